This design comes from an exercise in tuning for small area and a short achievable clock period on the open sky130 flow, not from production work. Where RTL was checked, it was by simulation tests only, not by an equivalence proof against the original. Order is by start time. A run may have started before the one above it ended, and the first run may already hold edits. Not every run is shown, and edits may drop behaviour that the tests do not exercise. The RTL of runs 2 to 7, 11 to 16 and 18 was laid out without a check of its function. No driver is modelled on the clock port, so clock power and skew are understated where the tree is cut down; a real chip needs a root buffer or a tree. Power and IR drop assume default switching activity.

**run.sh**
```bash
#!/bin/bash
# synth_recipe.tcl (not shown) runs the flow's synth.tcl, then flattens the netlist and writes it again
# the make line also repeats each setting of config.mk as NAME=value (left out here)
make -C /OpenROAD-flow-scripts/flow DESIGN_CONFIG=/design/flow/config.mk WORK_HOME=/design/flow/orfs CLKGATE_MAP_FILE= SYNTH_SCRIPT=/design/flow/synth_recipe.tcl finish
```
**config.mk**
```make
export PLATFORM = sky130hd
export DESIGN_NAME = top
export DESIGN_NICKNAME = top
export VERILOG_FILES = /design/flow/design.v
export SDC_FILE = /design/flow/constraint.sdc
export NUM_CORES = 4
export LEC_CHECK = 0
export CAP_MARGIN = 20
export CORE_MARGIN = 2
export CORE_UTILIZATION = 40
export SLEW_MARGIN = 20
```
**constraint.sdc**
```tcl
create_clock -name core_clock -period 10.0 [get_ports {clk}]
set_input_delay 2.0000 -clock core_clock [delete_from_list [all_inputs] [get_ports {clk}]]
set_output_delay 2.0000 -clock core_clock [all_outputs]
set_load 0.01 [all_outputs]
```
**design.v**
```verilog
module top (
    input clk,
    input rst_n,
    input vld_in,
    input [31:0] x,
    output reg vld_out,
    output reg [16:0] y
);
    parameter d_width = 32;
    parameter q_width = 16;
    reg     [d_width-1:0] D     [q_width:1]; 
    reg     [q_width-1:0] Q_z   [q_width:1]; 
    reg     [q_width-1:0] Q_q   [q_width:1]; 
    reg     valid_flag          [q_width:1]; 
    always@(posedge clk or negedge  rst_n)begin
        if(!rst_n)begin
            D[q_width] <= 0;
            Q_z[q_width] <= 0;
            Q_q[q_width] <= 0;
            valid_flag[q_width] <= 0;
        end else if(vld_in) begin
            D[q_width] <= x; 
            Q_z[q_width] <= {1'b1,{(q_width-1){1'b0}}}; 
            Q_q[q_width] <= 0; 
            valid_flag[q_width] <= 1;
        end else begin
            D[q_width] <= 0;
            Q_z[q_width] <= 0;
            Q_q[q_width] <= 0;
            valid_flag[q_width] <= 0;
        end 
    end
generate
genvar i; 
    for(i=q_width-1;i>=1;i=i-1)begin:U
        always@(posedge clk or negedge  rst_n)begin
            if(!rst_n)begin
                D[i] <= 0;
                Q_z[i] <= 0;
                Q_q[i] <= 0;
                valid_flag[i] <= 0;
            end else if(valid_flag[i+1])begin
                if(Q_z[i+1]*Q_z[i+1] > D[i+1]) begin
                    Q_z[i] <= {Q_q[i+1][q_width-1:i],1'b1,{{i-1}{1'b0}}};
                    Q_q[i] <= Q_q[i+1];
                end else begin
                    Q_z[i] <= {Q_z[i+1][q_width-1:i],1'b1,{{i-1}{1'b0}}};
                    Q_q[i] <= Q_z[i+1];
                end
                D[i] <= D[i+1];
                valid_flag[i] <= 1;
            end else begin
                valid_flag[i] <= 0;
                D[i] <= 0;
                Q_q[i] <= 0;
                Q_z[i] <= 0;
            end
        end
    end
endgenerate
    always@(posedge clk or negedge  rst_n) begin
        if(!rst_n) begin
            y <= 0;
            vld_out <= 0;
        end else if(valid_flag[1]) begin
            if(Q_z[1]*Q_z[1] > D[1]) begin
                y <= Q_q[1];
                vld_out <= 1;
            end else begin
                y <= {Q_q[1][q_width-1:1],Q_z[1][0]};
                vld_out <= 1;
             end
        end
        else begin
            y <= 0;
            vld_out <= 0;
         end
    end
endmodule
```
==> results.py, run 1 <==
metrics = {
    "clock_tree": {
        "post-cts-setup-buffer-count": 0,
        "htreeDepth": 3,
        "clk_pin_slew_worst_paths_ns": 0.06,
        "cts_tree": "built",
        "clock_path_buffers": 3,
        "cts_sinks": 665,
        "root_buffer": "clkbuf_16",
        "cts_buffers": 78,
        "cts-resized-gates": 0,
        "cts_hold_buf": 0,
        "insertion_delay_ns": 0.71,
    },
    "worst_setup_path": {
        "cp.buffers_inverters": 4,
        "crit_cells": 25,
        "max_stage_delay_ns": 0.83,
        "cp_top_family": "adder cells",
        "crit_top_cell": "fa_1",
        "worstPathArrival_ns": 8.56,
        "r2r_start": "Q_z[2][1]",
        "critPathCaptureType": "register",
        "rrSetupSlack_ns": 2.01,
        "reg2reg_depth": 25,
        "critical_path.max_fanout": 22,
        "reg2reg_to": "Q_z[1][1]",
        "start_kind": "register",
        "critical_path.slowest_cell": "dfrtp_1",
        "required_ns": 10.57,
        "crit_start": "Q_z[2][1]",
        "path_class": "register to register",
    },
    "die": {
        "coreArea_um2": 173400,
        "ios": 53,
        "die_w_um": 421.3,
        "start_util": 0.4016,
        "dieArea_um2": 177500,
        "num_rows": 153,
        "die_h_um": 421.3,
    },
    "synth": {
        "ys.flop_type": "dfrtp_1",
        "synthArstFlopShare": 1.000,
        "synth.avg_cell_area_um2": 9.925,
        "syn_area_um2": 69660,
        "yosysWarningCount": 5,
        "synth_cell_types": 74,
        "synth-seq-area-share": 0.2389,
        "synth-edff-count": 0,
        "synth-seq-cells": 665,
        "syn_inst": 7019,
    },
    "placed_design": {
        "place.gp.congestion": 0.8682,
        "dp_hpwl_mm": 123.0,
        "dp_slack_ns": 1.948,
        "portBuffers": 51,
    },
    "power": {
        "combPwrFrac": 0.145,
        "power.share.sequential": 0.419,
        "switching_power_uw": 2006,
        "leakagePower_uw": 0.04301,
        "powerDensity_nw_per_um2": 93.22,
        "vdd_drop_max_mv": 0.1301,
        "clockPowerShare": 0.436,
        "cellInternalPower_uw": 5018,
        "power.total_uw": 7024,
        "switching_share": 0.2856,
    },
    "final_layout": {
        "area_growth_pct": 8.169,
        "finalNetCount": 8915,
        "seq_area_um2": 16640,
        "multi_input_area_um2": 46830,
        "antennaDiodeCount": 0,
        "drive_gt1_frac": 0.02699,
        "fillers": 16714,
    },
    "drt": {
        "dr.pass1.iters": 7,
        "drt_iter0_markers": 1989,
        "drc": 0,
        "vias": 45215,
        "wl_mm": 150.6,
        "viasPerCell": 4.828,
        "antenna_left": 0,
        "routedWlPerCell_um": 16.08,
    },
    "grt": {
        "grt_max_degree": 183,
        "grt_pass1_vias": 49722,
        "grt_pass1_wl_mm": 257.5,
        "grt.total_usage": 0.1771,
        "overflow": 0,
        "antenna_found_initial": 2,
    },
    "timing": {
        "holdWs_ns": 0.4660,
        "fmax_ghz": 0.1252,
        "skew_ns": 0.05966,
        "fin_crit_sh": 0.7988,
        "period_needed_ns": 7.988,
        "worstMarginPinSlew_ns": 1.067,
        "rsz0062_at_grt": "false",
        "report.final.slew_viol_count": 0,
        "finalSetupViolations": 0,
        "hold_viol": 0,
        "tns_ns": 0,
        "slew_headroom": 0.2884,
        "setup_ws_ns": 2.012,
    },
    "min_path": {
        "holdPathStages": 1,
        "holdPathEnd": "D[5][7]",
        "min_path_type": "register to register",
        "hp-start": "D[6][7]",
    },
    "run_status": {
        "status": "finished clean",
    },
    "flow_run": {
        "drv_cap": 0,
    },
}
how the worst max path moves through the flow:
stage	end	slack [ns]
after floorplan	Q_z[1][1]	2.96
after global placement	Q_z[1][1]	2.07
after detailed placement	Q_z[1][1]	1.95
after CTS	Q_z[1][1]	1.96
after global routing	Q_z[1][1]	1.55
final	Q_z[1][1]	2.01
layout make-up:
class	count	area share
clock inverters	40	0.008884
clock buffers	102	0.02843
multi-input cells	4707	0.6215
inverters	1457	0.07258
well taps	2325	0.03861
flip-flops and latches	665	0.2208
repair buffers	69	0.009133
synth_stat cells, drive strengths merged, types with 55 or more instances:
cell,number,area share
inv,1457,0.079
ha,1106,0.20
and2,899,0.081
fa,796,0.23
dfrtp,665,0.24
nand2,377,0.020
a21oi,221,0.016
xnor2,190,0.024
clkbuf,187,0.010
a21o,157,0.017
nor2,156,0.0084
o21ai,126,0.0091
nor2b,80,0.0072
nand4,65,0.0058
xor2,57,0.0072
nor4,55,0.0049
kinds of logic after synthesis:
kind of cell | count (synthesis) | synth area share
xor+xnor | 247 | 0.03106
fa+ha+maj | 1903 | 0.4276
buf+inv | 1648 | 0.08887
compound gates | 696 | 0.06407
flops | 665 | 0.2389
simple gates | 1843 | 0.1470
other cells | 1 | 0.00005383
mux | 16 | 0.002533
registers in the layout (all words and copies together), names as in the netlist:
| name | cells |
|---|---|
| vld_out | 1 |
| D | 512 |
| Q_q | 1 |
| y | 16 |
| Q_z | 134 |
| valid_flag | 1 |
through the flow:
stage | cells | area, µm² | util
6_report | 9365 | 75350 | 0.4345
3_3_place_gp | 9223 | 72540 | 0.4182
5_1_grt | 9365 | 75350 | 0.4345
4_1_cts | 9365 | 75350 | 0.4345
2_1_floorplan | 7020 | 69660 | -
3_5_place_dp | 9223 | 72540 | 0.4182
routing by layer:
metal / GRT usage / up-vias / part of all wire
li1: - / 21996 / -
met1: 0.2380 / 22447 / 0.46
met2: 0.3040 / 567 / 0.49
met3: 0.01782 / 205 / 0.025
met4: 0.04803 / 0 / 0.026
met5: 0 / - / 0
power by group through the flow:
| stage | registers, µW | clock network, µW | logic (µW) |
|---|---|---|---|
| global route | 2960 | 3250 | 1180 |
| finish | 2950 | 3060 | 1020 |
| global placement | 2990 | 0 | 996 |
| CTS | 2950 | 3140 | 1030 |
| floorplan | 2860 | 0 | 756 |
| detailed placement | 3000 | 0 | 1020 |
cell usage in the layout, fill, tap and decap left out, types with 8 or more instances in the layout:
| cell | Yosys | routed |
|---|---|---|
| inv_1 | 1457 | 1457 |
| ha_1 | 1106 | 1106 |
| and2_1 | 899 | 899 |
| fa_1 | 796 | 796 |
| dfrtp_1 | 665 | 665 |
| nand2_1 | 377 | 377 |
| a21oi_1 | 221 | 221 |
| xnor2_1 | 190 | 190 |
| a21o_1 | 157 | 157 |
| nor2_1 | 156 | 156 |
| o21ai_0 | 124 | 124 |
| nor2b_1 | 80 | 80 |
| clkbuf_16 | 0 | 78 |
| nand4_1 | 65 | 65 |
| xor2_1 | 57 | 57 |
| nor4_1 | 55 | 55 |
| clkdlybuf4s50_1 | 0 | 50 |
| nand3_1 | 43 | 43 |
| nor3_1 | 33 | 33 |
| nand2b_1 | 29 | 29 |
| o21a_1 | 29 | 29 |
| a211oi_1 | 24 | 24 |
| and3_1 | 21 | 21 |
| a31oi_1 | 21 | 21 |
| or2_2 | 15 | 15 |
| o21bai_1 | 15 | 15 |
| buf_4 | 1 | 15 |
| clkbuf_1 | 187 | 14 |
| mux2_2 | 13 | 13 |
| nor4b_1 | 12 | 12 |
| and4_1 | 12 | 12 |
| o211ai_1 | 12 | 12 |
| o31ai_1 | 10 | 10 |
| bufinv_16 | 0 | 10 |
| clkinvlp_4 | 0 | 10 |
| clkbuf_8 | 0 | 10 |
| or4_1 | 9 | 9 |
| a31o_2 | 8 | 8 |
==> run 2, diff against run 1 <==
==> design.v (replaced) <==
module top (
    input clk,
    input rst_n,
    input vld_in,
    input [31:0] x,
    output reg vld_out,
    output reg [16:0] y
);
    wire [2:0] s1_0_sum = {1'b0, x[31:30]} - 3'd1;
    wire [1:0] s1_0_r = s1_0_sum[1:0];
    wire s1_0_q = ~s1_0_sum[2];
    reg v1;
    always @(posedge clk or negedge rst_n)
        if (!rst_n) v1 <= 1'b0;
        else v1 <= vld_in;
    reg [0:0] q1;
    reg [1:0] r1;
    reg [29:0] x1;
    always @(posedge clk) begin
        q1 <= s1_0_q;
        r1 <= s1_0_r;
        x1 <= x[29:0];
    end
    wire s2_1_s = ~q1[0];
    wire [3:0] s2_1_sum = {r1, x1[29:28]} + {~s2_1_s, q1 ^ {1{~s2_1_s}}, 2'b11};
    wire [2:0] s2_1_r = s2_1_sum[2:0];
    wire [1:0] s2_1_q = {q1, ~s2_1_sum[3]};
    reg v2;
    always @(posedge clk or negedge rst_n)
        if (!rst_n) v2 <= 1'b0;
        else v2 <= v1;
    reg [1:0] q2;
    reg [2:0] r2;
    reg [27:0] x2;
    always @(posedge clk) begin
        q2 <= s2_1_q;
        r2 <= s2_1_r;
        x2 <= x1[27:0];
    end
    wire s3_2_s = ~q2[0];
    wire [4:0] s3_2_sum = {r2, x2[27:26]} + {~s3_2_s, q2 ^ {2{~s3_2_s}}, 2'b11};
    wire [3:0] s3_2_r = s3_2_sum[3:0];
    wire [2:0] s3_2_q = {q2, ~s3_2_sum[4]};
    reg v3;
    always @(posedge clk or negedge rst_n)
        if (!rst_n) v3 <= 1'b0;
        else v3 <= v2;
    reg [2:0] q3;
    reg [3:0] r3;
    reg [25:0] x3;
    always @(posedge clk) begin
        q3 <= s3_2_q;
        r3 <= s3_2_r;
        x3 <= x2[25:0];
    end
    wire s4_3_s = ~q3[0];
    wire [5:0] s4_3_sum = {r3, x3[25:24]} + {~s4_3_s, q3 ^ {3{~s4_3_s}}, 2'b11};
    wire [4:0] s4_3_r = s4_3_sum[4:0];
    wire [3:0] s4_3_q = {q3, ~s4_3_sum[5]};
    reg v4;
    always @(posedge clk or negedge rst_n)
        if (!rst_n) v4 <= 1'b0;
        else v4 <= v3;
    reg [3:0] q4;
    reg [4:0] r4;
    reg [23:0] x4;
    always @(posedge clk) begin
        q4 <= s4_3_q;
        r4 <= s4_3_r;
        x4 <= x3[23:0];
    end
    wire s5_4_s = ~q4[0];
    wire [6:0] s5_4_sum = {r4, x4[23:22]} + {~s5_4_s, q4 ^ {4{~s5_4_s}}, 2'b11};
    wire [5:0] s5_4_r = s5_4_sum[5:0];
    wire [4:0] s5_4_q = {q4, ~s5_4_sum[6]};
    reg v5;
    always @(posedge clk or negedge rst_n)
        if (!rst_n) v5 <= 1'b0;
        else v5 <= v4;
    reg [4:0] q5;
    reg [5:0] r5;
    reg [21:0] x5;
    always @(posedge clk) begin
        q5 <= s5_4_q;
        r5 <= s5_4_r;
        x5 <= x4[21:0];
    end
    wire s6_5_s = ~q5[0];
    wire [7:0] s6_5_sum = {r5, x5[21:20]} + {~s6_5_s, q5 ^ {5{~s6_5_s}}, 2'b11};
    wire [6:0] s6_5_r = s6_5_sum[6:0];
    wire [5:0] s6_5_q = {q5, ~s6_5_sum[7]};
    reg v6;
    always @(posedge clk or negedge rst_n)
        if (!rst_n) v6 <= 1'b0;
        else v6 <= v5;
    reg [5:0] q6;
    reg [6:0] r6;
    reg [19:0] x6;
    always @(posedge clk) begin
        q6 <= s6_5_q;
        r6 <= s6_5_r;
        x6 <= x5[19:0];
    end
    wire s7_6_s = ~q6[0];
    wire [8:0] s7_6_sum = {r6, x6[19:18]} + {~s7_6_s, q6 ^ {6{~s7_6_s}}, 2'b11};
    wire [7:0] s7_6_r = s7_6_sum[7:0];
    wire [6:0] s7_6_q = {q6, ~s7_6_sum[8]};
    reg v7;
    always @(posedge clk or negedge rst_n)
        if (!rst_n) v7 <= 1'b0;
        else v7 <= v6;
    reg [6:0] q7;
    reg [7:0] r7;
    reg [17:0] x7;
    always @(posedge clk) begin
        q7 <= s7_6_q;
        r7 <= s7_6_r;
        x7 <= x6[17:0];
    end
    wire s8_7_s = ~q7[0];
    wire [9:0] s8_7_sum = {r7, x7[17:16]} + {~s8_7_s, q7 ^ {7{~s8_7_s}}, 2'b11};
    wire [8:0] s8_7_r = s8_7_sum[8:0];
    wire [7:0] s8_7_q = {q7, ~s8_7_sum[9]};
    reg v8;
    always @(posedge clk or negedge rst_n)
        if (!rst_n) v8 <= 1'b0;
        else v8 <= v7;
    reg [7:0] q8;
    reg [8:0] r8;
    reg [15:0] x8;
    always @(posedge clk) begin
        q8 <= s8_7_q;
        r8 <= s8_7_r;
        x8 <= x7[15:0];
    end
    wire s9_8_s = ~q8[0];
    wire [10:0] s9_8_sum = {r8, x8[15:14]} + {~s9_8_s, q8 ^ {8{~s9_8_s}}, 2'b11};
    wire [9:0] s9_8_r = s9_8_sum[9:0];
    wire [8:0] s9_8_q = {q8, ~s9_8_sum[10]};
    reg v9;
    always @(posedge clk or negedge rst_n)
        if (!rst_n) v9 <= 1'b0;
        else v9 <= v8;
    reg [8:0] q9;
    reg [9:0] r9;
    reg [13:0] x9;
    always @(posedge clk) begin
        q9 <= s9_8_q;
        r9 <= s9_8_r;
        x9 <= x8[13:0];
    end
    wire s10_9_s = ~q9[0];
    wire [11:0] s10_9_sum = {r9, x9[13:12]} + {~s10_9_s, q9 ^ {9{~s10_9_s}}, 2'b11};
    wire [10:0] s10_9_r = s10_9_sum[10:0];
    wire [9:0] s10_9_q = {q9, ~s10_9_sum[11]};
    reg v10;
    always @(posedge clk or negedge rst_n)
        if (!rst_n) v10 <= 1'b0;
        else v10 <= v9;
    reg [9:0] q10;
    reg [10:0] r10;
    reg [11:0] x10;
    always @(posedge clk) begin
        q10 <= s10_9_q;
        r10 <= s10_9_r;
        x10 <= x9[11:0];
    end
    wire s11_10_s = ~q10[0];
    wire [12:0] s11_10_sum = {r10, x10[11:10]} + {~s11_10_s, q10 ^ {10{~s11_10_s}}, 2'b11};
    wire [11:0] s11_10_r = s11_10_sum[11:0];
    wire [10:0] s11_10_q = {q10, ~s11_10_sum[12]};
    reg v11;
    always @(posedge clk or negedge rst_n)
        if (!rst_n) v11 <= 1'b0;
        else v11 <= v10;
    reg [10:0] q11;
    reg [11:0] r11;
    reg [9:0] x11;
    always @(posedge clk) begin
        q11 <= s11_10_q;
        r11 <= s11_10_r;
        x11 <= x10[9:0];
    end
    wire s12_11_s = ~q11[0];
    wire [13:0] s12_11_sum = {r11, x11[9:8]} + {~s12_11_s, q11 ^ {11{~s12_11_s}}, 2'b11};
    wire [12:0] s12_11_r = s12_11_sum[12:0];
    wire [11:0] s12_11_q = {q11, ~s12_11_sum[13]};
    reg v12;
    always @(posedge clk or negedge rst_n)
        if (!rst_n) v12 <= 1'b0;
        else v12 <= v11;
    reg [11:0] q12;
    reg [12:0] r12;
    reg [7:0] x12;
    always @(posedge clk) begin
        q12 <= s12_11_q;
        r12 <= s12_11_r;
        x12 <= x11[7:0];
    end
    wire s13_12_s = ~q12[0];
    wire [14:0] s13_12_sum = {r12, x12[7:6]} + {~s13_12_s, q12 ^ {12{~s13_12_s}}, 2'b11};
    wire [13:0] s13_12_r = s13_12_sum[13:0];
    wire [12:0] s13_12_q = {q12, ~s13_12_sum[14]};
    reg v13;
    always @(posedge clk or negedge rst_n)
        if (!rst_n) v13 <= 1'b0;
        else v13 <= v12;
    reg [12:0] q13;
    reg [13:0] r13;
    reg [5:0] x13;
    always @(posedge clk) begin
        q13 <= s13_12_q;
        r13 <= s13_12_r;
        x13 <= x12[5:0];
    end
    wire s14_13_s = ~q13[0];
    wire [15:0] s14_13_sum = {r13, x13[5:4]} + {~s14_13_s, q13 ^ {13{~s14_13_s}}, 2'b11};
    wire [14:0] s14_13_r = s14_13_sum[14:0];
    wire [13:0] s14_13_q = {q13, ~s14_13_sum[15]};
    reg v14;
    always @(posedge clk or negedge rst_n)
        if (!rst_n) v14 <= 1'b0;
        else v14 <= v13;
    reg [13:0] q14;
    reg [14:0] r14;
    reg [3:0] x14;
    always @(posedge clk) begin
        q14 <= s14_13_q;
        r14 <= s14_13_r;
        x14 <= x13[3:0];
    end
    wire s15_14_s = ~q14[0];
    wire [16:0] s15_14_sum = {r14, x14[3:2]} + {~s15_14_s, q14 ^ {14{~s15_14_s}}, 2'b11};
    wire [15:0] s15_14_r = s15_14_sum[15:0];
    wire [14:0] s15_14_q = {q14, ~s15_14_sum[16]};
    reg v15;
    always @(posedge clk or negedge rst_n)
        if (!rst_n) v15 <= 1'b0;
        else v15 <= v14;
    reg [14:0] q15;
    reg [15:0] r15;
    reg [1:0] x15;
    always @(posedge clk) begin
        q15 <= s15_14_q;
        r15 <= s15_14_r;
        x15 <= x14[1:0];
    end
    wire s16_15_s = ~q15[0];
    wire [17:0] s16_15_sum = {r15, x15[1:0]} + {~s16_15_s, q15 ^ {15{~s16_15_s}}, 2'b11};
    wire [15:0] s16_15_q = {q15, ~s16_15_sum[17]};
    reg v16;
    always @(posedge clk or negedge rst_n)
        if (!rst_n) v16 <= 1'b0;
        else v16 <= v15;
    reg [15:0] q16;
    always @(posedge clk) begin
        q16 <= s16_15_q;
    end
    always @(posedge clk or negedge rst_n)
        if (!rst_n) begin
            vld_out <= 1'b0;
            y <= 17'd0;
        end else begin
            vld_out <= v16;
            y <= {1'b0, q16 & {16{v16}}};
        end
endmodule
==> run 2 against run 1 <==
  * Highest routed layer unchanged
  * Still clean
  * Clock skew is 0.038 ns lower
  * Utilization is 4.3 points higher
  * Critical path type is now register to output port
  * Critical path depth is 24 lower
==> results.py, run 2 <==
metrics = {
    "final_layout": {
        "fillers": 3802,
        "antennaDiodeCount": 0,
        "final_common_cell": "dfxtp_1",
        "largest_reg_flops": 30,
        "area_growth_pct": 17.95,
        "top_register": "x1",
        "finalNetCount": 1649,
        "drive_gt1_frac": 0.06957,
        "stdcell_count": 2123,
        "layout_common_cells": "511 x dfxtp_1, 132 x xor2_1, 120 x ha_1",
        "top_regs": "x1 x30, x2 x28, x3 x26",
        "design_area_um2": 20570,
    },
    "worst_setup_path": {
        "crit_cells": 1,
        "required_ns": 8.00,
        "reg2reg_depth": 7,
        "critical_path.slowest_cell": "clkdlybuf4s50_1",
        "max_stage_delay_ns": 0.52,
        "start_kind": "register",
        "cp_top_family": "buffers and inverters",
        "worstPathArrival_ns": 1.42,
        "critical_path.max_fanout": 1,
        "cp.buffers_inverters": 1,
        "path_class": "register to output port",
        "critPathCaptureType": "output port",
        "path_cells": "clkdlybuf4s50_1",
    },
    "drt": {
        "drc": 0,
        "antenna_left": 0,
        "vias": 9436,
        "wl_mm": 24.51,
        "routedWlPerCell_um": 11.54,
        "dr.pass1.iters": 4,
        "viasPerCell": 4.445,
        "drt_iter0_markers": 363,
    },
    "synth": {
        "yosys.cell_count.top_type": "dfxtp_1",
        "synth_top_area_cell": "dfxtp_1",
        "synth.avg_cell_area_um2": 12.39,
        "ys.flop_type": "dfxtp_1",
        "synth_cell_types": 63,
        "synth-seq-cells": 544,
        "syn_inst": 1407,
        "synthTopCellsByArea": "dfxtp_1 59%, ha_1 8.6%, xor2_1 6.6%",
        "synth_top_area_frac": 0.5866,
        "syn_area_um2": 17440,
        "synth-seq-area-share": 0.6340,
        "synth-edff-count": 0,
        "yosys-top-cells-count": "511 x dfxtp_1, 132 x xor2_1, 120 x ha_1, 91 x xnor2_1, 74 x inv_1",
        "synthArstFlopShare": 0.06066,
        "yosysWarningCount": 1,
    },
    "grt": {
        "grt_pass1_wl_mm": 42.22,
        "overflow": 0,
        "grt.total_usage": 0.1137,
        "grt_use_met1": 0.1284,
        "grt.busiest_layer": "met2",
        "use_met3": 0.02853,
        "grt_pass1_vias": 9459,
        "use_met2": 0.1978,
        "grt_max_degree": 34,
        "antenna_found_initial": 0,
    },
    "timing": {
        "rsz0062_at_grt": "false",
        "period_needed_ns": 3.424,
        "hold_viol": 0,
        "worstMarginPinSlew_ns": 0.8530,
        "skew_ns": 0.02191,
        "report.final.slew_viol_count": 0,
        "fmax_ghz": 0.2921,
        "tns_ns": 0,
        "finalSetupViolations": 0,
        "slew_headroom": 0.4305,
        "fin_crit_sh": 0.3424,
        "setup_ws_ns": 6.576,
    },
    "clock_tree": {
        "insertion_delay_ns": 0.60,
        "post-cts-setup-buffer-count": 0,
        "cts_hold_buf": 0,
        "clk_pin_slew_worst_paths_ns": 0.06,
        "htreeDepth": 2,
        "cts_buffers": 53,
        "clock_path_buffers": 3,
        "root_buffer": "clkbuf_16",
        "cts_tree": "built",
        "cts-resized-gates": 0,
        "cts_sinks": 544,
    },
    "die": {
        "die_h_um": 212.8,
        "start_util": 0.4048,
        "die_w_um": 212.8,
        "ios": 53,
        "dieArea_um2": 45280,
        "num_rows": 76,
        "coreArea_um2": 43080,
    },
    "run_status": {
        "status": "finished clean",
    },
    "placed_design": {
        "dp_hpwl_mm": 17.29,
        "dp_slack_ns": 7.040,
        "place_inst": 2024,
        "placed_area_um2": 18610,
        "place.gp.congestion": 0.8295,
        "portBuffers": 51,
    },
    "flow_run": {
        "drv_cap": 0,
    },
    "min_path": {
        "holdPathStages": 0,
        "min_path_type": "register to register",
    },
}
==> run 2: cell type report <==
class                      count  area, µm²  area share
tap                          585      732.0     0.03558
multi-input combinational    769       6023      0.2928
sequential                   544      11060      0.5375
timing repair buffer          52      518.0     0.02518
clock inverter                24      414.1     0.02013
clock buffer                  75       1549     0.07530
inverter                      74      277.8     0.01350
==> run 2: kinds of logic (layout without fill, tap and decap cells) <==
kind of cell | count (synthesis) | in the layout | synth area share
flip-flops | 544 | 544 | 0.6340
AO/OA/AOI/OAI | 224 | 224 | 0.08775
XOR/XNOR | 223 | 223 | 0.1120
AND/OR/NAND/NOR | 201 | 201 | 0.05933
adder cells (fa/ha/maj) | 120 | 120 | 0.08610
buffers and inverters | 94 | 225 | 0.02066
other | 1 | 1 | 0.0002150
==> run 2: layer usage <==
| metal | routed length [µm] | vias to the layer above | share of wire |
|---|---|---|---|
| met5 | 0 | - | 0 |
| met2 | 11930 | 141 | 0.49 |
| met1 | 10670 | 4293 | 0.44 |
| met4 | 887 | 0 | 0.036 |
| met3 | 1016 | 73 | 0.041 |
| li1 | - | 4929 | - |
==> run 2: path summary, 6_finish.rpt <==
check | startpoint | to | slack [ns]
worst max register to register | q13[0] | r14[14] | 7.18
max in group asynchronous | rst_n | v6 | 7.89
worst min register to register | x4[7] | x5[7] | 0.32
min in group asynchronous | rst_n | y[5] | 1.81
worst min-delay path | x4[7] | x5[7] | 0.32
worst max-delay path | y[15] | y[15] | 6.58
==> run 2: stage by stage <==
| stage | util | hold WS, ns |
|---|---|---|
| 2_1_floorplan | - | 0.3096 |
| 3_3_place_gp | 0.4319 | 0.3101 |
| 3_5_place_dp | 0.4319 | 0.3121 |
| 4_1_cts | 0.4775 | 0.3197 |
| 5_1_grt | 0.4775 | 0.3257 |
| 6_report | 0.4775 | 0.3217 |
Power of run 2 is not shown: default switching activity piles up to over one toggle a cycle in this logic, so the estimate is an artifact.
==> run 3, diff against run 2 <==
--- a/config.mk
+++ b/config.mk
@@ -8,4 +8,7 @@
 export CAP_MARGIN = 20
 export CORE_MARGIN = 2
 export CORE_UTILIZATION = 40
+export CTS_BUF_LIST = sky130_fd_sc_hd__clkbuf_8
+export CTS_CLUSTER_DIAMETER = 50
+export CTS_CLUSTER_SIZE = 16
 export SLEW_MARGIN = 20
==> run 3 against run 2 <==
  * Still clean
  * Non-clock buffer count is the same
  * Synthesized cell count is the same
  * Flip-flop and latch count is the same
  * Critical path type unchanged
==> results.py, run 3 <==
metrics = {
    "timing": {
        "skew_ns": 0.03047,
        "finalSetupViolations": 0,
        "report.final.slew_viol_count": 0,
        "fin_crit_sh": 0.3468,
        "period_needed_ns": 3.468,
        "slew_headroom": 0.4322,
        "rsz0062_at_grt": "false",
        "setup_ws_ns": 6.532,
        "hold_viol": 0,
        "tns_ns": 0,
        "fmax_ghz": 0.2884,
        "worstMarginPinSlew_ns": 0.8505,
    },
    "clock_tree": {
        "cts-resized-gates": 0,
        "clock_path_buffers": 3,
        "insertion_delay_ns": 0.62,
        "clk_pin_slew_worst_paths_ns": 0.09,
        "post-cts-setup-buffer-count": 0,
        "htreeDepth": 2,
        "cts_sinks": 544,
        "cts_hold_buf": 0,
        "cts_tree": "built",
        "root_buffer": "clkbuf_8",
        "cts_buffers": 48,
    },
    "final_layout": {
        "final_common_cell": "dfxtp_1",
        "antennaDiodeCount": 0,
        "drive_gt1_frac": 0.06069,
        "largest_reg_flops": 30,
        "design_area_um2": 19580,
        "area_growth_pct": 12.25,
        "layout_common_cells": "511 x dfxtp_1, 132 x xor2_1, 120 x ha_1",
        "finalNetCount": 1644,
        "top_register": "x1",
        "top_regs": "x1 x30, x2 x28, x3 x26",
        "fin_util": 0.4544,
    },
    "grt": {
        "antenna_found_initial": 0,
        "overflow": 0,
        "grt_max_degree": 34,
        "grt_pass1_wl_mm": 41.41,
        "grt_pass1_vias": 9342,
        "grt.total_usage": 0.1109,
    },
    "drt": {
        "routedWlPerCell_um": 11.45,
        "wl_mm": 24.05,
        "viasPerCell": 4.458,
        "drt_iter0_markers": 373,
        "vias": 9367,
        "dr.pass1.iters": 4,
        "antenna_left": 0,
        "drc": 0,
    },
    "worst_setup_path": {
        "max_stage_delay_ns": 0.52,
        "start_kind": "register",
        "cp.buffers_inverters": 1,
        "required_ns": 8.00,
        "critical_path.slowest_cell": "clkdlybuf4s50_1",
        "r2r_start": "q13[0]",
        "worstPathArrival_ns": 1.47,
        "crit_start": "y[5]",
        "path_class": "register to output port",
        "critical_path.max_fanout": 1,
        "critPathCaptureType": "output port",
        "reg2reg_depth": 7,
        "cp_top_family": "buffers and inverters",
        "rrSetupSlack_ns": 7.21,
        "reg2reg_to": "r14[12]",
        "path_cells": "clkdlybuf4s50_1",
    },
    "synth": {
        "synth_top_area_frac": 0.5866,
        "synthTopCellsByArea": "dfxtp_1 59%, ha_1 8.6%, xor2_1 6.6%",
        "synth-edff-count": 0,
        "yosys.cell_count.top_type": "dfxtp_1",
        "synth_cell_types": 63,
        "synth-seq-cells": 544,
        "syn_inst": 1407,
        "ys.flop_type": "dfxtp_1",
        "yosysWarningCount": 1,
        "synth.avg_cell_area_um2": 12.39,
        "synth-seq-area-share": 0.6340,
        "synthArstFlopShare": 0.06066,
        "syn_area_um2": 17440,
        "synth_top_area_cell": "dfxtp_1",
        "yosys-top-cells-count": "511 x dfxtp_1, 132 x xor2_1, 120 x ha_1, 91 x xnor2_1, 74 x inv_1",
    },
    "die": {
        "coreArea_um2": 43080,
        "dieArea_um2": 45280,
        "num_rows": 76,
        "die_h_um": 212.8,
        "start_util": 0.4048,
        "ios": 53,
        "die_w_um": 212.8,
    },
    "min_path": {
        "holdPathStages": 0,
        "holdPathEnd": "x2[3]",
        "min_path_type": "register to register",
        "hp-start": "x1[3]",
    },
    "placed_design": {
        "place.gp.congestion": 0.8295,
        "portBuffers": 51,
        "dp_hpwl_mm": 17.29,
        "placed_area_um2": 18610,
        "dp_slack_ns": 7.040,
    },
    "flow_run": {
        "drv_cap": 0,
    },
    "run_status": {
        "status": "finished clean",
    },
}
[run 3: routing by layer]
metal,track usage,wire length (µm),up-vias
met5,0,0,-
met4,0.05787,850,0
met3,0.02530,935,71
met2,0.1955,11680,140
met1,0.1252,10590,4260
li1,-,-,4896
[run 3: area by class of cell]
| class | instances | area, µm² |
|---|---|---|
| Timing Repair Buffer | 52 | 518.0 |
| Clock buffer | 52 | 715.7 |
| Tap cell | 585 | 732.0 |
| Fill cell | 3922 | 23500 |
| Multi-Input combinational cell | 769 | 6023 |
| Sequential cell | 544 | 11060 |
| Clock inverter | 25 | 252.7 |
| Inverter | 74 | 277.8 |
[run 3: how the worst max path moves through the flow]
stage | slack, ns | to | cells after the start
4_1_cts | 6.45 | y[2] | 1
3_3_place_gp | 7.08 | r1[1] | 4
3_5_place_dp | 7.04 | r1[1] | 4
2_1_floorplan | 7.58 | r1[1] | 3
6_report | 6.53 | y[5] | 1
5_1_grt | 6.42 | y[6] | 1
[run 3: cells by family after synthesis]
group / synth area share
xor gates and xnor gates: 0.1120
other: 0.0002150
adders and majority gates: 0.08610
and+or+nand+nor: 0.05933
buffers and inverters: 0.02066
AOI/OAI and AO/OA: 0.08775
DFF: 0.6340
[run 3: metrics by stage]
| step | cells | hold WS (ns) |
|---|---|---|
| 2_1_floorplan | 1407 | 0.3096 |
| 3_3_place_gp | 2024 | 0.3101 |
| 3_5_place_dp | 2024 | 0.3121 |
| 4_1_cts | 2101 | 0.3055 |
| 5_1_grt | 2101 | 0.2939 |
| 6_report | 2101 | 0.3027 |
Power of run 3 is left out for the same reason.
==> run 4, diff against run 3 <==
--- a/config.mk
+++ b/config.mk
@@ -8,7 +8,7 @@
 export CAP_MARGIN = 20
 export CORE_MARGIN = 2
 export CORE_UTILIZATION = 40
-export CTS_BUF_LIST = sky130_fd_sc_hd__clkbuf_8
-export CTS_CLUSTER_DIAMETER = 50
-export CTS_CLUSTER_SIZE = 16
+export CTS_BUF_LIST = sky130_fd_sc_hd__clkbuf_4
+export CTS_CLUSTER_DIAMETER = 40
+export CTS_CLUSTER_SIZE = 10
 export SLEW_MARGIN = 20
==> run 4 against run 3 <==
  * Routed wire length increased by 2.7%
  * Synthesized area unchanged
  * Synthesized cell count did not move
  * Largest cell class unchanged
==> results.py, run 4 <==
metrics = {
    "synth": {
        "synth-seq-area-share": 0.6340,
        "synth-seq-cells": 544,
        "synth-edff-count": 0,
        "yosys.cell_count.top_type": "dfxtp_1",
        "ys.flop_type": "dfxtp_1",
        "yosysWarningCount": 1,
        "synth_top_area_frac": 0.5866,
        "synth_cell_types": 63,
        "synth.avg_cell_area_um2": 12.39,
        "synthArstFlopShare": 0.06066,
        "yosys-top-cells-count": "511 x dfxtp_1, 132 x xor2_1, 120 x ha_1, 91 x xnor2_1, 74 x inv_1",
        "syn_area_um2": 17440,
        "synth_top_area_cell": "dfxtp_1",
        "syn_inst": 1407,
        "synthTopCellsByArea": "dfxtp_1 59%, ha_1 8.6%, xor2_1 6.6%",
    },
    "worst_setup_path": {
        "max_stage_delay_ns": 0.52,
        "cp_top_family": "buffers and inverters",
        "r2r_start": "q13[0]",
        "rrSetupSlack_ns": 7.21,
        "critical_path.slowest_cell": "clkdlybuf4s50_1",
        "start_kind": "register",
        "path_class": "register to output port",
        "critPathCaptureType": "output port",
        "required_ns": 8.00,
        "worstPathArrival_ns": 1.62,
        "reg2reg_to": "r14[12]",
        "critical_path.max_fanout": 1,
        "cp.buffers_inverters": 1,
        "path_cells": "clkdlybuf4s50_1",
        "reg2reg_depth": 7,
    },
    "clock_tree": {
        "cts_sinks": 544,
        "post-cts-setup-buffer-count": 0,
        "insertion_delay_ns": 0.80,
        "htreeDepth": 3,
        "cts_tree": "built",
        "cts-resized-gates": 0,
        "cts_hold_buf": 0,
        "clk_pin_slew_worst_paths_ns": 0.10,
        "root_buffer": "clkbuf_4",
        "clock_path_buffers": 3,
        "cts_buffers": 80,
    },
    "timing": {
        "worstMarginPinSlew_ns": 0.8479,
        "hold_viol": 0,
        "period_needed_ns": 3.615,
        "setup_ws_ns": 6.385,
        "fmax_ghz": 0.2766,
        "skew_ns": 0.06460,
        "finalSetupViolations": 0,
        "rsz0062_at_grt": "false",
        "fin_crit_sh": 0.3615,
        "slew_headroom": 0.4339,
        "report.final.slew_viol_count": 0,
        "tns_ns": 0,
    },
    "placed_design": {
        "dp_hpwl_mm": 17.29,
        "place_inst": 2024,
        "place.gp.congestion": 0.8295,
        "dp_slack_ns": 7.040,
        "portBuffers": 51,
    },
    "drt": {
        "routedWlPerCell_um": 11.47,
        "antenna_left": 0,
        "drc": 0,
        "drt_iter0_markers": 329,
        "wl_mm": 24.69,
        "dr.pass1.iters": 4,
        "vias": 9614,
        "viasPerCell": 4.465,
    },
    "die": {
        "num_rows": 76,
        "ios": 53,
        "start_util": 0.4048,
        "dieArea_um2": 45280,
        "coreArea_um2": 43080,
        "die_w_um": 212.8,
        "die_h_um": 212.8,
    },
    "final_layout": {
        "largest_reg_flops": 30,
        "top_regs": "x1 x30, x2 x28, x3 x26",
        "area_growth_pct": 12.16,
        "stdcell_count": 2153,
        "final_common_cell": "dfxtp_1",
        "drive_gt1_frac": 0.08424,
        "finalNetCount": 1676,
        "top_register": "x1",
        "layout_common_cells": "511 x dfxtp_1, 132 x xor2_1, 120 x ha_1",
    },
    "grt": {
        "grt_max_degree": 34,
        "overflow": 0,
        "grt.total_usage": 0.1152,
        "antenna_found_initial": 1,
        "grt_pass1_wl_mm": 42.52,
        "grt_pass1_vias": 9658,
    },
    "flow_run": {
        "drv_cap": 0,
    },
    "min_path": {
        "holdPathStages": 0,
        "min_path_type": "register to register",
        "holdPathEnd": "x2[22]",
        "hp-start": "x1[22]",
    },
    "run_status": {
        "status": "finished clean",
    },
}
[run 4: cell counts after synthesis]
Identical to the previous run, type by type.
[run 4: layout make-up]
class                      instances  area (µm²)
fill                            3975       23520
sequential                       544       11060
inverter                          74       277.8
clock buffer                      86       645.6
timing repair buffer              52       518.0
antenna                            1       2.502
clock inverter                    42       305.3
multi-input combinational        769        6023
tap                              585       732.0
[run 4: per-stage QoR]
step / hold WS (ns) / utilization / instance area (µm²)
finish: 0.2948 / 0.4541 / 19560
global route: 0.2936 / 0.4541 / 19560
CTS: 0.2855 / 0.4540 / 19560
detailed placement: 0.3121 / 0.4319 / 18610
global placement: 0.3101 / 0.4319 / 18610
floorplan: 0.3096 / - / 17440
[run 4: worst register-to-register path, stage by stage, from the launching register on]
cell       delay (ns)
dfxtp_1          0.79
xor2_1           0.15
ha_1             0.38
and3_1           0.22
and2_1           0.17
a2111oi_1        0.65
nor2_1           0.17
xor2_1           0.17
[run 4: logic make-up after synthesis]
kind of cell,count (synthesis),share of synthesized area
other,1,0.0002150
buffers and inverters,94,0.02066
AOI/OAI and AO/OA,224,0.08775
xor gates and xnor gates,223,0.1120
and+or+nand+nor,201,0.05933
DFF,544,0.6340
adders and majority gates,120,0.08610
[run 4: worst max path at each step]
stage | from | end | cells past startpoint
floorplan | x[30] | r1[1] | 3
global placement | x[30] | r1[1] | 4
detailed placement | x[30] | r1[1] | 4
CTS | y[9] | y[9] | 1
global route | y[1] | y[1] | 1
finish | y[5] | y[5] | 1
[run 4: per-layer routing]
layer	part of all wire	routed length [µm]	up-vias	GRT usage
li1	-	-	5003	-
met1	0.43	10650	4341	0.1248
met2	0.48	11890	166	0.1981
met3	0.040	979	104	0.03074
met4	0.047	1167	0	0.07668
met5	0	0	-	0
Power of run 4 is left out for the same reason.
==> run 5, diff against run 4 <==
==> flow/run.sh (new file) <==
#!/bin/bash
# Standard ORFS layout, with the port buffers made from buf_2 cells instead of
# the flow's default choice (a slow clkdlybuf4s50_1 delay cell).
set -euo pipefail
export BUFFER_PORTS_ARGS="-buffer_cell sky130_fd_sc_hd__buf_2"
bash standard.sh > standard_flow.log 2>&1
==> standard.sh (new file) <==
#!/bin/bash
# synth_recipe.tcl (not shown) runs the flow's synth.tcl, then flattens the netlist and writes it again
# the make line also repeats each setting of config.mk as NAME=value (left out here)
make -C /OpenROAD-flow-scripts/flow DESIGN_CONFIG=/design/flow/config.mk WORK_HOME=/design/flow/orfs CLKGATE_MAP_FILE= SYNTH_SCRIPT=/design/flow/synth_recipe.tcl "${@:-finish}"
--- a/config.mk
+++ b/config.mk
@@ -8,7 +8,7 @@
 export CAP_MARGIN = 20
 export CORE_MARGIN = 2
 export CORE_UTILIZATION = 40
-export CTS_BUF_LIST = sky130_fd_sc_hd__clkbuf_4
-export CTS_CLUSTER_DIAMETER = 40
-export CTS_CLUSTER_SIZE = 10
+export CTS_BUF_LIST = sky130_fd_sc_hd__clkbuf_8
+export CTS_CLUSTER_DIAMETER = 50
+export CTS_CLUSTER_SIZE = 16
 export SLEW_MARGIN = 20
removed: run.sh
==> run 5 against run 4 <==
  * Still clean on timing, DRC and antenna
  * Synthesized area did not move
  * Fmax rose by 15%
  * Utilization fell by 0.71 points
  * Critical path depth did not move
  * Count of clock-buffer cells in the layout fell by 31
  * Sequential share of layout area rose by 0.89 points
  * Cell area fell by 1.6%
  * Critical path type unchanged
  * Critical endpoint is now y[2]
==> results.py, run 5 <==
metrics = {
    "clock_tree": {
        "insertion_delay_ns": 0.65,
        "root_buffer": "clkbuf_8",
        "cts_hold_buf": 0,
        "cts_buffers": 47,
        "cts_sinks": 544,
        "cts_tree": "built",
        "cts-resized-gates": 0,
        "post-cts-setup-buffer-count": 0,
        "clock_path_buffers": 3,
        "clk_pin_slew_worst_paths_ns": 0.09,
        "htreeDepth": 2,
    },
    "synth": {
        "synth_cell_types": 63,
        "synthTopCellsByArea": "dfxtp_1 59%, ha_1 8.6%, xor2_1 6.6%",
        "yosysWarningCount": 1,
        "syn_inst": 1407,
        "synth_top_area_cell": "dfxtp_1",
        "synth-edff-count": 0,
        "ys.flop_type": "dfxtp_1",
        "syn_area_um2": 17440,
        "synth.avg_cell_area_um2": 12.39,
        "synth-seq-cells": 544,
        "synth-seq-area-share": 0.6340,
        "synthArstFlopShare": 0.06066,
        "yosys.cell_count.top_type": "dfxtp_1",
        "yosys-top-cells-count": "511 x dfxtp_1, 132 x xor2_1, 120 x ha_1, 91 x xnor2_1, 74 x inv_1",
        "synth_top_area_frac": 0.5866,
    },
    "worst_setup_path": {
        "cp_top_family": "flip-flops",
        "start_kind": "register",
        "path_cells": "buf_2",
        "cp.buffers_inverters": 1,
        "required_ns": 8.00,
        "critical_path.slowest_cell": "dfrtp_1",
        "path_class": "register to output port",
        "critPathCaptureType": "output port",
        "max_stage_delay_ns": 0.38,
        "critical_path.max_fanout": 1,
        "worstPathArrival_ns": 1.15,
    },
    "final_layout": {
        "antennaDiodeCount": 0,
        "finalNetCount": 1642,
        "top_register": "x1",
        "drive_gt1_frac": 0.08923,
        "fin_util": 0.4470,
        "largest_reg_flops": 30,
        "top_regs": "x1 x30, x2 x28, x3 x26",
        "layout_common_cells": "511 x dfxtp_1, 132 x xor2_1, 120 x ha_1",
        "final_common_cell": "dfxtp_1",
        "area_growth_pct": 10.42,
        "stdcell_count": 2098,
    },
    "drt": {
        "viasPerCell": 4.440,
        "dr.pass1.iters": 4,
        "routedWlPerCell_um": 11.61,
        "wl_met3_mm": 1.110,
        "dr.max_layer_used": "met4",
        "vias": 9316,
        "drc": 0,
        "antenna_left": 0,
        "wl_met1_mm": 11.07,
        "met2_length_mm": 11.32,
        "wl_mm": 24.36,
        "drt_iter0_markers": 263,
    },
    "timing": {
        "fin_crit_sh": 0.3148,
        "skew_ns": 0.04500,
        "report.final.slew_viol_count": 0,
        "tns_ns": 0,
        "worstMarginPinSlew_ns": 0.8581,
        "period_needed_ns": 3.148,
        "finalSetupViolations": 0,
        "slew_headroom": 0.4272,
        "fmax_ghz": 0.3177,
        "hold_viol": 0,
        "rsz0062_at_grt": "false",
    },
    "die": {
        "start_util": 0.4048,
        "num_rows": 76,
        "die_h_um": 212.8,
        "ios": 53,
        "dieArea_um2": 45280,
        "coreArea_um2": 43080,
        "die_w_um": 212.8,
    },
    "flow_run": {
        "drv_cap": 0,
    },
    "grt": {
        "grt_max_degree": 34,
        "grt_pass1_vias": 9406,
        "grt_pass1_wl_mm": 41.85,
        "grt.total_usage": 0.1125,
        "overflow": 0,
        "antenna_found_initial": 0,
    },
    "placed_design": {
        "portBuffers": 51,
        "place.gp.congestion": 0.8156,
        "place_inst": 2023,
        "dp_hpwl_mm": 17.30,
    },
    "run_status": {
        "status": "finished clean",
    },
    "min_path": {
        "min_path_type": "register to register",
    },
}
## run 5: cell counts after synthesis
No cell type changed its count.
## run 5: layer usage
metal,vias to the layer above,track usage
met5,-,0
met1,4229,0.1296
met3,64,0.02839
li1,4885,-
met4,0,0.05667
met2,138,0.1941
## run 5: kinds of logic after synthesis
group / count (synthesis) / share of synthesized area
compound gates: 224 / 0.08775
flops: 544 / 0.6340
other cells: 1 / 0.0002150
buf+inv: 94 / 0.02066
simple gates: 201 / 0.05933
xor+xnor: 223 / 0.1120
fa+ha+maj: 120 / 0.08610
## run 5: final timing paths
path	to	depth (start not counted)	start	slack, ns
setup / recovery	y[2]	1	y[2]	6.85
hold / removal	x14[0]	0	x13[0]	0.31
setup reg to reg	q14[0]	7	q13[0]	7.26
hold reg to reg	x14[0]	0	x13[0]	0.31
max in group asynchronous	v3	1	rst_n	8.15
min in group asynchronous	v12	1	rst_n	1.39
## run 5: through the flow
stage / hold slack (ns) / setup WS, ns / area, µm²
4_1_cts: 0.3079 / 6.768 / 19260
2_1_floorplan: 0.3096 / 7.579 / 17440
3_5_place_dp: 0.3121 / 7.329 / 18340
3_3_place_gp: 0.3097 / 7.377 / 18340
6_report: 0.3096 / 6.852 / 19260
5_1_grt: 0.3157 / 6.759 / 19260
## run 5: layout make-up
type                            count  area [µm²]
Clock buffer                       55       757.0
Clock inverter                     20       155.1
Fill cell                        3963       23820
Inverter                           74       277.8
Multi-Input combinational cell    769        6023
Sequential cell                   544       11060
Tap cell                          585       732.0
Timing Repair Buffer               51       255.2
Power of run 5 is left out for the same reason.
==> run 6, diff against run 5 <==
==> design.v (replaced) <==
module top (
    input clk,
    input rst_n,
    input vld_in,
    input [31:0] x,
    output reg vld_out,
    output reg [16:0] y
);
    wire [2:0] s1_0_sum = {1'b0, x[31:30]} - 3'd1;
    wire [1:0] s1_0_r = s1_0_sum[1:0];
    wire [0:0] s1_0_q = ~s1_0_sum[2];
    wire s1_1_s = ~s1_0_q[0];
    wire [3:0] s1_1_sum = {s1_0_r, x[29:28]} + {~s1_1_s, s1_0_q ^ {1{~s1_1_s}}, 2'b11};
    wire [2:0] s1_1_r = s1_1_sum[2:0];
    wire [1:0] s1_1_q = {s1_0_q, ~s1_1_sum[3]};
    reg v1;
    always @(posedge clk or negedge rst_n)
        if (!rst_n) v1 <= 1'b0;
        else v1 <= vld_in;
    reg [1:0] q1;
    reg [2:0] r1;
    reg [27:0] x1;
    always @(posedge clk) begin
        q1 <= s1_1_q;
        r1 <= s1_1_r;
        x1 <= x[27:0];
    end
    wire s2_2_s = ~q1[0];
    wire [4:0] s2_2_sum = {r1, x1[27:26]} + {~s2_2_s, q1 ^ {2{~s2_2_s}}, 2'b11};
    wire [3:0] s2_2_r = s2_2_sum[3:0];
    wire [2:0] s2_2_q = {q1, ~s2_2_sum[4]};
    wire s2_3_s = ~s2_2_q[0];
    wire [5:0] s2_3_sum = {s2_2_r, x1[25:24]} + {~s2_3_s, s2_2_q ^ {3{~s2_3_s}}, 2'b11};
    wire [4:0] s2_3_r = s2_3_sum[4:0];
    wire [3:0] s2_3_q = {s2_2_q, ~s2_3_sum[5]};
    reg v2;
    always @(posedge clk or negedge rst_n)
        if (!rst_n) v2 <= 1'b0;
        else v2 <= v1;
    reg [3:0] q2;
    reg [4:0] r2;
    reg [23:0] x2;
    always @(posedge clk) begin
        q2 <= s2_3_q;
        r2 <= s2_3_r;
        x2 <= x1[23:0];
    end
    wire s3_4_s = ~q2[0];
    wire [6:0] s3_4_sum = {r2, x2[23:22]} + {~s3_4_s, q2 ^ {4{~s3_4_s}}, 2'b11};
    wire [5:0] s3_4_r = s3_4_sum[5:0];
    wire [4:0] s3_4_q = {q2, ~s3_4_sum[6]};
    wire s3_5_s = ~s3_4_q[0];
    wire [7:0] s3_5_sum = {s3_4_r, x2[21:20]} + {~s3_5_s, s3_4_q ^ {5{~s3_5_s}}, 2'b11};
    wire [6:0] s3_5_r = s3_5_sum[6:0];
    wire [5:0] s3_5_q = {s3_4_q, ~s3_5_sum[7]};
    reg v3;
    always @(posedge clk or negedge rst_n)
        if (!rst_n) v3 <= 1'b0;
        else v3 <= v2;
    reg [5:0] q3;
    reg [6:0] r3;
    reg [19:0] x3;
    always @(posedge clk) begin
        q3 <= s3_5_q;
        r3 <= s3_5_r;
        x3 <= x2[19:0];
    end
    wire s4_6_s = ~q3[0];
    wire [8:0] s4_6_sum = {r3, x3[19:18]} + {~s4_6_s, q3 ^ {6{~s4_6_s}}, 2'b11};
    wire [7:0] s4_6_r = s4_6_sum[7:0];
    wire [6:0] s4_6_q = {q3, ~s4_6_sum[8]};
    reg v4;
    always @(posedge clk or negedge rst_n)
        if (!rst_n) v4 <= 1'b0;
        else v4 <= v3;
    reg [6:0] q4;
    reg [7:0] r4;
    reg [17:0] x4;
    always @(posedge clk) begin
        q4 <= s4_6_q;
        r4 <= s4_6_r;
        x4 <= x3[17:0];
    end
    wire s5_7_s = ~q4[0];
    wire [9:0] s5_7_sum = {r4, x4[17:16]} + {~s5_7_s, q4 ^ {7{~s5_7_s}}, 2'b11};
    wire [8:0] s5_7_r = s5_7_sum[8:0];
    wire [7:0] s5_7_q = {q4, ~s5_7_sum[9]};
    reg v5;
    always @(posedge clk or negedge rst_n)
        if (!rst_n) v5 <= 1'b0;
        else v5 <= v4;
    reg [7:0] q5;
    reg [8:0] r5;
    reg [15:0] x5;
    always @(posedge clk) begin
        q5 <= s5_7_q;
        r5 <= s5_7_r;
        x5 <= x4[15:0];
    end
    wire s6_8_s = ~q5[0];
    wire [10:0] s6_8_sum = {r5, x5[15:14]} + {~s6_8_s, q5 ^ {8{~s6_8_s}}, 2'b11};
    wire [9:0] s6_8_r = s6_8_sum[9:0];
    wire [8:0] s6_8_q = {q5, ~s6_8_sum[10]};
    reg v6;
    always @(posedge clk or negedge rst_n)
        if (!rst_n) v6 <= 1'b0;
        else v6 <= v5;
    reg [8:0] q6;
    reg [9:0] r6;
    reg [13:0] x6;
    always @(posedge clk) begin
        q6 <= s6_8_q;
        r6 <= s6_8_r;
        x6 <= x5[13:0];
    end
    wire s7_9_s = ~q6[0];
    wire [11:0] s7_9_sum = {r6, x6[13:12]} + {~s7_9_s, q6 ^ {9{~s7_9_s}}, 2'b11};
    wire [10:0] s7_9_r = s7_9_sum[10:0];
    wire [9:0] s7_9_q = {q6, ~s7_9_sum[11]};
    reg v7;
    always @(posedge clk or negedge rst_n)
        if (!rst_n) v7 <= 1'b0;
        else v7 <= v6;
    reg [9:0] q7;
    reg [10:0] r7;
    reg [11:0] x7;
    always @(posedge clk) begin
        q7 <= s7_9_q;
        r7 <= s7_9_r;
        x7 <= x6[11:0];
    end
    wire s8_10_s = ~q7[0];
    wire [12:0] s8_10_sum = {r7, x7[11:10]} + {~s8_10_s, q7 ^ {10{~s8_10_s}}, 2'b11};
    wire [11:0] s8_10_r = s8_10_sum[11:0];
    wire [10:0] s8_10_q = {q7, ~s8_10_sum[12]};
    reg v8;
    always @(posedge clk or negedge rst_n)
        if (!rst_n) v8 <= 1'b0;
        else v8 <= v7;
    reg [10:0] q8;
    reg [11:0] r8;
    reg [9:0] x8;
    always @(posedge clk) begin
        q8 <= s8_10_q;
        r8 <= s8_10_r;
        x8 <= x7[9:0];
    end
    wire s9_11_s = ~q8[0];
    wire [13:0] s9_11_sum = {r8, x8[9:8]} + {~s9_11_s, q8 ^ {11{~s9_11_s}}, 2'b11};
    wire [12:0] s9_11_r = s9_11_sum[12:0];
    wire [11:0] s9_11_q = {q8, ~s9_11_sum[13]};
    reg v9;
    always @(posedge clk or negedge rst_n)
        if (!rst_n) v9 <= 1'b0;
        else v9 <= v8;
    reg [11:0] q9;
    reg [12:0] r9;
    reg [7:0] x9;
    always @(posedge clk) begin
        q9 <= s9_11_q;
        r9 <= s9_11_r;
        x9 <= x8[7:0];
    end
    wire s10_12_s = ~q9[0];
    wire [14:0] s10_12_sum = {r9, x9[7:6]} + {~s10_12_s, q9 ^ {12{~s10_12_s}}, 2'b11};
    wire [13:0] s10_12_r = s10_12_sum[13:0];
    wire [12:0] s10_12_q = {q9, ~s10_12_sum[14]};
    reg v10;
    always @(posedge clk or negedge rst_n)
        if (!rst_n) v10 <= 1'b0;
        else v10 <= v9;
    reg [12:0] q10;
    reg [13:0] r10;
    reg [5:0] x10;
    always @(posedge clk) begin
        q10 <= s10_12_q;
        r10 <= s10_12_r;
        x10 <= x9[5:0];
    end
    wire s11_13_s = ~q10[0];
    wire [15:0] s11_13_sum = {r10, x10[5:4]} + {~s11_13_s, q10 ^ {13{~s11_13_s}}, 2'b11};
    wire [14:0] s11_13_r = s11_13_sum[14:0];
    wire [13:0] s11_13_q = {q10, ~s11_13_sum[15]};
    reg v11;
    always @(posedge clk or negedge rst_n)
        if (!rst_n) v11 <= 1'b0;
        else v11 <= v10;
    reg [13:0] q11;
    reg [14:0] r11;
    reg [3:0] x11;
    always @(posedge clk) begin
        q11 <= s11_13_q;
        r11 <= s11_13_r;
        x11 <= x10[3:0];
    end
    wire s12_14_s = ~q11[0];
    wire [16:0] s12_14_sum = {r11, x11[3:2]} + {~s12_14_s, q11 ^ {14{~s12_14_s}}, 2'b11};
    wire [15:0] s12_14_r = s12_14_sum[15:0];
    wire [14:0] s12_14_q = {q11, ~s12_14_sum[16]};
    reg v12;
    always @(posedge clk or negedge rst_n)
        if (!rst_n) v12 <= 1'b0;
        else v12 <= v11;
    reg [14:0] q12;
    reg [15:0] r12;
    reg [1:0] x12;
    always @(posedge clk) begin
        q12 <= s12_14_q;
        r12 <= s12_14_r;
        x12 <= x11[1:0];
    end
    wire s13_15_s = ~q12[0];
    wire [17:0] s13_15_sum = {r12, x12[1:0]} + {~s13_15_s, q12 ^ {15{~s13_15_s}}, 2'b11};
    wire [15:0] s13_15_q = {q12, ~s13_15_sum[17]};
    reg v13;
    always @(posedge clk or negedge rst_n)
        if (!rst_n) v13 <= 1'b0;
        else v13 <= v12;
    reg [15:0] q13;
    always @(posedge clk) begin
        q13 <= s13_15_q;
    end
    reg v14;
    always @(posedge clk or negedge rst_n)
        if (!rst_n) v14 <= 1'b0;
        else v14 <= v13;
    reg [15:0] q14;
    always @(posedge clk) begin
        q14 <= q13;
    end
    reg v15;
    always @(posedge clk or negedge rst_n)
        if (!rst_n) v15 <= 1'b0;
        else v15 <= v14;
    reg [15:0] q15;
    always @(posedge clk) begin
        q15 <= q14;
    end
    reg v16;
    always @(posedge clk or negedge rst_n)
        if (!rst_n) v16 <= 1'b0;
        else v16 <= v15;
    reg [15:0] q16;
    always @(posedge clk) begin
        q16 <= q15;
    end
    always @(posedge clk or negedge rst_n)
        if (!rst_n) begin
            vld_out <= 1'b0;
            y <= 17'd0;
        end else begin
            vld_out <= v16;
            y <= {1'b0, q16 & {16{v16}}};
        end
endmodule
==> run.sh (new file) <==
#!/bin/bash
# synth_recipe.tcl (not shown) runs the flow's synth.tcl, then flattens the netlist and writes it again
# the make line also repeats each setting of config.mk as NAME=value (left out here)
make -C /OpenROAD-flow-scripts/flow DESIGN_CONFIG=/design/flow/config.mk WORK_HOME=/design/flow/orfs CLKGATE_MAP_FILE= SYNTH_SCRIPT=/design/flow/synth_recipe.tcl finish
removed: flow/run.sh
removed: standard.sh
==> run 6 against run 5 <==
  * Sequential share of layout area decreased by 2.8 points
  * Final cell count down 5.1%
  * Die area decreased by 6.2%
  * Via count is 3.0% lower
  * First-iteration DRC count grew 29%
  * Still clean on timing, DRC and antenna
  * Cell area is 4.5% lower
  * Non-clock buffer count grew 1
  * Critical path type unchanged
==> results.py, run 6 <==
metrics = {
    "run_status": {
        "status": "finished clean",
    },
    "clock_tree": {
        "root_buffer": "clkbuf_8",
        "cts_tree": "built",
        "insertion_delay_ns": 0.61,
        "cts_hold_buf": 0,
        "cts-resized-gates": 0,
        "clock_path_buffers": 3,
        "htreeDepth": 2,
        "cts_buffers": 45,
        "post-cts-setup-buffer-count": 0,
        "clk_pin_slew_worst_paths_ns": 0.09,
        "cts_sinks": 493,
    },
    "synth": {
        "synth-seq-cells": 493,
        "synthTopCellsByArea": "dfxtp_1 56%, ha_1 9.1%, xor2_1 7.0%",
        "yosysWarningCount": 1,
        "synth_cell_types": 66,
        "yosys.cell_count.top_type": "dfxtp_1",
        "synth_top_area_cell": "dfxtp_1",
        "synthArstFlopShare": 0.06694,
        "ys.flop_type": "dfxtp_1",
        "synth-edff-count": 0,
        "synth_top_area_frac": 0.5634,
        "syn_area_um2": 16350,
        "yosys-top-cells-count": "460 x dfxtp_1, 130 x xor2_1, 119 x ha_1, 75 x xnor2_1, 69 x inv_1",
        "synth-seq-area-share": 0.6139,
        "syn_inst": 1349,
        "synth.avg_cell_area_um2": 12.12,
    },
    "timing": {
        "worstMarginPinSlew_ns": 0.8885,
        "slew_headroom": 0.4069,
        "report.final.slew_viol_count": 0,
        "rsz0062_at_grt": "false",
        "skew_ns": 0.03120,
        "finalSetupViolations": 0,
        "period_needed_ns": 3.477,
        "hold_viol": 0,
        "fmax_ghz": 0.2876,
        "tns_ns": 0,
        "fin_crit_sh": 0.3477,
    },
    "final_layout": {
        "layout_common_cells": "460 x dfxtp_1, 130 x xor2_1, 119 x ha_1",
        "final_common_cell": "dfxtp_1",
        "drive_gt1_frac": 0.05822,
        "fillers": 3734,
        "finalNetCount": 1584,
        "area_growth_pct": 12.48,
        "largest_reg_flops": 28,
        "fin_util": 0.4534,
        "antennaDiodeCount": 0,
        "top_regs": "x1 x28, x2 x24, x3 x20",
        "top_register": "x1",
        "stdcell_count": 1992,
    },
    "worst_setup_path": {
        "crit_cells": 1,
        "r2r_start": "q2[0]",
        "rrSetupSlack_ns": 6.88,
        "required_ns": 8.00,
        "cp_top_family": "buffers and inverters",
        "critical_path.slowest_cell": "clkdlybuf4s50_1",
        "reg2reg_to": "q3[0]",
        "start_kind": "register",
        "critical_path.max_fanout": 1,
        "crit_end": "y[8]",
        "path_class": "register to output port",
        "max_stage_delay_ns": 0.53,
        "cp.buffers_inverters": 1,
        "reg2reg_depth": 14,
        "path_cells": "clkdlybuf4s50_1",
        "critPathCaptureType": "output port",
        "worstPathArrival_ns": 1.48,
        "crit_start": "y[8]",
    },
    "grt": {
        "grt_max_degree": 34,
        "grt_pass1_vias": 8879,
        "overflow": 0,
        "grt_pass1_wl_mm": 40.04,
        "antenna_found_initial": 0,
        "grt.total_usage": 0.1151,
    },
    "min_path": {
        "min_path_type": "register to register",
    },
    "die": {
        "coreArea_um2": 40550,
        "ios": 53,
        "die_h_um": 206.2,
        "die_w_um": 206.2,
        "dieArea_um2": 42500,
        "num_rows": 74,
        "start_util": 0.4031,
    },
    "placed_design": {
        "place.gp.congestion": 0.8514,
        "dp_hpwl_mm": 16.91,
        "portBuffers": 51,
        "place_inst": 1915,
    },
    "drt": {
        "vias": 9035,
        "drt_iter0_markers": 338,
        "drc": 0,
        "dr.pass1.iters": 6,
        "wl_mm": 23.65,
        "viasPerCell": 4.536,
        "routedWlPerCell_um": 11.87,
        "antenna_left": 0,
    },
    "flow_run": {
        "drv_cap": 0,
    },
}
[run 6: cell count changes after synthesis, moves of 9 or more]
cell	before	now
nand3_1	20	5
xnor2_1	91	75
o21ai_0	41	52
o21a_1	9	26
o211ai_1	18	9
nor2_1	50	62
dfxtp_1	511	460
[run 6: per-layer routing]
| metal | vias up | global-route usage | share of wire |
|---|---|---|---|
| met2 | 144 | 0.1988 | 0.48 |
| met5 | - | 0 | 0 |
| met1 | 4104 | 0.1294 | 0.44 |
| met4 | 0 | 0.07015 | 0.046 |
| met3 | 78 | 0.02523 | 0.039 |
| li1 | 4709 | - | - |
[run 6: through the flow]
step,hold WS (ns),worst slack [ns],area [µm²]
2_1_floorplan,0.3096,7.110,16350
3_3_place_gp,0.3099,6.945,17450
3_5_place_dp,0.3121,6.878,17450
4_1_cts,0.3143,6.449,18390
5_1_grt,0.3170,6.433,18390
6_report,0.3143,6.523,18390
[run 6: cells by family after synthesis]
| kind of cell | after synthesis | share of synthesized area |
|---|---|---|
| other cells | 1 | 0.0002294 |
| simple gates | 199 | 0.06223 |
| compound gates | 240 | 0.09683 |
| flops | 493 | 0.6139 |
| mux | 2 | 0.001225 |
| buf+inv | 87 | 0.02059 |
| fa+ha+maj | 119 | 0.09109 |
| xor+xnor | 208 | 0.1139 |
[run 6: how the worst min path moves through the flow]
stage | to | slack, ns | startpoint | cells past startpoint
2_1_floorplan | q14[0] | 0.31 | q13[0] | 0
3_3_place_gp | q14[12] | 0.31 | q13[12] | 0
3_5_place_dp | q14[11] | 0.31 | q13[11] | 0
4_1_cts | x8[0] | 0.31 | x7[0] | 0
5_1_grt | x8[0] | 0.32 | x7[0] | 0
6_report | x8[0] | 0.31 | x7[0] | 0
[run 6: area by class of cell]
type                            instances  area, µm²  share of cell area
Inverter                               69      259.0             0.01409
Clock inverter                         28      260.3             0.01415
Sequential cell                       493      10030              0.5458
Multi-Input combinational cell        769       5974              0.3249
Tap cell                              532      665.6             0.03620
Clock buffer                           49      674.4             0.03668
Timing Repair Buffer                   52      518.0             0.02817
[run 6: worst reg2reg max path, stage by stage (launching register included)]
cell	delay, ns
dfxtp_1	0.48
xor2_1	0.19
ha_1	0.29
nand2_1	0.09
o21bai_2	0.07
a21o_1	0.21
a21oi_4	0.23
xor2_1	0.18
ha_1	0.27
nand2b_1	0.10
o21bai_1	0.08
a21oi_1	0.23
o21bai_1	0.09
a21oi_1	0.18
xnor3_1	0.31
Power of run 6 is left out for the same reason.
==> run 7, diff against run 6 <==
==> design.v (replaced) <==
module top (
    input clk,
    input rst_n,
    input vld_in,
    input [31:0] x,
    output reg vld_out,
    output reg [16:0] y
);
    wire [2:0] s1_0_sum = {1'b0, x[31:30]} - 3'd1;
    wire [1:0] s1_0_r = s1_0_sum[1:0];
    wire [0:0] s1_0_q = ~s1_0_sum[2];
    wire s1_1_s = ~s1_0_q[0];
    wire [3:0] s1_1_sum = {s1_0_r, x[29:28]} + {~s1_1_s, s1_0_q ^ {1{~s1_1_s}}, 2'b11};
    wire [2:0] s1_1_r = s1_1_sum[2:0];
    wire [1:0] s1_1_q = {s1_0_q, ~s1_1_sum[3]};
    wire s1_2_s = ~s1_1_q[0];
    wire [4:0] s1_2_sum = {s1_1_r, x[27:26]} + {~s1_2_s, s1_1_q ^ {2{~s1_2_s}}, 2'b11};
    wire [3:0] s1_2_r = s1_2_sum[3:0];
    wire [2:0] s1_2_q = {s1_1_q, ~s1_2_sum[4]};
    wire s1_3_s = ~s1_2_q[0];
    wire [5:0] s1_3_sum = {s1_2_r, x[25:24]} + {~s1_3_s, s1_2_q ^ {3{~s1_3_s}}, 2'b11};
    wire [4:0] s1_3_r = s1_3_sum[4:0];
    wire [3:0] s1_3_q = {s1_2_q, ~s1_3_sum[5]};
    reg v1;
    always @(posedge clk or negedge rst_n)
        if (!rst_n) v1 <= 1'b0;
        else v1 <= vld_in;
    reg [3:0] q1;
    reg [4:0] r1;
    reg [23:0] x1;
    always @(posedge clk) begin
        q1 <= s1_3_q;
        r1 <= s1_3_r;
        x1 <= x[23:0];
    end
    wire s2_4_s = ~q1[0];
    wire [6:0] s2_4_sum = {r1, x1[23:22]} + {~s2_4_s, q1 ^ {4{~s2_4_s}}, 2'b11};
    wire [5:0] s2_4_r = s2_4_sum[5:0];
    wire [4:0] s2_4_q = {q1, ~s2_4_sum[6]};
    wire s2_5_s = ~s2_4_q[0];
    wire [7:0] s2_5_sum = {s2_4_r, x1[21:20]} + {~s2_5_s, s2_4_q ^ {5{~s2_5_s}}, 2'b11};
    wire [6:0] s2_5_r = s2_5_sum[6:0];
    wire [5:0] s2_5_q = {s2_4_q, ~s2_5_sum[7]};
    reg v2;
    always @(posedge clk or negedge rst_n)
        if (!rst_n) v2 <= 1'b0;
        else v2 <= v1;
    reg [5:0] q2;
    reg [6:0] r2;
    reg [19:0] x2;
    always @(posedge clk) begin
        q2 <= s2_5_q;
        r2 <= s2_5_r;
        x2 <= x1[19:0];
    end
    wire s3_6_s = ~q2[0];
    wire [8:0] s3_6_sum = {r2, x2[19:18]} + {~s3_6_s, q2 ^ {6{~s3_6_s}}, 2'b11};
    wire [7:0] s3_6_r = s3_6_sum[7:0];
    wire [6:0] s3_6_q = {q2, ~s3_6_sum[8]};
    reg v3;
    always @(posedge clk or negedge rst_n)
        if (!rst_n) v3 <= 1'b0;
        else v3 <= v2;
    reg [6:0] q3;
    reg [7:0] r3;
    reg [17:0] x3;
    always @(posedge clk) begin
        q3 <= s3_6_q;
        r3 <= s3_6_r;
        x3 <= x2[17:0];
    end
    wire s4_7_s = ~q3[0];
    wire [9:0] s4_7_sum = {r3, x3[17:16]} + {~s4_7_s, q3 ^ {7{~s4_7_s}}, 2'b11};
    wire [8:0] s4_7_r = s4_7_sum[8:0];
    wire [7:0] s4_7_q = {q3, ~s4_7_sum[9]};
    reg v4;
    always @(posedge clk or negedge rst_n)
        if (!rst_n) v4 <= 1'b0;
        else v4 <= v3;
    reg [7:0] q4;
    reg [8:0] r4;
    reg [15:0] x4;
    always @(posedge clk) begin
        q4 <= s4_7_q;
        r4 <= s4_7_r;
        x4 <= x3[15:0];
    end
    wire s5_8_s = ~q4[0];
    wire [10:0] s5_8_sum = {r4, x4[15:14]} + {~s5_8_s, q4 ^ {8{~s5_8_s}}, 2'b11};
    wire [9:0] s5_8_r = s5_8_sum[9:0];
    wire [8:0] s5_8_q = {q4, ~s5_8_sum[10]};
    reg v5;
    always @(posedge clk or negedge rst_n)
        if (!rst_n) v5 <= 1'b0;
        else v5 <= v4;
    reg [8:0] q5;
    reg [9:0] r5;
    reg [13:0] x5;
    always @(posedge clk) begin
        q5 <= s5_8_q;
        r5 <= s5_8_r;
        x5 <= x4[13:0];
    end
    wire s6_9_s = ~q5[0];
    wire [11:0] s6_9_sum = {r5, x5[13:12]} + {~s6_9_s, q5 ^ {9{~s6_9_s}}, 2'b11};
    wire [10:0] s6_9_r = s6_9_sum[10:0];
    wire [9:0] s6_9_q = {q5, ~s6_9_sum[11]};
    reg v6;
    always @(posedge clk or negedge rst_n)
        if (!rst_n) v6 <= 1'b0;
        else v6 <= v5;
    reg [9:0] q6;
    reg [10:0] r6;
    reg [11:0] x6;
    always @(posedge clk) begin
        q6 <= s6_9_q;
        r6 <= s6_9_r;
        x6 <= x5[11:0];
    end
    wire s7_10_s = ~q6[0];
    wire [12:0] s7_10_sum = {r6, x6[11:10]} + {~s7_10_s, q6 ^ {10{~s7_10_s}}, 2'b11};
    wire [11:0] s7_10_r = s7_10_sum[11:0];
    wire [10:0] s7_10_q = {q6, ~s7_10_sum[12]};
    reg v7;
    always @(posedge clk or negedge rst_n)
        if (!rst_n) v7 <= 1'b0;
        else v7 <= v6;
    reg [10:0] q7;
    reg [11:0] r7;
    reg [9:0] x7;
    always @(posedge clk) begin
        q7 <= s7_10_q;
        r7 <= s7_10_r;
        x7 <= x6[9:0];
    end
    wire s8_11_s = ~q7[0];
    wire [13:0] s8_11_sum = {r7, x7[9:8]} + {~s8_11_s, q7 ^ {11{~s8_11_s}}, 2'b11};
    wire [12:0] s8_11_r = s8_11_sum[12:0];
    wire [11:0] s8_11_q = {q7, ~s8_11_sum[13]};
    reg v8;
    always @(posedge clk or negedge rst_n)
        if (!rst_n) v8 <= 1'b0;
        else v8 <= v7;
    reg [11:0] q8;
    reg [12:0] r8;
    reg [7:0] x8;
    always @(posedge clk) begin
        q8 <= s8_11_q;
        r8 <= s8_11_r;
        x8 <= x7[7:0];
    end
    wire s9_12_s = ~q8[0];
    wire [14:0] s9_12_sum = {r8, x8[7:6]} + {~s9_12_s, q8 ^ {12{~s9_12_s}}, 2'b11};
    wire [13:0] s9_12_r = s9_12_sum[13:0];
    wire [12:0] s9_12_q = {q8, ~s9_12_sum[14]};
    reg v9;
    always @(posedge clk or negedge rst_n)
        if (!rst_n) v9 <= 1'b0;
        else v9 <= v8;
    reg [12:0] q9;
    reg [13:0] r9;
    reg [5:0] x9;
    always @(posedge clk) begin
        q9 <= s9_12_q;
        r9 <= s9_12_r;
        x9 <= x8[5:0];
    end
    wire s10_13_s = ~q9[0];
    wire [15:0] s10_13_sum = {r9, x9[5:4]} + {~s10_13_s, q9 ^ {13{~s10_13_s}}, 2'b11};
    wire [14:0] s10_13_r = s10_13_sum[14:0];
    wire [13:0] s10_13_q = {q9, ~s10_13_sum[15]};
    reg v10;
    always @(posedge clk or negedge rst_n)
        if (!rst_n) v10 <= 1'b0;
        else v10 <= v9;
    reg [13:0] q10;
    reg [14:0] r10;
    reg [3:0] x10;
    always @(posedge clk) begin
        q10 <= s10_13_q;
        r10 <= s10_13_r;
        x10 <= x9[3:0];
    end
    wire s11_14_s = ~q10[0];
    wire [16:0] s11_14_sum = {r10, x10[3:2]} + {~s11_14_s, q10 ^ {14{~s11_14_s}}, 2'b11};
    wire [15:0] s11_14_r = s11_14_sum[15:0];
    wire [14:0] s11_14_q = {q10, ~s11_14_sum[16]};
    reg v11;
    always @(posedge clk or negedge rst_n)
        if (!rst_n) v11 <= 1'b0;
        else v11 <= v10;
    reg [14:0] q11;
    reg [15:0] r11;
    reg [1:0] x11;
    always @(posedge clk) begin
        q11 <= s11_14_q;
        r11 <= s11_14_r;
        x11 <= x10[1:0];
    end
    wire s12_15_s = ~q11[0];
    wire [17:0] s12_15_sum = {r11, x11[1:0]} + {~s12_15_s, q11 ^ {15{~s12_15_s}}, 2'b11};
    wire [15:0] s12_15_q = {q11, ~s12_15_sum[17]};
    reg v12;
    always @(posedge clk or negedge rst_n)
        if (!rst_n) v12 <= 1'b0;
        else v12 <= v11;
    reg [15:0] q12;
    always @(posedge clk) begin
        q12 <= s12_15_q;
    end
    reg v13;
    always @(posedge clk or negedge rst_n)
        if (!rst_n) v13 <= 1'b0;
        else v13 <= v12;
    reg [15:0] q13;
    always @(posedge clk) begin
        q13 <= q12;
    end
    reg v14;
    always @(posedge clk or negedge rst_n)
        if (!rst_n) v14 <= 1'b0;
        else v14 <= v13;
    reg [15:0] q14;
    always @(posedge clk) begin
        q14 <= q13;
    end
    reg v15;
    always @(posedge clk or negedge rst_n)
        if (!rst_n) v15 <= 1'b0;
        else v15 <= v14;
    reg [15:0] q15;
    always @(posedge clk) begin
        q15 <= q14;
    end
    reg v16;
    always @(posedge clk or negedge rst_n)
        if (!rst_n) v16 <= 1'b0;
        else v16 <= v15;
    reg [15:0] q16;
    always @(posedge clk) begin
        q16 <= q15;
    end
    always @(posedge clk or negedge rst_n)
        if (!rst_n) begin
            vld_out <= 1'b0;
            y <= 17'd0;
        end else begin
            vld_out <= v16;
            y <= {1'b0, q16 & {16{v16}}};
        end
endmodule
==> flow/run.sh (new file) <==
#!/bin/bash
# Standard ORFS layout, with the port buffers made from buf_2 cells instead of
# the flow's default choice (a slow clkdlybuf4s50_1 delay cell).
set -euo pipefail
export BUFFER_PORTS_ARGS="-buffer_cell sky130_fd_sc_hd__buf_2"
bash standard.sh > standard_flow.log 2>&1
==> standard.sh (new file) <==
#!/bin/bash
# synth_recipe.tcl (not shown) runs the flow's synth.tcl, then flattens the netlist and writes it again
# the make line also repeats each setting of config.mk as NAME=value (left out here)
make -C /OpenROAD-flow-scripts/flow DESIGN_CONFIG=/design/flow/config.mk WORK_HOME=/design/flow/orfs CLKGATE_MAP_FILE= SYNTH_SCRIPT=/design/flow/synth_recipe.tcl "${@:-finish}"
removed: run.sh
==> run 7 against run 6 <==
  * Still clean
  * Routed wire length decreased by 2.8%
  * Non-clock buffer count unchanged
  * Utilization fell by 0.099 points
  * Die area decreased by 3.0%
  * Fmax shrank 18%
  * Final cell count down 3.0%
  * Count of clock-buffer cells in the layout fell by 5
  * Cell area decreased by 4.2%
  * Clock skew grew 0.0089 ns
  * First-iteration DRC count decreased by 13%
  * Worst hold slack got worse by 0.011 ns
  * Flip-flop and latch count fell by 17
  * Largest cell class unchanged
==> results.py, run 7 <==
metrics = {
    "die": {
        "die_w_um": 203.1,
        "start_util": 0.4073,
        "dieArea_um2": 41240,
        "ios": 53,
        "coreArea_um2": 38920,
        "die_h_um": 203.1,
        "num_rows": 72,
    },
    "timing": {
        "worstMarginPinSlew_ns": 0.7704,
        "fin_crit_sh": 0.4242,
        "skew_ns": 0.04012,
        "finalSetupViolations": 0,
        "report.final.slew_viol_count": 0,
        "tns_ns": 0,
        "hold_viol": 0,
        "rsz0062_at_grt": "false",
        "fmax_ghz": 0.2357,
        "period_needed_ns": 4.242,
        "slew_headroom": 0.4857,
    },
    "final_layout": {
        "largest_reg_flops": 24,
        "area_growth_pct": 11.07,
        "final_common_cell": "dfxtp_1",
        "drive_gt1_frac": 0.09329,
        "design_area_um2": 17610,
        "layout_common_cells": "443 x dfxtp_1, 127 x xor2_1, 119 x ha_1",
        "multi_input_area_um2": 5838,
        "top_regs": "x1 x24, x2 x20, x3 x18",
        "seq_area_um2": 9694,
        "antennaDiodeCount": 0,
        "top_register": "x1",
        "fillers": 3629,
        "finalNetCount": 1538,
    },
    "clock_tree": {
        "insertion_delay_ns": 0.63,
        "cts_tree": "built",
        "cts_hold_buf": 0,
        "clock_path_buffers": 3,
        "post-cts-setup-buffer-count": 0,
        "cts-resized-gates": 0,
        "cts_buffers": 43,
        "clk_pin_slew_worst_paths_ns": 0.09,
        "root_buffer": "clkbuf_8",
        "cts_sinks": 476,
        "htreeDepth": 2,
    },
    "placed_design": {
        "dp_hpwl_mm": 16.44,
        "portBuffers": 51,
        "placed_area_um2": 16700,
        "place.gp.congestion": 0.7656,
    },
    "synth": {
        "syn_area_um2": 15850,
        "synth-seq-area-share": 0.6116,
        "synth.avg_cell_area_um2": 12.17,
        "ys.flop_type": "dfxtp_1",
        "synth-seq-cells": 476,
        "synthTopCellsByArea": "dfxtp_1 56%, ha_1 9.4%, xor2_1 7.0%",
        "synth-edff-count": 0,
        "syn_inst": 1302,
        "synth_top_area_cell": "dfxtp_1",
        "synthArstFlopShare": 0.06933,
        "yosysWarningCount": 1,
        "synth_cell_types": 71,
        "yosys.cell_count.top_type": "dfxtp_1",
        "synth_top_area_frac": 0.5595,
        "yosys-top-cells-count": "443 x dfxtp_1, 127 x xor2_1, 119 x ha_1, 95 x xnor2_1, 68 x inv_1",
    },
    "drt": {
        "viasPerCell": 4.480,
        "vias": 8659,
        "drt_iter0_markers": 294,
        "drc": 0,
        "wl_mm": 22.98,
        "antenna_left": 0,
        "routedWlPerCell_um": 11.89,
        "dr.pass1.iters": 4,
    },
    "grt": {
        "grt.busiest_layer": "met2",
        "overflow": 0,
        "use_met3": 0.02681,
        "grt_pass1_vias": 8855,
        "grt_max_degree": 34,
        "grt_pass1_wl_mm": 40.09,
        "grt_use_met1": 0.1316,
        "grt.total_usage": 0.1172,
        "antenna_found_initial": 0,
        "use_met2": 0.2094,
    },
    "worst_setup_path": {
        "start_kind": "primary input",
        "crit_start": "x[28]",
        "critical_path.max_fanout": 4,
        "critPathCaptureType": "register",
        "reg2reg_to": "r11[15]",
        "reg2reg_depth": 8,
        "path_class": "primary input to register",
        "required_ns": 10.48,
        "crit_end": "q1[0]",
        "worstPathArrival_ns": 4.72,
        "r2r_start": "q10[0]",
        "rrSetupSlack_ns": 7.19,
    },
    "run_status": {
        "status": "finished clean",
    },
    "flow_run": {
        "drv_cap": 0,
    },
    "min_path": {
        "min_path_type": "register to register",
    },
}
run 7: layout make-up:
| type | instances | share of cell area |
|---|---|---|
| flip-flops and latches | 476 | 0.5506 |
| multi-input cells | 742 | 0.3316 |
| well taps | 518 | 0.03681 |
| clock inverters | 32 | 0.01691 |
| inverters | 69 | 0.01471 |
| repair buffers | 52 | 0.01492 |
| clock buffers | 44 | 0.03440 |
run 7: kinds of logic (layout without fill, tap and decap cells):
group                    Yosys count  in the layout  share of synthesized area
flip-flops                       476            476                     0.6116
XOR/XNOR                         223            223                     0.1237
AO/OA/AOI/OAI                    208            208                    0.08856
AND/OR/NAND/NOR                  190            190                    0.06125
adder cells (fa/ha/maj)          119            119                    0.09393
buffers and inverters             84            197                    0.02013
other                              1              1                  0.0002366
multiplexers                       1              1                  0.0006315
run 7: worst min-delay path by stage:
stage               slack [ns]     end    from  depth (start not counted)
floorplan                 0.31  q13[0]  q12[0]                          0
global placement          0.31  x4[15]  x3[15]                          0
detailed placement        0.31  q15[1]  q14[1]                          0
CTS                       0.30   x7[1]   x6[1]                          0
global route              0.31  x6[10]  x5[10]                          0
finish                    0.30   x7[5]   x6[5]                          0
run 7: critical path, stage by stage:
cell      delay (ns)
buf_2           0.13
nor3_1          0.35
xnor2_1         0.12
ha_1            0.33
a31oi_1         0.22
xor2_1          0.10
xnor2_1         0.39
xnor2_1         0.17
ha_1            0.33
nand2_1         0.07
o21bai_1        0.16
a21oi_1         0.10
xnor2_1         0.13
xnor2_1         0.12
run 7: stage by stage:
| step | setup WS, ns | hold WS, ns | std cells | util |
|---|---|---|---|---|
| after global routing | 5.516 | 0.3139 | 1933 | 0.4524 |
| after global placement | 5.264 | 0.3099 | 1857 | 0.4292 |
| final | 5.758 | 0.3031 | 1933 | 0.4524 |
| after floorplan | 5.548 | 0.3096 | 1302 | - |
| after detailed placement | 5.138 | 0.3121 | 1857 | 0.4292 |
| after CTS | 5.826 | 0.3035 | 1933 | 0.4524 |
run 7: layer usage:
layer	vias to the layer above	wire [µm]
li1	4529	-
met1	3972	10060
met2	110	11400
met3	48	841
met4	0	685
met5	-	0
Power of run 7 is left out for the same reason.
==> run 8, diff against run 7 <==
==> design.v (replaced) <==
module top (
    input clk,
    input rst_n,
    input vld_in,
    input [31:0] x,
    output reg vld_out,
    output reg [16:0] y
);
    wire [2:0] s1_0_sum = {1'b0, x[31:30]} - 3'd1;
    wire [1:0] s1_0_r = s1_0_sum[1:0];
    wire [0:0] s1_0_q = ~s1_0_sum[2];
    wire s1_1_s = ~s1_0_q[0];
    wire [3:0] s1_1_sum = {s1_0_r, x[29:28]} + {~s1_1_s, s1_0_q ^ {1{~s1_1_s}}, 2'b11};
    wire [2:0] s1_1_r = s1_1_sum[2:0];
    wire [1:0] s1_1_q = {s1_0_q, ~s1_1_sum[3]};
    wire s1_2_s = ~s1_1_q[0];
    wire [4:0] s1_2_sum = {s1_1_r, x[27:26]} + {~s1_2_s, s1_1_q ^ {2{~s1_2_s}}, 2'b11};
    wire [3:0] s1_2_r = s1_2_sum[3:0];
    wire [2:0] s1_2_q = {s1_1_q, ~s1_2_sum[4]};
    reg v1;
    always @(posedge clk or negedge rst_n)
        if (!rst_n) v1 <= 1'b0;
        else v1 <= vld_in;
    reg [2:0] q1;
    reg [3:0] r1;
    reg [25:0] x1;
    always @(posedge clk) begin
        q1 <= s1_2_q;
        r1 <= s1_2_r;
        x1 <= x[25:0];
    end
    wire s2_3_s = ~q1[0];
    wire [5:0] s2_3_sum = {r1, x1[25:24]} + {~s2_3_s, q1 ^ {3{~s2_3_s}}, 2'b11};
    wire [4:0] s2_3_r = s2_3_sum[4:0];
    wire [3:0] s2_3_q = {q1, ~s2_3_sum[5]};
    wire s2_4_s = ~s2_3_q[0];
    wire [6:0] s2_4_sum = {s2_3_r, x1[23:22]} + {~s2_4_s, s2_3_q ^ {4{~s2_4_s}}, 2'b11};
    wire [5:0] s2_4_r = s2_4_sum[5:0];
    wire [4:0] s2_4_q = {s2_3_q, ~s2_4_sum[6]};
    reg v2;
    always @(posedge clk or negedge rst_n)
        if (!rst_n) v2 <= 1'b0;
        else v2 <= v1;
    reg [4:0] q2;
    reg [5:0] r2;
    reg [21:0] x2;
    always @(posedge clk) begin
        q2 <= s2_4_q;
        r2 <= s2_4_r;
        x2 <= x1[21:0];
    end
    wire s3_5_s = ~q2[0];
    wire [7:0] s3_5_sum = {r2, x2[21:20]} + {~s3_5_s, q2 ^ {5{~s3_5_s}}, 2'b11};
    wire [6:0] s3_5_r = s3_5_sum[6:0];
    wire [5:0] s3_5_q = {q2, ~s3_5_sum[7]};
    reg v3;
    always @(posedge clk or negedge rst_n)
        if (!rst_n) v3 <= 1'b0;
        else v3 <= v2;
    reg [5:0] q3;
    reg [6:0] r3;
    reg [19:0] x3;
    always @(posedge clk) begin
        q3 <= s3_5_q;
        r3 <= s3_5_r;
        x3 <= x2[19:0];
    end
    wire s4_6_s = ~q3[0];
    wire [8:0] s4_6_sum = {r3, x3[19:18]} + {~s4_6_s, q3 ^ {6{~s4_6_s}}, 2'b11};
    wire [7:0] s4_6_r = s4_6_sum[7:0];
    wire [6:0] s4_6_q = {q3, ~s4_6_sum[8]};
    reg v4;
    always @(posedge clk or negedge rst_n)
        if (!rst_n) v4 <= 1'b0;
        else v4 <= v3;
    reg [6:0] q4;
    reg [7:0] r4;
    reg [17:0] x4;
    always @(posedge clk) begin
        q4 <= s4_6_q;
        r4 <= s4_6_r;
        x4 <= x3[17:0];
    end
    wire s5_7_s = ~q4[0];
    wire [9:0] s5_7_sum = {r4, x4[17:16]} + {~s5_7_s, q4 ^ {7{~s5_7_s}}, 2'b11};
    wire [8:0] s5_7_r = s5_7_sum[8:0];
    wire [7:0] s5_7_q = {q4, ~s5_7_sum[9]};
    reg v5;
    always @(posedge clk or negedge rst_n)
        if (!rst_n) v5 <= 1'b0;
        else v5 <= v4;
    reg [7:0] q5;
    reg [8:0] r5;
    reg [15:0] x5;
    always @(posedge clk) begin
        q5 <= s5_7_q;
        r5 <= s5_7_r;
        x5 <= x4[15:0];
    end
    wire s6_8_s = ~q5[0];
    wire [10:0] s6_8_sum = {r5, x5[15:14]} + {~s6_8_s, q5 ^ {8{~s6_8_s}}, 2'b11};
    wire [9:0] s6_8_r = s6_8_sum[9:0];
    wire [8:0] s6_8_q = {q5, ~s6_8_sum[10]};
    reg v6;
    always @(posedge clk or negedge rst_n)
        if (!rst_n) v6 <= 1'b0;
        else v6 <= v5;
    reg [8:0] q6;
    reg [9:0] r6;
    reg [13:0] x6;
    always @(posedge clk) begin
        q6 <= s6_8_q;
        r6 <= s6_8_r;
        x6 <= x5[13:0];
    end
    wire s7_9_s = ~q6[0];
    wire [11:0] s7_9_sum = {r6, x6[13:12]} + {~s7_9_s, q6 ^ {9{~s7_9_s}}, 2'b11};
    wire [10:0] s7_9_r = s7_9_sum[10:0];
    wire [9:0] s7_9_q = {q6, ~s7_9_sum[11]};
    reg v7;
    always @(posedge clk or negedge rst_n)
        if (!rst_n) v7 <= 1'b0;
        else v7 <= v6;
    reg [9:0] q7;
    reg [10:0] r7;
    reg [11:0] x7;
    always @(posedge clk) begin
        q7 <= s7_9_q;
        r7 <= s7_9_r;
        x7 <= x6[11:0];
    end
    wire s8_10_s = ~q7[0];
    wire [12:0] s8_10_sum = {r7, x7[11:10]} + {~s8_10_s, q7 ^ {10{~s8_10_s}}, 2'b11};
    wire [11:0] s8_10_r = s8_10_sum[11:0];
    wire [10:0] s8_10_q = {q7, ~s8_10_sum[12]};
    reg v8;
    always @(posedge clk or negedge rst_n)
        if (!rst_n) v8 <= 1'b0;
        else v8 <= v7;
    reg [10:0] q8;
    reg [11:0] r8;
    reg [9:0] x8;
    always @(posedge clk) begin
        q8 <= s8_10_q;
        r8 <= s8_10_r;
        x8 <= x7[9:0];
    end
    wire s9_11_s = ~q8[0];
    wire [13:0] s9_11_sum = {r8, x8[9:8]} + {~s9_11_s, q8 ^ {11{~s9_11_s}}, 2'b11};
    wire [12:0] s9_11_r = s9_11_sum[12:0];
    wire [11:0] s9_11_q = {q8, ~s9_11_sum[13]};
    reg v9;
    always @(posedge clk or negedge rst_n)
        if (!rst_n) v9 <= 1'b0;
        else v9 <= v8;
    reg [11:0] q9;
    reg [12:0] r9;
    reg [7:0] x9;
    always @(posedge clk) begin
        q9 <= s9_11_q;
        r9 <= s9_11_r;
        x9 <= x8[7:0];
    end
    wire s10_12_s = ~q9[0];
    wire [14:0] s10_12_sum = {r9, x9[7:6]} + {~s10_12_s, q9 ^ {12{~s10_12_s}}, 2'b11};
    wire [13:0] s10_12_r = s10_12_sum[13:0];
    wire [12:0] s10_12_q = {q9, ~s10_12_sum[14]};
    reg v10;
    always @(posedge clk or negedge rst_n)
        if (!rst_n) v10 <= 1'b0;
        else v10 <= v9;
    reg [12:0] q10;
    reg [13:0] r10;
    reg [5:0] x10;
    always @(posedge clk) begin
        q10 <= s10_12_q;
        r10 <= s10_12_r;
        x10 <= x9[5:0];
    end
    wire s11_13_s = ~q10[0];
    wire [15:0] s11_13_sum = {r10, x10[5:4]} + {~s11_13_s, q10 ^ {13{~s11_13_s}}, 2'b11};
    wire [14:0] s11_13_r = s11_13_sum[14:0];
    wire [13:0] s11_13_q = {q10, ~s11_13_sum[15]};
    reg v11;
    always @(posedge clk or negedge rst_n)
        if (!rst_n) v11 <= 1'b0;
        else v11 <= v10;
    reg [13:0] q11;
    reg [14:0] r11;
    reg [3:0] x11;
    always @(posedge clk) begin
        q11 <= s11_13_q;
        r11 <= s11_13_r;
        x11 <= x10[3:0];
    end
    wire s12_14_s = ~q11[0];
    wire [16:0] s12_14_sum = {r11, x11[3:2]} + {~s12_14_s, q11 ^ {14{~s12_14_s}}, 2'b11};
    wire [15:0] s12_14_r = s12_14_sum[15:0];
    wire [14:0] s12_14_q = {q11, ~s12_14_sum[16]};
    reg v12;
    always @(posedge clk or negedge rst_n)
        if (!rst_n) v12 <= 1'b0;
        else v12 <= v11;
    reg [14:0] q12;
    reg [15:0] r12;
    reg [1:0] x12;
    always @(posedge clk) begin
        q12 <= s12_14_q;
        r12 <= s12_14_r;
        x12 <= x11[1:0];
    end
    wire s13_15_s = ~q12[0];
    wire [17:0] s13_15_sum = {r12, x12[1:0]} + {~s13_15_s, q12 ^ {15{~s13_15_s}}, 2'b11};
    wire [15:0] s13_15_q = {q12, ~s13_15_sum[17]};
    reg v13;
    always @(posedge clk or negedge rst_n)
        if (!rst_n) v13 <= 1'b0;
        else v13 <= v12;
    reg [15:0] q13;
    always @(posedge clk) begin
        q13 <= s13_15_q;
    end
    reg v14;
    always @(posedge clk or negedge rst_n)
        if (!rst_n) v14 <= 1'b0;
        else v14 <= v13;
    reg [15:0] q14;
    always @(posedge clk) begin
        q14 <= q13;
    end
    reg v15;
    always @(posedge clk or negedge rst_n)
        if (!rst_n) v15 <= 1'b0;
        else v15 <= v14;
    reg [15:0] q15;
    always @(posedge clk) begin
        q15 <= q14;
    end
    reg v16;
    always @(posedge clk or negedge rst_n)
        if (!rst_n) v16 <= 1'b0;
        else v16 <= v15;
    reg [15:0] q16;
    always @(posedge clk) begin
        q16 <= q15;
    end
    always @(posedge clk or negedge rst_n)
        if (!rst_n) begin
            vld_out <= 1'b0;
            y <= 17'd0;
        end else begin
            vld_out <= v16;
            y <= {1'b0, q16 & {16{v16}}};
        end
endmodule
==> run 8 against run 7 <==
  * Die area up 3.2%
  * Synthesized cell count up 3.5%
  * Utilization is 0.70 points lower
  * Synthesized area rose by 3.2%
  * Largest cell class unchanged
  * Highest routed layer unchanged
  * Final cell count grew 2.6%
  * Critical path type is now register to output port
==> results.py, run 8 <==
metrics = {
    "synth": {
        "synth_cell_types": 69,
        "synthArstFlopShare": 0.06694,
        "syn_inst": 1347,
        "synth_top_area_frac": 0.5627,
        "synth-seq-area-share": 0.6131,
        "yosys-top-cells-count": "460 x dfxtp_1, 132 x xor2_1, 119 x ha_1, 86 x xnor2_1, 67 x nor2_1",
        "yosysWarningCount": 1,
        "yosys.cell_count.top_type": "dfxtp_1",
        "synthTopCellsByArea": "dfxtp_1 56%, ha_1 9.1%, xor2_1 7.1%",
        "synth-edff-count": 0,
        "synth_top_area_cell": "dfxtp_1",
        "ys.flop_type": "dfxtp_1",
        "synth-seq-cells": 493,
        "syn_area_um2": 16370,
        "synth.avg_cell_area_um2": 12.15,
    },
    "final_layout": {
        "area_growth_pct": 10.61,
        "finalNetCount": 1577,
        "antennaDiodeCount": 0,
        "layout_common_cells": "460 x dfxtp_1, 132 x xor2_1, 119 x ha_1",
        "final_common_cell": "dfxtp_1",
        "drive_gt1_frac": 0.09304,
        "design_area_um2": 18100,
        "largest_reg_flops": 26,
        "top_register": "x1",
        "top_regs": "x1 x26, x2 x22, x3 x20",
        "fin_util": 0.4454,
    },
    "clock_tree": {
        "insertion_delay_ns": 0.61,
        "clk_pin_slew_worst_paths_ns": 0.09,
        "post-cts-setup-buffer-count": 0,
        "cts_sinks": 493,
        "root_buffer": "clkbuf_8",
        "cts-resized-gates": 0,
        "clock_path_buffers": 3,
        "cts_hold_buf": 0,
        "htreeDepth": 2,
        "cts_buffers": 44,
        "cts_tree": "built",
    },
    "min_path": {
        "hp-start": "x4[5]",
        "holdPathEnd": "x5[5]",
        "holdPathStages": 0,
        "min_path_type": "register to register",
    },
    "grt": {
        "grt_max_degree": 34,
        "grt_pass1_wl_mm": 39.95,
        "overflow": 0,
        "grt.total_usage": 0.1147,
        "grt_pass1_vias": 9090,
        "antenna_found_initial": 0,
    },
    "timing": {
        "worstMarginPinSlew_ns": 0.8425,
        "finalSetupViolations": 0,
        "skew_ns": 0.01603,
        "fmax_ghz": 0.3215,
        "hold_viol": 0,
        "rsz0062_at_grt": "false",
        "report.final.slew_viol_count": 0,
        "tns_ns": 0,
        "slew_headroom": 0.4376,
        "period_needed_ns": 3.110,
        "fin_crit_sh": 0.3110,
    },
    "drt": {
        "routedWlPerCell_um": 11.80,
        "vias": 8982,
        "viasPerCell": 4.530,
        "drt_iter0_markers": 264,
        "wl_mm": 23.40,
        "dr.pass1.iters": 6,
        "antenna_left": 0,
        "drc": 0,
    },
    "worst_setup_path": {
        "start_kind": "register",
        "critPathCaptureType": "output port",
        "r2r_start": "q11[0]",
        "cp.buffers_inverters": 1,
        "rrSetupSlack_ns": 7.31,
        "required_ns": 8.00,
        "worstPathArrival_ns": 1.11,
        "max_stage_delay_ns": 0.37,
        "reg2reg_to": "r12[15]",
        "cp_top_family": "flip-flops",
        "path_cells": "buf_2",
        "critical_path.max_fanout": 1,
        "critical_path.slowest_cell": "dfrtp_1",
        "reg2reg_depth": 8,
        "path_class": "register to output port",
    },
    "placed_design": {
        "place.gp.congestion": 0.8411,
        "portBuffers": 51,
        "dp_hpwl_mm": 16.97,
        "placed_area_um2": 17200,
    },
    "run_status": {
        "status": "finished clean",
    },
    "die": {
        "start_util": 0.4026,
        "die_h_um": 206.3,
        "die_w_um": 206.3,
        "dieArea_um2": 42550,
        "num_rows": 74,
        "ios": 53,
        "coreArea_um2": 40650,
    },
    "flow_run": {
        "drv_cap": 0,
    },
}
==> run 8: cell types whose count changed after synthesis, sizes merged, moves of 5 or more <==
cell    before  now
nor2        61   67
dfxtp      443  460
nand2       30   42
inv         69   54
a21oi       60   70
xor2       127  132
a31oi       12    7
xnor2       96   86
nand2b      13   18
==> run 8: area by class of cell <==
class                           count  area (µm²)
Clock inverter                     26       244.0
Tap cell                          532       665.6
Fill cell                        3779       22540
Sequential cell                   493       10030
Timing Repair Buffer               51       255.2
Multi-Input combinational cell    779        6040
Clock buffer                       48       660.6
Inverter                           54       202.7
==> run 8: layer usage <==
metal / share of wire / global-route usage
met3: 0.042 / 0.02870
met5: 0 / 0
met4: 0.040 / 0.06378
met1: 0.40 / 0.1148
met2: 0.52 / 0.2155
==> run 8: cell families after synthesis <==
logic type               after synthesis  share of synthesized area
XOR/XNOR                             218                     0.1167
AO/OA/AOI/OAI                        223                    0.09274
multiplexers                           4                   0.002447
flip-flops                           493                     0.6131
buffers and inverters                 75                    0.01781
AND/OR/NAND/NOR                      214                    0.06598
adder cells (fa/ha/maj)              119                    0.09098
other                                  1                  0.0002291
==> run 8: how the worst max path moves through the flow <==
stage / from / end / slack [ns] / cells past startpoint
6_report: y[8] / y[8] / 6.89 / 1
3_5_place_dp: x[28] / q1[0] / 6.47 / 7
4_1_cts: y[8] / y[8] / 6.80 / 1
3_3_place_gp: x[28] / q1[0] / 6.56 / 7
2_1_floorplan: x[28] / q1[0] / 6.74 / 6
5_1_grt: y[8] / y[8] / 6.78 / 1
==> run 8: per-stage QoR <==
stage / hold slack (ns) / setup slack [ns] / std cells
floorplan: 0.3096 / 6.744 / 1347
global placement: 0.3097 / 6.560 / 1909
detailed placement: 0.3121 / 6.472 / 1909
CTS: 0.3214 / 6.804 / 1983
global route: 0.3237 / 6.778 / 1983
finish: 0.3196 / 6.890 / 1983
Power of run 8 is left out for the same reason.
==> run 9, diff against run 8 <==
--- a/config.mk
+++ b/config.mk
@@ -7,8 +7,8 @@
 export LEC_CHECK = 0
 export CAP_MARGIN = 20
 export CORE_MARGIN = 2
-export CORE_UTILIZATION = 40
-export CTS_BUF_LIST = sky130_fd_sc_hd__clkbuf_8
+export CORE_UTILIZATION = 60
+export CTS_BUF_LIST = sky130_fd_sc_hd__clkbuf_8 sky130_fd_sc_hd__clkbuf_16
 export CTS_CLUSTER_DIAMETER = 50
 export CTS_CLUSTER_SIZE = 16
 export SLEW_MARGIN = 20
==> run 9 against run 8 <==
  * Cell area rose by 0.46%
  * Die area fell by 33%
  * First-iteration DRC count rose by 38%
  * Utilization rose by 23 points
  * Sequential share of layout area fell by 0.25 points
  * Flip-flop and latch count did not move
  * Final cell count fell by 10%
  * Largest cell class unchanged
==> results.py, run 9 <==
metrics = {
    "run_status": {
        "status": "finished clean",
    },
    "min_path": {
        "min_path_type": "register to register",
    },
    "drt": {
        "wl_mm": 23.55,
        "dr.pass1.iters": 4,
        "drt_iter0_markers": 364,
        "vias": 8999,
        "routedWlPerCell_um": 13.19,
        "drc": 0,
        "antenna_left": 0,
        "viasPerCell": 5.041,
    },
    "final_layout": {
        "stdcell_count": 1785,
        "top_regs": "x1 x26, x2 x22, x3 x20",
        "top_register": "x1",
        "design_area_um2": 18180,
        "area_growth_pct": 11.12,
        "layout_common_cells": "460 x dfxtp_1, 132 x xor2_1, 119 x ha_1",
        "largest_reg_flops": 26,
        "final_common_cell": "dfxtp_1",
        "antennaDiodeCount": 0,
        "drive_gt1_frac": 0.08726,
        "finalNetCount": 1573,
    },
    "clock_tree": {
        "htreeDepth": 2,
        "insertion_delay_ns": 0.52,
        "cts-resized-gates": 0,
        "clk_pin_slew_worst_paths_ns": 0.06,
        "post-cts-setup-buffer-count": 0,
        "clock_path_buffers": 3,
        "cts_sinks": 493,
        "cts_hold_buf": 0,
        "root_buffer": "clkbuf_16",
        "cts_buffers": 40,
        "cts_tree": "built",
    },
    "placed_design": {
        "placed_area_um2": 16960,
        "dp_hpwl_mm": 16.80,
        "portBuffers": 51,
        "place.gp.congestion": 0.8300,
        "place_inst": 1718,
    },
    "die": {
        "num_rows": 60,
        "ios": 53,
        "dieArea_um2": 28610,
        "die_h_um": 169.2,
        "die_w_um": 169.2,
        "coreArea_um2": 26880,
        "start_util": 0.6089,
    },
    "timing": {
        "rsz0062_at_grt": "false",
        "hold_viol": 0,
        "worstMarginPinSlew_ns": 0.8651,
        "finalSetupViolations": 0,
        "holdWs_ns": 0.3219,
        "fin_crit_sh": 0.3016,
        "report.final.slew_viol_count": 0,
        "fmax_ghz": 0.3316,
        "skew_ns": 0.01431,
        "period_needed_ns": 3.016,
        "slew_headroom": 0.4225,
        "tns_ns": 0,
    },
    "synth": {
        "synth.avg_cell_area_um2": 12.15,
        "synth_top_area_frac": 0.5627,
        "syn_inst": 1347,
        "yosys.cell_count.top_type": "dfxtp_1",
        "synth_cell_types": 69,
        "synthArstFlopShare": 0.06694,
        "synth-seq-cells": 493,
        "ys.flop_type": "dfxtp_1",
        "synthTopCellsByArea": "dfxtp_1 56%, ha_1 9.1%, xor2_1 7.1%",
        "synth_top_area_cell": "dfxtp_1",
        "synth-edff-count": 0,
        "yosys-top-cells-count": "460 x dfxtp_1, 132 x xor2_1, 119 x ha_1, 86 x xnor2_1, 67 x nor2_1",
        "syn_area_um2": 16370,
        "synth-seq-area-share": 0.6131,
        "yosysWarningCount": 1,
    },
    "grt": {
        "use_met3": 0.03078,
        "grt_use_met1": 0.2019,
        "antenna_found_initial": 0,
        "grt_pass1_wl_mm": 39.65,
        "grt_max_degree": 34,
        "grt.total_usage": 0.1682,
        "grt_pass1_vias": 8747,
        "grt.busiest_layer": "met2",
        "use_met2": 0.3020,
        "overflow": 0,
    },
    "worst_setup_path": {
        "max_stage_delay_ns": 0.37,
        "critical_path.slowest_cell": "dfrtp_1",
        "critPathCaptureType": "output port",
        "rrSetupSlack_ns": 7.29,
        "path_cells": "buf_2",
        "path_class": "register to output port",
        "cp.buffers_inverters": 1,
        "worstPathArrival_ns": 1.02,
        "required_ns": 8.00,
        "start_kind": "register",
        "critical_path.max_fanout": 1,
        "cp_top_family": "flip-flops",
    },
    "flow_run": {
        "drv_cap": 0,
    },
}
run 9: cell counts after synthesis:
No cell type changed its count.
run 9: stage by stage:
| step | utilization | setup slack (ns) |
|---|---|---|
| floorplan | - | 6.744 |
| detailed placement | 0.6310 | 6.496 |
| global placement | 0.6310 | 6.564 |
| finish | 0.6766 | 6.984 |
| CTS | 0.6766 | 6.951 |
| global route | 0.6766 | 6.919 |
run 9: cells by family (layout without fill, tap and decap cells):
group / after synthesis / count (layout) / share of synthesized area
xor+xnor: 218 / 218 / 0.1167
fa+ha+maj: 119 / 119 / 0.09098
other cells: 1 / 1 / 0.0002291
simple gates: 214 / 214 / 0.06598
buf+inv: 75 / 172 / 0.01781
mux: 4 / 4 / 0.002447
flops: 493 / 493 / 0.6131
compound gates: 223 / 223 / 0.09274
run 9: worst register-to-register path: stages, from the launching register on:
cell	delay, ns
dfxtp_1	0.88
xor2_1	0.15
ha_1	0.39
a21oi_2	0.20
nand2_2	0.10
o2111ai_2	0.24
o22ai_2	0.16
o41ai_2	0.37
xnor2_1	0.16
run 9: path summary, 6_finish.rpt:
path / start / endpoint / cells after the start
max in group asynchronous: rst_n / y[2] / 1
min: x4[8] / x5[8] / 0
max: y[14] / y[14] / 1
max reg2reg: q11[0] / r12[15] / 8
min in group asynchronous: rst_n / y[7] / 1
min reg2reg: x4[8] / x5[8] / 0
run 9: area by class of cell:
type | count | area [µm²]
sequential | 493 | 10030
fill | 2040 | 8691
multi-input combinational | 779 | 6040
clock buffer | 44 | 1067
tap | 341 | 426.7
timing repair buffer | 51 | 255.2
inverter | 54 | 202.7
clock inverter | 23 | 158.9
run 9: per-layer routing:
layer	vias up	wire length, µm
met5	-	0
met4	0	622
met3	50	759
met2	125	11500
met1	4140	10660
li1	4684	-
Power of run 9 is left out for the same reason.
==> run 10, diff against run 9 <==
--- a/config.mk
+++ b/config.mk
@@ -8,7 +8,7 @@
 export CAP_MARGIN = 20
 export CORE_MARGIN = 2
 export CORE_UTILIZATION = 60
-export CTS_BUF_LIST = sky130_fd_sc_hd__clkbuf_8 sky130_fd_sc_hd__clkbuf_16
+export CTS_BUF_LIST = sky130_fd_sc_hd__clkbuf_8
 export CTS_CLUSTER_DIAMETER = 50
 export CTS_CLUSTER_SIZE = 16
 export SLEW_MARGIN = 20
==> run 10 against run 9 <==
  * Final cell count did not move
  * Global-route usage fell by 0.28 points
  * Clock skew rose by 0.00077 ns
  * Critical path type unchanged
  * Flip-flop and latch count did not move
  * Highest routed layer unchanged
==> results.py, run 10 <==
metrics = {
    "worst_setup_path": {
        "reg2reg_to": "r12[15]",
        "rrSetupSlack_ns": 7.29,
        "max_stage_delay_ns": 0.37,
        "start_kind": "register",
        "required_ns": 8.00,
        "worstPathArrival_ns": 1.06,
        "crit_end": "y[14]",
        "cp.buffers_inverters": 1,
        "critPathCaptureType": "output port",
        "reg2reg_depth": 8,
        "path_cells": "buf_2",
        "critical_path.slowest_cell": "dfrtp_1",
        "path_class": "register to output port",
        "crit_cells": 1,
        "r2r_start": "q11[0]",
        "critical_path.max_fanout": 1,
        "crit_start": "y[14]",
        "cp_top_family": "flip-flops",
    },
    "clock_tree": {
        "clk_pin_slew_worst_paths_ns": 0.09,
        "cts_buffers": 40,
        "root_buffer": "clkbuf_8",
        "cts_tree": "built",
        "cts_sinks": 493,
        "cts_hold_buf": 0,
        "cts-resized-gates": 0,
        "insertion_delay_ns": 0.55,
        "clock_path_buffers": 3,
        "post-cts-setup-buffer-count": 0,
        "htreeDepth": 2,
    },
    "synth": {
        "synthAdderAreaFrac": 0.09098,
        "syn_area_um2": 16370,
        "synth_top_area_frac": 0.5627,
        "synth_top_area_cell": "dfxtp_1",
        "synthSimpleGateAreaFrac": 0.06598,
        "synth-seq-area-share": 0.6131,
        "syn_inst": 1347,
        "synth_cell_types": 69,
        "synth-compound-area-share": 0.09274,
        "synth_xor_xnor_area_share": 0.1167,
        "synthTopCellsByArea": "dfxtp_1 56%, ha_1 9.1%, xor2_1 7.1%",
        "ys.flop_type": "dfxtp_1",
        "yosys-top-cells-count": "460 x dfxtp_1, 132 x xor2_1, 119 x ha_1, 86 x xnor2_1, 67 x nor2_1",
        "yosysWarningCount": 1,
        "synth_top_family_by_area": "XOR/XNOR gates",
        "synthArstFlopShare": 0.06694,
        "synth-seq-cells": 493,
        "synthMuxAreaShare": 0.002446,
        "synth-edff-count": 0,
        "yosys.cell_count.top_type": "dfxtp_1",
        "synth.avg_cell_area_um2": 12.15,
    },
    "timing": {
        "tns_ns": 0,
        "slew_headroom": 0.4172,
        "worstMarginPinSlew_ns": 0.8730,
        "hold_viol": 0,
        "fin_crit_sh": 0.3056,
        "period_needed_ns": 3.056,
        "skew_ns": 0.01508,
        "rsz0062_at_grt": "false",
        "report.final.slew_viol_count": 0,
        "fmax_ghz": 0.3273,
        "finalSetupViolations": 0,
    },
    "final_layout": {
        "design_area_um2": 17720,
        "fin_util": 0.6594,
        "antennaDiodeCount": 0,
        "area_growth_pct": 8.280,
        "layout_common_cells": "460 x dfxtp_1, 132 x xor2_1, 119 x ha_1",
        "top_register": "x1",
        "largest_reg_flops": 26,
        "final_common_cell": "dfxtp_1",
        "fillers": 2098,
        "finalNetCount": 1573,
        "top_regs": "x1 x26, x2 x22, x3 x20",
        "drive_gt1_frac": 0.08726,
    },
    "placed_design": {
        "placed_area_um2": 16960,
        "dp_hpwl_mm": 16.80,
        "portBuffers": 51,
        "place.gp.congestion": 0.8300,
    },
    "drt": {
        "dr.pass1.iters": 4,
        "drc": 0,
        "antenna_left": 0,
        "routedWlPerCell_um": 13.05,
        "wl_mm": 23.30,
        "viasPerCell": 5.018,
        "vias": 8958,
        "drt_iter0_markers": 313,
    },
    "die": {
        "ios": 53,
        "num_rows": 60,
        "die_h_um": 169.2,
        "die_w_um": 169.2,
        "start_util": 0.6089,
        "dieArea_um2": 28610,
        "coreArea_um2": 26880,
    },
    "grt": {
        "grt_pass1_vias": 8698,
        "overflow": 0,
        "grt.total_usage": 0.1654,
        "antenna_found_initial": 0,
        "grt_max_degree": 34,
        "grt_pass1_wl_mm": 39.11,
    },
    "run_status": {
        "status": "finished clean",
    },
    "flow_run": {
        "drv_cap": 0,
    },
    "min_path": {
        "hp-start": "x1[14]",
        "min_path_type": "register to register",
    },
}
[run 10: cell counts after synthesis]
Identical to the previous run, type by type.
[run 10: kinds of logic after synthesis]
group                    count (synthesis)
multiplexers                             4
AO/OA/AOI/OAI                          223
buffers and inverters                   75
AND/OR/NAND/NOR                        214
XOR/XNOR                               218
other                                    1
adder cells (fa/ha/maj)                119
flip-flops                             493
[run 10: layout make-up]
cell class / instances / area [µm²] / area share
multi-input combinational: 779 / 6040 / 0.3408
timing repair buffer: 51 / 255.2 / 0.01440
clock buffer: 44 / 605.6 / 0.03417
inverter: 54 / 202.7 / 0.01144
tap: 341 / 426.7 / 0.02408
clock inverter: 23 / 156.4 / 0.008826
sequential: 493 / 10030 / 0.5663
[run 10: layer usage]
metal,routed length [µm],vias up,GRT usage
li1,-,4676,-
met1,10670,4113,0.1997
met2,11230,113,0.2953
met3,739,56,0.02962
met4,657,0,0.06132
met5,0,-,0
[run 10: how the worst min path moves through the flow]
stage                   end  slack [ns]  depth (start not counted)
finish               x2[14]        0.32                          0
detailed placement  q14[15]        0.31                          0
floorplan            q14[0]        0.31                          0
CTS                  x7[10]        0.33                          0
global route         x6[13]        0.33                          0
global placement      x2[8]        0.31                          0
[run 10: metrics by stage]
stage / cells / setup slack, ns / hold WS (ns)
after floorplan: 1347 / 6.744 / 0.3096
after global placement: 1718 / 6.564 / 0.3096
after detailed placement: 1718 / 6.496 / 0.3121
after CTS: 1785 / 6.898 / 0.3256
after global routing: 1785 / 6.881 / 0.3302
final: 1785 / 6.944 / 0.3242
Power of run 10 is left out for the same reason.
==> run 11, diff against run 10 <==
--- a/design.v
+++ b/design.v
@@ -10,11 +10,44 @@
     wire [1:0] s1_0_r = s1_0_sum[1:0];
     wire [0:0] s1_0_q = ~s1_0_sum[2];
     wire s1_1_s = ~s1_0_q[0];
-    wire [3:0] s1_1_sum = {s1_0_r, x[29:28]} + {~s1_1_s, s1_0_q ^ {1{~s1_1_s}}, 2'b11};
+    wire [3:0] s1_1_a = {s1_0_r, x[29:28]};
+    wire [3:0] s1_1_b = {~s1_1_s, s1_0_q ^ {1{~s1_1_s}}, 2'b11};
+    wire [3:0] s1_1_p = s1_1_a ^ s1_1_b;
+    wire s1_1_n1 = (s1_1_a[0] & s1_1_b[0]);
+    wire s1_1_n2 = (s1_1_a[1] & s1_1_b[1]);
+    wire s1_1_n3 = (s1_1_a[2] & s1_1_b[2]);
+    wire s1_1_n4 = (s1_1_a[3] & s1_1_b[3]);
+    wire s1_1_n5 = s1_1_n2 | (s1_1_p[1] & s1_1_n1);
+    wire s1_1_n6 = s1_1_p[1] & s1_1_p[0];
+    wire s1_1_n7 = s1_1_n4 | (s1_1_p[3] & s1_1_n3);
+    wire s1_1_n8 = s1_1_p[3] & s1_1_p[2];
+    wire s1_1_n9 = s1_1_n3 | (s1_1_p[2] & s1_1_n5);
+    wire s1_1_n10 = s1_1_p[2] & s1_1_n6;
+    wire s1_1_n11 = s1_1_n7 | (s1_1_n8 & s1_1_n5);
+    wire s1_1_n12 = s1_1_n8 & s1_1_n6;
+    wire [3:0] s1_1_sum = {s1_1_p[3] ^ s1_1_n9, s1_1_p[2] ^ s1_1_n5, s1_1_p[1] ^ s1_1_n1, s1_1_p[0]};
     wire [2:0] s1_1_r = s1_1_sum[2:0];
     wire [1:0] s1_1_q = {s1_0_q, ~s1_1_sum[3]};
     wire s1_2_s = ~s1_1_q[0];
-    wire [4:0] s1_2_sum = {s1_1_r, x[27:26]} + {~s1_2_s, s1_1_q ^ {2{~s1_2_s}}, 2'b11};
+    wire [4:0] s1_2_a = {s1_1_r, x[27:26]};
+    wire [4:0] s1_2_b = {~s1_2_s, s1_1_q ^ {2{~s1_2_s}}, 2'b11};
+    wire [4:0] s1_2_p = s1_2_a ^ s1_2_b;
+    wire s1_2_n1 = (s1_2_a[0] & s1_2_b[0]);
+    wire s1_2_n2 = (s1_2_a[1] & s1_2_b[1]);
+    wire s1_2_n3 = (s1_2_a[2] & s1_2_b[2]);
+    wire s1_2_n4 = (s1_2_a[3] & s1_2_b[3]);
+    wire s1_2_n5 = (s1_2_a[4] & s1_2_b[4]);
+    wire s1_2_n6 = s1_2_n2 | (s1_2_p[1] & s1_2_n1);
+    wire s1_2_n7 = s1_2_p[1] & s1_2_p[0];
+    wire s1_2_n8 = s1_2_n4 | (s1_2_p[3] & s1_2_n3);
+    wire s1_2_n9 = s1_2_p[3] & s1_2_p[2];
+    wire s1_2_n10 = s1_2_n3 | (s1_2_p[2] & s1_2_n6);
+    wire s1_2_n11 = s1_2_p[2] & s1_2_n7;
+    wire s1_2_n12 = s1_2_n8 | (s1_2_n9 & s1_2_n6);
+    wire s1_2_n13 = s1_2_n9 & s1_2_n7;
+    wire s1_2_n14 = s1_2_n5 | (s1_2_p[4] & s1_2_n12);
+    wire s1_2_n15 = s1_2_p[4] & s1_2_n13;
+    wire [4:0] s1_2_sum = {s1_2_p[4] ^ s1_2_n12, s1_2_p[3] ^ s1_2_n10, s1_2_p[2] ^ s1_2_n6, s1_2_p[1] ^ s1_2_n1, s1_2_p[0]};
     wire [3:0] s1_2_r = s1_2_sum[3:0];
     wire [2:0] s1_2_q = {s1_1_q, ~s1_2_sum[4]};
     reg v1;
@@ -50,7 +83,42 @@
         x2 <= x1[21:0];
     end
     wire s3_5_s = ~q2[0];
-    wire [7:0] s3_5_sum = {r2, x2[21:20]} + {~s3_5_s, q2 ^ {5{~s3_5_s}}, 2'b11};
+    wire [7:0] s3_5_a = {r2, x2[21:20]};
+    wire [7:0] s3_5_b = {~s3_5_s, q2 ^ {5{~s3_5_s}}, 2'b11};
+    wire [7:0] s3_5_p = s3_5_a ^ s3_5_b;
+    wire s3_5_n1 = (s3_5_a[0] & s3_5_b[0]);
+    wire s3_5_n2 = (s3_5_a[1] & s3_5_b[1]);
+    wire s3_5_n3 = (s3_5_a[2] & s3_5_b[2]);
+    wire s3_5_n4 = (s3_5_a[3] & s3_5_b[3]);
+    wire s3_5_n5 = (s3_5_a[4] & s3_5_b[4]);
+    wire s3_5_n6 = (s3_5_a[5] & s3_5_b[5]);
+    wire s3_5_n7 = (s3_5_a[6] & s3_5_b[6]);
+    wire s3_5_n8 = (s3_5_a[7] & s3_5_b[7]);
+    wire s3_5_n9 = s3_5_n2 | (s3_5_p[1] & s3_5_n1);
+    wire s3_5_n10 = s3_5_p[1] & s3_5_p[0];
+    wire s3_5_n11 = s3_5_n4 | (s3_5_p[3] & s3_5_n3);
+    wire s3_5_n12 = s3_5_p[3] & s3_5_p[2];
+    wire s3_5_n13 = s3_5_n6 | (s3_5_p[5] & s3_5_n5);
+    wire s3_5_n14 = s3_5_p[5] & s3_5_p[4];
+    wire s3_5_n15 = s3_5_n8 | (s3_5_p[7] & s3_5_n7);
+    wire s3_5_n16 = s3_5_p[7] & s3_5_p[6];
+    wire s3_5_n17 = s3_5_n3 | (s3_5_p[2] & s3_5_n9);
+    wire s3_5_n18 = s3_5_p[2] & s3_5_n10;
+    wire s3_5_n19 = s3_5_n11 | (s3_5_n12 & s3_5_n9);
+    wire s3_5_n20 = s3_5_n12 & s3_5_n10;
+    wire s3_5_n21 = s3_5_n7 | (s3_5_p[6] & s3_5_n13);
+    wire s3_5_n22 = s3_5_p[6] & s3_5_n14;
+    wire s3_5_n23 = s3_5_n15 | (s3_5_n16 & s3_5_n13);
+    wire s3_5_n24 = s3_5_n16 & s3_5_n14;
+    wire s3_5_n25 = s3_5_n5 | (s3_5_p[4] & s3_5_n19);
+    wire s3_5_n26 = s3_5_p[4] & s3_5_n20;
+    wire s3_5_n27 = s3_5_n13 | (s3_5_n14 & s3_5_n19);
+    wire s3_5_n28 = s3_5_n14 & s3_5_n20;
+    wire s3_5_n29 = s3_5_n21 | (s3_5_n22 & s3_5_n19);
+    wire s3_5_n30 = s3_5_n22 & s3_5_n20;
+    wire s3_5_n31 = s3_5_n23 | (s3_5_n24 & s3_5_n19);
+    wire s3_5_n32 = s3_5_n24 & s3_5_n20;
+    wire [7:0] s3_5_sum = {s3_5_p[7] ^ s3_5_n29, s3_5_p[6] ^ s3_5_n27, s3_5_p[5] ^ s3_5_n25, s3_5_p[4] ^ s3_5_n19, s3_5_p[3] ^ s3_5_n17, s3_5_p[2] ^ s3_5_n9, s3_5_p[1] ^ s3_5_n1, s3_5_p[0]};
     wire [6:0] s3_5_r = s3_5_sum[6:0];
     wire [5:0] s3_5_q = {q2, ~s3_5_sum[7]};
     reg v3;
@@ -66,7 +134,45 @@
         x3 <= x2[19:0];
     end
     wire s4_6_s = ~q3[0];
-    wire [8:0] s4_6_sum = {r3, x3[19:18]} + {~s4_6_s, q3 ^ {6{~s4_6_s}}, 2'b11};
+    wire [8:0] s4_6_a = {r3, x3[19:18]};
+    wire [8:0] s4_6_b = {~s4_6_s, q3 ^ {6{~s4_6_s}}, 2'b11};
+    wire [8:0] s4_6_p = s4_6_a ^ s4_6_b;
+    wire s4_6_n1 = (s4_6_a[0] & s4_6_b[0]);
+    wire s4_6_n2 = (s4_6_a[1] & s4_6_b[1]);
+    wire s4_6_n3 = (s4_6_a[2] & s4_6_b[2]);
+    wire s4_6_n4 = (s4_6_a[3] & s4_6_b[3]);
+    wire s4_6_n5 = (s4_6_a[4] & s4_6_b[4]);
+    wire s4_6_n6 = (s4_6_a[5] & s4_6_b[5]);
+    wire s4_6_n7 = (s4_6_a[6] & s4_6_b[6]);
+    wire s4_6_n8 = (s4_6_a[7] & s4_6_b[7]);
+    wire s4_6_n9 = (s4_6_a[8] & s4_6_b[8]);
+    wire s4_6_n10 = s4_6_n2 | (s4_6_p[1] & s4_6_n1);
+    wire s4_6_n11 = s4_6_p[1] & s4_6_p[0];
+    wire s4_6_n12 = s4_6_n4 | (s4_6_p[3] & s4_6_n3);
+    wire s4_6_n13 = s4_6_p[3] & s4_6_p[2];
+    wire s4_6_n14 = s4_6_n6 | (s4_6_p[5] & s4_6_n5);
+    wire s4_6_n15 = s4_6_p[5] & s4_6_p[4];
+    wire s4_6_n16 = s4_6_n8 | (s4_6_p[7] & s4_6_n7);
+    wire s4_6_n17 = s4_6_p[7] & s4_6_p[6];
+    wire s4_6_n18 = s4_6_n3 | (s4_6_p[2] & s4_6_n10);
+    wire s4_6_n19 = s4_6_p[2] & s4_6_n11;
+    wire s4_6_n20 = s4_6_n12 | (s4_6_n13 & s4_6_n10);
+    wire s4_6_n21 = s4_6_n13 & s4_6_n11;
+    wire s4_6_n22 = s4_6_n7 | (s4_6_p[6] & s4_6_n14);
+    wire s4_6_n23 = s4_6_p[6] & s4_6_n15;
+    wire s4_6_n24 = s4_6_n16 | (s4_6_n17 & s4_6_n14);
+    wire s4_6_n25 = s4_6_n17 & s4_6_n15;
+    wire s4_6_n26 = s4_6_n5 | (s4_6_p[4] & s4_6_n20);
+    wire s4_6_n27 = s4_6_p[4] & s4_6_n21;
+    wire s4_6_n28 = s4_6_n14 | (s4_6_n15 & s4_6_n20);
+    wire s4_6_n29 = s4_6_n15 & s4_6_n21;
+    wire s4_6_n30 = s4_6_n22 | (s4_6_n23 & s4_6_n20);
+    wire s4_6_n31 = s4_6_n23 & s4_6_n21;
+    wire s4_6_n32 = s4_6_n24 | (s4_6_n25 & s4_6_n20);
+    wire s4_6_n33 = s4_6_n25 & s4_6_n21;
+    wire s4_6_n34 = s4_6_n9 | (s4_6_p[8] & s4_6_n32);
+    wire s4_6_n35 = s4_6_p[8] & s4_6_n33;
+    wire [8:0] s4_6_sum = {s4_6_p[8] ^ s4_6_n32, s4_6_p[7] ^ s4_6_n30, s4_6_p[6] ^ s4_6_n28, s4_6_p[5] ^ s4_6_n26, s4_6_p[4] ^ s4_6_n20, s4_6_p[3] ^ s4_6_n18, s4_6_p[2] ^ s4_6_n10, s4_6_p[1] ^ s4_6_n1, s4_6_p[0]};
     wire [7:0] s4_6_r = s4_6_sum[7:0];
     wire [6:0] s4_6_q = {q3, ~s4_6_sum[8]};
     reg v4;
@@ -82,7 +188,50 @@
         x4 <= x3[17:0];
     end
     wire s5_7_s = ~q4[0];
-    wire [9:0] s5_7_sum = {r4, x4[17:16]} + {~s5_7_s, q4 ^ {7{~s5_7_s}}, 2'b11};
+    wire [9:0] s5_7_a = {r4, x4[17:16]};
+    wire [9:0] s5_7_b = {~s5_7_s, q4 ^ {7{~s5_7_s}}, 2'b11};
+    wire [9:0] s5_7_p = s5_7_a ^ s5_7_b;
+    wire s5_7_n1 = (s5_7_a[0] & s5_7_b[0]);
+    wire s5_7_n2 = (s5_7_a[1] & s5_7_b[1]);
+    wire s5_7_n3 = (s5_7_a[2] & s5_7_b[2]);
+    wire s5_7_n4 = (s5_7_a[3] & s5_7_b[3]);
+    wire s5_7_n5 = (s5_7_a[4] & s5_7_b[4]);
+    wire s5_7_n6 = (s5_7_a[5] & s5_7_b[5]);
+    wire s5_7_n7 = (s5_7_a[6] & s5_7_b[6]);
+    wire s5_7_n8 = (s5_7_a[7] & s5_7_b[7]);
+    wire s5_7_n9 = (s5_7_a[8] & s5_7_b[8]);
+    wire s5_7_n10 = (s5_7_a[9] & s5_7_b[9]);
+    wire s5_7_n11 = s5_7_n2 | (s5_7_p[1] & s5_7_n1);
+    wire s5_7_n12 = s5_7_p[1] & s5_7_p[0];
+    wire s5_7_n13 = s5_7_n4 | (s5_7_p[3] & s5_7_n3);
+    wire s5_7_n14 = s5_7_p[3] & s5_7_p[2];
+    wire s5_7_n15 = s5_7_n6 | (s5_7_p[5] & s5_7_n5);
+    wire s5_7_n16 = s5_7_p[5] & s5_7_p[4];
+    wire s5_7_n17 = s5_7_n8 | (s5_7_p[7] & s5_7_n7);
+    wire s5_7_n18 = s5_7_p[7] & s5_7_p[6];
+    wire s5_7_n19 = s5_7_n10 | (s5_7_p[9] & s5_7_n9);
+    wire s5_7_n20 = s5_7_p[9] & s5_7_p[8];
+    wire s5_7_n21 = s5_7_n3 | (s5_7_p[2] & s5_7_n11);
+    wire s5_7_n22 = s5_7_p[2] & s5_7_n12;
+    wire s5_7_n23 = s5_7_n13 | (s5_7_n14 & s5_7_n11);
+    wire s5_7_n24 = s5_7_n14 & s5_7_n12;
+    wire s5_7_n25 = s5_7_n7 | (s5_7_p[6] & s5_7_n15);
+    wire s5_7_n26 = s5_7_p[6] & s5_7_n16;
+    wire s5_7_n27 = s5_7_n17 | (s5_7_n18 & s5_7_n15);
+    wire s5_7_n28 = s5_7_n18 & s5_7_n16;
+    wire s5_7_n29 = s5_7_n5 | (s5_7_p[4] & s5_7_n23);
+    wire s5_7_n30 = s5_7_p[4] & s5_7_n24;
+    wire s5_7_n31 = s5_7_n15 | (s5_7_n16 & s5_7_n23);
+    wire s5_7_n32 = s5_7_n16 & s5_7_n24;
+    wire s5_7_n33 = s5_7_n25 | (s5_7_n26 & s5_7_n23);
+    wire s5_7_n34 = s5_7_n26 & s5_7_n24;
+    wire s5_7_n35 = s5_7_n27 | (s5_7_n28 & s5_7_n23);
+    wire s5_7_n36 = s5_7_n28 & s5_7_n24;
+    wire s5_7_n37 = s5_7_n9 | (s5_7_p[8] & s5_7_n35);
+    wire s5_7_n38 = s5_7_p[8] & s5_7_n36;
+    wire s5_7_n39 = s5_7_n19 | (s5_7_n20 & s5_7_n35);
+    wire s5_7_n40 = s5_7_n20 & s5_7_n36;
+    wire [9:0] s5_7_sum = {s5_7_p[9] ^ s5_7_n37, s5_7_p[8] ^ s5_7_n35, s5_7_p[7] ^ s5_7_n33, s5_7_p[6] ^ s5_7_n31, s5_7_p[5] ^ s5_7_n29, s5_7_p[4] ^ s5_7_n23, s5_7_p[3] ^ s5_7_n21, s5_7_p[2] ^ s5_7_n11, s5_7_p[1] ^ s5_7_n1, s5_7_p[0]};
     wire [8:0] s5_7_r = s5_7_sum[8:0];
     wire [7:0] s5_7_q = {q4, ~s5_7_sum[9]};
     reg v5;
@@ -98,7 +247,55 @@
         x5 <= x4[15:0];
     end
     wire s6_8_s = ~q5[0];
-    wire [10:0] s6_8_sum = {r5, x5[15:14]} + {~s6_8_s, q5 ^ {8{~s6_8_s}}, 2'b11};
+    wire [10:0] s6_8_a = {r5, x5[15:14]};
+    wire [10:0] s6_8_b = {~s6_8_s, q5 ^ {8{~s6_8_s}}, 2'b11};
+    wire [10:0] s6_8_p = s6_8_a ^ s6_8_b;
+    wire s6_8_n1 = (s6_8_a[0] & s6_8_b[0]);
+    wire s6_8_n2 = (s6_8_a[1] & s6_8_b[1]);
+    wire s6_8_n3 = (s6_8_a[2] & s6_8_b[2]);
+    wire s6_8_n4 = (s6_8_a[3] & s6_8_b[3]);
+    wire s6_8_n5 = (s6_8_a[4] & s6_8_b[4]);
+    wire s6_8_n6 = (s6_8_a[5] & s6_8_b[5]);
+    wire s6_8_n7 = (s6_8_a[6] & s6_8_b[6]);
+    wire s6_8_n8 = (s6_8_a[7] & s6_8_b[7]);
+    wire s6_8_n9 = (s6_8_a[8] & s6_8_b[8]);
+    wire s6_8_n10 = (s6_8_a[9] & s6_8_b[9]);
+    wire s6_8_n11 = (s6_8_a[10] & s6_8_b[10]);
+    wire s6_8_n12 = s6_8_n2 | (s6_8_p[1] & s6_8_n1);
+    wire s6_8_n13 = s6_8_p[1] & s6_8_p[0];
+    wire s6_8_n14 = s6_8_n4 | (s6_8_p[3] & s6_8_n3);
+    wire s6_8_n15 = s6_8_p[3] & s6_8_p[2];
+    wire s6_8_n16 = s6_8_n6 | (s6_8_p[5] & s6_8_n5);
+    wire s6_8_n17 = s6_8_p[5] & s6_8_p[4];
+    wire s6_8_n18 = s6_8_n8 | (s6_8_p[7] & s6_8_n7);
+    wire s6_8_n19 = s6_8_p[7] & s6_8_p[6];
+    wire s6_8_n20 = s6_8_n10 | (s6_8_p[9] & s6_8_n9);
+    wire s6_8_n21 = s6_8_p[9] & s6_8_p[8];
+    wire s6_8_n22 = s6_8_n3 | (s6_8_p[2] & s6_8_n12);
+    wire s6_8_n23 = s6_8_p[2] & s6_8_n13;
+    wire s6_8_n24 = s6_8_n14 | (s6_8_n15 & s6_8_n12);
+    wire s6_8_n25 = s6_8_n15 & s6_8_n13;
+    wire s6_8_n26 = s6_8_n7 | (s6_8_p[6] & s6_8_n16);
+    wire s6_8_n27 = s6_8_p[6] & s6_8_n17;
+    wire s6_8_n28 = s6_8_n18 | (s6_8_n19 & s6_8_n16);
+    wire s6_8_n29 = s6_8_n19 & s6_8_n17;
+    wire s6_8_n30 = s6_8_n11 | (s6_8_p[10] & s6_8_n20);
+    wire s6_8_n31 = s6_8_p[10] & s6_8_n21;
+    wire s6_8_n32 = s6_8_n5 | (s6_8_p[4] & s6_8_n24);
+    wire s6_8_n33 = s6_8_p[4] & s6_8_n25;
+    wire s6_8_n34 = s6_8_n16 | (s6_8_n17 & s6_8_n24);
+    wire s6_8_n35 = s6_8_n17 & s6_8_n25;
+    wire s6_8_n36 = s6_8_n26 | (s6_8_n27 & s6_8_n24);
+    wire s6_8_n37 = s6_8_n27 & s6_8_n25;
+    wire s6_8_n38 = s6_8_n28 | (s6_8_n29 & s6_8_n24);
+    wire s6_8_n39 = s6_8_n29 & s6_8_n25;
+    wire s6_8_n40 = s6_8_n9 | (s6_8_p[8] & s6_8_n38);
+    wire s6_8_n41 = s6_8_p[8] & s6_8_n39;
+    wire s6_8_n42 = s6_8_n20 | (s6_8_n21 & s6_8_n38);
+    wire s6_8_n43 = s6_8_n21 & s6_8_n39;
+    wire s6_8_n44 = s6_8_n30 | (s6_8_n31 & s6_8_n38);
+    wire s6_8_n45 = s6_8_n31 & s6_8_n39;
+    wire [10:0] s6_8_sum = {s6_8_p[10] ^ s6_8_n42, s6_8_p[9] ^ s6_8_n40, s6_8_p[8] ^ s6_8_n38, s6_8_p[7] ^ s6_8_n36, s6_8_p[6] ^ s6_8_n34, s6_8_p[5] ^ s6_8_n32, s6_8_p[4] ^ s6_8_n24, s6_8_p[3] ^ s6_8_n22, s6_8_p[2] ^ s6_8_n12, s6_8_p[1] ^ s6_8_n1, s6_8_p[0]};
     wire [9:0] s6_8_r = s6_8_sum[9:0];
     wire [8:0] s6_8_q = {q5, ~s6_8_sum[10]};
     reg v6;
@@ -114,7 +311,62 @@
         x6 <= x5[13:0];
     end
     wire s7_9_s = ~q6[0];
-    wire [11:0] s7_9_sum = {r6, x6[13:12]} + {~s7_9_s, q6 ^ {9{~s7_9_s}}, 2'b11};
+    wire [11:0] s7_9_a = {r6, x6[13:12]};
+    wire [11:0] s7_9_b = {~s7_9_s, q6 ^ {9{~s7_9_s}}, 2'b11};
+    wire [11:0] s7_9_p = s7_9_a ^ s7_9_b;
+    wire s7_9_n1 = (s7_9_a[0] & s7_9_b[0]);
+    wire s7_9_n2 = (s7_9_a[1] & s7_9_b[1]);
+    wire s7_9_n3 = (s7_9_a[2] & s7_9_b[2]);
+    wire s7_9_n4 = (s7_9_a[3] & s7_9_b[3]);
+    wire s7_9_n5 = (s7_9_a[4] & s7_9_b[4]);
+    wire s7_9_n6 = (s7_9_a[5] & s7_9_b[5]);
+    wire s7_9_n7 = (s7_9_a[6] & s7_9_b[6]);
+    wire s7_9_n8 = (s7_9_a[7] & s7_9_b[7]);
+    wire s7_9_n9 = (s7_9_a[8] & s7_9_b[8]);
+    wire s7_9_n10 = (s7_9_a[9] & s7_9_b[9]);
+    wire s7_9_n11 = (s7_9_a[10] & s7_9_b[10]);
+    wire s7_9_n12 = (s7_9_a[11] & s7_9_b[11]);
+    wire s7_9_n13 = s7_9_n2 | (s7_9_p[1] & s7_9_n1);
+    wire s7_9_n14 = s7_9_p[1] & s7_9_p[0];
+    wire s7_9_n15 = s7_9_n4 | (s7_9_p[3] & s7_9_n3);
+    wire s7_9_n16 = s7_9_p[3] & s7_9_p[2];
+    wire s7_9_n17 = s7_9_n6 | (s7_9_p[5] & s7_9_n5);
+    wire s7_9_n18 = s7_9_p[5] & s7_9_p[4];
+    wire s7_9_n19 = s7_9_n8 | (s7_9_p[7] & s7_9_n7);
+    wire s7_9_n20 = s7_9_p[7] & s7_9_p[6];
+    wire s7_9_n21 = s7_9_n10 | (s7_9_p[9] & s7_9_n9);
+    wire s7_9_n22 = s7_9_p[9] & s7_9_p[8];
+    wire s7_9_n23 = s7_9_n12 | (s7_9_p[11] & s7_9_n11);
+    wire s7_9_n24 = s7_9_p[11] & s7_9_p[10];
+    wire s7_9_n25 = s7_9_n3 | (s7_9_p[2] & s7_9_n13);
+    wire s7_9_n26 = s7_9_p[2] & s7_9_n14;
+    wire s7_9_n27 = s7_9_n15 | (s7_9_n16 & s7_9_n13);
+    wire s7_9_n28 = s7_9_n16 & s7_9_n14;
+    wire s7_9_n29 = s7_9_n7 | (s7_9_p[6] & s7_9_n17);
+    wire s7_9_n30 = s7_9_p[6] & s7_9_n18;
+    wire s7_9_n31 = s7_9_n19 | (s7_9_n20 & s7_9_n17);
+    wire s7_9_n32 = s7_9_n20 & s7_9_n18;
+    wire s7_9_n33 = s7_9_n11 | (s7_9_p[10] & s7_9_n21);
+    wire s7_9_n34 = s7_9_p[10] & s7_9_n22;
+    wire s7_9_n35 = s7_9_n23 | (s7_9_n24 & s7_9_n21);
+    wire s7_9_n36 = s7_9_n24 & s7_9_n22;
+    wire s7_9_n37 = s7_9_n5 | (s7_9_p[4] & s7_9_n27);
+    wire s7_9_n38 = s7_9_p[4] & s7_9_n28;
+    wire s7_9_n39 = s7_9_n17 | (s7_9_n18 & s7_9_n27);
+    wire s7_9_n40 = s7_9_n18 & s7_9_n28;
+    wire s7_9_n41 = s7_9_n29 | (s7_9_n30 & s7_9_n27);
+    wire s7_9_n42 = s7_9_n30 & s7_9_n28;
+    wire s7_9_n43 = s7_9_n31 | (s7_9_n32 & s7_9_n27);
+    wire s7_9_n44 = s7_9_n32 & s7_9_n28;
+    wire s7_9_n45 = s7_9_n9 | (s7_9_p[8] & s7_9_n43);
+    wire s7_9_n46 = s7_9_p[8] & s7_9_n44;
+    wire s7_9_n47 = s7_9_n21 | (s7_9_n22 & s7_9_n43);
+    wire s7_9_n48 = s7_9_n22 & s7_9_n44;
+    wire s7_9_n49 = s7_9_n33 | (s7_9_n34 & s7_9_n43);
+    wire s7_9_n50 = s7_9_n34 & s7_9_n44;
+    wire s7_9_n51 = s7_9_n35 | (s7_9_n36 & s7_9_n43);
+    wire s7_9_n52 = s7_9_n36 & s7_9_n44;
+    wire [11:0] s7_9_sum = {s7_9_p[11] ^ s7_9_n49, s7_9_p[10] ^ s7_9_n47, s7_9_p[9] ^ s7_9_n45, s7_9_p[8] ^ s7_9_n43, s7_9_p[7] ^ s7_9_n41, s7_9_p[6] ^ s7_9_n39, s7_9_p[5] ^ s7_9_n37, s7_9_p[4] ^ s7_9_n27, s7_9_p[3] ^ s7_9_n25, s7_9_p[2] ^ s7_9_n13, s7_9_p[1] ^ s7_9_n1, s7_9_p[0]};
     wire [10:0] s7_9_r = s7_9_sum[10:0];
     wire [9:0] s7_9_q = {q6, ~s7_9_sum[11]};
     reg v7;
@@ -130,7 +382,67 @@
         x7 <= x6[11:0];
     end
     wire s8_10_s = ~q7[0];
-    wire [12:0] s8_10_sum = {r7, x7[11:10]} + {~s8_10_s, q7 ^ {10{~s8_10_s}}, 2'b11};
+    wire [12:0] s8_10_a = {r7, x7[11:10]};
+    wire [12:0] s8_10_b = {~s8_10_s, q7 ^ {10{~s8_10_s}}, 2'b11};
+    wire [12:0] s8_10_p = s8_10_a ^ s8_10_b;
+    wire s8_10_n1 = (s8_10_a[0] & s8_10_b[0]);
+    wire s8_10_n2 = (s8_10_a[1] & s8_10_b[1]);
+    wire s8_10_n3 = (s8_10_a[2] & s8_10_b[2]);
+    wire s8_10_n4 = (s8_10_a[3] & s8_10_b[3]);
+    wire s8_10_n5 = (s8_10_a[4] & s8_10_b[4]);
+    wire s8_10_n6 = (s8_10_a[5] & s8_10_b[5]);
+    wire s8_10_n7 = (s8_10_a[6] & s8_10_b[6]);
+    wire s8_10_n8 = (s8_10_a[7] & s8_10_b[7]);
+    wire s8_10_n9 = (s8_10_a[8] & s8_10_b[8]);
+    wire s8_10_n10 = (s8_10_a[9] & s8_10_b[9]);
+    wire s8_10_n11 = (s8_10_a[10] & s8_10_b[10]);
+    wire s8_10_n12 = (s8_10_a[11] & s8_10_b[11]);
+    wire s8_10_n13 = (s8_10_a[12] & s8_10_b[12]);
+    wire s8_10_n14 = s8_10_n2 | (s8_10_p[1] & s8_10_n1);
+    wire s8_10_n15 = s8_10_p[1] & s8_10_p[0];
+    wire s8_10_n16 = s8_10_n4 | (s8_10_p[3] & s8_10_n3);
+    wire s8_10_n17 = s8_10_p[3] & s8_10_p[2];
+    wire s8_10_n18 = s8_10_n6 | (s8_10_p[5] & s8_10_n5);
+    wire s8_10_n19 = s8_10_p[5] & s8_10_p[4];
+    wire s8_10_n20 = s8_10_n8 | (s8_10_p[7] & s8_10_n7);
+    wire s8_10_n21 = s8_10_p[7] & s8_10_p[6];
+    wire s8_10_n22 = s8_10_n10 | (s8_10_p[9] & s8_10_n9);
+    wire s8_10_n23 = s8_10_p[9] & s8_10_p[8];
+    wire s8_10_n24 = s8_10_n12 | (s8_10_p[11] & s8_10_n11);
+    wire s8_10_n25 = s8_10_p[11] & s8_10_p[10];
+    wire s8_10_n26 = s8_10_n3 | (s8_10_p[2] & s8_10_n14);
+    wire s8_10_n27 = s8_10_p[2] & s8_10_n15;
+    wire s8_10_n28 = s8_10_n16 | (s8_10_n17 & s8_10_n14);
+    wire s8_10_n29 = s8_10_n17 & s8_10_n15;
+    wire s8_10_n30 = s8_10_n7 | (s8_10_p[6] & s8_10_n18);
+    wire s8_10_n31 = s8_10_p[6] & s8_10_n19;
+    wire s8_10_n32 = s8_10_n20 | (s8_10_n21 & s8_10_n18);
+    wire s8_10_n33 = s8_10_n21 & s8_10_n19;
+    wire s8_10_n34 = s8_10_n11 | (s8_10_p[10] & s8_10_n22);
+    wire s8_10_n35 = s8_10_p[10] & s8_10_n23;
+    wire s8_10_n36 = s8_10_n24 | (s8_10_n25 & s8_10_n22);
+    wire s8_10_n37 = s8_10_n25 & s8_10_n23;
+    wire s8_10_n38 = s8_10_n5 | (s8_10_p[4] & s8_10_n28);
+    wire s8_10_n39 = s8_10_p[4] & s8_10_n29;
+    wire s8_10_n40 = s8_10_n18 | (s8_10_n19 & s8_10_n28);
+    wire s8_10_n41 = s8_10_n19 & s8_10_n29;
+    wire s8_10_n42 = s8_10_n30 | (s8_10_n31 & s8_10_n28);
+    wire s8_10_n43 = s8_10_n31 & s8_10_n29;
+    wire s8_10_n44 = s8_10_n32 | (s8_10_n33 & s8_10_n28);
+    wire s8_10_n45 = s8_10_n33 & s8_10_n29;
+    wire s8_10_n46 = s8_10_n13 | (s8_10_p[12] & s8_10_n36);
+    wire s8_10_n47 = s8_10_p[12] & s8_10_n37;
+    wire s8_10_n48 = s8_10_n9 | (s8_10_p[8] & s8_10_n44);
+    wire s8_10_n49 = s8_10_p[8] & s8_10_n45;
+    wire s8_10_n50 = s8_10_n22 | (s8_10_n23 & s8_10_n44);
+    wire s8_10_n51 = s8_10_n23 & s8_10_n45;
+    wire s8_10_n52 = s8_10_n34 | (s8_10_n35 & s8_10_n44);
+    wire s8_10_n53 = s8_10_n35 & s8_10_n45;
+    wire s8_10_n54 = s8_10_n36 | (s8_10_n37 & s8_10_n44);
+    wire s8_10_n55 = s8_10_n37 & s8_10_n45;
+    wire s8_10_n56 = s8_10_n46 | (s8_10_n47 & s8_10_n44);
+    wire s8_10_n57 = s8_10_n47 & s8_10_n45;
+    wire [12:0] s8_10_sum = {s8_10_p[12] ^ s8_10_n54, s8_10_p[11] ^ s8_10_n52, s8_10_p[10] ^ s8_10_n50, s8_10_p[9] ^ s8_10_n48, s8_10_p[8] ^ s8_10_n44, s8_10_p[7] ^ s8_10_n42, s8_10_p[6] ^ s8_10_n40, s8_10_p[5] ^ s8_10_n38, s8_10_p[4] ^ s8_10_n28, s8_10_p[3] ^ s8_10_n26, s8_10_p[2] ^ s8_10_n14, s8_10_p[1] ^ s8_10_n1, s8_10_p[0]};
     wire [11:0] s8_10_r = s8_10_sum[11:0];
     wire [10:0] s8_10_q = {q7, ~s8_10_sum[12]};
     reg v8;
@@ -146,7 +458,74 @@
         x8 <= x7[9:0];
     end
     wire s9_11_s = ~q8[0];
-    wire [13:0] s9_11_sum = {r8, x8[9:8]} + {~s9_11_s, q8 ^ {11{~s9_11_s}}, 2'b11};
+    wire [13:0] s9_11_a = {r8, x8[9:8]};
+    wire [13:0] s9_11_b = {~s9_11_s, q8 ^ {11{~s9_11_s}}, 2'b11};
+    wire [13:0] s9_11_p = s9_11_a ^ s9_11_b;
+    wire s9_11_n1 = (s9_11_a[0] & s9_11_b[0]);
+    wire s9_11_n2 = (s9_11_a[1] & s9_11_b[1]);
+    wire s9_11_n3 = (s9_11_a[2] & s9_11_b[2]);
+    wire s9_11_n4 = (s9_11_a[3] & s9_11_b[3]);
+    wire s9_11_n5 = (s9_11_a[4] & s9_11_b[4]);
+    wire s9_11_n6 = (s9_11_a[5] & s9_11_b[5]);
+    wire s9_11_n7 = (s9_11_a[6] & s9_11_b[6]);
+    wire s9_11_n8 = (s9_11_a[7] & s9_11_b[7]);
+    wire s9_11_n9 = (s9_11_a[8] & s9_11_b[8]);
+    wire s9_11_n10 = (s9_11_a[9] & s9_11_b[9]);
+    wire s9_11_n11 = (s9_11_a[10] & s9_11_b[10]);
+    wire s9_11_n12 = (s9_11_a[11] & s9_11_b[11]);
+    wire s9_11_n13 = (s9_11_a[12] & s9_11_b[12]);
+    wire s9_11_n14 = (s9_11_a[13] & s9_11_b[13]);
+    wire s9_11_n15 = s9_11_n2 | (s9_11_p[1] & s9_11_n1);
+    wire s9_11_n16 = s9_11_p[1] & s9_11_p[0];
+    wire s9_11_n17 = s9_11_n4 | (s9_11_p[3] & s9_11_n3);
+    wire s9_11_n18 = s9_11_p[3] & s9_11_p[2];
+    wire s9_11_n19 = s9_11_n6 | (s9_11_p[5] & s9_11_n5);
+    wire s9_11_n20 = s9_11_p[5] & s9_11_p[4];
+    wire s9_11_n21 = s9_11_n8 | (s9_11_p[7] & s9_11_n7);
+    wire s9_11_n22 = s9_11_p[7] & s9_11_p[6];
+    wire s9_11_n23 = s9_11_n10 | (s9_11_p[9] & s9_11_n9);
+    wire s9_11_n24 = s9_11_p[9] & s9_11_p[8];
+    wire s9_11_n25 = s9_11_n12 | (s9_11_p[11] & s9_11_n11);
+    wire s9_11_n26 = s9_11_p[11] & s9_11_p[10];
+    wire s9_11_n27 = s9_11_n14 | (s9_11_p[13] & s9_11_n13);
+    wire s9_11_n28 = s9_11_p[13] & s9_11_p[12];
+    wire s9_11_n29 = s9_11_n3 | (s9_11_p[2] & s9_11_n15);
+    wire s9_11_n30 = s9_11_p[2] & s9_11_n16;
+    wire s9_11_n31 = s9_11_n17 | (s9_11_n18 & s9_11_n15);
+    wire s9_11_n32 = s9_11_n18 & s9_11_n16;
+    wire s9_11_n33 = s9_11_n7 | (s9_11_p[6] & s9_11_n19);
+    wire s9_11_n34 = s9_11_p[6] & s9_11_n20;
+    wire s9_11_n35 = s9_11_n21 | (s9_11_n22 & s9_11_n19);
+    wire s9_11_n36 = s9_11_n22 & s9_11_n20;
+    wire s9_11_n37 = s9_11_n11 | (s9_11_p[10] & s9_11_n23);
+    wire s9_11_n38 = s9_11_p[10] & s9_11_n24;
+    wire s9_11_n39 = s9_11_n25 | (s9_11_n26 & s9_11_n23);
+    wire s9_11_n40 = s9_11_n26 & s9_11_n24;
+    wire s9_11_n41 = s9_11_n5 | (s9_11_p[4] & s9_11_n31);
+    wire s9_11_n42 = s9_11_p[4] & s9_11_n32;
+    wire s9_11_n43 = s9_11_n19 | (s9_11_n20 & s9_11_n31);
+    wire s9_11_n44 = s9_11_n20 & s9_11_n32;
+    wire s9_11_n45 = s9_11_n33 | (s9_11_n34 & s9_11_n31);
+    wire s9_11_n46 = s9_11_n34 & s9_11_n32;
+    wire s9_11_n47 = s9_11_n35 | (s9_11_n36 & s9_11_n31);
+    wire s9_11_n48 = s9_11_n36 & s9_11_n32;
+    wire s9_11_n49 = s9_11_n13 | (s9_11_p[12] & s9_11_n39);
+    wire s9_11_n50 = s9_11_p[12] & s9_11_n40;
+    wire s9_11_n51 = s9_11_n27 | (s9_11_n28 & s9_11_n39);
+    wire s9_11_n52 = s9_11_n28 & s9_11_n40;
+    wire s9_11_n53 = s9_11_n9 | (s9_11_p[8] & s9_11_n47);
+    wire s9_11_n54 = s9_11_p[8] & s9_11_n48;
+    wire s9_11_n55 = s9_11_n23 | (s9_11_n24 & s9_11_n47);
+    wire s9_11_n56 = s9_11_n24 & s9_11_n48;
+    wire s9_11_n57 = s9_11_n37 | (s9_11_n38 & s9_11_n47);
+    wire s9_11_n58 = s9_11_n38 & s9_11_n48;
+    wire s9_11_n59 = s9_11_n39 | (s9_11_n40 & s9_11_n47);
+    wire s9_11_n60 = s9_11_n40 & s9_11_n48;
+    wire s9_11_n61 = s9_11_n49 | (s9_11_n50 & s9_11_n47);
+    wire s9_11_n62 = s9_11_n50 & s9_11_n48;
+    wire s9_11_n63 = s9_11_n51 | (s9_11_n52 & s9_11_n47);
+    wire s9_11_n64 = s9_11_n52 & s9_11_n48;
+    wire [13:0] s9_11_sum = {s9_11_p[13] ^ s9_11_n61, s9_11_p[12] ^ s9_11_n59, s9_11_p[11] ^ s9_11_n57, s9_11_p[10] ^ s9_11_n55, s9_11_p[9] ^ s9_11_n53, s9_11_p[8] ^ s9_11_n47, s9_11_p[7] ^ s9_11_n45, s9_11_p[6] ^ s9_11_n43, s9_11_p[5] ^ s9_11_n41, s9_11_p[4] ^ s9_11_n31, s9_11_p[3] ^ s9_11_n29, s9_11_p[2] ^ s9_11_n15, s9_11_p[1] ^ s9_11_n1, s9_11_p[0]};
     wire [12:0] s9_11_r = s9_11_sum[12:0];
     wire [11:0] s9_11_q = {q8, ~s9_11_sum[13]};
     reg v9;
@@ -162,7 +541,81 @@
         x9 <= x8[7:0];
     end
     wire s10_12_s = ~q9[0];
-    wire [14:0] s10_12_sum = {r9, x9[7:6]} + {~s10_12_s, q9 ^ {12{~s10_12_s}}, 2'b11};
+    wire [14:0] s10_12_a = {r9, x9[7:6]};
+    wire [14:0] s10_12_b = {~s10_12_s, q9 ^ {12{~s10_12_s}}, 2'b11};
+    wire [14:0] s10_12_p = s10_12_a ^ s10_12_b;
+    wire s10_12_n1 = (s10_12_a[0] & s10_12_b[0]);
+    wire s10_12_n2 = (s10_12_a[1] & s10_12_b[1]);
+    wire s10_12_n3 = (s10_12_a[2] & s10_12_b[2]);
+    wire s10_12_n4 = (s10_12_a[3] & s10_12_b[3]);
+    wire s10_12_n5 = (s10_12_a[4] & s10_12_b[4]);
+    wire s10_12_n6 = (s10_12_a[5] & s10_12_b[5]);
+    wire s10_12_n7 = (s10_12_a[6] & s10_12_b[6]);
+    wire s10_12_n8 = (s10_12_a[7] & s10_12_b[7]);
+    wire s10_12_n9 = (s10_12_a[8] & s10_12_b[8]);
+    wire s10_12_n10 = (s10_12_a[9] & s10_12_b[9]);
+    wire s10_12_n11 = (s10_12_a[10] & s10_12_b[10]);
+    wire s10_12_n12 = (s10_12_a[11] & s10_12_b[11]);
+    wire s10_12_n13 = (s10_12_a[12] & s10_12_b[12]);
+    wire s10_12_n14 = (s10_12_a[13] & s10_12_b[13]);
+    wire s10_12_n15 = (s10_12_a[14] & s10_12_b[14]);
+    wire s10_12_n16 = s10_12_n2 | (s10_12_p[1] & s10_12_n1);
+    wire s10_12_n17 = s10_12_p[1] & s10_12_p[0];
+    wire s10_12_n18 = s10_12_n4 | (s10_12_p[3] & s10_12_n3);
+    wire s10_12_n19 = s10_12_p[3] & s10_12_p[2];
+    wire s10_12_n20 = s10_12_n6 | (s10_12_p[5] & s10_12_n5);
+    wire s10_12_n21 = s10_12_p[5] & s10_12_p[4];
+    wire s10_12_n22 = s10_12_n8 | (s10_12_p[7] & s10_12_n7);
+    wire s10_12_n23 = s10_12_p[7] & s10_12_p[6];
+    wire s10_12_n24 = s10_12_n10 | (s10_12_p[9] & s10_12_n9);
+    wire s10_12_n25 = s10_12_p[9] & s10_12_p[8];
+    wire s10_12_n26 = s10_12_n12 | (s10_12_p[11] & s10_12_n11);
+    wire s10_12_n27 = s10_12_p[11] & s10_12_p[10];
+    wire s10_12_n28 = s10_12_n14 | (s10_12_p[13] & s10_12_n13);
+    wire s10_12_n29 = s10_12_p[13] & s10_12_p[12];
+    wire s10_12_n30 = s10_12_n3 | (s10_12_p[2] & s10_12_n16);
+    wire s10_12_n31 = s10_12_p[2] & s10_12_n17;
+    wire s10_12_n32 = s10_12_n18 | (s10_12_n19 & s10_12_n16);
+    wire s10_12_n33 = s10_12_n19 & s10_12_n17;
+    wire s10_12_n34 = s10_12_n7 | (s10_12_p[6] & s10_12_n20);
+    wire s10_12_n35 = s10_12_p[6] & s10_12_n21;
+    wire s10_12_n36 = s10_12_n22 | (s10_12_n23 & s10_12_n20);
+    wire s10_12_n37 = s10_12_n23 & s10_12_n21;
+    wire s10_12_n38 = s10_12_n11 | (s10_12_p[10] & s10_12_n24);
+    wire s10_12_n39 = s10_12_p[10] & s10_12_n25;
+    wire s10_12_n40 = s10_12_n26 | (s10_12_n27 & s10_12_n24);
+    wire s10_12_n41 = s10_12_n27 & s10_12_n25;
+    wire s10_12_n42 = s10_12_n15 | (s10_12_p[14] & s10_12_n28);
+    wire s10_12_n43 = s10_12_p[14] & s10_12_n29;
+    wire s10_12_n44 = s10_12_n5 | (s10_12_p[4] & s10_12_n32);
+    wire s10_12_n45 = s10_12_p[4] & s10_12_n33;
+    wire s10_12_n46 = s10_12_n20 | (s10_12_n21 & s10_12_n32);
+    wire s10_12_n47 = s10_12_n21 & s10_12_n33;
+    wire s10_12_n48 = s10_12_n34 | (s10_12_n35 & s10_12_n32);
+    wire s10_12_n49 = s10_12_n35 & s10_12_n33;
+    wire s10_12_n50 = s10_12_n36 | (s10_12_n37 & s10_12_n32);
+    wire s10_12_n51 = s10_12_n37 & s10_12_n33;
+    wire s10_12_n52 = s10_12_n13 | (s10_12_p[12] & s10_12_n40);
+    wire s10_12_n53 = s10_12_p[12] & s10_12_n41;
+    wire s10_12_n54 = s10_12_n28 | (s10_12_n29 & s10_12_n40);
+    wire s10_12_n55 = s10_12_n29 & s10_12_n41;
+    wire s10_12_n56 = s10_12_n42 | (s10_12_n43 & s10_12_n40);
+    wire s10_12_n57 = s10_12_n43 & s10_12_n41;
+    wire s10_12_n58 = s10_12_n9 | (s10_12_p[8] & s10_12_n50);
+    wire s10_12_n59 = s10_12_p[8] & s10_12_n51;
+    wire s10_12_n60 = s10_12_n24 | (s10_12_n25 & s10_12_n50);
+    wire s10_12_n61 = s10_12_n25 & s10_12_n51;
+    wire s10_12_n62 = s10_12_n38 | (s10_12_n39 & s10_12_n50);
+    wire s10_12_n63 = s10_12_n39 & s10_12_n51;
+    wire s10_12_n64 = s10_12_n40 | (s10_12_n41 & s10_12_n50);
+    wire s10_12_n65 = s10_12_n41 & s10_12_n51;
+    wire s10_12_n66 = s10_12_n52 | (s10_12_n53 & s10_12_n50);
+    wire s10_12_n67 = s10_12_n53 & s10_12_n51;
+    wire s10_12_n68 = s10_12_n54 | (s10_12_n55 & s10_12_n50);
+    wire s10_12_n69 = s10_12_n55 & s10_12_n51;
+    wire s10_12_n70 = s10_12_n56 | (s10_12_n57 & s10_12_n50);
+    wire s10_12_n71 = s10_12_n57 & s10_12_n51;
+    wire [14:0] s10_12_sum = {s10_12_p[14] ^ s10_12_n68, s10_12_p[13] ^ s10_12_n66, s10_12_p[12] ^ s10_12_n64, s10_12_p[11] ^ s10_12_n62, s10_12_p[10] ^ s10_12_n60, s10_12_p[9] ^ s10_12_n58, s10_12_p[8] ^ s10_12_n50, s10_12_p[7] ^ s10_12_n48, s10_12_p[6] ^ s10_12_n46, s10_12_p[5] ^ s10_12_n44, s10_12_p[4] ^ s10_12_n32, s10_12_p[3] ^ s10_12_n30, s10_12_p[2] ^ s10_12_n16, s10_12_p[1] ^ s10_12_n1, s10_12_p[0]};
     wire [13:0] s10_12_r = s10_12_sum[13:0];
     wire [12:0] s10_12_q = {q9, ~s10_12_sum[14]};
     reg v10;
@@ -178,7 +631,90 @@
         x10 <= x9[5:0];
     end
     wire s11_13_s = ~q10[0];
-    wire [15:0] s11_13_sum = {r10, x10[5:4]} + {~s11_13_s, q10 ^ {13{~s11_13_s}}, 2'b11};
+    wire [15:0] s11_13_a = {r10, x10[5:4]};
+    wire [15:0] s11_13_b = {~s11_13_s, q10 ^ {13{~s11_13_s}}, 2'b11};
+    wire [15:0] s11_13_p = s11_13_a ^ s11_13_b;
+    wire s11_13_n1 = (s11_13_a[0] & s11_13_b[0]);
+    wire s11_13_n2 = (s11_13_a[1] & s11_13_b[1]);
+    wire s11_13_n3 = (s11_13_a[2] & s11_13_b[2]);
+    wire s11_13_n4 = (s11_13_a[3] & s11_13_b[3]);
+    wire s11_13_n5 = (s11_13_a[4] & s11_13_b[4]);
+    wire s11_13_n6 = (s11_13_a[5] & s11_13_b[5]);
+    wire s11_13_n7 = (s11_13_a[6] & s11_13_b[6]);
+    wire s11_13_n8 = (s11_13_a[7] & s11_13_b[7]);
+    wire s11_13_n9 = (s11_13_a[8] & s11_13_b[8]);
+    wire s11_13_n10 = (s11_13_a[9] & s11_13_b[9]);
+    wire s11_13_n11 = (s11_13_a[10] & s11_13_b[10]);
+    wire s11_13_n12 = (s11_13_a[11] & s11_13_b[11]);
+    wire s11_13_n13 = (s11_13_a[12] & s11_13_b[12]);
+    wire s11_13_n14 = (s11_13_a[13] & s11_13_b[13]);
+    wire s11_13_n15 = (s11_13_a[14] & s11_13_b[14]);
+    wire s11_13_n16 = (s11_13_a[15] & s11_13_b[15]);
+    wire s11_13_n17 = s11_13_n2 | (s11_13_p[1] & s11_13_n1);
+    wire s11_13_n18 = s11_13_p[1] & s11_13_p[0];
+    wire s11_13_n19 = s11_13_n4 | (s11_13_p[3] & s11_13_n3);
+    wire s11_13_n20 = s11_13_p[3] & s11_13_p[2];
+    wire s11_13_n21 = s11_13_n6 | (s11_13_p[5] & s11_13_n5);
+    wire s11_13_n22 = s11_13_p[5] & s11_13_p[4];
+    wire s11_13_n23 = s11_13_n8 | (s11_13_p[7] & s11_13_n7);
+    wire s11_13_n24 = s11_13_p[7] & s11_13_p[6];
+    wire s11_13_n25 = s11_13_n10 | (s11_13_p[9] & s11_13_n9);
+    wire s11_13_n26 = s11_13_p[9] & s11_13_p[8];
+    wire s11_13_n27 = s11_13_n12 | (s11_13_p[11] & s11_13_n11);
+    wire s11_13_n28 = s11_13_p[11] & s11_13_p[10];
+    wire s11_13_n29 = s11_13_n14 | (s11_13_p[13] & s11_13_n13);
+    wire s11_13_n30 = s11_13_p[13] & s11_13_p[12];
+    wire s11_13_n31 = s11_13_n16 | (s11_13_p[15] & s11_13_n15);
+    wire s11_13_n32 = s11_13_p[15] & s11_13_p[14];
+    wire s11_13_n33 = s11_13_n3 | (s11_13_p[2] & s11_13_n17);
+    wire s11_13_n34 = s11_13_p[2] & s11_13_n18;
+    wire s11_13_n35 = s11_13_n19 | (s11_13_n20 & s11_13_n17);
+    wire s11_13_n36 = s11_13_n20 & s11_13_n18;
+    wire s11_13_n37 = s11_13_n7 | (s11_13_p[6] & s11_13_n21);
+    wire s11_13_n38 = s11_13_p[6] & s11_13_n22;
+    wire s11_13_n39 = s11_13_n23 | (s11_13_n24 & s11_13_n21);
+    wire s11_13_n40 = s11_13_n24 & s11_13_n22;
+    wire s11_13_n41 = s11_13_n11 | (s11_13_p[10] & s11_13_n25);
+    wire s11_13_n42 = s11_13_p[10] & s11_13_n26;
+    wire s11_13_n43 = s11_13_n27 | (s11_13_n28 & s11_13_n25);
+    wire s11_13_n44 = s11_13_n28 & s11_13_n26;
+    wire s11_13_n45 = s11_13_n15 | (s11_13_p[14] & s11_13_n29);
+    wire s11_13_n46 = s11_13_p[14] & s11_13_n30;
+    wire s11_13_n47 = s11_13_n31 | (s11_13_n32 & s11_13_n29);
+    wire s11_13_n48 = s11_13_n32 & s11_13_n30;
+    wire s11_13_n49 = s11_13_n5 | (s11_13_p[4] & s11_13_n35);
+    wire s11_13_n50 = s11_13_p[4] & s11_13_n36;
+    wire s11_13_n51 = s11_13_n21 | (s11_13_n22 & s11_13_n35);
+    wire s11_13_n52 = s11_13_n22 & s11_13_n36;
+    wire s11_13_n53 = s11_13_n37 | (s11_13_n38 & s11_13_n35);
+    wire s11_13_n54 = s11_13_n38 & s11_13_n36;
+    wire s11_13_n55 = s11_13_n39 | (s11_13_n40 & s11_13_n35);
+    wire s11_13_n56 = s11_13_n40 & s11_13_n36;
+    wire s11_13_n57 = s11_13_n13 | (s11_13_p[12] & s11_13_n43);
+    wire s11_13_n58 = s11_13_p[12] & s11_13_n44;
+    wire s11_13_n59 = s11_13_n29 | (s11_13_n30 & s11_13_n43);
+    wire s11_13_n60 = s11_13_n30 & s11_13_n44;
+    wire s11_13_n61 = s11_13_n45 | (s11_13_n46 & s11_13_n43);
+    wire s11_13_n62 = s11_13_n46 & s11_13_n44;
+    wire s11_13_n63 = s11_13_n47 | (s11_13_n48 & s11_13_n43);
+    wire s11_13_n64 = s11_13_n48 & s11_13_n44;
+    wire s11_13_n65 = s11_13_n9 | (s11_13_p[8] & s11_13_n55);
+    wire s11_13_n66 = s11_13_p[8] & s11_13_n56;
+    wire s11_13_n67 = s11_13_n25 | (s11_13_n26 & s11_13_n55);
+    wire s11_13_n68 = s11_13_n26 & s11_13_n56;
+    wire s11_13_n69 = s11_13_n41 | (s11_13_n42 & s11_13_n55);
+    wire s11_13_n70 = s11_13_n42 & s11_13_n56;
+    wire s11_13_n71 = s11_13_n43 | (s11_13_n44 & s11_13_n55);
+    wire s11_13_n72 = s11_13_n44 & s11_13_n56;
+    wire s11_13_n73 = s11_13_n57 | (s11_13_n58 & s11_13_n55);
+    wire s11_13_n74 = s11_13_n58 & s11_13_n56;
+    wire s11_13_n75 = s11_13_n59 | (s11_13_n60 & s11_13_n55);
+    wire s11_13_n76 = s11_13_n60 & s11_13_n56;
+    wire s11_13_n77 = s11_13_n61 | (s11_13_n62 & s11_13_n55);
+    wire s11_13_n78 = s11_13_n62 & s11_13_n56;
+    wire s11_13_n79 = s11_13_n63 | (s11_13_n64 & s11_13_n55);
+    wire s11_13_n80 = s11_13_n64 & s11_13_n56;
+    wire [15:0] s11_13_sum = {s11_13_p[15] ^ s11_13_n77, s11_13_p[14] ^ s11_13_n75, s11_13_p[13] ^ s11_13_n73, s11_13_p[12] ^ s11_13_n71, s11_13_p[11] ^ s11_13_n69, s11_13_p[10] ^ s11_13_n67, s11_13_p[9] ^ s11_13_n65, s11_13_p[8] ^ s11_13_n55, s11_13_p[7] ^ s11_13_n53, s11_13_p[6] ^ s11_13_n51, s11_13_p[5] ^ s11_13_n49, s11_13_p[4] ^ s11_13_n35, s11_13_p[3] ^ s11_13_n33, s11_13_p[2] ^ s11_13_n17, s11_13_p[1] ^ s11_13_n1, s11_13_p[0]};
     wire [14:0] s11_13_r = s11_13_sum[14:0];
     wire [13:0] s11_13_q = {q10, ~s11_13_sum[15]};
     reg v11;
@@ -194,7 +730,93 @@
         x11 <= x10[3:0];
     end
     wire s12_14_s = ~q11[0];
-    wire [16:0] s12_14_sum = {r11, x11[3:2]} + {~s12_14_s, q11 ^ {14{~s12_14_s}}, 2'b11};
+    wire [16:0] s12_14_a = {r11, x11[3:2]};
+    wire [16:0] s12_14_b = {~s12_14_s, q11 ^ {14{~s12_14_s}}, 2'b11};
+    wire [16:0] s12_14_p = s12_14_a ^ s12_14_b;
+    wire s12_14_n1 = (s12_14_a[0] & s12_14_b[0]);
+    wire s12_14_n2 = (s12_14_a[1] & s12_14_b[1]);
+    wire s12_14_n3 = (s12_14_a[2] & s12_14_b[2]);
+    wire s12_14_n4 = (s12_14_a[3] & s12_14_b[3]);
+    wire s12_14_n5 = (s12_14_a[4] & s12_14_b[4]);
+    wire s12_14_n6 = (s12_14_a[5] & s12_14_b[5]);
+    wire s12_14_n7 = (s12_14_a[6] & s12_14_b[6]);
+    wire s12_14_n8 = (s12_14_a[7] & s12_14_b[7]);
+    wire s12_14_n9 = (s12_14_a[8] & s12_14_b[8]);
+    wire s12_14_n10 = (s12_14_a[9] & s12_14_b[9]);
+    wire s12_14_n11 = (s12_14_a[10] & s12_14_b[10]);
+    wire s12_14_n12 = (s12_14_a[11] & s12_14_b[11]);
+    wire s12_14_n13 = (s12_14_a[12] & s12_14_b[12]);
+    wire s12_14_n14 = (s12_14_a[13] & s12_14_b[13]);
+    wire s12_14_n15 = (s12_14_a[14] & s12_14_b[14]);
+    wire s12_14_n16 = (s12_14_a[15] & s12_14_b[15]);
+    wire s12_14_n17 = (s12_14_a[16] & s12_14_b[16]);
+    wire s12_14_n18 = s12_14_n2 | (s12_14_p[1] & s12_14_n1);
+    wire s12_14_n19 = s12_14_p[1] & s12_14_p[0];
+    wire s12_14_n20 = s12_14_n4 | (s12_14_p[3] & s12_14_n3);
+    wire s12_14_n21 = s12_14_p[3] & s12_14_p[2];
+    wire s12_14_n22 = s12_14_n6 | (s12_14_p[5] & s12_14_n5);
+    wire s12_14_n23 = s12_14_p[5] & s12_14_p[4];
+    wire s12_14_n24 = s12_14_n8 | (s12_14_p[7] & s12_14_n7);
+    wire s12_14_n25 = s12_14_p[7] & s12_14_p[6];
+    wire s12_14_n26 = s12_14_n10 | (s12_14_p[9] & s12_14_n9);
+    wire s12_14_n27 = s12_14_p[9] & s12_14_p[8];
+    wire s12_14_n28 = s12_14_n12 | (s12_14_p[11] & s12_14_n11);
+    wire s12_14_n29 = s12_14_p[11] & s12_14_p[10];
+    wire s12_14_n30 = s12_14_n14 | (s12_14_p[13] & s12_14_n13);
+    wire s12_14_n31 = s12_14_p[13] & s12_14_p[12];
+    wire s12_14_n32 = s12_14_n16 | (s12_14_p[15] & s12_14_n15);
+    wire s12_14_n33 = s12_14_p[15] & s12_14_p[14];
+    wire s12_14_n34 = s12_14_n3 | (s12_14_p[2] & s12_14_n18);
+    wire s12_14_n35 = s12_14_p[2] & s12_14_n19;
+    wire s12_14_n36 = s12_14_n20 | (s12_14_n21 & s12_14_n18);
+    wire s12_14_n37 = s12_14_n21 & s12_14_n19;
+    wire s12_14_n38 = s12_14_n7 | (s12_14_p[6] & s12_14_n22);
+    wire s12_14_n39 = s12_14_p[6] & s12_14_n23;
+    wire s12_14_n40 = s12_14_n24 | (s12_14_n25 & s12_14_n22);
+    wire s12_14_n41 = s12_14_n25 & s12_14_n23;
+    wire s12_14_n42 = s12_14_n11 | (s12_14_p[10] & s12_14_n26);
+    wire s12_14_n43 = s12_14_p[10] & s12_14_n27;
+    wire s12_14_n44 = s12_14_n28 | (s12_14_n29 & s12_14_n26);
+    wire s12_14_n45 = s12_14_n29 & s12_14_n27;
+    wire s12_14_n46 = s12_14_n15 | (s12_14_p[14] & s12_14_n30);
+    wire s12_14_n47 = s12_14_p[14] & s12_14_n31;
+    wire s12_14_n48 = s12_14_n32 | (s12_14_n33 & s12_14_n30);
+    wire s12_14_n49 = s12_14_n33 & s12_14_n31;
+    wire s12_14_n50 = s12_14_n5 | (s12_14_p[4] & s12_14_n36);
+    wire s12_14_n51 = s12_14_p[4] & s12_14_n37;
+    wire s12_14_n52 = s12_14_n22 | (s12_14_n23 & s12_14_n36);
+    wire s12_14_n53 = s12_14_n23 & s12_14_n37;
+    wire s12_14_n54 = s12_14_n38 | (s12_14_n39 & s12_14_n36);
+    wire s12_14_n55 = s12_14_n39 & s12_14_n37;
+    wire s12_14_n56 = s12_14_n40 | (s12_14_n41 & s12_14_n36);
+    wire s12_14_n57 = s12_14_n41 & s12_14_n37;
+    wire s12_14_n58 = s12_14_n13 | (s12_14_p[12] & s12_14_n44);
+    wire s12_14_n59 = s12_14_p[12] & s12_14_n45;
+    wire s12_14_n60 = s12_14_n30 | (s12_14_n31 & s12_14_n44);
+    wire s12_14_n61 = s12_14_n31 & s12_14_n45;
+    wire s12_14_n62 = s12_14_n46 | (s12_14_n47 & s12_14_n44);
+    wire s12_14_n63 = s12_14_n47 & s12_14_n45;
+    wire s12_14_n64 = s12_14_n48 | (s12_14_n49 & s12_14_n44);
+    wire s12_14_n65 = s12_14_n49 & s12_14_n45;
+    wire s12_14_n66 = s12_14_n9 | (s12_14_p[8] & s12_14_n56);
+    wire s12_14_n67 = s12_14_p[8] & s12_14_n57;
+    wire s12_14_n68 = s12_14_n26 | (s12_14_n27 & s12_14_n56);
+    wire s12_14_n69 = s12_14_n27 & s12_14_n57;
+    wire s12_14_n70 = s12_14_n42 | (s12_14_n43 & s12_14_n56);
+    wire s12_14_n71 = s12_14_n43 & s12_14_n57;
+    wire s12_14_n72 = s12_14_n44 | (s12_14_n45 & s12_14_n56);
+    wire s12_14_n73 = s12_14_n45 & s12_14_n57;
+    wire s12_14_n74 = s12_14_n58 | (s12_14_n59 & s12_14_n56);
+    wire s12_14_n75 = s12_14_n59 & s12_14_n57;
+    wire s12_14_n76 = s12_14_n60 | (s12_14_n61 & s12_14_n56);
+    wire s12_14_n77 = s12_14_n61 & s12_14_n57;
+    wire s12_14_n78 = s12_14_n62 | (s12_14_n63 & s12_14_n56);
+    wire s12_14_n79 = s12_14_n63 & s12_14_n57;
+    wire s12_14_n80 = s12_14_n64 | (s12_14_n65 & s12_14_n56);
+    wire s12_14_n81 = s12_14_n65 & s12_14_n57;
+    wire s12_14_n82 = s12_14_n17 | (s12_14_p[16] & s12_14_n80);
+    wire s12_14_n83 = s12_14_p[16] & s12_14_n81;
+    wire [16:0] s12_14_sum = {s12_14_p[16] ^ s12_14_n80, s12_14_p[15] ^ s12_14_n78, s12_14_p[14] ^ s12_14_n76, s12_14_p[13] ^ s12_14_n74, s12_14_p[12] ^ s12_14_n72, s12_14_p[11] ^ s12_14_n70, s12_14_p[10] ^ s12_14_n68, s12_14_p[9] ^ s12_14_n66, s12_14_p[8] ^ s12_14_n56, s12_14_p[7] ^ s12_14_n54, s12_14_p[6] ^ s12_14_n52, s12_14_p[5] ^ s12_14_n50, s12_14_p[4] ^ s12_14_n36, s12_14_p[3] ^ s12_14_n34, s12_14_p[2] ^ s12_14_n18, s12_14_p[1] ^ s12_14_n1, s12_14_p[0]};
     wire [15:0] s12_14_r = s12_14_sum[15:0];
     wire [14:0] s12_14_q = {q11, ~s12_14_sum[16]};
     reg v12;
@@ -210,7 +832,98 @@
         x12 <= x11[1:0];
     end
     wire s13_15_s = ~q12[0];
-    wire [17:0] s13_15_sum = {r12, x12[1:0]} + {~s13_15_s, q12 ^ {15{~s13_15_s}}, 2'b11};
+    wire [17:0] s13_15_a = {r12, x12[1:0]};
+    wire [17:0] s13_15_b = {~s13_15_s, q12 ^ {15{~s13_15_s}}, 2'b11};
+    wire [17:0] s13_15_p = s13_15_a ^ s13_15_b;
+    wire s13_15_n1 = (s13_15_a[0] & s13_15_b[0]);
+    wire s13_15_n2 = (s13_15_a[1] & s13_15_b[1]);
+    wire s13_15_n3 = (s13_15_a[2] & s13_15_b[2]);
+    wire s13_15_n4 = (s13_15_a[3] & s13_15_b[3]);
+    wire s13_15_n5 = (s13_15_a[4] & s13_15_b[4]);
+    wire s13_15_n6 = (s13_15_a[5] & s13_15_b[5]);
+    wire s13_15_n7 = (s13_15_a[6] & s13_15_b[6]);
+    wire s13_15_n8 = (s13_15_a[7] & s13_15_b[7]);
+    wire s13_15_n9 = (s13_15_a[8] & s13_15_b[8]);
+    wire s13_15_n10 = (s13_15_a[9] & s13_15_b[9]);
+    wire s13_15_n11 = (s13_15_a[10] & s13_15_b[10]);
+    wire s13_15_n12 = (s13_15_a[11] & s13_15_b[11]);
+    wire s13_15_n13 = (s13_15_a[12] & s13_15_b[12]);
+    wire s13_15_n14 = (s13_15_a[13] & s13_15_b[13]);
+    wire s13_15_n15 = (s13_15_a[14] & s13_15_b[14]);
+    wire s13_15_n16 = (s13_15_a[15] & s13_15_b[15]);
+    wire s13_15_n17 = (s13_15_a[16] & s13_15_b[16]);
+    wire s13_15_n18 = (s13_15_a[17] & s13_15_b[17]);
+    wire s13_15_n19 = s13_15_n2 | (s13_15_p[1] & s13_15_n1);
+    wire s13_15_n20 = s13_15_p[1] & s13_15_p[0];
+    wire s13_15_n21 = s13_15_n4 | (s13_15_p[3] & s13_15_n3);
+    wire s13_15_n22 = s13_15_p[3] & s13_15_p[2];
+    wire s13_15_n23 = s13_15_n6 | (s13_15_p[5] & s13_15_n5);
+    wire s13_15_n24 = s13_15_p[5] & s13_15_p[4];
+    wire s13_15_n25 = s13_15_n8 | (s13_15_p[7] & s13_15_n7);
+    wire s13_15_n26 = s13_15_p[7] & s13_15_p[6];
+    wire s13_15_n27 = s13_15_n10 | (s13_15_p[9] & s13_15_n9);
+    wire s13_15_n28 = s13_15_p[9] & s13_15_p[8];
+    wire s13_15_n29 = s13_15_n12 | (s13_15_p[11] & s13_15_n11);
+    wire s13_15_n30 = s13_15_p[11] & s13_15_p[10];
+    wire s13_15_n31 = s13_15_n14 | (s13_15_p[13] & s13_15_n13);
+    wire s13_15_n32 = s13_15_p[13] & s13_15_p[12];
+    wire s13_15_n33 = s13_15_n16 | (s13_15_p[15] & s13_15_n15);
+    wire s13_15_n34 = s13_15_p[15] & s13_15_p[14];
+    wire s13_15_n35 = s13_15_n18 | (s13_15_p[17] & s13_15_n17);
+    wire s13_15_n36 = s13_15_p[17] & s13_15_p[16];
+    wire s13_15_n37 = s13_15_n3 | (s13_15_p[2] & s13_15_n19);
+    wire s13_15_n38 = s13_15_p[2] & s13_15_n20;
+    wire s13_15_n39 = s13_15_n21 | (s13_15_n22 & s13_15_n19);
+    wire s13_15_n40 = s13_15_n22 & s13_15_n20;
+    wire s13_15_n41 = s13_15_n7 | (s13_15_p[6] & s13_15_n23);
+    wire s13_15_n42 = s13_15_p[6] & s13_15_n24;
+    wire s13_15_n43 = s13_15_n25 | (s13_15_n26 & s13_15_n23);
+    wire s13_15_n44 = s13_15_n26 & s13_15_n24;
+    wire s13_15_n45 = s13_15_n11 | (s13_15_p[10] & s13_15_n27);
+    wire s13_15_n46 = s13_15_p[10] & s13_15_n28;
+    wire s13_15_n47 = s13_15_n29 | (s13_15_n30 & s13_15_n27);
+    wire s13_15_n48 = s13_15_n30 & s13_15_n28;
+    wire s13_15_n49 = s13_15_n15 | (s13_15_p[14] & s13_15_n31);
+    wire s13_15_n50 = s13_15_p[14] & s13_15_n32;
+    wire s13_15_n51 = s13_15_n33 | (s13_15_n34 & s13_15_n31);
+    wire s13_15_n52 = s13_15_n34 & s13_15_n32;
+    wire s13_15_n53 = s13_15_n5 | (s13_15_p[4] & s13_15_n39);
+    wire s13_15_n54 = s13_15_p[4] & s13_15_n40;
+    wire s13_15_n55 = s13_15_n23 | (s13_15_n24 & s13_15_n39);
+    wire s13_15_n56 = s13_15_n24 & s13_15_n40;
+    wire s13_15_n57 = s13_15_n41 | (s13_15_n42 & s13_15_n39);
+    wire s13_15_n58 = s13_15_n42 & s13_15_n40;
+    wire s13_15_n59 = s13_15_n43 | (s13_15_n44 & s13_15_n39);
+    wire s13_15_n60 = s13_15_n44 & s13_15_n40;
+    wire s13_15_n61 = s13_15_n13 | (s13_15_p[12] & s13_15_n47);
+    wire s13_15_n62 = s13_15_p[12] & s13_15_n48;
+    wire s13_15_n63 = s13_15_n31 | (s13_15_n32 & s13_15_n47);
+    wire s13_15_n64 = s13_15_n32 & s13_15_n48;
+    wire s13_15_n65 = s13_15_n49 | (s13_15_n50 & s13_15_n47);
+    wire s13_15_n66 = s13_15_n50 & s13_15_n48;
+    wire s13_15_n67 = s13_15_n51 | (s13_15_n52 & s13_15_n47);
+    wire s13_15_n68 = s13_15_n52 & s13_15_n48;
+    wire s13_15_n69 = s13_15_n9 | (s13_15_p[8] & s13_15_n59);
+    wire s13_15_n70 = s13_15_p[8] & s13_15_n60;
+    wire s13_15_n71 = s13_15_n27 | (s13_15_n28 & s13_15_n59);
+    wire s13_15_n72 = s13_15_n28 & s13_15_n60;
+    wire s13_15_n73 = s13_15_n45 | (s13_15_n46 & s13_15_n59);
+    wire s13_15_n74 = s13_15_n46 & s13_15_n60;
+    wire s13_15_n75 = s13_15_n47 | (s13_15_n48 & s13_15_n59);
+    wire s13_15_n76 = s13_15_n48 & s13_15_n60;
+    wire s13_15_n77 = s13_15_n61 | (s13_15_n62 & s13_15_n59);
+    wire s13_15_n78 = s13_15_n62 & s13_15_n60;
+    wire s13_15_n79 = s13_15_n63 | (s13_15_n64 & s13_15_n59);
+    wire s13_15_n80 = s13_15_n64 & s13_15_n60;
+    wire s13_15_n81 = s13_15_n65 | (s13_15_n66 & s13_15_n59);
+    wire s13_15_n82 = s13_15_n66 & s13_15_n60;
+    wire s13_15_n83 = s13_15_n67 | (s13_15_n68 & s13_15_n59);
+    wire s13_15_n84 = s13_15_n68 & s13_15_n60;
+    wire s13_15_n85 = s13_15_n17 | (s13_15_p[16] & s13_15_n83);
+    wire s13_15_n86 = s13_15_p[16] & s13_15_n84;
+    wire s13_15_n87 = s13_15_n35 | (s13_15_n36 & s13_15_n83);
+    wire s13_15_n88 = s13_15_n36 & s13_15_n84;
+    wire [17:0] s13_15_sum = {s13_15_p[17] ^ s13_15_n85, s13_15_p[16] ^ s13_15_n83, s13_15_p[15] ^ s13_15_n81, s13_15_p[14] ^ s13_15_n79, s13_15_p[13] ^ s13_15_n77, s13_15_p[12] ^ s13_15_n75, s13_15_p[11] ^ s13_15_n73, s13_15_p[10] ^ s13_15_n71, s13_15_p[9] ^ s13_15_n69, s13_15_p[8] ^ s13_15_n59, s13_15_p[7] ^ s13_15_n57, s13_15_p[6] ^ s13_15_n55, s13_15_p[5] ^ s13_15_n53, s13_15_p[4] ^ s13_15_n39, s13_15_p[3] ^ s13_15_n37, s13_15_p[2] ^ s13_15_n19, s13_15_p[1] ^ s13_15_n1, s13_15_p[0]};
     wire [15:0] s13_15_q = {q12, ~s13_15_sum[17]};
     reg v13;
     always @(posedge clk or negedge rst_n)
==> run 11 against run 10 <==
  * Synthesized area fell by 4.1%
  * Die area fell by 4.0%
  * Sequential share of layout area rose by 1.7 points
  * Global-route usage fell by 0.73 points
  * Critical path type unchanged
==> results.py, run 11 <==
metrics = {
    "worst_setup_path": {
        "cp.buffers_inverters": 1,
        "reg2reg_depth": 8,
        "r2r_start": "q11[0]",
        "max_stage_delay_ns": 0.38,
        "rrSetupSlack_ns": 7.17,
        "reg2reg_to": "r12[15]",
        "worstPathArrival_ns": 1.07,
        "required_ns": 8.00,
        "critical_path.max_fanout": 1,
        "path_cells": "buf_2",
        "critPathCaptureType": "output port",
        "start_kind": "register",
        "cp_top_family": "flip-flops",
        "critical_path.slowest_cell": "dfrtp_1",
        "path_class": "register to output port",
    },
    "synth": {
        "synth_top_area_frac": 0.5869,
        "synth-edff-count": 0,
        "synth-seq-area-share": 0.6395,
        "syn_area_um2": 15690,
        "syn_inst": 1196,
        "yosys.cell_count.top_type": "dfxtp_1",
        "synth_top_area_cell": "dfxtp_1",
        "synthArstFlopShare": 0.06694,
        "synthTopCellsByArea": "dfxtp_1 59%, ha_1 10%, xor2_1 8.2%",
        "yosys-top-cells-count": "460 x dfxtp_1, 147 x xor2_1, 129 x ha_1, 86 x inv_1, 53 x xnor2_1",
        "synth.avg_cell_area_um2": 13.12,
        "ys.flop_type": "dfxtp_1",
        "synth-seq-cells": 493,
        "yosysWarningCount": 1,
        "synth_cell_types": 58,
    },
    "drt": {
        "viasPerCell": 4.798,
        "wl_mm": 20.80,
        "vias": 7855,
        "drt_iter0_markers": 314,
        "routedWlPerCell_um": 12.70,
        "dr.pass1.iters": 4,
        "drc": 0,
        "antenna_left": 0,
    },
    "clock_tree": {
        "insertion_delay_ns": 0.56,
        "root_buffer": "clkbuf_8",
        "cts_tree": "built",
        "cts_sinks": 493,
        "cts_buffers": 42,
        "cts-resized-gates": 0,
        "cts_hold_buf": 0,
        "htreeDepth": 2,
        "post-cts-setup-buffer-count": 0,
        "clk_pin_slew_worst_paths_ns": 0.09,
        "clock_path_buffers": 3,
    },
    "die": {
        "num_rows": 59,
        "start_util": 0.6073,
        "die_h_um": 165.7,
        "die_w_um": 165.7,
        "dieArea_um2": 27460,
        "coreArea_um2": 25840,
        "ios": 53,
    },
    "grt": {
        "grt_pass1_wl_mm": 36.18,
        "overflow": 0,
        "antenna_found_initial": 0,
        "grt_pass1_vias": 8131,
        "grt_max_degree": 34,
        "grt.total_usage": 0.1581,
    },
    "min_path": {
        "min_path_type": "register to register",
        "holdPathStages": 0,
        "hp-start": "x3[10]",
        "holdPathEnd": "x4[10]",
    },
    "final_layout": {
        "top_register": "x1",
        "layout_common_cells": "460 x dfxtp_1, 147 x xor2_1, 129 x ha_1",
        "antennaDiodeCount": 0,
        "drive_gt1_frac": 0.1014,
        "final_common_cell": "dfxtp_1",
        "finalNetCount": 1458,
        "area_growth_pct": 9.577,
        "top_regs": "x1 x26, x2 x22, x3 x20",
        "largest_reg_flops": 26,
    },
    "placed_design": {
        "dp_hpwl_mm": 15.01,
        "place.gp.congestion": 0.7489,
        "portBuffers": 51,
    },
    "timing": {
        "hold_viol": 0,
        "fin_crit_sh": 0.3072,
        "skew_ns": 0.01480,
        "report.final.slew_viol_count": 0,
        "slew_headroom": 0.4241,
        "tns_ns": 0,
        "period_needed_ns": 3.072,
        "worstMarginPinSlew_ns": 0.8626,
        "fmax_ghz": 0.3255,
        "finalSetupViolations": 0,
        "rsz0062_at_grt": "false",
    },
    "run_status": {
        "status": "finished clean",
    },
    "flow_run": {
        "drv_cap": 0,
    },
}
run 11: cell count changes in the layout (fill, tap and decap cells not counted), sizes merged, moves of 23 or more:
cell / delta
nor2: -36
a21oi: -31
xnor2: -33
o21ai: -33
inv: +33
nand2: -23
run 11: area by class of cell:
cell class	instances	area [µm²]
clock buffers	46	633.1
flip-flops and latches	493	10030
inverters	86	322.8
multi-input cells	601	5266
clock inverters	24	255.2
well taps	335	419.2
repair buffers	52	262.8
fillers	1984	8643
run 11: kinds of logic (layout without fill, tap and decap cells):
logic type | Yosys count | in the layout | synth area share
AO/OA/AOI/OAI | 120 | 120 | 0.05327
XOR/XNOR | 200 | 200 | 0.1116
adder cells (fa/ha/maj) | 147 | 147 | 0.1258
buffers and inverters | 102 | 208 | 0.02488
flip-flops | 493 | 493 | 0.6395
other | 1 | 1 | 0.0002390
AND/OR/NAND/NOR | 133 | 133 | 0.04465
run 11: worst max-delay path by stage:
stage / startpoint / to / slack (ns) / cells past startpoint
finish: y[13] / y[13] / 6.93 / 1
global placement: x[28] / q1[0] / 6.63 / 8
CTS: y[13] / y[13] / 6.87 / 1
detailed placement: x[28] / q1[0] / 6.55 / 8
floorplan: x[28] / q1[0] / 6.79 / 7
global route: y[1] / y[1] / 6.86 / 1
run 11: routing by layer:
layer	global-route usage	vias up	share of wire
met3	0.02867	66	0.030
li1	-	4068	-
met2	0.2878	104	0.50
met4	0.06805	0	0.036
met5	0	-	0
met1	0.1821	3617	0.44
run 11: through the flow:
step           utilization  setup slack [ns]  cell area, µm²  cells  hold WS (ns)
4_1_cts             0.6655             6.873           17190   1637        0.3233
6_report            0.6655             6.928           17190   1637        0.3207
2_1_floorplan            -             6.787           15690   1196        0.3096
5_1_grt             0.6655             6.863           17190   1637        0.3338
3_3_place_gp        0.6311             6.632           16310   1567        0.3100
3_5_place_dp        0.6311             6.553           16310   1567        0.3121
Power of run 11 is not shown: the default activity estimate is doubtful for this run.
==> run 12, diff against run 11 <==
==> flow/run.sh (replaced) <==
#!/bin/bash
# Standard ORFS layout with two changes: the port buffers are buf_2 cells
# instead of the flow's default choice (a slow clkdlybuf4s50_1 delay cell), and
# clock tree synthesis inserts no dummy balancing loads; timing repair aims
# for 7 ns of setup slack.
set -euo pipefail
export BUFFER_PORTS_ARGS="-buffer_cell sky130_fd_sc_hd__buf_2"
export CTS_ARGS="-sink_clustering_enable -repair_clock_nets -sink_clustering_size 16 -sink_clustering_max_diameter 50 -buf_list sky130_fd_sc_hd__clkbuf_8 -dont_use_dummy_load"
export SETUP_SLACK_MARGIN=7.0
bash standard.sh > standard_flow.log 2>&1
--- a/config.mk
+++ b/config.mk
@@ -8,7 +8,4 @@
 export CAP_MARGIN = 20
 export CORE_MARGIN = 2
 export CORE_UTILIZATION = 60
-export CTS_BUF_LIST = sky130_fd_sc_hd__clkbuf_8
-export CTS_CLUSTER_DIAMETER = 50
-export CTS_CLUSTER_SIZE = 16
 export SLEW_MARGIN = 20
==> run 12 against run 11 <==
  * Via count down 0.95%
  * Critical path depth did not move
  * Synthesized area did not move
  * Global-route usage fell by 0.42 points
  * Final cell count is 1.8% lower
  * First-iteration DRC count is 18% lower
  * Count of clock-buffer cells in the layout decreased by 5
  * Critical endpoint is now y[0]
  * Cell area shrank 1.6%
  * Clock skew up 0.033 ns
  * Flip-flop and latch count unchanged
  * Setup slack gained 0.013 ns
==> results.py, run 12 <==
metrics = {
    "drt": {
        "vias": 7780,
        "drc": 0,
        "wl_mm": 20.42,
        "drt_iter0_markers": 258,
        "dr.pass1.iters": 4,
        "antenna_left": 0,
        "routedWlPerCell_um": 12.70,
        "viasPerCell": 4.838,
    },
    "synth": {
        "synthMuxAreaShare": 0,
        "synth-compound-area-share": 0.05327,
        "synthSimpleGateAreaFrac": 0.04465,
        "synthAdderAreaFrac": 0.1258,
        "syn_area_um2": 15690,
        "synthArstFlopShare": 0.06694,
        "yosys.cell_count.top_type": "dfxtp_1",
        "yosys-top-cells-count": "460 x dfxtp_1, 147 x xor2_1, 129 x ha_1, 86 x inv_1, 53 x xnor2_1",
        "synth.avg_cell_area_um2": 13.12,
        "synth_top_area_cell": "dfxtp_1",
        "synth_top_family_by_area": "adder cells",
        "synth_top_area_frac": 0.5869,
        "yosysWarningCount": 1,
        "syn_inst": 1196,
        "synth-edff-count": 0,
        "synth_cell_types": 58,
        "synth-seq-area-share": 0.6395,
        "ys.flop_type": "dfxtp_1",
        "synth_xor_xnor_area_share": 0.1116,
        "synth-seq-cells": 493,
        "synthTopCellsByArea": "dfxtp_1 59%, ha_1 10%, xor2_1 8.2%",
    },
    "worst_setup_path": {
        "path_cells": "buf_2",
        "start_kind": "register",
        "cp.buffers_inverters": 1,
        "required_ns": 8.00,
        "critPathCaptureType": "output port",
        "worstPathArrival_ns": 1.06,
        "max_stage_delay_ns": 0.37,
        "critical_path.slowest_cell": "dfrtp_1",
        "critical_path.max_fanout": 1,
        "path_class": "register to output port",
        "cp_top_family": "flip-flops",
    },
    "timing": {
        "slew_headroom": 0.4279,
        "rsz0062_at_grt": "true",
        "period_needed_ns": 3.059,
        "holdWs_ns": 0.3084,
        "setup_ws_ns": 6.941,
        "skew_ns": 0.04800,
        "report.final.slew_viol_count": 0,
        "hold_viol": 0,
        "tns_ns": 0,
        "fmax_ghz": 0.3269,
        "worstMarginPinSlew_ns": 0.8569,
        "fin_crit_sh": 0.3059,
        "finalSetupViolations": 0,
    },
    "grt": {
        "grt_max_degree": 34,
        "antenna_found_initial": 0,
        "grt_pass1_vias": 7895,
        "grt_pass1_wl_mm": 35.31,
        "overflow": 0,
        "grt.total_usage": 0.1539,
    },
    "clock_tree": {
        "htreeDepth": 2,
        "cts_hold_buf": 0,
        "insertion_delay_ns": 0.56,
        "cts_sinks": 493,
        "clk_pin_slew_worst_paths_ns": 0.08,
        "root_buffer": "clkbuf_8",
        "cts_tree": "built",
        "cts_buffers": 41,
        "clock_path_buffers": 3,
        "cts-resized-gates": 0,
        "post-cts-setup-buffer-count": 0,
    },
    "final_layout": {
        "fillers": 1991,
        "final_common_cell": "dfxtp_1",
        "largest_reg_flops": 26,
        "area_growth_pct": 7.783,
        "antennaDiodeCount": 0,
        "drive_gt1_frac": 0.09191,
        "stdcell_count": 1608,
        "top_regs": "x1 x26, x2 x22, x3 x20",
        "finalNetCount": 1457,
        "layout_common_cells": "458 x dfxtp_1, 147 x xor2_1, 128 x ha_1",
        "top_register": "x1",
    },
    "placed_design": {
        "place_inst": 1567,
        "dp_hpwl_mm": 15.06,
        "place.gp.congestion": 0.7442,
        "dp_slack_ns": 6.664,
        "portBuffers": 51,
    },
    "flow_run": {
        "drv_cap": 0,
    },
    "min_path": {
        "min_path_type": "register to register",
    },
    "die": {
        "coreArea_um2": 25840,
        "die_w_um": 165.7,
        "ios": 53,
        "die_h_um": 165.7,
        "start_util": 0.6073,
        "num_rows": 59,
        "dieArea_um2": 27460,
    },
    "run_status": {
        "status": "finished clean",
    },
}
## run 12: cell types whose count changed in the layout (fill, tap and decap cells not counted), moves of 2 or more
cell	previous run	this run
clkinvlp_4	4	0
clkbuf_8	46	41
bufinv_16	4	0
dfxtp_1	460	458
inv_1	94	84
dfxtp_2	0	2
clkinv_4	2	0
inv_6	4	0
## run 12: kinds of logic after synthesis
| kind of cell | after synthesis |
|---|---|
| adders and majority gates | 147 |
| buffers and inverters | 102 |
| AOI/OAI and AO/OA | 120 |
| other | 1 |
| DFF | 493 |
| xor gates and xnor gates | 200 |
| and+or+nand+nor | 133 |
## run 12: through the flow
step / cell area [µm²] / utilization
2_1_floorplan: 15730 / -
5_1_grt: 16910 / 0.6546
4_1_cts: 16910 / 0.6545
6_report: 16910 / 0.6546
3_5_place_dp: 16350 / 0.6326
3_3_place_gp: 16350 / 0.6326
## run 12: per-layer routing
layer,vias to the layer above,share of wire,track usage
met5,-,0,0
met4,0,0.022,0.04839
met3,40,0.039,0.03369
met2,76,0.51,0.2814
met1,3629,0.43,0.1798
li1,4035,-,-
## run 12: path summary, 6_finish.rpt
check / slack, ns / startpoint / depth (start not counted) / to
setup / recovery: 6.94 / y[0] / 1 / y[0]
hold / removal: 0.31 / x4[11] / 0 / x5[11]
setup reg to reg: 7.24 / q7[0] / 8 / q8[0]
hold reg to reg: 0.31 / x4[11] / 0 / x5[11]
max in group asynchronous: 8.03 / rst_n / 1 / v1
min in group asynchronous: 1.50 / rst_n / 1 / y[11]
## run 12: layout make-up
class                      count  area [µm²]  area share
clock buffer                  41       564.3     0.03337
inverter                      86       342.8     0.02027
multi-input combinational    601        5286      0.3126
sequential                   493       10040      0.5935
tap                          335       419.2     0.02478
timing repair buffer          52       262.8     0.01554
Power of run 12 is not shown: the default activity estimate is doubtful for this run.
==> run 13, diff against run 12 <==
==> flow/run.sh (replaced) <==
#!/bin/bash
# Standard ORFS layout with two changes: the port buffers are buf_2 cells
# instead of the flow's default choice (a slow clkdlybuf4s50_1 delay cell), and
# clock tree synthesis inserts no dummy balancing loads.
set -euo pipefail
export BUFFER_PORTS_ARGS="-buffer_cell sky130_fd_sc_hd__buf_2"
export CTS_ARGS="-sink_clustering_enable -repair_clock_nets -sink_clustering_size 16 -sink_clustering_max_diameter 50 -buf_list sky130_fd_sc_hd__clkbuf_8 -dont_use_dummy_load"
bash standard.sh > standard_flow.log 2>&1
==> run 13 against run 12 <==
  * Sequential share of layout area grew 0.086 points
  * Critical endpoint is now y[13]
  * Synthesized area is the same
  * Final cell count is essentially flat
  * Highest routed layer unchanged
  * Still clean on timing, DRC and antenna
  * Non-clock buffer count is the same
  * Cell area shrank 0.17%
  * Utilization shrank 0.11 points
  * Clock skew shrank 0.013 ns
  * Worst hold slack lost 0.014 ns
  * Global-route usage grew 0.33 points
  * Register-to-register slack lost 0.05 ns
  * Via count is essentially flat
  * Count of clock-buffer cells in the layout grew 1
==> results.py, run 13 <==
metrics = {
    "synth": {
        "synth.avg_cell_area_um2": 13.12,
        "ys.flop_type": "dfxtp_1",
        "synth_top_area_cell": "dfxtp_1",
        "synth-edff-count": 0,
        "synth-seq-area-share": 0.6395,
        "syn_inst": 1196,
        "yosys.cell_count.top_type": "dfxtp_1",
        "syn_area_um2": 15690,
        "yosysWarningCount": 1,
        "synthArstFlopShare": 0.06694,
        "synth_top_area_frac": 0.5869,
        "synth_cell_types": 58,
        "synth-seq-cells": 493,
        "synthTopCellsByArea": "dfxtp_1 59%, ha_1 10%, xor2_1 8.2%",
        "yosys-top-cells-count": "460 x dfxtp_1, 147 x xor2_1, 129 x ha_1, 86 x inv_1, 53 x xnor2_1",
    },
    "worst_setup_path": {
        "cp_top_family": "flip-flops",
        "path_class": "register to output port",
        "crit_cells": 1,
        "path_cells": "buf_2",
        "critical_path.slowest_cell": "dfrtp_1",
        "required_ns": 8.00,
        "critical_path.max_fanout": 1,
        "start_kind": "register",
        "reg2reg_depth": 8,
        "cp.buffers_inverters": 1,
        "max_stage_delay_ns": 0.38,
        "critPathCaptureType": "output port",
        "worstPathArrival_ns": 1.07,
    },
    "timing": {
        "skew_ns": 0.03452,
        "period_needed_ns": 3.070,
        "slew_headroom": 0.4165,
        "rsz0062_at_grt": "false",
        "worstMarginPinSlew_ns": 0.8741,
        "fmax_ghz": 0.3258,
        "fin_crit_sh": 0.3070,
        "finalSetupViolations": 0,
        "holdWs_ns": 0.2943,
        "hold_viol": 0,
        "tns_ns": 0,
        "report.final.slew_viol_count": 0,
    },
    "final_layout": {
        "final_common_cell": "dfxtp_1",
        "seq_area_um2": 10030,
        "area_growth_pct": 7.599,
        "largest_reg_flops": 26,
        "antennaDiodeCount": 0,
        "top_register": "x1",
        "top_regs": "x1 x26, x2 x22, x3 x20",
        "layout_common_cells": "460 x dfxtp_1, 147 x xor2_1, 129 x ha_1",
        "fillers": 2013,
        "finalNetCount": 1458,
        "drive_gt1_frac": 0.08791,
        "multi_input_area_um2": 5266,
        "fin_util": 0.6535,
    },
    "min_path": {
        "min_path_type": "register to register",
        "holdPathStages": 0,
    },
    "grt": {
        "grt_pass1_wl_mm": 35.85,
        "grt_pass1_vias": 8015,
        "use_met3": 0.03465,
        "antenna_found_initial": 0,
        "grt.total_usage": 0.1572,
        "overflow": 0,
        "grt_use_met1": 0.1794,
        "grt.busiest_layer": "met2",
        "use_met2": 0.2865,
        "grt_max_degree": 34,
    },
    "clock_tree": {
        "clk_pin_slew_worst_paths_ns": 0.09,
        "cts-resized-gates": 0,
        "cts_tree": "built",
        "cts_sinks": 493,
        "cts_buffers": 42,
        "insertion_delay_ns": 0.56,
        "root_buffer": "clkbuf_8",
        "htreeDepth": 2,
        "post-cts-setup-buffer-count": 0,
        "clock_path_buffers": 3,
        "cts_hold_buf": 0,
    },
    "die": {
        "num_rows": 59,
        "coreArea_um2": 25840,
        "dieArea_um2": 27460,
        "start_util": 0.6073,
        "die_w_um": 165.7,
        "ios": 53,
        "die_h_um": 165.7,
    },
    "drt": {
        "viasPerCell": 4.831,
        "drt_iter0_markers": 337,
        "vias": 7773,
        "dr.pass1.iters": 4,
        "antenna_left": 0,
        "wl_mm": 20.59,
        "routedWlPerCell_um": 12.80,
        "drc": 0,
    },
    "flow_run": {
        "drv_cap": 0,
    },
    "placed_design": {
        "portBuffers": 51,
        "dp_hpwl_mm": 15.01,
        "place.gp.congestion": 0.7489,
    },
    "run_status": {
        "status": "finished clean",
    },
}
run 13: cell types whose count changed in the layout (fill, tap and decap cells not counted), sizes merged:
| cell | delta |
|---|---|
| clkbuf | +1 |
run 13: final timing paths:
| check | start | end | slack, ns |
|---|---|---|---|
| min in group asynchronous | rst_n | y[3] | 1.48 |
| max in group asynchronous | rst_n | v1 | 8.05 |
| worst min-delay path | x3[10] | x4[10] | 0.29 |
| worst max register to register | q11[0] | r12[15] | 7.19 |
| worst max-delay path | y[13] | y[13] | 6.93 |
| worst min register to register | x3[10] | x4[10] | 0.29 |
run 13: kinds of logic (layout without fill, tap and decap cells):
group           Yosys count  after routing  synth area share
buf+inv                 102            180           0.02488
fa+ha+maj               147            147            0.1258
flops                   493            493            0.6395
other cells               1              1         0.0002390
simple gates            133            133           0.04465
compound gates          120            120           0.05327
xor+xnor                200            200            0.1116
run 13: final cells by class:
| type | count | share of cell area |
|---|---|---|
| clock buffer | 42 | 0.03424 |
| sequential | 493 | 0.5943 |
| tap | 335 | 0.02483 |
| timing repair buffer | 52 | 0.01556 |
| multi-input combinational | 601 | 0.3119 |
| inverter | 86 | 0.01912 |
run 13: stage by stage:
stage | cells | area [µm²] | setup slack (ns)
2_1_floorplan | 1196 | 15690 | 6.787
3_3_place_gp | 1567 | 16310 | 6.632
3_5_place_dp | 1567 | 16310 | 6.553
4_1_cts | 1609 | 16880 | 6.886
5_1_grt | 1609 | 16880 | 6.865
6_report | 1609 | 16880 | 6.930
run 13: metal layers:
metal  share of wire  routed length (µm)
met5               0                   0
met4           0.032                 656
met3           0.037                 753
met2            0.49               10190
met1            0.44                8993
Power of run 13 is not shown: the default activity estimate is doubtful for this run.
==> run 14, diff against run 13 <==
==> flow/run.sh (replaced) <==
#!/bin/bash
# Standard ORFS layout with two changes: the port buffers are buf_2 cells
# instead of the flow's default choice (a slow clkdlybuf4s50_1 delay cell), and
# clock tree synthesis inserts no dummy balancing loads.
set -euo pipefail
export BUFFER_PORTS_ARGS="-buffer_cell sky130_fd_sc_hd__buf_2"
export CTS_ARGS="-sink_clustering_enable -repair_clock_nets -sink_clustering_size 30 -sink_clustering_max_diameter 80 -buf_list {sky130_fd_sc_hd__clkbuf_8 sky130_fd_sc_hd__clkbuf_16} -root_buf sky130_fd_sc_hd__clkbuf_16 -dont_use_dummy_load"
bash standard.sh > standard_flow.log 2>&1
==> run 14 against run 13 <==
  * Worst hold slack lost 0.0035 ns
  * Still clean
  * Setup slack gained 0.020 ns
  * Count of clock-buffer cells in the layout shrank 22
  * Sequential share of layout area grew 0.27 points
  * Routed wire length shrank 1.5%
  * Critical path depth is the same
  * Final cell count shrank 1.4%
==> results.py, run 14 <==
metrics = {
    "run_status": {
        "status": "finished clean",
    },
    "final_layout": {
        "top_register": "x1",
        "fin_util": 0.6505,
        "top_regs": "x1 x26, x2 x22, x3 x20",
        "final_common_cell": "dfxtp_1",
        "layout_common_cells": "460 x dfxtp_1, 147 x xor2_1, 129 x ha_1",
        "finalNetCount": 1436,
        "fillers": 2028,
        "antennaDiodeCount": 0,
        "largest_reg_flops": 26,
        "drive_gt1_frac": 0.07188,
        "area_growth_pct": 7.105,
    },
    "grt": {
        "grt.total_usage": 0.1529,
        "grt_pass1_wl_mm": 35.24,
        "overflow": 0,
        "grt_pass1_vias": 7766,
        "antenna_found_initial": 0,
        "grt_max_degree": 34,
    },
    "synth": {
        "synth-seq-area-share": 0.6395,
        "synth-edff-count": 0,
        "synth_top_area_cell": "dfxtp_1",
        "synth_cell_types": 58,
        "synthArstFlopShare": 0.06694,
        "ys.flop_type": "dfxtp_1",
        "yosys-top-cells-count": "460 x dfxtp_1, 147 x xor2_1, 129 x ha_1, 86 x inv_1, 53 x xnor2_1",
        "synth_top_area_frac": 0.5869,
        "syn_inst": 1196,
        "synth.avg_cell_area_um2": 13.12,
        "synthTopCellsByArea": "dfxtp_1 59%, ha_1 10%, xor2_1 8.2%",
        "yosysWarningCount": 1,
        "yosys.cell_count.top_type": "dfxtp_1",
        "syn_area_um2": 15690,
        "synth-seq-cells": 493,
    },
    "min_path": {
        "min_path_type": "register to register",
    },
    "worst_setup_path": {
        "critical_path.max_fanout": 1,
        "reg2reg_depth": 8,
        "path_cells": "buf_2",
        "cp_top_family": "flip-flops",
        "critical_path.slowest_cell": "dfrtp_1",
        "critPathCaptureType": "output port",
        "crit_cells": 1,
        "r2r_start": "q11[0]",
        "required_ns": 8.00,
        "start_kind": "register",
        "crit_start": "y[0]",
        "path_class": "register to output port",
        "reg2reg_to": "r12[15]",
        "worstPathArrival_ns": 1.05,
        "crit_end": "y[0]",
        "cp.buffers_inverters": 1,
        "max_stage_delay_ns": 0.39,
        "rrSetupSlack_ns": 7.15,
    },
    "timing": {
        "tns_ns": 0,
        "finalSetupViolations": 0,
        "slew_headroom": 0.4185,
        "period_needed_ns": 3.050,
        "worstMarginPinSlew_ns": 0.8711,
        "fin_crit_sh": 0.3050,
        "setup_ws_ns": 6.950,
        "skew_ns": 0.04223,
        "report.final.slew_viol_count": 0,
        "rsz0062_at_grt": "false",
        "hold_viol": 0,
        "fmax_ghz": 0.3279,
        "holdWs_ns": 0.2907,
    },
    "placed_design": {
        "dp_slack_ns": 6.553,
        "portBuffers": 51,
        "dp_hpwl_mm": 15.01,
        "place.gp.congestion": 0.7489,
    },
    "clock_tree": {
        "cts-resized-gates": 0,
        "htreeDepth": 1,
        "cts_buffers": 20,
        "clk_pin_slew_worst_paths_ns": 0.10,
        "cts_sinks": 493,
        "cts_hold_buf": 0,
        "root_buffer": "clkbuf_16",
        "post-cts-setup-buffer-count": 0,
        "insertion_delay_ns": 0.53,
        "cts_tree": "built",
        "clock_path_buffers": 3,
    },
    "flow_run": {
        "drv_cap": 0,
    },
    "die": {
        "start_util": 0.6073,
        "num_rows": 59,
        "dieArea_um2": 27460,
        "ios": 53,
        "die_w_um": 165.7,
        "die_h_um": 165.7,
        "coreArea_um2": 25840,
    },
    "drt": {
        "antenna_left": 0,
        "drt_iter0_markers": 301,
        "routedWlPerCell_um": 12.78,
        "drc": 0,
        "dr.pass1.iters": 4,
        "vias": 7613,
        "viasPerCell": 4.797,
        "wl_mm": 20.29,
    },
}
run 14: layout make-up:
| cell class | count | area [µm²] | share of cell area |
|---|---|---|---|
| repair buffers | 52 | 262.8 | 0.01563 |
| inverters | 86 | 322.8 | 0.01921 |
| clock buffers | 20 | 500.5 | 0.02978 |
| multi-input cells | 601 | 5266 | 0.3134 |
| well taps | 335 | 419.2 | 0.02494 |
| flip-flops and latches | 493 | 10030 | 0.5971 |
run 14: worst min-delay path by stage:
stage                     cells past startpoint     end  slack (ns)    from
after floorplan                               0  q14[0]        0.31  q13[0]
after global placement                        0   x7[8]        0.31   x6[8]
after detailed placement                      0  q14[5]        0.31  q13[5]
after CTS                                     0  x5[12]        0.29  x4[12]
after global routing                          0  x2[10]        0.30  x1[10]
final                                         0  x5[12]        0.29  x4[12]
run 14: worst reg2reg max path, delay by kind of cell (launching register included):
kind            cells  cell delay [ns]
fa+ha+maj           1             0.30
xor+xnor            2             0.46
flops               1             0.88
simple gates        2             0.30
compound gates      3             0.81
run 14: cell families (layout without fill, tap and decap cells):
| family | Yosys count | after routing | share of synthesized area |
|---|---|---|---|
| adder cells (fa/ha/maj) | 147 | 147 | 0.1258 |
| XOR/XNOR | 200 | 200 | 0.1116 |
| AO/OA/AOI/OAI | 120 | 120 | 0.05327 |
| other | 1 | 1 | 0.0002390 |
| buffers and inverters | 102 | 158 | 0.02488 |
| AND/OR/NAND/NOR | 133 | 133 | 0.04465 |
| flip-flops | 493 | 493 | 0.6395 |
run 14: per-stage QoR:
step                instances  cell area [µm²]
floorplan                1196            15690
global placement         1567            16310
detailed placement       1567            16310
CTS                      1587            16810
global route             1587            16810
finish                   1587            16810
run 14: metal layers:
metal	up-vias	track usage	share of wire	wire [µm]
met4	0	0.04197	0.027	538
met3	32	0.02389	0.027	545
met2	69	0.2854	0.50	10150
li1	3988	-	-	-
met1	3524	0.1826	0.45	9055
met5	-	0	0	0
Power of run 14 is left out: the tool's default activity adds up to more than one toggle a clock period on the data nets, which glitch-free logic cannot reach.
==> run 15, diff against run 14 <==
==> design.v (replaced) <==
module top (
    input clk,
    input rst_n,
    input vld_in,
    input [31:0] x,
    output reg vld_out,
    output reg [16:0] y
);
    wire [2:0] s1_0_sum = {1'b0, x[31:30]} - 3'd1;
    wire [1:0] s1_0_r = s1_0_sum[1:0];
    wire [0:0] s1_0_q = ~s1_0_sum[2];
    wire s1_1_s = ~s1_0_q[0];
    wire [3:0] s1_1_a = {s1_0_r, x[29:28]};
    wire [3:0] s1_1_b = {~s1_1_s, s1_0_q ^ {1{~s1_1_s}}, 2'b11};
    wire [3:0] s1_1_p = s1_1_a ^ s1_1_b;
    wire s1_1_n1 = (s1_1_a[0] & s1_1_b[0]);
    wire s1_1_n2 = (s1_1_a[1] & s1_1_b[1]);
    wire s1_1_n3 = (s1_1_a[2] & s1_1_b[2]);
    wire s1_1_n4 = (s1_1_a[3] & s1_1_b[3]);
    wire s1_1_n5 = s1_1_n2 | (s1_1_p[1] & s1_1_n1);
    wire s1_1_n6 = s1_1_p[1] & s1_1_p[0];
    wire s1_1_n7 = s1_1_n4 | (s1_1_p[3] & s1_1_n3);
    wire s1_1_n8 = s1_1_p[3] & s1_1_p[2];
    wire s1_1_n9 = s1_1_n3 | (s1_1_p[2] & s1_1_n5);
    wire s1_1_n10 = s1_1_p[2] & s1_1_n6;
    wire s1_1_n11 = s1_1_n7 | (s1_1_n8 & s1_1_n5);
    wire s1_1_n12 = s1_1_n8 & s1_1_n6;
    wire [3:0] s1_1_sum = {s1_1_p[3] ^ s1_1_n9, s1_1_p[2] ^ s1_1_n5, s1_1_p[1] ^ s1_1_n1, s1_1_p[0]};
    wire [2:0] s1_1_r = s1_1_sum[2:0];
    wire [1:0] s1_1_q = {s1_0_q, ~s1_1_sum[3]};
    wire s1_2_s = ~s1_1_q[0];
    wire [4:0] s1_2_a = {s1_1_r, x[27:26]};
    wire [4:0] s1_2_b = {~s1_2_s, s1_1_q ^ {2{~s1_2_s}}, 2'b11};
    wire [4:0] s1_2_p = s1_2_a ^ s1_2_b;
    wire s1_2_n1 = (s1_2_a[0] & s1_2_b[0]);
    wire s1_2_n2 = (s1_2_a[1] & s1_2_b[1]);
    wire s1_2_n3 = (s1_2_a[2] & s1_2_b[2]);
    wire s1_2_n4 = (s1_2_a[3] & s1_2_b[3]);
    wire s1_2_n5 = (s1_2_a[4] & s1_2_b[4]);
    wire s1_2_n6 = s1_2_n2 | (s1_2_p[1] & s1_2_n1);
    wire s1_2_n7 = s1_2_p[1] & s1_2_p[0];
    wire s1_2_n8 = s1_2_n4 | (s1_2_p[3] & s1_2_n3);
    wire s1_2_n9 = s1_2_p[3] & s1_2_p[2];
    wire s1_2_n10 = s1_2_n3 | (s1_2_p[2] & s1_2_n6);
    wire s1_2_n11 = s1_2_p[2] & s1_2_n7;
    wire s1_2_n12 = s1_2_n8 | (s1_2_n9 & s1_2_n6);
    wire s1_2_n13 = s1_2_n9 & s1_2_n7;
    wire s1_2_n14 = s1_2_n5 | (s1_2_p[4] & s1_2_n12);
    wire s1_2_n15 = s1_2_p[4] & s1_2_n13;
    wire [4:0] s1_2_sum = {s1_2_p[4] ^ s1_2_n12, s1_2_p[3] ^ s1_2_n10, s1_2_p[2] ^ s1_2_n6, s1_2_p[1] ^ s1_2_n1, s1_2_p[0]};
    wire [3:0] s1_2_r = s1_2_sum[3:0];
    wire [2:0] s1_2_q = {s1_1_q, ~s1_2_sum[4]};
    reg v1;
    always @(posedge clk or negedge rst_n)
        if (!rst_n) v1 <= 1'b0;
        else v1 <= vld_in;
    reg [2:0] q1;
    reg [3:0] r1;
    reg [25:0] x1;
    always @(posedge clk) begin
        q1 <= s1_2_q;
        r1 <= s1_2_r;
        x1 <= x[25:0];
    end
    wire s2_3_s = ~q1[0];
    wire [5:0] s2_3_sum = {r1, x1[25:24]} + {~s2_3_s, q1 ^ {3{~s2_3_s}}, 2'b11};
    wire [4:0] s2_3_r = s2_3_sum[4:0];
    wire [3:0] s2_3_q = {q1, ~s2_3_sum[5]};
    wire s2_4_s = ~s2_3_q[0];
    wire [6:0] s2_4_sum = {s2_3_r, x1[23:22]} + {~s2_4_s, s2_3_q ^ {4{~s2_4_s}}, 2'b11};
    wire [5:0] s2_4_r = s2_4_sum[5:0];
    wire [4:0] s2_4_q = {s2_3_q, ~s2_4_sum[6]};
    reg v2;
    always @(posedge clk or negedge rst_n)
        if (!rst_n) v2 <= 1'b0;
        else v2 <= v1;
    reg [4:0] q2;
    reg [5:0] r2;
    reg [21:0] x2;
    always @(posedge clk) begin
        q2 <= s2_4_q;
        r2 <= s2_4_r;
        x2 <= x1[21:0];
    end
    wire s3_5_s = ~q2[0];
    wire [7:0] s3_5_a = {r2, x2[21:20]};
    wire [7:0] s3_5_b = {~s3_5_s, q2 ^ {5{~s3_5_s}}, 2'b11};
    wire [7:0] s3_5_p = s3_5_a ^ s3_5_b;
    wire s3_5_n1 = (s3_5_a[0] & s3_5_b[0]);
    wire s3_5_n2 = (s3_5_a[1] & s3_5_b[1]);
    wire s3_5_n3 = (s3_5_a[2] & s3_5_b[2]);
    wire s3_5_n4 = (s3_5_a[3] & s3_5_b[3]);
    wire s3_5_n5 = (s3_5_a[4] & s3_5_b[4]);
    wire s3_5_n6 = (s3_5_a[5] & s3_5_b[5]);
    wire s3_5_n7 = (s3_5_a[6] & s3_5_b[6]);
    wire s3_5_n8 = (s3_5_a[7] & s3_5_b[7]);
    wire s3_5_n9 = s3_5_n2 | (s3_5_p[1] & s3_5_n1);
    wire s3_5_n10 = s3_5_p[1] & s3_5_p[0];
    wire s3_5_n11 = s3_5_n4 | (s3_5_p[3] & s3_5_n3);
    wire s3_5_n12 = s3_5_p[3] & s3_5_p[2];
    wire s3_5_n13 = s3_5_n6 | (s3_5_p[5] & s3_5_n5);
    wire s3_5_n14 = s3_5_p[5] & s3_5_p[4];
    wire s3_5_n15 = s3_5_n8 | (s3_5_p[7] & s3_5_n7);
    wire s3_5_n16 = s3_5_p[7] & s3_5_p[6];
    wire s3_5_n17 = s3_5_n3 | (s3_5_p[2] & s3_5_n9);
    wire s3_5_n18 = s3_5_p[2] & s3_5_n10;
    wire s3_5_n19 = s3_5_n11 | (s3_5_n12 & s3_5_n9);
    wire s3_5_n20 = s3_5_n12 & s3_5_n10;
    wire s3_5_n21 = s3_5_n7 | (s3_5_p[6] & s3_5_n13);
    wire s3_5_n22 = s3_5_p[6] & s3_5_n14;
    wire s3_5_n23 = s3_5_n15 | (s3_5_n16 & s3_5_n13);
    wire s3_5_n24 = s3_5_n16 & s3_5_n14;
    wire s3_5_n25 = s3_5_n5 | (s3_5_p[4] & s3_5_n19);
    wire s3_5_n26 = s3_5_p[4] & s3_5_n20;
    wire s3_5_n27 = s3_5_n13 | (s3_5_n14 & s3_5_n19);
    wire s3_5_n28 = s3_5_n14 & s3_5_n20;
    wire s3_5_n29 = s3_5_n21 | (s3_5_n22 & s3_5_n19);
    wire s3_5_n30 = s3_5_n22 & s3_5_n20;
    wire s3_5_n31 = s3_5_n23 | (s3_5_n24 & s3_5_n19);
    wire s3_5_n32 = s3_5_n24 & s3_5_n20;
    wire [7:0] s3_5_sum = {s3_5_p[7] ^ s3_5_n29, s3_5_p[6] ^ s3_5_n27, s3_5_p[5] ^ s3_5_n25, s3_5_p[4] ^ s3_5_n19, s3_5_p[3] ^ s3_5_n17, s3_5_p[2] ^ s3_5_n9, s3_5_p[1] ^ s3_5_n1, s3_5_p[0]};
    wire [6:0] s3_5_r = s3_5_sum[6:0];
    wire [5:0] s3_5_q = {q2, ~s3_5_sum[7]};
    wire s3_6_s = ~s3_5_q[0];
    wire [8:0] s3_6_a = {s3_5_r, x2[19:18]};
    wire [8:0] s3_6_b = {~s3_6_s, s3_5_q ^ {6{~s3_6_s}}, 2'b11};
    wire [8:0] s3_6_p = s3_6_a ^ s3_6_b;
    wire s3_6_n1 = (s3_6_a[0] & s3_6_b[0]);
    wire s3_6_n2 = (s3_6_a[1] & s3_6_b[1]);
    wire s3_6_n3 = (s3_6_a[2] & s3_6_b[2]);
    wire s3_6_n4 = (s3_6_a[3] & s3_6_b[3]);
    wire s3_6_n5 = (s3_6_a[4] & s3_6_b[4]);
    wire s3_6_n6 = (s3_6_a[5] & s3_6_b[5]);
    wire s3_6_n7 = (s3_6_a[6] & s3_6_b[6]);
    wire s3_6_n8 = (s3_6_a[7] & s3_6_b[7]);
    wire s3_6_n9 = (s3_6_a[8] & s3_6_b[8]);
    wire s3_6_n10 = s3_6_n2 | (s3_6_p[1] & s3_6_n1);
    wire s3_6_n11 = s3_6_p[1] & s3_6_p[0];
    wire s3_6_n12 = s3_6_n4 | (s3_6_p[3] & s3_6_n3);
    wire s3_6_n13 = s3_6_p[3] & s3_6_p[2];
    wire s3_6_n14 = s3_6_n6 | (s3_6_p[5] & s3_6_n5);
    wire s3_6_n15 = s3_6_p[5] & s3_6_p[4];
    wire s3_6_n16 = s3_6_n8 | (s3_6_p[7] & s3_6_n7);
    wire s3_6_n17 = s3_6_p[7] & s3_6_p[6];
    wire s3_6_n18 = s3_6_n3 | (s3_6_p[2] & s3_6_n10);
    wire s3_6_n19 = s3_6_p[2] & s3_6_n11;
    wire s3_6_n20 = s3_6_n12 | (s3_6_n13 & s3_6_n10);
    wire s3_6_n21 = s3_6_n13 & s3_6_n11;
    wire s3_6_n22 = s3_6_n7 | (s3_6_p[6] & s3_6_n14);
    wire s3_6_n23 = s3_6_p[6] & s3_6_n15;
    wire s3_6_n24 = s3_6_n16 | (s3_6_n17 & s3_6_n14);
    wire s3_6_n25 = s3_6_n17 & s3_6_n15;
    wire s3_6_n26 = s3_6_n5 | (s3_6_p[4] & s3_6_n20);
    wire s3_6_n27 = s3_6_p[4] & s3_6_n21;
    wire s3_6_n28 = s3_6_n14 | (s3_6_n15 & s3_6_n20);
    wire s3_6_n29 = s3_6_n15 & s3_6_n21;
    wire s3_6_n30 = s3_6_n22 | (s3_6_n23 & s3_6_n20);
    wire s3_6_n31 = s3_6_n23 & s3_6_n21;
    wire s3_6_n32 = s3_6_n24 | (s3_6_n25 & s3_6_n20);
    wire s3_6_n33 = s3_6_n25 & s3_6_n21;
    wire s3_6_n34 = s3_6_n9 | (s3_6_p[8] & s3_6_n32);
    wire s3_6_n35 = s3_6_p[8] & s3_6_n33;
    wire [8:0] s3_6_sum = {s3_6_p[8] ^ s3_6_n32, s3_6_p[7] ^ s3_6_n30, s3_6_p[6] ^ s3_6_n28, s3_6_p[5] ^ s3_6_n26, s3_6_p[4] ^ s3_6_n20, s3_6_p[3] ^ s3_6_n18, s3_6_p[2] ^ s3_6_n10, s3_6_p[1] ^ s3_6_n1, s3_6_p[0]};
    wire [7:0] s3_6_r = s3_6_sum[7:0];
    wire [6:0] s3_6_q = {s3_5_q, ~s3_6_sum[8]};
    reg v3;
    always @(posedge clk or negedge rst_n)
        if (!rst_n) v3 <= 1'b0;
        else v3 <= v2;
    reg [6:0] q3;
    reg [7:0] r3;
    reg [17:0] x3;
    always @(posedge clk) begin
        q3 <= s3_6_q;
        r3 <= s3_6_r;
        x3 <= x2[17:0];
    end
    wire s4_7_s = ~q3[0];
    wire [9:0] s4_7_a = {r3, x3[17:16]};
    wire [9:0] s4_7_b = {~s4_7_s, q3 ^ {7{~s4_7_s}}, 2'b11};
    wire [9:0] s4_7_p = s4_7_a ^ s4_7_b;
    wire s4_7_n1 = (s4_7_a[0] & s4_7_b[0]);
    wire s4_7_n2 = (s4_7_a[1] & s4_7_b[1]);
    wire s4_7_n3 = (s4_7_a[2] & s4_7_b[2]);
    wire s4_7_n4 = (s4_7_a[3] & s4_7_b[3]);
    wire s4_7_n5 = (s4_7_a[4] & s4_7_b[4]);
    wire s4_7_n6 = (s4_7_a[5] & s4_7_b[5]);
    wire s4_7_n7 = (s4_7_a[6] & s4_7_b[6]);
    wire s4_7_n8 = (s4_7_a[7] & s4_7_b[7]);
    wire s4_7_n9 = (s4_7_a[8] & s4_7_b[8]);
    wire s4_7_n10 = (s4_7_a[9] & s4_7_b[9]);
    wire s4_7_n11 = s4_7_n2 | (s4_7_p[1] & s4_7_n1);
    wire s4_7_n12 = s4_7_p[1] & s4_7_p[0];
    wire s4_7_n13 = s4_7_n4 | (s4_7_p[3] & s4_7_n3);
    wire s4_7_n14 = s4_7_p[3] & s4_7_p[2];
    wire s4_7_n15 = s4_7_n6 | (s4_7_p[5] & s4_7_n5);
    wire s4_7_n16 = s4_7_p[5] & s4_7_p[4];
    wire s4_7_n17 = s4_7_n8 | (s4_7_p[7] & s4_7_n7);
    wire s4_7_n18 = s4_7_p[7] & s4_7_p[6];
    wire s4_7_n19 = s4_7_n10 | (s4_7_p[9] & s4_7_n9);
    wire s4_7_n20 = s4_7_p[9] & s4_7_p[8];
    wire s4_7_n21 = s4_7_n3 | (s4_7_p[2] & s4_7_n11);
    wire s4_7_n22 = s4_7_p[2] & s4_7_n12;
    wire s4_7_n23 = s4_7_n13 | (s4_7_n14 & s4_7_n11);
    wire s4_7_n24 = s4_7_n14 & s4_7_n12;
    wire s4_7_n25 = s4_7_n7 | (s4_7_p[6] & s4_7_n15);
    wire s4_7_n26 = s4_7_p[6] & s4_7_n16;
    wire s4_7_n27 = s4_7_n17 | (s4_7_n18 & s4_7_n15);
    wire s4_7_n28 = s4_7_n18 & s4_7_n16;
    wire s4_7_n29 = s4_7_n5 | (s4_7_p[4] & s4_7_n23);
    wire s4_7_n30 = s4_7_p[4] & s4_7_n24;
    wire s4_7_n31 = s4_7_n15 | (s4_7_n16 & s4_7_n23);
    wire s4_7_n32 = s4_7_n16 & s4_7_n24;
    wire s4_7_n33 = s4_7_n25 | (s4_7_n26 & s4_7_n23);
    wire s4_7_n34 = s4_7_n26 & s4_7_n24;
    wire s4_7_n35 = s4_7_n27 | (s4_7_n28 & s4_7_n23);
    wire s4_7_n36 = s4_7_n28 & s4_7_n24;
    wire s4_7_n37 = s4_7_n9 | (s4_7_p[8] & s4_7_n35);
    wire s4_7_n38 = s4_7_p[8] & s4_7_n36;
    wire s4_7_n39 = s4_7_n19 | (s4_7_n20 & s4_7_n35);
    wire s4_7_n40 = s4_7_n20 & s4_7_n36;
    wire [9:0] s4_7_sum = {s4_7_p[9] ^ s4_7_n37, s4_7_p[8] ^ s4_7_n35, s4_7_p[7] ^ s4_7_n33, s4_7_p[6] ^ s4_7_n31, s4_7_p[5] ^ s4_7_n29, s4_7_p[4] ^ s4_7_n23, s4_7_p[3] ^ s4_7_n21, s4_7_p[2] ^ s4_7_n11, s4_7_p[1] ^ s4_7_n1, s4_7_p[0]};
    wire [8:0] s4_7_r = s4_7_sum[8:0];
    wire [7:0] s4_7_q = {q3, ~s4_7_sum[9]};
    reg v4;
    always @(posedge clk or negedge rst_n)
        if (!rst_n) v4 <= 1'b0;
        else v4 <= v3;
    reg [7:0] q4;
    reg [8:0] r4;
    reg [15:0] x4;
    always @(posedge clk) begin
        q4 <= s4_7_q;
        r4 <= s4_7_r;
        x4 <= x3[15:0];
    end
    wire s5_8_s = ~q4[0];
    wire [10:0] s5_8_a = {r4, x4[15:14]};
    wire [10:0] s5_8_b = {~s5_8_s, q4 ^ {8{~s5_8_s}}, 2'b11};
    wire [10:0] s5_8_p = s5_8_a ^ s5_8_b;
    wire s5_8_n1 = (s5_8_a[0] & s5_8_b[0]);
    wire s5_8_n2 = (s5_8_a[1] & s5_8_b[1]);
    wire s5_8_n3 = (s5_8_a[2] & s5_8_b[2]);
    wire s5_8_n4 = (s5_8_a[3] & s5_8_b[3]);
    wire s5_8_n5 = (s5_8_a[4] & s5_8_b[4]);
    wire s5_8_n6 = (s5_8_a[5] & s5_8_b[5]);
    wire s5_8_n7 = (s5_8_a[6] & s5_8_b[6]);
    wire s5_8_n8 = (s5_8_a[7] & s5_8_b[7]);
    wire s5_8_n9 = (s5_8_a[8] & s5_8_b[8]);
    wire s5_8_n10 = (s5_8_a[9] & s5_8_b[9]);
    wire s5_8_n11 = (s5_8_a[10] & s5_8_b[10]);
    wire s5_8_n12 = s5_8_n2 | (s5_8_p[1] & s5_8_n1);
    wire s5_8_n13 = s5_8_p[1] & s5_8_p[0];
    wire s5_8_n14 = s5_8_n4 | (s5_8_p[3] & s5_8_n3);
    wire s5_8_n15 = s5_8_p[3] & s5_8_p[2];
    wire s5_8_n16 = s5_8_n6 | (s5_8_p[5] & s5_8_n5);
    wire s5_8_n17 = s5_8_p[5] & s5_8_p[4];
    wire s5_8_n18 = s5_8_n8 | (s5_8_p[7] & s5_8_n7);
    wire s5_8_n19 = s5_8_p[7] & s5_8_p[6];
    wire s5_8_n20 = s5_8_n10 | (s5_8_p[9] & s5_8_n9);
    wire s5_8_n21 = s5_8_p[9] & s5_8_p[8];
    wire s5_8_n22 = s5_8_n3 | (s5_8_p[2] & s5_8_n12);
    wire s5_8_n23 = s5_8_p[2] & s5_8_n13;
    wire s5_8_n24 = s5_8_n14 | (s5_8_n15 & s5_8_n12);
    wire s5_8_n25 = s5_8_n15 & s5_8_n13;
    wire s5_8_n26 = s5_8_n7 | (s5_8_p[6] & s5_8_n16);
    wire s5_8_n27 = s5_8_p[6] & s5_8_n17;
    wire s5_8_n28 = s5_8_n18 | (s5_8_n19 & s5_8_n16);
    wire s5_8_n29 = s5_8_n19 & s5_8_n17;
    wire s5_8_n30 = s5_8_n11 | (s5_8_p[10] & s5_8_n20);
    wire s5_8_n31 = s5_8_p[10] & s5_8_n21;
    wire s5_8_n32 = s5_8_n5 | (s5_8_p[4] & s5_8_n24);
    wire s5_8_n33 = s5_8_p[4] & s5_8_n25;
    wire s5_8_n34 = s5_8_n16 | (s5_8_n17 & s5_8_n24);
    wire s5_8_n35 = s5_8_n17 & s5_8_n25;
    wire s5_8_n36 = s5_8_n26 | (s5_8_n27 & s5_8_n24);
    wire s5_8_n37 = s5_8_n27 & s5_8_n25;
    wire s5_8_n38 = s5_8_n28 | (s5_8_n29 & s5_8_n24);
    wire s5_8_n39 = s5_8_n29 & s5_8_n25;
    wire s5_8_n40 = s5_8_n9 | (s5_8_p[8] & s5_8_n38);
    wire s5_8_n41 = s5_8_p[8] & s5_8_n39;
    wire s5_8_n42 = s5_8_n20 | (s5_8_n21 & s5_8_n38);
    wire s5_8_n43 = s5_8_n21 & s5_8_n39;
    wire s5_8_n44 = s5_8_n30 | (s5_8_n31 & s5_8_n38);
    wire s5_8_n45 = s5_8_n31 & s5_8_n39;
    wire [10:0] s5_8_sum = {s5_8_p[10] ^ s5_8_n42, s5_8_p[9] ^ s5_8_n40, s5_8_p[8] ^ s5_8_n38, s5_8_p[7] ^ s5_8_n36, s5_8_p[6] ^ s5_8_n34, s5_8_p[5] ^ s5_8_n32, s5_8_p[4] ^ s5_8_n24, s5_8_p[3] ^ s5_8_n22, s5_8_p[2] ^ s5_8_n12, s5_8_p[1] ^ s5_8_n1, s5_8_p[0]};
    wire [9:0] s5_8_r = s5_8_sum[9:0];
    wire [8:0] s5_8_q = {q4, ~s5_8_sum[10]};
    reg v5;
    always @(posedge clk or negedge rst_n)
        if (!rst_n) v5 <= 1'b0;
        else v5 <= v4;
    reg [8:0] q5;
    reg [9:0] r5;
    reg [13:0] x5;
    always @(posedge clk) begin
        q5 <= s5_8_q;
        r5 <= s5_8_r;
        x5 <= x4[13:0];
    end
    wire s6_9_s = ~q5[0];
    wire [11:0] s6_9_a = {r5, x5[13:12]};
    wire [11:0] s6_9_b = {~s6_9_s, q5 ^ {9{~s6_9_s}}, 2'b11};
    wire [11:0] s6_9_p = s6_9_a ^ s6_9_b;
    wire s6_9_n1 = (s6_9_a[0] & s6_9_b[0]);
    wire s6_9_n2 = (s6_9_a[1] & s6_9_b[1]);
    wire s6_9_n3 = (s6_9_a[2] & s6_9_b[2]);
    wire s6_9_n4 = (s6_9_a[3] & s6_9_b[3]);
    wire s6_9_n5 = (s6_9_a[4] & s6_9_b[4]);
    wire s6_9_n6 = (s6_9_a[5] & s6_9_b[5]);
    wire s6_9_n7 = (s6_9_a[6] & s6_9_b[6]);
    wire s6_9_n8 = (s6_9_a[7] & s6_9_b[7]);
    wire s6_9_n9 = (s6_9_a[8] & s6_9_b[8]);
    wire s6_9_n10 = (s6_9_a[9] & s6_9_b[9]);
    wire s6_9_n11 = (s6_9_a[10] & s6_9_b[10]);
    wire s6_9_n12 = (s6_9_a[11] & s6_9_b[11]);
    wire s6_9_n13 = s6_9_n2 | (s6_9_p[1] & s6_9_n1);
    wire s6_9_n14 = s6_9_p[1] & s6_9_p[0];
    wire s6_9_n15 = s6_9_n4 | (s6_9_p[3] & s6_9_n3);
    wire s6_9_n16 = s6_9_p[3] & s6_9_p[2];
    wire s6_9_n17 = s6_9_n6 | (s6_9_p[5] & s6_9_n5);
    wire s6_9_n18 = s6_9_p[5] & s6_9_p[4];
    wire s6_9_n19 = s6_9_n8 | (s6_9_p[7] & s6_9_n7);
    wire s6_9_n20 = s6_9_p[7] & s6_9_p[6];
    wire s6_9_n21 = s6_9_n10 | (s6_9_p[9] & s6_9_n9);
    wire s6_9_n22 = s6_9_p[9] & s6_9_p[8];
    wire s6_9_n23 = s6_9_n12 | (s6_9_p[11] & s6_9_n11);
    wire s6_9_n24 = s6_9_p[11] & s6_9_p[10];
    wire s6_9_n25 = s6_9_n3 | (s6_9_p[2] & s6_9_n13);
    wire s6_9_n26 = s6_9_p[2] & s6_9_n14;
    wire s6_9_n27 = s6_9_n15 | (s6_9_n16 & s6_9_n13);
    wire s6_9_n28 = s6_9_n16 & s6_9_n14;
    wire s6_9_n29 = s6_9_n7 | (s6_9_p[6] & s6_9_n17);
    wire s6_9_n30 = s6_9_p[6] & s6_9_n18;
    wire s6_9_n31 = s6_9_n19 | (s6_9_n20 & s6_9_n17);
    wire s6_9_n32 = s6_9_n20 & s6_9_n18;
    wire s6_9_n33 = s6_9_n11 | (s6_9_p[10] & s6_9_n21);
    wire s6_9_n34 = s6_9_p[10] & s6_9_n22;
    wire s6_9_n35 = s6_9_n23 | (s6_9_n24 & s6_9_n21);
    wire s6_9_n36 = s6_9_n24 & s6_9_n22;
    wire s6_9_n37 = s6_9_n5 | (s6_9_p[4] & s6_9_n27);
    wire s6_9_n38 = s6_9_p[4] & s6_9_n28;
    wire s6_9_n39 = s6_9_n17 | (s6_9_n18 & s6_9_n27);
    wire s6_9_n40 = s6_9_n18 & s6_9_n28;
    wire s6_9_n41 = s6_9_n29 | (s6_9_n30 & s6_9_n27);
    wire s6_9_n42 = s6_9_n30 & s6_9_n28;
    wire s6_9_n43 = s6_9_n31 | (s6_9_n32 & s6_9_n27);
    wire s6_9_n44 = s6_9_n32 & s6_9_n28;
    wire s6_9_n45 = s6_9_n9 | (s6_9_p[8] & s6_9_n43);
    wire s6_9_n46 = s6_9_p[8] & s6_9_n44;
    wire s6_9_n47 = s6_9_n21 | (s6_9_n22 & s6_9_n43);
    wire s6_9_n48 = s6_9_n22 & s6_9_n44;
    wire s6_9_n49 = s6_9_n33 | (s6_9_n34 & s6_9_n43);
    wire s6_9_n50 = s6_9_n34 & s6_9_n44;
    wire s6_9_n51 = s6_9_n35 | (s6_9_n36 & s6_9_n43);
    wire s6_9_n52 = s6_9_n36 & s6_9_n44;
    wire [11:0] s6_9_sum = {s6_9_p[11] ^ s6_9_n49, s6_9_p[10] ^ s6_9_n47, s6_9_p[9] ^ s6_9_n45, s6_9_p[8] ^ s6_9_n43, s6_9_p[7] ^ s6_9_n41, s6_9_p[6] ^ s6_9_n39, s6_9_p[5] ^ s6_9_n37, s6_9_p[4] ^ s6_9_n27, s6_9_p[3] ^ s6_9_n25, s6_9_p[2] ^ s6_9_n13, s6_9_p[1] ^ s6_9_n1, s6_9_p[0]};
    wire [10:0] s6_9_r = s6_9_sum[10:0];
    wire [9:0] s6_9_q = {q5, ~s6_9_sum[11]};
    reg v6;
    always @(posedge clk or negedge rst_n)
        if (!rst_n) v6 <= 1'b0;
        else v6 <= v5;
    reg [9:0] q6;
    reg [10:0] r6;
    reg [11:0] x6;
    always @(posedge clk) begin
        q6 <= s6_9_q;
        r6 <= s6_9_r;
        x6 <= x5[11:0];
    end
    wire s7_10_s = ~q6[0];
    wire [12:0] s7_10_a = {r6, x6[11:10]};
    wire [12:0] s7_10_b = {~s7_10_s, q6 ^ {10{~s7_10_s}}, 2'b11};
    wire [12:0] s7_10_p = s7_10_a ^ s7_10_b;
    wire s7_10_n1 = (s7_10_a[0] & s7_10_b[0]);
    wire s7_10_n2 = (s7_10_a[1] & s7_10_b[1]);
    wire s7_10_n3 = (s7_10_a[2] & s7_10_b[2]);
    wire s7_10_n4 = (s7_10_a[3] & s7_10_b[3]);
    wire s7_10_n5 = (s7_10_a[4] & s7_10_b[4]);
    wire s7_10_n6 = (s7_10_a[5] & s7_10_b[5]);
    wire s7_10_n7 = (s7_10_a[6] & s7_10_b[6]);
    wire s7_10_n8 = (s7_10_a[7] & s7_10_b[7]);
    wire s7_10_n9 = (s7_10_a[8] & s7_10_b[8]);
    wire s7_10_n10 = (s7_10_a[9] & s7_10_b[9]);
    wire s7_10_n11 = (s7_10_a[10] & s7_10_b[10]);
    wire s7_10_n12 = (s7_10_a[11] & s7_10_b[11]);
    wire s7_10_n13 = (s7_10_a[12] & s7_10_b[12]);
    wire s7_10_n14 = s7_10_n2 | (s7_10_p[1] & s7_10_n1);
    wire s7_10_n15 = s7_10_p[1] & s7_10_p[0];
    wire s7_10_n16 = s7_10_n4 | (s7_10_p[3] & s7_10_n3);
    wire s7_10_n17 = s7_10_p[3] & s7_10_p[2];
    wire s7_10_n18 = s7_10_n6 | (s7_10_p[5] & s7_10_n5);
    wire s7_10_n19 = s7_10_p[5] & s7_10_p[4];
    wire s7_10_n20 = s7_10_n8 | (s7_10_p[7] & s7_10_n7);
    wire s7_10_n21 = s7_10_p[7] & s7_10_p[6];
    wire s7_10_n22 = s7_10_n10 | (s7_10_p[9] & s7_10_n9);
    wire s7_10_n23 = s7_10_p[9] & s7_10_p[8];
    wire s7_10_n24 = s7_10_n12 | (s7_10_p[11] & s7_10_n11);
    wire s7_10_n25 = s7_10_p[11] & s7_10_p[10];
    wire s7_10_n26 = s7_10_n3 | (s7_10_p[2] & s7_10_n14);
    wire s7_10_n27 = s7_10_p[2] & s7_10_n15;
    wire s7_10_n28 = s7_10_n16 | (s7_10_n17 & s7_10_n14);
    wire s7_10_n29 = s7_10_n17 & s7_10_n15;
    wire s7_10_n30 = s7_10_n7 | (s7_10_p[6] & s7_10_n18);
    wire s7_10_n31 = s7_10_p[6] & s7_10_n19;
    wire s7_10_n32 = s7_10_n20 | (s7_10_n21 & s7_10_n18);
    wire s7_10_n33 = s7_10_n21 & s7_10_n19;
    wire s7_10_n34 = s7_10_n11 | (s7_10_p[10] & s7_10_n22);
    wire s7_10_n35 = s7_10_p[10] & s7_10_n23;
    wire s7_10_n36 = s7_10_n24 | (s7_10_n25 & s7_10_n22);
    wire s7_10_n37 = s7_10_n25 & s7_10_n23;
    wire s7_10_n38 = s7_10_n5 | (s7_10_p[4] & s7_10_n28);
    wire s7_10_n39 = s7_10_p[4] & s7_10_n29;
    wire s7_10_n40 = s7_10_n18 | (s7_10_n19 & s7_10_n28);
    wire s7_10_n41 = s7_10_n19 & s7_10_n29;
    wire s7_10_n42 = s7_10_n30 | (s7_10_n31 & s7_10_n28);
    wire s7_10_n43 = s7_10_n31 & s7_10_n29;
    wire s7_10_n44 = s7_10_n32 | (s7_10_n33 & s7_10_n28);
    wire s7_10_n45 = s7_10_n33 & s7_10_n29;
    wire s7_10_n46 = s7_10_n13 | (s7_10_p[12] & s7_10_n36);
    wire s7_10_n47 = s7_10_p[12] & s7_10_n37;
    wire s7_10_n48 = s7_10_n9 | (s7_10_p[8] & s7_10_n44);
    wire s7_10_n49 = s7_10_p[8] & s7_10_n45;
    wire s7_10_n50 = s7_10_n22 | (s7_10_n23 & s7_10_n44);
    wire s7_10_n51 = s7_10_n23 & s7_10_n45;
    wire s7_10_n52 = s7_10_n34 | (s7_10_n35 & s7_10_n44);
    wire s7_10_n53 = s7_10_n35 & s7_10_n45;
    wire s7_10_n54 = s7_10_n36 | (s7_10_n37 & s7_10_n44);
    wire s7_10_n55 = s7_10_n37 & s7_10_n45;
    wire s7_10_n56 = s7_10_n46 | (s7_10_n47 & s7_10_n44);
    wire s7_10_n57 = s7_10_n47 & s7_10_n45;
    wire [12:0] s7_10_sum = {s7_10_p[12] ^ s7_10_n54, s7_10_p[11] ^ s7_10_n52, s7_10_p[10] ^ s7_10_n50, s7_10_p[9] ^ s7_10_n48, s7_10_p[8] ^ s7_10_n44, s7_10_p[7] ^ s7_10_n42, s7_10_p[6] ^ s7_10_n40, s7_10_p[5] ^ s7_10_n38, s7_10_p[4] ^ s7_10_n28, s7_10_p[3] ^ s7_10_n26, s7_10_p[2] ^ s7_10_n14, s7_10_p[1] ^ s7_10_n1, s7_10_p[0]};
    wire [11:0] s7_10_r = s7_10_sum[11:0];
    wire [10:0] s7_10_q = {q6, ~s7_10_sum[12]};
    reg v7;
    always @(posedge clk or negedge rst_n)
        if (!rst_n) v7 <= 1'b0;
        else v7 <= v6;
    reg [10:0] q7;
    reg [11:0] r7;
    reg [9:0] x7;
    always @(posedge clk) begin
        q7 <= s7_10_q;
        r7 <= s7_10_r;
        x7 <= x6[9:0];
    end
    wire s8_11_s = ~q7[0];
    wire [13:0] s8_11_a = {r7, x7[9:8]};
    wire [13:0] s8_11_b = {~s8_11_s, q7 ^ {11{~s8_11_s}}, 2'b11};
    wire [13:0] s8_11_p = s8_11_a ^ s8_11_b;
    wire s8_11_n1 = (s8_11_a[0] & s8_11_b[0]);
    wire s8_11_n2 = (s8_11_a[1] & s8_11_b[1]);
    wire s8_11_n3 = (s8_11_a[2] & s8_11_b[2]);
    wire s8_11_n4 = (s8_11_a[3] & s8_11_b[3]);
    wire s8_11_n5 = (s8_11_a[4] & s8_11_b[4]);
    wire s8_11_n6 = (s8_11_a[5] & s8_11_b[5]);
    wire s8_11_n7 = (s8_11_a[6] & s8_11_b[6]);
    wire s8_11_n8 = (s8_11_a[7] & s8_11_b[7]);
    wire s8_11_n9 = (s8_11_a[8] & s8_11_b[8]);
    wire s8_11_n10 = (s8_11_a[9] & s8_11_b[9]);
    wire s8_11_n11 = (s8_11_a[10] & s8_11_b[10]);
    wire s8_11_n12 = (s8_11_a[11] & s8_11_b[11]);
    wire s8_11_n13 = (s8_11_a[12] & s8_11_b[12]);
    wire s8_11_n14 = (s8_11_a[13] & s8_11_b[13]);
    wire s8_11_n15 = s8_11_n2 | (s8_11_p[1] & s8_11_n1);
    wire s8_11_n16 = s8_11_p[1] & s8_11_p[0];
    wire s8_11_n17 = s8_11_n4 | (s8_11_p[3] & s8_11_n3);
    wire s8_11_n18 = s8_11_p[3] & s8_11_p[2];
    wire s8_11_n19 = s8_11_n6 | (s8_11_p[5] & s8_11_n5);
    wire s8_11_n20 = s8_11_p[5] & s8_11_p[4];
    wire s8_11_n21 = s8_11_n8 | (s8_11_p[7] & s8_11_n7);
    wire s8_11_n22 = s8_11_p[7] & s8_11_p[6];
    wire s8_11_n23 = s8_11_n10 | (s8_11_p[9] & s8_11_n9);
    wire s8_11_n24 = s8_11_p[9] & s8_11_p[8];
    wire s8_11_n25 = s8_11_n12 | (s8_11_p[11] & s8_11_n11);
    wire s8_11_n26 = s8_11_p[11] & s8_11_p[10];
    wire s8_11_n27 = s8_11_n14 | (s8_11_p[13] & s8_11_n13);
    wire s8_11_n28 = s8_11_p[13] & s8_11_p[12];
    wire s8_11_n29 = s8_11_n3 | (s8_11_p[2] & s8_11_n15);
    wire s8_11_n30 = s8_11_p[2] & s8_11_n16;
    wire s8_11_n31 = s8_11_n17 | (s8_11_n18 & s8_11_n15);
    wire s8_11_n32 = s8_11_n18 & s8_11_n16;
    wire s8_11_n33 = s8_11_n7 | (s8_11_p[6] & s8_11_n19);
    wire s8_11_n34 = s8_11_p[6] & s8_11_n20;
    wire s8_11_n35 = s8_11_n21 | (s8_11_n22 & s8_11_n19);
    wire s8_11_n36 = s8_11_n22 & s8_11_n20;
    wire s8_11_n37 = s8_11_n11 | (s8_11_p[10] & s8_11_n23);
    wire s8_11_n38 = s8_11_p[10] & s8_11_n24;
    wire s8_11_n39 = s8_11_n25 | (s8_11_n26 & s8_11_n23);
    wire s8_11_n40 = s8_11_n26 & s8_11_n24;
    wire s8_11_n41 = s8_11_n5 | (s8_11_p[4] & s8_11_n31);
    wire s8_11_n42 = s8_11_p[4] & s8_11_n32;
    wire s8_11_n43 = s8_11_n19 | (s8_11_n20 & s8_11_n31);
    wire s8_11_n44 = s8_11_n20 & s8_11_n32;
    wire s8_11_n45 = s8_11_n33 | (s8_11_n34 & s8_11_n31);
    wire s8_11_n46 = s8_11_n34 & s8_11_n32;
    wire s8_11_n47 = s8_11_n35 | (s8_11_n36 & s8_11_n31);
    wire s8_11_n48 = s8_11_n36 & s8_11_n32;
    wire s8_11_n49 = s8_11_n13 | (s8_11_p[12] & s8_11_n39);
    wire s8_11_n50 = s8_11_p[12] & s8_11_n40;
    wire s8_11_n51 = s8_11_n27 | (s8_11_n28 & s8_11_n39);
    wire s8_11_n52 = s8_11_n28 & s8_11_n40;
    wire s8_11_n53 = s8_11_n9 | (s8_11_p[8] & s8_11_n47);
    wire s8_11_n54 = s8_11_p[8] & s8_11_n48;
    wire s8_11_n55 = s8_11_n23 | (s8_11_n24 & s8_11_n47);
    wire s8_11_n56 = s8_11_n24 & s8_11_n48;
    wire s8_11_n57 = s8_11_n37 | (s8_11_n38 & s8_11_n47);
    wire s8_11_n58 = s8_11_n38 & s8_11_n48;
    wire s8_11_n59 = s8_11_n39 | (s8_11_n40 & s8_11_n47);
    wire s8_11_n60 = s8_11_n40 & s8_11_n48;
    wire s8_11_n61 = s8_11_n49 | (s8_11_n50 & s8_11_n47);
    wire s8_11_n62 = s8_11_n50 & s8_11_n48;
    wire s8_11_n63 = s8_11_n51 | (s8_11_n52 & s8_11_n47);
    wire s8_11_n64 = s8_11_n52 & s8_11_n48;
    wire [13:0] s8_11_sum = {s8_11_p[13] ^ s8_11_n61, s8_11_p[12] ^ s8_11_n59, s8_11_p[11] ^ s8_11_n57, s8_11_p[10] ^ s8_11_n55, s8_11_p[9] ^ s8_11_n53, s8_11_p[8] ^ s8_11_n47, s8_11_p[7] ^ s8_11_n45, s8_11_p[6] ^ s8_11_n43, s8_11_p[5] ^ s8_11_n41, s8_11_p[4] ^ s8_11_n31, s8_11_p[3] ^ s8_11_n29, s8_11_p[2] ^ s8_11_n15, s8_11_p[1] ^ s8_11_n1, s8_11_p[0]};
    wire [12:0] s8_11_r = s8_11_sum[12:0];
    wire [11:0] s8_11_q = {q7, ~s8_11_sum[13]};
    reg v8;
    always @(posedge clk or negedge rst_n)
        if (!rst_n) v8 <= 1'b0;
        else v8 <= v7;
    reg [11:0] q8;
    reg [12:0] r8;
    reg [7:0] x8;
    always @(posedge clk) begin
        q8 <= s8_11_q;
        r8 <= s8_11_r;
        x8 <= x7[7:0];
    end
    wire s9_12_s = ~q8[0];
    wire [14:0] s9_12_a = {r8, x8[7:6]};
    wire [14:0] s9_12_b = {~s9_12_s, q8 ^ {12{~s9_12_s}}, 2'b11};
    wire [14:0] s9_12_p = s9_12_a ^ s9_12_b;
    wire s9_12_n1 = (s9_12_a[0] & s9_12_b[0]);
    wire s9_12_n2 = (s9_12_a[1] & s9_12_b[1]);
    wire s9_12_n3 = (s9_12_a[2] & s9_12_b[2]);
    wire s9_12_n4 = (s9_12_a[3] & s9_12_b[3]);
    wire s9_12_n5 = (s9_12_a[4] & s9_12_b[4]);
    wire s9_12_n6 = (s9_12_a[5] & s9_12_b[5]);
    wire s9_12_n7 = (s9_12_a[6] & s9_12_b[6]);
    wire s9_12_n8 = (s9_12_a[7] & s9_12_b[7]);
    wire s9_12_n9 = (s9_12_a[8] & s9_12_b[8]);
    wire s9_12_n10 = (s9_12_a[9] & s9_12_b[9]);
    wire s9_12_n11 = (s9_12_a[10] & s9_12_b[10]);
    wire s9_12_n12 = (s9_12_a[11] & s9_12_b[11]);
    wire s9_12_n13 = (s9_12_a[12] & s9_12_b[12]);
    wire s9_12_n14 = (s9_12_a[13] & s9_12_b[13]);
    wire s9_12_n15 = (s9_12_a[14] & s9_12_b[14]);
    wire s9_12_n16 = s9_12_n2 | (s9_12_p[1] & s9_12_n1);
    wire s9_12_n17 = s9_12_p[1] & s9_12_p[0];
    wire s9_12_n18 = s9_12_n4 | (s9_12_p[3] & s9_12_n3);
    wire s9_12_n19 = s9_12_p[3] & s9_12_p[2];
    wire s9_12_n20 = s9_12_n6 | (s9_12_p[5] & s9_12_n5);
    wire s9_12_n21 = s9_12_p[5] & s9_12_p[4];
    wire s9_12_n22 = s9_12_n8 | (s9_12_p[7] & s9_12_n7);
    wire s9_12_n23 = s9_12_p[7] & s9_12_p[6];
    wire s9_12_n24 = s9_12_n10 | (s9_12_p[9] & s9_12_n9);
    wire s9_12_n25 = s9_12_p[9] & s9_12_p[8];
    wire s9_12_n26 = s9_12_n12 | (s9_12_p[11] & s9_12_n11);
    wire s9_12_n27 = s9_12_p[11] & s9_12_p[10];
    wire s9_12_n28 = s9_12_n14 | (s9_12_p[13] & s9_12_n13);
    wire s9_12_n29 = s9_12_p[13] & s9_12_p[12];
    wire s9_12_n30 = s9_12_n3 | (s9_12_p[2] & s9_12_n16);
    wire s9_12_n31 = s9_12_p[2] & s9_12_n17;
    wire s9_12_n32 = s9_12_n18 | (s9_12_n19 & s9_12_n16);
    wire s9_12_n33 = s9_12_n19 & s9_12_n17;
    wire s9_12_n34 = s9_12_n7 | (s9_12_p[6] & s9_12_n20);
    wire s9_12_n35 = s9_12_p[6] & s9_12_n21;
    wire s9_12_n36 = s9_12_n22 | (s9_12_n23 & s9_12_n20);
    wire s9_12_n37 = s9_12_n23 & s9_12_n21;
    wire s9_12_n38 = s9_12_n11 | (s9_12_p[10] & s9_12_n24);
    wire s9_12_n39 = s9_12_p[10] & s9_12_n25;
    wire s9_12_n40 = s9_12_n26 | (s9_12_n27 & s9_12_n24);
    wire s9_12_n41 = s9_12_n27 & s9_12_n25;
    wire s9_12_n42 = s9_12_n15 | (s9_12_p[14] & s9_12_n28);
    wire s9_12_n43 = s9_12_p[14] & s9_12_n29;
    wire s9_12_n44 = s9_12_n5 | (s9_12_p[4] & s9_12_n32);
    wire s9_12_n45 = s9_12_p[4] & s9_12_n33;
    wire s9_12_n46 = s9_12_n20 | (s9_12_n21 & s9_12_n32);
    wire s9_12_n47 = s9_12_n21 & s9_12_n33;
    wire s9_12_n48 = s9_12_n34 | (s9_12_n35 & s9_12_n32);
    wire s9_12_n49 = s9_12_n35 & s9_12_n33;
    wire s9_12_n50 = s9_12_n36 | (s9_12_n37 & s9_12_n32);
    wire s9_12_n51 = s9_12_n37 & s9_12_n33;
    wire s9_12_n52 = s9_12_n13 | (s9_12_p[12] & s9_12_n40);
    wire s9_12_n53 = s9_12_p[12] & s9_12_n41;
    wire s9_12_n54 = s9_12_n28 | (s9_12_n29 & s9_12_n40);
    wire s9_12_n55 = s9_12_n29 & s9_12_n41;
    wire s9_12_n56 = s9_12_n42 | (s9_12_n43 & s9_12_n40);
    wire s9_12_n57 = s9_12_n43 & s9_12_n41;
    wire s9_12_n58 = s9_12_n9 | (s9_12_p[8] & s9_12_n50);
    wire s9_12_n59 = s9_12_p[8] & s9_12_n51;
    wire s9_12_n60 = s9_12_n24 | (s9_12_n25 & s9_12_n50);
    wire s9_12_n61 = s9_12_n25 & s9_12_n51;
    wire s9_12_n62 = s9_12_n38 | (s9_12_n39 & s9_12_n50);
    wire s9_12_n63 = s9_12_n39 & s9_12_n51;
    wire s9_12_n64 = s9_12_n40 | (s9_12_n41 & s9_12_n50);
    wire s9_12_n65 = s9_12_n41 & s9_12_n51;
    wire s9_12_n66 = s9_12_n52 | (s9_12_n53 & s9_12_n50);
    wire s9_12_n67 = s9_12_n53 & s9_12_n51;
    wire s9_12_n68 = s9_12_n54 | (s9_12_n55 & s9_12_n50);
    wire s9_12_n69 = s9_12_n55 & s9_12_n51;
    wire s9_12_n70 = s9_12_n56 | (s9_12_n57 & s9_12_n50);
    wire s9_12_n71 = s9_12_n57 & s9_12_n51;
    wire [14:0] s9_12_sum = {s9_12_p[14] ^ s9_12_n68, s9_12_p[13] ^ s9_12_n66, s9_12_p[12] ^ s9_12_n64, s9_12_p[11] ^ s9_12_n62, s9_12_p[10] ^ s9_12_n60, s9_12_p[9] ^ s9_12_n58, s9_12_p[8] ^ s9_12_n50, s9_12_p[7] ^ s9_12_n48, s9_12_p[6] ^ s9_12_n46, s9_12_p[5] ^ s9_12_n44, s9_12_p[4] ^ s9_12_n32, s9_12_p[3] ^ s9_12_n30, s9_12_p[2] ^ s9_12_n16, s9_12_p[1] ^ s9_12_n1, s9_12_p[0]};
    wire [13:0] s9_12_r = s9_12_sum[13:0];
    wire [12:0] s9_12_q = {q8, ~s9_12_sum[14]};
    reg v9;
    always @(posedge clk or negedge rst_n)
        if (!rst_n) v9 <= 1'b0;
        else v9 <= v8;
    reg [12:0] q9;
    reg [13:0] r9;
    reg [5:0] x9;
    always @(posedge clk) begin
        q9 <= s9_12_q;
        r9 <= s9_12_r;
        x9 <= x8[5:0];
    end
    wire s10_13_s = ~q9[0];
    wire [15:0] s10_13_a = {r9, x9[5:4]};
    wire [15:0] s10_13_b = {~s10_13_s, q9 ^ {13{~s10_13_s}}, 2'b11};
    wire [15:0] s10_13_p = s10_13_a ^ s10_13_b;
    wire s10_13_n1 = (s10_13_a[0] & s10_13_b[0]);
    wire s10_13_n2 = (s10_13_a[1] & s10_13_b[1]);
    wire s10_13_n3 = (s10_13_a[2] & s10_13_b[2]);
    wire s10_13_n4 = (s10_13_a[3] & s10_13_b[3]);
    wire s10_13_n5 = (s10_13_a[4] & s10_13_b[4]);
    wire s10_13_n6 = (s10_13_a[5] & s10_13_b[5]);
    wire s10_13_n7 = (s10_13_a[6] & s10_13_b[6]);
    wire s10_13_n8 = (s10_13_a[7] & s10_13_b[7]);
    wire s10_13_n9 = (s10_13_a[8] & s10_13_b[8]);
    wire s10_13_n10 = (s10_13_a[9] & s10_13_b[9]);
    wire s10_13_n11 = (s10_13_a[10] & s10_13_b[10]);
    wire s10_13_n12 = (s10_13_a[11] & s10_13_b[11]);
    wire s10_13_n13 = (s10_13_a[12] & s10_13_b[12]);
    wire s10_13_n14 = (s10_13_a[13] & s10_13_b[13]);
    wire s10_13_n15 = (s10_13_a[14] & s10_13_b[14]);
    wire s10_13_n16 = (s10_13_a[15] & s10_13_b[15]);
    wire s10_13_n17 = s10_13_n2 | (s10_13_p[1] & s10_13_n1);
    wire s10_13_n18 = s10_13_p[1] & s10_13_p[0];
    wire s10_13_n19 = s10_13_n4 | (s10_13_p[3] & s10_13_n3);
    wire s10_13_n20 = s10_13_p[3] & s10_13_p[2];
    wire s10_13_n21 = s10_13_n6 | (s10_13_p[5] & s10_13_n5);
    wire s10_13_n22 = s10_13_p[5] & s10_13_p[4];
    wire s10_13_n23 = s10_13_n8 | (s10_13_p[7] & s10_13_n7);
    wire s10_13_n24 = s10_13_p[7] & s10_13_p[6];
    wire s10_13_n25 = s10_13_n10 | (s10_13_p[9] & s10_13_n9);
    wire s10_13_n26 = s10_13_p[9] & s10_13_p[8];
    wire s10_13_n27 = s10_13_n12 | (s10_13_p[11] & s10_13_n11);
    wire s10_13_n28 = s10_13_p[11] & s10_13_p[10];
    wire s10_13_n29 = s10_13_n14 | (s10_13_p[13] & s10_13_n13);
    wire s10_13_n30 = s10_13_p[13] & s10_13_p[12];
    wire s10_13_n31 = s10_13_n16 | (s10_13_p[15] & s10_13_n15);
    wire s10_13_n32 = s10_13_p[15] & s10_13_p[14];
    wire s10_13_n33 = s10_13_n3 | (s10_13_p[2] & s10_13_n17);
    wire s10_13_n34 = s10_13_p[2] & s10_13_n18;
    wire s10_13_n35 = s10_13_n19 | (s10_13_n20 & s10_13_n17);
    wire s10_13_n36 = s10_13_n20 & s10_13_n18;
    wire s10_13_n37 = s10_13_n7 | (s10_13_p[6] & s10_13_n21);
    wire s10_13_n38 = s10_13_p[6] & s10_13_n22;
    wire s10_13_n39 = s10_13_n23 | (s10_13_n24 & s10_13_n21);
    wire s10_13_n40 = s10_13_n24 & s10_13_n22;
    wire s10_13_n41 = s10_13_n11 | (s10_13_p[10] & s10_13_n25);
    wire s10_13_n42 = s10_13_p[10] & s10_13_n26;
    wire s10_13_n43 = s10_13_n27 | (s10_13_n28 & s10_13_n25);
    wire s10_13_n44 = s10_13_n28 & s10_13_n26;
    wire s10_13_n45 = s10_13_n15 | (s10_13_p[14] & s10_13_n29);
    wire s10_13_n46 = s10_13_p[14] & s10_13_n30;
    wire s10_13_n47 = s10_13_n31 | (s10_13_n32 & s10_13_n29);
    wire s10_13_n48 = s10_13_n32 & s10_13_n30;
    wire s10_13_n49 = s10_13_n5 | (s10_13_p[4] & s10_13_n35);
    wire s10_13_n50 = s10_13_p[4] & s10_13_n36;
    wire s10_13_n51 = s10_13_n21 | (s10_13_n22 & s10_13_n35);
    wire s10_13_n52 = s10_13_n22 & s10_13_n36;
    wire s10_13_n53 = s10_13_n37 | (s10_13_n38 & s10_13_n35);
    wire s10_13_n54 = s10_13_n38 & s10_13_n36;
    wire s10_13_n55 = s10_13_n39 | (s10_13_n40 & s10_13_n35);
    wire s10_13_n56 = s10_13_n40 & s10_13_n36;
    wire s10_13_n57 = s10_13_n13 | (s10_13_p[12] & s10_13_n43);
    wire s10_13_n58 = s10_13_p[12] & s10_13_n44;
    wire s10_13_n59 = s10_13_n29 | (s10_13_n30 & s10_13_n43);
    wire s10_13_n60 = s10_13_n30 & s10_13_n44;
    wire s10_13_n61 = s10_13_n45 | (s10_13_n46 & s10_13_n43);
    wire s10_13_n62 = s10_13_n46 & s10_13_n44;
    wire s10_13_n63 = s10_13_n47 | (s10_13_n48 & s10_13_n43);
    wire s10_13_n64 = s10_13_n48 & s10_13_n44;
    wire s10_13_n65 = s10_13_n9 | (s10_13_p[8] & s10_13_n55);
    wire s10_13_n66 = s10_13_p[8] & s10_13_n56;
    wire s10_13_n67 = s10_13_n25 | (s10_13_n26 & s10_13_n55);
    wire s10_13_n68 = s10_13_n26 & s10_13_n56;
    wire s10_13_n69 = s10_13_n41 | (s10_13_n42 & s10_13_n55);
    wire s10_13_n70 = s10_13_n42 & s10_13_n56;
    wire s10_13_n71 = s10_13_n43 | (s10_13_n44 & s10_13_n55);
    wire s10_13_n72 = s10_13_n44 & s10_13_n56;
    wire s10_13_n73 = s10_13_n57 | (s10_13_n58 & s10_13_n55);
    wire s10_13_n74 = s10_13_n58 & s10_13_n56;
    wire s10_13_n75 = s10_13_n59 | (s10_13_n60 & s10_13_n55);
    wire s10_13_n76 = s10_13_n60 & s10_13_n56;
    wire s10_13_n77 = s10_13_n61 | (s10_13_n62 & s10_13_n55);
    wire s10_13_n78 = s10_13_n62 & s10_13_n56;
    wire s10_13_n79 = s10_13_n63 | (s10_13_n64 & s10_13_n55);
    wire s10_13_n80 = s10_13_n64 & s10_13_n56;
    wire [15:0] s10_13_sum = {s10_13_p[15] ^ s10_13_n77, s10_13_p[14] ^ s10_13_n75, s10_13_p[13] ^ s10_13_n73, s10_13_p[12] ^ s10_13_n71, s10_13_p[11] ^ s10_13_n69, s10_13_p[10] ^ s10_13_n67, s10_13_p[9] ^ s10_13_n65, s10_13_p[8] ^ s10_13_n55, s10_13_p[7] ^ s10_13_n53, s10_13_p[6] ^ s10_13_n51, s10_13_p[5] ^ s10_13_n49, s10_13_p[4] ^ s10_13_n35, s10_13_p[3] ^ s10_13_n33, s10_13_p[2] ^ s10_13_n17, s10_13_p[1] ^ s10_13_n1, s10_13_p[0]};
    wire [14:0] s10_13_r = s10_13_sum[14:0];
    wire [13:0] s10_13_q = {q9, ~s10_13_sum[15]};
    reg v10;
    always @(posedge clk or negedge rst_n)
        if (!rst_n) v10 <= 1'b0;
        else v10 <= v9;
    reg [13:0] q10;
    reg [14:0] r10;
    reg [3:0] x10;
    always @(posedge clk) begin
        q10 <= s10_13_q;
        r10 <= s10_13_r;
        x10 <= x9[3:0];
    end
    wire s11_14_s = ~q10[0];
    wire [16:0] s11_14_a = {r10, x10[3:2]};
    wire [16:0] s11_14_b = {~s11_14_s, q10 ^ {14{~s11_14_s}}, 2'b11};
    wire [16:0] s11_14_p = s11_14_a ^ s11_14_b;
    wire s11_14_n1 = (s11_14_a[0] & s11_14_b[0]);
    wire s11_14_n2 = (s11_14_a[1] & s11_14_b[1]);
    wire s11_14_n3 = (s11_14_a[2] & s11_14_b[2]);
    wire s11_14_n4 = (s11_14_a[3] & s11_14_b[3]);
    wire s11_14_n5 = (s11_14_a[4] & s11_14_b[4]);
    wire s11_14_n6 = (s11_14_a[5] & s11_14_b[5]);
    wire s11_14_n7 = (s11_14_a[6] & s11_14_b[6]);
    wire s11_14_n8 = (s11_14_a[7] & s11_14_b[7]);
    wire s11_14_n9 = (s11_14_a[8] & s11_14_b[8]);
    wire s11_14_n10 = (s11_14_a[9] & s11_14_b[9]);
    wire s11_14_n11 = (s11_14_a[10] & s11_14_b[10]);
    wire s11_14_n12 = (s11_14_a[11] & s11_14_b[11]);
    wire s11_14_n13 = (s11_14_a[12] & s11_14_b[12]);
    wire s11_14_n14 = (s11_14_a[13] & s11_14_b[13]);
    wire s11_14_n15 = (s11_14_a[14] & s11_14_b[14]);
    wire s11_14_n16 = (s11_14_a[15] & s11_14_b[15]);
    wire s11_14_n17 = (s11_14_a[16] & s11_14_b[16]);
    wire s11_14_n18 = s11_14_n2 | (s11_14_p[1] & s11_14_n1);
    wire s11_14_n19 = s11_14_p[1] & s11_14_p[0];
    wire s11_14_n20 = s11_14_n4 | (s11_14_p[3] & s11_14_n3);
    wire s11_14_n21 = s11_14_p[3] & s11_14_p[2];
    wire s11_14_n22 = s11_14_n6 | (s11_14_p[5] & s11_14_n5);
    wire s11_14_n23 = s11_14_p[5] & s11_14_p[4];
    wire s11_14_n24 = s11_14_n8 | (s11_14_p[7] & s11_14_n7);
    wire s11_14_n25 = s11_14_p[7] & s11_14_p[6];
    wire s11_14_n26 = s11_14_n10 | (s11_14_p[9] & s11_14_n9);
    wire s11_14_n27 = s11_14_p[9] & s11_14_p[8];
    wire s11_14_n28 = s11_14_n12 | (s11_14_p[11] & s11_14_n11);
    wire s11_14_n29 = s11_14_p[11] & s11_14_p[10];
    wire s11_14_n30 = s11_14_n14 | (s11_14_p[13] & s11_14_n13);
    wire s11_14_n31 = s11_14_p[13] & s11_14_p[12];
    wire s11_14_n32 = s11_14_n16 | (s11_14_p[15] & s11_14_n15);
    wire s11_14_n33 = s11_14_p[15] & s11_14_p[14];
    wire s11_14_n34 = s11_14_n3 | (s11_14_p[2] & s11_14_n18);
    wire s11_14_n35 = s11_14_p[2] & s11_14_n19;
    wire s11_14_n36 = s11_14_n20 | (s11_14_n21 & s11_14_n18);
    wire s11_14_n37 = s11_14_n21 & s11_14_n19;
    wire s11_14_n38 = s11_14_n7 | (s11_14_p[6] & s11_14_n22);
    wire s11_14_n39 = s11_14_p[6] & s11_14_n23;
    wire s11_14_n40 = s11_14_n24 | (s11_14_n25 & s11_14_n22);
    wire s11_14_n41 = s11_14_n25 & s11_14_n23;
    wire s11_14_n42 = s11_14_n11 | (s11_14_p[10] & s11_14_n26);
    wire s11_14_n43 = s11_14_p[10] & s11_14_n27;
    wire s11_14_n44 = s11_14_n28 | (s11_14_n29 & s11_14_n26);
    wire s11_14_n45 = s11_14_n29 & s11_14_n27;
    wire s11_14_n46 = s11_14_n15 | (s11_14_p[14] & s11_14_n30);
    wire s11_14_n47 = s11_14_p[14] & s11_14_n31;
    wire s11_14_n48 = s11_14_n32 | (s11_14_n33 & s11_14_n30);
    wire s11_14_n49 = s11_14_n33 & s11_14_n31;
    wire s11_14_n50 = s11_14_n5 | (s11_14_p[4] & s11_14_n36);
    wire s11_14_n51 = s11_14_p[4] & s11_14_n37;
    wire s11_14_n52 = s11_14_n22 | (s11_14_n23 & s11_14_n36);
    wire s11_14_n53 = s11_14_n23 & s11_14_n37;
    wire s11_14_n54 = s11_14_n38 | (s11_14_n39 & s11_14_n36);
    wire s11_14_n55 = s11_14_n39 & s11_14_n37;
    wire s11_14_n56 = s11_14_n40 | (s11_14_n41 & s11_14_n36);
    wire s11_14_n57 = s11_14_n41 & s11_14_n37;
    wire s11_14_n58 = s11_14_n13 | (s11_14_p[12] & s11_14_n44);
    wire s11_14_n59 = s11_14_p[12] & s11_14_n45;
    wire s11_14_n60 = s11_14_n30 | (s11_14_n31 & s11_14_n44);
    wire s11_14_n61 = s11_14_n31 & s11_14_n45;
    wire s11_14_n62 = s11_14_n46 | (s11_14_n47 & s11_14_n44);
    wire s11_14_n63 = s11_14_n47 & s11_14_n45;
    wire s11_14_n64 = s11_14_n48 | (s11_14_n49 & s11_14_n44);
    wire s11_14_n65 = s11_14_n49 & s11_14_n45;
    wire s11_14_n66 = s11_14_n9 | (s11_14_p[8] & s11_14_n56);
    wire s11_14_n67 = s11_14_p[8] & s11_14_n57;
    wire s11_14_n68 = s11_14_n26 | (s11_14_n27 & s11_14_n56);
    wire s11_14_n69 = s11_14_n27 & s11_14_n57;
    wire s11_14_n70 = s11_14_n42 | (s11_14_n43 & s11_14_n56);
    wire s11_14_n71 = s11_14_n43 & s11_14_n57;
    wire s11_14_n72 = s11_14_n44 | (s11_14_n45 & s11_14_n56);
    wire s11_14_n73 = s11_14_n45 & s11_14_n57;
    wire s11_14_n74 = s11_14_n58 | (s11_14_n59 & s11_14_n56);
    wire s11_14_n75 = s11_14_n59 & s11_14_n57;
    wire s11_14_n76 = s11_14_n60 | (s11_14_n61 & s11_14_n56);
    wire s11_14_n77 = s11_14_n61 & s11_14_n57;
    wire s11_14_n78 = s11_14_n62 | (s11_14_n63 & s11_14_n56);
    wire s11_14_n79 = s11_14_n63 & s11_14_n57;
    wire s11_14_n80 = s11_14_n64 | (s11_14_n65 & s11_14_n56);
    wire s11_14_n81 = s11_14_n65 & s11_14_n57;
    wire s11_14_n82 = s11_14_n17 | (s11_14_p[16] & s11_14_n80);
    wire s11_14_n83 = s11_14_p[16] & s11_14_n81;
    wire [16:0] s11_14_sum = {s11_14_p[16] ^ s11_14_n80, s11_14_p[15] ^ s11_14_n78, s11_14_p[14] ^ s11_14_n76, s11_14_p[13] ^ s11_14_n74, s11_14_p[12] ^ s11_14_n72, s11_14_p[11] ^ s11_14_n70, s11_14_p[10] ^ s11_14_n68, s11_14_p[9] ^ s11_14_n66, s11_14_p[8] ^ s11_14_n56, s11_14_p[7] ^ s11_14_n54, s11_14_p[6] ^ s11_14_n52, s11_14_p[5] ^ s11_14_n50, s11_14_p[4] ^ s11_14_n36, s11_14_p[3] ^ s11_14_n34, s11_14_p[2] ^ s11_14_n18, s11_14_p[1] ^ s11_14_n1, s11_14_p[0]};
    wire [15:0] s11_14_r = s11_14_sum[15:0];
    wire [14:0] s11_14_q = {q10, ~s11_14_sum[16]};
    reg v11;
    always @(posedge clk or negedge rst_n)
        if (!rst_n) v11 <= 1'b0;
        else v11 <= v10;
    reg [14:0] q11;
    reg [15:0] r11;
    reg [1:0] x11;
    always @(posedge clk) begin
        q11 <= s11_14_q;
        r11 <= s11_14_r;
        x11 <= x10[1:0];
    end
    wire s12_15_s = ~q11[0];
    wire [17:0] s12_15_a = {r11, x11[1:0]};
    wire [17:0] s12_15_b = {~s12_15_s, q11 ^ {15{~s12_15_s}}, 2'b11};
    wire [17:0] s12_15_p = s12_15_a ^ s12_15_b;
    wire s12_15_n1 = (s12_15_a[0] & s12_15_b[0]);
    wire s12_15_n2 = (s12_15_a[1] & s12_15_b[1]);
    wire s12_15_n3 = (s12_15_a[2] & s12_15_b[2]);
    wire s12_15_n4 = (s12_15_a[3] & s12_15_b[3]);
    wire s12_15_n5 = (s12_15_a[4] & s12_15_b[4]);
    wire s12_15_n6 = (s12_15_a[5] & s12_15_b[5]);
    wire s12_15_n7 = (s12_15_a[6] & s12_15_b[6]);
    wire s12_15_n8 = (s12_15_a[7] & s12_15_b[7]);
    wire s12_15_n9 = (s12_15_a[8] & s12_15_b[8]);
    wire s12_15_n10 = (s12_15_a[9] & s12_15_b[9]);
    wire s12_15_n11 = (s12_15_a[10] & s12_15_b[10]);
    wire s12_15_n12 = (s12_15_a[11] & s12_15_b[11]);
    wire s12_15_n13 = (s12_15_a[12] & s12_15_b[12]);
    wire s12_15_n14 = (s12_15_a[13] & s12_15_b[13]);
    wire s12_15_n15 = (s12_15_a[14] & s12_15_b[14]);
    wire s12_15_n16 = (s12_15_a[15] & s12_15_b[15]);
    wire s12_15_n17 = (s12_15_a[16] & s12_15_b[16]);
    wire s12_15_n18 = (s12_15_a[17] & s12_15_b[17]);
    wire s12_15_n19 = s12_15_n2 | (s12_15_p[1] & s12_15_n1);
    wire s12_15_n20 = s12_15_p[1] & s12_15_p[0];
    wire s12_15_n21 = s12_15_n4 | (s12_15_p[3] & s12_15_n3);
    wire s12_15_n22 = s12_15_p[3] & s12_15_p[2];
    wire s12_15_n23 = s12_15_n6 | (s12_15_p[5] & s12_15_n5);
    wire s12_15_n24 = s12_15_p[5] & s12_15_p[4];
    wire s12_15_n25 = s12_15_n8 | (s12_15_p[7] & s12_15_n7);
    wire s12_15_n26 = s12_15_p[7] & s12_15_p[6];
    wire s12_15_n27 = s12_15_n10 | (s12_15_p[9] & s12_15_n9);
    wire s12_15_n28 = s12_15_p[9] & s12_15_p[8];
    wire s12_15_n29 = s12_15_n12 | (s12_15_p[11] & s12_15_n11);
    wire s12_15_n30 = s12_15_p[11] & s12_15_p[10];
    wire s12_15_n31 = s12_15_n14 | (s12_15_p[13] & s12_15_n13);
    wire s12_15_n32 = s12_15_p[13] & s12_15_p[12];
    wire s12_15_n33 = s12_15_n16 | (s12_15_p[15] & s12_15_n15);
    wire s12_15_n34 = s12_15_p[15] & s12_15_p[14];
    wire s12_15_n35 = s12_15_n18 | (s12_15_p[17] & s12_15_n17);
    wire s12_15_n36 = s12_15_p[17] & s12_15_p[16];
    wire s12_15_n37 = s12_15_n3 | (s12_15_p[2] & s12_15_n19);
    wire s12_15_n38 = s12_15_p[2] & s12_15_n20;
    wire s12_15_n39 = s12_15_n21 | (s12_15_n22 & s12_15_n19);
    wire s12_15_n40 = s12_15_n22 & s12_15_n20;
    wire s12_15_n41 = s12_15_n7 | (s12_15_p[6] & s12_15_n23);
    wire s12_15_n42 = s12_15_p[6] & s12_15_n24;
    wire s12_15_n43 = s12_15_n25 | (s12_15_n26 & s12_15_n23);
    wire s12_15_n44 = s12_15_n26 & s12_15_n24;
    wire s12_15_n45 = s12_15_n11 | (s12_15_p[10] & s12_15_n27);
    wire s12_15_n46 = s12_15_p[10] & s12_15_n28;
    wire s12_15_n47 = s12_15_n29 | (s12_15_n30 & s12_15_n27);
    wire s12_15_n48 = s12_15_n30 & s12_15_n28;
    wire s12_15_n49 = s12_15_n15 | (s12_15_p[14] & s12_15_n31);
    wire s12_15_n50 = s12_15_p[14] & s12_15_n32;
    wire s12_15_n51 = s12_15_n33 | (s12_15_n34 & s12_15_n31);
    wire s12_15_n52 = s12_15_n34 & s12_15_n32;
    wire s12_15_n53 = s12_15_n5 | (s12_15_p[4] & s12_15_n39);
    wire s12_15_n54 = s12_15_p[4] & s12_15_n40;
    wire s12_15_n55 = s12_15_n23 | (s12_15_n24 & s12_15_n39);
    wire s12_15_n56 = s12_15_n24 & s12_15_n40;
    wire s12_15_n57 = s12_15_n41 | (s12_15_n42 & s12_15_n39);
    wire s12_15_n58 = s12_15_n42 & s12_15_n40;
    wire s12_15_n59 = s12_15_n43 | (s12_15_n44 & s12_15_n39);
    wire s12_15_n60 = s12_15_n44 & s12_15_n40;
    wire s12_15_n61 = s12_15_n13 | (s12_15_p[12] & s12_15_n47);
    wire s12_15_n62 = s12_15_p[12] & s12_15_n48;
    wire s12_15_n63 = s12_15_n31 | (s12_15_n32 & s12_15_n47);
    wire s12_15_n64 = s12_15_n32 & s12_15_n48;
    wire s12_15_n65 = s12_15_n49 | (s12_15_n50 & s12_15_n47);
    wire s12_15_n66 = s12_15_n50 & s12_15_n48;
    wire s12_15_n67 = s12_15_n51 | (s12_15_n52 & s12_15_n47);
    wire s12_15_n68 = s12_15_n52 & s12_15_n48;
    wire s12_15_n69 = s12_15_n9 | (s12_15_p[8] & s12_15_n59);
    wire s12_15_n70 = s12_15_p[8] & s12_15_n60;
    wire s12_15_n71 = s12_15_n27 | (s12_15_n28 & s12_15_n59);
    wire s12_15_n72 = s12_15_n28 & s12_15_n60;
    wire s12_15_n73 = s12_15_n45 | (s12_15_n46 & s12_15_n59);
    wire s12_15_n74 = s12_15_n46 & s12_15_n60;
    wire s12_15_n75 = s12_15_n47 | (s12_15_n48 & s12_15_n59);
    wire s12_15_n76 = s12_15_n48 & s12_15_n60;
    wire s12_15_n77 = s12_15_n61 | (s12_15_n62 & s12_15_n59);
    wire s12_15_n78 = s12_15_n62 & s12_15_n60;
    wire s12_15_n79 = s12_15_n63 | (s12_15_n64 & s12_15_n59);
    wire s12_15_n80 = s12_15_n64 & s12_15_n60;
    wire s12_15_n81 = s12_15_n65 | (s12_15_n66 & s12_15_n59);
    wire s12_15_n82 = s12_15_n66 & s12_15_n60;
    wire s12_15_n83 = s12_15_n67 | (s12_15_n68 & s12_15_n59);
    wire s12_15_n84 = s12_15_n68 & s12_15_n60;
    wire s12_15_n85 = s12_15_n17 | (s12_15_p[16] & s12_15_n83);
    wire s12_15_n86 = s12_15_p[16] & s12_15_n84;
    wire s12_15_n87 = s12_15_n35 | (s12_15_n36 & s12_15_n83);
    wire s12_15_n88 = s12_15_n36 & s12_15_n84;
    wire [17:0] s12_15_sum = {s12_15_p[17] ^ s12_15_n85, s12_15_p[16] ^ s12_15_n83, s12_15_p[15] ^ s12_15_n81, s12_15_p[14] ^ s12_15_n79, s12_15_p[13] ^ s12_15_n77, s12_15_p[12] ^ s12_15_n75, s12_15_p[11] ^ s12_15_n73, s12_15_p[10] ^ s12_15_n71, s12_15_p[9] ^ s12_15_n69, s12_15_p[8] ^ s12_15_n59, s12_15_p[7] ^ s12_15_n57, s12_15_p[6] ^ s12_15_n55, s12_15_p[5] ^ s12_15_n53, s12_15_p[4] ^ s12_15_n39, s12_15_p[3] ^ s12_15_n37, s12_15_p[2] ^ s12_15_n19, s12_15_p[1] ^ s12_15_n1, s12_15_p[0]};
    wire [15:0] s12_15_q = {q11, ~s12_15_sum[17]};
    reg v12;
    always @(posedge clk or negedge rst_n)
        if (!rst_n) v12 <= 1'b0;
        else v12 <= v11;
    reg [15:0] q12;
    always @(posedge clk) begin
        q12 <= s12_15_q;
    end
    reg v13;
    always @(posedge clk or negedge rst_n)
        if (!rst_n) v13 <= 1'b0;
        else v13 <= v12;
    reg [15:0] q13;
    always @(posedge clk) begin
        q13 <= q12;
    end
    reg v14;
    always @(posedge clk or negedge rst_n)
        if (!rst_n) v14 <= 1'b0;
        else v14 <= v13;
    reg [15:0] q14;
    always @(posedge clk) begin
        q14 <= q13;
    end
    reg v15;
    always @(posedge clk or negedge rst_n)
        if (!rst_n) v15 <= 1'b0;
        else v15 <= v14;
    reg [15:0] q15;
    always @(posedge clk) begin
        q15 <= q14;
    end
    reg v16;
    always @(posedge clk or negedge rst_n)
        if (!rst_n) v16 <= 1'b0;
        else v16 <= v15;
    reg [15:0] q16;
    always @(posedge clk) begin
        q16 <= q15;
    end
    always @(posedge clk or negedge rst_n)
        if (!rst_n) begin
            vld_out <= 1'b0;
            y <= 17'd0;
        end else begin
            vld_out <= v16;
            y <= {1'b0, q16 & {16{v16}}};
        end
endmodule
==> flow/run.sh (replaced) <==
#!/bin/bash
# Standard ORFS layout with two changes: the port buffers are buf_2 cells
# instead of the flow's default choice (a slow clkdlybuf4s50_1 delay cell), and
# clock tree synthesis inserts no dummy balancing loads; timing repair aims
# for 7 ns of setup slack.
set -euo pipefail
export BUFFER_PORTS_ARGS="-buffer_cell sky130_fd_sc_hd__buf_2"
export CTS_ARGS="-sink_clustering_enable -repair_clock_nets -sink_clustering_size 16 -sink_clustering_max_diameter 50 -buf_list sky130_fd_sc_hd__clkbuf_8 -dont_use_dummy_load"
export SETUP_SLACK_MARGIN=7.0
bash standard.sh > standard_flow.log 2>&1
==> run 15 against run 14 <==
  * Critical path depth unchanged
  * Global-route usage rose by 0.53 points
  * Via count grew 2.4%
  * Count of clock-buffer cells in the layout up 21
  * Routed wire length up 0.31%
  * Synthesized area down 1.6%
  * Critical endpoint is now y[3]
  * Largest cell class unchanged
==> results.py, run 15 <==
metrics = {
    "final_layout": {
        "layout_common_cells": "438 x dfxtp_1, 133 x xor2_1, 128 x ha_1",
        "top_regs": "x1 x26, x2 x22, x3 x18",
        "antennaDiodeCount": 0,
        "top_register": "x1",
        "fillers": 1935,
        "area_growth_pct": 8.586,
        "drive_gt1_frac": 0.09860,
        "seq_area_um2": 9703,
        "largest_reg_flops": 26,
        "final_common_cell": "dfxtp_1",
        "multi_input_area_um2": 5323,
        "finalNetCount": 1472,
    },
    "synth": {
        "syn_inst": 1207,
        "synthTopCellsByArea": "dfxtp_1 57%, ha_1 10%, xor2_1 7.7%",
        "synth.avg_cell_area_um2": 12.80,
        "synth-seq-cells": 476,
        "synth_top_area_frac": 0.5741,
        "synth-edff-count": 0,
        "ys.flop_type": "dfxtp_1",
        "yosys.cell_count.top_type": "dfxtp_1",
        "synth_top_area_cell": "dfxtp_1",
        "yosys-top-cells-count": "443 x dfxtp_1, 135 x xor2_1, 129 x ha_1, 114 x inv_1, 65 x xnor2_1",
        "yosysWarningCount": 1,
        "syn_area_um2": 15450,
        "synthArstFlopShare": 0.06933,
        "synth-seq-area-share": 0.6276,
        "synth_cell_types": 58,
    },
    "placed_design": {
        "portBuffers": 51,
        "dp_hpwl_mm": 14.94,
        "place.gp.congestion": 0.8045,
    },
    "timing": {
        "finalSetupViolations": 0,
        "rsz0062_at_grt": "true",
        "slew_headroom": 0.4036,
        "period_needed_ns": 3.064,
        "fmax_ghz": 0.3264,
        "hold_viol": 0,
        "report.final.slew_viol_count": 0,
        "tns_ns": 0,
        "worstMarginPinSlew_ns": 0.8934,
        "fin_crit_sh": 0.3064,
        "skew_ns": 0.07005,
    },
    "clock_tree": {
        "clk_pin_slew_worst_paths_ns": 0.09,
        "clock_path_buffers": 3,
        "cts_sinks": 476,
        "cts_hold_buf": 0,
        "insertion_delay_ns": 0.56,
        "cts_buffers": 41,
        "cts_tree": "built",
        "root_buffer": "clkbuf_8",
        "htreeDepth": 2,
    },
    "drt": {
        "dr.pass1.iters": 4,
        "routedWlPerCell_um": 12.58,
        "antenna_left": 0,
        "drc": 0,
        "drt_iter0_markers": 281,
        "wl_mm": 20.35,
        "viasPerCell": 4.817,
        "vias": 7794,
    },
    "grt": {
        "grt_pass1_vias": 7862,
        "antenna_found_initial": 0,
        "grt_pass1_wl_mm": 34.63,
        "grt.total_usage": 0.1582,
        "grt_max_degree": 34,
        "overflow": 0,
    },
    "worst_setup_path": {
        "required_ns": 8.00,
        "start_kind": "register",
        "critPathCaptureType": "output port",
        "cp.buffers_inverters": 1,
        "worstPathArrival_ns": 1.06,
        "cp_top_family": "flip-flops",
        "max_stage_delay_ns": 0.39,
        "critical_path.slowest_cell": "dfrtp_1",
        "path_class": "register to output port",
        "path_cells": "buf_6",
        "critical_path.max_fanout": 1,
    },
    "die": {
        "die_h_um": 164.5,
        "ios": 53,
        "coreArea_um2": 25250,
        "dieArea_um2": 27050,
        "die_w_um": 164.5,
        "start_util": 0.6117,
        "num_rows": 58,
    },
    "min_path": {
        "min_path_type": "register to register",
    },
    "run_status": {
        "status": "finished clean",
    },
    "flow_run": {
        "drv_cap": 0,
    },
}
[run 15: changes by cell type after synthesis, sizes merged, moves of 3 or more]
cell    before  now
inv         86  114
dfxtp      460  443
xnor2       53   66
xor2       147  135
a21oi       39   45
nor2        31   37
nand2       19   24
o21bai       8    3
or2          5    1
o21ai       12    9
[run 15: what timing repair did]
item | 4_1_cts | 5_1_grt
buffers inserted | 3 | 1
resized for setup | 3 | 15
pin swaps | 3 | 10
setup endpoints to repair | 20 | 29
[run 15: area by class of cell]
cell class | instances | area share
Sequential cell | 476 | 0.5785
Multi-Input combinational cell | 602 | 0.3173
Clock buffer | 41 | 0.03364
Inverter | 114 | 0.02670
Tap cell | 330 | 0.02462
Timing Repair Buffer | 55 | 0.01925
[run 15: logic make-up after synthesis]
| kind of cell | Yosys count | share of synthesized area |
|---|---|---|
| AO/OA/AOI/OAI | 117 | 0.05257 |
| AND/OR/NAND/NOR | 136 | 0.04479 |
| adder cells (fa/ha/maj) | 147 | 0.1278 |
| other | 1 | 0.0002428 |
| flip-flops | 476 | 0.6276 |
| XOR/XNOR | 201 | 0.1152 |
| buffers and inverters | 129 | 0.03183 |
[run 15: path summary, 6_finish.rpt]
check | from | end | slack, ns | cells past startpoint
min in group asynchronous | rst_n | y[5] | 1.50 | 1
max | y[3] | y[3] | 6.94 | 1
min reg2reg | x3[3] | x4[3] | 0.29 | 0
max reg2reg | q2[0] | q3[0] | 7.00 | 14
max in group asynchronous | rst_n | v3 | 7.98 | 1
min | x3[3] | x4[3] | 0.29 | 0
[run 15: per-stage QoR]
step           utilization  worst slack (ns)  hold WS (ns)  instances  instance area [µm²]
2_1_floorplan            -             6.902        0.3096       1207                15510
3_3_place_gp        0.6378             6.681        0.3095       1573                16110
3_5_place_dp        0.6378             6.588        0.3121       1573                16110
4_1_cts             0.6613             6.879        0.2785       1617                16700
5_1_grt             0.6642             6.857        0.2910       1618                16770
6_report            0.6642             6.936        0.2898       1618                16770
[run 15: per-layer routing]
layer	global-route usage	vias up	wire, µm
li1	-	4040	-
met1	0.1798	3617	8795
met2	0.2946	91	10310
met3	0.03139	46	679
met4	0.05534	0	561
met5	0	-	0
Power of run 15 is left out for the same reason.
==> run 16, diff against run 15 <==
==> design.v: back to that of run 11 <==
==> flow/run.sh (replaced) <==
#!/bin/bash
# Standard ORFS layout with these changes:
#  - the port buffers are buf_2 cells instead of the flow's default choice
#    (a slow clkdlybuf4s50_1 delay cell);
#  - clock tree synthesis uses clkbuf_8/clkbuf_16, larger sink clusters and no
#    dummy balancing loads;
set -euo pipefail
here=$(pwd)
export BUFFER_PORTS_ARGS="-buffer_cell sky130_fd_sc_hd__buf_2"
export CTS_ARGS="-sink_clustering_enable -repair_clock_nets -sink_clustering_size 30 -sink_clustering_max_diameter 80 -buf_list {sky130_fd_sc_hd__clkbuf_8 sky130_fd_sc_hd__clkbuf_16} -root_buf sky130_fd_sc_hd__clkbuf_16 -dont_use_dummy_load"
export SETUP_SLACK_MARGIN=${SETUP_SLACK_MARGIN:-7.0}
bash standard.sh cts > standard_cts.log 2>&1
res=$(ls -d "$here"/orfs/results/*/top/base)
cp "$res/4_cts.odb" "$res/4_cts_with_root.odb"
RES="$res" openroad -no_init -exit "$here/flow/drop_root.tcl" > drop_root.log 2>&1
bash standard.sh > standard_flow.log 2>&1
==> flow/drop_root.tcl (new file) <==
read_db $::env(RES)/4_cts.odb
set block [ord::get_db_block]
set clk [$block findNet clk]
set loads {}
foreach it [$clk getITerms] { lappend loads $it }
if {[llength $loads] != 1} { puts "root: clock port drives [llength $loads] pins; unchanged"; exit 0 }
set root [[lindex $loads 0] getInst]
set out ""
foreach it [$root getITerms] {
  if {[$it isOutputSignal]} { set out [$it getNet] }
}
set sinks {}
foreach it [$out getITerms] {
  if {![$it isOutputSignal]} { lappend sinks $it }
}
if {[llength $sinks] > 4} { puts "root drives [llength $sinks] pins; unchanged"; exit 0 }
puts "removing [$root getName] ([[$root getMaster] getName]) driving [llength $sinks] pins"
foreach it $sinks {
  $it disconnect
  $it connect $clk
}
foreach it [$root getITerms] { $it disconnect }
odb::dbInst_destroy $root
odb::dbNet_destroy $out
write_db $::env(RES)/4_cts.odb
==> run 16 against run 15 <==
  * Count of clock-buffer cells in the layout decreased by 22
  * First-iteration DRC count decreased by 1.4%
  * Critical path type is now primary input to register
  * Still clean on timing, DRC and antenna
  * Setup slack improved by 0.14 ns
  * Worst hold slack improved by 0.016 ns
  * Sequential share of layout area increased by 1.8 points
  * Synthesized area increased by 1.6%
  * Synthesized cell count decreased by 0.91%
  * Clock skew decreased by 0.043 ns
  * Critical path depth increased by 7
==> results.py, run 16 <==
metrics = {
    "run_status": {
        "status": "finished clean",
    },
    "worst_setup_path": {
        "crit_start": "x[28]",
        "required_ns": 10.33,
        "worstPathArrival_ns": 3.25,
        "r2r_start": "q4[0]",
        "max_stage_delay_ns": 0.33,
        "critical_path.slowest_cell": "ha_1",
        "path_class": "primary input to register",
        "critPathCaptureType": "register",
        "start_kind": "primary input",
        "path_cells": "buf_2 > inv_12 > ha_4 > nor2b_4 > xnor2_1 > ha_1 > a31oi_1 > xor2_1",
        "critical_path.max_fanout": 3,
        "cp_top_family": "adder cells",
        "cp.buffers_inverters": 2,
    },
    "synth": {
        "syn_area_um2": 15690,
        "syn_inst": 1196,
        "yosys-top-cells-count": "460 x dfxtp_1, 147 x xor2_1, 129 x ha_1, 86 x inv_1, 53 x xnor2_1",
        "synth_cell_types": 58,
        "synthArstFlopShare": 0.06694,
        "yosys.cell_count.top_type": "dfxtp_1",
        "synthTopCellsByArea": "dfxtp_1 59%, ha_1 10%, xor2_1 8.2%",
        "synth-edff-count": 0,
        "synth-seq-area-share": 0.6395,
        "synth.avg_cell_area_um2": 13.12,
        "ys.flop_type": "dfxtp_1",
        "synth_top_area_frac": 0.5869,
        "synth_top_area_cell": "dfxtp_1",
        "synth-seq-cells": 493,
        "yosysWarningCount": 1,
    },
    "flow_run": {
        "drv_cap": 0,
    },
    "timing": {
        "period_needed_ns": 2.920,
        "fin_crit_sh": 0.2920,
        "hold_viol": 0,
        "rsz0062_at_grt": "false",
        "slew_headroom": 0.4314,
        "fmax_ghz": 0.3425,
        "holdWs_ns": 0.3054,
        "report.final.slew_viol_count": 0,
        "worstMarginPinSlew_ns": 0.8518,
        "finalSetupViolations": 0,
        "skew_ns": 0.02655,
        "tns_ns": 0,
    },
    "min_path": {
        "min_path_type": "register to register",
        "hp-start": "x2[8]",
    },
    "grt": {
        "grt.total_usage": 0.1487,
        "overflow": 0,
        "grt_max_degree": 34,
        "grt_pass1_wl_mm": 34.44,
        "antenna_found_initial": 0,
        "grt_pass1_vias": 7655,
    },
    "drt": {
        "viasPerCell": 4.818,
        "dr.pass1.iters": 6,
        "vias": 7642,
        "drt_iter0_markers": 277,
        "routedWlPerCell_um": 12.68,
        "antenna_left": 0,
        "drc": 0,
        "wl_mm": 20.11,
    },
    "final_layout": {
        "finalNetCount": 1435,
        "antennaDiodeCount": 0,
        "final_common_cell": "dfxtp_1",
        "area_growth_pct": 7.224,
        "largest_reg_flops": 26,
        "drive_gt1_frac": 0.07674,
        "fillers": 1997,
        "seq_area_um2": 10040,
        "top_regs": "x1 x26, x2 x22, x3 x20",
        "multi_input_area_um2": 5286,
        "top_register": "x1",
        "layout_common_cells": "457 x dfxtp_1, 147 x xor2_1, 128 x ha_1",
    },
    "die": {
        "start_util": 0.6073,
        "coreArea_um2": 25840,
        "ios": 53,
        "num_rows": 59,
        "dieArea_um2": 27460,
        "die_h_um": 165.7,
        "die_w_um": 165.7,
    },
    "clock_tree": {
        "cts_hold_buf": 0,
        "insertion_delay_ns": 0.39,
        "clk_pin_slew_worst_paths_ns": 0.10,
        "cts_sinks": 493,
        "post-cts-setup-buffer-count": 0,
    },
    "placed_design": {
        "portBuffers": 51,
        "dp_hpwl_mm": 15.06,
        "place.gp.congestion": 0.7442,
    },
}
[run 16: changes by cell type after synthesis, moves of 5 or more]
cell     previous run  this run
nand2_1            24        19
xnor2_1            65        53
dfxtp_1           443       460
nor2_1             37        31
inv_1             114        86
a21oi_1            43        38
xor2_1            135       147
[run 16: cell type report]
type                            instances  area share
Clock buffer                           19     0.02826
Inverter                               86     0.02038
Multi-Input combinational cell        601      0.3142
Sequential cell                       493      0.5966
Tap cell                              335     0.02491
Timing Repair Buffer                   52     0.01562
[run 16: stage by stage]
step	util	area [µm²]	setup WS, ns	instances
after floorplan	-	15730	6.936	1196
after global placement	0.6326	16350	6.710	1567
after detailed placement	0.6326	16350	6.664	1567
after CTS	0.6520	16850	6.920	1587
after global routing	0.6512	16820	7.004	1586
final	0.6512	16820	7.080	1586
[run 16: path summary, 6_finish.rpt]
check / to / slack, ns / depth (start not counted)
worst max-delay path: q1[0] / 7.08 / 8
worst min-delay path: x3[8] / 0.31 / 0
worst max register to register: r5[8] / 7.23 / 10
worst min register to register: x3[8] / 0.31 / 0
max in group asynchronous: v1 / 7.89 / 1
min in group asynchronous: v16 / 1.65 / 1
[run 16: what timing repair did]
action | in CTS | in global routing
endpoints found under the setup margin | 17 | 4
gates resized for setup | 0 | 3
cloned | 0 | 0
[run 16: logic make-up (layout without fill, tap and decap cells)]
| logic type | count (synthesis) | in the layout | synth area share |
|---|---|---|---|
| buf+inv | 102 | 157 | 0.02488 |
| xor+xnor | 200 | 200 | 0.1116 |
| compound gates | 120 | 120 | 0.05327 |
| simple gates | 133 | 133 | 0.04465 |
| flops | 493 | 493 | 0.6395 |
| fa+ha+maj | 147 | 147 | 0.1258 |
| other cells | 1 | 1 | 0.0002390 |
[run 16: per-layer routing]
layer	wire (µm)	track usage	vias up
li1	-	-	3988
met1	8948	0.1816	3569
met2	10220	0.2775	61
met3	506	0.02055	24
met4	436	0.03554	0
met5	0	0	-
Power of run 16 is left out for the same reason.
==> run 17, diff against run 16 <==
--- a/design.v
+++ b/design.v
@@ -6,50 +6,77 @@
     output reg vld_out,
     output reg [16:0] y
 );
-    wire [2:0] s1_0_sum = {1'b0, x[31:30]} - 3'd1;
-    wire [1:0] s1_0_r = s1_0_sum[1:0];
-    wire [0:0] s1_0_q = ~s1_0_sum[2];
-    wire s1_1_s = ~s1_0_q[0];
-    wire [3:0] s1_1_a = {s1_0_r, x[29:28]};
-    wire [3:0] s1_1_b = {~s1_1_s, s1_0_q ^ {1{~s1_1_s}}, 2'b11};
-    wire [3:0] s1_1_p = s1_1_a ^ s1_1_b;
-    wire s1_1_n1 = (s1_1_a[0] & s1_1_b[0]);
-    wire s1_1_n2 = (s1_1_a[1] & s1_1_b[1]);
-    wire s1_1_n3 = (s1_1_a[2] & s1_1_b[2]);
-    wire s1_1_n4 = (s1_1_a[3] & s1_1_b[3]);
-    wire s1_1_n5 = s1_1_n2 | (s1_1_p[1] & s1_1_n1);
-    wire s1_1_n6 = s1_1_p[1] & s1_1_p[0];
-    wire s1_1_n7 = s1_1_n4 | (s1_1_p[3] & s1_1_n3);
-    wire s1_1_n8 = s1_1_p[3] & s1_1_p[2];
-    wire s1_1_n9 = s1_1_n3 | (s1_1_p[2] & s1_1_n5);
-    wire s1_1_n10 = s1_1_p[2] & s1_1_n6;
-    wire s1_1_n11 = s1_1_n7 | (s1_1_n8 & s1_1_n5);
-    wire s1_1_n12 = s1_1_n8 & s1_1_n6;
-    wire [3:0] s1_1_sum = {s1_1_p[3] ^ s1_1_n9, s1_1_p[2] ^ s1_1_n5, s1_1_p[1] ^ s1_1_n1, s1_1_p[0]};
-    wire [2:0] s1_1_r = s1_1_sum[2:0];
-    wire [1:0] s1_1_q = {s1_0_q, ~s1_1_sum[3]};
-    wire s1_2_s = ~s1_1_q[0];
-    wire [4:0] s1_2_a = {s1_1_r, x[27:26]};
-    wire [4:0] s1_2_b = {~s1_2_s, s1_1_q ^ {2{~s1_2_s}}, 2'b11};
-    wire [4:0] s1_2_p = s1_2_a ^ s1_2_b;
-    wire s1_2_n1 = (s1_2_a[0] & s1_2_b[0]);
-    wire s1_2_n2 = (s1_2_a[1] & s1_2_b[1]);
-    wire s1_2_n3 = (s1_2_a[2] & s1_2_b[2]);
-    wire s1_2_n4 = (s1_2_a[3] & s1_2_b[3]);
-    wire s1_2_n5 = (s1_2_a[4] & s1_2_b[4]);
-    wire s1_2_n6 = s1_2_n2 | (s1_2_p[1] & s1_2_n1);
-    wire s1_2_n7 = s1_2_p[1] & s1_2_p[0];
-    wire s1_2_n8 = s1_2_n4 | (s1_2_p[3] & s1_2_n3);
-    wire s1_2_n9 = s1_2_p[3] & s1_2_p[2];
-    wire s1_2_n10 = s1_2_n3 | (s1_2_p[2] & s1_2_n6);
-    wire s1_2_n11 = s1_2_p[2] & s1_2_n7;
-    wire s1_2_n12 = s1_2_n8 | (s1_2_n9 & s1_2_n6);
-    wire s1_2_n13 = s1_2_n9 & s1_2_n7;
-    wire s1_2_n14 = s1_2_n5 | (s1_2_p[4] & s1_2_n12);
-    wire s1_2_n15 = s1_2_p[4] & s1_2_n13;
-    wire [4:0] s1_2_sum = {s1_2_p[4] ^ s1_2_n12, s1_2_p[3] ^ s1_2_n10, s1_2_p[2] ^ s1_2_n6, s1_2_p[1] ^ s1_2_n1, s1_2_p[0]};
-    wire [3:0] s1_2_r = s1_2_sum[3:0];
-    wire [2:0] s1_2_q = {s1_1_q, ~s1_2_sum[4]};
+    reg [2:0] lut_q;
+    reg [3:0] lut_r;
+    always @(*) begin
+        case (x[31:26])
+            6'd0: begin lut_q = 3'd0; lut_r = 4'd15; end
+            6'd1: begin lut_q = 3'd1; lut_r = 4'd0; end
+            6'd2: begin lut_q = 3'd1; lut_r = 4'd1; end
+            6'd3: begin lut_q = 3'd1; lut_r = 4'd2; end
+            6'd4: begin lut_q = 3'd2; lut_r = 4'd11; end
+            6'd5: begin lut_q = 3'd2; lut_r = 4'd12; end
+            6'd6: begin lut_q = 3'd2; lut_r = 4'd13; end
+            6'd7: begin lut_q = 3'd2; lut_r = 4'd14; end
+            6'd8: begin lut_q = 3'd2; lut_r = 4'd15; end
+            6'd9: begin lut_q = 3'd3; lut_r = 4'd0; end
+            6'd10: begin lut_q = 3'd3; lut_r = 4'd1; end
+            6'd11: begin lut_q = 3'd3; lut_r = 4'd2; end
+            6'd12: begin lut_q = 3'd3; lut_r = 4'd3; end
+            6'd13: begin lut_q = 3'd3; lut_r = 4'd4; end
+            6'd14: begin lut_q = 3'd3; lut_r = 4'd5; end
+            6'd15: begin lut_q = 3'd3; lut_r = 4'd6; end
+            6'd16: begin lut_q = 3'd4; lut_r = 4'd7; end
+            6'd17: begin lut_q = 3'd4; lut_r = 4'd8; end
+            6'd18: begin lut_q = 3'd4; lut_r = 4'd9; end
+            6'd19: begin lut_q = 3'd4; lut_r = 4'd10; end
+            6'd20: begin lut_q = 3'd4; lut_r = 4'd11; end
+            6'd21: begin lut_q = 3'd4; lut_r = 4'd12; end
+            6'd22: begin lut_q = 3'd4; lut_r = 4'd13; end
+            6'd23: begin lut_q = 3'd4; lut_r = 4'd14; end
+            6'd24: begin lut_q = 3'd4; lut_r = 4'd15; end
+            6'd25: begin lut_q = 3'd5; lut_r = 4'd0; end
+            6'd26: begin lut_q = 3'd5; lut_r = 4'd1; end
+            6'd27: begin lut_q = 3'd5; lut_r = 4'd2; end
+            6'd28: begin lut_q = 3'd5; lut_r = 4'd3; end
+            6'd29: begin lut_q = 3'd5; lut_r = 4'd4; end
+            6'd30: begin lut_q = 3'd5; lut_r = 4'd5; end
+            6'd31: begin lut_q = 3'd5; lut_r = 4'd6; end
+            6'd32: begin lut_q = 3'd5; lut_r = 4'd7; end
+            6'd33: begin lut_q = 3'd5; lut_r = 4'd8; end
+            6'd34: begin lut_q = 3'd5; lut_r = 4'd9; end
+            6'd35: begin lut_q = 3'd5; lut_r = 4'd10; end
+            6'd36: begin lut_q = 3'd6; lut_r = 4'd3; end
+            6'd37: begin lut_q = 3'd6; lut_r = 4'd4; end
+            6'd38: begin lut_q = 3'd6; lut_r = 4'd5; end
+            6'd39: begin lut_q = 3'd6; lut_r = 4'd6; end
+            6'd40: begin lut_q = 3'd6; lut_r = 4'd7; end
+            6'd41: begin lut_q = 3'd6; lut_r = 4'd8; end
+            6'd42: begin lut_q = 3'd6; lut_r = 4'd9; end
+            6'd43: begin lut_q = 3'd6; lut_r = 4'd10; end
+            6'd44: begin lut_q = 3'd6; lut_r = 4'd11; end
+            6'd45: begin lut_q = 3'd6; lut_r = 4'd12; end
+            6'd46: begin lut_q = 3'd6; lut_r = 4'd13; end
+            6'd47: begin lut_q = 3'd6; lut_r = 4'd14; end
+            6'd48: begin lut_q = 3'd6; lut_r = 4'd15; end
+            6'd49: begin lut_q = 3'd7; lut_r = 4'd0; end
+            6'd50: begin lut_q = 3'd7; lut_r = 4'd1; end
+            6'd51: begin lut_q = 3'd7; lut_r = 4'd2; end
+            6'd52: begin lut_q = 3'd7; lut_r = 4'd3; end
+            6'd53: begin lut_q = 3'd7; lut_r = 4'd4; end
+            6'd54: begin lut_q = 3'd7; lut_r = 4'd5; end
+            6'd55: begin lut_q = 3'd7; lut_r = 4'd6; end
+            6'd56: begin lut_q = 3'd7; lut_r = 4'd7; end
+            6'd57: begin lut_q = 3'd7; lut_r = 4'd8; end
+            6'd58: begin lut_q = 3'd7; lut_r = 4'd9; end
+            6'd59: begin lut_q = 3'd7; lut_r = 4'd10; end
+            6'd60: begin lut_q = 3'd7; lut_r = 4'd11; end
+            6'd61: begin lut_q = 3'd7; lut_r = 4'd12; end
+            6'd62: begin lut_q = 3'd7; lut_r = 4'd13; end
+            6'd63: begin lut_q = 3'd7; lut_r = 4'd14; end
+            default: begin lut_q = 3'd0; lut_r = 4'd0; end
+        endcase
+    end
     reg v1;
     always @(posedge clk or negedge rst_n)
         if (!rst_n) v1 <= 1'b0;
@@ -58,8 +85,8 @@
     reg [3:0] r1;
     reg [25:0] x1;
     always @(posedge clk) begin
-        q1 <= s1_2_q;
-        r1 <= s1_2_r;
+        q1 <= lut_q;
+        r1 <= lut_r;
         x1 <= x[25:0];
     end
     wire s2_3_s = ~q1[0];
==> run 17 against run 16 <==
  * Die area barely moved
  * Routed wire length grew 1.2%
  * Critical path type is now register to output port
  * Count of clock-buffer cells in the layout unchanged
  * Still clean on timing, DRC and antenna
  * Via count is 0.41% higher
  * Synthesized cell count hardly changed
  * Register-to-register slack worse by 0.03 ns
==> results.py, run 17 <==
metrics = {
    "run_status": {
        "status": "finished clean",
    },
    "synth": {
        "synth_top_area_cell": "dfxtp_1",
        "synth.avg_cell_area_um2": 13.11,
        "yosys-top-cells-count": "460 x dfxtp_1, 145 x xor2_1, 127 x ha_1, 82 x inv_1, 54 x xnor2_1",
        "synth-seq-area-share": 0.6392,
        "syn_inst": 1197,
        "synth-edff-count": 0,
        "synth-seq-cells": 493,
        "synthTopCellsByArea": "dfxtp_1 59%, ha_1 10%, xor2_1 8.1%",
        "synth_cell_types": 61,
        "synth_top_area_frac": 0.5866,
        "ys.flop_type": "dfxtp_1",
        "synthArstFlopShare": 0.06694,
        "yosys.cell_count.top_type": "dfxtp_1",
        "yosysWarningCount": 1,
        "syn_area_um2": 15700,
    },
    "drt": {
        "vias": 7673,
        "wl_mm": 20.35,
        "drc": 0,
        "dr.pass1.iters": 4,
        "routedWlPerCell_um": 12.83,
        "viasPerCell": 4.838,
        "drt_iter0_markers": 267,
        "antenna_left": 0,
    },
    "timing": {
        "skew_ns": 0.03571,
        "period_needed_ns": 2.914,
        "rsz0062_at_grt": "false",
        "setup_ws_ns": 7.086,
        "report.final.slew_viol_count": 0,
        "fin_crit_sh": 0.2914,
        "worstMarginPinSlew_ns": 0.7235,
        "hold_viol": 0,
        "tns_ns": 0,
        "finalSetupViolations": 0,
        "slew_headroom": 0.5177,
        "holdWs_ns": 0.2946,
        "fmax_ghz": 0.3432,
    },
    "min_path": {
        "min_path_type": "register to register",
        "holdPathStages": 0,
    },
    "worst_setup_path": {
        "cp_top_family": "flip-flops",
        "cp.buffers_inverters": 1,
        "reg2reg_depth": 12,
        "worstPathArrival_ns": 0.91,
        "path_cells": "buf_2",
        "start_kind": "register",
        "max_stage_delay_ns": 0.39,
        "critPathCaptureType": "output port",
        "required_ns": 8.00,
        "critical_path.slowest_cell": "dfrtp_1",
        "critical_path.max_fanout": 1,
        "rrSetupSlack_ns": 7.20,
        "crit_cells": 1,
        "path_class": "register to output port",
    },
    "die": {
        "coreArea_um2": 25840,
        "dieArea_um2": 27470,
        "die_h_um": 165.8,
        "ios": 53,
        "start_util": 0.6076,
        "die_w_um": 165.8,
        "num_rows": 59,
    },
    "clock_tree": {
        "cts_sinks": 493,
        "cts_hold_buf": 0,
        "insertion_delay_ns": 0.40,
        "clk_pin_slew_worst_paths_ns": 0.10,
    },
    "final_layout": {
        "largest_reg_flops": 26,
        "top_regs": "x1 x26, x2 x22, x3 x20",
        "area_growth_pct": 7.006,
        "final_common_cell": "dfxtp_1",
        "multi_input_area_um2": 5293,
        "antennaDiodeCount": 0,
        "seq_area_um2": 10040,
        "finalNetCount": 1433,
        "layout_common_cells": "456 x dfxtp_1, 145 x xor2_1, 127 x ha_1",
        "fillers": 1992,
        "stdcell_count": 1586,
        "top_register": "x1",
        "drive_gt1_frac": 0.07594,
    },
    "placed_design": {
        "dp_slack_ns": 6.977,
        "place.gp.congestion": 0.7875,
        "dp_hpwl_mm": 15.30,
        "portBuffers": 51,
        "place_inst": 1567,
    },
    "grt": {
        "grt_pass1_wl_mm": 34.76,
        "grt_max_degree": 34,
        "overflow": 0,
        "grt.total_usage": 0.1504,
        "antenna_found_initial": 0,
        "grt_pass1_vias": 7751,
    },
    "flow_run": {
        "drv_cap": 0,
    },
}
==> run 17: changes by cell type after synthesis, moves of 3 or more <==
| cell | previous run | this run |
|---|---|---|
| a21oi_1 | 38 | 41 |
| inv_1 | 86 | 82 |
| nand3_1 | 13 | 10 |
| nand4_1 | 7 | 4 |
| o21ai_0 | 12 | 15 |
==> run 17: cells by family (layout without fill, tap and decap cells) <==
group / count (synthesis) / in the layout / share of synthesized area
AND/OR/NAND/NOR: 131 / 131 / 0.04408
flip-flops: 493 / 493 / 0.6392
adder cells (fa/ha/maj): 145 / 145 / 0.1242
other: 1 / 1 / 0.0002389
AO/OA/AOI/OAI: 129 / 129 / 0.05715
XOR/XNOR: 199 / 199 / 0.1110
buffers and inverters: 99 / 153 / 0.02407
==> run 17: worst register-to-register path, cell delays in order (launching register included) <==
cell      delay, ns
dfxtp_1        0.44
xor2_1         0.21
ha_1           0.29
nand2_1        0.09
o21bai_1       0.06
a21oi_1        0.31
xnor2_2        0.17
xnor2_1        0.16
ha_1           0.35
a21oi_1        0.14
o21ai_0        0.11
xnor2_1        0.27
xnor2_1        0.15
==> run 17: final timing paths <==
kind | to | start
min in group asynchronous | y[13] | rst_n
worst max-delay path | y[3] | y[3]
worst max register to register | q2[0] | q1[0]
worst min register to register | x5[12] | x4[12]
worst min-delay path | x5[12] | x4[12]
max in group asynchronous | v14 | rst_n
==> run 17: cell type report <==
| type | instances | share of cell area |
|---|---|---|
| Sequential cell | 493 | 0.5977 |
| Tap cell | 335 | 0.02495 |
| Multi-Input combinational cell | 605 | 0.3151 |
| Inverter | 82 | 0.01832 |
| Timing Repair Buffer | 52 | 0.01564 |
| Clock buffer | 19 | 0.02831 |
==> run 17: per-stage QoR <==
step           cell area [µm²]  utilization
3_5_place_dp             16310       0.6312
2_1_floorplan            15700            -
4_1_cts                  16810       0.6506
5_1_grt                  16800       0.6501
6_report                 16800       0.6501
3_3_place_gp             16310       0.6312
==> run 17: repair_timing <==
| action | 4_1_cts | 5_1_grt |
|---|---|---|
| gates resized for setup | 0 | 5 |
| cloned | 0 | 0 |
| buffers inserted | 0 | 0 |
| setup endpoints to repair | 17 | 9 |
==> run 17: layer usage <==
metal	vias up	GRT usage	part of all wire
met4	0	0.06011	0.040
li1	4004	-	-
met5	-	0	0
met3	36	0.01907	0.026
met1	3553	0.1646	0.42
met2	80	0.2923	0.51
Power of run 17 is not shown: the default activity estimate is doubtful for this run.
==> run 18, diff against run 17 <==
==> design.v (replaced) <==
module top (
    input clk,
    input rst_n,
    input vld_in,
    input [31:0] x,
    output reg vld_out,
    output reg [16:0] y
);
    reg [2:0] lut_q;
    reg [3:0] lut_r;
    always @(*) begin
        case (x[31:26])
            6'd0: begin lut_q = 3'd0; lut_r = 4'd15; end
            6'd1: begin lut_q = 3'd1; lut_r = 4'd0; end
            6'd2: begin lut_q = 3'd1; lut_r = 4'd1; end
            6'd3: begin lut_q = 3'd1; lut_r = 4'd2; end
            6'd4: begin lut_q = 3'd2; lut_r = 4'd11; end
            6'd5: begin lut_q = 3'd2; lut_r = 4'd12; end
            6'd6: begin lut_q = 3'd2; lut_r = 4'd13; end
            6'd7: begin lut_q = 3'd2; lut_r = 4'd14; end
            6'd8: begin lut_q = 3'd2; lut_r = 4'd15; end
            6'd9: begin lut_q = 3'd3; lut_r = 4'd0; end
            6'd10: begin lut_q = 3'd3; lut_r = 4'd1; end
            6'd11: begin lut_q = 3'd3; lut_r = 4'd2; end
            6'd12: begin lut_q = 3'd3; lut_r = 4'd3; end
            6'd13: begin lut_q = 3'd3; lut_r = 4'd4; end
            6'd14: begin lut_q = 3'd3; lut_r = 4'd5; end
            6'd15: begin lut_q = 3'd3; lut_r = 4'd6; end
            6'd16: begin lut_q = 3'd4; lut_r = 4'd7; end
            6'd17: begin lut_q = 3'd4; lut_r = 4'd8; end
            6'd18: begin lut_q = 3'd4; lut_r = 4'd9; end
            6'd19: begin lut_q = 3'd4; lut_r = 4'd10; end
            6'd20: begin lut_q = 3'd4; lut_r = 4'd11; end
            6'd21: begin lut_q = 3'd4; lut_r = 4'd12; end
            6'd22: begin lut_q = 3'd4; lut_r = 4'd13; end
            6'd23: begin lut_q = 3'd4; lut_r = 4'd14; end
            6'd24: begin lut_q = 3'd4; lut_r = 4'd15; end
            6'd25: begin lut_q = 3'd5; lut_r = 4'd0; end
            6'd26: begin lut_q = 3'd5; lut_r = 4'd1; end
            6'd27: begin lut_q = 3'd5; lut_r = 4'd2; end
            6'd28: begin lut_q = 3'd5; lut_r = 4'd3; end
            6'd29: begin lut_q = 3'd5; lut_r = 4'd4; end
            6'd30: begin lut_q = 3'd5; lut_r = 4'd5; end
            6'd31: begin lut_q = 3'd5; lut_r = 4'd6; end
            6'd32: begin lut_q = 3'd5; lut_r = 4'd7; end
            6'd33: begin lut_q = 3'd5; lut_r = 4'd8; end
            6'd34: begin lut_q = 3'd5; lut_r = 4'd9; end
            6'd35: begin lut_q = 3'd5; lut_r = 4'd10; end
            6'd36: begin lut_q = 3'd6; lut_r = 4'd3; end
            6'd37: begin lut_q = 3'd6; lut_r = 4'd4; end
            6'd38: begin lut_q = 3'd6; lut_r = 4'd5; end
            6'd39: begin lut_q = 3'd6; lut_r = 4'd6; end
            6'd40: begin lut_q = 3'd6; lut_r = 4'd7; end
            6'd41: begin lut_q = 3'd6; lut_r = 4'd8; end
            6'd42: begin lut_q = 3'd6; lut_r = 4'd9; end
            6'd43: begin lut_q = 3'd6; lut_r = 4'd10; end
            6'd44: begin lut_q = 3'd6; lut_r = 4'd11; end
            6'd45: begin lut_q = 3'd6; lut_r = 4'd12; end
            6'd46: begin lut_q = 3'd6; lut_r = 4'd13; end
            6'd47: begin lut_q = 3'd6; lut_r = 4'd14; end
            6'd48: begin lut_q = 3'd6; lut_r = 4'd15; end
            6'd49: begin lut_q = 3'd7; lut_r = 4'd0; end
            6'd50: begin lut_q = 3'd7; lut_r = 4'd1; end
            6'd51: begin lut_q = 3'd7; lut_r = 4'd2; end
            6'd52: begin lut_q = 3'd7; lut_r = 4'd3; end
            6'd53: begin lut_q = 3'd7; lut_r = 4'd4; end
            6'd54: begin lut_q = 3'd7; lut_r = 4'd5; end
            6'd55: begin lut_q = 3'd7; lut_r = 4'd6; end
            6'd56: begin lut_q = 3'd7; lut_r = 4'd7; end
            6'd57: begin lut_q = 3'd7; lut_r = 4'd8; end
            6'd58: begin lut_q = 3'd7; lut_r = 4'd9; end
            6'd59: begin lut_q = 3'd7; lut_r = 4'd10; end
            6'd60: begin lut_q = 3'd7; lut_r = 4'd11; end
            6'd61: begin lut_q = 3'd7; lut_r = 4'd12; end
            6'd62: begin lut_q = 3'd7; lut_r = 4'd13; end
            6'd63: begin lut_q = 3'd7; lut_r = 4'd14; end
            default: begin lut_q = 3'd0; lut_r = 4'd0; end
        endcase
    end
    reg v1;
    always @(posedge clk or negedge rst_n)
        if (!rst_n) v1 <= 1'b0;
        else v1 <= vld_in;
    reg [2:0] q1;
    reg [3:0] r1;
    reg [25:0] x1;
    always @(posedge clk) begin
        q1 <= lut_q;
        r1 <= lut_r;
        x1 <= x[25:0];
    end
    wire s2_3_s = ~q1[0];
    wire [5:0] s2_3_sum = {r1, x1[25:24]} + {~s2_3_s, q1 ^ {3{~s2_3_s}}, 2'b11};
    wire [4:0] s2_3_r = s2_3_sum[4:0];
    wire [3:0] s2_3_q = {q1, ~s2_3_sum[5]};
    wire s2_4_s = ~s2_3_q[0];
    wire [6:0] s2_4_sum = {s2_3_r, x1[23:22]} + {~s2_4_s, s2_3_q ^ {4{~s2_4_s}}, 2'b11};
    wire [5:0] s2_4_r = s2_4_sum[5:0];
    wire [4:0] s2_4_q = {s2_3_q, ~s2_4_sum[6]};
    reg v2;
    always @(posedge clk or negedge rst_n)
        if (!rst_n) v2 <= 1'b0;
        else v2 <= v1;
    reg [4:0] q2;
    reg [5:0] r2;
    reg [21:0] x2;
    always @(posedge clk) begin
        q2 <= s2_4_q;
        r2 <= s2_4_r;
        x2 <= x1[21:0];
    end
    wire s3_5_s = ~q2[0];
    wire [7:0] s3_5_sum = {r2, x2[21:20]} + {~s3_5_s, q2 ^ {5{~s3_5_s}}, 2'b11};
    wire [6:0] s3_5_r = s3_5_sum[6:0];
    wire [5:0] s3_5_q = {q2, ~s3_5_sum[7]};
    wire s3_6_s = ~s3_5_q[0];
    wire [8:0] s3_6_sum = {s3_5_r, x2[19:18]} + {~s3_6_s, s3_5_q ^ {6{~s3_6_s}}, 2'b11};
    wire [7:0] s3_6_r = s3_6_sum[7:0];
    wire [6:0] s3_6_q = {s3_5_q, ~s3_6_sum[8]};
    reg v3;
    always @(posedge clk or negedge rst_n)
        if (!rst_n) v3 <= 1'b0;
        else v3 <= v2;
    reg [6:0] q3;
    reg [7:0] r3;
    reg [17:0] x3;
    always @(posedge clk) begin
        q3 <= s3_6_q;
        r3 <= s3_6_r;
        x3 <= x2[17:0];
    end
    wire s4_7_s = ~q3[0];
    wire [9:0] s4_7_a = {r3, x3[17:16]};
    wire [9:0] s4_7_b = {~s4_7_s, q3 ^ {7{~s4_7_s}}, 2'b11};
    wire [9:0] s4_7_p = s4_7_a ^ s4_7_b;
    wire s4_7_n1 = (s4_7_a[0] & s4_7_b[0]);
    wire s4_7_n2 = (s4_7_a[1] & s4_7_b[1]);
    wire s4_7_n3 = (s4_7_a[2] & s4_7_b[2]);
    wire s4_7_n4 = (s4_7_a[3] & s4_7_b[3]);
    wire s4_7_n5 = (s4_7_a[4] & s4_7_b[4]);
    wire s4_7_n6 = (s4_7_a[5] & s4_7_b[5]);
    wire s4_7_n7 = (s4_7_a[6] & s4_7_b[6]);
    wire s4_7_n8 = (s4_7_a[7] & s4_7_b[7]);
    wire s4_7_n9 = (s4_7_a[8] & s4_7_b[8]);
    wire s4_7_n10 = (s4_7_a[9] & s4_7_b[9]);
    wire s4_7_n11 = s4_7_n2 | (s4_7_p[1] & s4_7_n1);
    wire s4_7_n12 = s4_7_p[1] & s4_7_p[0];
    wire s4_7_n13 = s4_7_n4 | (s4_7_p[3] & s4_7_n3);
    wire s4_7_n14 = s4_7_p[3] & s4_7_p[2];
    wire s4_7_n15 = s4_7_n6 | (s4_7_p[5] & s4_7_n5);
    wire s4_7_n16 = s4_7_p[5] & s4_7_p[4];
    wire s4_7_n17 = s4_7_n8 | (s4_7_p[7] & s4_7_n7);
    wire s4_7_n18 = s4_7_p[7] & s4_7_p[6];
    wire s4_7_n19 = s4_7_n10 | (s4_7_p[9] & s4_7_n9);
    wire s4_7_n20 = s4_7_p[9] & s4_7_p[8];
    wire s4_7_n21 = s4_7_n3 | (s4_7_p[2] & s4_7_n11);
    wire s4_7_n22 = s4_7_p[2] & s4_7_n12;
    wire s4_7_n23 = s4_7_n13 | (s4_7_n14 & s4_7_n11);
    wire s4_7_n24 = s4_7_n14 & s4_7_n12;
    wire s4_7_n25 = s4_7_n7 | (s4_7_p[6] & s4_7_n15);
    wire s4_7_n26 = s4_7_p[6] & s4_7_n16;
    wire s4_7_n27 = s4_7_n17 | (s4_7_n18 & s4_7_n15);
    wire s4_7_n28 = s4_7_n18 & s4_7_n16;
    wire s4_7_n29 = s4_7_n5 | (s4_7_p[4] & s4_7_n23);
    wire s4_7_n30 = s4_7_p[4] & s4_7_n24;
    wire s4_7_n31 = s4_7_n15 | (s4_7_n16 & s4_7_n23);
    wire s4_7_n32 = s4_7_n16 & s4_7_n24;
    wire s4_7_n33 = s4_7_n25 | (s4_7_n26 & s4_7_n23);
    wire s4_7_n34 = s4_7_n26 & s4_7_n24;
    wire s4_7_n35 = s4_7_n27 | (s4_7_n28 & s4_7_n23);
    wire s4_7_n36 = s4_7_n28 & s4_7_n24;
    wire s4_7_n37 = s4_7_n9 | (s4_7_p[8] & s4_7_n35);
    wire s4_7_n38 = s4_7_p[8] & s4_7_n36;
    wire s4_7_n39 = s4_7_n19 | (s4_7_n20 & s4_7_n35);
    wire s4_7_n40 = s4_7_n20 & s4_7_n36;
    wire [9:0] s4_7_sum = {s4_7_p[9] ^ s4_7_n37, s4_7_p[8] ^ s4_7_n35, s4_7_p[7] ^ s4_7_n33, s4_7_p[6] ^ s4_7_n31, s4_7_p[5] ^ s4_7_n29, s4_7_p[4] ^ s4_7_n23, s4_7_p[3] ^ s4_7_n21, s4_7_p[2] ^ s4_7_n11, s4_7_p[1] ^ s4_7_n1, s4_7_p[0]};
    wire [8:0] s4_7_r = s4_7_sum[8:0];
    wire [7:0] s4_7_q = {q3, ~s4_7_sum[9]};
    reg v4;
    always @(posedge clk or negedge rst_n)
        if (!rst_n) v4 <= 1'b0;
        else v4 <= v3;
    reg [7:0] q4;
    reg [8:0] r4;
    reg [15:0] x4;
    always @(posedge clk) begin
        q4 <= s4_7_q;
        r4 <= s4_7_r;
        x4 <= x3[15:0];
    end
    wire s5_8_s = ~q4[0];
    wire [10:0] s5_8_a = {r4, x4[15:14]};
    wire [10:0] s5_8_b = {~s5_8_s, q4 ^ {8{~s5_8_s}}, 2'b11};
    wire [10:0] s5_8_p = s5_8_a ^ s5_8_b;
    wire s5_8_n1 = (s5_8_a[0] & s5_8_b[0]);
    wire s5_8_n2 = (s5_8_a[1] & s5_8_b[1]);
    wire s5_8_n3 = (s5_8_a[2] & s5_8_b[2]);
    wire s5_8_n4 = (s5_8_a[3] & s5_8_b[3]);
    wire s5_8_n5 = (s5_8_a[4] & s5_8_b[4]);
    wire s5_8_n6 = (s5_8_a[5] & s5_8_b[5]);
    wire s5_8_n7 = (s5_8_a[6] & s5_8_b[6]);
    wire s5_8_n8 = (s5_8_a[7] & s5_8_b[7]);
    wire s5_8_n9 = (s5_8_a[8] & s5_8_b[8]);
    wire s5_8_n10 = (s5_8_a[9] & s5_8_b[9]);
    wire s5_8_n11 = (s5_8_a[10] & s5_8_b[10]);
    wire s5_8_n12 = s5_8_n2 | (s5_8_p[1] & s5_8_n1);
    wire s5_8_n13 = s5_8_p[1] & s5_8_p[0];
    wire s5_8_n14 = s5_8_n4 | (s5_8_p[3] & s5_8_n3);
    wire s5_8_n15 = s5_8_p[3] & s5_8_p[2];
    wire s5_8_n16 = s5_8_n6 | (s5_8_p[5] & s5_8_n5);
    wire s5_8_n17 = s5_8_p[5] & s5_8_p[4];
    wire s5_8_n18 = s5_8_n8 | (s5_8_p[7] & s5_8_n7);
    wire s5_8_n19 = s5_8_p[7] & s5_8_p[6];
    wire s5_8_n20 = s5_8_n10 | (s5_8_p[9] & s5_8_n9);
    wire s5_8_n21 = s5_8_p[9] & s5_8_p[8];
    wire s5_8_n22 = s5_8_n3 | (s5_8_p[2] & s5_8_n12);
    wire s5_8_n23 = s5_8_p[2] & s5_8_n13;
    wire s5_8_n24 = s5_8_n14 | (s5_8_n15 & s5_8_n12);
    wire s5_8_n25 = s5_8_n15 & s5_8_n13;
    wire s5_8_n26 = s5_8_n7 | (s5_8_p[6] & s5_8_n16);
    wire s5_8_n27 = s5_8_p[6] & s5_8_n17;
    wire s5_8_n28 = s5_8_n18 | (s5_8_n19 & s5_8_n16);
    wire s5_8_n29 = s5_8_n19 & s5_8_n17;
    wire s5_8_n30 = s5_8_n11 | (s5_8_p[10] & s5_8_n20);
    wire s5_8_n31 = s5_8_p[10] & s5_8_n21;
    wire s5_8_n32 = s5_8_n5 | (s5_8_p[4] & s5_8_n24);
    wire s5_8_n33 = s5_8_p[4] & s5_8_n25;
    wire s5_8_n34 = s5_8_n16 | (s5_8_n17 & s5_8_n24);
    wire s5_8_n35 = s5_8_n17 & s5_8_n25;
    wire s5_8_n36 = s5_8_n26 | (s5_8_n27 & s5_8_n24);
    wire s5_8_n37 = s5_8_n27 & s5_8_n25;
    wire s5_8_n38 = s5_8_n28 | (s5_8_n29 & s5_8_n24);
    wire s5_8_n39 = s5_8_n29 & s5_8_n25;
    wire s5_8_n40 = s5_8_n9 | (s5_8_p[8] & s5_8_n38);
    wire s5_8_n41 = s5_8_p[8] & s5_8_n39;
    wire s5_8_n42 = s5_8_n20 | (s5_8_n21 & s5_8_n38);
    wire s5_8_n43 = s5_8_n21 & s5_8_n39;
    wire s5_8_n44 = s5_8_n30 | (s5_8_n31 & s5_8_n38);
    wire s5_8_n45 = s5_8_n31 & s5_8_n39;
    wire [10:0] s5_8_sum = {s5_8_p[10] ^ s5_8_n42, s5_8_p[9] ^ s5_8_n40, s5_8_p[8] ^ s5_8_n38, s5_8_p[7] ^ s5_8_n36, s5_8_p[6] ^ s5_8_n34, s5_8_p[5] ^ s5_8_n32, s5_8_p[4] ^ s5_8_n24, s5_8_p[3] ^ s5_8_n22, s5_8_p[2] ^ s5_8_n12, s5_8_p[1] ^ s5_8_n1, s5_8_p[0]};
    wire [9:0] s5_8_r = s5_8_sum[9:0];
    wire [8:0] s5_8_q = {q4, ~s5_8_sum[10]};
    reg v5;
    always @(posedge clk or negedge rst_n)
        if (!rst_n) v5 <= 1'b0;
        else v5 <= v4;
    reg [8:0] q5;
    reg [9:0] r5;
    reg [13:0] x5;
    always @(posedge clk) begin
        q5 <= s5_8_q;
        r5 <= s5_8_r;
        x5 <= x4[13:0];
    end
    wire s6_9_s = ~q5[0];
    wire [11:0] s6_9_a = {r5, x5[13:12]};
    wire [11:0] s6_9_b = {~s6_9_s, q5 ^ {9{~s6_9_s}}, 2'b11};
    wire [11:0] s6_9_p = s6_9_a ^ s6_9_b;
    wire s6_9_n1 = (s6_9_a[0] & s6_9_b[0]);
    wire s6_9_n2 = (s6_9_a[1] & s6_9_b[1]);
    wire s6_9_n3 = (s6_9_a[2] & s6_9_b[2]);
    wire s6_9_n4 = (s6_9_a[3] & s6_9_b[3]);
    wire s6_9_n5 = (s6_9_a[4] & s6_9_b[4]);
    wire s6_9_n6 = (s6_9_a[5] & s6_9_b[5]);
    wire s6_9_n7 = (s6_9_a[6] & s6_9_b[6]);
    wire s6_9_n8 = (s6_9_a[7] & s6_9_b[7]);
    wire s6_9_n9 = (s6_9_a[8] & s6_9_b[8]);
    wire s6_9_n10 = (s6_9_a[9] & s6_9_b[9]);
    wire s6_9_n11 = (s6_9_a[10] & s6_9_b[10]);
    wire s6_9_n12 = (s6_9_a[11] & s6_9_b[11]);
    wire s6_9_n13 = s6_9_n2 | (s6_9_p[1] & s6_9_n1);
    wire s6_9_n14 = s6_9_p[1] & s6_9_p[0];
    wire s6_9_n15 = s6_9_n4 | (s6_9_p[3] & s6_9_n3);
    wire s6_9_n16 = s6_9_p[3] & s6_9_p[2];
    wire s6_9_n17 = s6_9_n6 | (s6_9_p[5] & s6_9_n5);
    wire s6_9_n18 = s6_9_p[5] & s6_9_p[4];
    wire s6_9_n19 = s6_9_n8 | (s6_9_p[7] & s6_9_n7);
    wire s6_9_n20 = s6_9_p[7] & s6_9_p[6];
    wire s6_9_n21 = s6_9_n10 | (s6_9_p[9] & s6_9_n9);
    wire s6_9_n22 = s6_9_p[9] & s6_9_p[8];
    wire s6_9_n23 = s6_9_n12 | (s6_9_p[11] & s6_9_n11);
    wire s6_9_n24 = s6_9_p[11] & s6_9_p[10];
    wire s6_9_n25 = s6_9_n3 | (s6_9_p[2] & s6_9_n13);
    wire s6_9_n26 = s6_9_p[2] & s6_9_n14;
    wire s6_9_n27 = s6_9_n15 | (s6_9_n16 & s6_9_n13);
    wire s6_9_n28 = s6_9_n16 & s6_9_n14;
    wire s6_9_n29 = s6_9_n7 | (s6_9_p[6] & s6_9_n17);
    wire s6_9_n30 = s6_9_p[6] & s6_9_n18;
    wire s6_9_n31 = s6_9_n19 | (s6_9_n20 & s6_9_n17);
    wire s6_9_n32 = s6_9_n20 & s6_9_n18;
    wire s6_9_n33 = s6_9_n11 | (s6_9_p[10] & s6_9_n21);
    wire s6_9_n34 = s6_9_p[10] & s6_9_n22;
    wire s6_9_n35 = s6_9_n23 | (s6_9_n24 & s6_9_n21);
    wire s6_9_n36 = s6_9_n24 & s6_9_n22;
    wire s6_9_n37 = s6_9_n5 | (s6_9_p[4] & s6_9_n27);
    wire s6_9_n38 = s6_9_p[4] & s6_9_n28;
    wire s6_9_n39 = s6_9_n17 | (s6_9_n18 & s6_9_n27);
    wire s6_9_n40 = s6_9_n18 & s6_9_n28;
    wire s6_9_n41 = s6_9_n29 | (s6_9_n30 & s6_9_n27);
    wire s6_9_n42 = s6_9_n30 & s6_9_n28;
    wire s6_9_n43 = s6_9_n31 | (s6_9_n32 & s6_9_n27);
    wire s6_9_n44 = s6_9_n32 & s6_9_n28;
    wire s6_9_n45 = s6_9_n9 | (s6_9_p[8] & s6_9_n43);
    wire s6_9_n46 = s6_9_p[8] & s6_9_n44;
    wire s6_9_n47 = s6_9_n21 | (s6_9_n22 & s6_9_n43);
    wire s6_9_n48 = s6_9_n22 & s6_9_n44;
    wire s6_9_n49 = s6_9_n33 | (s6_9_n34 & s6_9_n43);
    wire s6_9_n50 = s6_9_n34 & s6_9_n44;
    wire s6_9_n51 = s6_9_n35 | (s6_9_n36 & s6_9_n43);
    wire s6_9_n52 = s6_9_n36 & s6_9_n44;
    wire [11:0] s6_9_sum = {s6_9_p[11] ^ s6_9_n49, s6_9_p[10] ^ s6_9_n47, s6_9_p[9] ^ s6_9_n45, s6_9_p[8] ^ s6_9_n43, s6_9_p[7] ^ s6_9_n41, s6_9_p[6] ^ s6_9_n39, s6_9_p[5] ^ s6_9_n37, s6_9_p[4] ^ s6_9_n27, s6_9_p[3] ^ s6_9_n25, s6_9_p[2] ^ s6_9_n13, s6_9_p[1] ^ s6_9_n1, s6_9_p[0]};
    wire [10:0] s6_9_r = s6_9_sum[10:0];
    wire [9:0] s6_9_q = {q5, ~s6_9_sum[11]};
    reg v6;
    always @(posedge clk or negedge rst_n)
        if (!rst_n) v6 <= 1'b0;
        else v6 <= v5;
    reg [9:0] q6;
    reg [10:0] r6;
    reg [11:0] x6;
    always @(posedge clk) begin
        q6 <= s6_9_q;
        r6 <= s6_9_r;
        x6 <= x5[11:0];
    end
    wire s7_10_s = ~q6[0];
    wire [12:0] s7_10_a = {r6, x6[11:10]};
    wire [12:0] s7_10_b = {~s7_10_s, q6 ^ {10{~s7_10_s}}, 2'b11};
    wire [12:0] s7_10_p = s7_10_a ^ s7_10_b;
    wire s7_10_n1 = (s7_10_a[0] & s7_10_b[0]);
    wire s7_10_n2 = (s7_10_a[1] & s7_10_b[1]);
    wire s7_10_n3 = (s7_10_a[2] & s7_10_b[2]);
    wire s7_10_n4 = (s7_10_a[3] & s7_10_b[3]);
    wire s7_10_n5 = (s7_10_a[4] & s7_10_b[4]);
    wire s7_10_n6 = (s7_10_a[5] & s7_10_b[5]);
    wire s7_10_n7 = (s7_10_a[6] & s7_10_b[6]);
    wire s7_10_n8 = (s7_10_a[7] & s7_10_b[7]);
    wire s7_10_n9 = (s7_10_a[8] & s7_10_b[8]);
    wire s7_10_n10 = (s7_10_a[9] & s7_10_b[9]);
    wire s7_10_n11 = (s7_10_a[10] & s7_10_b[10]);
    wire s7_10_n12 = (s7_10_a[11] & s7_10_b[11]);
    wire s7_10_n13 = (s7_10_a[12] & s7_10_b[12]);
    wire s7_10_n14 = s7_10_n2 | (s7_10_p[1] & s7_10_n1);
    wire s7_10_n15 = s7_10_p[1] & s7_10_p[0];
    wire s7_10_n16 = s7_10_n4 | (s7_10_p[3] & s7_10_n3);
    wire s7_10_n17 = s7_10_p[3] & s7_10_p[2];
    wire s7_10_n18 = s7_10_n6 | (s7_10_p[5] & s7_10_n5);
    wire s7_10_n19 = s7_10_p[5] & s7_10_p[4];
    wire s7_10_n20 = s7_10_n8 | (s7_10_p[7] & s7_10_n7);
    wire s7_10_n21 = s7_10_p[7] & s7_10_p[6];
    wire s7_10_n22 = s7_10_n10 | (s7_10_p[9] & s7_10_n9);
    wire s7_10_n23 = s7_10_p[9] & s7_10_p[8];
    wire s7_10_n24 = s7_10_n12 | (s7_10_p[11] & s7_10_n11);
    wire s7_10_n25 = s7_10_p[11] & s7_10_p[10];
    wire s7_10_n26 = s7_10_n3 | (s7_10_p[2] & s7_10_n14);
    wire s7_10_n27 = s7_10_p[2] & s7_10_n15;
    wire s7_10_n28 = s7_10_n16 | (s7_10_n17 & s7_10_n14);
    wire s7_10_n29 = s7_10_n17 & s7_10_n15;
    wire s7_10_n30 = s7_10_n7 | (s7_10_p[6] & s7_10_n18);
    wire s7_10_n31 = s7_10_p[6] & s7_10_n19;
    wire s7_10_n32 = s7_10_n20 | (s7_10_n21 & s7_10_n18);
    wire s7_10_n33 = s7_10_n21 & s7_10_n19;
    wire s7_10_n34 = s7_10_n11 | (s7_10_p[10] & s7_10_n22);
    wire s7_10_n35 = s7_10_p[10] & s7_10_n23;
    wire s7_10_n36 = s7_10_n24 | (s7_10_n25 & s7_10_n22);
    wire s7_10_n37 = s7_10_n25 & s7_10_n23;
    wire s7_10_n38 = s7_10_n5 | (s7_10_p[4] & s7_10_n28);
    wire s7_10_n39 = s7_10_p[4] & s7_10_n29;
    wire s7_10_n40 = s7_10_n18 | (s7_10_n19 & s7_10_n28);
    wire s7_10_n41 = s7_10_n19 & s7_10_n29;
    wire s7_10_n42 = s7_10_n30 | (s7_10_n31 & s7_10_n28);
    wire s7_10_n43 = s7_10_n31 & s7_10_n29;
    wire s7_10_n44 = s7_10_n32 | (s7_10_n33 & s7_10_n28);
    wire s7_10_n45 = s7_10_n33 & s7_10_n29;
    wire s7_10_n46 = s7_10_n13 | (s7_10_p[12] & s7_10_n36);
    wire s7_10_n47 = s7_10_p[12] & s7_10_n37;
    wire s7_10_n48 = s7_10_n9 | (s7_10_p[8] & s7_10_n44);
    wire s7_10_n49 = s7_10_p[8] & s7_10_n45;
    wire s7_10_n50 = s7_10_n22 | (s7_10_n23 & s7_10_n44);
    wire s7_10_n51 = s7_10_n23 & s7_10_n45;
    wire s7_10_n52 = s7_10_n34 | (s7_10_n35 & s7_10_n44);
    wire s7_10_n53 = s7_10_n35 & s7_10_n45;
    wire s7_10_n54 = s7_10_n36 | (s7_10_n37 & s7_10_n44);
    wire s7_10_n55 = s7_10_n37 & s7_10_n45;
    wire s7_10_n56 = s7_10_n46 | (s7_10_n47 & s7_10_n44);
    wire s7_10_n57 = s7_10_n47 & s7_10_n45;
    wire [12:0] s7_10_sum = {s7_10_p[12] ^ s7_10_n54, s7_10_p[11] ^ s7_10_n52, s7_10_p[10] ^ s7_10_n50, s7_10_p[9] ^ s7_10_n48, s7_10_p[8] ^ s7_10_n44, s7_10_p[7] ^ s7_10_n42, s7_10_p[6] ^ s7_10_n40, s7_10_p[5] ^ s7_10_n38, s7_10_p[4] ^ s7_10_n28, s7_10_p[3] ^ s7_10_n26, s7_10_p[2] ^ s7_10_n14, s7_10_p[1] ^ s7_10_n1, s7_10_p[0]};
    wire [11:0] s7_10_r = s7_10_sum[11:0];
    wire [10:0] s7_10_q = {q6, ~s7_10_sum[12]};
    reg v7;
    always @(posedge clk or negedge rst_n)
        if (!rst_n) v7 <= 1'b0;
        else v7 <= v6;
    reg [10:0] q7;
    reg [11:0] r7;
    reg [9:0] x7;
    always @(posedge clk) begin
        q7 <= s7_10_q;
        r7 <= s7_10_r;
        x7 <= x6[9:0];
    end
    wire s8_11_s = ~q7[0];
    wire [13:0] s8_11_a = {r7, x7[9:8]};
    wire [13:0] s8_11_b = {~s8_11_s, q7 ^ {11{~s8_11_s}}, 2'b11};
    wire [13:0] s8_11_p = s8_11_a ^ s8_11_b;
    wire s8_11_n1 = (s8_11_a[0] & s8_11_b[0]);
    wire s8_11_n2 = (s8_11_a[1] & s8_11_b[1]);
    wire s8_11_n3 = (s8_11_a[2] & s8_11_b[2]);
    wire s8_11_n4 = (s8_11_a[3] & s8_11_b[3]);
    wire s8_11_n5 = (s8_11_a[4] & s8_11_b[4]);
    wire s8_11_n6 = (s8_11_a[5] & s8_11_b[5]);
    wire s8_11_n7 = (s8_11_a[6] & s8_11_b[6]);
    wire s8_11_n8 = (s8_11_a[7] & s8_11_b[7]);
    wire s8_11_n9 = (s8_11_a[8] & s8_11_b[8]);
    wire s8_11_n10 = (s8_11_a[9] & s8_11_b[9]);
    wire s8_11_n11 = (s8_11_a[10] & s8_11_b[10]);
    wire s8_11_n12 = (s8_11_a[11] & s8_11_b[11]);
    wire s8_11_n13 = (s8_11_a[12] & s8_11_b[12]);
    wire s8_11_n14 = (s8_11_a[13] & s8_11_b[13]);
    wire s8_11_n15 = s8_11_n2 | (s8_11_p[1] & s8_11_n1);
    wire s8_11_n16 = s8_11_p[1] & s8_11_p[0];
    wire s8_11_n17 = s8_11_n4 | (s8_11_p[3] & s8_11_n3);
    wire s8_11_n18 = s8_11_p[3] & s8_11_p[2];
    wire s8_11_n19 = s8_11_n6 | (s8_11_p[5] & s8_11_n5);
    wire s8_11_n20 = s8_11_p[5] & s8_11_p[4];
    wire s8_11_n21 = s8_11_n8 | (s8_11_p[7] & s8_11_n7);
    wire s8_11_n22 = s8_11_p[7] & s8_11_p[6];
    wire s8_11_n23 = s8_11_n10 | (s8_11_p[9] & s8_11_n9);
    wire s8_11_n24 = s8_11_p[9] & s8_11_p[8];
    wire s8_11_n25 = s8_11_n12 | (s8_11_p[11] & s8_11_n11);
    wire s8_11_n26 = s8_11_p[11] & s8_11_p[10];
    wire s8_11_n27 = s8_11_n14 | (s8_11_p[13] & s8_11_n13);
    wire s8_11_n28 = s8_11_p[13] & s8_11_p[12];
    wire s8_11_n29 = s8_11_n3 | (s8_11_p[2] & s8_11_n15);
    wire s8_11_n30 = s8_11_p[2] & s8_11_n16;
    wire s8_11_n31 = s8_11_n17 | (s8_11_n18 & s8_11_n15);
    wire s8_11_n32 = s8_11_n18 & s8_11_n16;
    wire s8_11_n33 = s8_11_n7 | (s8_11_p[6] & s8_11_n19);
    wire s8_11_n34 = s8_11_p[6] & s8_11_n20;
    wire s8_11_n35 = s8_11_n21 | (s8_11_n22 & s8_11_n19);
    wire s8_11_n36 = s8_11_n22 & s8_11_n20;
    wire s8_11_n37 = s8_11_n11 | (s8_11_p[10] & s8_11_n23);
    wire s8_11_n38 = s8_11_p[10] & s8_11_n24;
    wire s8_11_n39 = s8_11_n25 | (s8_11_n26 & s8_11_n23);
    wire s8_11_n40 = s8_11_n26 & s8_11_n24;
    wire s8_11_n41 = s8_11_n5 | (s8_11_p[4] & s8_11_n31);
    wire s8_11_n42 = s8_11_p[4] & s8_11_n32;
    wire s8_11_n43 = s8_11_n19 | (s8_11_n20 & s8_11_n31);
    wire s8_11_n44 = s8_11_n20 & s8_11_n32;
    wire s8_11_n45 = s8_11_n33 | (s8_11_n34 & s8_11_n31);
    wire s8_11_n46 = s8_11_n34 & s8_11_n32;
    wire s8_11_n47 = s8_11_n35 | (s8_11_n36 & s8_11_n31);
    wire s8_11_n48 = s8_11_n36 & s8_11_n32;
    wire s8_11_n49 = s8_11_n13 | (s8_11_p[12] & s8_11_n39);
    wire s8_11_n50 = s8_11_p[12] & s8_11_n40;
    wire s8_11_n51 = s8_11_n27 | (s8_11_n28 & s8_11_n39);
    wire s8_11_n52 = s8_11_n28 & s8_11_n40;
    wire s8_11_n53 = s8_11_n9 | (s8_11_p[8] & s8_11_n47);
    wire s8_11_n54 = s8_11_p[8] & s8_11_n48;
    wire s8_11_n55 = s8_11_n23 | (s8_11_n24 & s8_11_n47);
    wire s8_11_n56 = s8_11_n24 & s8_11_n48;
    wire s8_11_n57 = s8_11_n37 | (s8_11_n38 & s8_11_n47);
    wire s8_11_n58 = s8_11_n38 & s8_11_n48;
    wire s8_11_n59 = s8_11_n39 | (s8_11_n40 & s8_11_n47);
    wire s8_11_n60 = s8_11_n40 & s8_11_n48;
    wire s8_11_n61 = s8_11_n49 | (s8_11_n50 & s8_11_n47);
    wire s8_11_n62 = s8_11_n50 & s8_11_n48;
    wire s8_11_n63 = s8_11_n51 | (s8_11_n52 & s8_11_n47);
    wire s8_11_n64 = s8_11_n52 & s8_11_n48;
    wire [13:0] s8_11_sum = {s8_11_p[13] ^ s8_11_n61, s8_11_p[12] ^ s8_11_n59, s8_11_p[11] ^ s8_11_n57, s8_11_p[10] ^ s8_11_n55, s8_11_p[9] ^ s8_11_n53, s8_11_p[8] ^ s8_11_n47, s8_11_p[7] ^ s8_11_n45, s8_11_p[6] ^ s8_11_n43, s8_11_p[5] ^ s8_11_n41, s8_11_p[4] ^ s8_11_n31, s8_11_p[3] ^ s8_11_n29, s8_11_p[2] ^ s8_11_n15, s8_11_p[1] ^ s8_11_n1, s8_11_p[0]};
    wire [12:0] s8_11_r = s8_11_sum[12:0];
    wire [11:0] s8_11_q = {q7, ~s8_11_sum[13]};
    reg v8;
    always @(posedge clk or negedge rst_n)
        if (!rst_n) v8 <= 1'b0;
        else v8 <= v7;
    reg [11:0] q8;
    reg [12:0] r8;
    reg [7:0] x8;
    always @(posedge clk) begin
        q8 <= s8_11_q;
        r8 <= s8_11_r;
        x8 <= x7[7:0];
    end
    wire s9_12_s = ~q8[0];
    wire [14:0] s9_12_a = {r8, x8[7:6]};
    wire [14:0] s9_12_b = {~s9_12_s, q8 ^ {12{~s9_12_s}}, 2'b11};
    wire [14:0] s9_12_p = s9_12_a ^ s9_12_b;
    wire s9_12_n1 = (s9_12_a[0] & s9_12_b[0]);
    wire s9_12_n2 = (s9_12_a[1] & s9_12_b[1]);
    wire s9_12_n3 = (s9_12_a[2] & s9_12_b[2]);
    wire s9_12_n4 = (s9_12_a[3] & s9_12_b[3]);
    wire s9_12_n5 = (s9_12_a[4] & s9_12_b[4]);
    wire s9_12_n6 = (s9_12_a[5] & s9_12_b[5]);
    wire s9_12_n7 = (s9_12_a[6] & s9_12_b[6]);
    wire s9_12_n8 = (s9_12_a[7] & s9_12_b[7]);
    wire s9_12_n9 = (s9_12_a[8] & s9_12_b[8]);
    wire s9_12_n10 = (s9_12_a[9] & s9_12_b[9]);
    wire s9_12_n11 = (s9_12_a[10] & s9_12_b[10]);
    wire s9_12_n12 = (s9_12_a[11] & s9_12_b[11]);
    wire s9_12_n13 = (s9_12_a[12] & s9_12_b[12]);
    wire s9_12_n14 = (s9_12_a[13] & s9_12_b[13]);
    wire s9_12_n15 = (s9_12_a[14] & s9_12_b[14]);
    wire s9_12_n16 = s9_12_n2 | (s9_12_p[1] & s9_12_n1);
    wire s9_12_n17 = s9_12_p[1] & s9_12_p[0];
    wire s9_12_n18 = s9_12_n4 | (s9_12_p[3] & s9_12_n3);
    wire s9_12_n19 = s9_12_p[3] & s9_12_p[2];
    wire s9_12_n20 = s9_12_n6 | (s9_12_p[5] & s9_12_n5);
    wire s9_12_n21 = s9_12_p[5] & s9_12_p[4];
    wire s9_12_n22 = s9_12_n8 | (s9_12_p[7] & s9_12_n7);
    wire s9_12_n23 = s9_12_p[7] & s9_12_p[6];
    wire s9_12_n24 = s9_12_n10 | (s9_12_p[9] & s9_12_n9);
    wire s9_12_n25 = s9_12_p[9] & s9_12_p[8];
    wire s9_12_n26 = s9_12_n12 | (s9_12_p[11] & s9_12_n11);
    wire s9_12_n27 = s9_12_p[11] & s9_12_p[10];
    wire s9_12_n28 = s9_12_n14 | (s9_12_p[13] & s9_12_n13);
    wire s9_12_n29 = s9_12_p[13] & s9_12_p[12];
    wire s9_12_n30 = s9_12_n3 | (s9_12_p[2] & s9_12_n16);
    wire s9_12_n31 = s9_12_p[2] & s9_12_n17;
    wire s9_12_n32 = s9_12_n18 | (s9_12_n19 & s9_12_n16);
    wire s9_12_n33 = s9_12_n19 & s9_12_n17;
    wire s9_12_n34 = s9_12_n7 | (s9_12_p[6] & s9_12_n20);
    wire s9_12_n35 = s9_12_p[6] & s9_12_n21;
    wire s9_12_n36 = s9_12_n22 | (s9_12_n23 & s9_12_n20);
    wire s9_12_n37 = s9_12_n23 & s9_12_n21;
    wire s9_12_n38 = s9_12_n11 | (s9_12_p[10] & s9_12_n24);
    wire s9_12_n39 = s9_12_p[10] & s9_12_n25;
    wire s9_12_n40 = s9_12_n26 | (s9_12_n27 & s9_12_n24);
    wire s9_12_n41 = s9_12_n27 & s9_12_n25;
    wire s9_12_n42 = s9_12_n15 | (s9_12_p[14] & s9_12_n28);
    wire s9_12_n43 = s9_12_p[14] & s9_12_n29;
    wire s9_12_n44 = s9_12_n5 | (s9_12_p[4] & s9_12_n32);
    wire s9_12_n45 = s9_12_p[4] & s9_12_n33;
    wire s9_12_n46 = s9_12_n20 | (s9_12_n21 & s9_12_n32);
    wire s9_12_n47 = s9_12_n21 & s9_12_n33;
    wire s9_12_n48 = s9_12_n34 | (s9_12_n35 & s9_12_n32);
    wire s9_12_n49 = s9_12_n35 & s9_12_n33;
    wire s9_12_n50 = s9_12_n36 | (s9_12_n37 & s9_12_n32);
    wire s9_12_n51 = s9_12_n37 & s9_12_n33;
    wire s9_12_n52 = s9_12_n13 | (s9_12_p[12] & s9_12_n40);
    wire s9_12_n53 = s9_12_p[12] & s9_12_n41;
    wire s9_12_n54 = s9_12_n28 | (s9_12_n29 & s9_12_n40);
    wire s9_12_n55 = s9_12_n29 & s9_12_n41;
    wire s9_12_n56 = s9_12_n42 | (s9_12_n43 & s9_12_n40);
    wire s9_12_n57 = s9_12_n43 & s9_12_n41;
    wire s9_12_n58 = s9_12_n9 | (s9_12_p[8] & s9_12_n50);
    wire s9_12_n59 = s9_12_p[8] & s9_12_n51;
    wire s9_12_n60 = s9_12_n24 | (s9_12_n25 & s9_12_n50);
    wire s9_12_n61 = s9_12_n25 & s9_12_n51;
    wire s9_12_n62 = s9_12_n38 | (s9_12_n39 & s9_12_n50);
    wire s9_12_n63 = s9_12_n39 & s9_12_n51;
    wire s9_12_n64 = s9_12_n40 | (s9_12_n41 & s9_12_n50);
    wire s9_12_n65 = s9_12_n41 & s9_12_n51;
    wire s9_12_n66 = s9_12_n52 | (s9_12_n53 & s9_12_n50);
    wire s9_12_n67 = s9_12_n53 & s9_12_n51;
    wire s9_12_n68 = s9_12_n54 | (s9_12_n55 & s9_12_n50);
    wire s9_12_n69 = s9_12_n55 & s9_12_n51;
    wire s9_12_n70 = s9_12_n56 | (s9_12_n57 & s9_12_n50);
    wire s9_12_n71 = s9_12_n57 & s9_12_n51;
    wire [14:0] s9_12_sum = {s9_12_p[14] ^ s9_12_n68, s9_12_p[13] ^ s9_12_n66, s9_12_p[12] ^ s9_12_n64, s9_12_p[11] ^ s9_12_n62, s9_12_p[10] ^ s9_12_n60, s9_12_p[9] ^ s9_12_n58, s9_12_p[8] ^ s9_12_n50, s9_12_p[7] ^ s9_12_n48, s9_12_p[6] ^ s9_12_n46, s9_12_p[5] ^ s9_12_n44, s9_12_p[4] ^ s9_12_n32, s9_12_p[3] ^ s9_12_n30, s9_12_p[2] ^ s9_12_n16, s9_12_p[1] ^ s9_12_n1, s9_12_p[0]};
    wire [13:0] s9_12_r = s9_12_sum[13:0];
    wire [12:0] s9_12_q = {q8, ~s9_12_sum[14]};
    reg v9;
    always @(posedge clk or negedge rst_n)
        if (!rst_n) v9 <= 1'b0;
        else v9 <= v8;
    reg [12:0] q9;
    reg [13:0] r9;
    reg [5:0] x9;
    always @(posedge clk) begin
        q9 <= s9_12_q;
        r9 <= s9_12_r;
        x9 <= x8[5:0];
    end
    wire s10_13_s = ~q9[0];
    wire [15:0] s10_13_a = {r9, x9[5:4]};
    wire [15:0] s10_13_b = {~s10_13_s, q9 ^ {13{~s10_13_s}}, 2'b11};
    wire [15:0] s10_13_p = s10_13_a ^ s10_13_b;
    wire s10_13_n1 = (s10_13_a[0] & s10_13_b[0]);
    wire s10_13_n2 = (s10_13_a[1] & s10_13_b[1]);
    wire s10_13_n3 = (s10_13_a[2] & s10_13_b[2]);
    wire s10_13_n4 = (s10_13_a[3] & s10_13_b[3]);
    wire s10_13_n5 = (s10_13_a[4] & s10_13_b[4]);
    wire s10_13_n6 = (s10_13_a[5] & s10_13_b[5]);
    wire s10_13_n7 = (s10_13_a[6] & s10_13_b[6]);
    wire s10_13_n8 = (s10_13_a[7] & s10_13_b[7]);
    wire s10_13_n9 = (s10_13_a[8] & s10_13_b[8]);
    wire s10_13_n10 = (s10_13_a[9] & s10_13_b[9]);
    wire s10_13_n11 = (s10_13_a[10] & s10_13_b[10]);
    wire s10_13_n12 = (s10_13_a[11] & s10_13_b[11]);
    wire s10_13_n13 = (s10_13_a[12] & s10_13_b[12]);
    wire s10_13_n14 = (s10_13_a[13] & s10_13_b[13]);
    wire s10_13_n15 = (s10_13_a[14] & s10_13_b[14]);
    wire s10_13_n16 = (s10_13_a[15] & s10_13_b[15]);
    wire s10_13_n17 = s10_13_n2 | (s10_13_p[1] & s10_13_n1);
    wire s10_13_n18 = s10_13_p[1] & s10_13_p[0];
    wire s10_13_n19 = s10_13_n4 | (s10_13_p[3] & s10_13_n3);
    wire s10_13_n20 = s10_13_p[3] & s10_13_p[2];
    wire s10_13_n21 = s10_13_n6 | (s10_13_p[5] & s10_13_n5);
    wire s10_13_n22 = s10_13_p[5] & s10_13_p[4];
    wire s10_13_n23 = s10_13_n8 | (s10_13_p[7] & s10_13_n7);
    wire s10_13_n24 = s10_13_p[7] & s10_13_p[6];
    wire s10_13_n25 = s10_13_n10 | (s10_13_p[9] & s10_13_n9);
    wire s10_13_n26 = s10_13_p[9] & s10_13_p[8];
    wire s10_13_n27 = s10_13_n12 | (s10_13_p[11] & s10_13_n11);
    wire s10_13_n28 = s10_13_p[11] & s10_13_p[10];
    wire s10_13_n29 = s10_13_n14 | (s10_13_p[13] & s10_13_n13);
    wire s10_13_n30 = s10_13_p[13] & s10_13_p[12];
    wire s10_13_n31 = s10_13_n16 | (s10_13_p[15] & s10_13_n15);
    wire s10_13_n32 = s10_13_p[15] & s10_13_p[14];
    wire s10_13_n33 = s10_13_n3 | (s10_13_p[2] & s10_13_n17);
    wire s10_13_n34 = s10_13_p[2] & s10_13_n18;
    wire s10_13_n35 = s10_13_n19 | (s10_13_n20 & s10_13_n17);
    wire s10_13_n36 = s10_13_n20 & s10_13_n18;
    wire s10_13_n37 = s10_13_n7 | (s10_13_p[6] & s10_13_n21);
    wire s10_13_n38 = s10_13_p[6] & s10_13_n22;
    wire s10_13_n39 = s10_13_n23 | (s10_13_n24 & s10_13_n21);
    wire s10_13_n40 = s10_13_n24 & s10_13_n22;
    wire s10_13_n41 = s10_13_n11 | (s10_13_p[10] & s10_13_n25);
    wire s10_13_n42 = s10_13_p[10] & s10_13_n26;
    wire s10_13_n43 = s10_13_n27 | (s10_13_n28 & s10_13_n25);
    wire s10_13_n44 = s10_13_n28 & s10_13_n26;
    wire s10_13_n45 = s10_13_n15 | (s10_13_p[14] & s10_13_n29);
    wire s10_13_n46 = s10_13_p[14] & s10_13_n30;
    wire s10_13_n47 = s10_13_n31 | (s10_13_n32 & s10_13_n29);
    wire s10_13_n48 = s10_13_n32 & s10_13_n30;
    wire s10_13_n49 = s10_13_n5 | (s10_13_p[4] & s10_13_n35);
    wire s10_13_n50 = s10_13_p[4] & s10_13_n36;
    wire s10_13_n51 = s10_13_n21 | (s10_13_n22 & s10_13_n35);
    wire s10_13_n52 = s10_13_n22 & s10_13_n36;
    wire s10_13_n53 = s10_13_n37 | (s10_13_n38 & s10_13_n35);
    wire s10_13_n54 = s10_13_n38 & s10_13_n36;
    wire s10_13_n55 = s10_13_n39 | (s10_13_n40 & s10_13_n35);
    wire s10_13_n56 = s10_13_n40 & s10_13_n36;
    wire s10_13_n57 = s10_13_n13 | (s10_13_p[12] & s10_13_n43);
    wire s10_13_n58 = s10_13_p[12] & s10_13_n44;
    wire s10_13_n59 = s10_13_n29 | (s10_13_n30 & s10_13_n43);
    wire s10_13_n60 = s10_13_n30 & s10_13_n44;
    wire s10_13_n61 = s10_13_n45 | (s10_13_n46 & s10_13_n43);
    wire s10_13_n62 = s10_13_n46 & s10_13_n44;
    wire s10_13_n63 = s10_13_n47 | (s10_13_n48 & s10_13_n43);
    wire s10_13_n64 = s10_13_n48 & s10_13_n44;
    wire s10_13_n65 = s10_13_n9 | (s10_13_p[8] & s10_13_n55);
    wire s10_13_n66 = s10_13_p[8] & s10_13_n56;
    wire s10_13_n67 = s10_13_n25 | (s10_13_n26 & s10_13_n55);
    wire s10_13_n68 = s10_13_n26 & s10_13_n56;
    wire s10_13_n69 = s10_13_n41 | (s10_13_n42 & s10_13_n55);
    wire s10_13_n70 = s10_13_n42 & s10_13_n56;
    wire s10_13_n71 = s10_13_n43 | (s10_13_n44 & s10_13_n55);
    wire s10_13_n72 = s10_13_n44 & s10_13_n56;
    wire s10_13_n73 = s10_13_n57 | (s10_13_n58 & s10_13_n55);
    wire s10_13_n74 = s10_13_n58 & s10_13_n56;
    wire s10_13_n75 = s10_13_n59 | (s10_13_n60 & s10_13_n55);
    wire s10_13_n76 = s10_13_n60 & s10_13_n56;
    wire s10_13_n77 = s10_13_n61 | (s10_13_n62 & s10_13_n55);
    wire s10_13_n78 = s10_13_n62 & s10_13_n56;
    wire s10_13_n79 = s10_13_n63 | (s10_13_n64 & s10_13_n55);
    wire s10_13_n80 = s10_13_n64 & s10_13_n56;
    wire [15:0] s10_13_sum = {s10_13_p[15] ^ s10_13_n77, s10_13_p[14] ^ s10_13_n75, s10_13_p[13] ^ s10_13_n73, s10_13_p[12] ^ s10_13_n71, s10_13_p[11] ^ s10_13_n69, s10_13_p[10] ^ s10_13_n67, s10_13_p[9] ^ s10_13_n65, s10_13_p[8] ^ s10_13_n55, s10_13_p[7] ^ s10_13_n53, s10_13_p[6] ^ s10_13_n51, s10_13_p[5] ^ s10_13_n49, s10_13_p[4] ^ s10_13_n35, s10_13_p[3] ^ s10_13_n33, s10_13_p[2] ^ s10_13_n17, s10_13_p[1] ^ s10_13_n1, s10_13_p[0]};
    wire [14:0] s10_13_r = s10_13_sum[14:0];
    wire [13:0] s10_13_q = {q9, ~s10_13_sum[15]};
    reg v10;
    always @(posedge clk or negedge rst_n)
        if (!rst_n) v10 <= 1'b0;
        else v10 <= v9;
    reg [13:0] q10;
    reg [14:0] r10;
    reg [3:0] x10;
    always @(posedge clk) begin
        q10 <= s10_13_q;
        r10 <= s10_13_r;
        x10 <= x9[3:0];
    end
    wire s11_14_s = ~q10[0];
    wire [16:0] s11_14_a = {r10, x10[3:2]};
    wire [16:0] s11_14_b = {~s11_14_s, q10 ^ {14{~s11_14_s}}, 2'b11};
    wire [16:0] s11_14_p = s11_14_a ^ s11_14_b;
    wire s11_14_n1 = (s11_14_a[0] & s11_14_b[0]);
    wire s11_14_n2 = (s11_14_a[1] & s11_14_b[1]);
    wire s11_14_n3 = (s11_14_a[2] & s11_14_b[2]);
    wire s11_14_n4 = (s11_14_a[3] & s11_14_b[3]);
    wire s11_14_n5 = (s11_14_a[4] & s11_14_b[4]);
    wire s11_14_n6 = (s11_14_a[5] & s11_14_b[5]);
    wire s11_14_n7 = (s11_14_a[6] & s11_14_b[6]);
    wire s11_14_n8 = (s11_14_a[7] & s11_14_b[7]);
    wire s11_14_n9 = (s11_14_a[8] & s11_14_b[8]);
    wire s11_14_n10 = (s11_14_a[9] & s11_14_b[9]);
    wire s11_14_n11 = (s11_14_a[10] & s11_14_b[10]);
    wire s11_14_n12 = (s11_14_a[11] & s11_14_b[11]);
    wire s11_14_n13 = (s11_14_a[12] & s11_14_b[12]);
    wire s11_14_n14 = (s11_14_a[13] & s11_14_b[13]);
    wire s11_14_n15 = (s11_14_a[14] & s11_14_b[14]);
    wire s11_14_n16 = (s11_14_a[15] & s11_14_b[15]);
    wire s11_14_n17 = (s11_14_a[16] & s11_14_b[16]);
    wire s11_14_n18 = s11_14_n2 | (s11_14_p[1] & s11_14_n1);
    wire s11_14_n19 = s11_14_p[1] & s11_14_p[0];
    wire s11_14_n20 = s11_14_n4 | (s11_14_p[3] & s11_14_n3);
    wire s11_14_n21 = s11_14_p[3] & s11_14_p[2];
    wire s11_14_n22 = s11_14_n6 | (s11_14_p[5] & s11_14_n5);
    wire s11_14_n23 = s11_14_p[5] & s11_14_p[4];
    wire s11_14_n24 = s11_14_n8 | (s11_14_p[7] & s11_14_n7);
    wire s11_14_n25 = s11_14_p[7] & s11_14_p[6];
    wire s11_14_n26 = s11_14_n10 | (s11_14_p[9] & s11_14_n9);
    wire s11_14_n27 = s11_14_p[9] & s11_14_p[8];
    wire s11_14_n28 = s11_14_n12 | (s11_14_p[11] & s11_14_n11);
    wire s11_14_n29 = s11_14_p[11] & s11_14_p[10];
    wire s11_14_n30 = s11_14_n14 | (s11_14_p[13] & s11_14_n13);
    wire s11_14_n31 = s11_14_p[13] & s11_14_p[12];
    wire s11_14_n32 = s11_14_n16 | (s11_14_p[15] & s11_14_n15);
    wire s11_14_n33 = s11_14_p[15] & s11_14_p[14];
    wire s11_14_n34 = s11_14_n3 | (s11_14_p[2] & s11_14_n18);
    wire s11_14_n35 = s11_14_p[2] & s11_14_n19;
    wire s11_14_n36 = s11_14_n20 | (s11_14_n21 & s11_14_n18);
    wire s11_14_n37 = s11_14_n21 & s11_14_n19;
    wire s11_14_n38 = s11_14_n7 | (s11_14_p[6] & s11_14_n22);
    wire s11_14_n39 = s11_14_p[6] & s11_14_n23;
    wire s11_14_n40 = s11_14_n24 | (s11_14_n25 & s11_14_n22);
    wire s11_14_n41 = s11_14_n25 & s11_14_n23;
    wire s11_14_n42 = s11_14_n11 | (s11_14_p[10] & s11_14_n26);
    wire s11_14_n43 = s11_14_p[10] & s11_14_n27;
    wire s11_14_n44 = s11_14_n28 | (s11_14_n29 & s11_14_n26);
    wire s11_14_n45 = s11_14_n29 & s11_14_n27;
    wire s11_14_n46 = s11_14_n15 | (s11_14_p[14] & s11_14_n30);
    wire s11_14_n47 = s11_14_p[14] & s11_14_n31;
    wire s11_14_n48 = s11_14_n32 | (s11_14_n33 & s11_14_n30);
    wire s11_14_n49 = s11_14_n33 & s11_14_n31;
    wire s11_14_n50 = s11_14_n5 | (s11_14_p[4] & s11_14_n36);
    wire s11_14_n51 = s11_14_p[4] & s11_14_n37;
    wire s11_14_n52 = s11_14_n22 | (s11_14_n23 & s11_14_n36);
    wire s11_14_n53 = s11_14_n23 & s11_14_n37;
    wire s11_14_n54 = s11_14_n38 | (s11_14_n39 & s11_14_n36);
    wire s11_14_n55 = s11_14_n39 & s11_14_n37;
    wire s11_14_n56 = s11_14_n40 | (s11_14_n41 & s11_14_n36);
    wire s11_14_n57 = s11_14_n41 & s11_14_n37;
    wire s11_14_n58 = s11_14_n13 | (s11_14_p[12] & s11_14_n44);
    wire s11_14_n59 = s11_14_p[12] & s11_14_n45;
    wire s11_14_n60 = s11_14_n30 | (s11_14_n31 & s11_14_n44);
    wire s11_14_n61 = s11_14_n31 & s11_14_n45;
    wire s11_14_n62 = s11_14_n46 | (s11_14_n47 & s11_14_n44);
    wire s11_14_n63 = s11_14_n47 & s11_14_n45;
    wire s11_14_n64 = s11_14_n48 | (s11_14_n49 & s11_14_n44);
    wire s11_14_n65 = s11_14_n49 & s11_14_n45;
    wire s11_14_n66 = s11_14_n9 | (s11_14_p[8] & s11_14_n56);
    wire s11_14_n67 = s11_14_p[8] & s11_14_n57;
    wire s11_14_n68 = s11_14_n26 | (s11_14_n27 & s11_14_n56);
    wire s11_14_n69 = s11_14_n27 & s11_14_n57;
    wire s11_14_n70 = s11_14_n42 | (s11_14_n43 & s11_14_n56);
    wire s11_14_n71 = s11_14_n43 & s11_14_n57;
    wire s11_14_n72 = s11_14_n44 | (s11_14_n45 & s11_14_n56);
    wire s11_14_n73 = s11_14_n45 & s11_14_n57;
    wire s11_14_n74 = s11_14_n58 | (s11_14_n59 & s11_14_n56);
    wire s11_14_n75 = s11_14_n59 & s11_14_n57;
    wire s11_14_n76 = s11_14_n60 | (s11_14_n61 & s11_14_n56);
    wire s11_14_n77 = s11_14_n61 & s11_14_n57;
    wire s11_14_n78 = s11_14_n62 | (s11_14_n63 & s11_14_n56);
    wire s11_14_n79 = s11_14_n63 & s11_14_n57;
    wire s11_14_n80 = s11_14_n64 | (s11_14_n65 & s11_14_n56);
    wire s11_14_n81 = s11_14_n65 & s11_14_n57;
    wire s11_14_n82 = s11_14_n17 | (s11_14_p[16] & s11_14_n80);
    wire s11_14_n83 = s11_14_p[16] & s11_14_n81;
    wire [16:0] s11_14_sum = {s11_14_p[16] ^ s11_14_n80, s11_14_p[15] ^ s11_14_n78, s11_14_p[14] ^ s11_14_n76, s11_14_p[13] ^ s11_14_n74, s11_14_p[12] ^ s11_14_n72, s11_14_p[11] ^ s11_14_n70, s11_14_p[10] ^ s11_14_n68, s11_14_p[9] ^ s11_14_n66, s11_14_p[8] ^ s11_14_n56, s11_14_p[7] ^ s11_14_n54, s11_14_p[6] ^ s11_14_n52, s11_14_p[5] ^ s11_14_n50, s11_14_p[4] ^ s11_14_n36, s11_14_p[3] ^ s11_14_n34, s11_14_p[2] ^ s11_14_n18, s11_14_p[1] ^ s11_14_n1, s11_14_p[0]};
    wire [15:0] s11_14_r = s11_14_sum[15:0];
    wire [14:0] s11_14_q = {q10, ~s11_14_sum[16]};
    reg v11;
    always @(posedge clk or negedge rst_n)
        if (!rst_n) v11 <= 1'b0;
        else v11 <= v10;
    reg [14:0] q11;
    reg [15:0] r11;
    reg [1:0] x11;
    always @(posedge clk) begin
        q11 <= s11_14_q;
        r11 <= s11_14_r;
        x11 <= x10[1:0];
    end
    wire s12_15_s = ~q11[0];
    wire [17:0] s12_15_a = {r11, x11[1:0]};
    wire [17:0] s12_15_b = {~s12_15_s, q11 ^ {15{~s12_15_s}}, 2'b11};
    wire [17:0] s12_15_p = s12_15_a ^ s12_15_b;
    wire s12_15_n1 = (s12_15_a[0] & s12_15_b[0]);
    wire s12_15_n2 = (s12_15_a[1] & s12_15_b[1]);
    wire s12_15_n3 = (s12_15_a[2] & s12_15_b[2]);
    wire s12_15_n4 = (s12_15_a[3] & s12_15_b[3]);
    wire s12_15_n5 = (s12_15_a[4] & s12_15_b[4]);
    wire s12_15_n6 = (s12_15_a[5] & s12_15_b[5]);
    wire s12_15_n7 = (s12_15_a[6] & s12_15_b[6]);
    wire s12_15_n8 = (s12_15_a[7] & s12_15_b[7]);
    wire s12_15_n9 = (s12_15_a[8] & s12_15_b[8]);
    wire s12_15_n10 = (s12_15_a[9] & s12_15_b[9]);
    wire s12_15_n11 = (s12_15_a[10] & s12_15_b[10]);
    wire s12_15_n12 = (s12_15_a[11] & s12_15_b[11]);
    wire s12_15_n13 = (s12_15_a[12] & s12_15_b[12]);
    wire s12_15_n14 = (s12_15_a[13] & s12_15_b[13]);
    wire s12_15_n15 = (s12_15_a[14] & s12_15_b[14]);
    wire s12_15_n16 = (s12_15_a[15] & s12_15_b[15]);
    wire s12_15_n17 = (s12_15_a[16] & s12_15_b[16]);
    wire s12_15_n18 = (s12_15_a[17] & s12_15_b[17]);
    wire s12_15_n19 = s12_15_n2 | (s12_15_p[1] & s12_15_n1);
    wire s12_15_n20 = s12_15_p[1] & s12_15_p[0];
    wire s12_15_n21 = s12_15_n4 | (s12_15_p[3] & s12_15_n3);
    wire s12_15_n22 = s12_15_p[3] & s12_15_p[2];
    wire s12_15_n23 = s12_15_n6 | (s12_15_p[5] & s12_15_n5);
    wire s12_15_n24 = s12_15_p[5] & s12_15_p[4];
    wire s12_15_n25 = s12_15_n8 | (s12_15_p[7] & s12_15_n7);
    wire s12_15_n26 = s12_15_p[7] & s12_15_p[6];
    wire s12_15_n27 = s12_15_n10 | (s12_15_p[9] & s12_15_n9);
    wire s12_15_n28 = s12_15_p[9] & s12_15_p[8];
    wire s12_15_n29 = s12_15_n12 | (s12_15_p[11] & s12_15_n11);
    wire s12_15_n30 = s12_15_p[11] & s12_15_p[10];
    wire s12_15_n31 = s12_15_n14 | (s12_15_p[13] & s12_15_n13);
    wire s12_15_n32 = s12_15_p[13] & s12_15_p[12];
    wire s12_15_n33 = s12_15_n16 | (s12_15_p[15] & s12_15_n15);
    wire s12_15_n34 = s12_15_p[15] & s12_15_p[14];
    wire s12_15_n35 = s12_15_n18 | (s12_15_p[17] & s12_15_n17);
    wire s12_15_n36 = s12_15_p[17] & s12_15_p[16];
    wire s12_15_n37 = s12_15_n3 | (s12_15_p[2] & s12_15_n19);
    wire s12_15_n38 = s12_15_p[2] & s12_15_n20;
    wire s12_15_n39 = s12_15_n21 | (s12_15_n22 & s12_15_n19);
    wire s12_15_n40 = s12_15_n22 & s12_15_n20;
    wire s12_15_n41 = s12_15_n7 | (s12_15_p[6] & s12_15_n23);
    wire s12_15_n42 = s12_15_p[6] & s12_15_n24;
    wire s12_15_n43 = s12_15_n25 | (s12_15_n26 & s12_15_n23);
    wire s12_15_n44 = s12_15_n26 & s12_15_n24;
    wire s12_15_n45 = s12_15_n11 | (s12_15_p[10] & s12_15_n27);
    wire s12_15_n46 = s12_15_p[10] & s12_15_n28;
    wire s12_15_n47 = s12_15_n29 | (s12_15_n30 & s12_15_n27);
    wire s12_15_n48 = s12_15_n30 & s12_15_n28;
    wire s12_15_n49 = s12_15_n15 | (s12_15_p[14] & s12_15_n31);
    wire s12_15_n50 = s12_15_p[14] & s12_15_n32;
    wire s12_15_n51 = s12_15_n33 | (s12_15_n34 & s12_15_n31);
    wire s12_15_n52 = s12_15_n34 & s12_15_n32;
    wire s12_15_n53 = s12_15_n5 | (s12_15_p[4] & s12_15_n39);
    wire s12_15_n54 = s12_15_p[4] & s12_15_n40;
    wire s12_15_n55 = s12_15_n23 | (s12_15_n24 & s12_15_n39);
    wire s12_15_n56 = s12_15_n24 & s12_15_n40;
    wire s12_15_n57 = s12_15_n41 | (s12_15_n42 & s12_15_n39);
    wire s12_15_n58 = s12_15_n42 & s12_15_n40;
    wire s12_15_n59 = s12_15_n43 | (s12_15_n44 & s12_15_n39);
    wire s12_15_n60 = s12_15_n44 & s12_15_n40;
    wire s12_15_n61 = s12_15_n13 | (s12_15_p[12] & s12_15_n47);
    wire s12_15_n62 = s12_15_p[12] & s12_15_n48;
    wire s12_15_n63 = s12_15_n31 | (s12_15_n32 & s12_15_n47);
    wire s12_15_n64 = s12_15_n32 & s12_15_n48;
    wire s12_15_n65 = s12_15_n49 | (s12_15_n50 & s12_15_n47);
    wire s12_15_n66 = s12_15_n50 & s12_15_n48;
    wire s12_15_n67 = s12_15_n51 | (s12_15_n52 & s12_15_n47);
    wire s12_15_n68 = s12_15_n52 & s12_15_n48;
    wire s12_15_n69 = s12_15_n9 | (s12_15_p[8] & s12_15_n59);
    wire s12_15_n70 = s12_15_p[8] & s12_15_n60;
    wire s12_15_n71 = s12_15_n27 | (s12_15_n28 & s12_15_n59);
    wire s12_15_n72 = s12_15_n28 & s12_15_n60;
    wire s12_15_n73 = s12_15_n45 | (s12_15_n46 & s12_15_n59);
    wire s12_15_n74 = s12_15_n46 & s12_15_n60;
    wire s12_15_n75 = s12_15_n47 | (s12_15_n48 & s12_15_n59);
    wire s12_15_n76 = s12_15_n48 & s12_15_n60;
    wire s12_15_n77 = s12_15_n61 | (s12_15_n62 & s12_15_n59);
    wire s12_15_n78 = s12_15_n62 & s12_15_n60;
    wire s12_15_n79 = s12_15_n63 | (s12_15_n64 & s12_15_n59);
    wire s12_15_n80 = s12_15_n64 & s12_15_n60;
    wire s12_15_n81 = s12_15_n65 | (s12_15_n66 & s12_15_n59);
    wire s12_15_n82 = s12_15_n66 & s12_15_n60;
    wire s12_15_n83 = s12_15_n67 | (s12_15_n68 & s12_15_n59);
    wire s12_15_n84 = s12_15_n68 & s12_15_n60;
    wire s12_15_n85 = s12_15_n17 | (s12_15_p[16] & s12_15_n83);
    wire s12_15_n86 = s12_15_p[16] & s12_15_n84;
    wire s12_15_n87 = s12_15_n35 | (s12_15_n36 & s12_15_n83);
    wire s12_15_n88 = s12_15_n36 & s12_15_n84;
    wire [17:0] s12_15_sum = {s12_15_p[17] ^ s12_15_n85, s12_15_p[16] ^ s12_15_n83, s12_15_p[15] ^ s12_15_n81, s12_15_p[14] ^ s12_15_n79, s12_15_p[13] ^ s12_15_n77, s12_15_p[12] ^ s12_15_n75, s12_15_p[11] ^ s12_15_n73, s12_15_p[10] ^ s12_15_n71, s12_15_p[9] ^ s12_15_n69, s12_15_p[8] ^ s12_15_n59, s12_15_p[7] ^ s12_15_n57, s12_15_p[6] ^ s12_15_n55, s12_15_p[5] ^ s12_15_n53, s12_15_p[4] ^ s12_15_n39, s12_15_p[3] ^ s12_15_n37, s12_15_p[2] ^ s12_15_n19, s12_15_p[1] ^ s12_15_n1, s12_15_p[0]};
    wire [15:0] s12_15_q = {q11, ~s12_15_sum[17]};
    reg v12;
    always @(posedge clk or negedge rst_n)
        if (!rst_n) v12 <= 1'b0;
        else v12 <= v11;
    reg [15:0] q12;
    always @(posedge clk) begin
        q12 <= s12_15_q;
    end
    reg v13;
    always @(posedge clk or negedge rst_n)
        if (!rst_n) v13 <= 1'b0;
        else v13 <= v12;
    reg [15:0] q13;
    always @(posedge clk) begin
        q13 <= q12;
    end
    reg v14;
    always @(posedge clk or negedge rst_n)
        if (!rst_n) v14 <= 1'b0;
        else v14 <= v13;
    reg [15:0] q14;
    always @(posedge clk) begin
        q14 <= q13;
    end
    reg v15;
    always @(posedge clk or negedge rst_n)
        if (!rst_n) v15 <= 1'b0;
        else v15 <= v14;
    reg [15:0] q15;
    always @(posedge clk) begin
        q15 <= q14;
    end
    reg v16;
    always @(posedge clk or negedge rst_n)
        if (!rst_n) v16 <= 1'b0;
        else v16 <= v15;
    reg [15:0] q16;
    always @(posedge clk) begin
        q16 <= q15;
    end
    always @(posedge clk or negedge rst_n)
        if (!rst_n) begin
            vld_out <= 1'b0;
            y <= 17'd0;
        end else begin
            vld_out <= v16;
            y <= {1'b0, q16 & {16{v16}}};
        end
endmodule
--- a/flow/run.sh
+++ b/flow/run.sh
@@ -8,7 +8,7 @@
 here=$(pwd)
 export BUFFER_PORTS_ARGS="-buffer_cell sky130_fd_sc_hd__buf_2"
 export CTS_ARGS="-sink_clustering_enable -repair_clock_nets -sink_clustering_size 30 -sink_clustering_max_diameter 80 -buf_list {sky130_fd_sc_hd__clkbuf_8 sky130_fd_sc_hd__clkbuf_16} -root_buf sky130_fd_sc_hd__clkbuf_16 -dont_use_dummy_load"
-export SETUP_SLACK_MARGIN=${SETUP_SLACK_MARGIN:-7.0}
+export SETUP_SLACK_MARGIN=${SETUP_SLACK_MARGIN:-7.1}
 bash standard.sh cts > standard_cts.log 2>&1
 res=$(ls -d "$here"/orfs/results/*/top/base)
 cp "$res/4_cts.odb" "$res/4_cts_with_root.odb"
==> run 18 against run 17 <==
  * Still clean
  * Sequential share of layout area is 2.0 points lower
  * Flip-flop and latch count down 17
  * Register-to-register slack got worse by 0.17 ns
  * Critical path depth up 13
  * Setup slack worse by 0.053 ns
  * Via count is 1.2% higher
  * Die area down 0.92%
  * Utilization rose by 1.4 points
  * Non-clock buffer count is 6 higher
  * Highest routed layer unchanged
==> results.py, run 18 <==
metrics = {
    "worst_setup_path": {
        "critical_path.max_fanout": 6,
        "start_kind": "register",
        "worstPathArrival_ns": 3.25,
        "required_ns": 10.28,
        "critPathCaptureType": "register",
        "path_class": "register to register",
    },
    "die": {
        "num_rows": 58,
        "ios": 53,
        "dieArea_um2": 27220,
        "coreArea_um2": 25330,
        "die_w_um": 165.0,
        "start_util": 0.6140,
        "die_h_um": 165.0,
    },
    "synth": {
        "yosysWarningCount": 1,
        "syn_area_um2": 15550,
        "synthArstFlopShare": 0.06933,
        "synth-edff-count": 0,
        "synthTopCellsByArea": "dfxtp_1 57%, ha_1 10%, xor2_1 7.3%",
        "yosys-top-cells-count": "443 x dfxtp_1, 130 x xor2_1, 125 x ha_1, 117 x inv_1, 63 x xnor2_1",
        "yosys.cell_count.top_type": "dfxtp_1",
        "synth-seq-area-share": 0.6234,
        "ys.flop_type": "dfxtp_1",
        "synth.avg_cell_area_um2": 12.67,
        "synth_top_area_frac": 0.5703,
        "synth_cell_types": 65,
        "synth_top_area_cell": "dfxtp_1",
        "synth-seq-cells": 476,
        "syn_inst": 1227,
    },
    "final_layout": {
        "area_growth_pct": 8.094,
        "fillers": 1956,
        "seq_area_um2": 9707,
        "final_common_cell": "dfxtp_1",
        "drive_gt1_frac": 0.08146,
        "top_register": "x1",
        "largest_reg_flops": 26,
        "design_area_um2": 16810,
        "layout_common_cells": "437 x dfxtp_1, 129 x xor2_1, 124 x ha_1",
        "top_regs": "x1 x26, x2 x22, x3 x18",
        "antennaDiodeCount": 0,
        "finalNetCount": 1467,
        "multi_input_area_um2": 5411,
    },
    "timing": {
        "period_needed_ns": 2.967,
        "skew_ns": 0.03789,
        "setup_ws_ns": 7.033,
        "report.final.slew_viol_count": 0,
        "rsz0062_at_grt": "true",
        "fmax_ghz": 0.3370,
        "finalSetupViolations": 0,
        "worstMarginPinSlew_ns": 0.8301,
        "tns_ns": 0,
        "hold_viol": 0,
        "fin_crit_sh": 0.2967,
        "slew_headroom": 0.4458,
    },
    "placed_design": {
        "dp_hpwl_mm": 14.93,
        "portBuffers": 51,
        "placed_area_um2": 16180,
        "place.gp.congestion": 0.8162,
        "dp_slack_ns": 6.831,
    },
    "run_status": {
        "status": "finished clean",
    },
    "grt": {
        "grt_use_met1": 0.1770,
        "grt_max_degree": 34,
        "antenna_found_initial": 0,
        "grt_pass1_vias": 7798,
        "overflow": 0,
        "use_met3": 0.01783,
        "grt.busiest_layer": "met2",
        "grt_pass1_wl_mm": 34.22,
        "grt.total_usage": 0.1527,
        "use_met2": 0.2915,
    },
    "drt": {
        "routedWlPerCell_um": 12.34,
        "antenna_left": 0,
        "dr.pass1.iters": 4,
        "drc": 0,
        "vias": 7765,
        "drt_iter0_markers": 269,
        "wl_mm": 19.98,
        "viasPerCell": 4.796,
    },
    "min_path": {
        "min_path_type": "register to register",
    },
    "flow_run": {
        "drv_cap": 0,
    },
    "clock_tree": {
        "clk_pin_slew_worst_paths_ns": 0.11,
        "insertion_delay_ns": 0.38,
        "cts_hold_buf": 0,
        "cts_sinks": 476,
    },
}
run 18: layer usage:
layer / up-vias / wire [µm]
li1: 4084 / -
met3: 35 / 435
met2: 75 / 10100
met5: - / 0
met1: 3571 / 8795
met4: 0 / 645
run 18: area by class of cell:
| class | instances | area share |
|---|---|---|
| Clock buffer | 19 | 0.02828 |
| Inverter | 117 | 0.02613 |
| Multi-Input combinational cell | 619 | 0.3219 |
| Sequential cell | 476 | 0.5774 |
| Tap cell | 330 | 0.02456 |
| Timing Repair Buffer | 58 | 0.02166 |
run 18: critical path, cell delays in order, from the launching register on:
cell      delay [ns]
dfxtp_4         0.44
xor2_4          0.19
ha_4            0.23
a21oi_2         0.17
a21boi_2        0.09
o21ai_2         0.16
nand2b_4        0.10
xnor2_2         0.13
ha_1            0.32
nor3b_2         0.17
o21a_1          0.22
o21ai_1         0.12
nand2b_1        0.09
a31oi_1         0.20
xnor3_1         0.23
run 18: cells by family (layout without fill, tap and decap cells):
logic type	after synthesis	in the layout	share of synthesized area
DFF	476	476	0.6234
adders and majority gates	141	141	0.1212
AOI/OAI and AO/OA	123	123	0.05664
other	1	1	0.0002411
buffers and inverters	132	194	0.03234
xor gates and xnor gates	196	196	0.1130
and+or+nand+nor	158	158	0.05326
run 18: path summary, 6_finish.rpt:
path / start / endpoint / slack, ns / cells after the start
worst min-delay path: x1[8] / x2[8] / 0.28 / 0
worst min register to register: x1[8] / x2[8] / 0.28 / 0
worst max register to register: q2[0] / q3[0] / 7.03 / 14
max in group asynchronous: rst_n / v6 / 7.87 / 1
worst max-delay path: q2[0] / q3[0] / 7.03 / 14
min in group asynchronous: rst_n / y[9] / 1.63 / 1
run 18: what timing repair did:
action                     4_1_cts  5_1_grt
gates cloned                     0        0
buffers inserted                 2        4
pin swaps                        0        8
setup endpoints to repair       20       34
resized for setup                1       21
run 18: per-stage QoR:
step | util | hold slack (ns) | instances
after CTS | 0.6593 | 0.2838 | 1616
after detailed placement | 0.6389 | 0.3121 | 1594
after floorplan | - | 0.3096 | 1227
after global routing | 0.6637 | 0.2827 | 1619
after global placement | 0.6389 | 0.3098 | 1594
final | 0.6637 | 0.2819 | 1619
Power of run 18 is not shown: default switching activity piles up to over one toggle a cycle in this logic, so the estimate is an artifact.
==> run 19, diff against run 18 <==
==> design.v: back to that of run 17 <==
--- a/flow/run.sh
+++ b/flow/run.sh
@@ -7,8 +7,8 @@
 set -euo pipefail
 here=$(pwd)
 export BUFFER_PORTS_ARGS="-buffer_cell sky130_fd_sc_hd__buf_2"
-export CTS_ARGS="-sink_clustering_enable -repair_clock_nets -sink_clustering_size 30 -sink_clustering_max_diameter 80 -buf_list {sky130_fd_sc_hd__clkbuf_8 sky130_fd_sc_hd__clkbuf_16} -root_buf sky130_fd_sc_hd__clkbuf_16 -dont_use_dummy_load"
-export SETUP_SLACK_MARGIN=${SETUP_SLACK_MARGIN:-7.1}
+export CTS_ARGS="-sink_clustering_enable -repair_clock_nets -sink_clustering_size 20 -sink_clustering_max_diameter 60 -buf_list {sky130_fd_sc_hd__clkbuf_8 sky130_fd_sc_hd__clkbuf_16} -root_buf sky130_fd_sc_hd__clkbuf_16 -dont_use_dummy_load"
+export SETUP_SLACK_MARGIN=${SETUP_SLACK_MARGIN:-7.0}
 bash standard.sh cts > standard_cts.log 2>&1
 res=$(ls -d "$here"/orfs/results/*/top/base)
 cp "$res/4_cts.odb" "$res/4_cts_with_root.odb"
==> run 19 against run 18 <==
  * First-iteration DRC count grew 6.3%
  * Register-to-register slack gained 0.21 ns
  * Synthesized cell count shrank 2.4%
  * Die area grew 0.92%
  * Utilization grew 0.064 points
  * Fmax grew 3.4%
  * Non-clock buffer count shrank 6
  * Cell area grew 2.1%
  * Via count grew 0.30%
  * Global-route usage is essentially flat
==> results.py, run 19 <==
metrics = {
    "run_status": {
        "status": "finished clean",
    },
    "drt": {
        "drc": 0,
        "vias": 7788,
        "dr.pass1.iters": 6,
        "wl_mm": 20.44,
        "antenna_left": 0,
        "viasPerCell": 4.864,
        "routedWlPerCell_um": 12.76,
        "drt_iter0_markers": 286,
    },
    "die": {
        "num_rows": 59,
        "ios": 53,
        "coreArea_um2": 25840,
        "die_w_um": 165.8,
        "start_util": 0.6076,
        "dieArea_um2": 27470,
        "die_h_um": 165.8,
    },
    "synth": {
        "yosysWarningCount": 1,
        "synth-seq-area-share": 0.6392,
        "synthArstFlopShare": 0.06694,
        "syn_inst": 1197,
        "synth.avg_cell_area_um2": 13.11,
        "yosys-top-cells-count": "460 x dfxtp_1, 145 x xor2_1, 127 x ha_1, 82 x inv_1, 54 x xnor2_1",
        "syn_area_um2": 15700,
        "synthTopCellsByArea": "dfxtp_1 59%, ha_1 10%, xor2_1 8.1%",
        "synth_cell_types": 61,
        "synth_top_area_frac": 0.5866,
        "synth-edff-count": 0,
        "synth_top_area_cell": "dfxtp_1",
        "ys.flop_type": "dfxtp_1",
        "yosys.cell_count.top_type": "dfxtp_1",
        "synth-seq-cells": 493,
    },
    "flow_run": {
        "drv_cap": 0,
    },
    "grt": {
        "overflow": 0,
        "grt_max_degree": 34,
        "grt_pass1_vias": 7893,
        "grt.total_usage": 0.1525,
        "antenna_found_initial": 0,
        "grt_pass1_wl_mm": 34.93,
    },
    "timing": {
        "tns_ns": 0,
        "period_needed_ns": 2.869,
        "rsz0062_at_grt": "false",
        "finalSetupViolations": 0,
        "skew_ns": 0.03514,
        "fin_crit_sh": 0.2869,
        "holdWs_ns": 0.2932,
        "fmax_ghz": 0.3486,
        "hold_viol": 0,
        "worstMarginPinSlew_ns": 0.7224,
        "slew_headroom": 0.5178,
        "report.final.slew_viol_count": 0,
    },
    "worst_setup_path": {
        "required_ns": 8.00,
        "worstPathArrival_ns": 0.87,
        "critical_path.max_fanout": 1,
        "rrSetupSlack_ns": 7.24,
        "cp_top_family": "flip-flops",
        "path_class": "register to output port",
        "r2r_start": "q1[0]",
        "start_kind": "register",
        "cp.buffers_inverters": 1,
        "crit_start": "y[3]",
        "critPathCaptureType": "output port",
        "reg2reg_to": "q2[0]",
        "max_stage_delay_ns": 0.38,
        "critical_path.slowest_cell": "dfrtp_1",
        "reg2reg_depth": 12,
        "path_cells": "buf_2",
    },
    "final_layout": {
        "final_common_cell": "dfxtp_1",
        "fillers": 1948,
        "design_area_um2": 17170,
        "area_growth_pct": 9.350,
        "layout_common_cells": "456 x dfxtp_1, 145 x xor2_1, 127 x ha_1",
        "finalNetCount": 1448,
        "drive_gt1_frac": 0.08610,
        "antennaDiodeCount": 0,
        "top_regs": "x1 x26, x2 x22, x3 x20",
        "fin_util": 0.6644,
        "largest_reg_flops": 26,
        "top_register": "x1",
    },
    "placed_design": {
        "placed_area_um2": 16310,
        "dp_hpwl_mm": 15.30,
        "portBuffers": 51,
        "place.gp.congestion": 0.7875,
    },
    "clock_tree": {
        "cts_hold_buf": 0,
        "post-cts-setup-buffer-count": 0,
        "cts_sinks": 493,
        "insertion_delay_ns": 0.35,
        "clk_pin_slew_worst_paths_ns": 0.07,
    },
    "min_path": {
        "hp-start": "x3[14]",
        "holdPathStages": 0,
        "holdPathEnd": "x4[14]",
        "min_path_type": "register to register",
    },
}
run 19: cell types whose count changed in the layout (fill, tap and decap cells not counted), moves of 5 or more:
cell       change
xnor2_1        -8
buf_4          -6
dfxtp_1       +19
buf_6          -9
inv_1         -35
o21ai_0        +7
nor2_1        -13
nor3_1         -5
xor2_1        +16
nand2_1        -5
clkbuf_16     +15
or2_2          +5
buf_2          +9
run 19: cells by family (layout without fill, tap and decap cells):
group                    count (synthesis)  after routing  synth area share
buffers and inverters                   99            168           0.02407
XOR/XNOR                               199            199            0.1110
AO/OA/AOI/OAI                          129            129           0.05715
flip-flops                             493            493            0.6392
adder cells (fa/ha/maj)                145            145            0.1242
other                                    1              1         0.0002389
AND/OR/NAND/NOR                        131            131           0.04408
run 19: how the worst max path moves through the flow:
stage                          to  slack, ns  depth (start not counted)
after detailed placement    r1[3]       6.98                          7
after CTS                    y[3]       6.94                          1
after global routing        q8[0]       7.03                          8
after floorplan           r12[15]       7.15                         10
after global placement      r1[3]       7.03                          7
final                        y[3]       7.13                          1
run 19: cell type report:
class                   count  area (µm²)  area share
flip-flops and latches    493       10040      0.5849
multi-input cells         605        5285      0.3079
clock buffers              34       850.8     0.04957
well taps                 335       419.2     0.02442
inverters                  82       307.8     0.01793
repair buffers             52       262.8     0.01531
run 19: repair_timing:
action                                 4_1_cts  5_1_grt
gates resized for setup                      0        4
endpoints found under the hold margin        0        0
setup endpoints to repair                   17        8
run 19: metal layers:
layer | part of all wire | global-route usage | vias to the layer above | wire (µm)
met5 | 0 | 0 | - | 0
met4 | 0.029 | 0.05558 | 0 | 591
met3 | 0.035 | 0.03098 | 36 | 721
met2 | 0.52 | 0.2928 | 95 | 10650
met1 | 0.41 | 0.1645 | 3613 | 8472
li1 | - | - | 4044 | -
run 19: stage by stage:
stage / cells / setup slack (ns)
global placement: 1567 / 7.028
floorplan: 1197 / 7.152
CTS: 1602 / 6.940
detailed placement: 1567 / 6.977
global route: 1601 / 7.026
finish: 1601 / 7.131
Power of run 19 is not shown: the default activity estimate is doubtful for this run.
==> run 20, diff against run 19 <==
--- a/flow/run.sh
+++ b/flow/run.sh
@@ -7,7 +7,7 @@
 set -euo pipefail
 here=$(pwd)
 export BUFFER_PORTS_ARGS="-buffer_cell sky130_fd_sc_hd__buf_2"
-export CTS_ARGS="-sink_clustering_enable -repair_clock_nets -sink_clustering_size 20 -sink_clustering_max_diameter 60 -buf_list {sky130_fd_sc_hd__clkbuf_8 sky130_fd_sc_hd__clkbuf_16} -root_buf sky130_fd_sc_hd__clkbuf_16 -dont_use_dummy_load"
+export CTS_ARGS="-sink_clustering_enable -repair_clock_nets -sink_clustering_size 30 -sink_clustering_max_diameter 80 -buf_list {sky130_fd_sc_hd__clkbuf_8 sky130_fd_sc_hd__clkbuf_16} -root_buf sky130_fd_sc_hd__clkbuf_16 -dont_use_dummy_load"
 export SETUP_SLACK_MARGIN=${SETUP_SLACK_MARGIN:-7.0}
 bash standard.sh cts > standard_cts.log 2>&1
 res=$(ls -d "$here"/orfs/results/*/top/base)
--- a/config.mk
+++ b/config.mk
@@ -7,5 +7,5 @@
 export LEC_CHECK = 0
 export CAP_MARGIN = 20
 export CORE_MARGIN = 2
-export CORE_UTILIZATION = 60
+export CORE_UTILIZATION = 75
 export SLEW_MARGIN = 20
==> run 20 against run 19 <==
  * Still clean
  * Flip-flop and latch count unchanged
  * Synthesized cell count unchanged
  * Synthesized area unchanged
  * First-iteration DRC count decreased by 17%
  * Global-route usage increased by 5.6 points
  * Register-to-register slack got worse by 0.07 ns
  * Sequential share of layout area increased by 1.6 points
  * Cell area decreased by 2.7%
  * Utilization increased by 16 points
  * Worst hold slack improved by 0.0036 ns
==> results.py, run 20 <==
metrics = {
    "final_layout": {
        "antennaDiodeCount": 0,
        "top_register": "x1",
        "final_common_cell": "dfxtp_1",
        "finalNetCount": 1432,
        "layout_common_cells": "458 x dfxtp_1, 145 x xor2_1, 127 x ha_1",
        "area_growth_pct": 6.448,
        "top_regs": "x1 x26, x2 x22, x3 x20",
        "largest_reg_flops": 26,
        "drive_gt1_frac": 0.07440,
    },
    "clock_tree": {
        "clk_pin_slew_worst_paths_ns": 0.10,
        "cts_sinks": 493,
        "post-cts-setup-buffer-count": 0,
        "insertion_delay_ns": 0.38,
    },
    "worst_setup_path": {
        "start_kind": "register",
        "crit_cells": 1,
        "worstPathArrival_ns": 0.91,
        "cp_top_family": "flip-flops",
        "required_ns": 8.00,
        "critical_path.slowest_cell": "dfrtp_1",
        "rrSetupSlack_ns": 7.17,
        "critical_path.max_fanout": 1,
        "reg2reg_depth": 8,
        "max_stage_delay_ns": 0.38,
        "path_class": "register to output port",
        "critPathCaptureType": "output port",
        "path_cells": "buf_2",
        "cp.buffers_inverters": 1,
    },
    "die": {
        "dieArea_um2": 22100,
        "num_rows": 52,
        "ios": 53,
        "die_h_um": 148.7,
        "start_util": 0.7708,
        "coreArea_um2": 20360,
        "die_w_um": 148.7,
    },
    "timing": {
        "slew_headroom": 0.4132,
        "finalSetupViolations": 0,
        "skew_ns": 0.04196,
        "rsz0062_at_grt": "false",
        "worstMarginPinSlew_ns": 0.8790,
        "fin_crit_sh": 0.2906,
        "fmax_ghz": 0.3441,
        "period_needed_ns": 2.906,
        "tns_ns": 0,
        "hold_viol": 0,
        "report.final.slew_viol_count": 0,
    },
    "synth": {
        "synthArstFlopShare": 0.06694,
        "ys.flop_type": "dfxtp_1",
        "yosys.cell_count.top_type": "dfxtp_1",
        "synth.avg_cell_area_um2": 13.11,
        "syn_area_um2": 15700,
        "synth_top_area_cell": "dfxtp_1",
        "synth_cell_types": 61,
        "synth-seq-cells": 493,
        "synth-seq-area-share": 0.6392,
        "synth_top_area_frac": 0.5866,
        "yosysWarningCount": 1,
        "yosys-top-cells-count": "460 x dfxtp_1, 145 x xor2_1, 127 x ha_1, 82 x inv_1, 54 x xnor2_1",
        "syn_inst": 1197,
        "synth-edff-count": 0,
        "synthTopCellsByArea": "dfxtp_1 59%, ha_1 10%, xor2_1 8.1%",
    },
    "placed_design": {
        "portBuffers": 51,
        "place.gp.congestion": 0.8799,
        "dp_hpwl_mm": 16.23,
    },
    "grt": {
        "overflow": 0,
        "grt_pass1_vias": 8455,
        "antenna_found_initial": 0,
        "grt.total_usage": 0.2082,
        "grt_use_met1": 0.2158,
        "use_met2": 0.4218,
        "grt.busiest_layer": "met2",
        "grt_max_degree": 34,
        "grt_pass1_wl_mm": 37.31,
        "use_met3": 0.02362,
    },
    "drt": {
        "drt_iter0_markers": 236,
        "viasPerCell": 5.207,
        "routedWlPerCell_um": 14.59,
        "drc": 0,
        "antenna_left": 0,
        "vias": 7915,
        "wl_mm": 22.17,
        "dr.pass1.iters": 4,
    },
    "run_status": {
        "status": "finished clean",
    },
    "min_path": {
        "holdPathStages": 0,
        "min_path_type": "register to register",
    },
    "flow_run": {
        "drv_cap": 0,
    },
}
-- run 20: cell counts after synthesis --
Identical to the previous run, type by type.
-- run 20: final cells by class --
cell class | instances | area (µm²)
Multi-Input combinational cell | 605 | 5296
Fill cell | 1158 | 3655
Sequential cell | 493 | 10040
Inverter | 82 | 307.8
Tap cell | 270 | 337.8
Clock buffer | 19 | 475.5
Timing Repair Buffer | 51 | 255.2
-- run 20: logic make-up after synthesis --
group,share of synthesized area
AOI/OAI and AO/OA,0.05715
adders and majority gates,0.1242
DFF,0.6392
xor gates and xnor gates,0.1110
buffers and inverters,0.02407
other,0.0002389
and+or+nand+nor,0.04408
-- run 20: per-stage QoR --
| stage | utilization | worst slack (ns) | area (µm²) | std cells | hold slack, ns |
|---|---|---|---|---|---|
| finish | 0.8205 | 7.094 | 16710 | 1520 | 0.2968 |
| global route | 0.8205 | 7.025 | 16710 | 1520 | 0.2951 |
| CTS | 0.8211 | 6.937 | 16720 | 1521 | 0.3014 |
| detailed placement | 0.7965 | 6.986 | 16220 | 1501 | 0.3121 |
| global placement | 0.7965 | 7.029 | 16220 | 1501 | 0.3096 |
| floorplan | - | 7.152 | 15700 | 1197 | 0.3096 |
-- run 20: metal layers --
layer  vias up  wire length [µm]
met4         0               854
met2       104             12180
met5         -                 0
li1       4007                 -
met3        63               482
met1      3741              8652
-- run 20: path summary, 6_finish.rpt --
path / endpoint / startpoint
max in group asynchronous: v1 / rst_n
max: y[3] / y[3]
min reg2reg: x5[14] / x4[14]
min: x5[14] / x4[14]
max reg2reg: r10[9] / q9[0]
min in group asynchronous: y[0] / rst_n
-- run 20: timing repair --
action                                  CTS  global route
pin swaps                                 0             0
hold buffers                              0             0
gates resized for setup                   0             4
cloned                                    0             0
endpoints found under the setup margin   17             6
endpoints found under the hold margin     0             0
Power of run 20 is left out: the tool's default activity adds up to more than one toggle a clock period on the data nets, which glitch-free logic cannot reach.
==> run 21, diff against run 20 <==
--- a/flow/run.sh
+++ b/flow/run.sh
@@ -7,7 +7,7 @@
 set -euo pipefail
 here=$(pwd)
 export BUFFER_PORTS_ARGS="-buffer_cell sky130_fd_sc_hd__buf_2"
-export CTS_ARGS="-sink_clustering_enable -repair_clock_nets -sink_clustering_size 30 -sink_clustering_max_diameter 80 -buf_list {sky130_fd_sc_hd__clkbuf_8 sky130_fd_sc_hd__clkbuf_16} -root_buf sky130_fd_sc_hd__clkbuf_16 -dont_use_dummy_load"
+export CTS_ARGS="-sink_clustering_enable -repair_clock_nets -sink_clustering_size 20 -sink_clustering_max_diameter 60 -buf_list sky130_fd_sc_hd__clkbuf_8 -root_buf sky130_fd_sc_hd__clkbuf_16 -dont_use_dummy_load"
 export SETUP_SLACK_MARGIN=${SETUP_SLACK_MARGIN:-7.0}
 bash standard.sh cts > standard_cts.log 2>&1
 res=$(ls -d "$here"/orfs/results/*/top/base)
==> run 21 against run 20 <==
  * Count of clock-buffer cells in the layout grew 11
  * Critical path depth is the same
  * Clock skew grew 0.0032 ns
  * Routed wire length shrank 2.3%
  * Still clean
  * Utilization shrank 0.20 points
==> results.py, run 21 <==
metrics = {
    "worst_setup_path": {
        "critPathCaptureType": "output port",
        "rrSetupSlack_ns": 7.20,
        "reg2reg_depth": 8,
        "path_cells": "buf_2",
        "start_kind": "register",
        "r2r_start": "q9[0]",
        "cp_top_family": "flip-flops",
        "reg2reg_to": "r10[9]",
        "critical_path.slowest_cell": "dfrtp_1",
        "required_ns": 8.00,
        "critical_path.max_fanout": 1,
        "worstPathArrival_ns": 0.90,
        "path_class": "register to output port",
        "max_stage_delay_ns": 0.38,
        "cp.buffers_inverters": 1,
    },
    "min_path": {
        "holdPathEnd": "x4[14]",
        "hp-start": "x3[14]",
        "min_path_type": "register to register",
        "holdPathStages": 0,
    },
    "grt": {
        "antenna_found_initial": 0,
        "grt_pass1_vias": 8475,
        "grt.total_usage": 0.2022,
        "overflow": 0,
        "grt_pass1_wl_mm": 36.49,
        "grt_max_degree": 34,
    },
    "placed_design": {
        "dp_hpwl_mm": 16.23,
        "portBuffers": 51,
        "place.gp.congestion": 0.8799,
    },
    "run_status": {
        "status": "finished clean",
    },
    "synth": {
        "synth-seq-area-share": 0.6392,
        "synth-edff-count": 0,
        "yosys-top-cells-count": "460 x dfxtp_1, 145 x xor2_1, 127 x ha_1, 82 x inv_1, 54 x xnor2_1",
        "synth.avg_cell_area_um2": 13.11,
        "synth-seq-cells": 493,
        "ys.flop_type": "dfxtp_1",
        "synthTopCellsByArea": "dfxtp_1 59%, ha_1 10%, xor2_1 8.1%",
        "synth_cell_types": 61,
        "syn_area_um2": 15700,
        "yosys.cell_count.top_type": "dfxtp_1",
        "synthArstFlopShare": 0.06694,
        "yosysWarningCount": 1,
        "synth_top_area_cell": "dfxtp_1",
        "synth_top_area_frac": 0.5866,
        "syn_inst": 1197,
    },
    "timing": {
        "fin_crit_sh": 0.2895,
        "tns_ns": 0,
        "report.final.slew_viol_count": 0,
        "finalSetupViolations": 0,
        "fmax_ghz": 0.3454,
        "slew_headroom": 0.4210,
        "rsz0062_at_grt": "false",
        "skew_ns": 0.04519,
        "worstMarginPinSlew_ns": 0.8673,
        "hold_viol": 0,
        "period_needed_ns": 2.895,
        "holdWs_ns": 0.2795,
    },
    "drt": {
        "drc": 0,
        "viasPerCell": 5.183,
        "wl_mm": 21.65,
        "drt_iter0_markers": 220,
        "antenna_left": 0,
        "routedWlPerCell_um": 14.14,
        "vias": 7935,
        "dr.pass1.iters": 5,
    },
    "die": {
        "dieArea_um2": 22100,
        "ios": 53,
        "num_rows": 52,
        "coreArea_um2": 20360,
        "start_util": 0.7708,
        "die_h_um": 148.7,
        "die_w_um": 148.7,
    },
    "clock_tree": {
        "post-cts-setup-buffer-count": 0,
        "insertion_delay_ns": 0.39,
        "clk_pin_slew_worst_paths_ns": 0.11,
        "cts_hold_buf": 0,
        "cts_sinks": 493,
    },
    "final_layout": {
        "layout_common_cells": "458 x dfxtp_1, 145 x xor2_1, 127 x ha_1",
        "drive_gt1_frac": 0.08247,
        "top_regs": "x1 x26, x2 x22, x3 x20",
        "final_common_cell": "dfxtp_1",
        "antennaDiodeCount": 0,
        "top_register": "x1",
        "finalNetCount": 1443,
        "area_growth_pct": 6.193,
        "largest_reg_flops": 26,
    },
    "flow_run": {
        "drv_cap": 0,
    },
}
-- run 21: worst max-delay path by stage --
stage / startpoint / end / slack (ns) / cells past startpoint
2_1_floorplan: q11[0] / r12[15] / 7.15 / 10
3_3_place_gp: x[26] / r1[3] / 7.03 / 7
3_5_place_dp: x[26] / r1[3] / 6.99 / 7
4_1_cts: y[7] / y[7] / 6.94 / 1
5_1_grt: q5[0] / r6[8] / 7.03 / 8
6_report: y[3] / y[3] / 7.10 / 1
-- run 21: timing repair --
item	4_1_cts	5_1_grt
gates resized for setup	0	4
hold endpoints to repair	0	0
setup endpoints to repair	17	6
-- run 21: stage by stage --
step             util  area [µm²]  worst slack (ns)  cells
6_report       0.8186       16670             7.105   1531
5_1_grt        0.8186       16670             7.025   1531
4_1_cts        0.8191       16680             6.940   1532
3_5_place_dp   0.7965       16220             6.986   1501
3_3_place_gp   0.7965       16220             7.029   1501
2_1_floorplan       -       15700             7.152   1197
-- run 21: cells by family (layout without fill, tap and decap cells) --
kind of cell	count (synthesis)	after routing	share of synthesized area
flops	493	493	0.6392
xor+xnor	199	199	0.1110
fa+ha+maj	145	145	0.1242
simple gates	131	131	0.04408
compound gates	129	129	0.05715
buf+inv	99	163	0.02407
other cells	1	1	0.0002389
-- run 21: metal layers --
layer,track usage,routed length (µm)
met1,0.2069,8371
met2,0.4123,11890
met3,0.02699,606
met4,0.07381,779
met5,0,0
-- run 21: area by class of cell --
class	instances	area, µm²
timing repair buffer	51	255.2
sequential	493	10040
fill	1191	3695
clock buffer	30	435.4
tap	270	337.8
inverter	82	307.8
multi-input combinational	605	5296
Power of run 21 is not shown: the default activity estimate is doubtful for this run.
==> run 22, diff against run 21 <==
--- a/flow/run.sh
+++ b/flow/run.sh
@@ -7,7 +7,7 @@
 set -euo pipefail
 here=$(pwd)
 export BUFFER_PORTS_ARGS="-buffer_cell sky130_fd_sc_hd__buf_2"
-export CTS_ARGS="-sink_clustering_enable -repair_clock_nets -sink_clustering_size 20 -sink_clustering_max_diameter 60 -buf_list sky130_fd_sc_hd__clkbuf_8 -root_buf sky130_fd_sc_hd__clkbuf_16 -dont_use_dummy_load"
+export CTS_ARGS="-sink_clustering_enable -repair_clock_nets -sink_clustering_size 25 -sink_clustering_max_diameter 70 -buf_list {sky130_fd_sc_hd__clkbuf_8 sky130_fd_sc_hd__clkbuf_16} -root_buf sky130_fd_sc_hd__clkbuf_16 -dont_use_dummy_load"
 export SETUP_SLACK_MARGIN=${SETUP_SLACK_MARGIN:-7.0}
 bash standard.sh cts > standard_cts.log 2>&1
 res=$(ls -d "$here"/orfs/results/*/top/base)
==> run 22 against run 21 <==
  * Still clean on timing, DRC and antenna
  * Flip-flop and latch count unchanged
  * Die area stayed put
  * Fmax is 0.27% lower
  * Critical path type unchanged
  * Highest routed layer unchanged
==> results.py, run 22 <==
metrics = {
    "synth": {
        "syn_area_um2": 15700,
        "ys.flop_type": "dfxtp_1",
        "synth-seq-cells": 493,
        "synthTopCellsByArea": "dfxtp_1 59%, ha_1 10%, xor2_1 8.1%",
        "synth_cell_types": 61,
        "synth_top_area_frac": 0.5866,
        "syn_inst": 1197,
        "synth_top_area_cell": "dfxtp_1",
        "yosys.cell_count.top_type": "dfxtp_1",
        "synthArstFlopShare": 0.06694,
        "yosysWarningCount": 1,
        "yosys-top-cells-count": "460 x dfxtp_1, 145 x xor2_1, 127 x ha_1, 82 x inv_1, 54 x xnor2_1",
        "synth.avg_cell_area_um2": 13.11,
        "synth-seq-area-share": 0.6392,
        "synth-edff-count": 0,
    },
    "grt": {
        "grt_pass1_vias": 8539,
        "antenna_found_initial": 0,
        "grt.total_usage": 0.2143,
        "grt_max_degree": 34,
        "overflow": 0,
        "grt_pass1_wl_mm": 38.25,
    },
    "die": {
        "start_util": 0.7708,
        "coreArea_um2": 20360,
        "num_rows": 52,
        "die_w_um": 148.7,
        "ios": 53,
        "dieArea_um2": 22100,
        "die_h_um": 148.7,
    },
    "timing": {
        "slew_headroom": 0.4150,
        "fin_crit_sh": 0.2903,
        "worstMarginPinSlew_ns": 0.8764,
        "tns_ns": 0,
        "report.final.slew_viol_count": 0,
        "fmax_ghz": 0.3445,
        "skew_ns": 0.04115,
        "hold_viol": 0,
        "finalSetupViolations": 0,
        "period_needed_ns": 2.903,
        "rsz0062_at_grt": "false",
    },
    "worst_setup_path": {
        "start_kind": "register",
        "crit_start": "y[3]",
        "reg2reg_depth": 8,
        "path_cells": "buf_2",
        "path_class": "register to output port",
        "crit_cells": 1,
        "cp.buffers_inverters": 1,
        "required_ns": 8.00,
        "worstPathArrival_ns": 0.90,
        "cp_top_family": "flip-flops",
        "r2r_start": "q9[0]",
        "critical_path.max_fanout": 1,
        "critical_path.slowest_cell": "dfrtp_1",
        "max_stage_delay_ns": 0.37,
        "critPathCaptureType": "output port",
    },
    "placed_design": {
        "dp_hpwl_mm": 16.23,
        "place.gp.congestion": 0.8799,
        "portBuffers": 51,
    },
    "min_path": {
        "holdPathStages": 0,
        "hp-start": "x5[13]",
        "min_path_type": "register to register",
    },
    "final_layout": {
        "layout_common_cells": "458 x dfxtp_1, 145 x xor2_1, 127 x ha_1",
        "top_regs": "x1 x26, x2 x22, x3 x20",
        "top_register": "x1",
        "final_common_cell": "dfxtp_1",
        "largest_reg_flops": 26,
        "fillers": 1121,
        "finalNetCount": 1435,
        "area_growth_pct": 6.934,
        "multi_input_area_um2": 5298,
        "antennaDiodeCount": 0,
        "fin_util": 0.8243,
        "drive_gt1_frac": 0.07662,
        "seq_area_um2": 10040,
    },
    "drt": {
        "wl_mm": 22.83,
        "vias": 7936,
        "drc": 0,
        "antenna_left": 0,
        "viasPerCell": 5.211,
        "dr.pass1.iters": 4,
        "drt_iter0_markers": 243,
        "routedWlPerCell_um": 14.99,
    },
    "clock_tree": {
        "cts_sinks": 493,
        "post-cts-setup-buffer-count": 0,
        "insertion_delay_ns": 0.41,
        "clk_pin_slew_worst_paths_ns": 0.09,
    },
    "run_status": {
        "status": "finished clean",
    },
    "flow_run": {
        "drv_cap": 0,
    },
}
## run 22: cells by family after synthesis
family / synth area share
and+or+nand+nor: 0.04408
adders and majority gates: 0.1242
DFF: 0.6392
buffers and inverters: 0.02407
other: 0.0002389
xor gates and xnor gates: 0.1110
AOI/OAI and AO/OA: 0.05715
## run 22: what timing repair did
action	4_1_cts	5_1_grt
setup endpoints to repair	18	3
resized for setup	1	4
hold buffers	0	0
gates cloned	0	0
## run 22: per-stage QoR
step / cell area, µm² / instances / worst slack, ns / hold slack [ns]
6_report: 16790 / 1523 / 7.097 / 0.3106
5_1_grt: 16790 / 1523 / 7.011 / 0.3173
4_1_cts: 16800 / 1524 / 6.937 / 0.3082
3_5_place_dp: 16220 / 1501 / 6.986 / 0.3121
3_3_place_gp: 16220 / 1501 / 7.029 / 0.3096
2_1_floorplan: 15700 / 1197 / 7.152 / 0.3096
## run 22: final cells by class
cell class                 count  area share
inverter                      82     0.01834
tap                          270     0.02013
sequential                   493      0.5979
clock buffer                  22     0.03280
timing repair buffer          51     0.01521
multi-input combinational    605      0.3156
## run 22: layer usage
metal	GRT usage	up-vias	part of all wire
li1	-	4017	-
met1	0.2213	3740	0.38
met2	0.4333	121	0.55
met3	0.02546	58	0.028
met4	0.08524	0	0.036
met5	0	-	0
## run 22: worst paths after layout
kind | endpoint | slack, ns
hold reg to reg | x6[13] | 0.31
setup / recovery | y[3] | 7.10
hold / removal | x6[13] | 0.31
max in group asynchronous | v3 | 7.82
min in group asynchronous | y[1] | 1.67
setup reg to reg | r10[9] | 7.13
Power of run 22 is left out: the tool's default activity adds up to more than one toggle a clock period on the data nets, which glitch-free logic cannot reach.
==> run 23, diff against run 22 <==
--- a/flow/run.sh
+++ b/flow/run.sh
@@ -7,7 +7,7 @@
 set -euo pipefail
 here=$(pwd)
 export BUFFER_PORTS_ARGS="-buffer_cell sky130_fd_sc_hd__buf_2"
-export CTS_ARGS="-sink_clustering_enable -repair_clock_nets -sink_clustering_size 25 -sink_clustering_max_diameter 70 -buf_list {sky130_fd_sc_hd__clkbuf_8 sky130_fd_sc_hd__clkbuf_16} -root_buf sky130_fd_sc_hd__clkbuf_16 -dont_use_dummy_load"
+export CTS_ARGS="-sink_clustering_enable -repair_clock_nets -sink_clustering_size 20 -sink_clustering_max_diameter 60 -buf_list sky130_fd_sc_hd__clkbuf_8 -root_buf sky130_fd_sc_hd__clkbuf_16 -dont_use_dummy_load"
 export SETUP_SLACK_MARGIN=${SETUP_SLACK_MARGIN:-7.0}
 bash standard.sh cts > standard_cts.log 2>&1
 res=$(ls -d "$here"/orfs/results/*/top/base)
==> flow/drop_root.tcl (replaced) <==
read_db $::env(RES)/4_cts.odb
set block [ord::get_db_block]
set db [ord::get_db]
set clk [$block findNet clk]

proc out_net {inst} {
  foreach it [$inst getITerms] {
    if {[$it isOutputSignal]} { return [$it getNet] }
  }
  return ""
}
proc sinks_of {net} {
  set s {}
  foreach it [$net getITerms] {
    if {![$it isOutputSignal]} { lappend s $it }
  }
  return $s
}

set loads [sinks_of $clk]
if {[llength $loads] != 1} { puts "root: clock port drives [llength $loads] pins; unchanged"; exit 0 }
set root [[lindex $loads 0] getInst]
set out [out_net $root]
set sinks [sinks_of $out]
if {[llength $sinks] > 4} { puts "root drives [llength $sinks] pins; unchanged"; exit 0 }
puts "removing [$root getName] ([[$root getMaster] getName]) driving [llength $sinks] pins"
foreach it $sinks {
  $it disconnect
  $it connect $clk
}
foreach it [$root getITerms] { $it disconnect }
odb::dbInst_destroy $root
odb::dbNet_destroy $out

set n 0
while {[llength [sinks_of $clk]] < 4} {
  # the buffer on the port with the most loads
  set best ""
  set bestn 0
  foreach it [sinks_of $clk] {
    set inst [$it getInst]
    set k [llength [sinks_of [out_net $inst]]]
    if {$k > $bestn} { set best $inst; set bestn $k }
  }
  if {$bestn < 4} { break }
  set onet [out_net $best]
  set pts {}
  set xs {}
  set ys {}
  foreach it [sinks_of $onet] {
    set loc [[$it getInst] getLocation]
    lappend pts [list $it [lindex $loc 0] [lindex $loc 1]]
    lappend xs [lindex $loc 0]
    lappend ys [lindex $loc 1]
  }
  set xs [lsort -integer $xs]
  set ys [lsort -integer $ys]
  set axis [expr {([lindex $xs end] - [lindex $xs 0]) >= ([lindex $ys end] - [lindex $ys 0]) ? 1 : 2}]
  set pts [lsort -integer -index $axis $pts]
  set half [expr {[llength $pts] / 2}]
  set moved [lrange $pts $half end]
  set cx 0
  set cy 0
  foreach p $moved { incr cx [lindex $p 1]; incr cy [lindex $p 2] }
  set cx [expr {$cx / [llength $moved]}]
  set cy [expr {$cy / [llength $moved]}]
  incr n
  set name "[$best getName]_split$n"
  set clone [odb::dbInst_create $block [$best getMaster] $name]
  $clone setLocation $cx $cy
  $clone setPlacementStatus PLACED
  set nnet [odb::dbNet_create $block "${name}_net"]
  $nnet setSigType CLOCK
  foreach it [$clone getITerms] {
    set mt [$it getMTerm]
    if {[$mt getSigType] eq "POWER" || [$mt getSigType] eq "GROUND"} { continue }
    if {[$it isOutputSignal]} { $it connect $nnet } else { $it connect $clk }
  }
  foreach p $moved {
    set it [lindex $p 0]
    $it disconnect
    $it connect $nnet
  }
  puts "split [$best getName]: [llength $moved] of $bestn loads to $name"
}
# put the new buffers on legal sites
detailed_placement
check_placement
write_db $::env(RES)/4_cts.odb
==> run 23 against run 22 <==
  * Count of clock-buffer cells in the layout up 8
  * Via count hardly changed
  * Final cell count grew 0.66%
  * Non-clock buffer count grew 2
  * Synthesized cell count stayed put
  * Still clean
  * Clock skew increased by 0.0040 ns
  * Register-to-register slack better by 0.06 ns
  * Worst hold slack lost 0.031 ns
  * Sequential share of layout area is 0.24 points higher
  * Fmax up 2.2%
==> results.py, run 23 <==
metrics = {
    "synth": {
        "synth_top_area_frac": 0.5866,
        "synth_top_area_cell": "dfxtp_1",
        "synth.avg_cell_area_um2": 13.11,
        "synthTopCellsByArea": "dfxtp_1 59%, ha_1 10%, xor2_1 8.1%",
        "synth_cell_types": 61,
        "synth-edff-count": 0,
        "ys.flop_type": "dfxtp_1",
        "yosys.cell_count.top_type": "dfxtp_1",
        "yosysWarningCount": 1,
        "syn_inst": 1197,
        "yosys-top-cells-count": "460 x dfxtp_1, 145 x xor2_1, 127 x ha_1, 82 x inv_1, 54 x xnor2_1",
        "synthArstFlopShare": 0.06694,
        "synth-seq-cells": 493,
        "syn_area_um2": 15700,
        "synth-seq-area-share": 0.6392,
    },
    "timing": {
        "report.final.slew_viol_count": 0,
        "rsz0062_at_grt": "false",
        "finalSetupViolations": 0,
        "fin_crit_sh": 0.2842,
        "fmax_ghz": 0.3519,
        "worstMarginPinSlew_ns": 0.8676,
        "slew_headroom": 0.4208,
        "hold_viol": 0,
        "period_needed_ns": 2.842,
        "tns_ns": 0,
        "skew_ns": 0.04520,
    },
    "placed_design": {
        "dp_hpwl_mm": 16.23,
        "place_inst": 1501,
        "place.gp.congestion": 0.8799,
        "portBuffers": 51,
    },
    "clock_tree": {
        "clk_pin_slew_worst_paths_ns": 0.11,
        "insertion_delay_ns": 0.33,
        "post-cts-setup-buffer-count": 0,
        "cts_sinks": 493,
        "cts_hold_buf": 0,
    },
    "grt": {
        "grt.total_usage": 0.2041,
        "antenna_found_initial": 0,
        "grt_pass1_wl_mm": 36.64,
        "grt_pass1_vias": 8501,
        "overflow": 0,
        "grt_max_degree": 34,
    },
    "final_layout": {
        "top_regs": "x1 x26, x2 x22, x3 x20",
        "area_growth_pct": 6.512,
        "largest_reg_flops": 26,
        "stdcell_count": 1533,
        "finalNetCount": 1445,
        "drive_gt1_frac": 0.08393,
        "final_common_cell": "dfxtp_1",
        "antennaDiodeCount": 0,
        "top_register": "x1",
        "layout_common_cells": "458 x dfxtp_1, 145 x xor2_1, 127 x ha_1",
    },
    "worst_setup_path": {
        "required_ns": 8.00,
        "path_cells": "buf_2",
        "crit_start": "y[3]",
        "start_kind": "register",
        "critPathCaptureType": "output port",
        "max_stage_delay_ns": 0.38,
        "worstPathArrival_ns": 0.84,
        "r2r_start": "q4[0]",
        "cp_top_family": "flip-flops",
        "critical_path.slowest_cell": "dfrtp_1",
        "cp.buffers_inverters": 1,
        "path_class": "register to output port",
        "critical_path.max_fanout": 1,
    },
    "die": {
        "start_util": 0.7708,
        "die_h_um": 148.7,
        "num_rows": 52,
        "coreArea_um2": 20360,
        "dieArea_um2": 22100,
        "die_w_um": 148.7,
        "ios": 53,
    },
    "flow_run": {
        "drv_cap": 0,
    },
    "drt": {
        "drt_iter0_markers": 246,
        "vias": 7931,
        "wl_mm": 21.70,
        "routedWlPerCell_um": 14.15,
        "antenna_left": 0,
        "dr.pass1.iters": 5,
        "drc": 0,
        "viasPerCell": 5.174,
    },
    "min_path": {
        "min_path_type": "register to register",
        "hp-start": "x3[14]",
    },
    "run_status": {
        "status": "finished clean",
    },
}
==> run 23: layer usage <==
metal	vias to the layer above	wire [µm]	track usage
met5	-	0	0
met4	0	833	0.08238
met3	64	590	0.02699
met2	129	11890	0.4134
met1	3712	8382	0.2078
li1	4026	-	-
==> run 23: layout make-up <==
class                   instances  area [µm²]
flip-flops and latches        493       10040
repair buffers                 51       255.2
inverters                      82       307.8
plain buffers                   2       50.05
multi-input cells             605        5296
well taps                     270       337.8
clock buffers                  30       435.4
fillers                      1180        3645
==> run 23: cell families after synthesis <==
group,count (synthesis),share of synthesized area
and+or+nand+nor,131,0.04408
other,1,0.0002389
xor gates and xnor gates,199,0.1110
adders and majority gates,145,0.1242
DFF,493,0.6392
buffers and inverters,99,0.02407
AOI/OAI and AO/OA,129,0.05715
==> run 23: stage by stage <==
| step | setup WS, ns | instance area (µm²) | hold slack [ns] | util |
|---|---|---|---|---|
| global placement | 7.029 | 16220 | 0.3096 | 0.7965 |
| floorplan | 7.152 | 15700 | 0.3096 | - |
| finish | 7.158 | 16720 | 0.2791 | 0.8210 |
| detailed placement | 6.986 | 16220 | 0.3121 | 0.7965 |
| CTS | 6.940 | 16680 | 0.2886 | 0.8191 |
| global route | 7.006 | 16720 | 0.2818 | 0.8210 |
==> run 23: path summary, 6_finish.rpt <==
| path | to | slack, ns | depth (start not counted) |
|---|---|---|---|
| setup / recovery | y[3] | 7.16 | 1 |
| hold / removal | x4[14] | 0.28 | 0 |
| setup reg to reg | r5[8] | 7.19 | 10 |
| hold reg to reg | x4[14] | 0.28 | 0 |
| max in group asynchronous | v4 | 7.79 | 1 |
| min in group asynchronous | y[14] | 1.73 | 1 |
==> run 23: what timing repair did <==
item | 4_1_cts | 5_1_grt
resized for setup | 0 | 4
gates cloned | 0 | 0
setup endpoints to repair | 17 | 6
Power of run 23 is not shown: the default activity estimate is doubtful for this run.
==> run 24, diff against run 23 <==
--- a/flow/run.sh
+++ b/flow/run.sh
@@ -8,7 +8,7 @@
 here=$(pwd)
 export BUFFER_PORTS_ARGS="-buffer_cell sky130_fd_sc_hd__buf_2"
 export CTS_ARGS="-sink_clustering_enable -repair_clock_nets -sink_clustering_size 20 -sink_clustering_max_diameter 60 -buf_list sky130_fd_sc_hd__clkbuf_8 -root_buf sky130_fd_sc_hd__clkbuf_16 -dont_use_dummy_load"
-export SETUP_SLACK_MARGIN=${SETUP_SLACK_MARGIN:-7.0}
+export SETUP_SLACK_MARGIN=${SETUP_SLACK_MARGIN:-7.2}
 bash standard.sh cts > standard_cts.log 2>&1
 res=$(ls -d "$here"/orfs/results/*/top/base)
 cp "$res/4_cts.odb" "$res/4_cts_with_root.odb"
==> run 24 against run 23 <==
  * Still clean
  * Setup slack worse by 0.0030 ns
  * First-iteration DRC count down 16%
  * Synthesized cell count unchanged
  * Critical endpoint is now y[12]
==> results.py, run 24 <==
metrics = {
    "synth": {
        "synth_xor_xnor_area_share": 0.1110,
        "yosysWarningCount": 1,
        "synth_top_area_cell": "dfxtp_1",
        "synth_top_family_by_area": "adder cells",
        "syn_inst": 1197,
        "synth.avg_cell_area_um2": 13.11,
        "ys.flop_type": "dfxtp_1",
        "synth-seq-area-share": 0.6392,
        "synthSimpleGateAreaFrac": 0.04408,
        "yosys.cell_count.top_type": "dfxtp_1",
        "synthAdderAreaFrac": 0.1242,
        "synthMuxAreaShare": 0,
        "synthArstFlopShare": 0.06694,
        "synth-edff-count": 0,
        "yosys-top-cells-count": "460 x dfxtp_1, 145 x xor2_1, 127 x ha_1, 82 x inv_1, 54 x xnor2_1",
        "synthTopCellsByArea": "dfxtp_1 59%, ha_1 10%, xor2_1 8.1%",
        "synth-compound-area-share": 0.05715,
        "synth-seq-cells": 493,
        "synth_cell_types": 61,
        "syn_area_um2": 15700,
        "synth_top_area_frac": 0.5866,
    },
    "grt": {
        "grt_pass1_wl_mm": 37.30,
        "grt.busiest_layer": "met2",
        "grt_pass1_vias": 8392,
        "use_met3": 0.02699,
        "use_met2": 0.4211,
        "grt.total_usage": 0.2085,
        "overflow": 0,
        "antenna_found_initial": 0,
        "grt_use_met1": 0.2177,
        "grt_max_degree": 34,
    },
    "timing": {
        "fmax_ghz": 0.3515,
        "slew_headroom": 0.4608,
        "hold_viol": 0,
        "finalSetupViolations": 0,
        "worstMarginPinSlew_ns": 0.8087,
        "skew_ns": 0.03092,
        "period_needed_ns": 2.845,
        "rsz0062_at_grt": "true",
        "fin_crit_sh": 0.2845,
        "tns_ns": 0,
        "report.final.slew_viol_count": 0,
        "holdWs_ns": 0.3126,
    },
    "worst_setup_path": {
        "r2r_start": "q8[0]",
        "reg2reg_to": "r9[12]",
        "worstPathArrival_ns": 0.84,
        "critPathCaptureType": "output port",
        "critical_path.slowest_cell": "dfrtp_1",
        "path_cells": "buf_2",
        "start_kind": "register",
        "critical_path.max_fanout": 1,
        "required_ns": 8.00,
        "cp.buffers_inverters": 1,
        "path_class": "register to output port",
        "rrSetupSlack_ns": 7.36,
        "max_stage_delay_ns": 0.38,
        "crit_cells": 1,
        "reg2reg_depth": 8,
        "cp_top_family": "flip-flops",
    },
    "placed_design": {
        "placed_area_um2": 16230,
        "portBuffers": 51,
        "place.gp.congestion": 0.8989,
        "dp_hpwl_mm": 16.28,
        "place_inst": 1502,
    },
    "drt": {
        "antenna_left": 0,
        "drc": 0,
        "wl_mm": 22.62,
        "vias": 7991,
        "dr.pass1.iters": 4,
        "viasPerCell": 5.206,
        "drt_iter0_markers": 206,
        "routedWlPerCell_um": 14.74,
    },
    "final_layout": {
        "drive_gt1_frac": 0.09328,
        "stdcell_count": 1535,
        "antennaDiodeCount": 0,
        "layout_common_cells": "451 x dfxtp_1, 144 x xor2_1, 126 x ha_1",
        "largest_reg_flops": 26,
        "finalNetCount": 1447,
        "top_regs": "x1 x26, x2 x22, x3 x20",
        "final_common_cell": "dfxtp_1",
        "area_growth_pct": 6.727,
        "top_register": "x1",
        "design_area_um2": 16750,
    },
    "run_status": {
        "status": "finished clean",
    },
    "die": {
        "ios": 53,
        "die_h_um": 148.7,
        "num_rows": 52,
        "die_w_um": 148.7,
        "dieArea_um2": 22100,
        "coreArea_um2": 20360,
        "start_util": 0.7708,
    },
    "min_path": {
        "holdPathEnd": "x4[15]",
        "hp-start": "x3[15]",
        "min_path_type": "register to register",
        "holdPathStages": 0,
    },
    "clock_tree": {
        "clk_pin_slew_worst_paths_ns": 0.11,
        "cts_hold_buf": 0,
        "cts_sinks": 493,
        "insertion_delay_ns": 0.33,
    },
    "flow_run": {
        "drv_cap": 0,
    },
}
==> run 24: cell counts after synthesis <==
No cell type changed its count.
==> run 24: how the worst max path moves through the flow <==
| stage | startpoint | to | slack, ns |
|---|---|---|---|
| 6_report | y[12] | y[12] | 7.16 |
| 5_1_grt | y[11] | y[11] | 7.12 |
| 4_1_cts | y[12] | y[12] | 6.93 |
| 3_5_place_dp | x[26] | r1[3] | 7.03 |
| 3_3_place_gp | x[26] | r1[3] | 7.09 |
| 2_1_floorplan | x[26] | r1[3] | 7.21 |
==> run 24: cell type report <==
cell class	count	area, µm²
Tap cell	270	337.8
Inverter	82	307.8
Timing Repair Buffer	55	291.5
Buffer	2	50.05
Sequential cell	493	10050
Multi-Input combinational cell	605	5310
Fill cell	1161	3611
Clock buffer	28	407.9
==> run 24: per-stage QoR <==
stage | util | setup WS [ns]
after detailed placement | 0.7970 | 7.031
after floorplan | - | 7.215
after global routing | 0.8227 | 7.119
after global placement | 0.7970 | 7.087
after CTS | 0.8186 | 6.933
final | 0.8227 | 7.155
==> run 24: timing repair <==
action	4_1_cts	5_1_grt
pin swaps	0	6
gates resized for setup	5	10
setup buffers	0	3
setup endpoints to repair	25	30
==> run 24: layer usage <==
metal,share of wire,vias up
met1,0.39,3798
li1,-,4032
met2,0.56,116
met3,0.026,45
met5,0,-
met4,0.031,0
==> run 24: cell families after synthesis <==
kind of cell	after synthesis
AO/OA/AOI/OAI	129
XOR/XNOR	199
adder cells (fa/ha/maj)	145
buffers and inverters	99
flip-flops	493
other	1
AND/OR/NAND/NOR	131
Power of run 24 is not shown: the default activity estimate is doubtful for this run.
==> run 25, diff against run 24 <==
==> flow/run.sh (replaced) <==
#!/bin/bash
# Standard ORFS layout with these changes:
#  - the port buffers are buf_2 cells instead of the flow's default choice
#    (a slow clkdlybuf4s50_1 delay cell);
#  - clock tree synthesis uses clkbuf_8 buffers (clkbuf_16 at the root), sink
#    clusters of up to 20 flip-flops and no
#    dummy balancing loads;
set -euo pipefail
here=$(pwd)
export BUFFER_PORTS_ARGS="-buffer_cell sky130_fd_sc_hd__buf_2"
export CTS_ARGS="-sink_clustering_enable -repair_clock_nets -sink_clustering_size 20 -sink_clustering_max_diameter 60 -buf_list sky130_fd_sc_hd__clkbuf_8 -root_buf sky130_fd_sc_hd__clkbuf_16 -dont_use_dummy_load"
export SETUP_SLACK_MARGIN=${SETUP_SLACK_MARGIN:-7.0}
bash standard.sh cts > standard_cts.log 2>&1
res=$(ls -d "$here"/orfs/results/*/top/base)
cp "$res/4_cts.odb" "$res/4_cts_with_root.odb"
RES="$res" openroad -no_init -exit "$here/flow/drop_root.tcl" > drop_root.log 2>&1
bash standard.sh > standard_flow.log 2>&1
==> run 25 against run 24 <==
  * Utilization down 0.17 points
  * Via count shrank 0.75%
  * First-iteration DRC count up 19%
  * Routed wire length is 4.1% lower
  * Synthesized cell count is the same
  * Final cell count fell by 0.13%
  * Register-to-register slack lost 0.17 ns
  * Worst hold slack got worse by 0.033 ns
  * Sequential share of layout area grew 0.054 points
  * Fmax up 0.10%
  * Critical path type unchanged
  * Highest routed layer unchanged
==> results.py, run 25 <==
metrics = {
    "run_status": {
        "status": "finished clean",
    },
    "worst_setup_path": {
        "rrSetupSlack_ns": 7.19,
        "critPathCaptureType": "output port",
        "reg2reg_depth": 10,
        "critical_path.slowest_cell": "dfrtp_1",
        "required_ns": 8.00,
        "max_stage_delay_ns": 0.38,
        "cp.buffers_inverters": 1,
        "crit_cells": 1,
        "r2r_start": "q4[0]",
        "worstPathArrival_ns": 0.84,
        "reg2reg_to": "r5[8]",
        "path_cells": "buf_2",
        "start_kind": "register",
        "cp_top_family": "flip-flops",
        "path_class": "register to output port",
        "critical_path.max_fanout": 1,
    },
    "die": {
        "coreArea_um2": 20360,
        "die_h_um": 148.7,
        "num_rows": 52,
        "dieArea_um2": 22100,
        "start_util": 0.7708,
        "die_w_um": 148.7,
        "ios": 53,
    },
    "final_layout": {
        "top_regs": "x1 x26, x2 x22, x3 x20",
        "area_growth_pct": 6.512,
        "fillers": 1180,
        "top_register": "x1",
        "antennaDiodeCount": 0,
        "layout_common_cells": "458 x dfxtp_1, 145 x xor2_1, 127 x ha_1",
        "final_common_cell": "dfxtp_1",
        "finalNetCount": 1445,
        "drive_gt1_frac": 0.08393,
        "fin_util": 0.8210,
        "largest_reg_flops": 26,
    },
    "clock_tree": {
        "cts_sinks": 493,
        "cts_hold_buf": 0,
        "clk_pin_slew_worst_paths_ns": 0.11,
        "post-cts-setup-buffer-count": 0,
        "insertion_delay_ns": 0.33,
        "cts-resized-gates": 0,
    },
    "drt": {
        "vias": 7931,
        "dr.pass1.iters": 5,
        "routedWlPerCell_um": 14.15,
        "antenna_left": 0,
        "wl_mm": 21.70,
        "drt_iter0_markers": 246,
        "drc": 0,
        "viasPerCell": 5.174,
    },
    "synth": {
        "synth_cell_types": 61,
        "yosysWarningCount": 1,
        "synth-seq-area-share": 0.6392,
        "synth_top_area_cell": "dfxtp_1",
        "yosys-top-cells-count": "460 x dfxtp_1, 145 x xor2_1, 127 x ha_1, 82 x inv_1, 54 x xnor2_1",
        "synth-edff-count": 0,
        "synthArstFlopShare": 0.06694,
        "synth-seq-cells": 493,
        "syn_inst": 1197,
        "yosys.cell_count.top_type": "dfxtp_1",
        "synth_top_area_frac": 0.5866,
        "synth.avg_cell_area_um2": 13.11,
        "ys.flop_type": "dfxtp_1",
        "syn_area_um2": 15700,
        "synthTopCellsByArea": "dfxtp_1 59%, ha_1 10%, xor2_1 8.1%",
    },
    "timing": {
        "report.final.slew_viol_count": 0,
        "slew_headroom": 0.4208,
        "skew_ns": 0.04520,
        "rsz0062_at_grt": "false",
        "period_needed_ns": 2.842,
        "tns_ns": 0,
        "hold_viol": 0,
        "worstMarginPinSlew_ns": 0.8676,
        "finalSetupViolations": 0,
        "fmax_ghz": 0.3519,
        "fin_crit_sh": 0.2842,
    },
    "placed_design": {
        "portBuffers": 51,
        "dp_hpwl_mm": 16.23,
        "place.gp.congestion": 0.8799,
    },
    "min_path": {
        "holdPathEnd": "x4[14]",
        "hp-start": "x3[14]",
        "holdPathStages": 0,
        "min_path_type": "register to register",
    },
    "grt": {
        "grt_max_degree": 34,
        "antenna_found_initial": 0,
        "overflow": 0,
        "grt_pass1_wl_mm": 36.64,
        "grt_pass1_vias": 8501,
        "grt.total_usage": 0.2041,
    },
    "flow_run": {
        "drv_cap": 0,
    },
}
[run 25: cell counts after synthesis]
Identical to the previous run, type by type.
[run 25: cell families (layout without fill, tap and decap cells)]
| group | count (synthesis) | after routing | share of synthesized area |
|---|---|---|---|
| fa+ha+maj | 145 | 145 | 0.1242 |
| other cells | 1 | 1 | 0.0002389 |
| compound gates | 129 | 129 | 0.05715 |
| buf+inv | 99 | 165 | 0.02407 |
| flops | 493 | 493 | 0.6392 |
| xor+xnor | 199 | 199 | 0.1110 |
| simple gates | 131 | 131 | 0.04408 |
[run 25: per-layer routing]
| metal | up-vias | global-route usage | routed length, µm |
|---|---|---|---|
| met5 | - | 0 | 0 |
| met4 | 0 | 0.08238 | 833 |
| met3 | 64 | 0.02699 | 590 |
| met2 | 129 | 0.4134 | 11890 |
| met1 | 3712 | 0.2078 | 8382 |
| li1 | 4026 | - | - |
[run 25: layout make-up]
cell class,instances,area [µm²],area share
tap,270,337.8,0.02021
clock buffer,30,435.4,0.02604
multi-input combinational,605,5296,0.3168
sequential,493,10040,0.6003
inverter,82,307.8,0.01841
timing repair buffer,51,255.2,0.01527
buffer,2,50.05,0.002993
[run 25: how the worst max path moves through the flow]
stage,start,slack (ns),to
5_1_grt,q5[0],7.01,r6[8]
4_1_cts,y[7],6.94,y[7]
2_1_floorplan,q11[0],7.15,r12[15]
6_report,y[3],7.16,y[3]
3_5_place_dp,x[26],6.99,r1[3]
3_3_place_gp,x[26],7.03,r1[3]
[run 25: through the flow]
stage	instance area, µm²	worst slack, ns	std cells	hold WS (ns)
final	16720	7.158	1533	0.2791
after global routing	16720	7.006	1533	0.2818
after CTS	16680	6.940	1532	0.2886
after detailed placement	16220	6.986	1501	0.3121
after global placement	16220	7.029	1501	0.3096
after floorplan	15700	7.152	1197	0.3096
Power of run 25 is not shown: the default activity estimate is doubtful for this run.
==> run 26, diff against run 25 <==
--- a/config.mk
+++ b/config.mk
@@ -7,5 +7,5 @@
 export LEC_CHECK = 0
 export CAP_MARGIN = 20
 export CORE_MARGIN = 2
-export CORE_UTILIZATION = 75
+export CORE_UTILIZATION = 85
 export SLEW_MARGIN = 20
==> run 26 against run 25 <==
  * Still clean on timing, DRC and antenna
  * Die area shrank 11%
  * Setup slack got worse by 0.013 ns
  * Cell area decreased by 0.37%
  * Critical path type unchanged
  * Critical endpoint is now y[15]
==> results.py, run 26 <==
metrics = {
    "grt": {
        "grt.total_usage": 0.3202,
        "overflow": 0,
        "antenna_found_initial": 0,
        "grt_pass1_vias": 9840,
        "grt_max_degree": 34,
        "grt_pass1_wl_mm": 48.98,
    },
    "worst_setup_path": {
        "path_class": "register to output port",
        "critical_path.max_fanout": 1,
        "critical_path.slowest_cell": "dfrtp_1",
        "critPathCaptureType": "output port",
        "crit_cells": 1,
        "cp.buffers_inverters": 1,
        "worstPathArrival_ns": 0.85,
        "required_ns": 8.00,
        "crit_end": "y[15]",
        "crit_start": "y[15]",
        "rrSetupSlack_ns": 7.17,
        "start_kind": "register",
        "path_cells": "buf_2",
        "reg2reg_to": "r6[8]",
        "reg2reg_depth": 8,
        "cp_top_family": "flip-flops",
        "max_stage_delay_ns": 0.38,
        "r2r_start": "q5[0]",
    },
    "run_status": {
        "status": "finished clean",
    },
    "final_layout": {
        "top_register": "x1",
        "design_area_um2": 16660,
        "largest_reg_flops": 26,
        "layout_common_cells": "455 x dfxtp_1, 145 x xor2_1, 127 x ha_1",
        "area_growth_pct": 6.113,
        "drive_gt1_frac": 0.08558,
        "antennaDiodeCount": 0,
        "stdcell_count": 1491,
        "top_regs": "x1 x26, x2 x22, x3 x20",
        "final_common_cell": "dfxtp_1",
        "finalNetCount": 1444,
        "fin_util": 0.9241,
    },
    "drt": {
        "wl_mm": 31.21,
        "viasPerCell": 5.836,
        "vias": 8701,
        "dr.pass1.iters": 4,
        "antenna_left": 0,
        "routedWlPerCell_um": 20.93,
        "drt_iter0_markers": 371,
        "drc": 0,
    },
    "die": {
        "num_rows": 49,
        "die_h_um": 139.9,
        "ios": 53,
        "die_w_um": 139.9,
        "dieArea_um2": 19570,
        "start_util": 0.8709,
        "coreArea_um2": 18020,
    },
    "synth": {
        "synthTopCellsByArea": "dfxtp_1 59%, ha_1 10%, xor2_1 8.1%",
        "synth.avg_cell_area_um2": 13.11,
        "synth_top_area_cell": "dfxtp_1",
        "syn_inst": 1197,
        "synthArstFlopShare": 0.06694,
        "yosys.cell_count.top_type": "dfxtp_1",
        "synth-seq-area-share": 0.6392,
        "synth-seq-cells": 493,
        "synth_cell_types": 61,
        "ys.flop_type": "dfxtp_1",
        "synth_top_area_frac": 0.5866,
        "yosys-top-cells-count": "460 x dfxtp_1, 145 x xor2_1, 127 x ha_1, 82 x inv_1, 54 x xnor2_1",
        "yosysWarningCount": 1,
        "synth-edff-count": 0,
        "syn_area_um2": 15700,
    },
    "timing": {
        "rsz0062_at_grt": "false",
        "slew_headroom": 0.4511,
        "hold_viol": 0,
        "fin_crit_sh": 0.2854,
        "period_needed_ns": 2.854,
        "finalSetupViolations": 0,
        "skew_ns": 0.03713,
        "worstMarginPinSlew_ns": 0.8234,
        "fmax_ghz": 0.3503,
        "tns_ns": 0,
        "report.final.slew_viol_count": 0,
    },
    "clock_tree": {
        "cts_hold_buf": 0,
        "cts_sinks": 493,
        "insertion_delay_ns": 0.34,
        "clk_pin_slew_worst_paths_ns": 0.11,
        "post-cts-setup-buffer-count": 0,
        "cts-resized-gates": 3,
    },
    "placed_design": {
        "dp_hpwl_mm": 20.06,
        "place.gp.congestion": 0.8261,
        "portBuffers": 51,
        "place_inst": 1461,
        "placed_area_um2": 16180,
    },
    "flow_run": {
        "drv_cap": 0,
    },
    "min_path": {
        "min_path_type": "register to register",
        "hp-start": "x1[2]",
    },
}
==> run 26: cells by family (layout without fill, tap and decap cells) <==
| logic type | count (synthesis) | after routing | share of synthesized area |
|---|---|---|---|
| flops | 493 | 493 | 0.6392 |
| xor+xnor | 199 | 199 | 0.1110 |
| fa+ha+maj | 145 | 145 | 0.1242 |
| simple gates | 131 | 131 | 0.04408 |
| compound gates | 129 | 129 | 0.05715 |
| buf+inv | 99 | 164 | 0.02407 |
| other cells | 1 | 1 | 0.0002389 |
==> run 26: worst min-delay path by stage <==
| stage | slack, ns | endpoint | cells past startpoint |
|---|---|---|---|
| 2_1_floorplan | 0.31 | q14[0] | 0 |
| 6_report | 0.31 | x2[2] | 0 |
| 3_5_place_dp | 0.31 | q14[5] | 0 |
| 5_1_grt | 0.33 | x2[2] | 0 |
| 4_1_cts | 0.32 | x2[2] | 0 |
| 3_3_place_gp | 0.31 | x5[6] | 0 |
==> run 26: worst register-to-register path, delay by kind of cell (launching register included) <==
| kind | cells | cell delay, ns |
|---|---|---|
| AO/OA/AOI/OAI | 2 | 0.52 |
| flip-flops | 1 | 0.69 |
| AND/OR/NAND/NOR | 2 | 0.35 |
| buffers and inverters | 1 | 0.06 |
| adder cells (fa/ha/maj) | 2 | 0.81 |
| XOR/XNOR | 1 | 0.36 |
==> run 26: layout make-up <==
cell class                 count  area, µm²
sequential                   493      10050
multi-input combinational    605       5296
fill                         609       1368
clock buffer                  28      407.9
inverter                      82      307.8
tap                          229      286.5
timing repair buffer          52      262.8
buffer                         2      50.05
==> run 26: metal layers <==
| layer | GRT usage | vias to the layer above | part of all wire |
|---|---|---|---|
| met5 | 0 | - | 0 |
| met2 | 0.6395 | 282 | 0.55 |
| met3 | 0.04137 | 141 | 0.034 |
| li1 | - | 4021 | - |
| met4 | 0.1953 | 0 | 0.066 |
| met1 | 0.3055 | 4257 | 0.35 |
==> run 26: per-stage QoR <==
stage / hold WS (ns) / setup WS, ns
after floorplan: 0.3096 / 7.152
after global placement: 0.3095 / 7.035
after detailed placement: 0.3121 / 6.902
after CTS: 0.3160 / 6.932
after global routing: 0.3251 / 7.014
final: 0.3131 / 7.146
Power of run 26 is left out: the tool's default activity adds up to more than one toggle a clock period on the data nets, which glitch-free logic cannot reach.
==> run 27, diff against run 26 <==
--- a/flow/run.sh
+++ b/flow/run.sh
@@ -8,7 +8,7 @@
 set -euo pipefail
 here=$(pwd)
 export BUFFER_PORTS_ARGS="-buffer_cell sky130_fd_sc_hd__buf_2"
-export CTS_ARGS="-sink_clustering_enable -repair_clock_nets -sink_clustering_size 20 -sink_clustering_max_diameter 60 -buf_list sky130_fd_sc_hd__clkbuf_8 -root_buf sky130_fd_sc_hd__clkbuf_16 -dont_use_dummy_load"
+export CTS_ARGS="-sink_clustering_enable -repair_clock_nets -sink_clustering_size 16 -sink_clustering_max_diameter 50 -buf_list sky130_fd_sc_hd__clkbuf_8 -root_buf sky130_fd_sc_hd__clkbuf_16 -dont_use_dummy_load"
 export SETUP_SLACK_MARGIN=${SETUP_SLACK_MARGIN:-7.0}
 bash standard.sh cts > standard_cts.log 2>&1
 res=$(ls -d "$here"/orfs/results/*/top/base)
--- a/config.mk
+++ b/config.mk
@@ -7,5 +7,5 @@
 export LEC_CHECK = 0
 export CAP_MARGIN = 20
 export CORE_MARGIN = 2
-export CORE_UTILIZATION = 85
+export CORE_UTILIZATION = 75
 export SLEW_MARGIN = 20
==> run 27 against run 26 <==
  * Fmax grew 1.2%
  * Via count shrank 7.7%
  * Sequential share of layout area fell by 0.53 points
  * Setup slack better by 0.035 ns
  * Die area up 13%
  * Utilization is 10 points lower
  * Routed wire length shrank 28%
  * Global-route usage shrank 11 points
  * Highest routed layer unchanged
  * Clock skew up 0.014 ns
  * Flip-flop and latch count stayed put
  * Cell area up 0.80%
==> results.py, run 27 <==
metrics = {
    "placed_design": {
        "dp_hpwl_mm": 16.23,
        "portBuffers": 51,
        "place.gp.congestion": 0.8799,
        "placed_area_um2": 16220,
    },
    "synth": {
        "synth.avg_cell_area_um2": 13.11,
        "yosysWarningCount": 1,
        "syn_inst": 1197,
        "ys.flop_type": "dfxtp_1",
        "synth_top_area_frac": 0.5866,
        "synthArstFlopShare": 0.06694,
        "yosys-top-cells-count": "460 x dfxtp_1, 145 x xor2_1, 127 x ha_1, 82 x inv_1, 54 x xnor2_1",
        "synth-edff-count": 0,
        "synth-seq-area-share": 0.6392,
        "syn_area_um2": 15700,
        "yosys.cell_count.top_type": "dfxtp_1",
        "synth_top_area_cell": "dfxtp_1",
        "synth_cell_types": 61,
        "synthTopCellsByArea": "dfxtp_1 59%, ha_1 10%, xor2_1 8.1%",
        "synth-seq-cells": 493,
    },
    "clock_tree": {
        "post-cts-setup-buffer-count": 0,
        "cts_sinks": 493,
        "insertion_delay_ns": 0.33,
        "clk_pin_slew_worst_paths_ns": 0.09,
    },
    "drt": {
        "wl_mm": 22.38,
        "wl_met1_mm": 8.529,
        "routedWlPerCell_um": 14.54,
        "wl_met3_um": 605,
        "viasPerCell": 5.217,
        "met2_length_mm": 12.43,
        "antenna_left": 0,
        "vias": 8029,
        "drc": 0,
        "dr.pass1.iters": 4,
        "drt_iter0_markers": 315,
        "dr.max_layer_used": "met4",
    },
    "grt": {
        "antenna_found_initial": 0,
        "grt_pass1_wl_mm": 38.05,
        "grt.total_usage": 0.2139,
        "overflow": 0,
        "grt_max_degree": 34,
        "grt_pass1_vias": 8654,
    },
    "final_layout": {
        "largest_reg_flops": 26,
        "top_regs": "x1 x26, x2 x22, x3 x20",
        "area_growth_pct": 6.966,
        "design_area_um2": 16790,
        "finalNetCount": 1451,
        "drive_gt1_frac": 0.08668,
        "top_register": "x1",
        "layout_common_cells": "458 x dfxtp_1, 145 x xor2_1, 127 x ha_1",
        "antennaDiodeCount": 0,
        "final_common_cell": "dfxtp_1",
    },
    "die": {
        "dieArea_um2": 22100,
        "die_w_um": 148.7,
        "die_h_um": 148.7,
        "ios": 53,
        "coreArea_um2": 20360,
        "num_rows": 52,
        "start_util": 0.7708,
    },
    "min_path": {
        "min_path_type": "register to register",
        "hp-start": "x3[17]",
    },
    "timing": {
        "fmax_ghz": 0.3547,
        "period_needed_ns": 2.820,
        "slew_headroom": 0.4072,
        "hold_viol": 0,
        "skew_ns": 0.05139,
        "tns_ns": 0,
        "worstMarginPinSlew_ns": 0.8880,
        "finalSetupViolations": 0,
        "report.final.slew_viol_count": 0,
        "fin_crit_sh": 0.2820,
        "holdWs_ns": 0.2621,
        "rsz0062_at_grt": "false",
    },
    "flow_run": {
        "drv_cap": 0,
    },
    "worst_setup_path": {
        "cp.buffers_inverters": 1,
        "crit_start": "y[9]",
        "critical_path.slowest_cell": "dfrtp_1",
        "cp_top_family": "flip-flops",
        "required_ns": 8.00,
        "r2r_start": "q4[0]",
        "max_stage_delay_ns": 0.36,
        "critical_path.max_fanout": 1,
        "path_cells": "buf_2",
        "path_class": "register to output port",
        "start_kind": "register",
        "critPathCaptureType": "output port",
        "worstPathArrival_ns": 0.82,
    },
    "run_status": {
        "status": "finished clean",
    },
}
## run 27: metrics by stage
stage / worst slack [ns] / util / std cells
after floorplan: 7.152 / - / 1197
after global placement: 7.029 / 0.7965 / 1501
after detailed placement: 6.986 / 0.7965 / 1501
after CTS: 6.984 / 0.8257 / 1540
after global routing: 7.001 / 0.8245 / 1539
final: 7.180 / 0.8245 / 1539
## run 27: per-layer routing
| layer | track usage | up-vias |
|---|---|---|
| li1 | - | 4039 |
| met1 | 0.2146 | 3803 |
| met2 | 0.4338 | 120 |
| met3 | 0.03129 | 67 |
| met4 | 0.08857 | 0 |
| met5 | 0 | - |
## run 27: logic make-up (layout without fill, tap and decap cells)
kind of cell,Yosys count,in the layout,share of synthesized area
xor+xnor,199,199,0.1110
other cells,1,1,0.0002389
compound gates,129,129,0.05715
simple gates,131,131,0.04408
buf+inv,99,171,0.02407
flops,493,493,0.6392
fa+ha+maj,145,145,0.1242
## run 27: layout make-up
type	instances	area, µm²
Clock buffer	38	568.0
Tap cell	270	337.8
Sequential cell	493	10040
Multi-Input combinational cell	605	5285
Timing Repair Buffer	51	255.2
Inverter	82	307.8
Fill cell	1162	3573
## run 27: final timing paths
path	end	slack, ns	cells past startpoint
max	y[9]	7.18	1
min	x4[17]	0.26	0
max reg2reg	r5[8]	7.18	10
min reg2reg	x4[17]	0.26	0
max in group asynchronous	v5	7.77	1
min in group asynchronous	y[13]	1.73	1
## run 27: timing repair
action,CTS,global route
resized for setup,1,1
hold buffers,0,0
cloned,0,0
pin swaps,0,0
endpoints found under the setup margin,14,1
Power of run 27 is not shown: the default activity estimate is doubtful for this run.
==> run 28, diff against run 27 <==
==> run.sh (new file) <==
#!/bin/bash
# synth_recipe.tcl (not shown) runs the flow's synth.tcl, then flattens the netlist and writes it again
# the make line also repeats each setting of config.mk as NAME=value (left out here)
make -C /OpenROAD-flow-scripts/flow DESIGN_CONFIG=/design/flow/config.mk WORK_HOME=/design/flow/orfs CLKGATE_MAP_FILE= SYNTH_SCRIPT=/design/flow/synth_recipe.tcl finish
--- a/config.mk
+++ b/config.mk
@@ -7,5 +7,8 @@
 export LEC_CHECK = 0
 export CAP_MARGIN = 20
 export CORE_MARGIN = 2
-export CORE_UTILIZATION = 75
+export CORE_UTILIZATION = 60
+export CTS_BUF_LIST = sky130_fd_sc_hd__clkbuf_8
+export CTS_CLUSTER_DIAMETER = 50
+export CTS_CLUSTER_SIZE = 16
 export SLEW_MARGIN = 20
removed: flow/run.sh
removed: flow/drop_root.tcl
removed: standard.sh
==> run 28 against run 27 <==
  * Clock skew decreased by 0.035 ns
  * Register-to-register slack worse by 0.10 ns
  * Routed wire length decreased by 7.8%
  * Critical path depth stayed put
  * Flip-flop and latch count is the same
  * Worst hold slack better by 0.061 ns
  * Utilization is 15 points lower
  * Synthesized cell count unchanged
  * Sequential share of layout area decreased by 2.0 points
  * Cell area grew 3.5%
  * First-iteration DRC count shrank 31%
  * Critical endpoint is now y[13]
  * Highest routed layer unchanged
==> results.py, run 28 <==
metrics = {
    "run_status": {
        "status": "finished clean",
    },
    "grt": {
        "antenna_found_initial": 0,
        "grt.total_usage": 0.1533,
        "grt_pass1_vias": 7879,
        "overflow": 0,
        "grt_pass1_wl_mm": 35.06,
        "grt_max_degree": 34,
    },
    "synth": {
        "synth_top_area_frac": 0.5866,
        "synth_top_area_cell": "dfxtp_1",
        "synth-edff-count": 0,
        "synth_xor_xnor_area_share": 0.1110,
        "yosys-top-cells-count": "460 x dfxtp_1, 145 x xor2_1, 127 x ha_1, 82 x inv_1, 54 x xnor2_1",
        "synthAdderAreaFrac": 0.1242,
        "synthArstFlopShare": 0.06694,
        "synth-seq-cells": 493,
        "synth_cell_types": 61,
        "yosys.cell_count.top_type": "dfxtp_1",
        "syn_inst": 1197,
        "synth-compound-area-share": 0.05715,
        "synthMuxAreaShare": 0,
        "yosysWarningCount": 1,
        "synth-seq-area-share": 0.6392,
        "ys.flop_type": "dfxtp_1",
        "synth_top_family_by_area": "adder cells",
        "synthTopCellsByArea": "dfxtp_1 59%, ha_1 10%, xor2_1 8.1%",
        "synth.avg_cell_area_um2": 13.11,
        "synthSimpleGateAreaFrac": 0.04408,
        "syn_area_um2": 15700,
    },
    "die": {
        "dieArea_um2": 27470,
        "start_util": 0.6076,
        "num_rows": 59,
        "ios": 53,
        "coreArea_um2": 25840,
        "die_h_um": 165.8,
        "die_w_um": 165.8,
    },
    "clock_tree": {
        "cts_buffers": 41,
        "root_buffer": "clkbuf_8",
        "post-cts-setup-buffer-count": 0,
        "cts_tree": "built",
        "cts_hold_buf": 0,
        "clk_pin_slew_worst_paths_ns": 0.09,
        "htreeDepth": 2,
        "cts-resized-gates": 0,
        "insertion_delay_ns": 0.54,
        "clock_path_buffers": 3,
        "cts_sinks": 493,
    },
    "final_layout": {
        "largest_reg_flops": 26,
        "top_regs": "x1 x26, x2 x22, x3 x20",
        "drive_gt1_frac": 0.06149,
        "antennaDiodeCount": 0,
        "stdcell_count": 1636,
        "layout_common_cells": "460 x dfxtp_1, 145 x xor2_1, 127 x ha_1",
        "final_common_cell": "dfxtp_1",
        "finalNetCount": 1455,
        "area_growth_pct": 10.70,
        "top_register": "x1",
    },
    "timing": {
        "finalSetupViolations": 0,
        "tns_ns": 0,
        "setup_ws_ns": 6.596,
        "skew_ns": 0.01649,
        "report.final.slew_viol_count": 0,
        "fmax_ghz": 0.2937,
        "holdWs_ns": 0.3226,
        "worstMarginPinSlew_ns": 0.8317,
        "hold_viol": 0,
        "period_needed_ns": 3.404,
        "rsz0062_at_grt": "false",
        "fin_crit_sh": 0.3404,
        "slew_headroom": 0.4448,
    },
    "placed_design": {
        "dp_hpwl_mm": 15.45,
        "portBuffers": 51,
        "dp_slack_ns": 6.560,
        "place_inst": 1567,
        "place.gp.congestion": 0.8066,
    },
    "worst_setup_path": {
        "cp.buffers_inverters": 1,
        "critical_path.slowest_cell": "clkdlybuf4s50_1",
        "required_ns": 8.00,
        "start_kind": "register",
        "max_stage_delay_ns": 0.53,
        "critPathCaptureType": "output port",
        "path_cells": "clkdlybuf4s50_1",
        "path_class": "register to output port",
        "critical_path.max_fanout": 1,
        "crit_cells": 1,
        "reg2reg_depth": 8,
        "worstPathArrival_ns": 1.40,
        "cp_top_family": "buffers and inverters",
    },
    "drt": {
        "antenna_left": 0,
        "routedWlPerCell_um": 12.61,
        "drt_iter0_markers": 216,
        "vias": 7902,
        "dr.pass1.iters": 4,
        "drc": 0,
        "viasPerCell": 4.830,
        "wl_mm": 20.64,
    },
    "flow_run": {
        "drv_cap": 0,
    },
    "min_path": {
        "holdPathStages": 0,
        "min_path_type": "register to register",
    },
}
[run 28: cell counts after synthesis]
Identical to the previous run, type by type.
[run 28: stage by stage]
stage,utilization,area (µm²)
after floorplan,-,15700
after global routing,0.6725,17380
final,0.6725,17380
after CTS,0.6725,17380
after global placement,0.6411,16560
after detailed placement,0.6411,16560
[run 28: cell families after synthesis]
family | count (synthesis)
other cells | 1
compound gates | 129
simple gates | 131
flops | 493
xor+xnor | 199
buf+inv | 99
fa+ha+maj | 145
[run 28: final timing paths]
kind                            startpoint       to  slack, ns
worst min-delay path                x2[11]   x3[11]       0.32
min in group asynchronous            rst_n    y[11]       1.86
worst max register to register      q11[0]  r12[15]       7.08
max in group asynchronous            rst_n       v9       7.81
worst max-delay path                 y[13]    y[13]       6.60
worst min register to register      x2[11]   x3[11]       0.32
[run 28: layout make-up]
class                      instances  area, µm²
sequential                       493      10030
fill                            1978       8461
multi-input combinational        605       5285
clock buffer                      46      633.1
timing repair buffer              52      518.0
tap                              335      419.2
inverter                          82      307.8
clock inverter                    23      178.9
[run 28: layer usage]
layer,up-vias,share of wire,track usage
li1,4069,-,-
met1,3668,0.41,0.1664
met2,102,0.52,0.2874
met3,63,0.031,0.02884
met4,0,0.042,0.07146
met5,-,0,0
Power of run 28 is not shown: the default activity estimate is doubtful for this run.

[static timing again, ports no longer ideal]
How much do the figures lean on ideal ports? The routed layouts below were timed once more, with nothing changed but the port constraints.
Step 1 sets driving cells, clkbuf_16 on the clock port and buf_2 on the other inputs (assumed; they add their load-dependent delay and slew).
Step 2 also shifts input and output timing later by t, the mid clock arrival at the registers, as if the neighbouring blocks saw the same clock.
a / b / c = ideal ports / drivers / drivers and shift; a / b = the first two.
| run | t, ns | slack for setup (ns) | worst slew at a driven data input, ns | cell pins on the clock port's net |
|---|---|---|---|---|
| run 1 | 0.754 | 2.012 / 2.012 / 2.012 | 0.08 | 1 |
| run 2 | 0.642 | 6.576 / 6.522 / 7.029 | 0.04 | 1 |
| run 3 | 0.655 | 6.532 / 6.480 / 7.031 | 0.04 | 1 |
| run 4 | 0.803 | 6.385 / 6.339 / 7.032 | 0.04 | 1 |
| run 5 | 0.677 | 6.852 / 6.800 / 7.261 | 0.04 | 1 |
| run 6 | 0.645 | 6.523 / 6.475 / 6.876 | 0.06 | 1 |
| run 7 | 0.657 | 5.758 / 5.790 / 5.134 | 0.04 | 1 |
| run 8 | 0.643 | 6.890 / 6.840 / 6.489 | 0.03 | 1 |
| run 9 | 0.569 | 6.984 / 6.933 / 6.494 | 0.03 | 1 |
| run 10 | 0.596 | 6.944 / 6.898 / 6.492 | 0.03 | 1 |
| run 11 | 0.597 | 6.928 / 6.884 / 6.565 | 0.03 | 1 |
| run 12 | 0.572 | 6.941 / 6.901 / 6.678 | 0.03 | 1 |
| run 13 | 0.587 | 6.930 / 6.886 / 6.547 | 0.03 | 1 |
| run 14 | 0.551 | 6.950 / 6.904 / 6.585 | 0.03 | 1 |
| run 15 | 0.565 | 6.936 / 6.894 / 6.607 | 0.03 | 1 |
| run 16 | 0.443 | 7.080 / 7.035 / 6.676 | 0.03 | 2 |
| run 17 | 0.447 | 7.086 / 7.026 / 6.993 | 0.03 | 2 |
| run 18 | 0.431 | 7.033 / 7.033 / 7.033 | 0.03 | 2 |
| run 19 | 0.419 | 7.131 / 7.041 / 6.981 | 0.03 | 4 |
| run 20 | 0.432 | 7.094 / 7.033 / 7.000 | 0.03 | 2 |
| run 21 | 0.432 | 7.105 / 7.045 / 7.014 | 0.03 | 2 |
| run 22 | 0.445 | 7.097 / 7.038 / 7.011 | 0.03 | 2 |
| run 23 | 0.396 | 7.158 / 7.073 / 7.015 | 0.03 | 4 |
| run 24 | 0.400 | 7.155 / 7.074 / 7.052 | 0.03 | 4 |
| run 25 | 0.396 | 7.158 / 7.073 / 7.015 | 0.03 | 4 |
| run 26 | 0.409 | 7.146 / 7.058 / 6.899 | 0.06 | 4 |
| run 27 | 0.396 | 7.180 / 7.090 / 6.988 | 0.03 | 4 |
| run 28 | 0.572 | 6.596 / 6.555 / 6.575 | 0.04 | 1 |
After both steps every run listed still meets setup and hold. The setup slack of run 7, which loses most, moves by +0.032 ns with the drivers and by -0.624 ns with both steps.
